Context: an optimization exercise on an open-source flow, tuned for small area. The choices shown serve that exercise and are no tape-out recipe.
At most, simulation tests tie the RTL to the original design; equivalence was not proved.
The runs stand in the order in which they began. Some may have run side by side, so a run need not build on the results above it, and the first need not be the original design.
Not every run is shown, and edits may drop behaviour that the tests do not exercise.
Function not checked in run 1: the RTL went through the layout flow alone.
No driver is modelled on the clock port, so clock power and skew are understated where the tree is cut down; a real chip needs a root buffer or a tree.

==> design.v <==
module  ball ( input         Clk,                 
                             Reset,               
                             frame_clk,           
					input [15:0]  keycode,
               input [9:0]   DrawX, DrawY,        
					output logic [9:0]ballX, ballY,
					output left_out, attack_out
              );
    parameter [9:0] Ball_X_Center=320;   
    parameter [9:0] Ball_Y_Center=240;   
    parameter [9:0] Ball_X_Min=0;        
    parameter [9:0] Ball_X_Max=639;      
    parameter [9:0] Ball_Y_Min=0;        
    parameter [9:0] Ball_Y_Max=479;      
    parameter [9:0] Ball_X_Step=1;       
    parameter [9:0] Ball_Y_Step=1;       
    parameter [9:0] Ball_X_Size=15;         
	 parameter [9:0] Ball_Y_Size=28;
    logic [9:0] Ball_X_Pos, Ball_X_Motion, Ball_Y_Pos, Ball_Y_Motion;
    logic [9:0] Ball_X_Pos_in, Ball_X_Motion_in, Ball_Y_Pos_in, Ball_Y_Motion_in;
	 logic left, left_in, attack, attack_in;
    int Size_X, Size_Y;
    assign Size_X = Ball_X_Size;
	 assign Size_Y = Ball_Y_Size;
	 assign ballX = Ball_X_Pos;
	 assign ballY = Ball_Y_Pos;
	 assign left_out = left;
	 assign attack_out = attack;
    logic frame_clk_delayed;
    logic frame_clk_rising_edge;
    always_ff @ (posedge Clk) begin
        frame_clk_delayed <= frame_clk;
    end
    assign frame_clk_rising_edge = (frame_clk == 1'b1) && (frame_clk_delayed == 1'b0);
    always_ff @ (posedge Clk)
    begin
        if (Reset)
        begin
            Ball_X_Pos <= Ball_X_Center;
            Ball_Y_Pos <= Ball_Y_Center;
            Ball_X_Motion <= 10'd0;
            Ball_Y_Motion <= 10'd0;
            left <= 1'b0;
            attack <= 1'b0;
        end
        else if (frame_clk_rising_edge)         
        begin
            Ball_X_Pos <= Ball_X_Pos_in;
            Ball_Y_Pos <= Ball_Y_Pos_in;
            Ball_X_Motion <= Ball_X_Motion_in;
            Ball_Y_Motion <= Ball_Y_Motion_in;
				left <= left_in;
				attack <= attack_in;
        end
    end
    always_comb
    begin
        Ball_X_Motion_in = 10'd0;
        Ball_Y_Motion_in = 10'd0;
		  left_in = left;
		  attack_in = 10'd0;
		 unique case(keycode[7:0])
				8'h1A:  
					begin
						Ball_X_Motion_in=0;
						Ball_Y_Motion_in=(~(Ball_Y_Step)+1'b1);
					end
				8'h07:  
					begin
						Ball_Y_Motion_in=0;
						Ball_X_Motion_in=Ball_X_Step;
						left_in = 0;
					end
				8'h16:  
					begin
						Ball_X_Motion_in=0;
						Ball_Y_Motion_in=Ball_Y_Step;
					end
				8'h04:  
					begin
						Ball_X_Motion_in=(~(Ball_X_Step)+1'b1);
						Ball_Y_Motion_in=0;
						left_in = 1;
					end
				8'h08:  
					begin
						Ball_X_Motion_in = 0;
						Ball_Y_Motion_in = 0;
						attack_in = 1;
					end
				default: ;
			endcase
        if( Ball_Y_Pos + Ball_Y_Size >= Ball_Y_Max )   
				begin
				Ball_X_Motion_in = 0;
            Ball_Y_Motion_in = (~(Ball_Y_Step) + 1'b1);   
				end
        else if ( Ball_Y_Pos <= Ball_Y_Min + Ball_Y_Size )   
				begin
				Ball_X_Motion_in = 0;
            Ball_Y_Motion_in = Ball_Y_Step;
				end
		  else if (Ball_X_Pos+Ball_X_Size>=Ball_X_Max)
				begin
				Ball_X_Motion_in = (~(Ball_X_Step) + 1'b1);
				Ball_Y_Motion_in = 0;
				end
			else if (Ball_X_Pos <= Ball_X_Min + Ball_X_Size )
				begin
				Ball_X_Motion_in = Ball_X_Step;
				Ball_Y_Motion_in = 0;
				end
	    else if(Ball_X_Pos+14 == 184 && ((Ball_Y_Pos-21<=230 && Ball_Y_Pos-21>=66) || (Ball_Y_Pos+21<=230 && Ball_Y_Pos+21>=66)
			|| (Ball_Y_Pos<=230 && Ball_Y_Pos>=66)))
				begin
				Ball_X_Motion_in = (~(Ball_X_Step) + 1'b1);
				Ball_Y_Motion_in = 0;
				end
	    else if(Ball_X_Pos-14 == 191 && ((Ball_Y_Pos-21<=230 && Ball_Y_Pos-21>=66) || (Ball_Y_Pos+21<=230 && Ball_Y_Pos+21>=66)
			|| (Ball_Y_Pos<=230 && Ball_Y_Pos>=66)))
				begin
				Ball_X_Motion_in = Ball_X_Step;
				Ball_Y_Motion_in = 0;
				end
	    else if (Ball_Y_Pos-21 == 230 && Ball_X_Pos-14<=191 && Ball_X_Pos+14>=184)
				begin
				Ball_X_Motion_in =0;
				Ball_Y_Motion_in =Ball_Y_Step;
				end
	    else if(Ball_Y_Pos+21 ==66 && Ball_X_Pos-14<=191 && Ball_X_Pos+14>=184)
				begin
				Ball_X_Motion_in = 0;
				Ball_Y_Motion_in = (~(Ball_Y_Step) + 1'b1);
				end
	    else if(Ball_X_Pos+14 == 184 && ((Ball_Y_Pos-21<=72 && Ball_Y_Pos-21>=66) || (Ball_Y_Pos+21<=72 && Ball_Y_Pos+21>=66)
			|| (Ball_Y_Pos<=72 && Ball_Y_Pos>=66)))
				begin
				Ball_X_Motion_in = (~(Ball_X_Step) + 1'b1);
				Ball_Y_Motion_in = 0;
				end
	    else if(Ball_X_Pos-14 == 540 && ((Ball_Y_Pos-21<=72 && Ball_Y_Pos-21>=66) || (Ball_Y_Pos+21<=72 && Ball_Y_Pos+21>=66)
			|| (Ball_Y_Pos<=72 && Ball_Y_Pos>=66)))
				begin
				Ball_X_Motion_in = Ball_X_Step;
				Ball_Y_Motion_in = 0;
				end
	    else if (Ball_Y_Pos-21 == 72 && Ball_X_Pos-14<=540 && Ball_X_Pos+14>=184)
				begin
				Ball_X_Motion_in =0;
				Ball_Y_Motion_in =Ball_Y_Step;
				end
	    else if(Ball_Y_Pos+21 ==66 && Ball_X_Pos-14<=540 && Ball_X_Pos+14>=184)
				begin
				Ball_X_Motion_in = 0;
				Ball_Y_Motion_in = (~(Ball_Y_Step) + 1'b1);
				end
	    else if(Ball_X_Pos+14 == 412 && ((Ball_Y_Pos-21<=230 && Ball_Y_Pos-21>=66) || (Ball_Y_Pos+21<=230 && Ball_Y_Pos+21>=66)
			|| (Ball_Y_Pos<=230 && Ball_Y_Pos>=66)))
				begin
				Ball_X_Motion_in = (~(Ball_X_Step) + 1'b1);
				Ball_Y_Motion_in = 0;
				end
	    else if(Ball_X_Pos-14 == 415 && ((Ball_Y_Pos-21<=230 && Ball_Y_Pos-21>=66) || (Ball_Y_Pos+21<=230 && Ball_Y_Pos+21>=66)
			|| (Ball_Y_Pos<=230 && Ball_Y_Pos>=66)))
				begin
				Ball_X_Motion_in = Ball_X_Step;
				Ball_Y_Motion_in = 0;
				end
	    else if (Ball_Y_Pos-21 == 230 && Ball_X_Pos-14<=415 && Ball_X_Pos+14>=412)
				begin
				Ball_X_Motion_in =0;
				Ball_Y_Motion_in =Ball_Y_Step;
				end
	    else if(Ball_Y_Pos+21 ==66 && Ball_X_Pos-14<=415 && Ball_X_Pos+14>=412)
				begin
				Ball_X_Motion_in = 0;
				Ball_Y_Motion_in = (~(Ball_Y_Step) + 1'b1);
				end
	    else if(Ball_X_Pos+14 == 532 && ((Ball_Y_Pos-21<=286 && Ball_Y_Pos-21>=64) || (Ball_Y_Pos+21<=286 && Ball_Y_Pos+21>=64)
			|| (Ball_Y_Pos<=286 && Ball_Y_Pos>=66)))
				begin
				Ball_X_Motion_in = (~(Ball_X_Step) + 1'b1);
				Ball_Y_Motion_in = 0;
				end
	    else if(Ball_X_Pos-14 == 540 && ((Ball_Y_Pos-21<=286 && Ball_Y_Pos-21>=64) || (Ball_Y_Pos+21<=286 && Ball_Y_Pos+21>=64)
			|| (Ball_Y_Pos<=286 && Ball_Y_Pos>=66)))
				begin
				Ball_X_Motion_in = Ball_X_Step;
				Ball_Y_Motion_in = 0;
				end
	    else if (Ball_Y_Pos-21 == 286 && Ball_X_Pos-14<=540 && Ball_X_Pos+14>=532)
				begin
				Ball_X_Motion_in =0;
				Ball_Y_Motion_in =Ball_Y_Step;
				end
	    else if(Ball_Y_Pos+21 ==66 && Ball_X_Pos-14<=540 && Ball_X_Pos+14>=532)
				begin
				Ball_X_Motion_in = 0;
				Ball_Y_Motion_in = (~(Ball_Y_Step) + 1'b1);
				end
        else if(Ball_X_Pos+14 == 55 && ((Ball_Y_Pos-21<=108 && Ball_Y_Pos-21>=102) || (Ball_Y_Pos+21<=108 && Ball_Y_Pos+21>=102)
  			|| (Ball_Y_Pos<=108 && Ball_Y_Pos>=102)))
  				begin
  				Ball_X_Motion_in = (~(Ball_X_Step) + 1'b1);
  				Ball_Y_Motion_in = 0;
  				end
  	    else if(Ball_X_Pos-14 == 186 && ((Ball_Y_Pos-21<=250 && Ball_Y_Pos-21>=66) || (Ball_Y_Pos+21<=108 && Ball_Y_Pos+21>=102)
  			|| (Ball_Y_Pos<=108 && Ball_Y_Pos>=102)))
  				begin
  				Ball_X_Motion_in = Ball_X_Step;
  				Ball_Y_Motion_in = 0;
  				end
  	    else if (Ball_Y_Pos-21 == 108 && Ball_X_Pos-14<=186 && Ball_X_Pos+14>=55)
  				begin
  				Ball_X_Motion_in =0;
  				Ball_Y_Motion_in =Ball_Y_Step;
  				end
  	    else if(Ball_Y_Pos+21 ==102 && Ball_X_Pos-14<=186 && Ball_X_Pos+14>=55)
  				begin
  				Ball_X_Motion_in = 0;
  				Ball_Y_Motion_in = (~(Ball_Y_Step) + 1'b1);
  				end
          else if(Ball_X_Pos+14 == 55 && ((Ball_Y_Pos-21<=250 && Ball_Y_Pos-21>=102) || (Ball_Y_Pos+21<=250 && Ball_Y_Pos+21>=102)
    			|| (Ball_Y_Pos<=250 && Ball_Y_Pos>=102)))
    				begin
    				Ball_X_Motion_in = (~(Ball_X_Step) + 1'b1);
    				Ball_Y_Motion_in = 0;
    				end
    	    else if(Ball_X_Pos-14 == 60 && ((Ball_Y_Pos-21<=250 && Ball_Y_Pos-21>=102) || (Ball_Y_Pos+21<=250 && Ball_Y_Pos+21>=66)
    			|| (Ball_Y_Pos<=250 && Ball_Y_Pos>=66)))
    				begin
    				Ball_X_Motion_in = Ball_X_Step;
    				Ball_Y_Motion_in = 0;
    				end
    	    else if (Ball_Y_Pos-21 == 250 && Ball_X_Pos-14<=60 && Ball_X_Pos+14>=55)
    				begin
    				Ball_X_Motion_in =0;
    				Ball_Y_Motion_in =Ball_Y_Step;
    				end
    	    else if(Ball_Y_Pos+21 ==102 && Ball_X_Pos-14<=60 && Ball_X_Pos+14>=55)
    				begin
    				Ball_X_Motion_in = 0;
    				Ball_Y_Motion_in = (~(Ball_Y_Step) + 1'b1);
    				end
            else if(Ball_X_Pos+14 == 55 && ((Ball_Y_Pos-21<=175 && Ball_Y_Pos-21>=179) || (Ball_Y_Pos+21<=175 && Ball_Y_Pos+21>=175)
      			|| (Ball_Y_Pos<=179 && Ball_Y_Pos>=175)))
      				begin
      				Ball_X_Motion_in = (~(Ball_X_Step) + 1'b1);
      				Ball_Y_Motion_in = 0;
      				end
      	    else if(Ball_X_Pos-14 == 100 && ((Ball_Y_Pos-21<=175 && Ball_Y_Pos-21>=179) || (Ball_Y_Pos+21<=175 && Ball_Y_Pos+21>=179)
      			|| (Ball_Y_Pos<=179 && Ball_Y_Pos>=175)))
      				begin
      				Ball_X_Motion_in = Ball_X_Step;
      				Ball_Y_Motion_in = 0;
      				end
      	    else if (Ball_Y_Pos-21 == 179 && Ball_X_Pos-14<=100 && Ball_X_Pos+14>=55)
      				begin
      				Ball_X_Motion_in =0;
      				Ball_Y_Motion_in =Ball_Y_Step;
      				end
      	    else if(Ball_Y_Pos+21 ==175 && Ball_X_Pos-14<=100 && Ball_X_Pos+14>=55)
      				begin
      				Ball_X_Motion_in = 0;
      				Ball_Y_Motion_in = (~(Ball_Y_Step) + 1'b1);
      				end
              else if(Ball_X_Pos+14 == 140 && ((Ball_Y_Pos-21<=180 && Ball_Y_Pos-21>=102) || (Ball_Y_Pos+21<=180 && Ball_Y_Pos+21>=102)
              || (Ball_Y_Pos<=180 && Ball_Y_Pos>=102)))
                begin
                Ball_X_Motion_in = (~(Ball_X_Step) + 1'b1);
                Ball_Y_Motion_in = 0;
                end
              else if(Ball_X_Pos-14 == 141 && ((Ball_Y_Pos-21<=180 && Ball_Y_Pos-21>=102) || (Ball_Y_Pos+21<=180 && Ball_Y_Pos+21>=102)
              || (Ball_Y_Pos<=180 && Ball_Y_Pos>=102)))
                begin
                Ball_X_Motion_in = Ball_X_Step;
                Ball_Y_Motion_in = 0;
                end
              else if (Ball_Y_Pos-21 == 180 && Ball_X_Pos-14<=141 && Ball_X_Pos+14>=140)
                begin
                Ball_X_Motion_in =0;
                Ball_Y_Motion_in =Ball_Y_Step;
                end
              else if(Ball_Y_Pos+21 ==102 && Ball_X_Pos-14<=141 && Ball_X_Pos+14>=140)
                begin
                Ball_X_Motion_in = 0;
                Ball_Y_Motion_in = (~(Ball_Y_Step) + 1'b1);
                end
                else if(Ball_X_Pos+14 == 133 && ((Ball_Y_Pos-21<=179 && Ball_Y_Pos-21>=174) || (Ball_Y_Pos+21<=179 && Ball_Y_Pos+21>=174)
          			|| (Ball_Y_Pos<=179 && Ball_Y_Pos>=174)))
          				begin
          				Ball_X_Motion_in = (~(Ball_X_Step) + 1'b1);
          				Ball_Y_Motion_in = 0;
          				end
          	    else if(Ball_X_Pos-14 == 146 && ((Ball_Y_Pos-21<=179 && Ball_Y_Pos-21>=174) || (Ball_Y_Pos+21<=179 && Ball_Y_Pos+21>=174)
          			|| (Ball_Y_Pos<=179 && Ball_Y_Pos>=174)))
          				begin
          				Ball_X_Motion_in = Ball_X_Step;
          				Ball_Y_Motion_in = 0;
          				end
          	    else if (Ball_Y_Pos-21 == 179 && Ball_X_Pos-14<=146 && Ball_X_Pos+14>=133)
          				begin
          				Ball_X_Motion_in =0;
          				Ball_Y_Motion_in =Ball_Y_Step;
          				end
          	    else if(Ball_Y_Pos+21 ==174 && Ball_X_Pos-14<=146 && Ball_X_Pos+14>=133)
          				begin
          				Ball_X_Motion_in = 0;
          				Ball_Y_Motion_in = (~(Ball_Y_Step) + 1'b1);
          				end
                  else if(Ball_X_Pos+14 == 178 && ((Ball_Y_Pos-21<=179 && Ball_Y_Pos-21>=174) || (Ball_Y_Pos+21<=179 && Ball_Y_Pos+21>=174)
            			|| (Ball_Y_Pos<=179 && Ball_Y_Pos>=174)))
            				begin
            				Ball_X_Motion_in = (~(Ball_X_Step) + 1'b1);
            				Ball_Y_Motion_in = 0;
            				end
            	    else if(Ball_X_Pos-14 == 192 && ((Ball_Y_Pos-21<=179 && Ball_Y_Pos-21>=174) || (Ball_Y_Pos+21<=179 && Ball_Y_Pos+21>=174)
            			|| (Ball_Y_Pos<=179 && Ball_Y_Pos>=174)))
            				begin
            				Ball_X_Motion_in = Ball_X_Step;
            				Ball_Y_Motion_in = 0;
            				end
            	    else if (Ball_Y_Pos-21 == 179 && Ball_X_Pos-14<=192 && Ball_X_Pos+14>=178)
            				begin
            				Ball_X_Motion_in =0;
            				Ball_Y_Motion_in =Ball_Y_Step;
            				end
            	    else if(Ball_Y_Pos+21 ==174 && Ball_X_Pos-14<=192 && Ball_X_Pos+14>=178)
            				begin
            				Ball_X_Motion_in = 0;
            				Ball_Y_Motion_in = (~(Ball_Y_Step) + 1'b1);
            				end
                    else if(Ball_X_Pos+14 == 414 && ((Ball_Y_Pos-21<=194 && Ball_Y_Pos-21>=188) || (Ball_Y_Pos+21<=194 && Ball_Y_Pos+21>=188)
              			|| (Ball_Y_Pos<=194 && Ball_Y_Pos>=188)))
              				begin
              				Ball_X_Motion_in = (~(Ball_X_Step) + 1'b1);
              				Ball_Y_Motion_in = 0;
              				end
              	    else if(Ball_X_Pos-14 == 432 && ((Ball_Y_Pos-21<=194 && Ball_Y_Pos-21>=188) || (Ball_Y_Pos+21<=194 && Ball_Y_Pos+21>=188)
              			|| (Ball_Y_Pos<=194 && Ball_Y_Pos>=188)))
              				begin
              				Ball_X_Motion_in = Ball_X_Step;
              				Ball_Y_Motion_in = 0;
              				end
              	    else if (Ball_Y_Pos-21 == 194 && Ball_X_Pos-14<=432 && Ball_X_Pos+14>=414)
              				begin
              				Ball_X_Motion_in =0;
              				Ball_Y_Motion_in =Ball_Y_Step;
              				end
              	    else if(Ball_Y_Pos+21 ==188 && Ball_X_Pos-14<=432 && Ball_X_Pos+14>=414)
              				begin
              				Ball_X_Motion_in = 0;
              				Ball_Y_Motion_in = (~(Ball_Y_Step) + 1'b1);
              				end
                      else if(Ball_X_Pos+14 == 475 && ((Ball_Y_Pos-21<=194 && Ball_Y_Pos-21>=188) || (Ball_Y_Pos+21<=194 && Ball_Y_Pos+21>=188)
                      || (Ball_Y_Pos<=194 && Ball_Y_Pos>=188)))
                        begin
                        Ball_X_Motion_in = (~(Ball_X_Step) + 1'b1);
                        Ball_Y_Motion_in = 0;
                        end
                      else if(Ball_X_Pos-14 == 540 && ((Ball_Y_Pos-21<=194 && Ball_Y_Pos-21>=188) || (Ball_Y_Pos+21<=194 && Ball_Y_Pos+21>=188)
                      || (Ball_Y_Pos<=194 && Ball_Y_Pos>=188)))
                        begin
                        Ball_X_Motion_in = Ball_X_Step;
                        Ball_Y_Motion_in = 0;
                        end
                      else if (Ball_Y_Pos-21 == 194 && Ball_X_Pos-14<=540 && Ball_X_Pos+14>=475)
                        begin
                        Ball_X_Motion_in =0;
                        Ball_Y_Motion_in =Ball_Y_Step;
                        end
                      else if(Ball_Y_Pos+21 ==188 && Ball_X_Pos-14<=540 && Ball_X_Pos+14>=475)
                        begin
                        Ball_X_Motion_in = 0;
                        Ball_Y_Motion_in = (~(Ball_Y_Step) + 1'b1);
                        end
                        else if(Ball_X_Pos+14 == 475 && ((Ball_Y_Pos-21<=287 && Ball_Y_Pos-21>=280) || (Ball_Y_Pos+21<=287 && Ball_Y_Pos+21>=280)
                        || (Ball_Y_Pos<=287 && Ball_Y_Pos>=280)))
                          begin
                          Ball_X_Motion_in = (~(Ball_X_Step) + 1'b1);
                          Ball_Y_Motion_in = 0;
                          end
                        else if(Ball_X_Pos-14 == 540 && ((Ball_Y_Pos-21<=287 && Ball_Y_Pos-21>=280) || (Ball_Y_Pos+21<=287 && Ball_Y_Pos+21>=280)
                        || (Ball_Y_Pos<=287 && Ball_Y_Pos>=280)))
                          begin
                          Ball_X_Motion_in = Ball_X_Step;
                          Ball_Y_Motion_in = 0;
                          end
                        else if (Ball_Y_Pos-21 == 287 && Ball_X_Pos-14<=540 && Ball_X_Pos+14>=475)
                          begin
                          Ball_X_Motion_in =0;
                          Ball_Y_Motion_in =Ball_Y_Step;
                          end
                        else if(Ball_Y_Pos+21 ==280 && Ball_X_Pos-14<=540 && Ball_X_Pos+14>=475)
                          begin
                          Ball_X_Motion_in = 0;
                          Ball_Y_Motion_in = (~(Ball_Y_Step) + 1'b1);
                          end
                          else if(Ball_X_Pos+14 == 321 && ((Ball_Y_Pos-21<=287 && Ball_Y_Pos-21>=280) || (Ball_Y_Pos+21<=287 && Ball_Y_Pos+21>=280)
                          || (Ball_Y_Pos<=287 && Ball_Y_Pos>=280)))
                            begin
                            Ball_X_Motion_in = (~(Ball_X_Step) + 1'b1);
                            Ball_Y_Motion_in = 0;
                            end
                          else if(Ball_X_Pos-14 == 428 && ((Ball_Y_Pos-21<=287 && Ball_Y_Pos-21>=280) || (Ball_Y_Pos+21<=287 && Ball_Y_Pos+21>=280)
                          || (Ball_Y_Pos<=287 && Ball_Y_Pos>=280)))
                            begin
                            Ball_X_Motion_in = Ball_X_Step;
                            Ball_Y_Motion_in = 0;
                            end
                          else if (Ball_Y_Pos-21 == 287 && Ball_X_Pos-14<=428 && Ball_X_Pos+14>=321)
                            begin
                            Ball_X_Motion_in =0;
                            Ball_Y_Motion_in =Ball_Y_Step;
                            end
                          else if(Ball_Y_Pos+21 ==280 && Ball_X_Pos-14<=428 && Ball_X_Pos+14>=321)
                            begin
                            Ball_X_Motion_in = 0;
                            Ball_Y_Motion_in = (~(Ball_Y_Step) + 1'b1);
                            end
                            else if(Ball_X_Pos+14 == 185 && ((Ball_Y_Pos-21<=287 && Ball_Y_Pos-21>=280) || (Ball_Y_Pos+21<=287 && Ball_Y_Pos+21>=280)
                            || (Ball_Y_Pos<=287 && Ball_Y_Pos>=280)))
                              begin
                              Ball_X_Motion_in = (~(Ball_X_Step) + 1'b1);
                              Ball_Y_Motion_in = 0;
                              end
                            else if(Ball_X_Pos-14 == 257 && ((Ball_Y_Pos-21<=287 && Ball_Y_Pos-21>=280) || (Ball_Y_Pos+21<=287 && Ball_Y_Pos+21>=280)
                            || (Ball_Y_Pos<=287 && Ball_Y_Pos>=280)))
                              begin
                              Ball_X_Motion_in = Ball_X_Step;
                              Ball_Y_Motion_in = 0;
                              end
                            else if (Ball_Y_Pos-21 == 287 && Ball_X_Pos-14<=257 && Ball_X_Pos+14>=185)
                              begin
                              Ball_X_Motion_in =0;
                              Ball_Y_Motion_in =Ball_Y_Step;
                              end
                            else if(Ball_Y_Pos+21 ==280 && Ball_X_Pos-14<=257 && Ball_X_Pos+14>=185)
                              begin
                              Ball_X_Motion_in = 0;
                              Ball_Y_Motion_in = (~(Ball_Y_Step) + 1'b1);
                              end
                              else if(Ball_X_Pos+14 == 10 && ((Ball_Y_Pos-21<=287 && Ball_Y_Pos-21>=280) || (Ball_Y_Pos+21<=287 && Ball_Y_Pos+21>=280)
                              || (Ball_Y_Pos<=287 && Ball_Y_Pos>=280)))
                                begin
                                Ball_X_Motion_in = (~(Ball_X_Step) + 1'b1);
                                Ball_Y_Motion_in = 0;
                                end
                              else if(Ball_X_Pos-14 == 60 && ((Ball_Y_Pos-21<=287 && Ball_Y_Pos-21>=280) || (Ball_Y_Pos+21<=287 && Ball_Y_Pos+21>=280)
                              || (Ball_Y_Pos<=287 && Ball_Y_Pos>=280)))
                                begin
                                Ball_X_Motion_in = Ball_X_Step;
                                Ball_Y_Motion_in = 0;
                                end
                              else if (Ball_Y_Pos-21 == 287 && Ball_X_Pos-14<=60 && Ball_X_Pos+14>=10)
                                begin
                                Ball_X_Motion_in =0;
                                Ball_Y_Motion_in =Ball_Y_Step;
                                end
                              else if(Ball_Y_Pos+21 ==280 && Ball_X_Pos-14<=60 && Ball_X_Pos+14>=10)
                                begin
                                Ball_X_Motion_in = 0;
                                Ball_Y_Motion_in = (~(Ball_Y_Step) + 1'b1);
                                end
                                else if(Ball_X_Pos+14 == 15 && ((Ball_Y_Pos-21<=191 && Ball_Y_Pos-21>=183) || (Ball_Y_Pos+21<=191 && Ball_Y_Pos+21>=183)
                                || (Ball_Y_Pos<=191 && Ball_Y_Pos>=183)))
                                  begin
                                  Ball_X_Motion_in = (~(Ball_X_Step) + 1'b1);
                                  Ball_Y_Motion_in = 0;
                                  end
                                else if(Ball_X_Pos-14 == 60 && ((Ball_Y_Pos-21<=191 && Ball_Y_Pos-21>=280) || (Ball_Y_Pos+21<=191 && Ball_Y_Pos+21>=280)
                                || (Ball_Y_Pos<=191 && Ball_Y_Pos>=183)))
                                  begin
                                  Ball_X_Motion_in = Ball_X_Step;
                                  Ball_Y_Motion_in = 0;
                                  end
                                else if (Ball_Y_Pos-21 == 191 && Ball_X_Pos-14<=60 && Ball_X_Pos+14>=15)
                                  begin
                                  Ball_X_Motion_in =0;
                                  Ball_Y_Motion_in =Ball_Y_Step;
                                  end
                                else if(Ball_Y_Pos+21 ==183 && Ball_X_Pos-14<=60 && Ball_X_Pos+14>=15)
                                  begin
                                  Ball_X_Motion_in = 0;
                                  Ball_Y_Motion_in = (~(Ball_Y_Step) + 1'b1);
                                  end
                                else if(Ball_X_Pos+14 == 185 && ((Ball_Y_Pos-21<=350 && Ball_Y_Pos-21>=280) || (Ball_Y_Pos+21<=350 && Ball_Y_Pos+21>=280)
                                || (Ball_Y_Pos<=350 && Ball_Y_Pos>=280)))
                                begin
                                Ball_X_Motion_in = (~(Ball_X_Step) + 1'b1);
                                Ball_Y_Motion_in = 0;
                                end
                                else if(Ball_X_Pos-14 == 191 && ((Ball_Y_Pos-21<=350 && Ball_Y_Pos-21>=280) || (Ball_Y_Pos+21<=350 && Ball_Y_Pos+21>=280)
                                || (Ball_Y_Pos<=350 && Ball_Y_Pos>=280)))
                                begin
                                Ball_X_Motion_in = Ball_X_Step;
                                Ball_Y_Motion_in = 0;
                                end
                                else if (Ball_Y_Pos-21 == 191 && Ball_X_Pos-14<=350 && Ball_X_Pos+14>=280)
                                begin
                                Ball_X_Motion_in =0;
                                Ball_Y_Motion_in =Ball_Y_Step;
                                end
                                else if(Ball_Y_Pos+21 ==183 && Ball_X_Pos-14<=350 && Ball_X_Pos+14>=280)
                                begin
                                Ball_X_Motion_in = 0;
                                Ball_Y_Motion_in = (~(Ball_Y_Step) + 1'b1);
                                end
else if(Ball_X_Pos+14 == 75 && ((Ball_Y_Pos-21<=350 && Ball_Y_Pos-21>=345) || (Ball_Y_Pos+21<=350 && Ball_Y_Pos+21>=345)
|| (Ball_Y_Pos<=350 && Ball_Y_Pos>=345)))
begin
Ball_X_Motion_in = (~(Ball_X_Step) + 1'b1);
Ball_Y_Motion_in = 0;
end
else if(Ball_X_Pos-14 == 170 && ((Ball_Y_Pos-21<=350 && Ball_Y_Pos-21>=345) || (Ball_Y_Pos+21<=350 && Ball_Y_Pos+21>=345)
|| (Ball_Y_Pos<=350 && Ball_Y_Pos>=345)))
begin
Ball_X_Motion_in = Ball_X_Step;
Ball_Y_Motion_in = 0;
end
else if (Ball_Y_Pos-21 == 350 && Ball_X_Pos-14<=170 && Ball_X_Pos+14>=75)
begin
Ball_X_Motion_in =0;
Ball_Y_Motion_in =Ball_Y_Step;
end
else if(Ball_Y_Pos+21 ==345 && Ball_X_Pos-14<=170 && Ball_X_Pos+14>=75)
begin
Ball_X_Motion_in = 0;
Ball_Y_Motion_in = (~(Ball_Y_Step) + 1'b1);
end
else if(Ball_X_Pos+14 == 185 && ((Ball_Y_Pos-21<=336 && Ball_Y_Pos-21>=329) || (Ball_Y_Pos+21<=336 && Ball_Y_Pos+21>=329)
|| (Ball_Y_Pos<=336 && Ball_Y_Pos>=329)))
begin
Ball_X_Motion_in = (~(Ball_X_Step) + 1'b1);
Ball_Y_Motion_in = 0;
end
else if(Ball_X_Pos-14 == 255 && ((Ball_Y_Pos-21<=336 && Ball_Y_Pos-21>=329) || (Ball_Y_Pos+21<=336 && Ball_Y_Pos+21>=329)
|| (Ball_Y_Pos<=350 && Ball_Y_Pos>=345)))
begin
Ball_X_Motion_in = Ball_X_Step;
Ball_Y_Motion_in = 0;
end
else if (Ball_Y_Pos-21 == 336 && Ball_X_Pos-14<=255 && Ball_X_Pos+14>=185)
begin
Ball_X_Motion_in =0;
Ball_Y_Motion_in =Ball_Y_Step;
end
else if(Ball_Y_Pos+21 ==329 && Ball_X_Pos-14<=255 && Ball_X_Pos+14>=185)
begin
Ball_X_Motion_in = 0;
Ball_Y_Motion_in = (~(Ball_Y_Step) + 1'b1);
end
else if(Ball_X_Pos+14 == 385 && ((Ball_Y_Pos-21<=334 && Ball_Y_Pos-21>=280) || (Ball_Y_Pos+21<=334 && Ball_Y_Pos+21>=280)
|| (Ball_Y_Pos<=350 && Ball_Y_Pos>=345)))
begin
Ball_X_Motion_in = (~(Ball_X_Step) + 1'b1);
Ball_Y_Motion_in = 0;
end
else if(Ball_X_Pos-14 == 391 && ((Ball_Y_Pos-21<=334 && Ball_Y_Pos-21>=280) || (Ball_Y_Pos+21<=334 && Ball_Y_Pos+21>=280)
|| (Ball_Y_Pos<=334 && Ball_Y_Pos>=280)))
begin
Ball_X_Motion_in = Ball_X_Step;
Ball_Y_Motion_in = 0;
end
else if (Ball_Y_Pos-21 == 334 && Ball_X_Pos-14<=391 && Ball_X_Pos+14>=385)
begin
Ball_X_Motion_in =0;
Ball_Y_Motion_in =Ball_Y_Step;
end
else if(Ball_Y_Pos+21 ==280 && Ball_X_Pos-14<=391 && Ball_X_Pos+14>=385)
begin
Ball_X_Motion_in = 0;
Ball_Y_Motion_in = (~(Ball_Y_Step) + 1'b1);
end
else if(Ball_X_Pos+14 == 405 && ((Ball_Y_Pos-21<=350 && Ball_Y_Pos-21>=345) || (Ball_Y_Pos+21<=350 && Ball_Y_Pos+21>=345)
|| (Ball_Y_Pos<=350 && Ball_Y_Pos>=345)))
begin
Ball_X_Motion_in = (~(Ball_X_Step) + 1'b1);
Ball_Y_Motion_in = 0;
end
else if(Ball_X_Pos-14 == 502 && ((Ball_Y_Pos-21<=350 && Ball_Y_Pos-21>=345) || (Ball_Y_Pos+21<=350 && Ball_Y_Pos+21>=345)
|| (Ball_Y_Pos<=350 && Ball_Y_Pos>=345)))
begin
Ball_X_Motion_in = Ball_X_Step;
Ball_Y_Motion_in = 0;
end
else if (Ball_Y_Pos-21 == 350 && Ball_X_Pos-14<=502 && Ball_X_Pos+14>=405)
begin
Ball_X_Motion_in =0;
Ball_Y_Motion_in =Ball_Y_Step;
end
else if(Ball_Y_Pos+21 ==345 && Ball_X_Pos-14<=502 && Ball_X_Pos+14>=405)
begin
Ball_X_Motion_in = 0;
Ball_Y_Motion_in = (~(Ball_Y_Step) + 1'b1);
end
else if(Ball_X_Pos+14 == 325 && ((Ball_Y_Pos-21<=337 && Ball_Y_Pos-21>=332) || (Ball_Y_Pos+21<=337 && Ball_Y_Pos+21>=332)
|| (Ball_Y_Pos<=337 && Ball_Y_Pos>=332)))
begin
Ball_X_Motion_in = (~(Ball_X_Step) + 1'b1);
Ball_Y_Motion_in = 0;
end
else if(Ball_X_Pos-14 == 390 && ((Ball_Y_Pos-21<=337 && Ball_Y_Pos-21>=332) || (Ball_Y_Pos+21<=337 && Ball_Y_Pos+21>=332)
|| (Ball_Y_Pos<=337 && Ball_Y_Pos>=332)))
begin
Ball_X_Motion_in = Ball_X_Step;
Ball_Y_Motion_in = 0;
end
else if (Ball_Y_Pos-21 == 337 && Ball_X_Pos-14<=390 && Ball_X_Pos+14>=325)
begin
Ball_X_Motion_in =0;
Ball_Y_Motion_in =Ball_Y_Step;
end
else if(Ball_Y_Pos+21 ==332 && Ball_X_Pos-14<=390 && Ball_X_Pos+14>=325)
begin
Ball_X_Motion_in = 0;
Ball_Y_Motion_in = (~(Ball_Y_Step) + 1'b1);
end
else if(Ball_X_Pos+14 == 517 && ((Ball_Y_Pos-21<=350 && Ball_Y_Pos-21>=280) || (Ball_Y_Pos+21<=350 && Ball_Y_Pos+21>=280)
|| (Ball_Y_Pos<=350 && Ball_Y_Pos>=280)))
begin
Ball_X_Motion_in = (~(Ball_X_Step) + 1'b1);
Ball_Y_Motion_in = 0;
end
else if(Ball_X_Pos-14 == 523 && ((Ball_Y_Pos-21<=350 && Ball_Y_Pos-21>=280) || (Ball_Y_Pos+21<=191 && Ball_Y_Pos+21>=280)
|| (Ball_Y_Pos<=350 && Ball_Y_Pos>=280)))
begin
Ball_X_Motion_in = Ball_X_Step;
Ball_Y_Motion_in = 0;
end
else if (Ball_Y_Pos-21 == 350 && Ball_X_Pos-14<=523 && Ball_X_Pos+14>=517)
begin
Ball_X_Motion_in =0;
Ball_Y_Motion_in =Ball_Y_Step;
end
else if(Ball_Y_Pos+21 ==280 && Ball_X_Pos-14<=523 && Ball_X_Pos+14>=517)
begin
Ball_X_Motion_in = 0;
Ball_Y_Motion_in = (~(Ball_Y_Step) + 1'b1);
end
else if(Ball_X_Pos+14 == 186 && ((Ball_Y_Pos-21<=336 && Ball_Y_Pos-21>=330) || (Ball_Y_Pos+21<=336 && Ball_Y_Pos+21>=330)
|| (Ball_Y_Pos<=336 && Ball_Y_Pos>=330)))
begin
Ball_X_Motion_in = (~(Ball_X_Step) + 1'b1);
Ball_Y_Motion_in = 0;
end
else if(Ball_X_Pos-14 == 255 && ((Ball_Y_Pos-21<=336 && Ball_Y_Pos-21>=330) || (Ball_Y_Pos+21<=336 && Ball_Y_Pos+21>=330)
|| (Ball_Y_Pos<=336 && Ball_Y_Pos>=330)))
begin
Ball_X_Motion_in = Ball_X_Step;
Ball_Y_Motion_in = 0;
end
else if (Ball_Y_Pos-21 == 336 && Ball_X_Pos-14<=255 && Ball_X_Pos+14>=186)
begin
Ball_X_Motion_in =0;
Ball_Y_Motion_in =Ball_Y_Step;
end
else if(Ball_Y_Pos+21 ==330 && Ball_X_Pos-14<=255 && Ball_X_Pos+14>=186)
begin
Ball_X_Motion_in = 0;
Ball_Y_Motion_in = (~(Ball_Y_Step) + 1'b1);
end
        Ball_X_Pos_in = Ball_X_Pos + Ball_X_Motion;
        Ball_Y_Pos_in = Ball_Y_Pos + Ball_Y_Motion;
    end
endmodule
==> run.sh <==
#!/bin/bash
# synth_recipe.tcl (not shown) runs the flow's synth.tcl, then flattens the netlist and writes it again
# the make line also repeats each setting of config.mk as NAME=value (left out here)
make -C /OpenROAD-flow-scripts/flow DESIGN_CONFIG=/design/flow/config.mk WORK_HOME=/design/flow/orfs CLKGATE_MAP_FILE= SYNTH_SCRIPT=/design/flow/synth_recipe.tcl finish
==> config.mk <==
export PLATFORM = sky130hd
export DESIGN_NAME = ball
export DESIGN_NICKNAME = ball
export VERILOG_FILES = /design/flow/design.v
export SDC_FILE = /design/flow/constraint.sdc
export NUM_CORES = 4
export LEC_CHECK = 0
export CAP_MARGIN = 20
export CORE_MARGIN = 2
export CORE_UTILIZATION = 40
export SLEW_MARGIN = 20
==> constraint.sdc <==
create_clock -name core_clock -period 10.0 [get_ports {Clk}]
set_input_delay 2.0000 -clock core_clock [delete_from_list [all_inputs] [get_ports {Clk}]]
set_output_delay 2.0000 -clock core_clock [all_outputs]
set_load 0.01 [all_outputs]
==> results of run 1 <==
[Yosys cell counts, types with 8 or more instances]
| master | count |
|---|---|
| o21ai_0 | 76 |
| nor3_1 | 65 |
| or3_1 | 20 |
| and3_1 | 13 |
| a2111oi_0 | 11 |
| or2_2 | 20 |
| buf_2 | 48 |
| a21o_1 | 24 |
| o221ai_1 | 11 |
| a22oi_1 | 9 |
| o22ai_1 | 9 |
| a21boi_0 | 10 |
| o211ai_1 | 39 |
| nand3_1 | 53 |
| o2111ai_1 | 18 |
| clkbuf_1 | 46 |
| a211o_1 | 18 |
| inv_1 | 39 |
| o32ai_1 | 9 |
| nand2_1 | 144 |
| nor2_1 | 122 |
| buf_1 | 12 |
| nand4_1 | 25 |
| o211a_1 | 9 |
| o21a_1 | 12 |
| o21bai_1 | 9 |
| dfxtp_1 | 27 |
| xnor2_1 | 35 |
| a31oi_1 | 23 |
| and2_1 | 28 |
| ha_1 | 31 |
| nor2b_1 | 30 |
| a211oi_1 | 33 |
| nor4_1 | 42 |
| nand2b_1 | 30 |
| a21oi_1 | 132 |
| xor2_1 | 8 |
| o31ai_1 | 9 |
| nor3b_1 | 8 |
[per-stage QoR]
step	hold slack [ns]	cells	cell area, um^2	utilization, %	worst slack (ns)
global route	0.4983	1785	10300	42.71	3.882
finish	0.4703	1786	10300	42.72	4.041
CTS	0.4756	1785	10300	42.71	4.366
floorplan	0.4762	1504	9744	-	5.659
detailed placement	0.4583	1781	10220	42.39	4.395
global placement	0.4467	1781	10220	42.39	4.394
[registers in the layout, summed over array words and instances (netlist names)]
signal / flops
Ball_Y_Motion: 2
Ball_X_Motion: 2
attack: 1
left: 1
Ball_Y_Pos: 10
Ball_X_Pos: 10
frame_clk_delayed: 1
[routing by layer]
layer  vias to the layer above  track usage (%)  wire [um]
met5                         -                0          0
met2                      1069            53.33      19890
met4                         0            11.18       1859
met3                       167            9.766       6855
met1                      6214            52.44      20470
li1                       5776                -          -
[area by class of cell]
class | count | share of cell area [%]
Antenna cell | 1 | 0.02430
Clock buffer | 4 | 0.7654
Inverter | 42 | 1.531
Multi-Input combinational cell | 1326 | 83.14
Sequential cell | 27 | 5.309
Tap cell | 324 | 3.936
Timing Repair Buffer | 62 | 5.297
[worst max-delay path by stage]
stage	slack [ns]	startpoint	to	cells past startpoint
after floorplan	5.66	Ball_Y_Pos[1]	Ball_X_Motion[8]	16
after global placement	4.39	Ball_Y_Pos[0]	Ball_X_Motion[0]	14
after detailed placement	4.39	Ball_Y_Pos[0]	Ball_X_Motion[0]	14
after CTS	4.37	Ball_Y_Pos[0]	Ball_X_Motion[0]	14
after global routing	3.88	Ball_Y_Pos[0]	Ball_X_Motion[0]	14
final	4.04	Ball_Y_Pos[0]	Ball_X_Motion[0]	14
[worst max-delay path, stage by stage (launching register included)]
cell       delay [ns]
dfxtp_1          0.30
buf_4            0.26
inv_1            0.34
ha_1             0.75
and3b_1          0.29
nor2_1           0.58
o2111ai_1        0.51
nor3_1           0.80
o2111ai_1        0.34
o311ai_2         0.29
a22oi_1          0.23
o2111a_1         0.31
a211oi_1         0.35
o21ai_0          0.12
a31oi_1          0.33
[kinds of logic after synthesis]
family / after synthesis / share of synthesized area [%]
simple gates: 662 / 36.09
compound gates: 579 / 42.50
buf+inv: 151 / 6.587
xor+xnor: 44 / 4.032
fa+ha+maj: 33 / 4.391
flops: 27 / 5.547
mux: 8 / 0.8475
==> notes.md, run 1 <==
Core Box Area 24110 um^2; WP data arrival 6.10 ns; # clock sinks 27; clock latency at the later pin of the worst-skew pair 0.26 ns; CP Capture Type register; Yosys top cell area share 6.780%; area taken by multi-input logic gates 8562 um^2; Synth Flop Type dfxtp_1; HP Start attack; Die Span X 160.1 um; Seq. cell area 546.8 um^2; Vias/cell 7.405; Post-synth EDFFs 0; sequential area share after synthesis 5.547%; drt first-iter violations 2319; most frequent cells in the layout nand2_1, a21oi_1, nor2_1; most common library cell in the layout ignoring fill and taps nand2_1; data required time of the worst path 10.15 ns; area leader, netlist a21oi_1; post-synthesis area per instance 6.479 um^2; CP Launch Type register; FP Rows 57; Port Buffers 32; starting density of the core 40.42%; HP Class register to register; final setup vio count 0; Final Max Tran Viols 0; gr usage total 36.67%; DRT Wirelength 49.07 mm; Synth async-reset ratio 0%; outcome no timing/DRC/antenna violations; largest net degree at the start of global routing 63; hold buffers post-CTS 0; via count 13230; Synth area leaders a21oi_1, dfxtp_1, nand2_1; setup_tns 0 ns; worst slew pin tran 1.147 ns; antenna violations before repair 0; fmax 167.8 MHz; Syn Inst Count 1504; final worst path period need 5.959 ns; fraction of layout cells with a size suffix above 1 6.571%; Min-Delay Endpoint attack; Post-DP HPWL 38.11 mm; Synthesized Nets 1576; DRT Pass-1 Iters 7; CTS tree yes; Area growth syn-to-layout 5.688%; RR Startpoint Ball_Y_Pos[0]; Unique masters post-synth 102; skew final 0.002793 ns; final net count 1534; post-cts resize count 0; reg2reg setup slack 4.04 ns; clock-pin slew on the worst setup and hold paths 0.07 ns; Filler cells 2692; unrepaired setup endpoints after global routing false; worst-case reg-to-reg path depth 14; H-tree Lvls 1; final hold viol count 0; critical-path maximum fanout 36; CTS Buf Count 3; WL per Instance 27.48 um; Hold Path Depth 2; first-pass GRT wire length 73.91 mm; Placer Congestion 1.086; Residual DRC 0; crit path kind register to register; RR Endpoint Ball_X_Motion[0]; vias in the first global route 11950; MaxCap Viol Count 0; DIE AREA 25630 um^2; clock root cell clkbuf_16; io pins 61; flops & latches, synth 27; Post-CTS Setup Bufs 0; GR Overflow Total 0; die height 160.1 um; remaining antenna violation count 0; Max transition margin 21.55%; Syn. warnings 1; CTS Buffer Depth 2; Synth Cell Area 9744 um^2; Final Cycle Share 59.59%
Power of run 1 is not shown: the default activity estimate is doubtful for this run.
==> run 2: changes to the inputs <==
==> design.v (replaced) <==
module ball ( input Clk, Reset, frame_clk,
              input [15:0] keycode,
              input [9:0] DrawX, DrawY,
              output logic [9:0] ballX, ballY,
              output left_out, attack_out );
  logic fcd;
  logic [9:0] X, Y;
  logic mr, ml, md, mu, left, attack;
  wire tick = frame_clk & ~fcd;
  wire hitV, hitH, dirX, dirY;
  ball_ov u_ov( .X(X), .Y(Y), .hitV(hitV), .hitH(hitH), .dirX(dirX), .dirY(dirY));
  wire [7:0] k = keycode[7:0];
  wire k_up = k == 8'h1A, k_rt = k == 8'h07, k_dn = k == 8'h16, k_lt = k == 8'h04, k_at = k == 8'h08;
  wire n_mr = hitV ? dirX : (~hitH & k_rt);
  wire n_ml = hitV ? ~dirX : (~hitH & k_lt);
  wire n_md = ~hitV & (hitH ? dirY : k_dn);
  wire n_mu = ~hitV & (hitH ? ~dirY : k_up);
  logic [9:0] xa, xz, ya, yz, tx, ty;
  always_comb begin
    xa[0] = 1'b1; xz[0] = 1'b1; ya[0] = 1'b1; yz[0] = 1'b1;
    for (int i = 1; i < 10; i++) begin
      xa[i] = xa[i-1] & X[i-1]; xz[i] = xz[i-1] & ~X[i-1];
      ya[i] = ya[i-1] & Y[i-1]; yz[i] = yz[i-1] & ~Y[i-1];
    end
    for (int i = 0; i < 10; i++) begin
      tx[i] = tick & ((mr & xa[i]) | (ml & xz[i]));
      ty[i] = tick & ((md & ya[i]) | (mu & yz[i]));
    end
  end
  always_ff @(posedge Clk) fcd <= frame_clk;
  always_ff @(posedge Clk) begin
    if (Reset) begin
      X <= 10'd320; Y <= 10'd240;
    end else begin
      X <= X ^ tx;
      Y <= Y ^ ty;
    end
  end
  always_ff @(posedge Clk) begin
    if (Reset) begin
      mr <= 0; ml <= 0; md <= 0; mu <= 0; left <= 0; attack <= 0;
    end else if (tick) begin
      mr <= n_mr; ml <= n_ml; md <= n_md; mu <= n_mu;
      left <= k_lt | (left & ~k_rt);
      attack <= k_at;
    end
  end
  assign ballX = X; assign ballY = Y;
  assign left_out = left; assign attack_out = attack;
endmodule
module ball_ov(input [9:0] X, input [9:0] Y, output hitV, output hitH, output dirX, output dirY);
  wire new_n25, new_n26, new_n27, new_n28, new_n29, new_n30, new_n31,
    new_n32, new_n33, new_n34, new_n35, new_n36, new_n37, new_n38, new_n39,
    new_n40, new_n41, new_n42, new_n43, new_n44, new_n45, new_n46, new_n47,
    new_n48, new_n49, new_n50, new_n51, new_n52, new_n53, new_n54, new_n55,
    new_n56, new_n57, new_n58, new_n59, new_n60, new_n61, new_n62, new_n63,
    new_n64, new_n65, new_n66, new_n67, new_n68, new_n69, new_n70, new_n71,
    new_n72, new_n73, new_n74, new_n75, new_n76, new_n77, new_n78, new_n79,
    new_n80, new_n81, new_n82, new_n83, new_n84, new_n85, new_n86, new_n87,
    new_n88, new_n89, new_n90, new_n91, new_n92, new_n93, new_n94, new_n95,
    new_n96, new_n97, new_n98, new_n99, new_n100, new_n101, new_n102,
    new_n103, new_n104, new_n105, new_n106, new_n107, new_n108, new_n109,
    new_n110, new_n111, new_n112, new_n113, new_n114, new_n115, new_n116,
    new_n117, new_n118, new_n119, new_n120, new_n121, new_n122, new_n123,
    new_n124, new_n125, new_n126, new_n127, new_n128, new_n129, new_n130,
    new_n131, new_n132, new_n133, new_n134, new_n135, new_n136, new_n137,
    new_n138, new_n139, new_n140, new_n141, new_n142, new_n143, new_n144,
    new_n145, new_n146, new_n147, new_n148, new_n149, new_n150, new_n151,
    new_n152, new_n153, new_n154, new_n155, new_n156, new_n157, new_n158,
    new_n159, new_n160, new_n161, new_n162, new_n163, new_n164, new_n165,
    new_n166, new_n167, new_n168, new_n169, new_n170, new_n171, new_n172,
    new_n173, new_n174, new_n175, new_n176, new_n177, new_n178, new_n179,
    new_n180, new_n181, new_n182, new_n183, new_n184, new_n185, new_n186,
    new_n187, new_n188, new_n189, new_n190, new_n191, new_n192, new_n193,
    new_n194, new_n195, new_n196, new_n197, new_n198, new_n199, new_n200,
    new_n201, new_n202, new_n203, new_n204, new_n205, new_n206, new_n207,
    new_n208, new_n209, new_n210, new_n211, new_n212, new_n213, new_n214,
    new_n215, new_n216, new_n217, new_n218, new_n219, new_n220, new_n221,
    new_n222, new_n223, new_n224, new_n225, new_n226, new_n227, new_n228,
    new_n229, new_n230, new_n231, new_n232, new_n233, new_n234, new_n235,
    new_n236, new_n237, new_n238, new_n239, new_n240, new_n241, new_n242,
    new_n243, new_n244, new_n245, new_n246, new_n247, new_n248, new_n249,
    new_n250, new_n251, new_n252, new_n253, new_n254, new_n255, new_n256,
    new_n257, new_n258, new_n259, new_n260, new_n261, new_n262, new_n263,
    new_n264, new_n265, new_n266, new_n267, new_n268, new_n269, new_n270,
    new_n271, new_n272, new_n273, new_n274, new_n275, new_n276, new_n277,
    new_n278, new_n279, new_n280, new_n281, new_n282, new_n283, new_n284,
    new_n285, new_n286, new_n287, new_n288, new_n289, new_n290, new_n291,
    new_n292, new_n293, new_n294, new_n295, new_n296, new_n297, new_n298,
    new_n299, new_n300, new_n301, new_n302, new_n303, new_n304, new_n305,
    new_n306, new_n307, new_n308, new_n309, new_n310, new_n311, new_n312,
    new_n313, new_n314, new_n315, new_n316, new_n317, new_n318, new_n319,
    new_n320, new_n321, new_n322, new_n323, new_n324, new_n325, new_n326,
    new_n327, new_n328, new_n329, new_n330, new_n331, new_n332, new_n333,
    new_n334, new_n335, new_n336, new_n337, new_n338, new_n339, new_n340,
    new_n341, new_n342, new_n343, new_n344, new_n345, new_n346, new_n347,
    new_n348, new_n349, new_n350, new_n351, new_n352, new_n353, new_n354,
    new_n355, new_n356, new_n357, new_n358, new_n359, new_n360, new_n361,
    new_n362, new_n363, new_n364, new_n365, new_n366, new_n367, new_n368,
    new_n369, new_n370, new_n371, new_n372, new_n373, new_n374, new_n375,
    new_n376, new_n377, new_n378, new_n379, new_n380, new_n381, new_n382,
    new_n383, new_n384, new_n385, new_n386, new_n387, new_n388, new_n389,
    new_n390, new_n391, new_n392, new_n393, new_n394, new_n395, new_n396,
    new_n397, new_n399, new_n400, new_n401, new_n402, new_n403, new_n404,
    new_n405, new_n406, new_n407, new_n408, new_n409, new_n410, new_n411,
    new_n412, new_n413, new_n414, new_n415, new_n416, new_n417, new_n418,
    new_n419, new_n420, new_n421, new_n422, new_n423, new_n424, new_n425,
    new_n426, new_n427, new_n428, new_n429, new_n430, new_n431, new_n432,
    new_n433, new_n434, new_n435, new_n436, new_n437, new_n438, new_n439,
    new_n440, new_n441, new_n442, new_n443, new_n444, new_n445, new_n446,
    new_n447, new_n448, new_n449, new_n450, new_n451, new_n452, new_n453,
    new_n454, new_n455, new_n456, new_n457, new_n458, new_n459, new_n460,
    new_n461, new_n462, new_n463, new_n464, new_n465, new_n466, new_n467,
    new_n468, new_n469, new_n470, new_n471, new_n472, new_n473, new_n474,
    new_n475, new_n476, new_n477, new_n478, new_n479, new_n480, new_n481,
    new_n482, new_n483, new_n484, new_n485, new_n486, new_n487, new_n488,
    new_n489, new_n490, new_n491, new_n492, new_n493, new_n494, new_n495,
    new_n496, new_n497, new_n498, new_n499, new_n500, new_n501, new_n502,
    new_n503, new_n504, new_n505, new_n506, new_n507, new_n508, new_n509,
    new_n510, new_n511, new_n512, new_n513, new_n514, new_n515, new_n516,
    new_n517, new_n518, new_n519, new_n521, new_n522, new_n523, new_n524,
    new_n525, new_n526, new_n527, new_n528, new_n529, new_n530, new_n531,
    new_n532, new_n533, new_n534, new_n535, new_n536, new_n537, new_n538,
    new_n539, new_n540, new_n541, new_n542, new_n543, new_n544, new_n545,
    new_n546, new_n547, new_n548, new_n549, new_n550, new_n551, new_n552,
    new_n553, new_n554, new_n555, new_n556, new_n557, new_n558, new_n559,
    new_n560, new_n561, new_n562, new_n563, new_n564, new_n565, new_n567,
    new_n568, new_n569, new_n570, new_n571, new_n572, new_n573;
  assign new_n25 = ~X[6] & ~X[7];
  assign new_n26 = ~X[9] & new_n25;
  assign new_n27 = ~Y[7] & Y[8];
  assign new_n28 = ~Y[9] & new_n27;
  assign new_n29 = ~Y[1] & ~Y[2];
  assign new_n30 = ~Y[4] & ~Y[5];
  assign new_n31 = Y[3] & new_n30;
  assign new_n32 = new_n29 & new_n31;
  assign new_n33 = ~Y[3] & ~Y[5];
  assign new_n34 = ~Y[4] & new_n33;
  assign new_n35 = Y[6] & ~new_n34;
  assign new_n36 = ~new_n32 & new_n35;
  assign new_n37 = Y[6] & ~new_n30;
  assign new_n38 = new_n29 & new_n33;
  assign new_n39 = ~Y[0] & new_n38;
  assign new_n40 = new_n37 & ~new_n39;
  assign new_n41 = new_n36 & ~new_n40;
  assign new_n42 = Y[2] & Y[3];
  assign new_n43 = Y[4] & Y[5];
  assign new_n44 = Y[8] & new_n43;
  assign new_n45 = Y[1] & Y[2];
  assign new_n46 = Y[0] & Y[2];
  assign new_n47 = ~new_n45 & ~new_n46;
  assign new_n48 = ~Y[3] & new_n47;
  assign new_n49 = new_n44 & ~new_n48;
  assign new_n50 = ~new_n42 & new_n49;
  assign new_n51 = ~new_n36 & new_n50;
  assign new_n52 = ~new_n41 & ~new_n51;
  assign new_n53 = new_n28 & ~new_n52;
  assign new_n54 = Y[6] & new_n28;
  assign new_n55 = ~Y[4] & Y[5];
  assign new_n56 = ~Y[3] & new_n55;
  assign new_n57 = ~new_n45 & new_n56;
  assign new_n58 = Y[3] & ~Y[5];
  assign new_n59 = Y[4] & new_n58;
  assign new_n60 = ~Y[0] & new_n29;
  assign new_n61 = new_n59 & ~new_n60;
  assign new_n62 = ~new_n57 & ~new_n61;
  assign new_n63 = new_n54 & ~new_n62;
  assign new_n64 = ~new_n53 & ~new_n63;
  assign new_n65 = new_n26 & ~new_n64;
  assign new_n66 = ~Y[2] & ~Y[3];
  assign new_n67 = new_n44 & ~new_n66;
  assign new_n68 = Y[6] & new_n67;
  assign new_n69 = new_n28 & ~new_n68;
  assign new_n70 = Y[1] & ~Y[2];
  assign new_n71 = Y[0] & new_n70;
  assign new_n72 = ~Y[2] & ~new_n71;
  assign new_n73 = ~Y[4] & ~new_n72;
  assign new_n74 = new_n58 & ~new_n73;
  assign new_n75 = new_n34 & ~new_n72;
  assign new_n76 = new_n43 & new_n48;
  assign new_n77 = Y[3] & ~new_n47;
  assign new_n78 = new_n55 & new_n77;
  assign new_n79 = ~new_n76 & ~new_n78;
  assign new_n80 = ~new_n75 & new_n79;
  assign new_n81 = ~new_n74 & new_n80;
  assign new_n82 = ~new_n30 & new_n81;
  assign new_n83 = Y[1] & new_n42;
  assign new_n84 = new_n55 & new_n83;
  assign new_n85 = ~new_n43 & ~new_n84;
  assign new_n86 = ~new_n66 & ~new_n84;
  assign new_n87 = ~new_n85 & ~new_n86;
  assign new_n88 = Y[0] & new_n45;
  assign new_n89 = ~new_n60 & ~new_n88;
  assign new_n90 = new_n59 & new_n89;
  assign new_n91 = ~new_n87 & ~new_n90;
  assign new_n92 = Y[2] & new_n34;
  assign new_n93 = ~new_n32 & ~new_n92;
  assign new_n94 = new_n91 & new_n93;
  assign new_n95 = ~Y[6] & ~Y[7];
  assign new_n96 = ~Y[3] & new_n95;
  assign new_n97 = new_n94 & new_n96;
  assign new_n98 = ~new_n82 & new_n97;
  assign new_n99 = new_n69 & ~new_n98;
  assign new_n100 = ~Y[8] & ~Y[9];
  assign new_n101 = Y[6] & Y[7];
  assign new_n102 = new_n43 & new_n101;
  assign new_n103 = new_n42 & new_n102;
  assign new_n104 = new_n100 & ~new_n103;
  assign new_n105 = ~Y[6] & ~new_n43;
  assign new_n106 = ~new_n78 & new_n105;
  assign new_n107 = ~Y[7] & new_n106;
  assign new_n108 = new_n104 & ~new_n107;
  assign new_n109 = ~X[8] & ~new_n108;
  assign new_n110 = ~new_n99 & new_n109;
  assign new_n111 = X[6] & X[7];
  assign new_n112 = Y[7] & new_n100;
  assign new_n113 = new_n31 & new_n60;
  assign new_n114 = Y[6] & ~new_n113;
  assign new_n115 = ~new_n75 & new_n114;
  assign new_n116 = new_n33 & ~new_n41;
  assign new_n117 = new_n115 & new_n116;
  assign new_n118 = ~Y[3] & ~new_n88;
  assign new_n119 = ~Y[6] & ~new_n118;
  assign new_n120 = Y[4] & ~new_n42;
  assign new_n121 = Y[5] & ~new_n120;
  assign new_n122 = new_n119 & new_n121;
  assign new_n123 = ~new_n87 & new_n122;
  assign new_n124 = ~new_n117 & ~new_n123;
  assign new_n125 = new_n112 & ~new_n124;
  assign new_n126 = ~Y[6] & new_n28;
  assign new_n127 = ~new_n81 & new_n126;
  assign new_n128 = X[8] & ~new_n127;
  assign new_n129 = ~new_n125 & new_n128;
  assign new_n130 = new_n111 & ~new_n129;
  assign new_n131 = ~new_n110 & new_n130;
  assign new_n132 = ~new_n65 & ~new_n131;
  assign new_n133 = X[0] & ~X[4];
  assign new_n134 = X[2] & X[3];
  assign new_n135 = ~X[1] & new_n134;
  assign new_n136 = new_n133 & new_n135;
  assign new_n137 = ~X[5] & new_n136;
  assign new_n138 = ~new_n132 & new_n137;
  assign new_n139 = X[4] & new_n125;
  assign new_n140 = Y[5] & Y[6];
  assign new_n141 = ~Y[7] & ~Y[8];
  assign new_n142 = ~new_n140 & new_n141;
  assign new_n143 = Y[4] & Y[6];
  assign new_n144 = new_n83 & new_n143;
  assign new_n145 = new_n142 & ~new_n144;
  assign new_n146 = new_n85 & new_n145;
  assign new_n147 = Y[4] & new_n77;
  assign new_n148 = Y[6] & ~new_n147;
  assign new_n149 = new_n146 & ~new_n148;
  assign new_n150 = ~X[4] & ~X[5];
  assign new_n151 = new_n104 & new_n150;
  assign new_n152 = ~new_n149 & new_n151;
  assign new_n153 = ~new_n139 & ~new_n152;
  assign new_n154 = ~X[6] & X[7];
  assign new_n155 = X[8] & new_n154;
  assign new_n156 = X[1] & new_n134;
  assign new_n157 = new_n155 & new_n156;
  assign new_n158 = ~new_n153 & new_n157;
  assign new_n159 = Y[3] & new_n73;
  assign new_n160 = new_n82 & new_n159;
  assign new_n161 = ~new_n67 & ~new_n145;
  assign new_n162 = ~new_n160 & ~new_n161;
  assign new_n163 = X[1] & X[2];
  assign new_n164 = ~X[3] & new_n150;
  assign new_n165 = ~X[6] & new_n164;
  assign new_n166 = new_n163 & new_n165;
  assign new_n167 = ~new_n100 & ~new_n126;
  assign new_n168 = X[9] & ~new_n167;
  assign new_n169 = new_n166 & new_n168;
  assign new_n170 = ~new_n162 & new_n169;
  assign new_n171 = X[1] & ~X[2];
  assign new_n172 = X[3] & new_n171;
  assign new_n173 = ~X[4] & ~new_n134;
  assign new_n174 = ~new_n172 & new_n173;
  assign new_n175 = X[5] & ~X[8];
  assign new_n176 = new_n154 & new_n175;
  assign new_n177 = ~new_n174 & new_n176;
  assign new_n178 = ~new_n173 & new_n176;
  assign new_n179 = ~new_n111 & ~new_n178;
  assign new_n180 = new_n177 & new_n179;
  assign new_n181 = new_n108 & new_n180;
  assign new_n182 = new_n54 & new_n87;
  assign new_n183 = X[3] & X[4];
  assign new_n184 = ~X[1] & ~X[2];
  assign new_n185 = new_n183 & new_n184;
  assign new_n186 = new_n176 & new_n185;
  assign new_n187 = new_n182 & new_n186;
  assign new_n188 = ~new_n181 & ~new_n187;
  assign new_n189 = ~new_n170 & new_n188;
  assign new_n190 = ~new_n158 & new_n189;
  assign new_n191 = ~X[0] & ~new_n190;
  assign new_n192 = new_n34 & new_n72;
  assign new_n193 = new_n180 & ~new_n192;
  assign new_n194 = ~Y[6] & ~new_n49;
  assign new_n195 = ~new_n193 & new_n194;
  assign new_n196 = ~X[5] & ~X[6];
  assign new_n197 = X[9] & new_n196;
  assign new_n198 = new_n185 & new_n197;
  assign new_n199 = ~new_n180 & ~new_n198;
  assign new_n200 = new_n69 & ~new_n199;
  assign new_n201 = ~new_n195 & new_n200;
  assign new_n202 = new_n155 & new_n166;
  assign new_n203 = new_n182 & new_n202;
  assign new_n204 = ~new_n201 & ~new_n203;
  assign new_n205 = X[0] & ~new_n204;
  assign new_n206 = new_n58 & new_n88;
  assign new_n207 = new_n47 & new_n56;
  assign new_n208 = ~new_n206 & ~new_n207;
  assign new_n209 = new_n54 & ~new_n208;
  assign new_n210 = ~new_n53 & ~new_n209;
  assign new_n211 = ~X[4] & ~new_n156;
  assign new_n212 = ~new_n136 & new_n211;
  assign new_n213 = new_n134 & new_n176;
  assign new_n214 = new_n212 & new_n213;
  assign new_n215 = ~new_n210 & new_n214;
  assign new_n216 = ~Y[6] & new_n91;
  assign new_n217 = X[4] & X[5];
  assign new_n218 = X[0] & new_n217;
  assign new_n219 = ~X[3] & new_n163;
  assign new_n220 = new_n218 & new_n219;
  assign new_n221 = ~X[8] & ~X[9];
  assign new_n222 = ~X[7] & new_n221;
  assign new_n223 = new_n220 & new_n222;
  assign new_n224 = ~X[0] & new_n150;
  assign new_n225 = ~X[8] & new_n111;
  assign new_n226 = new_n224 & new_n225;
  assign new_n227 = ~X[0] & ~X[3];
  assign new_n228 = ~X[1] & new_n227;
  assign new_n229 = new_n176 & new_n228;
  assign new_n230 = ~new_n226 & ~new_n229;
  assign new_n231 = ~new_n223 & new_n230;
  assign new_n232 = new_n112 & ~new_n115;
  assign new_n233 = ~new_n231 & new_n232;
  assign new_n234 = ~new_n216 & new_n233;
  assign new_n235 = new_n37 & ~new_n38;
  assign new_n236 = ~new_n70 & ~new_n235;
  assign new_n237 = new_n36 & new_n236;
  assign new_n238 = new_n43 & ~new_n77;
  assign new_n239 = new_n119 & new_n238;
  assign new_n240 = Y[8] & new_n140;
  assign new_n241 = new_n56 & new_n240;
  assign new_n242 = new_n89 & new_n241;
  assign new_n243 = ~new_n239 & ~new_n242;
  assign new_n244 = ~new_n237 & new_n243;
  assign new_n245 = X[8] & new_n25;
  assign new_n246 = new_n220 & new_n245;
  assign new_n247 = ~X[5] & new_n155;
  assign new_n248 = ~X[1] & ~X[3];
  assign new_n249 = ~X[2] & ~X[3];
  assign new_n250 = X[4] & ~new_n249;
  assign new_n251 = new_n248 & new_n250;
  assign new_n252 = new_n247 & new_n251;
  assign new_n253 = ~Y[3] & new_n71;
  assign new_n254 = ~X[0] & ~new_n253;
  assign new_n255 = new_n252 & new_n254;
  assign new_n256 = ~new_n246 & ~new_n255;
  assign new_n257 = new_n28 & ~new_n256;
  assign new_n258 = ~new_n244 & new_n257;
  assign new_n259 = ~new_n104 & new_n226;
  assign new_n260 = ~new_n40 & new_n141;
  assign new_n261 = Y[8] & ~new_n30;
  assign new_n262 = new_n25 & new_n133;
  assign new_n263 = new_n221 & new_n262;
  assign new_n264 = ~new_n261 & new_n263;
  assign new_n265 = ~new_n260 & new_n264;
  assign new_n266 = ~new_n259 & ~new_n265;
  assign new_n267 = X[3] & new_n184;
  assign new_n268 = ~new_n167 & new_n267;
  assign new_n269 = ~new_n266 & new_n268;
  assign new_n270 = ~new_n258 & ~new_n269;
  assign new_n271 = ~new_n234 & new_n270;
  assign new_n272 = ~new_n215 & new_n271;
  assign new_n273 = ~new_n205 & new_n272;
  assign new_n274 = X[5] & new_n183;
  assign new_n275 = ~X[6] & ~new_n274;
  assign new_n276 = ~X[7] & X[8];
  assign new_n277 = ~new_n275 & new_n276;
  assign new_n278 = ~X[3] & new_n171;
  assign new_n279 = new_n217 & new_n278;
  assign new_n280 = new_n277 & new_n279;
  assign new_n281 = ~new_n252 & ~new_n280;
  assign new_n282 = ~Y[4] & new_n66;
  assign new_n283 = new_n140 & ~new_n282;
  assign new_n284 = X[0] & ~new_n283;
  assign new_n285 = ~new_n281 & new_n284;
  assign new_n286 = new_n47 & new_n92;
  assign new_n287 = new_n43 & ~new_n72;
  assign new_n288 = ~new_n286 & ~new_n287;
  assign new_n289 = Y[6] & ~new_n288;
  assign new_n290 = ~X[5] & new_n211;
  assign new_n291 = X[8] & ~new_n290;
  assign new_n292 = new_n111 & new_n291;
  assign new_n293 = new_n220 & new_n292;
  assign new_n294 = ~new_n289 & new_n293;
  assign new_n295 = ~new_n285 & ~new_n294;
  assign new_n296 = new_n99 & ~new_n295;
  assign new_n297 = new_n26 & new_n150;
  assign new_n298 = new_n156 & new_n297;
  assign new_n299 = X[0] & new_n298;
  assign new_n300 = new_n155 & new_n274;
  assign new_n301 = ~new_n218 & ~new_n300;
  assign new_n302 = ~X[3] & new_n245;
  assign new_n303 = new_n218 & ~new_n302;
  assign new_n304 = new_n171 & ~new_n303;
  assign new_n305 = ~new_n301 & new_n304;
  assign new_n306 = ~new_n299 & ~new_n305;
  assign new_n307 = new_n127 & ~new_n306;
  assign new_n308 = X[4] & ~X[9];
  assign new_n309 = ~Y[6] & new_n308;
  assign new_n310 = new_n227 & new_n309;
  assign new_n311 = ~X[7] & ~X[8];
  assign new_n312 = new_n171 & new_n311;
  assign new_n313 = ~Y[0] & ~new_n43;
  assign new_n314 = new_n112 & ~new_n313;
  assign new_n315 = new_n312 & new_n314;
  assign new_n316 = new_n310 & new_n315;
  assign new_n317 = new_n87 & new_n316;
  assign new_n318 = new_n136 & new_n155;
  assign new_n319 = new_n104 & new_n318;
  assign new_n320 = ~new_n146 & new_n319;
  assign new_n321 = ~new_n317 & ~new_n320;
  assign new_n322 = X[5] & ~new_n321;
  assign new_n323 = ~Y[4] & ~Y[8];
  assign new_n324 = new_n95 & new_n323;
  assign new_n325 = ~new_n159 & new_n324;
  assign new_n326 = ~Y[5] & ~Y[8];
  assign new_n327 = new_n95 & new_n326;
  assign new_n328 = ~X[0] & X[9];
  assign new_n329 = ~X[6] & new_n328;
  assign new_n330 = new_n173 & new_n329;
  assign new_n331 = ~new_n327 & new_n330;
  assign new_n332 = ~new_n49 & new_n331;
  assign new_n333 = X[5] & ~new_n174;
  assign new_n334 = ~new_n167 & new_n333;
  assign new_n335 = new_n332 & new_n334;
  assign new_n336 = ~new_n325 & new_n335;
  assign new_n337 = ~new_n322 & ~new_n336;
  assign new_n338 = ~new_n307 & new_n337;
  assign new_n339 = new_n165 & new_n328;
  assign new_n340 = X[1] & new_n218;
  assign new_n341 = new_n217 & ~new_n249;
  assign new_n342 = ~new_n340 & ~new_n341;
  assign new_n343 = X[6] & ~new_n342;
  assign new_n344 = new_n222 & ~new_n343;
  assign new_n345 = X[0] & new_n274;
  assign new_n346 = new_n344 & new_n345;
  assign new_n347 = ~new_n339 & ~new_n346;
  assign new_n348 = ~X[1] & X[2];
  assign new_n349 = new_n54 & new_n348;
  assign new_n350 = ~new_n94 & new_n349;
  assign new_n351 = ~new_n347 & new_n350;
  assign new_n352 = Y[8] & new_n101;
  assign new_n353 = ~new_n192 & new_n352;
  assign new_n354 = ~new_n147 & new_n327;
  assign new_n355 = ~Y[9] & ~new_n354;
  assign new_n356 = ~new_n353 & new_n355;
  assign new_n357 = ~X[0] & ~new_n356;
  assign new_n358 = X[6] & X[9];
  assign new_n359 = new_n217 & new_n358;
  assign new_n360 = ~new_n357 & new_n359;
  assign new_n361 = ~new_n351 & ~new_n360;
  assign new_n362 = new_n338 & new_n361;
  assign new_n363 = ~new_n296 & new_n362;
  assign new_n364 = X[0] & ~new_n356;
  assign new_n365 = new_n297 & ~new_n364;
  assign new_n366 = ~Y[4] & Y[6];
  assign new_n367 = Y[4] & Y[7];
  assign new_n368 = ~new_n366 & ~new_n367;
  assign new_n369 = new_n38 & new_n368;
  assign new_n370 = new_n112 & ~new_n369;
  assign new_n371 = ~new_n36 & new_n370;
  assign new_n372 = ~Y[9] & new_n141;
  assign new_n373 = new_n235 & new_n372;
  assign new_n374 = ~new_n371 & ~new_n373;
  assign new_n375 = X[6] & ~X[7];
  assign new_n376 = new_n274 & new_n375;
  assign new_n377 = new_n163 & new_n376;
  assign new_n378 = ~X[0] & new_n377;
  assign new_n379 = X[0] & X[4];
  assign new_n380 = new_n154 & new_n379;
  assign new_n381 = new_n172 & new_n380;
  assign new_n382 = ~new_n378 & ~new_n381;
  assign new_n383 = ~new_n374 & ~new_n382;
  assign new_n384 = ~new_n365 & ~new_n383;
  assign new_n385 = ~X[8] & ~new_n384;
  assign new_n386 = ~new_n82 & new_n126;
  assign new_n387 = ~Y[9] & new_n260;
  assign new_n388 = ~new_n106 & new_n387;
  assign new_n389 = ~new_n370 & ~new_n388;
  assign new_n390 = ~new_n386 & new_n389;
  assign new_n391 = new_n172 & new_n224;
  assign new_n392 = new_n222 & new_n391;
  assign new_n393 = ~new_n390 & new_n392;
  assign new_n394 = ~new_n385 & ~new_n393;
  assign new_n395 = new_n363 & new_n394;
  assign new_n396 = new_n273 & new_n395;
  assign new_n397 = ~new_n191 & new_n396;
  assign hitV = new_n138 | ~new_n397;
  assign new_n399 = Y[8] & ~new_n72;
  assign new_n400 = new_n98 & new_n399;
  assign new_n401 = ~new_n221 & ~new_n297;
  assign new_n402 = ~X[8] & new_n179;
  assign new_n403 = ~new_n401 & ~new_n402;
  assign new_n404 = new_n44 & new_n96;
  assign new_n405 = ~new_n154 & new_n404;
  assign new_n406 = Y[0] & new_n241;
  assign new_n407 = ~new_n405 & ~new_n406;
  assign new_n408 = ~Y[1] & Y[2];
  assign new_n409 = ~new_n298 & new_n408;
  assign new_n410 = ~new_n407 & new_n409;
  assign new_n411 = new_n403 & new_n410;
  assign new_n412 = ~new_n400 & ~new_n411;
  assign new_n413 = new_n25 & ~new_n333;
  assign new_n414 = ~X[8] & new_n413;
  assign new_n415 = X[9] & ~new_n414;
  assign new_n416 = ~X[9] & ~new_n292;
  assign new_n417 = ~new_n415 & ~new_n416;
  assign new_n418 = ~X[5] & new_n174;
  assign new_n419 = X[6] & ~new_n418;
  assign new_n420 = new_n222 & ~new_n419;
  assign new_n421 = ~new_n184 & new_n300;
  assign new_n422 = new_n25 & ~new_n341;
  assign new_n423 = X[8] & ~X[9];
  assign new_n424 = ~new_n111 & new_n423;
  assign new_n425 = ~new_n422 & new_n424;
  assign new_n426 = ~new_n421 & new_n425;
  assign new_n427 = ~new_n420 & ~new_n426;
  assign new_n428 = ~new_n403 & new_n427;
  assign new_n429 = ~new_n417 & new_n428;
  assign new_n430 = ~new_n412 & ~new_n429;
  assign new_n431 = new_n163 & new_n274;
  assign new_n432 = X[7] & new_n423;
  assign new_n433 = X[5] & new_n432;
  assign new_n434 = ~new_n431 & new_n433;
  assign new_n435 = ~new_n417 & ~new_n434;
  assign new_n436 = ~Y[6] & ~Y[8];
  assign new_n437 = Y[7] & new_n436;
  assign new_n438 = new_n56 & new_n437;
  assign new_n439 = Y[4] & new_n33;
  assign new_n440 = new_n101 & new_n439;
  assign new_n441 = ~new_n438 & ~new_n440;
  assign new_n442 = new_n88 & ~new_n441;
  assign new_n443 = ~new_n435 & new_n442;
  assign new_n444 = new_n174 & new_n196;
  assign new_n445 = ~X[7] & new_n423;
  assign new_n446 = ~new_n444 & new_n445;
  assign new_n447 = ~new_n420 & ~new_n446;
  assign new_n448 = new_n70 & new_n438;
  assign new_n449 = new_n408 & new_n440;
  assign new_n450 = ~new_n448 & ~new_n449;
  assign new_n451 = X[5] & X[6];
  assign new_n452 = ~new_n212 & new_n451;
  assign new_n453 = ~new_n450 & ~new_n452;
  assign new_n454 = ~new_n447 & new_n453;
  assign new_n455 = ~Y[2] & new_n436;
  assign new_n456 = new_n59 & new_n455;
  assign new_n457 = Y[1] & new_n456;
  assign new_n458 = ~new_n413 & new_n457;
  assign new_n459 = new_n344 & new_n458;
  assign new_n460 = ~new_n454 & ~new_n459;
  assign new_n461 = ~Y[0] & ~new_n460;
  assign new_n462 = ~new_n443 & ~new_n461;
  assign new_n463 = ~X[6] & ~new_n431;
  assign new_n464 = new_n222 & ~new_n463;
  assign new_n465 = ~new_n165 & new_n432;
  assign new_n466 = new_n197 & new_n311;
  assign new_n467 = new_n183 & ~new_n184;
  assign new_n468 = new_n466 & ~new_n467;
  assign new_n469 = ~new_n465 & ~new_n468;
  assign new_n470 = ~new_n464 & new_n469;
  assign new_n471 = new_n154 & new_n221;
  assign new_n472 = ~new_n274 & new_n471;
  assign new_n473 = new_n470 & ~new_n472;
  assign new_n474 = Y[4] & ~new_n473;
  assign new_n475 = new_n341 & new_n375;
  assign new_n476 = ~X[5] & X[7];
  assign new_n477 = ~X[6] & new_n476;
  assign new_n478 = ~new_n475 & ~new_n477;
  assign new_n479 = ~X[6] & ~new_n248;
  assign new_n480 = new_n250 & new_n479;
  assign new_n481 = ~Y[4] & new_n423;
  assign new_n482 = ~new_n480 & new_n481;
  assign new_n483 = ~new_n478 & new_n482;
  assign new_n484 = ~new_n474 & ~new_n483;
  assign new_n485 = new_n240 & new_n253;
  assign new_n486 = ~new_n484 & new_n485;
  assign new_n487 = ~new_n111 & new_n221;
  assign new_n488 = ~new_n177 & new_n487;
  assign new_n489 = new_n324 & ~new_n488;
  assign new_n490 = new_n142 & new_n143;
  assign new_n491 = ~new_n222 & new_n490;
  assign new_n492 = ~new_n489 & ~new_n491;
  assign new_n493 = new_n42 & ~new_n492;
  assign new_n494 = ~new_n154 & ~new_n376;
  assign new_n495 = ~X[4] & new_n249;
  assign new_n496 = X[5] & new_n495;
  assign new_n497 = new_n221 & ~new_n496;
  assign new_n498 = ~new_n494 & new_n497;
  assign new_n499 = new_n456 & new_n498;
  assign new_n500 = ~new_n493 & ~new_n499;
  assign new_n501 = Y[0] & ~Y[1];
  assign new_n502 = ~new_n415 & new_n501;
  assign new_n503 = ~new_n500 & new_n502;
  assign new_n504 = ~new_n486 & ~new_n503;
  assign new_n505 = new_n462 & new_n504;
  assign new_n506 = X[5] & ~new_n211;
  assign new_n507 = new_n154 & ~new_n506;
  assign new_n508 = new_n291 & new_n507;
  assign new_n509 = new_n225 & new_n290;
  assign new_n510 = ~new_n177 & ~new_n509;
  assign new_n511 = ~new_n508 & new_n510;
  assign new_n512 = Y[3] & new_n71;
  assign new_n513 = new_n102 & new_n512;
  assign new_n514 = ~new_n511 & new_n513;
  assign new_n515 = Y[4] & ~new_n46;
  assign new_n516 = ~new_n72 & new_n515;
  assign new_n517 = ~new_n46 & ~new_n323;
  assign new_n518 = ~Y[5] & ~new_n517;
  assign new_n519 = ~new_n140 & ~new_n518;
  assign dirY = new_n516 | ~new_n519;
  assign new_n521 = new_n289 & ~dirY;
  assign new_n522 = ~new_n154 & new_n470;
  assign new_n523 = new_n521 & ~new_n522;
  assign new_n524 = new_n247 & ~new_n250;
  assign new_n525 = ~new_n277 & ~new_n524;
  assign new_n526 = new_n45 & new_n242;
  assign new_n527 = ~X[7] & new_n88;
  assign new_n528 = new_n404 & new_n527;
  assign new_n529 = ~new_n526 & ~new_n528;
  assign new_n530 = ~new_n525 & ~new_n529;
  assign new_n531 = ~new_n523 & ~new_n530;
  assign new_n532 = ~new_n514 & new_n531;
  assign new_n533 = ~X[9] & ~new_n532;
  assign new_n534 = Y[0] & ~Y[8];
  assign new_n535 = new_n487 & new_n534;
  assign new_n536 = new_n369 & new_n535;
  assign new_n537 = new_n31 & new_n95;
  assign new_n538 = new_n88 & new_n537;
  assign new_n539 = new_n420 & new_n538;
  assign new_n540 = ~new_n536 & ~new_n539;
  assign new_n541 = ~new_n413 & ~new_n540;
  assign new_n542 = new_n466 & new_n495;
  assign new_n543 = new_n521 & new_n542;
  assign new_n544 = ~new_n344 & ~new_n498;
  assign new_n545 = X[4] & new_n134;
  assign new_n546 = new_n476 & ~new_n545;
  assign new_n547 = Y[0] & ~new_n546;
  assign new_n548 = ~new_n377 & new_n547;
  assign new_n549 = new_n32 & new_n101;
  assign new_n550 = ~new_n548 & new_n549;
  assign new_n551 = ~new_n544 & new_n550;
  assign new_n552 = X[9] & new_n253;
  assign new_n553 = ~new_n163 & new_n164;
  assign new_n554 = new_n404 & ~new_n553;
  assign new_n555 = new_n552 & new_n554;
  assign new_n556 = new_n414 & new_n555;
  assign new_n557 = new_n47 & new_n327;
  assign new_n558 = ~new_n72 & new_n352;
  assign new_n559 = ~new_n557 & ~new_n558;
  assign new_n560 = ~new_n556 & new_n559;
  assign new_n561 = ~new_n551 & new_n560;
  assign new_n562 = ~new_n543 & new_n561;
  assign new_n563 = ~new_n541 & new_n562;
  assign new_n564 = ~new_n533 & new_n563;
  assign new_n565 = new_n505 & new_n564;
  assign hitH = new_n430 | ~new_n565;
  assign new_n567 = X[8] & new_n476;
  assign new_n568 = X[3] & ~new_n175;
  assign new_n569 = ~new_n567 & new_n568;
  assign new_n570 = ~X[2] & X[7];
  assign new_n571 = ~new_n196 & ~new_n570;
  assign new_n572 = ~X[1] & ~new_n571;
  assign new_n573 = ~new_n312 & ~new_n572;
  assign dirX = new_n569 | ~new_n573;
endmodule
--- a/config.mk
+++ b/config.mk
@@ -6,4 +6,5 @@
 export NUM_CORES = 4
 export LEC_CHECK = 0
+export ABC_AREA = 1
 export CAP_MARGIN = 20
 export CORE_MARGIN = 2
==> notes.md, run 2 <==
most frequent cell after synthesis nand2_1; MaxCap Viol Count 0 (unchanged); CTS Buf Count 3 (unchanged); Post-synth top cells nand2_1, nor2_1, nand3_1; area leader, netlist nand2_1; CP Capture Type output port; final setup vio count 0 (unchanged); unrepaired setup endpoints after global routing false; outcome no timing/DRC/antenna violations; final net count 771 (-50%); top flop regs X x10, Y x10; most frequent cells in the layout nand2_1, nor2_1, nand3_1; crit path kind register to output port; Area growth syn-to-layout 10.82%; via count 5058 (-62%); WP data arrival 1.95 ns (-4.15 ns); combinational family with the most area after synthesis simple AND/OR/NAND/NOR gates; Syn. warnings 1 (unchanged); final worst path period need 3.950 ns (-2.009 ns); CP Launch Type register; mux cell area share after synthesis 0% (-0.85 points); XOR/XNOR Fraction of Synth Area 0% (-4.0 points); remaining antenna violation count 0 (unchanged); Syn Inst Count 719 (-52%); Synth Flop Type dfxtp_1; DRT Pass-1 Iters 5 (-2); Crit path max-delay family flip-flops; io pins 61 (unchanged); Final Max Tran Viols 0 (unchanged); die height 98.83 um (-38%); DRT Wirelength 15.53 mm (-68%); Final Cycle Share 39.50% (-20 points); first-pass GRT wire length 24.30 mm (-67%); WL per Instance 18.50 um (-33%); Residual DRC 0 (unchanged); fmax 253.1 MHz (+51%); DIE AREA 9767 um^2 (-62%); post-synthesis area per instance 5.003 um^2 (-23%); Compound-Gate Fraction of Synth Area 18.30% (-24 points); skew final 0.005738 ns (+0.002945 ns); gr usage total 31.30% (-5.4 points); most common library cell in the layout ignoring fill and taps nand2_1; crit path buf inv count 1 (-1); clock-pin slew on the worst setup and hold paths 0.09 ns (+0.02 ns); H-tree Lvls 1 (unchanged); crit-path max cell delay 0.98 ns (+0.18 ns); Synth area leaders nand2_1, dfxtp_1, nor2_1; starting density of the core 41.25% (+0.82 points); vias in the first global route 4653 (-61%); Post-synth EDFFs 0 (unchanged); critical-path cell list clkdlybuf4s50_1; CTS tree yes; clock root cell clkbuf_8; GR Overflow Total 0 (unchanged); FP Rows 34 (-40%); Synth async-reset ratio 0% (unchanged); flops & latches, synth 27 (unchanged); CTS Buffer Depth 2 (unchanged); antenna cells 0 (-1); largest net degree at the start of global routing 25 (-60%); Unique masters post-synth 32 (-69%); Slowest-stage cell, CP dfxtp_1; Yosys top cell area share 21.91% (+15 points); # clock sinks 27 (unchanged); Synth Cell Area 3597 um^2 (-63%); post-cts resize count 0 (unchanged); adder-cell share of the synthesized area 0% (-4.4 points); critical-path maximum fanout 24 (-33%); drt first-iter violations 673 (-71%); Port Buffers 32 (unchanged); setup_tns 0 ns (unchanged); worst slew pin tran 0.9902 ns (-0.1569 ns); Placer Congestion 1.017 (-6.4%); sequential area share after synthesis 15.03% (+9.5 points); Max transition margin 33.90% (+12 points); Die Span X 98.83 um (-38%); clock latency at the later pin of the worst-skew pair 0.27 ns (about the same); HP Class register to register; fraction of layout cells with a size suffix above 1 3.146% (-3.4 points); final hold viol count 0 (unchanged); data required time of the worst path 8.00 ns (-2.15 ns); antenna violations before repair 0 (unchanged); Synthesized Nets 758 (-52%); simple-gate area share of the yosys netlist 54.71% (+19 points); Post-CTS Setup Bufs 0 (unchanged); hold buffers post-CTS 0 (unchanged); Vias/cell 6.029 (-19%); Core Box Area 8721 um^2 (-64%); Post-DP HPWL 12.29 mm (-68%)
run 2: per-layer routing:
metal | GRT usage (%) | vias up | share of wire (%) | routed length [um]
li1 | - | 2393 | - | -
met1 | 43.05 | 2245 | 42 | 6465
met2 | 46.57 | 355 | 42 | 6529
met3 | 5.248 | 65 | 11 | 1686
met4 | 16.86 | 0 | 5.4 | 843
met5 | 0 | - | 0 | 0
run 2: layout make-up:
type                    count  area [um^2]
repair buffers             34        335.3
multi-input cells         585         2626
fillers                   960         4735
well taps                 108        135.1
flip-flops and latches     27        540.5
inverters                  81        304.0
clock buffers               4        45.04
run 2: kinds of logic after synthesis:
logic type | count (synthesis)
flops | 27
simple gates | 461
compound gates | 124
buf+inv | 107
run 2: metrics by stage:
step	cells	setup WS (ns)	hold slack (ns)	area (um^2)	utilization (%)
final	839	6.050	0.4748	3986	45.71
after global routing	839	6.029	0.4994	3986	45.71
after CTS	839	6.116	0.4744	3986	45.71
after detailed placement	835	6.142	0.4613	3941	45.19
after global placement	835	6.148	0.4573	3941	45.19
after floorplan	719	6.909	0.4453	3597	-
run 2: path summary, 6_finish.rpt:
check / start / to / slack [ns] / cells after the start
max: Y[4] / ballY[4] / 6.05 / 1
min: ml / ml / 0.47 / 2
max reg2reg: Y[4] / mr / 6.83 / 14
min reg2reg: ml / ml / 0.47 / 2
Power of run 2 is not shown: the default activity estimate is doubtful for this run.
==> run 3: changes to the inputs <==
==> design.v (replaced) <==
module ball ( input Clk, Reset, frame_clk,
              input [15:0] keycode,
              input [9:0] DrawX, DrawY,
              output logic [9:0] ballX, ballY,
              output left_out, attack_out );
  logic fcd;
  logic [9:0] X, Y;
  logic mr, ml, md, mu, left, attack;
  wire [9:0] Xn, Yn;
  wire mrn, mln, mdn, mun, leftn, attackn;
  ball_next u_next(.X(X), .Y(Y), .mr(mr), .ml(ml), .md(md), .mu(mu), .left(left), .attack(attack),
                   .fcd(fcd), .frame_clk(frame_clk), .Reset(Reset), .k(keycode[7:0]),
                   .Xn(Xn), .Yn(Yn), .mrn(mrn), .mln(mln), .mdn(mdn), .mun(mun),
                   .leftn(leftn), .attackn(attackn));
  always_ff @(posedge Clk) begin
    fcd <= frame_clk;
    X <= Xn; Y <= Yn;
    mr <= mrn; ml <= mln; md <= mdn; mu <= mun;
    left <= leftn; attack <= attackn;
  end
  assign ballX = X; assign ballY = Y;
  assign left_out = left; assign attack_out = attack;
endmodule
module ball_next(input [9:0] X, input [9:0] Y, input mr, input ml, input md, input mu, input left, input attack, input fcd, input frame_clk, input Reset, input [7:0] k, output [9:0] Xn, output [9:0] Yn, output mrn, output mln, output mdn, output mun, output leftn, output attackn);
  wire new_n64, new_n65, new_n66, new_n67, new_n68, new_n69, new_n71,
    new_n72, new_n73, new_n74, new_n75, new_n76, new_n77, new_n79, new_n80,
    new_n81, new_n82, new_n83, new_n84, new_n85, new_n86, new_n87, new_n89,
    new_n90, new_n91, new_n92, new_n93, new_n94, new_n95, new_n97, new_n98,
    new_n99, new_n100, new_n101, new_n102, new_n103, new_n104, new_n105,
    new_n107, new_n108, new_n109, new_n110, new_n111, new_n112, new_n113,
    new_n114, new_n115, new_n116, new_n118, new_n119, new_n120, new_n121,
    new_n122, new_n123, new_n124, new_n125, new_n127, new_n128, new_n129,
    new_n130, new_n131, new_n132, new_n133, new_n134, new_n135, new_n136,
    new_n137, new_n138, new_n139, new_n141, new_n142, new_n143, new_n144,
    new_n145, new_n146, new_n147, new_n149, new_n150, new_n151, new_n152,
    new_n153, new_n154, new_n155, new_n157, new_n158, new_n159, new_n160,
    new_n161, new_n163, new_n164, new_n165, new_n166, new_n167, new_n168,
    new_n169, new_n171, new_n172, new_n173, new_n174, new_n175, new_n176,
    new_n177, new_n179, new_n180, new_n181, new_n182, new_n183, new_n184,
    new_n185, new_n186, new_n188, new_n189, new_n190, new_n191, new_n192,
    new_n193, new_n194, new_n195, new_n196, new_n197, new_n199, new_n200,
    new_n201, new_n202, new_n203, new_n204, new_n205, new_n206, new_n208,
    new_n209, new_n210, new_n211, new_n212, new_n213, new_n214, new_n215,
    new_n216, new_n217, new_n218, new_n219, new_n220, new_n221, new_n223,
    new_n224, new_n225, new_n226, new_n227, new_n228, new_n229, new_n230,
    new_n231, new_n232, new_n233, new_n234, new_n235, new_n236, new_n237,
    new_n238, new_n239, new_n240, new_n241, new_n242, new_n243, new_n244,
    new_n245, new_n246, new_n247, new_n248, new_n249, new_n250, new_n251,
    new_n252, new_n253, new_n254, new_n255, new_n256, new_n258, new_n259,
    new_n260, new_n261, new_n262, new_n263, new_n264, new_n265, new_n266,
    new_n268, new_n269, new_n270, new_n271, new_n272, new_n273, new_n274,
    new_n275, new_n276, new_n278, new_n279, new_n280, new_n281, new_n282,
    new_n283, new_n284, new_n285, new_n286, new_n287, new_n288, new_n289,
    new_n290, new_n291, new_n292, new_n293, new_n294, new_n295, new_n296,
    new_n297, new_n298, new_n299, new_n300, new_n301, new_n302, new_n303,
    new_n304, new_n305, new_n306, new_n307, new_n308, new_n309, new_n310,
    new_n311, new_n312, new_n313, new_n314, new_n315, new_n316, new_n317,
    new_n318, new_n319, new_n320, new_n321, new_n322, new_n323, new_n324,
    new_n325, new_n326, new_n327, new_n328, new_n329, new_n330, new_n331,
    new_n332, new_n333, new_n334, new_n335, new_n336, new_n337, new_n338,
    new_n339, new_n340, new_n341, new_n342, new_n343, new_n344, new_n345,
    new_n346, new_n347, new_n348, new_n349, new_n350, new_n351, new_n352,
    new_n353, new_n354, new_n355, new_n356, new_n357, new_n358, new_n359,
    new_n360, new_n361, new_n362, new_n363, new_n364, new_n365, new_n366,
    new_n367, new_n368, new_n369, new_n370, new_n371, new_n372, new_n373,
    new_n374, new_n375, new_n376, new_n377, new_n378, new_n379, new_n380,
    new_n381, new_n382, new_n383, new_n384, new_n385, new_n386, new_n387,
    new_n388, new_n389, new_n390, new_n391, new_n392, new_n393, new_n394,
    new_n395, new_n396, new_n397, new_n398, new_n399, new_n400, new_n401,
    new_n402, new_n403, new_n404, new_n405, new_n406, new_n407, new_n408,
    new_n409, new_n410, new_n411, new_n412, new_n413, new_n414, new_n415,
    new_n416, new_n417, new_n418, new_n419, new_n420, new_n421, new_n422,
    new_n423, new_n424, new_n425, new_n426, new_n427, new_n428, new_n429,
    new_n430, new_n431, new_n432, new_n433, new_n434, new_n435, new_n436,
    new_n437, new_n438, new_n439, new_n440, new_n441, new_n442, new_n443,
    new_n444, new_n445, new_n446, new_n447, new_n448, new_n449, new_n450,
    new_n451, new_n452, new_n453, new_n454, new_n455, new_n456, new_n457,
    new_n458, new_n459, new_n460, new_n461, new_n462, new_n463, new_n464,
    new_n465, new_n466, new_n467, new_n468, new_n469, new_n470, new_n471,
    new_n472, new_n473, new_n474, new_n475, new_n476, new_n477, new_n478,
    new_n479, new_n480, new_n481, new_n482, new_n483, new_n484, new_n485,
    new_n486, new_n487, new_n488, new_n489, new_n490, new_n491, new_n492,
    new_n493, new_n494, new_n495, new_n496, new_n497, new_n498, new_n499,
    new_n500, new_n501, new_n502, new_n503, new_n504, new_n505, new_n506,
    new_n507, new_n508, new_n509, new_n510, new_n511, new_n512, new_n513,
    new_n514, new_n515, new_n516, new_n517, new_n518, new_n519, new_n520,
    new_n521, new_n522, new_n523, new_n524, new_n525, new_n526, new_n527,
    new_n528, new_n529, new_n530, new_n531, new_n532, new_n533, new_n534,
    new_n535, new_n536, new_n537, new_n538, new_n539, new_n540, new_n541,
    new_n542, new_n543, new_n544, new_n545, new_n546, new_n547, new_n548,
    new_n549, new_n550, new_n551, new_n552, new_n553, new_n554, new_n555,
    new_n556, new_n557, new_n558, new_n559, new_n560, new_n561, new_n562,
    new_n563, new_n564, new_n565, new_n566, new_n567, new_n568, new_n569,
    new_n570, new_n571, new_n572, new_n573, new_n574, new_n575, new_n576,
    new_n577, new_n578, new_n579, new_n580, new_n581, new_n582, new_n583,
    new_n584, new_n585, new_n586, new_n587, new_n588, new_n589, new_n590,
    new_n591, new_n592, new_n593, new_n594, new_n595, new_n596, new_n597,
    new_n598, new_n599, new_n600, new_n601, new_n602, new_n603, new_n604,
    new_n605, new_n606, new_n607, new_n608, new_n609, new_n610, new_n611,
    new_n612, new_n613, new_n614, new_n615, new_n616, new_n617, new_n618,
    new_n619, new_n620, new_n621, new_n622, new_n623, new_n624, new_n625,
    new_n626, new_n627, new_n628, new_n629, new_n630, new_n631, new_n632,
    new_n633, new_n634, new_n635, new_n636, new_n637, new_n638, new_n639,
    new_n640, new_n641, new_n642, new_n643, new_n644, new_n645, new_n646,
    new_n647, new_n648, new_n649, new_n650, new_n651, new_n652, new_n653,
    new_n654, new_n655, new_n656, new_n657, new_n658, new_n659, new_n660,
    new_n661, new_n662, new_n663, new_n664, new_n665, new_n666, new_n667,
    new_n668, new_n669, new_n670, new_n671, new_n672, new_n673, new_n674,
    new_n675, new_n676, new_n677, new_n678, new_n679, new_n680, new_n681,
    new_n682, new_n683, new_n684, new_n685, new_n686, new_n687, new_n688,
    new_n689, new_n690, new_n691, new_n692, new_n693, new_n694, new_n695,
    new_n696, new_n697, new_n698, new_n699, new_n700, new_n701, new_n702,
    new_n703, new_n704, new_n705, new_n706, new_n707, new_n708, new_n709,
    new_n710, new_n711, new_n712, new_n713, new_n714, new_n715, new_n716,
    new_n717, new_n718, new_n719, new_n720, new_n721, new_n722, new_n723,
    new_n724, new_n725, new_n726, new_n727, new_n728, new_n729, new_n730,
    new_n731, new_n732, new_n733, new_n734, new_n735, new_n736, new_n737,
    new_n738, new_n739, new_n740, new_n741, new_n743, new_n744, new_n745,
    new_n746, new_n747, new_n748, new_n749, new_n750, new_n751, new_n753,
    new_n754, new_n755, new_n756, new_n757, new_n758, new_n759, new_n760,
    new_n761, new_n763, new_n764, new_n765, new_n766, new_n767, new_n768,
    new_n769, new_n771, new_n772, new_n774, new_n775;
  assign new_n64 = ~fcd & frame_clk;
  assign new_n65 = ~mr & ~ml;
  assign new_n66 = new_n64 & ~new_n65;
  assign new_n67 = ~X[0] & ~new_n66;
  assign new_n68 = X[0] & new_n66;
  assign new_n69 = ~Reset & ~new_n68;
  assign Xn[0] = ~new_n67 & new_n69;
  assign new_n71 = X[0] & ~mr;
  assign new_n72 = ~X[0] & ~ml;
  assign new_n73 = new_n64 & ~new_n72;
  assign new_n74 = ~new_n71 & new_n73;
  assign new_n75 = ~X[1] & ~new_n74;
  assign new_n76 = X[1] & new_n74;
  assign new_n77 = ~Reset & ~new_n76;
  assign Xn[1] = ~new_n75 & new_n77;
  assign new_n79 = X[0] & X[1];
  assign new_n80 = mr & new_n79;
  assign new_n81 = ~X[0] & ~X[1];
  assign new_n82 = ml & new_n81;
  assign new_n83 = ~new_n80 & ~new_n82;
  assign new_n84 = new_n64 & ~new_n83;
  assign new_n85 = X[2] & new_n84;
  assign new_n86 = ~X[2] & ~new_n84;
  assign new_n87 = ~Reset & ~new_n86;
  assign Xn[2] = ~new_n85 & new_n87;
  assign new_n89 = X[1] & X[2];
  assign new_n90 = ~X[1] & ~X[2];
  assign new_n91 = ~new_n89 & ~new_n90;
  assign new_n92 = new_n84 & ~new_n91;
  assign new_n93 = ~X[3] & ~new_n92;
  assign new_n94 = X[3] & new_n92;
  assign new_n95 = ~Reset & ~new_n94;
  assign Xn[3] = ~new_n93 & new_n95;
  assign new_n97 = ~X[1] & X[2];
  assign new_n98 = X[2] & X[3];
  assign new_n99 = ~X[1] & ~X[3];
  assign new_n100 = ~new_n98 & ~new_n99;
  assign new_n101 = ~new_n97 & ~new_n100;
  assign new_n102 = new_n84 & new_n101;
  assign new_n103 = ~X[4] & ~new_n102;
  assign new_n104 = X[4] & new_n102;
  assign new_n105 = ~Reset & ~new_n104;
  assign Xn[4] = ~new_n103 & new_n105;
  assign new_n107 = ~X[2] & ~X[3];
  assign new_n108 = ~X[4] & new_n107;
  assign new_n109 = ~X[1] & new_n108;
  assign new_n110 = X[3] & new_n89;
  assign new_n111 = X[4] & new_n110;
  assign new_n112 = ~new_n109 & ~new_n111;
  assign new_n113 = new_n84 & ~new_n112;
  assign new_n114 = X[5] & new_n113;
  assign new_n115 = ~X[5] & ~new_n113;
  assign new_n116 = ~Reset & ~new_n115;
  assign Xn[5] = ~new_n114 & new_n116;
  assign new_n118 = ~X[4] & ~X[5];
  assign new_n119 = X[4] & ~new_n107;
  assign new_n120 = X[5] & new_n119;
  assign new_n121 = ~new_n118 & ~new_n120;
  assign new_n122 = new_n113 & ~new_n121;
  assign new_n123 = X[6] & ~new_n122;
  assign new_n124 = ~X[6] & new_n122;
  assign new_n125 = ~Reset & ~new_n124;
  assign Xn[6] = new_n123 | ~new_n125;
  assign new_n127 = ~X[4] & ~new_n98;
  assign new_n128 = X[5] & ~new_n127;
  assign new_n129 = ~X[4] & new_n81;
  assign new_n130 = X[6] & ~new_n129;
  assign new_n131 = new_n128 & new_n130;
  assign new_n132 = X[3] & ~new_n90;
  assign new_n133 = new_n118 & ~new_n132;
  assign new_n134 = ~X[6] & new_n133;
  assign new_n135 = ~new_n131 & ~new_n134;
  assign new_n136 = new_n113 & ~new_n135;
  assign new_n137 = X[7] & new_n136;
  assign new_n138 = ~X[7] & ~new_n136;
  assign new_n139 = ~Reset & ~new_n138;
  assign Xn[7] = ~new_n137 & new_n139;
  assign new_n141 = ~X[6] & X[7];
  assign new_n142 = X[6] & ~X[7];
  assign new_n143 = ~new_n141 & ~new_n142;
  assign new_n144 = new_n136 & new_n143;
  assign new_n145 = ~X[8] & new_n144;
  assign new_n146 = X[8] & ~new_n144;
  assign new_n147 = ~Reset & ~new_n146;
  assign Xn[8] = new_n145 | ~new_n147;
  assign new_n149 = X[7] & X[8];
  assign new_n150 = ~X[7] & ~X[8];
  assign new_n151 = ~new_n149 & ~new_n150;
  assign new_n152 = new_n144 & ~new_n151;
  assign new_n153 = ~X[9] & ~new_n152;
  assign new_n154 = X[9] & new_n152;
  assign new_n155 = ~Reset & ~new_n154;
  assign Xn[9] = ~new_n153 & new_n155;
  assign new_n157 = ~md & ~mu;
  assign new_n158 = new_n64 & ~new_n157;
  assign new_n159 = ~Y[0] & ~new_n158;
  assign new_n160 = Y[0] & new_n158;
  assign new_n161 = ~Reset & ~new_n160;
  assign Yn[0] = ~new_n159 & new_n161;
  assign new_n163 = Y[0] & ~md;
  assign new_n164 = ~Y[0] & ~mu;
  assign new_n165 = new_n64 & ~new_n164;
  assign new_n166 = ~new_n163 & new_n165;
  assign new_n167 = Y[1] & new_n166;
  assign new_n168 = ~Y[1] & ~new_n166;
  assign new_n169 = ~Reset & ~new_n168;
  assign Yn[1] = ~new_n167 & new_n169;
  assign new_n171 = Y[0] & Y[1];
  assign new_n172 = ~Y[0] & ~Y[1];
  assign new_n173 = ~new_n171 & ~new_n172;
  assign new_n174 = new_n166 & ~new_n173;
  assign new_n175 = Y[2] & new_n174;
  assign new_n176 = ~Y[2] & ~new_n174;
  assign new_n177 = ~Reset & ~new_n176;
  assign Yn[2] = ~new_n175 & new_n177;
  assign new_n179 = ~Y[2] & ~new_n171;
  assign new_n180 = Y[2] & ~new_n172;
  assign new_n181 = ~new_n179 & ~new_n180;
  assign new_n182 = ~new_n173 & ~new_n181;
  assign new_n183 = new_n166 & new_n182;
  assign new_n184 = Y[3] & new_n183;
  assign new_n185 = ~Y[3] & ~new_n183;
  assign new_n186 = ~Reset & ~new_n185;
  assign Yn[3] = ~new_n184 & new_n186;
  assign new_n188 = Y[0] & Y[2];
  assign new_n189 = Y[1] & new_n188;
  assign new_n190 = ~Y[3] & ~new_n189;
  assign new_n191 = Y[2] & Y[3];
  assign new_n192 = ~new_n172 & new_n191;
  assign new_n193 = ~new_n190 & ~new_n192;
  assign new_n194 = new_n183 & ~new_n193;
  assign new_n195 = Y[4] & ~new_n194;
  assign new_n196 = ~Y[4] & new_n194;
  assign new_n197 = ~Reset & ~new_n196;
  assign Yn[4] = new_n195 | ~new_n197;
  assign new_n199 = Y[4] & new_n191;
  assign new_n200 = ~Y[2] & ~Y[3];
  assign new_n201 = ~Y[4] & new_n200;
  assign new_n202 = ~new_n199 & ~new_n201;
  assign new_n203 = new_n183 & ~new_n202;
  assign new_n204 = ~Y[5] & new_n203;
  assign new_n205 = Y[5] & ~new_n203;
  assign new_n206 = ~Reset & ~new_n205;
  assign Yn[5] = new_n204 | ~new_n206;
  assign new_n208 = Y[4] & ~Y[5];
  assign new_n209 = Y[3] & new_n208;
  assign new_n210 = ~new_n182 & new_n209;
  assign new_n211 = ~Y[4] & Y[5];
  assign new_n212 = ~Y[3] & new_n211;
  assign new_n213 = ~Y[1] & new_n212;
  assign new_n214 = Y[3] & ~new_n172;
  assign new_n215 = new_n208 & new_n214;
  assign new_n216 = ~new_n213 & ~new_n215;
  assign new_n217 = ~new_n210 & new_n216;
  assign new_n218 = new_n203 & new_n217;
  assign new_n219 = ~Y[6] & new_n218;
  assign new_n220 = Y[6] & ~new_n218;
  assign new_n221 = ~Reset & ~new_n220;
  assign Yn[6] = new_n219 | ~new_n221;
  assign new_n223 = ~Y[1] & ~Y[2];
  assign new_n224 = ~Y[5] & new_n223;
  assign new_n225 = ~Y[3] & new_n224;
  assign new_n226 = ~Y[0] & new_n225;
  assign new_n227 = ~Y[4] & ~Y[5];
  assign new_n228 = Y[6] & ~new_n227;
  assign new_n229 = ~new_n226 & new_n228;
  assign new_n230 = Y[3] & ~new_n223;
  assign new_n231 = new_n227 & ~new_n230;
  assign new_n232 = ~new_n199 & ~new_n231;
  assign new_n233 = ~new_n229 & new_n232;
  assign new_n234 = ~Y[1] & new_n233;
  assign new_n235 = ~Y[3] & ~new_n180;
  assign new_n236 = Y[4] & Y[5];
  assign new_n237 = new_n235 & new_n236;
  assign new_n238 = new_n192 & new_n211;
  assign new_n239 = ~new_n237 & ~new_n238;
  assign new_n240 = ~new_n179 & new_n231;
  assign new_n241 = Y[3] & ~Y[5];
  assign new_n242 = ~Y[4] & ~new_n179;
  assign new_n243 = new_n241 & ~new_n242;
  assign new_n244 = ~new_n240 & ~new_n243;
  assign new_n245 = new_n239 & new_n244;
  assign new_n246 = ~new_n234 & ~new_n245;
  assign new_n247 = ~new_n211 & new_n233;
  assign new_n248 = Y[5] & Y[6];
  assign new_n249 = ~Y[6] & new_n190;
  assign new_n250 = ~new_n248 & ~new_n249;
  assign new_n251 = ~new_n247 & new_n250;
  assign new_n252 = ~new_n246 & new_n251;
  assign new_n253 = new_n218 & ~new_n252;
  assign new_n254 = Y[7] & ~new_n253;
  assign new_n255 = ~Y[7] & new_n253;
  assign new_n256 = ~Reset & ~new_n255;
  assign Yn[7] = new_n254 | ~new_n256;
  assign new_n258 = Y[6] & Y[7];
  assign new_n259 = Y[5] & new_n258;
  assign new_n260 = ~Y[6] & ~Y[7];
  assign new_n261 = ~Y[5] & new_n260;
  assign new_n262 = ~new_n259 & ~new_n261;
  assign new_n263 = new_n218 & ~new_n262;
  assign new_n264 = ~Y[8] & ~new_n263;
  assign new_n265 = Y[8] & new_n263;
  assign new_n266 = ~Reset & ~new_n265;
  assign Yn[8] = ~new_n264 & new_n266;
  assign new_n268 = ~Y[8] & new_n261;
  assign new_n269 = ~new_n180 & new_n268;
  assign new_n270 = Y[8] & new_n258;
  assign new_n271 = ~new_n179 & new_n270;
  assign new_n272 = ~new_n269 & ~new_n271;
  assign new_n273 = new_n218 & ~new_n272;
  assign new_n274 = ~Y[9] & ~new_n273;
  assign new_n275 = Y[9] & new_n273;
  assign new_n276 = ~Reset & ~new_n275;
  assign Yn[9] = ~new_n274 & new_n276;
  assign new_n278 = ~X[3] & X[8];
  assign new_n279 = new_n143 & new_n278;
  assign new_n280 = X[0] & ~X[6];
  assign new_n281 = new_n279 & new_n280;
  assign new_n282 = X[3] & ~X[6];
  assign new_n283 = ~X[0] & new_n149;
  assign new_n284 = new_n282 & new_n283;
  assign new_n285 = ~new_n281 & ~new_n284;
  assign new_n286 = new_n111 & ~new_n285;
  assign new_n287 = ~X[5] & ~X[6];
  assign new_n288 = ~X[2] & X[7];
  assign new_n289 = ~new_n287 & ~new_n288;
  assign new_n290 = ~X[1] & ~new_n289;
  assign new_n291 = ~X[5] & new_n149;
  assign new_n292 = X[5] & ~X[8];
  assign new_n293 = X[3] & ~new_n292;
  assign new_n294 = ~new_n291 & new_n293;
  assign new_n295 = ~new_n290 & ~new_n294;
  assign new_n296 = X[0] & ~X[1];
  assign new_n297 = X[3] & new_n118;
  assign new_n298 = new_n296 & new_n297;
  assign new_n299 = new_n295 & new_n298;
  assign new_n300 = ~new_n286 & ~new_n299;
  assign new_n301 = new_n252 & ~new_n300;
  assign new_n302 = X[1] & ~X[2];
  assign new_n303 = ~X[0] & new_n302;
  assign new_n304 = ~X[9] & new_n150;
  assign new_n305 = new_n297 & new_n304;
  assign new_n306 = new_n303 & new_n305;
  assign new_n307 = ~Y[4] & ~Y[6];
  assign new_n308 = Y[4] & ~Y[7];
  assign new_n309 = ~new_n307 & ~new_n308;
  assign new_n310 = new_n225 & ~new_n309;
  assign new_n311 = new_n306 & ~new_n310;
  assign new_n312 = ~new_n301 & ~new_n311;
  assign new_n313 = Y[7] & ~new_n312;
  assign new_n314 = ~X[3] & new_n304;
  assign new_n315 = new_n79 & new_n120;
  assign new_n316 = new_n314 & new_n315;
  assign new_n317 = ~X[6] & new_n99;
  assign new_n318 = ~new_n118 & ~new_n317;
  assign new_n319 = X[7] & ~X[8];
  assign new_n320 = ~X[0] & new_n319;
  assign new_n321 = ~new_n287 & new_n320;
  assign new_n322 = ~new_n318 & new_n321;
  assign new_n323 = ~new_n316 & ~new_n322;
  assign new_n324 = ~Y[4] & new_n258;
  assign new_n325 = ~new_n214 & new_n324;
  assign new_n326 = ~new_n245 & new_n325;
  assign new_n327 = Y[3] & new_n211;
  assign new_n328 = Y[1] & Y[2];
  assign new_n329 = new_n327 & new_n328;
  assign new_n330 = ~new_n236 & ~new_n329;
  assign new_n331 = ~new_n200 & new_n236;
  assign new_n332 = ~new_n330 & ~new_n331;
  assign new_n333 = ~new_n210 & ~new_n332;
  assign new_n334 = ~Y[6] & Y[7];
  assign new_n335 = ~new_n333 & new_n334;
  assign new_n336 = ~new_n326 & ~new_n335;
  assign new_n337 = ~new_n323 & ~new_n336;
  assign new_n338 = ~Y[7] & ~new_n228;
  assign new_n339 = ~new_n310 & ~new_n338;
  assign new_n340 = new_n280 & new_n288;
  assign new_n341 = X[5] & new_n142;
  assign new_n342 = ~X[0] & X[2];
  assign new_n343 = new_n341 & new_n342;
  assign new_n344 = ~new_n340 & ~new_n343;
  assign new_n345 = ~new_n231 & new_n258;
  assign new_n346 = X[3] & X[4];
  assign new_n347 = X[1] & ~X[8];
  assign new_n348 = new_n346 & new_n347;
  assign new_n349 = ~new_n345 & new_n348;
  assign new_n350 = ~new_n344 & new_n349;
  assign new_n351 = new_n339 & new_n350;
  assign new_n352 = ~new_n337 & ~new_n351;
  assign new_n353 = ~new_n313 & new_n352;
  assign new_n354 = ~Y[8] & ~new_n353;
  assign new_n355 = new_n199 & new_n259;
  assign new_n356 = ~Y[8] & ~new_n355;
  assign new_n357 = X[6] & new_n319;
  assign new_n358 = new_n297 & new_n357;
  assign new_n359 = Y[8] & ~new_n260;
  assign new_n360 = new_n81 & ~new_n359;
  assign new_n361 = new_n358 & new_n360;
  assign new_n362 = ~new_n356 & new_n361;
  assign new_n363 = Y[8] & new_n260;
  assign new_n364 = ~Y[9] & new_n363;
  assign new_n365 = new_n227 & new_n364;
  assign new_n366 = ~Y[7] & ~new_n229;
  assign new_n367 = ~Y[8] & ~new_n366;
  assign new_n368 = ~new_n365 & ~new_n367;
  assign new_n369 = new_n282 & new_n296;
  assign new_n370 = new_n304 & new_n369;
  assign new_n371 = ~X[4] & new_n370;
  assign new_n372 = ~new_n368 & new_n371;
  assign new_n373 = ~new_n362 & ~new_n372;
  assign new_n374 = ~X[2] & ~new_n373;
  assign new_n375 = new_n231 & new_n245;
  assign new_n376 = new_n270 & ~new_n375;
  assign new_n377 = ~new_n172 & new_n199;
  assign new_n378 = new_n268 & ~new_n377;
  assign new_n379 = X[4] & X[5];
  assign new_n380 = X[6] & new_n379;
  assign new_n381 = X[9] & new_n380;
  assign new_n382 = ~X[6] & new_n118;
  assign new_n383 = new_n304 & new_n382;
  assign new_n384 = ~new_n381 & ~new_n383;
  assign new_n385 = ~new_n378 & ~new_n384;
  assign new_n386 = ~new_n376 & new_n385;
  assign new_n387 = ~new_n374 & ~new_n386;
  assign new_n388 = ~new_n354 & new_n387;
  assign new_n389 = ~Y[9] & ~new_n388;
  assign new_n390 = new_n260 & new_n330;
  assign new_n391 = ~Y[9] & new_n356;
  assign new_n392 = new_n149 & new_n391;
  assign new_n393 = ~new_n390 & new_n392;
  assign new_n394 = Y[1] & new_n199;
  assign new_n395 = ~Y[5] & ~Y[7];
  assign new_n396 = ~new_n394 & new_n395;
  assign new_n397 = new_n377 & new_n396;
  assign new_n398 = new_n110 & new_n382;
  assign new_n399 = ~new_n397 & new_n398;
  assign new_n400 = new_n393 & new_n399;
  assign new_n401 = ~X[6] & ~new_n128;
  assign new_n402 = X[5] & new_n132;
  assign new_n403 = new_n401 & ~new_n402;
  assign new_n404 = ~new_n110 & new_n118;
  assign new_n405 = X[6] & ~new_n404;
  assign new_n406 = new_n319 & ~new_n405;
  assign new_n407 = ~new_n403 & new_n406;
  assign new_n408 = ~Y[7] & ~Y[9];
  assign new_n409 = Y[6] & Y[8];
  assign new_n410 = new_n408 & new_n409;
  assign new_n411 = new_n90 & new_n346;
  assign new_n412 = new_n410 & new_n411;
  assign new_n413 = new_n332 & new_n412;
  assign new_n414 = new_n407 & new_n413;
  assign new_n415 = ~X[0] & ~new_n383;
  assign new_n416 = ~new_n414 & new_n415;
  assign new_n417 = ~new_n400 & new_n416;
  assign new_n418 = new_n211 & new_n235;
  assign new_n419 = new_n189 & new_n241;
  assign new_n420 = ~new_n418 & ~new_n419;
  assign new_n421 = ~new_n233 & new_n420;
  assign new_n422 = new_n217 & new_n421;
  assign new_n423 = ~Y[3] & new_n236;
  assign new_n424 = new_n363 & new_n423;
  assign new_n425 = new_n172 & new_n424;
  assign new_n426 = new_n260 & ~new_n331;
  assign new_n427 = Y[8] & ~new_n426;
  assign new_n428 = ~new_n425 & new_n427;
  assign new_n429 = new_n408 & new_n428;
  assign new_n430 = ~X[7] & ~X[9];
  assign new_n431 = new_n98 & new_n430;
  assign new_n432 = new_n382 & new_n431;
  assign new_n433 = new_n429 & new_n432;
  assign new_n434 = ~new_n422 & new_n433;
  assign new_n435 = ~new_n238 & new_n390;
  assign new_n436 = new_n391 & ~new_n435;
  assign new_n437 = Y[2] & new_n425;
  assign new_n438 = new_n201 & new_n261;
  assign new_n439 = ~new_n437 & ~new_n438;
  assign new_n440 = ~new_n331 & new_n410;
  assign new_n441 = ~new_n364 & ~new_n440;
  assign new_n442 = new_n439 & ~new_n441;
  assign new_n443 = ~new_n436 & ~new_n442;
  assign new_n444 = new_n358 & ~new_n443;
  assign new_n445 = ~X[4] & X[5];
  assign new_n446 = new_n282 & new_n445;
  assign new_n447 = ~new_n396 & new_n446;
  assign new_n448 = new_n393 & new_n447;
  assign new_n449 = ~new_n444 & ~new_n448;
  assign new_n450 = ~new_n434 & new_n449;
  assign new_n451 = new_n97 & ~new_n450;
  assign new_n452 = Y[6] & ~new_n201;
  assign new_n453 = new_n429 & ~new_n452;
  assign new_n454 = ~new_n440 & ~new_n453;
  assign new_n455 = X[9] & new_n287;
  assign new_n456 = new_n411 & new_n455;
  assign new_n457 = ~new_n454 & new_n456;
  assign new_n458 = X[0] & ~new_n381;
  assign new_n459 = ~new_n457 & new_n458;
  assign new_n460 = ~new_n451 & new_n459;
  assign new_n461 = ~new_n417 & ~new_n460;
  assign new_n462 = new_n193 & new_n453;
  assign new_n463 = ~Y[4] & ~new_n191;
  assign new_n464 = new_n410 & ~new_n463;
  assign new_n465 = ~new_n339 & new_n464;
  assign new_n466 = ~new_n462 & ~new_n465;
  assign new_n467 = new_n212 & new_n410;
  assign new_n468 = ~new_n182 & new_n467;
  assign new_n469 = ~new_n171 & new_n468;
  assign new_n470 = ~X[0] & ~new_n469;
  assign new_n471 = new_n466 & new_n470;
  assign new_n472 = new_n248 & ~new_n453;
  assign new_n473 = new_n442 & ~new_n472;
  assign new_n474 = X[0] & ~new_n473;
  assign new_n475 = X[0] & new_n302;
  assign new_n476 = new_n341 & new_n475;
  assign new_n477 = X[7] & new_n287;
  assign new_n478 = new_n97 & new_n477;
  assign new_n479 = ~new_n476 & ~new_n478;
  assign new_n480 = X[4] & new_n278;
  assign new_n481 = ~new_n479 & new_n480;
  assign new_n482 = ~new_n474 & new_n481;
  assign new_n483 = ~new_n471 & new_n482;
  assign new_n484 = new_n366 & new_n436;
  assign new_n485 = ~new_n365 & ~new_n484;
  assign new_n486 = new_n306 & ~new_n485;
  assign new_n487 = ~new_n200 & new_n231;
  assign new_n488 = new_n333 & ~new_n487;
  assign new_n489 = new_n370 & new_n379;
  assign new_n490 = ~X[3] & new_n382;
  assign new_n491 = X[9] & new_n81;
  assign new_n492 = Y[5] & new_n79;
  assign new_n493 = new_n149 & new_n492;
  assign new_n494 = ~new_n491 & ~new_n493;
  assign new_n495 = new_n490 & ~new_n494;
  assign new_n496 = ~new_n489 & ~new_n495;
  assign new_n497 = X[2] & new_n410;
  assign new_n498 = ~new_n496 & new_n497;
  assign new_n499 = new_n302 & new_n379;
  assign new_n500 = ~Y[6] & ~Y[8];
  assign new_n501 = Y[5] & Y[7];
  assign new_n502 = new_n500 & new_n501;
  assign new_n503 = ~X[0] & ~Y[9];
  assign new_n504 = ~Y[0] & Y[2];
  assign new_n505 = new_n503 & ~new_n504;
  assign new_n506 = new_n502 & new_n505;
  assign new_n507 = new_n499 & new_n506;
  assign new_n508 = new_n314 & new_n507;
  assign new_n509 = ~new_n498 & ~new_n508;
  assign new_n510 = ~new_n488 & ~new_n509;
  assign new_n511 = new_n303 & new_n446;
  assign new_n512 = ~X[9] & ~new_n319;
  assign new_n513 = new_n511 & ~new_n512;
  assign new_n514 = new_n436 & new_n513;
  assign new_n515 = ~new_n285 & new_n499;
  assign new_n516 = new_n79 & new_n432;
  assign new_n517 = ~new_n306 & ~new_n516;
  assign new_n518 = ~new_n299 & new_n517;
  assign new_n519 = ~new_n515 & new_n518;
  assign new_n520 = ~new_n245 & new_n364;
  assign new_n521 = ~new_n519 & new_n520;
  assign new_n522 = ~Y[9] & new_n511;
  assign new_n523 = new_n490 & new_n503;
  assign new_n524 = ~new_n427 & new_n523;
  assign new_n525 = ~new_n522 & ~new_n524;
  assign new_n526 = ~new_n260 & ~new_n396;
  assign new_n527 = new_n181 & new_n327;
  assign new_n528 = ~Y[8] & ~new_n527;
  assign new_n529 = ~new_n526 & new_n528;
  assign new_n530 = ~new_n89 & new_n490;
  assign new_n531 = X[9] & ~new_n530;
  assign new_n532 = ~new_n428 & new_n531;
  assign new_n533 = ~new_n529 & new_n532;
  assign new_n534 = ~new_n525 & new_n533;
  assign new_n535 = ~new_n521 & ~new_n534;
  assign new_n536 = ~new_n514 & new_n535;
  assign new_n537 = ~new_n510 & new_n536;
  assign new_n538 = ~new_n486 & new_n537;
  assign new_n539 = ~X[0] & new_n97;
  assign new_n540 = new_n429 & new_n539;
  assign new_n541 = ~new_n421 & new_n540;
  assign new_n542 = new_n375 & ~new_n440;
  assign new_n543 = ~new_n441 & new_n475;
  assign new_n544 = ~new_n542 & new_n543;
  assign new_n545 = ~new_n541 & ~new_n544;
  assign new_n546 = new_n319 & new_n446;
  assign new_n547 = ~new_n545 & new_n546;
  assign new_n548 = ~Y[4] & ~Y[8];
  assign new_n549 = ~new_n188 & ~new_n548;
  assign new_n550 = ~Y[5] & ~new_n549;
  assign new_n551 = Y[4] & new_n504;
  assign new_n552 = ~new_n248 & ~new_n551;
  assign new_n553 = ~new_n550 & new_n552;
  assign new_n554 = Y[2] & Y[6];
  assign new_n555 = new_n235 & new_n554;
  assign new_n556 = new_n553 & new_n555;
  assign new_n557 = ~Y[2] & new_n171;
  assign new_n558 = Y[4] & new_n557;
  assign new_n559 = new_n248 & new_n558;
  assign new_n560 = X[6] & ~new_n559;
  assign new_n561 = ~new_n556 & new_n560;
  assign new_n562 = ~new_n468 & ~new_n561;
  assign new_n563 = new_n442 & ~new_n562;
  assign new_n564 = new_n466 & ~new_n563;
  assign new_n565 = new_n279 & new_n315;
  assign new_n566 = ~new_n564 & new_n565;
  assign new_n567 = ~new_n547 & ~new_n566;
  assign new_n568 = new_n538 & new_n567;
  assign new_n569 = ~new_n483 & new_n568;
  assign new_n570 = ~new_n461 & new_n569;
  assign new_n571 = ~new_n389 & new_n570;
  assign new_n572 = ~new_n111 & new_n143;
  assign new_n573 = new_n150 & new_n403;
  assign new_n574 = ~X[8] & ~X[9];
  assign new_n575 = ~new_n141 & ~new_n150;
  assign new_n576 = new_n574 & ~new_n575;
  assign new_n577 = ~new_n573 & new_n576;
  assign new_n578 = ~new_n572 & new_n577;
  assign new_n579 = X[5] & new_n346;
  assign new_n580 = X[7] & new_n579;
  assign new_n581 = new_n578 & ~new_n580;
  assign new_n582 = ~new_n90 & new_n346;
  assign new_n583 = new_n150 & new_n455;
  assign new_n584 = ~new_n582 & new_n583;
  assign new_n585 = ~X[9] & new_n149;
  assign new_n586 = ~new_n490 & new_n585;
  assign new_n587 = ~new_n584 & ~new_n586;
  assign new_n588 = ~new_n581 & new_n587;
  assign new_n589 = new_n558 & ~new_n588;
  assign new_n590 = ~new_n99 & new_n119;
  assign new_n591 = new_n477 & ~new_n590;
  assign new_n592 = new_n120 & new_n142;
  assign new_n593 = ~new_n591 & ~new_n592;
  assign new_n594 = new_n557 & ~new_n593;
  assign new_n595 = ~X[6] & new_n404;
  assign new_n596 = X[8] & ~new_n595;
  assign new_n597 = ~Y[1] & new_n188;
  assign new_n598 = ~new_n596 & new_n597;
  assign new_n599 = new_n593 & new_n598;
  assign new_n600 = ~new_n594 & ~new_n599;
  assign new_n601 = ~X[6] & ~new_n579;
  assign new_n602 = ~X[7] & ~new_n601;
  assign new_n603 = ~new_n119 & new_n141;
  assign new_n604 = ~new_n602 & ~new_n603;
  assign new_n605 = ~new_n189 & ~new_n604;
  assign new_n606 = X[5] & X[7];
  assign new_n607 = new_n328 & ~new_n606;
  assign new_n608 = new_n605 & new_n607;
  assign new_n609 = new_n600 & ~new_n608;
  assign new_n610 = X[7] & ~new_n401;
  assign new_n611 = new_n574 & ~new_n610;
  assign new_n612 = ~X[9] & ~Y[4];
  assign new_n613 = ~new_n611 & new_n612;
  assign new_n614 = ~new_n609 & new_n613;
  assign new_n615 = ~new_n589 & ~new_n614;
  assign new_n616 = Y[8] & new_n248;
  assign new_n617 = ~new_n615 & new_n616;
  assign new_n618 = X[5] & ~new_n111;
  assign new_n619 = ~new_n405 & ~new_n618;
  assign new_n620 = new_n149 & ~new_n619;
  assign new_n621 = ~X[9] & ~new_n620;
  assign new_n622 = new_n189 & ~new_n621;
  assign new_n623 = X[8] & ~new_n135;
  assign new_n624 = X[6] & ~new_n133;
  assign new_n625 = ~X[8] & new_n624;
  assign new_n626 = ~Y[0] & ~new_n328;
  assign new_n627 = new_n430 & new_n626;
  assign new_n628 = ~new_n625 & new_n627;
  assign new_n629 = ~new_n623 & new_n628;
  assign new_n630 = ~new_n622 & ~new_n629;
  assign new_n631 = X[9] & ~new_n573;
  assign new_n632 = new_n208 & new_n554;
  assign new_n633 = Y[1] & new_n211;
  assign new_n634 = new_n500 & new_n633;
  assign new_n635 = ~new_n632 & ~new_n634;
  assign new_n636 = Y[7] & ~new_n635;
  assign new_n637 = ~new_n631 & new_n636;
  assign new_n638 = ~new_n630 & new_n637;
  assign new_n639 = ~Y[3] & ~new_n638;
  assign new_n640 = ~new_n617 & new_n639;
  assign new_n641 = ~X[4] & ~new_n110;
  assign new_n642 = X[5] & ~new_n641;
  assign new_n643 = new_n141 & ~new_n642;
  assign new_n644 = new_n596 & new_n643;
  assign new_n645 = ~new_n407 & ~new_n644;
  assign new_n646 = ~X[9] & new_n259;
  assign new_n647 = new_n558 & new_n646;
  assign new_n648 = ~new_n645 & new_n647;
  assign new_n649 = X[2] & new_n346;
  assign new_n650 = ~X[5] & ~new_n649;
  assign new_n651 = X[6] & new_n89;
  assign new_n652 = Y[0] & Y[6];
  assign new_n653 = ~new_n108 & ~new_n652;
  assign new_n654 = ~new_n651 & ~new_n653;
  assign new_n655 = ~new_n650 & new_n654;
  assign new_n656 = ~new_n143 & new_n574;
  assign new_n657 = new_n224 & ~new_n228;
  assign new_n658 = new_n656 & new_n657;
  assign new_n659 = ~X[7] & ~new_n579;
  assign new_n660 = Y[0] & ~Y[8];
  assign new_n661 = Y[4] & new_n660;
  assign new_n662 = ~new_n258 & ~new_n661;
  assign new_n663 = ~new_n659 & ~new_n662;
  assign new_n664 = new_n658 & new_n663;
  assign new_n665 = ~new_n655 & new_n664;
  assign new_n666 = Y[3] & ~new_n665;
  assign new_n667 = ~new_n648 & new_n666;
  assign new_n668 = ~new_n640 & ~new_n667;
  assign new_n669 = new_n310 & new_n577;
  assign new_n670 = new_n611 & new_n645;
  assign new_n671 = new_n307 & ~new_n670;
  assign new_n672 = Y[6] & new_n208;
  assign new_n673 = ~new_n304 & new_n672;
  assign new_n674 = ~new_n671 & ~new_n673;
  assign new_n675 = ~Y[1] & ~Y[7];
  assign new_n676 = new_n191 & new_n675;
  assign new_n677 = ~new_n631 & new_n676;
  assign new_n678 = ~new_n674 & new_n677;
  assign new_n679 = ~new_n669 & ~new_n678;
  assign new_n680 = new_n660 & ~new_n679;
  assign new_n681 = new_n531 & new_n557;
  assign new_n682 = new_n600 & ~new_n602;
  assign new_n683 = new_n575 & ~new_n605;
  assign new_n684 = ~new_n682 & new_n683;
  assign new_n685 = ~new_n681 & ~new_n684;
  assign new_n686 = new_n424 & ~new_n631;
  assign new_n687 = ~new_n685 & new_n686;
  assign new_n688 = ~new_n179 & ~new_n439;
  assign new_n689 = ~Y[7] & new_n307;
  assign new_n690 = new_n419 & new_n689;
  assign new_n691 = ~new_n403 & new_n690;
  assign new_n692 = ~new_n688 & ~new_n691;
  assign new_n693 = ~new_n624 & ~new_n692;
  assign new_n694 = new_n215 & new_n500;
  assign new_n695 = ~new_n403 & new_n694;
  assign new_n696 = ~new_n326 & ~new_n695;
  assign new_n697 = ~new_n79 & new_n107;
  assign new_n698 = new_n380 & ~new_n697;
  assign new_n699 = ~Y[0] & ~Y[2];
  assign new_n700 = ~new_n698 & new_n699;
  assign new_n701 = ~new_n696 & new_n700;
  assign new_n702 = ~new_n693 & ~new_n701;
  assign new_n703 = new_n304 & ~new_n702;
  assign new_n704 = new_n108 & new_n583;
  assign new_n705 = ~new_n585 & ~new_n704;
  assign new_n706 = ~new_n578 & new_n705;
  assign new_n707 = new_n556 & ~new_n706;
  assign new_n708 = ~new_n611 & new_n688;
  assign new_n709 = ~X[7] & ~new_n121;
  assign new_n710 = X[5] & new_n582;
  assign new_n711 = new_n141 & ~new_n710;
  assign new_n712 = X[8] & ~new_n405;
  assign new_n713 = ~new_n711 & new_n712;
  assign new_n714 = ~new_n709 & new_n713;
  assign new_n715 = ~new_n631 & ~new_n714;
  assign new_n716 = new_n708 & new_n715;
  assign new_n717 = new_n272 & ~new_n716;
  assign new_n718 = ~new_n707 & new_n717;
  assign new_n719 = ~new_n703 & new_n718;
  assign new_n720 = ~new_n687 & new_n719;
  assign new_n721 = ~new_n680 & new_n720;
  assign new_n722 = ~new_n668 & new_n721;
  assign new_n723 = new_n571 & new_n722;
  assign new_n724 = ~k[5] & ~k[6];
  assign new_n725 = ~k[7] & new_n724;
  assign new_n726 = k[1] & new_n725;
  assign new_n727 = k[2] & ~k[3];
  assign new_n728 = new_n726 & new_n727;
  assign new_n729 = k[0] & ~k[4];
  assign new_n730 = new_n64 & new_n729;
  assign new_n731 = new_n728 & new_n730;
  assign new_n732 = ~Reset & new_n731;
  assign new_n733 = new_n723 & new_n732;
  assign new_n734 = ~Reset & new_n64;
  assign new_n735 = ~new_n571 & new_n734;
  assign new_n736 = new_n150 & new_n302;
  assign new_n737 = new_n295 & ~new_n736;
  assign new_n738 = new_n735 & ~new_n737;
  assign new_n739 = ~Reset & ~new_n64;
  assign new_n740 = mr & new_n739;
  assign new_n741 = ~new_n738 & ~new_n740;
  assign mrn = new_n733 | ~new_n741;
  assign new_n743 = new_n735 & new_n737;
  assign new_n744 = ml & new_n739;
  assign new_n745 = ~k[0] & ~k[1];
  assign new_n746 = ~k[4] & new_n745;
  assign new_n747 = new_n734 & new_n746;
  assign new_n748 = new_n725 & new_n747;
  assign new_n749 = new_n727 & new_n748;
  assign new_n750 = new_n723 & new_n749;
  assign new_n751 = ~new_n744 & ~new_n750;
  assign mln = new_n743 | ~new_n751;
  assign new_n753 = md & new_n739;
  assign new_n754 = new_n571 & new_n734;
  assign new_n755 = ~k[0] & k[4];
  assign new_n756 = new_n728 & new_n755;
  assign new_n757 = new_n722 & ~new_n756;
  assign new_n758 = new_n553 & ~new_n558;
  assign new_n759 = ~new_n722 & new_n758;
  assign new_n760 = ~new_n757 & ~new_n759;
  assign new_n761 = new_n754 & new_n760;
  assign mdn = new_n753 | new_n761;
  assign new_n763 = mu & new_n739;
  assign new_n764 = ~k[2] & k[3];
  assign new_n765 = new_n755 & new_n764;
  assign new_n766 = new_n726 & new_n765;
  assign new_n767 = new_n722 & new_n766;
  assign new_n768 = ~new_n759 & ~new_n767;
  assign new_n769 = new_n754 & ~new_n768;
  assign mun = new_n763 | new_n769;
  assign new_n771 = left & ~Reset;
  assign new_n772 = ~new_n749 & ~new_n771;
  assign leftn = ~new_n731 & ~new_n772;
  assign new_n774 = new_n748 & new_n764;
  assign new_n775 = attack & new_n739;
  assign attackn = new_n774 | new_n775;
endmodule
==> flow/run.sh (new file) <==
#!/bin/bash
# Own layout flow: the standard flow (standard.sh) with two changes:
#  - synthesis: the standard flow's synthesis script unchanged, except that ABC's cell mapping uses
#    flow/area.abc (area-oriented mapping) instead of ORFS's abc_area.script;
#  - placement: the port buffers are the smallest buffer cell (buf_1).
# Registers, their names and cells are the standard synthesis's.
set -euo pipefail
here=$(pwd)
{ head -n 1 synth_recipe.tcl; cat flow/abc_override.tcl; tail -n +2 synth_recipe.tcl; } > my_synth.tcl
sed "s#SYNTH_SCRIPT=[^ ]*synth_recipe.tcl#SYNTH_SCRIPT=$here/my_synth.tcl#" standard.sh > my_standard.sh
grep -q "SYNTH_SCRIPT=$here/my_synth.tcl" my_standard.sh
export MY_ABC_SCRIPT=$here/flow/area.abc
export BUFFER_PORTS_ARGS="-buffer_cell sky130_fd_sc_hd__buf_1"
bash my_standard.sh > flow.log 2>&1
==> flow/abc_override.tcl (new file) <==
# ABC runs with the script named by MY_ABC_SCRIPT in place of the one synth.tcl passes.
proc abc {args} {
  set i [lsearch -exact $args -script]
  if { $i >= 0 } { lset args [expr {$i + 1}] $::env(MY_ABC_SCRIPT) }
  puts "abc (own flow script): $args"
  yosys abc {*}$args
}
==> flow/area.abc (new file) <==
strash
dch -f
amap
topo
==> standard.sh (new file) <==
#!/bin/bash
# synth_recipe.tcl (not shown) runs the flow's synth.tcl, then flattens the netlist and writes it again
# the make line also repeats each setting of config.mk as NAME=value (left out here)
make -C /OpenROAD-flow-scripts/flow DESIGN_CONFIG=/design/flow/config.mk WORK_HOME=/design/flow/orfs CLKGATE_MAP_FILE= SYNTH_SCRIPT=/design/flow/synth_recipe.tcl "${@:-finish}"
removed: run.sh
==> notes.md, run 3 <==
CP Capture Type register; clock root cell clkbuf_8; Post-DP HPWL 10.21 mm (-17%); Placer Congestion 1.017 (about the same); Compound-Gate Fraction of Synth Area 34.93% (+17 points); critical-path maximum fanout 8 (-67%); MaxCap Viol Count 0 (unchanged); Synth Flop Type dfxtp_1; area taken by multi-input logic gates 2163 um^2 (-18%); WL per Instance 21.64 um (+17%); fin worst setup slack 5.349 ns (-0.7008 ns); adder-cell share of the synthesized area 4.669% (+4.7 points); CP Launch Type register; io pins 61 (unchanged); Area growth syn-to-layout 10.19%; largest net degree at the start of global routing 20 (-20%); Post-CTS Setup Bufs 0 (unchanged); most common library cell in the layout ignoring fill and taps nor2_1; Most Crowded Layer GR met2; Synth async-reset ratio 0% (unchanged); FP Rows 31 (-8.8%); crit-path max cell delay 0.67 ns (-0.31 ns); final worst path period need 4.651 ns (+0.7008 ns); Post-synth EDFFs 0 (unchanged); antenna violations before repair 1 (+1); most frequent cell after synthesis nor2_1; DRT Pass-1 Iters 6 (+1); via count 4102 (-19%); Syn Inst Count 475 (-34%); mux cell area share after synthesis 0% (unchanged); Yosys top cell area share 18.34% (-3.6 points); top flop regs X x10, Y x10; remaining antenna violation count 0 (unchanged); clock latency at the later pin of the worst-skew pair 0.29 ns (+0.02 ns); simple-gate area share of the yosys netlist 33.79% (-21 points); data required time of the worst path 10.22 ns (+2.22 ns); most frequent cells in the layout nor2_1, clkinv_1, nand2_1; first-pass GRT wire length 20.25 mm (-17%); Die Span X 89.85 um (-9.1%); Max transition margin 44.18% (+10 points); M1 GR Usage 42.97% (-0.074 points); Final Max Tran Viols 0 (unchanged); Unique masters post-synth 46 (+44%); die height 89.85 um (-9.1%); Filler cells 796 (-17%); Syn. warnings 1 (unchanged); unrepaired setup endpoints after global routing false; clock-pin slew on the worst setup and hold paths 0.12 ns (+0.03 ns); post-cts resize count 0 (unchanged); Vias/cell 6.703 (+11%); CTS Buf Count 3 (unchanged); flops & latches, synth 27 (unchanged); hold buffers post-CTS 0 (unchanged); post-synthesis area per instance 6.206 um^2 (+24%); GR Overflow Total 0 (unchanged); worst slew pin tran 0.8285 ns (-0.1616 ns); crit path kind register to register; Placed Instances 607 (-27%); CTS tree yes; XOR/XNOR Fraction of Synth Area 0% (unchanged); Post-synth top cells nor2_1, clkinv_1, nand2_1; Place WS 5.450 ns (-0.6917 ns); sequential area share after synthesis 18.34% (+3.3 points); final net count 563 (-27%); critical-path cell list clkinv_1 -> nor2_1 -> o21ai_0 -> nand2_1 -> a21oi_1 -> clkinv_1 -> nor2_1 -> nor3_1 -> o21ai_0 -> a21oi_1 -> o21ai_0 -> o41a_1 -> nor3_1 -> nor3_1 -> o21ai_0 -> nor3b_1 -> nor2_1 -> o22ai_1; Final Cycle Share 46.51% (+7.0 points); WP data arrival 4.88 ns (+2.93 ns); met3 Use GR 4.946% (-0.30 points); H-tree Lvls 1 (unchanged); starting density of the core 41.08% (-0.17 points); DRT Wirelength 13.25 mm (-15%); Core Box Area 7176 um^2 (-18%); combinational family with the most area after synthesis compound AO/OA/AOI/OAI gates; Slowest-stage cell, CP o21ai_0; Finished Layout Cells 612 (-27%); drt first-iter violations 694 (+3.1%); Port Buffers 32 (unchanged); M2 GR Usage 49.18% (+2.6 points); CTS Buffer Depth 2 (unchanged); skew final 0.004883 ns (-0.0008555 ns); # clock sinks 27 (unchanged); gr usage total 31.44% (+0.14 points); Residual DRC 0 (unchanged); final setup vio count 0 (unchanged); DIE AREA 8072 um^2 (-17%); area leader, netlist dfxtp_1; fmax 215.0 MHz (-15%); Seq. cell area 540.5 um^2 (unchanged); Synth Cell Area 2948 um^2 (-18%); final hold viol count 0 (unchanged); vias in the first global route 3706 (-20%); Most common cell on crit path o21ai_0; outcome no timing/DRC/antenna violations; Synthesized Nets 525 (-31%); fraction of layout cells with a size suffix above 1 0.9766% (-2.2 points); setup_tns 0 ns (unchanged); Synth area leaders dfxtp_1, nor2_1, clkinv_1; HP Class register to register
[run 3: kinds of logic after synthesis]
logic type                 Yosys count
AOI/OAI and AO/OA                  144
adders and majority gates           11
buffers and inverters               65
DFF                                 27
and+or+nand+nor                    228
[run 3: layer usage]
layer	up-vias	wire, um
met5	-	0
met1	1853	5527
met3	74	1453
met2	336	5625
li1	1839	-
met4	0	639
[run 3: cell type report]
cell class,instances,share of cell area (%)
clock inverters,1,0.1541
flip-flops and latches,27,16.64
clock buffers,3,1.271
diodes,1,0.07704
repair buffers,33,3.929
multi-input cells,383,66.60
inverters,65,7.512
well taps,99,3.814
[run 3: stage by stage]
stage                     hold slack, ns  instance area, um^2  utilization (%)
after floorplan                   0.4450                 2948                -
after global placement            0.4613                 3199            44.59
after detailed placement          0.4685                 3199            44.59
after CTS                         0.4870                 3246            45.23
after global routing              0.5097                 3246            45.23
final                             0.4853                 3248            45.27
[run 3: worst paths after layout]
| kind | startpoint | end | slack [ns] | cells past startpoint |
|---|---|---|---|---|
| worst min register to register | left | left | 0.49 | 2 |
| worst max register to register | X[2] | mu | 5.35 | 18 |
| worst min-delay path | left | left | 0.49 | 2 |
| worst max-delay path | X[2] | mu | 5.35 | 18 |
[run 3: worst max-delay path: cells and delay by family, from the launching register on]
| family | cells | cell delay [ns] |
|---|---|---|
| AND/OR/NAND/NOR | 8 | 1.81 |
| AO/OA/AOI/OAI | 8 | 1.73 |
| flip-flops | 1 | 0.59 |
| buffers and inverters | 2 | 0.45 |
Power of run 3 is not shown: the default activity estimate is doubtful for this run.
==> run 4: changes to the inputs <==
==> design.v (replaced) <==
module ball ( input Clk, Reset, frame_clk,
              input [15:0] keycode,
              input [9:0] DrawX, DrawY,
              output logic [9:0] ballX, ballY,
              output left_out, attack_out );
  logic fcd;
  logic [9:0] X, Y;
  logic mv, ax, ng, left, attack;
  wire [9:0] Xn, Yn;
  wire mvn, axn, ngn, leftn, attackn;
  ball_next u_next(.X(X), .Y(Y), .mv(mv), .ax(ax), .ng(ng), .left(left), .attack(attack),
                   .fcd(fcd), .frame_clk(frame_clk), .Reset(Reset), .k(keycode[7:0]),
                   .Xn(Xn), .Yn(Yn), .mvn(mvn), .axn(axn), .ngn(ngn),
                   .leftn(leftn), .attackn(attackn));
  always_ff @(posedge Clk) begin
    fcd <= frame_clk;
    X <= Xn; Y <= Yn;
    mv <= mvn; ax <= axn; ng <= ngn;
    left <= leftn; attack <= attackn;
  end
  assign ballX = X; assign ballY = Y;
  assign left_out = left; assign attack_out = attack;
endmodule
module ball_next(input [9:0] X, input [9:0] Y, input mv, input ax, input ng, input left, input attack, input fcd, input frame_clk, input Reset, input [7:0] k, output [9:0] Xn, output [9:0] Yn, output mvn, output axn, output ngn, output leftn, output attackn);
  wire new_n62, new_n63, new_n64, new_n65, new_n66, new_n67, new_n69,
    new_n70, new_n71, new_n72, new_n73, new_n74, new_n75, new_n76, new_n78,
    new_n79, new_n80, new_n81, new_n82, new_n83, new_n84, new_n85, new_n86,
    new_n88, new_n89, new_n90, new_n91, new_n92, new_n93, new_n94, new_n96,
    new_n97, new_n98, new_n99, new_n100, new_n101, new_n102, new_n104,
    new_n105, new_n106, new_n107, new_n108, new_n109, new_n110, new_n111,
    new_n112, new_n114, new_n115, new_n116, new_n117, new_n118, new_n119,
    new_n120, new_n121, new_n122, new_n123, new_n125, new_n126, new_n127,
    new_n128, new_n129, new_n130, new_n131, new_n132, new_n133, new_n134,
    new_n135, new_n136, new_n137, new_n139, new_n140, new_n141, new_n142,
    new_n143, new_n144, new_n145, new_n146, new_n147, new_n149, new_n150,
    new_n151, new_n152, new_n153, new_n154, new_n155, new_n157, new_n158,
    new_n159, new_n160, new_n162, new_n163, new_n164, new_n165, new_n166,
    new_n167, new_n168, new_n170, new_n171, new_n172, new_n173, new_n174,
    new_n175, new_n176, new_n178, new_n179, new_n180, new_n181, new_n182,
    new_n183, new_n184, new_n185, new_n187, new_n188, new_n189, new_n190,
    new_n191, new_n192, new_n193, new_n194, new_n196, new_n197, new_n198,
    new_n199, new_n200, new_n201, new_n202, new_n203, new_n204, new_n205,
    new_n207, new_n208, new_n209, new_n210, new_n211, new_n212, new_n213,
    new_n214, new_n215, new_n216, new_n217, new_n218, new_n220, new_n221,
    new_n222, new_n223, new_n224, new_n225, new_n226, new_n227, new_n229,
    new_n230, new_n231, new_n232, new_n233, new_n234, new_n235, new_n236,
    new_n237, new_n239, new_n240, new_n241, new_n242, new_n243, new_n244,
    new_n245, new_n246, new_n247, new_n248, new_n249, new_n250, new_n252,
    new_n253, new_n254, new_n255, new_n256, new_n257, new_n258, new_n259,
    new_n260, new_n261, new_n262, new_n263, new_n264, new_n265, new_n266,
    new_n267, new_n268, new_n269, new_n270, new_n271, new_n272, new_n273,
    new_n274, new_n275, new_n276, new_n277, new_n278, new_n279, new_n280,
    new_n281, new_n282, new_n283, new_n284, new_n285, new_n286, new_n287,
    new_n288, new_n289, new_n290, new_n291, new_n292, new_n293, new_n294,
    new_n295, new_n296, new_n297, new_n298, new_n299, new_n300, new_n301,
    new_n302, new_n303, new_n304, new_n305, new_n306, new_n307, new_n308,
    new_n309, new_n310, new_n311, new_n312, new_n313, new_n314, new_n315,
    new_n316, new_n317, new_n318, new_n319, new_n320, new_n321, new_n322,
    new_n323, new_n324, new_n325, new_n326, new_n327, new_n328, new_n329,
    new_n330, new_n331, new_n332, new_n333, new_n334, new_n335, new_n336,
    new_n337, new_n338, new_n339, new_n340, new_n341, new_n342, new_n343,
    new_n344, new_n345, new_n346, new_n347, new_n348, new_n349, new_n350,
    new_n351, new_n352, new_n353, new_n354, new_n355, new_n356, new_n357,
    new_n358, new_n359, new_n360, new_n361, new_n362, new_n363, new_n364,
    new_n365, new_n366, new_n367, new_n368, new_n369, new_n370, new_n371,
    new_n372, new_n373, new_n374, new_n375, new_n376, new_n377, new_n378,
    new_n379, new_n380, new_n381, new_n382, new_n383, new_n384, new_n385,
    new_n386, new_n387, new_n388, new_n389, new_n390, new_n391, new_n392,
    new_n393, new_n394, new_n395, new_n396, new_n397, new_n398, new_n399,
    new_n400, new_n401, new_n402, new_n403, new_n404, new_n405, new_n406,
    new_n407, new_n408, new_n409, new_n410, new_n411, new_n412, new_n413,
    new_n414, new_n415, new_n416, new_n417, new_n418, new_n419, new_n420,
    new_n421, new_n422, new_n423, new_n424, new_n425, new_n426, new_n427,
    new_n428, new_n429, new_n430, new_n431, new_n432, new_n433, new_n434,
    new_n435, new_n436, new_n437, new_n438, new_n439, new_n440, new_n441,
    new_n442, new_n443, new_n444, new_n445, new_n446, new_n447, new_n448,
    new_n449, new_n450, new_n451, new_n452, new_n453, new_n454, new_n455,
    new_n456, new_n457, new_n458, new_n459, new_n460, new_n461, new_n462,
    new_n463, new_n464, new_n465, new_n466, new_n467, new_n468, new_n469,
    new_n470, new_n471, new_n472, new_n473, new_n474, new_n475, new_n476,
    new_n477, new_n478, new_n479, new_n480, new_n481, new_n482, new_n483,
    new_n484, new_n485, new_n486, new_n487, new_n488, new_n489, new_n490,
    new_n491, new_n492, new_n493, new_n494, new_n495, new_n496, new_n497,
    new_n498, new_n499, new_n500, new_n501, new_n502, new_n503, new_n504,
    new_n505, new_n506, new_n507, new_n508, new_n509, new_n510, new_n511,
    new_n512, new_n513, new_n514, new_n515, new_n516, new_n517, new_n518,
    new_n519, new_n520, new_n521, new_n522, new_n523, new_n524, new_n525,
    new_n526, new_n527, new_n528, new_n529, new_n530, new_n531, new_n532,
    new_n533, new_n534, new_n535, new_n536, new_n537, new_n538, new_n539,
    new_n540, new_n541, new_n542, new_n543, new_n544, new_n545, new_n546,
    new_n547, new_n548, new_n549, new_n550, new_n551, new_n552, new_n553,
    new_n554, new_n555, new_n556, new_n557, new_n558, new_n559, new_n560,
    new_n561, new_n562, new_n563, new_n564, new_n565, new_n566, new_n567,
    new_n568, new_n569, new_n570, new_n571, new_n572, new_n573, new_n574,
    new_n575, new_n576, new_n577, new_n578, new_n579, new_n580, new_n581,
    new_n582, new_n583, new_n584, new_n585, new_n586, new_n587, new_n588,
    new_n589, new_n590, new_n591, new_n592, new_n593, new_n594, new_n595,
    new_n596, new_n597, new_n598, new_n599, new_n600, new_n601, new_n602,
    new_n603, new_n604, new_n605, new_n606, new_n607, new_n608, new_n609,
    new_n610, new_n611, new_n612, new_n613, new_n614, new_n615, new_n616,
    new_n617, new_n618, new_n619, new_n620, new_n621, new_n622, new_n623,
    new_n624, new_n625, new_n626, new_n627, new_n628, new_n629, new_n630,
    new_n631, new_n632, new_n633, new_n634, new_n635, new_n636, new_n637,
    new_n638, new_n639, new_n640, new_n641, new_n642, new_n643, new_n644,
    new_n645, new_n646, new_n647, new_n648, new_n649, new_n650, new_n651,
    new_n652, new_n653, new_n654, new_n655, new_n656, new_n657, new_n658,
    new_n659, new_n660, new_n661, new_n662, new_n663, new_n664, new_n665,
    new_n666, new_n667, new_n668, new_n669, new_n670, new_n671, new_n672,
    new_n673, new_n674, new_n675, new_n676, new_n677, new_n678, new_n679,
    new_n680, new_n681, new_n682, new_n683, new_n684, new_n685, new_n686,
    new_n687, new_n688, new_n689, new_n690, new_n691, new_n692, new_n693,
    new_n694, new_n695, new_n696, new_n697, new_n698, new_n699, new_n700,
    new_n701, new_n702, new_n703, new_n704, new_n705, new_n706, new_n707,
    new_n708, new_n709, new_n710, new_n711, new_n712, new_n713, new_n714,
    new_n715, new_n716, new_n717, new_n718, new_n719, new_n720, new_n721,
    new_n722, new_n723, new_n725, new_n726, new_n728, new_n729, new_n730,
    new_n731, new_n732, new_n733, new_n734, new_n735, new_n736, new_n737,
    new_n738, new_n739, new_n740, new_n741, new_n742, new_n743, new_n744,
    new_n745, new_n746, new_n747, new_n748, new_n749, new_n750, new_n751,
    new_n752, new_n754, new_n755, new_n756, new_n757, new_n759, new_n760,
    new_n761, new_n762, new_n763;
  assign new_n62 = ~fcd & frame_clk;
  assign new_n63 = mv & new_n62;
  assign new_n64 = ax & new_n63;
  assign new_n65 = X[0] & ~new_n64;
  assign new_n66 = ~X[0] & new_n64;
  assign new_n67 = ~new_n65 & ~new_n66;
  assign Xn[0] = ~Reset & ~new_n67;
  assign new_n69 = ng & new_n64;
  assign new_n70 = ~new_n65 & ~new_n69;
  assign new_n71 = X[0] & ~X[1];
  assign new_n72 = ~X[0] & X[1];
  assign new_n73 = ~new_n71 & ~new_n72;
  assign new_n74 = ~new_n70 & ~new_n73;
  assign new_n75 = new_n70 & new_n73;
  assign new_n76 = ~Reset & ~new_n75;
  assign Xn[1] = ~new_n74 & new_n76;
  assign new_n78 = ~X[0] & ~X[1];
  assign new_n79 = ng & new_n78;
  assign new_n80 = X[0] & X[1];
  assign new_n81 = ~ng & new_n80;
  assign new_n82 = ~new_n79 & ~new_n81;
  assign new_n83 = new_n64 & ~new_n82;
  assign new_n84 = ~X[2] & ~new_n83;
  assign new_n85 = X[2] & new_n83;
  assign new_n86 = ~Reset & ~new_n85;
  assign Xn[2] = ~new_n84 & new_n86;
  assign new_n88 = X[2] & ~new_n81;
  assign new_n89 = ~X[2] & ~new_n79;
  assign new_n90 = new_n64 & ~new_n89;
  assign new_n91 = ~new_n88 & new_n90;
  assign new_n92 = X[3] & new_n91;
  assign new_n93 = ~X[3] & ~new_n91;
  assign new_n94 = ~Reset & ~new_n93;
  assign Xn[3] = ~new_n92 & new_n94;
  assign new_n96 = X[2] & ~X[3];
  assign new_n97 = ~X[2] & X[3];
  assign new_n98 = ~new_n96 & ~new_n97;
  assign new_n99 = new_n91 & new_n98;
  assign new_n100 = ~X[4] & ~new_n99;
  assign new_n101 = X[4] & new_n99;
  assign new_n102 = ~Reset & ~new_n101;
  assign Xn[4] = ~new_n100 & new_n102;
  assign new_n104 = X[2] & X[3];
  assign new_n105 = X[4] & new_n104;
  assign new_n106 = ~X[2] & ~X[3];
  assign new_n107 = ~X[4] & new_n106;
  assign new_n108 = ~new_n105 & ~new_n107;
  assign new_n109 = new_n91 & ~new_n108;
  assign new_n110 = X[5] & new_n109;
  assign new_n111 = ~X[5] & ~new_n109;
  assign new_n112 = ~Reset & ~new_n111;
  assign Xn[5] = ~new_n110 & new_n112;
  assign new_n114 = ~X[4] & ~X[5];
  assign new_n115 = new_n80 & new_n104;
  assign new_n116 = new_n114 & ~new_n115;
  assign new_n117 = X[5] & new_n104;
  assign new_n118 = ~new_n78 & new_n117;
  assign new_n119 = ~new_n116 & ~new_n118;
  assign new_n120 = new_n109 & ~new_n119;
  assign new_n121 = ~X[6] & new_n120;
  assign new_n122 = X[6] & ~new_n120;
  assign new_n123 = ~Reset & ~new_n122;
  assign Xn[6] = new_n121 | ~new_n123;
  assign new_n125 = X[4] & X[5];
  assign new_n126 = new_n119 & ~new_n125;
  assign new_n127 = X[5] & X[6];
  assign new_n128 = ~X[1] & ~X[2];
  assign new_n129 = X[3] & ~new_n128;
  assign new_n130 = ~X[5] & ~X[6];
  assign new_n131 = ~new_n129 & new_n130;
  assign new_n132 = ~new_n127 & ~new_n131;
  assign new_n133 = ~new_n126 & ~new_n132;
  assign new_n134 = new_n109 & new_n133;
  assign new_n135 = ~X[7] & ~new_n134;
  assign new_n136 = X[7] & new_n134;
  assign new_n137 = ~Reset & ~new_n136;
  assign Xn[7] = ~new_n135 & new_n137;
  assign new_n139 = ~X[6] & ~X[7];
  assign new_n140 = ng & new_n139;
  assign new_n141 = X[6] & X[7];
  assign new_n142 = ~ng & new_n141;
  assign new_n143 = ~new_n140 & ~new_n142;
  assign new_n144 = new_n120 & ~new_n143;
  assign new_n145 = X[8] & ~new_n144;
  assign new_n146 = ~X[8] & new_n144;
  assign new_n147 = ~Reset & ~new_n146;
  assign Xn[8] = new_n145 | ~new_n147;
  assign new_n149 = X[8] & ~new_n142;
  assign new_n150 = ~X[8] & ~new_n140;
  assign new_n151 = ~new_n149 & ~new_n150;
  assign new_n152 = new_n120 & new_n151;
  assign new_n153 = ~X[9] & ~new_n152;
  assign new_n154 = X[9] & new_n152;
  assign new_n155 = ~Reset & ~new_n154;
  assign Xn[9] = ~new_n153 & new_n155;
  assign new_n157 = ~ax & new_n63;
  assign new_n158 = Y[0] & new_n157;
  assign new_n159 = ~Y[0] & ~new_n157;
  assign new_n160 = ~Reset & ~new_n159;
  assign Yn[0] = ~new_n158 & new_n160;
  assign new_n162 = Y[0] & ~ng;
  assign new_n163 = ~Y[0] & ng;
  assign new_n164 = ~new_n162 & ~new_n163;
  assign new_n165 = new_n157 & ~new_n164;
  assign new_n166 = Y[1] & new_n165;
  assign new_n167 = ~Y[1] & ~new_n165;
  assign new_n168 = ~Reset & ~new_n167;
  assign Yn[1] = ~new_n166 & new_n168;
  assign new_n170 = ~Y[0] & ~Y[1];
  assign new_n171 = Y[0] & Y[1];
  assign new_n172 = ~new_n170 & ~new_n171;
  assign new_n173 = new_n165 & ~new_n172;
  assign new_n174 = ~Y[2] & ~new_n173;
  assign new_n175 = Y[2] & new_n173;
  assign new_n176 = ~Reset & ~new_n175;
  assign Yn[2] = ~new_n174 & new_n176;
  assign new_n178 = ~Y[2] & new_n170;
  assign new_n179 = Y[0] & Y[2];
  assign new_n180 = Y[1] & new_n179;
  assign new_n181 = ~new_n178 & ~new_n180;
  assign new_n182 = new_n165 & ~new_n181;
  assign new_n183 = Y[3] & new_n182;
  assign new_n184 = ~Y[3] & ~new_n182;
  assign new_n185 = ~Reset & ~new_n184;
  assign Yn[3] = ~new_n183 & new_n185;
  assign new_n187 = ~Y[3] & ~new_n180;
  assign new_n188 = Y[2] & ~new_n170;
  assign new_n189 = Y[3] & new_n188;
  assign new_n190 = ~new_n187 & ~new_n189;
  assign new_n191 = new_n182 & ~new_n190;
  assign new_n192 = Y[4] & ~new_n191;
  assign new_n193 = ~Y[4] & new_n191;
  assign new_n194 = ~Reset & ~new_n193;
  assign Yn[4] = new_n192 | ~new_n194;
  assign new_n196 = Y[2] & Y[3];
  assign new_n197 = Y[1] & new_n196;
  assign new_n198 = ~Y[4] & new_n197;
  assign new_n199 = ~Y[2] & ~Y[3];
  assign new_n200 = Y[4] & new_n199;
  assign new_n201 = ~new_n198 & ~new_n200;
  assign new_n202 = new_n191 & new_n201;
  assign new_n203 = ~Y[5] & new_n202;
  assign new_n204 = Y[5] & ~new_n202;
  assign new_n205 = ~Reset & ~new_n204;
  assign Yn[5] = new_n203 | ~new_n205;
  assign new_n207 = ~Y[4] & Y[5];
  assign new_n208 = ~Y[3] & new_n207;
  assign new_n209 = Y[1] & Y[2];
  assign new_n210 = new_n208 & ~new_n209;
  assign new_n211 = Y[3] & Y[4];
  assign new_n212 = ~Y[5] & new_n211;
  assign new_n213 = ~new_n178 & new_n212;
  assign new_n214 = ~new_n210 & ~new_n213;
  assign new_n215 = new_n202 & new_n214;
  assign new_n216 = ~Y[6] & new_n215;
  assign new_n217 = Y[6] & ~new_n215;
  assign new_n218 = ~Reset & ~new_n217;
  assign Yn[6] = new_n216 | ~new_n218;
  assign new_n220 = ~Y[4] & ~Y[5];
  assign new_n221 = Y[6] & ~new_n220;
  assign new_n222 = ~Y[6] & new_n220;
  assign new_n223 = ~new_n221 & ~new_n222;
  assign new_n224 = new_n215 & ~new_n223;
  assign new_n225 = Y[7] & ~new_n224;
  assign new_n226 = ~Y[7] & new_n224;
  assign new_n227 = ~Reset & ~new_n226;
  assign Yn[7] = new_n225 | ~new_n227;
  assign new_n229 = Y[3] & Y[7];
  assign new_n230 = Y[6] & new_n229;
  assign new_n231 = ~Y[6] & ~Y[7];
  assign new_n232 = ~Y[3] & new_n231;
  assign new_n233 = ~new_n230 & ~new_n232;
  assign new_n234 = new_n215 & ~new_n233;
  assign new_n235 = ~Y[8] & ~new_n234;
  assign new_n236 = Y[8] & new_n234;
  assign new_n237 = ~Reset & ~new_n236;
  assign Yn[8] = ~new_n235 & new_n237;
  assign new_n239 = Y[6] & Y[8];
  assign new_n240 = Y[7] & new_n239;
  assign new_n241 = ~Y[2] & ~new_n171;
  assign new_n242 = new_n240 & ~new_n241;
  assign new_n243 = ~Y[5] & new_n231;
  assign new_n244 = ~Y[8] & new_n243;
  assign new_n245 = ~new_n188 & new_n244;
  assign new_n246 = ~new_n242 & ~new_n245;
  assign new_n247 = new_n215 & ~new_n246;
  assign new_n248 = ~Y[9] & ~new_n247;
  assign new_n249 = Y[9] & new_n247;
  assign new_n250 = ~Reset & ~new_n249;
  assign Yn[9] = ~new_n248 & new_n250;
  assign new_n252 = ~Y[7] & Y[8];
  assign new_n253 = ~Y[9] & new_n252;
  assign new_n254 = new_n222 & new_n253;
  assign new_n255 = ~Y[8] & ~Y[9];
  assign new_n256 = new_n196 & new_n220;
  assign new_n257 = ~Y[1] & ~Y[5];
  assign new_n258 = new_n200 & new_n257;
  assign new_n259 = ~new_n256 & ~new_n258;
  assign new_n260 = ~Y[0] & ~new_n259;
  assign new_n261 = new_n221 & ~new_n260;
  assign new_n262 = ~Y[7] & ~new_n261;
  assign new_n263 = new_n255 & ~new_n262;
  assign new_n264 = ~new_n254 & ~new_n263;
  assign new_n265 = ~X[8] & ~X[9];
  assign new_n266 = new_n139 & new_n265;
  assign new_n267 = ~X[4] & new_n266;
  assign new_n268 = ~new_n264 & new_n267;
  assign new_n269 = Y[4] & Y[5];
  assign new_n270 = Y[8] & new_n269;
  assign new_n271 = new_n232 & new_n270;
  assign new_n272 = Y[2] & new_n170;
  assign new_n273 = new_n271 & new_n272;
  assign new_n274 = ~new_n199 & new_n269;
  assign new_n275 = ~new_n273 & new_n274;
  assign new_n276 = ~Y[6] & new_n253;
  assign new_n277 = ~new_n275 & new_n276;
  assign new_n278 = Y[6] & new_n274;
  assign new_n279 = new_n253 & ~new_n278;
  assign new_n280 = ~new_n277 & new_n279;
  assign new_n281 = X[9] & new_n130;
  assign new_n282 = X[4] & new_n281;
  assign new_n283 = new_n280 & new_n282;
  assign new_n284 = ~new_n268 & ~new_n283;
  assign new_n285 = new_n71 & ~new_n284;
  assign new_n286 = ~Y[4] & ~new_n241;
  assign new_n287 = Y[3] & new_n286;
  assign new_n288 = ~Y[3] & ~new_n286;
  assign new_n289 = ~new_n287 & ~new_n288;
  assign new_n290 = ~Y[5] & ~new_n289;
  assign new_n291 = ~new_n189 & new_n207;
  assign new_n292 = ~new_n290 & ~new_n291;
  assign new_n293 = new_n277 & new_n292;
  assign new_n294 = new_n199 & new_n222;
  assign new_n295 = new_n279 & ~new_n294;
  assign new_n296 = ~new_n293 & ~new_n295;
  assign new_n297 = ~X[6] & X[7];
  assign new_n298 = X[5] & ~X[8];
  assign new_n299 = new_n297 & new_n298;
  assign new_n300 = ~X[4] & new_n299;
  assign new_n301 = new_n80 & new_n300;
  assign new_n302 = ~new_n296 & new_n301;
  assign new_n303 = new_n230 & new_n269;
  assign new_n304 = Y[2] & new_n303;
  assign new_n305 = new_n255 & new_n304;
  assign new_n306 = ~new_n276 & ~new_n305;
  assign new_n307 = new_n114 & new_n141;
  assign new_n308 = ~X[8] & new_n307;
  assign new_n309 = new_n78 & new_n308;
  assign new_n310 = ~new_n306 & new_n309;
  assign new_n311 = ~new_n302 & ~new_n310;
  assign new_n312 = ~new_n285 & new_n311;
  assign new_n313 = new_n97 & ~new_n312;
  assign new_n314 = ~Y[1] & ~Y[2];
  assign new_n315 = Y[3] & ~new_n314;
  assign new_n316 = new_n220 & ~new_n315;
  assign new_n317 = Y[6] & new_n316;
  assign new_n318 = ~new_n261 & ~new_n317;
  assign new_n319 = Y[7] & new_n290;
  assign new_n320 = ~new_n318 & new_n319;
  assign new_n321 = ~Y[4] & new_n320;
  assign new_n322 = new_n240 & ~new_n321;
  assign new_n323 = Y[4] & new_n189;
  assign new_n324 = new_n244 & ~new_n323;
  assign new_n325 = ~Y[9] & ~new_n324;
  assign new_n326 = ~new_n322 & new_n325;
  assign new_n327 = X[0] & ~new_n326;
  assign new_n328 = new_n114 & new_n266;
  assign new_n329 = ~new_n327 & new_n328;
  assign new_n330 = ~Y[4] & new_n190;
  assign new_n331 = new_n196 & ~new_n198;
  assign new_n332 = ~new_n330 & ~new_n331;
  assign new_n333 = ~Y[6] & Y[7];
  assign new_n334 = Y[5] & new_n333;
  assign new_n335 = ~new_n332 & new_n334;
  assign new_n336 = ~new_n320 & ~new_n335;
  assign new_n337 = X[8] & new_n297;
  assign new_n338 = new_n72 & new_n337;
  assign new_n339 = new_n105 & new_n338;
  assign new_n340 = ~new_n336 & new_n339;
  assign new_n341 = ~Y[0] & Y[3];
  assign new_n342 = new_n241 & ~new_n341;
  assign new_n343 = new_n317 & ~new_n342;
  assign new_n344 = Y[5] & ~new_n201;
  assign new_n345 = ~new_n180 & new_n213;
  assign new_n346 = ~new_n344 & ~new_n345;
  assign new_n347 = ~Y[6] & ~new_n346;
  assign new_n348 = ~new_n343 & ~new_n347;
  assign new_n349 = X[0] & new_n96;
  assign new_n350 = ~X[0] & Y[5];
  assign new_n351 = new_n106 & new_n350;
  assign new_n352 = ~new_n341 & new_n351;
  assign new_n353 = ~new_n349 & ~new_n352;
  assign new_n354 = ~X[7] & new_n265;
  assign new_n355 = X[1] & new_n125;
  assign new_n356 = new_n354 & new_n355;
  assign new_n357 = ~new_n353 & new_n356;
  assign new_n358 = new_n78 & new_n299;
  assign new_n359 = ~X[3] & new_n358;
  assign new_n360 = ~X[0] & new_n308;
  assign new_n361 = ~new_n359 & ~new_n360;
  assign new_n362 = ~new_n357 & new_n361;
  assign new_n363 = Y[7] & ~new_n362;
  assign new_n364 = ~new_n348 & new_n363;
  assign new_n365 = Y[6] & ~new_n316;
  assign new_n366 = Y[7] & ~new_n365;
  assign new_n367 = ~Y[7] & new_n221;
  assign new_n368 = new_n259 & new_n367;
  assign new_n369 = ~new_n366 & ~new_n368;
  assign new_n370 = X[3] & new_n125;
  assign new_n371 = X[6] & ~X[7];
  assign new_n372 = new_n370 & new_n371;
  assign new_n373 = new_n72 & new_n105;
  assign new_n374 = new_n372 & new_n373;
  assign new_n375 = X[4] & new_n80;
  assign new_n376 = new_n97 & new_n297;
  assign new_n377 = new_n375 & new_n376;
  assign new_n378 = ~new_n374 & ~new_n377;
  assign new_n379 = ~X[8] & ~new_n378;
  assign new_n380 = ~new_n369 & new_n379;
  assign new_n381 = new_n114 & new_n354;
  assign new_n382 = new_n72 & new_n97;
  assign new_n383 = new_n381 & new_n382;
  assign new_n384 = Y[7] & new_n383;
  assign new_n385 = ~new_n380 & ~new_n384;
  assign new_n386 = ~Y[1] & new_n199;
  assign new_n387 = new_n222 & new_n386;
  assign new_n388 = ~new_n385 & ~new_n387;
  assign new_n389 = ~new_n364 & ~new_n388;
  assign new_n390 = ~new_n340 & new_n389;
  assign new_n391 = new_n255 & ~new_n390;
  assign new_n392 = ~Y[6] & new_n196;
  assign new_n393 = new_n318 & ~new_n392;
  assign new_n394 = ~new_n199 & new_n316;
  assign new_n395 = ~new_n345 & ~new_n394;
  assign new_n396 = Y[2] & new_n172;
  assign new_n397 = new_n395 & ~new_n396;
  assign new_n398 = ~X[0] & ~new_n397;
  assign new_n399 = ~new_n214 & ~new_n398;
  assign new_n400 = ~new_n393 & ~new_n399;
  assign new_n401 = ~X[4] & new_n104;
  assign new_n402 = new_n358 & new_n401;
  assign new_n403 = ~X[9] & new_n114;
  assign new_n404 = new_n139 & new_n403;
  assign new_n405 = new_n71 & new_n104;
  assign new_n406 = new_n404 & new_n405;
  assign new_n407 = ~new_n402 & ~new_n406;
  assign new_n408 = ~new_n400 & ~new_n407;
  assign new_n409 = ~X[4] & new_n96;
  assign new_n410 = new_n281 & new_n409;
  assign new_n411 = new_n78 & new_n410;
  assign new_n412 = new_n125 & new_n266;
  assign new_n413 = new_n405 & new_n412;
  assign new_n414 = ~new_n411 & ~new_n413;
  assign new_n415 = ~new_n395 & ~new_n414;
  assign new_n416 = ~new_n408 & ~new_n415;
  assign new_n417 = new_n280 & ~new_n416;
  assign new_n418 = new_n262 & new_n383;
  assign new_n419 = new_n308 & new_n405;
  assign new_n420 = new_n300 & new_n382;
  assign new_n421 = ~new_n419 & ~new_n420;
  assign new_n422 = ~new_n418 & new_n421;
  assign new_n423 = ~Y[4] & new_n231;
  assign new_n424 = ~new_n189 & new_n423;
  assign new_n425 = ~new_n243 & new_n255;
  assign new_n426 = ~new_n304 & new_n425;
  assign new_n427 = ~new_n424 & new_n426;
  assign new_n428 = ~new_n422 & new_n427;
  assign new_n429 = new_n115 & new_n404;
  assign new_n430 = ~new_n383 & ~new_n429;
  assign new_n431 = ~X[2] & new_n370;
  assign new_n432 = new_n338 & new_n431;
  assign new_n433 = new_n80 & new_n125;
  assign new_n434 = new_n139 & new_n433;
  assign new_n435 = X[8] & new_n106;
  assign new_n436 = new_n434 & new_n435;
  assign new_n437 = ~new_n432 & ~new_n436;
  assign new_n438 = new_n430 & new_n437;
  assign new_n439 = new_n293 & ~new_n438;
  assign new_n440 = ~new_n188 & new_n287;
  assign new_n441 = ~new_n221 & ~new_n440;
  assign new_n442 = ~Y[5] & ~new_n197;
  assign new_n443 = ~new_n441 & ~new_n442;
  assign new_n444 = ~Y[7] & ~Y[8];
  assign new_n445 = ~new_n443 & new_n444;
  assign new_n446 = ~Y[9] & new_n231;
  assign new_n447 = ~new_n274 & new_n446;
  assign new_n448 = ~new_n255 & ~new_n447;
  assign new_n449 = new_n72 & new_n410;
  assign new_n450 = ~new_n448 & new_n449;
  assign new_n451 = ~new_n445 & new_n450;
  assign new_n452 = new_n106 & new_n371;
  assign new_n453 = new_n433 & new_n452;
  assign new_n454 = ~X[5] & new_n297;
  assign new_n455 = ~X[1] & X[4];
  assign new_n456 = new_n454 & new_n455;
  assign new_n457 = new_n349 & new_n456;
  assign new_n458 = ~new_n453 & ~new_n457;
  assign new_n459 = ~Y[4] & new_n199;
  assign new_n460 = Y[5] & new_n239;
  assign new_n461 = ~new_n459 & new_n460;
  assign new_n462 = X[8] & ~new_n461;
  assign new_n463 = ~new_n458 & new_n462;
  assign new_n464 = ~new_n419 & ~new_n463;
  assign new_n465 = ~new_n273 & new_n295;
  assign new_n466 = ~new_n464 & new_n465;
  assign new_n467 = new_n254 & new_n383;
  assign new_n468 = new_n358 & new_n431;
  assign new_n469 = ~X[3] & new_n114;
  assign new_n470 = new_n337 & new_n469;
  assign new_n471 = X[2] & new_n80;
  assign new_n472 = new_n470 & new_n471;
  assign new_n473 = ~new_n468 & ~new_n472;
  assign new_n474 = new_n414 & new_n473;
  assign new_n475 = Y[6] & new_n253;
  assign new_n476 = new_n344 & new_n475;
  assign new_n477 = ~new_n474 & new_n476;
  assign new_n478 = ~new_n467 & ~new_n477;
  assign new_n479 = ~new_n466 & new_n478;
  assign new_n480 = ~new_n451 & new_n479;
  assign new_n481 = ~new_n439 & new_n480;
  assign new_n482 = ~new_n428 & new_n481;
  assign new_n483 = ~new_n417 & new_n482;
  assign new_n484 = ~new_n391 & new_n483;
  assign new_n485 = ~new_n329 & new_n484;
  assign new_n486 = ~new_n313 & new_n485;
  assign new_n487 = ~new_n106 & new_n125;
  assign new_n488 = new_n371 & new_n487;
  assign new_n489 = new_n354 & ~new_n453;
  assign new_n490 = ~new_n488 & new_n489;
  assign new_n491 = ~new_n105 & new_n454;
  assign new_n492 = ~new_n372 & ~new_n491;
  assign new_n493 = ~new_n107 & new_n297;
  assign new_n494 = new_n492 & ~new_n493;
  assign new_n495 = new_n265 & ~new_n494;
  assign new_n496 = ~new_n490 & ~new_n495;
  assign new_n497 = X[1] & new_n105;
  assign new_n498 = X[5] & ~new_n497;
  assign new_n499 = ~new_n492 & ~new_n498;
  assign new_n500 = Y[0] & ~new_n499;
  assign new_n501 = new_n229 & ~new_n500;
  assign new_n502 = ~new_n496 & new_n501;
  assign new_n503 = ~X[6] & ~new_n498;
  assign new_n504 = new_n298 & new_n503;
  assign new_n505 = ~X[8] & new_n371;
  assign new_n506 = X[7] & X[8];
  assign new_n507 = ~new_n297 & ~new_n506;
  assign new_n508 = ~new_n505 & new_n507;
  assign new_n509 = ~new_n504 & new_n508;
  assign new_n510 = ~X[9] & ~new_n509;
  assign new_n511 = ~X[7] & ~X[8];
  assign new_n512 = new_n281 & new_n511;
  assign new_n513 = new_n107 & new_n512;
  assign new_n514 = ~new_n510 & ~new_n513;
  assign new_n515 = Y[8] & new_n272;
  assign new_n516 = ~new_n514 & new_n515;
  assign new_n517 = ~new_n502 & ~new_n516;
  assign new_n518 = new_n317 & ~new_n517;
  assign new_n519 = ~X[4] & ~X[6];
  assign new_n520 = ~new_n129 & new_n519;
  assign new_n521 = ~new_n130 & ~new_n520;
  assign new_n522 = X[9] & new_n511;
  assign new_n523 = ~new_n521 & new_n522;
  assign new_n524 = ~X[9] & new_n506;
  assign new_n525 = X[1] & new_n104;
  assign new_n526 = ~X[4] & ~new_n127;
  assign new_n527 = ~new_n525 & new_n526;
  assign new_n528 = new_n524 & ~new_n527;
  assign new_n529 = ~new_n503 & new_n528;
  assign new_n530 = ~new_n523 & ~new_n529;
  assign new_n531 = new_n180 & ~new_n530;
  assign new_n532 = ~new_n129 & new_n381;
  assign new_n533 = ~new_n266 & ~new_n532;
  assign new_n534 = X[8] & ~X[9];
  assign new_n535 = ~X[7] & new_n534;
  assign new_n536 = ~new_n133 & new_n535;
  assign new_n537 = new_n533 & ~new_n536;
  assign new_n538 = ~Y[2] & Y[5];
  assign new_n539 = ~new_n257 & ~new_n538;
  assign new_n540 = ~Y[0] & ~new_n314;
  assign new_n541 = ~new_n539 & new_n540;
  assign new_n542 = ~new_n537 & new_n541;
  assign new_n543 = ~new_n531 & ~new_n542;
  assign new_n544 = ~Y[8] & new_n333;
  assign new_n545 = new_n208 & new_n544;
  assign new_n546 = ~new_n320 & ~new_n545;
  assign new_n547 = ~new_n543 & ~new_n546;
  assign new_n548 = new_n208 & new_n239;
  assign new_n549 = ~Y[2] & new_n171;
  assign new_n550 = ~X[3] & new_n456;
  assign new_n551 = ~new_n488 & ~new_n550;
  assign new_n552 = new_n549 & ~new_n551;
  assign new_n553 = X[4] & ~new_n106;
  assign new_n554 = new_n454 & ~new_n553;
  assign new_n555 = ~X[6] & ~new_n370;
  assign new_n556 = ~X[7] & ~new_n555;
  assign new_n557 = ~new_n554 & ~new_n556;
  assign new_n558 = X[8] & Y[2];
  assign new_n559 = X[7] & Y[0];
  assign new_n560 = ~new_n558 & ~new_n559;
  assign new_n561 = Y[1] & ~new_n179;
  assign new_n562 = ~new_n560 & new_n561;
  assign new_n563 = ~new_n557 & new_n562;
  assign new_n564 = ~new_n552 & ~new_n563;
  assign new_n565 = new_n548 & ~new_n564;
  assign new_n566 = ~Y[3] & new_n549;
  assign new_n567 = ~Y[7] & new_n222;
  assign new_n568 = new_n566 & new_n567;
  assign new_n569 = ~new_n273 & ~new_n568;
  assign new_n570 = ~new_n565 & new_n569;
  assign new_n571 = X[6] & ~new_n527;
  assign new_n572 = ~new_n371 & ~new_n571;
  assign new_n573 = new_n534 & ~new_n572;
  assign new_n574 = X[7] & new_n265;
  assign new_n575 = ~new_n404 & ~new_n574;
  assign new_n576 = ~X[6] & ~new_n125;
  assign new_n577 = new_n265 & new_n576;
  assign new_n578 = ~new_n117 & new_n577;
  assign new_n579 = ~new_n575 & ~new_n578;
  assign new_n580 = new_n487 & new_n535;
  assign new_n581 = ~X[6] & new_n524;
  assign new_n582 = new_n125 & new_n129;
  assign new_n583 = new_n581 & ~new_n582;
  assign new_n584 = ~new_n580 & ~new_n583;
  assign new_n585 = ~new_n579 & new_n584;
  assign new_n586 = ~new_n523 & new_n533;
  assign new_n587 = new_n585 & new_n586;
  assign new_n588 = ~new_n573 & new_n587;
  assign new_n589 = ~new_n570 & ~new_n588;
  assign new_n590 = X[1] & X[2];
  assign new_n591 = new_n469 & ~new_n590;
  assign new_n592 = new_n549 & ~new_n591;
  assign new_n593 = new_n523 & new_n592;
  assign new_n594 = new_n180 & new_n535;
  assign new_n595 = ~new_n555 & new_n594;
  assign new_n596 = ~new_n593 & ~new_n595;
  assign new_n597 = new_n271 & ~new_n596;
  assign new_n598 = new_n271 & ~new_n297;
  assign new_n599 = Y[0] & new_n548;
  assign new_n600 = ~new_n598 & ~new_n599;
  assign new_n601 = ~new_n265 & new_n525;
  assign new_n602 = ~Y[1] & Y[2];
  assign new_n603 = ~new_n601 & new_n602;
  assign new_n604 = ~new_n600 & new_n603;
  assign new_n605 = new_n579 & new_n604;
  assign new_n606 = new_n246 & ~new_n605;
  assign new_n607 = ~new_n597 & new_n606;
  assign new_n608 = new_n257 & new_n367;
  assign new_n609 = ~new_n222 & ~new_n608;
  assign new_n610 = ~Y[8] & ~new_n141;
  assign new_n611 = new_n265 & new_n610;
  assign new_n612 = new_n386 & new_n611;
  assign new_n613 = ~new_n609 & new_n612;
  assign new_n614 = new_n197 & new_n567;
  assign new_n615 = ~new_n533 & new_n614;
  assign new_n616 = ~new_n613 & ~new_n615;
  assign new_n617 = ~new_n521 & ~new_n533;
  assign new_n618 = Y[0] & ~new_n617;
  assign new_n619 = ~new_n616 & new_n618;
  assign new_n620 = new_n126 & new_n581;
  assign new_n621 = new_n521 & new_n574;
  assign new_n622 = ~new_n571 & new_n621;
  assign new_n623 = ~new_n620 & ~new_n622;
  assign new_n624 = new_n303 & new_n549;
  assign new_n625 = ~new_n623 & new_n624;
  assign new_n626 = ~new_n619 & ~new_n625;
  assign new_n627 = new_n607 & new_n626;
  assign new_n628 = ~new_n589 & new_n627;
  assign new_n629 = ~new_n547 & new_n628;
  assign new_n630 = ~new_n197 & new_n423;
  assign new_n631 = new_n265 & ~new_n521;
  assign new_n632 = new_n630 & ~new_n631;
  assign new_n633 = ~new_n608 & ~new_n632;
  assign new_n634 = ~X[9] & ~new_n511;
  assign new_n635 = ~new_n523 & ~new_n634;
  assign new_n636 = new_n189 & ~new_n635;
  assign new_n637 = ~new_n633 & new_n636;
  assign new_n638 = ~Y[0] & new_n521;
  assign new_n639 = ~new_n495 & ~new_n638;
  assign new_n640 = Y[1] & ~new_n490;
  assign new_n641 = new_n213 & ~new_n640;
  assign new_n642 = ~new_n639 & new_n641;
  assign new_n643 = new_n393 & new_n642;
  assign new_n644 = ~new_n637 & ~new_n643;
  assign new_n645 = ~Y[8] & ~new_n644;
  assign new_n646 = X[4] & new_n129;
  assign new_n647 = new_n512 & ~new_n646;
  assign new_n648 = ~new_n470 & new_n510;
  assign new_n649 = ~new_n647 & ~new_n648;
  assign new_n650 = new_n370 & new_n574;
  assign new_n651 = new_n566 & ~new_n650;
  assign new_n652 = new_n461 & new_n651;
  assign new_n653 = ~new_n649 & new_n652;
  assign new_n654 = ~new_n645 & ~new_n653;
  assign new_n655 = new_n629 & new_n654;
  assign new_n656 = ~new_n518 & new_n655;
  assign new_n657 = new_n255 & ~new_n336;
  assign new_n658 = ~new_n293 & ~new_n657;
  assign new_n659 = new_n307 & new_n405;
  assign new_n660 = ~new_n658 & new_n659;
  assign new_n661 = new_n337 & new_n401;
  assign new_n662 = ~X[5] & ~new_n72;
  assign new_n663 = X[5] & ~new_n71;
  assign new_n664 = ~new_n662 & ~new_n663;
  assign new_n665 = new_n661 & new_n664;
  assign new_n666 = ~new_n630 & new_n665;
  assign new_n667 = new_n426 & new_n666;
  assign new_n668 = new_n181 & new_n208;
  assign new_n669 = new_n259 & ~new_n668;
  assign new_n670 = Y[6] & ~new_n669;
  assign new_n671 = ~Y[6] & new_n274;
  assign new_n672 = new_n190 & new_n671;
  assign new_n673 = ~new_n670 & ~new_n672;
  assign new_n674 = ~X[0] & new_n456;
  assign new_n675 = ~new_n434 & ~new_n674;
  assign new_n676 = new_n253 & ~new_n675;
  assign new_n677 = ~new_n673 & new_n676;
  assign new_n678 = new_n141 & new_n433;
  assign new_n679 = new_n295 & new_n678;
  assign new_n680 = ~new_n677 & ~new_n679;
  assign new_n681 = X[8] & new_n96;
  assign new_n682 = ~new_n680 & new_n681;
  assign new_n683 = ~new_n667 & ~new_n682;
  assign new_n684 = ~new_n660 & new_n683;
  assign new_n685 = new_n656 & ~new_n684;
  assign new_n686 = ~X[0] & ~new_n326;
  assign new_n687 = X[4] & X[6];
  assign new_n688 = ~new_n686 & new_n687;
  assign new_n689 = ~new_n287 & new_n423;
  assign new_n690 = new_n425 & ~new_n689;
  assign new_n691 = ~new_n277 & ~new_n690;
  assign new_n692 = new_n382 & new_n519;
  assign new_n693 = ~new_n691 & new_n692;
  assign new_n694 = ~new_n688 & ~new_n693;
  assign new_n695 = X[5] & X[9];
  assign new_n696 = ~new_n694 & new_n695;
  assign new_n697 = ~new_n685 & ~new_n696;
  assign new_n698 = new_n486 & new_n697;
  assign new_n699 = ~k[5] & ~k[6];
  assign new_n700 = ~k[7] & new_n699;
  assign new_n701 = k[2] & ~k[3];
  assign new_n702 = new_n700 & new_n701;
  assign new_n703 = ~k[0] & new_n702;
  assign new_n704 = ~k[1] & ~k[4];
  assign new_n705 = new_n703 & new_n704;
  assign new_n706 = k[0] & k[1];
  assign new_n707 = ~k[4] & new_n706;
  assign new_n708 = new_n702 & new_n707;
  assign new_n709 = ~new_n705 & ~new_n708;
  assign new_n710 = new_n656 & ~new_n709;
  assign new_n711 = new_n62 & ~new_n710;
  assign new_n712 = new_n698 & new_n711;
  assign new_n713 = k[1] & k[4];
  assign new_n714 = ~k[0] & ~k[2];
  assign new_n715 = k[3] & new_n714;
  assign new_n716 = new_n700 & new_n715;
  assign new_n717 = new_n713 & new_n716;
  assign new_n718 = new_n656 & ~new_n717;
  assign new_n719 = new_n703 & new_n713;
  assign new_n720 = new_n718 & ~new_n719;
  assign new_n721 = new_n712 & new_n720;
  assign new_n722 = ~mv & ~new_n62;
  assign new_n723 = ~Reset & ~new_n722;
  assign mvn = ~new_n721 & new_n723;
  assign new_n725 = ~ax & ~new_n62;
  assign new_n726 = ~Reset & ~new_n725;
  assign axn = ~new_n712 & new_n726;
  assign new_n728 = ~X[5] & new_n506;
  assign new_n729 = X[3] & ~new_n298;
  assign new_n730 = ~new_n728 & new_n729;
  assign new_n731 = ~X[2] & X[7];
  assign new_n732 = ~new_n130 & ~new_n731;
  assign new_n733 = ~X[1] & ~new_n732;
  assign new_n734 = X[1] & ~X[2];
  assign new_n735 = new_n511 & new_n734;
  assign new_n736 = ~new_n733 & ~new_n735;
  assign new_n737 = ~new_n730 & new_n736;
  assign new_n738 = ~new_n698 & new_n737;
  assign new_n739 = ~new_n705 & new_n718;
  assign new_n740 = Y[8] & ~new_n179;
  assign new_n741 = new_n220 & new_n740;
  assign new_n742 = ~Y[6] & new_n188;
  assign new_n743 = ~new_n241 & ~new_n742;
  assign new_n744 = ~new_n220 & ~new_n743;
  assign new_n745 = ~new_n741 & ~new_n744;
  assign new_n746 = ~new_n656 & new_n745;
  assign new_n747 = ~new_n739 & ~new_n746;
  assign new_n748 = new_n698 & new_n747;
  assign new_n749 = new_n62 & ~new_n748;
  assign new_n750 = ~new_n738 & new_n749;
  assign new_n751 = ~ng & ~new_n62;
  assign new_n752 = ~Reset & ~new_n751;
  assign ngn = ~new_n750 & new_n752;
  assign new_n754 = new_n62 & new_n705;
  assign new_n755 = ~left & ~new_n754;
  assign new_n756 = new_n62 & new_n708;
  assign new_n757 = ~Reset & ~new_n756;
  assign leftn = ~new_n755 & new_n757;
  assign new_n759 = attack & ~Reset;
  assign new_n760 = ~new_n62 & new_n759;
  assign new_n761 = ~Reset & new_n62;
  assign new_n762 = new_n704 & new_n761;
  assign new_n763 = new_n716 & new_n762;
  assign attackn = new_n760 | new_n763;
endmodule
==> notes.md, run 4 <==
outcome no timing/DRC/antenna violations; Post-CTS Setup Bufs 0 (unchanged); Placer Congestion 0.9931 (-2.3%); antenna cells 0 (-1); most common library cell in the layout ignoring fill and taps nor2_1; data required time of the worst path 10.20 ns (-0.02 ns); Final Cycle Share 49.32% (+2.8 points); CP Launch Type register; Port Buffers 32 (unchanged); worst slew pin tran 0.7506 ns (-0.07792 ns); remaining antenna violation count 0 (unchanged); Core Box Area 7137 um^2 (-0.54%); unrepaired setup endpoints after global routing false; top flop regs X x10, Y x10; clock latency at the later pin of the worst-skew pair 0.27 ns (-0.02 ns); flops & latches, synth 26 (-3.7%); area leader, netlist dfxtp_1; HP Class register to register; Die Span X 89.37 um (-0.53%); Most common cell on crit path clkinv_1; Slowest-stage cell, CP dfxtp_1; first-pass GRT wire length 19.71 mm (-2.7%); worst-case reg-to-reg path depth 17 (-1); CTS Buffer Depth 2 (unchanged); Area growth syn-to-layout 10.82%; Most Crowded Layer GR met2; crit path buf inv count 4 (+2); M1 GR Usage 48.17% (+5.2 points); FP Rows 31 (unchanged); fraction of layout cells with a size suffix above 1 0.7737% (-0.20 points); WL per Instance 20.79 um (-3.9%); vias in the first global route 3580 (-3.4%); io pins 61 (unchanged); CTS tree yes; Final Max Tran Viols 0 (unchanged); Post-DP HPWL 10.22 mm (about the same); CTS Buf Count 3 (unchanged); Unique masters post-synth 40 (-13%); clock-pin slew on the worst setup and hold paths 0.09 ns (-0.03 ns); Synth Cell Area 2915 um^2 (-1.1%); crit-path max cell delay 0.65 ns (-0.02 ns); Residual DRC 0 (unchanged); crit path kind register to register; Stages on worst setup path 17 (-1); Filler cells 806 (+1.3%); M2 GR Usage 48.75% (-0.43 points); CP Capture Type register; DIE AREA 7987 um^2 (-1.1%); Synthesized Nets 531 (+1.1%); Syn. warnings 1 (unchanged); critical-path cell list clkinv_1 -> nor2_1 -> clkinv_1 -> nand2_1 -> o21ai_0 -> a21oi_1 -> nor4_1 -> o21a_1 -> or4_1 -> nor3_1 -> clkinv_1 -> nor2_1 -> nor3_1 -> o31ai_1 -> clkinv_1 -> a2111o_1 -> a31oi_1; Synth area leaders dfxtp_1, nor2_1, clkinv_1; final setup vio count 0 (unchanged); via count 3972 (-3.2%); Hold Path Depth 2 (unchanged); Crit path max-delay family simple AND/OR/NAND/NOR gates; DRT Pass-1 Iters 7 (+1); final hold viol count 0 (unchanged); DRT Wirelength 12.81 mm (-3.3%); critical-path maximum fanout 11 (+3); most frequent cells in the layout nor2_1, clkinv_1, nor3_1, nand2_1, buf_1; H-tree Lvls 1 (unchanged); antenna violations before repair 0 (-1); gr usage total 32.63% (+1.2 points); final worst path period need 4.932 ns (+0.2810 ns); met3 Use GR 2.401% (-2.5 points); Max transition margin 49.96% (+5.8 points); Synth async-reset ratio 0% (unchanged); hold buffers post-CTS 0 (unchanged); Yosys top cell area share 17.85% (-0.48 points); MaxCap Viol Count 0 (unchanged); final net count 568 (+0.89%); WP data arrival 5.13 ns (+0.25 ns); fmax 202.8 MHz (-5.7%); setup_tns 0 ns (unchanged); GR Overflow Total 0 (unchanged); clock root cell clkbuf_8; post-synthesis area per instance 6.061 um^2 (-2.3%); largest net degree at the start of global routing 17 (-15%); starting density of the core 40.85% (-0.23 points); Synth Flop Type dfxtp_1; Syn Inst Count 481 (+1.3%); most frequent cell after synthesis nor2_1; drt first-iter violations 540 (-22%); die height 89.37 um (-0.53%); post-cts resize count 0 (unchanged); Post-synth EDFFs 0 (unchanged); sequential area share after synthesis 17.85% (-0.48 points); # clock sinks 26 (-3.7%); skew final 0.001750 ns (-0.003133 ns); Post-synth top cells nor2_1, clkinv_1, nand2_1, nor3_1, a21oi_1; Vias/cell 6.448 (-3.8%)
==> run 4: logic make-up (layout without fill, tap and decap cells) <==
family / after synthesis / in the layout / share of synthesized area [%]
buffers and inverters: 68 / 104 / 8.755
DFF: 26 / 26 / 17.85
adders and majority gates: 11 / 11 / 4.721
AOI/OAI and AO/OA: 150 / 150 / 34.55
and+or+nand+nor: 226 / 226 / 34.12
==> run 4: per-layer routing <==
metal	vias to the layer above	routed length, um
met3	43	1162
met5	-	0
met2	265	5567
li1	1846	-
met4	0	521
met1	1818	5553
==> run 4: layout make-up <==
class                   instances  area (um^2)  area share, %
multi-input cells             387         2140          66.23
flip-flops and latches         26        520.5          16.11
inverters                      68        255.2          7.901
well taps                      99        123.9          3.834
repair buffers                 32        120.1          3.718
clock buffers                   3        41.29          1.278
clock inverters                 1        30.03         0.9295
==> run 4: final timing paths <==
path | startpoint | to | slack [ns]
worst min register to register | ax | ax | 0.51
worst min-delay path | ax | ax | 0.51
worst max-delay path | X[4] | ng | 5.07
worst max register to register | X[4] | ng | 5.07
==> run 4: worst register-to-register path, stage by stage, from the launching register on <==
cell and delay [ns]:
dfxtp_1 0.65, clkinv_1 0.44, nor2_1 0.39, clkinv_1 0.34, nand2_1 0.16, o21ai_0 0.13, a21oi_1 0.23, nor4_1 0.08
o21a_1 0.20, or4_1 0.51, nor3_1 0.39, clkinv_1 0.27, nor2_1 0.16, nor3_1 0.08, o31ai_1 0.16, clkinv_1 0.19
a2111o_1 0.31, a31oi_1 0.17
==> run 4: metrics by stage <==
step / instance area [um^2] / hold WS, ns / utilization, % / std cells / setup slack, ns
4_1_cts: 3231 / 0.5153 / 45.27 / 616 / 5.279
3_5_place_dp: 3159 / 0.5023 / 44.27 / 612 / 5.314
3_3_place_gp: 3159 / 0.4940 / 44.27 / 612 / 5.255
6_report: 3231 / 0.5146 / 45.27 / 616 / 5.068
5_1_grt: 3231 / 0.5265 / 45.27 / 616 / 4.778
2_1_floorplan: 2915 / 0.4814 / - / 481 / 6.142
Power of run 4 is not shown: the default activity estimate is doubtful for this run.
==> run 5: changes to the inputs <==
==> design.v (replaced) <==
module ball ( input Clk, Reset, frame_clk,
              input [15:0] keycode,
              input [9:0] DrawX, DrawY,
              output logic [9:0] ballX, ballY,
              output left_out, attack_out );
  logic fcd;
  logic [9:0] X, Y;
  logic mv, ax, ng, left, attack;
  wire [9:0] Xn, Yn;
  wire mvn, axn, ngn, leftn, attackn;
  ball_next u_next(.X(X), .Y(Y), .mv(mv), .ax(ax), .ng(ng), .left(left), .attack(attack),
                   .fcd(fcd), .frame_clk(frame_clk), .Reset(Reset), .k(keycode[7:0]),
                   .Xn(Xn), .Yn(Yn), .mvn(mvn), .axn(axn), .ngn(ngn),
                   .leftn(leftn), .attackn(attackn));
  always_ff @(posedge Clk) begin
    fcd <= frame_clk;
    X <= Xn; Y <= Yn;
    mv <= mvn; ax <= axn; ng <= ngn;
    left <= leftn; attack <= attackn;
  end
  assign ballX = X; assign ballY = Y;
  assign left_out = left; assign attack_out = attack;
endmodule
module ball_next(input [9:0] X, input [9:0] Y, input mv, input ax, input ng, input left, input attack, input fcd, input frame_clk, input Reset, input [7:0] k, output [9:0] Xn, output [9:0] Yn, output mvn, output axn, output ngn, output leftn, output attackn);
  wire new_n62, new_n63, new_n64, new_n65, new_n66, new_n67, new_n69,
    new_n70, new_n71, new_n72, new_n73, new_n74, new_n75, new_n77, new_n78,
    new_n79, new_n80, new_n81, new_n82, new_n83, new_n85, new_n86, new_n87,
    new_n88, new_n89, new_n90, new_n91, new_n93, new_n94, new_n95, new_n96,
    new_n97, new_n98, new_n99, new_n101, new_n102, new_n103, new_n104,
    new_n105, new_n106, new_n107, new_n108, new_n109, new_n111, new_n112,
    new_n113, new_n114, new_n115, new_n116, new_n117, new_n118, new_n119,
    new_n120, new_n121, new_n122, new_n124, new_n125, new_n126, new_n127,
    new_n128, new_n129, new_n130, new_n131, new_n132, new_n133, new_n135,
    new_n136, new_n137, new_n138, new_n139, new_n140, new_n141, new_n142,
    new_n143, new_n144, new_n145, new_n146, new_n148, new_n149, new_n150,
    new_n151, new_n152, new_n153, new_n154, new_n155, new_n156, new_n158,
    new_n159, new_n160, new_n161, new_n163, new_n164, new_n165, new_n166,
    new_n167, new_n168, new_n169, new_n171, new_n172, new_n173, new_n174,
    new_n175, new_n176, new_n177, new_n179, new_n180, new_n181, new_n182,
    new_n183, new_n184, new_n185, new_n186, new_n188, new_n189, new_n190,
    new_n191, new_n192, new_n193, new_n194, new_n196, new_n197, new_n198,
    new_n199, new_n200, new_n201, new_n202, new_n204, new_n205, new_n206,
    new_n207, new_n208, new_n209, new_n210, new_n211, new_n212, new_n214,
    new_n215, new_n216, new_n217, new_n218, new_n219, new_n220, new_n221,
    new_n222, new_n223, new_n224, new_n225, new_n226, new_n227, new_n229,
    new_n230, new_n231, new_n232, new_n233, new_n234, new_n235, new_n236,
    new_n237, new_n238, new_n239, new_n240, new_n241, new_n242, new_n243,
    new_n244, new_n245, new_n246, new_n247, new_n248, new_n249, new_n250,
    new_n252, new_n253, new_n254, new_n255, new_n256, new_n257, new_n258,
    new_n259, new_n260, new_n261, new_n262, new_n263, new_n265, new_n266,
    new_n267, new_n268, new_n269, new_n270, new_n271, new_n272, new_n273,
    new_n274, new_n275, new_n276, new_n277, new_n278, new_n279, new_n280,
    new_n281, new_n282, new_n283, new_n284, new_n285, new_n286, new_n287,
    new_n288, new_n289, new_n290, new_n291, new_n292, new_n293, new_n294,
    new_n295, new_n296, new_n297, new_n298, new_n299, new_n300, new_n301,
    new_n302, new_n303, new_n304, new_n305, new_n306, new_n307, new_n308,
    new_n309, new_n310, new_n311, new_n312, new_n313, new_n314, new_n315,
    new_n316, new_n317, new_n318, new_n319, new_n320, new_n321, new_n322,
    new_n323, new_n324, new_n325, new_n326, new_n327, new_n328, new_n329,
    new_n330, new_n331, new_n332, new_n333, new_n334, new_n335, new_n336,
    new_n337, new_n338, new_n339, new_n340, new_n341, new_n342, new_n343,
    new_n344, new_n345, new_n346, new_n347, new_n348, new_n349, new_n350,
    new_n351, new_n352, new_n353, new_n354, new_n355, new_n356, new_n357,
    new_n358, new_n359, new_n360, new_n361, new_n362, new_n363, new_n364,
    new_n365, new_n366, new_n367, new_n368, new_n369, new_n370, new_n371,
    new_n372, new_n373, new_n374, new_n375, new_n376, new_n377, new_n378,
    new_n379, new_n380, new_n381, new_n382, new_n383, new_n384, new_n385,
    new_n386, new_n387, new_n388, new_n389, new_n390, new_n391, new_n392,
    new_n393, new_n394, new_n395, new_n396, new_n397, new_n398, new_n399,
    new_n400, new_n401, new_n402, new_n403, new_n404, new_n405, new_n406,
    new_n407, new_n408, new_n409, new_n410, new_n411, new_n412, new_n413,
    new_n414, new_n415, new_n416, new_n417, new_n418, new_n419, new_n420,
    new_n421, new_n422, new_n423, new_n424, new_n425, new_n426, new_n427,
    new_n428, new_n429, new_n430, new_n431, new_n432, new_n433, new_n434,
    new_n435, new_n436, new_n437, new_n438, new_n439, new_n440, new_n441,
    new_n442, new_n443, new_n444, new_n445, new_n446, new_n447, new_n448,
    new_n449, new_n450, new_n451, new_n452, new_n453, new_n454, new_n455,
    new_n456, new_n457, new_n458, new_n459, new_n460, new_n461, new_n462,
    new_n463, new_n464, new_n465, new_n466, new_n467, new_n468, new_n469,
    new_n470, new_n471, new_n472, new_n473, new_n474, new_n475, new_n476,
    new_n477, new_n478, new_n479, new_n480, new_n481, new_n482, new_n483,
    new_n484, new_n485, new_n486, new_n487, new_n488, new_n489, new_n490,
    new_n491, new_n492, new_n493, new_n494, new_n495, new_n496, new_n497,
    new_n498, new_n499, new_n500, new_n501, new_n502, new_n503, new_n504,
    new_n505, new_n506, new_n507, new_n508, new_n509, new_n510, new_n511,
    new_n512, new_n513, new_n514, new_n515, new_n516, new_n517, new_n518,
    new_n519, new_n520, new_n521, new_n522, new_n523, new_n524, new_n525,
    new_n526, new_n527, new_n528, new_n529, new_n530, new_n531, new_n532,
    new_n533, new_n534, new_n535, new_n536, new_n537, new_n538, new_n539,
    new_n540, new_n541, new_n542, new_n543, new_n544, new_n545, new_n546,
    new_n547, new_n548, new_n549, new_n550, new_n551, new_n552, new_n553,
    new_n554, new_n555, new_n556, new_n557, new_n558, new_n559, new_n560,
    new_n561, new_n562, new_n563, new_n564, new_n565, new_n566, new_n567,
    new_n568, new_n569, new_n570, new_n571, new_n572, new_n573, new_n574,
    new_n575, new_n576, new_n577, new_n578, new_n579, new_n580, new_n581,
    new_n582, new_n583, new_n584, new_n585, new_n586, new_n587, new_n588,
    new_n589, new_n590, new_n591, new_n592, new_n593, new_n594, new_n595,
    new_n596, new_n597, new_n598, new_n599, new_n600, new_n601, new_n602,
    new_n603, new_n604, new_n605, new_n606, new_n607, new_n608, new_n609,
    new_n610, new_n611, new_n612, new_n613, new_n614, new_n615, new_n616,
    new_n617, new_n618, new_n619, new_n620, new_n621, new_n622, new_n623,
    new_n624, new_n625, new_n626, new_n627, new_n628, new_n629, new_n630,
    new_n631, new_n632, new_n633, new_n634, new_n635, new_n636, new_n637,
    new_n638, new_n639, new_n640, new_n641, new_n642, new_n643, new_n644,
    new_n645, new_n646, new_n647, new_n648, new_n649, new_n650, new_n651,
    new_n652, new_n653, new_n654, new_n655, new_n656, new_n657, new_n658,
    new_n659, new_n660, new_n661, new_n662, new_n663, new_n664, new_n665,
    new_n666, new_n667, new_n668, new_n669, new_n670, new_n671, new_n672,
    new_n673, new_n674, new_n675, new_n676, new_n677, new_n678, new_n679,
    new_n680, new_n681, new_n682, new_n683, new_n684, new_n685, new_n686,
    new_n687, new_n688, new_n689, new_n690, new_n691, new_n692, new_n693,
    new_n694, new_n695, new_n696, new_n697, new_n698, new_n699, new_n700,
    new_n701, new_n702, new_n703, new_n704, new_n705, new_n706, new_n707,
    new_n708, new_n709, new_n710, new_n711, new_n712, new_n713, new_n714,
    new_n716, new_n717, new_n719, new_n720, new_n721, new_n722, new_n723,
    new_n724, new_n725, new_n726, new_n727, new_n728, new_n729, new_n730,
    new_n731, new_n732, new_n733, new_n734, new_n735, new_n736, new_n737,
    new_n738, new_n739, new_n740, new_n741, new_n742, new_n743, new_n744,
    new_n745, new_n746, new_n747, new_n749, new_n750, new_n751, new_n752,
    new_n754, new_n755, new_n756;
  assign new_n62 = ~fcd & frame_clk;
  assign new_n63 = mv & new_n62;
  assign new_n64 = ax & new_n63;
  assign new_n65 = X[0] & new_n64;
  assign new_n66 = ~X[0] & ~new_n64;
  assign new_n67 = ~Reset & ~new_n66;
  assign Xn[0] = ~new_n65 & new_n67;
  assign new_n69 = X[0] & ~ng;
  assign new_n70 = ~X[0] & ng;
  assign new_n71 = ~new_n69 & ~new_n70;
  assign new_n72 = new_n64 & ~new_n71;
  assign new_n73 = X[1] & new_n72;
  assign new_n74 = ~X[1] & ~new_n72;
  assign new_n75 = ~Reset & ~new_n74;
  assign Xn[1] = ~new_n73 & new_n75;
  assign new_n77 = ~X[0] & ~X[1];
  assign new_n78 = X[0] & X[1];
  assign new_n79 = ~new_n77 & ~new_n78;
  assign new_n80 = new_n72 & ~new_n79;
  assign new_n81 = X[2] & new_n80;
  assign new_n82 = ~X[2] & ~new_n80;
  assign new_n83 = ~Reset & ~new_n82;
  assign Xn[2] = ~new_n81 & new_n83;
  assign new_n85 = ~X[1] & ~X[2];
  assign new_n86 = X[1] & X[2];
  assign new_n87 = ~new_n85 & ~new_n86;
  assign new_n88 = new_n80 & ~new_n87;
  assign new_n89 = X[3] & new_n88;
  assign new_n90 = ~X[3] & ~new_n88;
  assign new_n91 = ~Reset & ~new_n90;
  assign Xn[3] = ~new_n89 & new_n91;
  assign new_n93 = X[0] & ~X[3];
  assign new_n94 = ~X[0] & X[3];
  assign new_n95 = ~new_n93 & ~new_n94;
  assign new_n96 = new_n88 & new_n95;
  assign new_n97 = X[4] & new_n96;
  assign new_n98 = ~X[4] & ~new_n96;
  assign new_n99 = ~Reset & ~new_n98;
  assign Xn[4] = ~new_n97 & new_n99;
  assign new_n101 = ~X[2] & ~X[3];
  assign new_n102 = ~X[4] & new_n101;
  assign new_n103 = X[2] & X[3];
  assign new_n104 = X[4] & new_n103;
  assign new_n105 = ~new_n102 & ~new_n104;
  assign new_n106 = new_n88 & ~new_n105;
  assign new_n107 = X[5] & new_n106;
  assign new_n108 = ~X[5] & ~new_n106;
  assign new_n109 = ~Reset & ~new_n108;
  assign Xn[5] = ~new_n107 & new_n109;
  assign new_n111 = ~new_n77 & new_n103;
  assign new_n112 = ~X[4] & ~new_n111;
  assign new_n113 = X[5] & ~new_n112;
  assign new_n114 = ~X[4] & ~X[5];
  assign new_n115 = X[1] & new_n103;
  assign new_n116 = X[0] & new_n115;
  assign new_n117 = new_n114 & ~new_n116;
  assign new_n118 = ~new_n113 & ~new_n117;
  assign new_n119 = new_n106 & ~new_n118;
  assign new_n120 = X[6] & ~new_n119;
  assign new_n121 = ~X[6] & new_n119;
  assign new_n122 = ~Reset & ~new_n121;
  assign Xn[6] = new_n120 | ~new_n122;
  assign new_n124 = X[4] & X[5];
  assign new_n125 = X[6] & new_n124;
  assign new_n126 = new_n78 & new_n125;
  assign new_n127 = ~X[6] & new_n114;
  assign new_n128 = ~X[3] & new_n127;
  assign new_n129 = ~new_n126 & ~new_n128;
  assign new_n130 = new_n96 & ~new_n129;
  assign new_n131 = X[7] & new_n130;
  assign new_n132 = ~X[7] & ~new_n130;
  assign new_n133 = ~Reset & ~new_n132;
  assign Xn[7] = ~new_n131 & new_n133;
  assign new_n135 = X[6] & X[7];
  assign new_n136 = ~X[4] & X[5];
  assign new_n137 = new_n101 & new_n136;
  assign new_n138 = X[7] & ~new_n137;
  assign new_n139 = X[3] & new_n124;
  assign new_n140 = X[6] & new_n139;
  assign new_n141 = ~new_n138 & ~new_n140;
  assign new_n142 = ~new_n135 & ~new_n141;
  assign new_n143 = new_n130 & ~new_n142;
  assign new_n144 = X[8] & ~new_n143;
  assign new_n145 = ~X[8] & new_n143;
  assign new_n146 = ~Reset & ~new_n145;
  assign Xn[8] = new_n144 | ~new_n146;
  assign new_n148 = X[7] & X[8];
  assign new_n149 = ~ng & ~new_n148;
  assign new_n150 = ~X[7] & ~X[8];
  assign new_n151 = ng & ~new_n150;
  assign new_n152 = ~new_n149 & ~new_n151;
  assign new_n153 = new_n130 & new_n152;
  assign new_n154 = ~X[9] & ~new_n153;
  assign new_n155 = X[9] & new_n153;
  assign new_n156 = ~Reset & ~new_n155;
  assign Xn[9] = ~new_n154 & new_n156;
  assign new_n158 = ~ax & new_n63;
  assign new_n159 = Y[0] & new_n158;
  assign new_n160 = ~Y[0] & ~new_n158;
  assign new_n161 = ~Reset & ~new_n160;
  assign Yn[0] = ~new_n159 & new_n161;
  assign new_n163 = Y[0] & ~ng;
  assign new_n164 = ~Y[0] & ng;
  assign new_n165 = ~new_n163 & ~new_n164;
  assign new_n166 = new_n158 & ~new_n165;
  assign new_n167 = Y[1] & new_n166;
  assign new_n168 = ~Y[1] & ~new_n166;
  assign new_n169 = ~Reset & ~new_n168;
  assign Yn[1] = ~new_n167 & new_n169;
  assign new_n171 = ~Y[0] & ~Y[1];
  assign new_n172 = Y[0] & Y[1];
  assign new_n173 = ~new_n171 & ~new_n172;
  assign new_n174 = new_n166 & ~new_n173;
  assign new_n175 = ~Y[2] & ~new_n174;
  assign new_n176 = Y[2] & new_n174;
  assign new_n177 = ~Reset & ~new_n176;
  assign Yn[2] = ~new_n175 & new_n177;
  assign new_n179 = Y[1] & Y[2];
  assign new_n180 = Y[0] & new_n179;
  assign new_n181 = ~Y[2] & new_n171;
  assign new_n182 = ~new_n180 & ~new_n181;
  assign new_n183 = new_n166 & ~new_n182;
  assign new_n184 = Y[3] & new_n183;
  assign new_n185 = ~Y[3] & ~new_n183;
  assign new_n186 = ~Reset & ~new_n185;
  assign Yn[3] = ~new_n184 & new_n186;
  assign new_n188 = ~Y[2] & ~Y[3];
  assign new_n189 = Y[2] & Y[3];
  assign new_n190 = ~new_n188 & ~new_n189;
  assign new_n191 = new_n183 & ~new_n190;
  assign new_n192 = ~Y[4] & new_n191;
  assign new_n193 = Y[4] & ~new_n191;
  assign new_n194 = ~Reset & ~new_n193;
  assign Yn[4] = new_n192 | ~new_n194;
  assign new_n196 = ~Y[4] & new_n188;
  assign new_n197 = Y[4] & new_n189;
  assign new_n198 = ~new_n196 & ~new_n197;
  assign new_n199 = new_n183 & ~new_n198;
  assign new_n200 = Y[5] & ~new_n199;
  assign new_n201 = ~Y[5] & new_n199;
  assign new_n202 = ~Reset & ~new_n201;
  assign Yn[5] = new_n200 | ~new_n202;
  assign new_n204 = ~Y[1] & ~Y[2];
  assign new_n205 = Y[3] & ~new_n204;
  assign new_n206 = ~Y[5] & new_n205;
  assign new_n207 = ~Y[3] & Y[5];
  assign new_n208 = ~new_n206 & ~new_n207;
  assign new_n209 = new_n199 & new_n208;
  assign new_n210 = ~Y[6] & new_n209;
  assign new_n211 = Y[6] & ~new_n209;
  assign new_n212 = ~Reset & ~new_n211;
  assign Yn[6] = new_n210 | ~new_n212;
  assign new_n214 = Y[4] & Y[5];
  assign new_n215 = ~new_n188 & new_n214;
  assign new_n216 = Y[6] & ~new_n215;
  assign new_n217 = ~Y[2] & ~new_n172;
  assign new_n218 = ~Y[4] & ~new_n217;
  assign new_n219 = ~Y[3] & ~new_n218;
  assign new_n220 = ~Y[4] & ~Y[5];
  assign new_n221 = new_n219 & new_n220;
  assign new_n222 = ~Y[6] & ~new_n221;
  assign new_n223 = ~new_n216 & ~new_n222;
  assign new_n224 = new_n191 & new_n223;
  assign new_n225 = Y[7] & ~new_n224;
  assign new_n226 = ~Y[7] & new_n224;
  assign new_n227 = ~Reset & ~new_n226;
  assign Yn[7] = new_n225 | ~new_n227;
  assign new_n229 = ~Y[6] & ~Y[7];
  assign new_n230 = Y[1] & new_n189;
  assign new_n231 = ~Y[4] & ~new_n230;
  assign new_n232 = Y[5] & ~new_n231;
  assign new_n233 = new_n229 & ~new_n232;
  assign new_n234 = Y[2] & Y[4];
  assign new_n235 = Y[6] & Y[7];
  assign new_n236 = Y[3] & Y[5];
  assign new_n237 = new_n235 & new_n236;
  assign new_n238 = new_n234 & new_n237;
  assign new_n239 = ~new_n233 & ~new_n238;
  assign new_n240 = Y[4] & Y[6];
  assign new_n241 = ~Y[1] & ~Y[5];
  assign new_n242 = new_n188 & new_n241;
  assign new_n243 = new_n240 & ~new_n242;
  assign new_n244 = ~new_n189 & new_n220;
  assign new_n245 = ~new_n243 & ~new_n244;
  assign new_n246 = new_n191 & ~new_n245;
  assign new_n247 = ~new_n239 & new_n246;
  assign new_n248 = ~Y[8] & ~new_n247;
  assign new_n249 = Y[8] & new_n247;
  assign new_n250 = ~Reset & ~new_n249;
  assign Yn[8] = ~new_n248 & new_n250;
  assign new_n252 = Y[8] & new_n235;
  assign new_n253 = ~new_n217 & new_n252;
  assign new_n254 = ~Y[7] & ~Y[8];
  assign new_n255 = ~Y[5] & new_n254;
  assign new_n256 = ~Y[6] & new_n255;
  assign new_n257 = Y[2] & ~new_n171;
  assign new_n258 = new_n256 & ~new_n257;
  assign new_n259 = ~new_n253 & ~new_n258;
  assign new_n260 = new_n209 & ~new_n259;
  assign new_n261 = ~Y[9] & ~new_n260;
  assign new_n262 = Y[9] & new_n260;
  assign new_n263 = ~Reset & ~new_n262;
  assign Yn[9] = ~new_n261 & new_n263;
  assign new_n265 = ~X[5] & ~X[6];
  assign new_n266 = X[3] & ~new_n85;
  assign new_n267 = ~X[4] & ~X[6];
  assign new_n268 = ~new_n266 & new_n267;
  assign new_n269 = ~new_n265 & ~new_n268;
  assign new_n270 = X[9] & new_n150;
  assign new_n271 = ~new_n269 & new_n270;
  assign new_n272 = ~X[9] & new_n148;
  assign new_n273 = new_n114 & ~new_n115;
  assign new_n274 = X[6] & ~new_n273;
  assign new_n275 = new_n115 & new_n136;
  assign new_n276 = ~new_n115 & new_n124;
  assign new_n277 = ~new_n275 & ~new_n276;
  assign new_n278 = ~new_n274 & new_n277;
  assign new_n279 = new_n272 & ~new_n278;
  assign new_n280 = ~new_n271 & ~new_n279;
  assign new_n281 = new_n180 & ~new_n280;
  assign new_n282 = ~new_n265 & ~new_n267;
  assign new_n283 = ~new_n274 & new_n282;
  assign new_n284 = new_n148 & ~new_n283;
  assign new_n285 = ~new_n103 & new_n267;
  assign new_n286 = X[7] & ~X[8];
  assign new_n287 = ~new_n265 & new_n286;
  assign new_n288 = ~new_n285 & new_n287;
  assign new_n289 = ~X[7] & X[8];
  assign new_n290 = new_n127 & new_n289;
  assign new_n291 = ~new_n288 & ~new_n290;
  assign new_n292 = ~X[6] & ~new_n139;
  assign new_n293 = new_n289 & ~new_n292;
  assign new_n294 = X[8] & new_n124;
  assign new_n295 = ~X[2] & ~X[7];
  assign new_n296 = ~new_n266 & ~new_n295;
  assign new_n297 = new_n294 & new_n296;
  assign new_n298 = ~new_n293 & ~new_n297;
  assign new_n299 = new_n291 & new_n298;
  assign new_n300 = ~new_n284 & new_n299;
  assign new_n301 = ~X[9] & ~new_n300;
  assign new_n302 = ~X[7] & ~X[9];
  assign new_n303 = ~X[8] & new_n302;
  assign new_n304 = new_n114 & ~new_n266;
  assign new_n305 = X[6] & ~new_n304;
  assign new_n306 = new_n303 & ~new_n305;
  assign new_n307 = ~new_n271 & ~new_n306;
  assign new_n308 = ~new_n301 & new_n307;
  assign new_n309 = ~new_n113 & ~new_n308;
  assign new_n310 = X[6] & ~new_n309;
  assign new_n311 = Y[2] & new_n171;
  assign new_n312 = ~Y[5] & new_n311;
  assign new_n313 = Y[1] & Y[5];
  assign new_n314 = new_n217 & new_n313;
  assign new_n315 = ~new_n312 & ~new_n314;
  assign new_n316 = ~new_n266 & new_n290;
  assign new_n317 = new_n302 & ~new_n316;
  assign new_n318 = ~new_n315 & new_n317;
  assign new_n319 = ~new_n310 & new_n318;
  assign new_n320 = ~new_n281 & ~new_n319;
  assign new_n321 = ~Y[4] & ~Y[6];
  assign new_n322 = ~Y[5] & new_n240;
  assign new_n323 = ~new_n321 & ~new_n322;
  assign new_n324 = ~Y[8] & ~new_n220;
  assign new_n325 = ~Y[3] & Y[7];
  assign new_n326 = new_n324 & new_n325;
  assign new_n327 = ~new_n323 & new_n326;
  assign new_n328 = ~new_n320 & new_n327;
  assign new_n329 = ~new_n269 & ~new_n308;
  assign new_n330 = Y[4] & ~Y[7];
  assign new_n331 = ~new_n321 & ~new_n330;
  assign new_n332 = ~Y[8] & new_n242;
  assign new_n333 = ~new_n331 & new_n332;
  assign new_n334 = new_n220 & new_n229;
  assign new_n335 = new_n230 & new_n334;
  assign new_n336 = new_n306 & new_n335;
  assign new_n337 = ~new_n333 & ~new_n336;
  assign new_n338 = ~X[8] & ~X[9];
  assign new_n339 = ~new_n135 & new_n338;
  assign new_n340 = X[3] & X[4];
  assign new_n341 = ~new_n85 & new_n340;
  assign new_n342 = new_n150 & new_n265;
  assign new_n343 = ~new_n341 & new_n342;
  assign new_n344 = ~new_n339 & ~new_n343;
  assign new_n345 = ~new_n337 & ~new_n344;
  assign new_n346 = ~new_n329 & new_n345;
  assign new_n347 = X[7] & ~X[9];
  assign new_n348 = ~Y[4] & ~new_n269;
  assign new_n349 = new_n347 & ~new_n348;
  assign new_n350 = X[8] & ~X[9];
  assign new_n351 = ~new_n271 & ~new_n350;
  assign new_n352 = ~new_n349 & new_n351;
  assign new_n353 = ~Y[1] & new_n189;
  assign new_n354 = new_n254 & new_n353;
  assign new_n355 = ~new_n323 & new_n354;
  assign new_n356 = ~new_n352 & new_n355;
  assign new_n357 = ~new_n346 & ~new_n356;
  assign new_n358 = Y[0] & ~new_n357;
  assign new_n359 = ~new_n101 & new_n125;
  assign new_n360 = ~new_n265 & ~new_n359;
  assign new_n361 = ~Y[2] & ~new_n360;
  assign new_n362 = X[4] & new_n86;
  assign new_n363 = new_n148 & new_n265;
  assign new_n364 = ~new_n362 & new_n363;
  assign new_n365 = X[4] & new_n364;
  assign new_n366 = X[2] & new_n365;
  assign new_n367 = ~Y[0] & ~new_n366;
  assign new_n368 = ~new_n361 & ~new_n367;
  assign new_n369 = ~new_n340 & new_n364;
  assign new_n370 = ~new_n293 & ~new_n369;
  assign new_n371 = Y[5] & Y[6];
  assign new_n372 = ~Y[3] & Y[8];
  assign new_n373 = new_n371 & new_n372;
  assign new_n374 = ~Y[4] & new_n373;
  assign new_n375 = Y[1] & ~new_n217;
  assign new_n376 = new_n374 & new_n375;
  assign new_n377 = ~new_n370 & new_n376;
  assign new_n378 = ~new_n368 & new_n377;
  assign new_n379 = ~Y[7] & Y[8];
  assign new_n380 = ~Y[6] & new_n379;
  assign new_n381 = ~Y[3] & new_n214;
  assign new_n382 = new_n380 & new_n381;
  assign new_n383 = new_n311 & new_n382;
  assign new_n384 = new_n172 & new_n188;
  assign new_n385 = new_n334 & new_n384;
  assign new_n386 = ~new_n383 & ~new_n385;
  assign new_n387 = new_n180 & new_n382;
  assign new_n388 = new_n293 & new_n387;
  assign new_n389 = new_n386 & ~new_n388;
  assign new_n390 = ~new_n378 & new_n389;
  assign new_n391 = ~new_n308 & ~new_n390;
  assign new_n392 = new_n259 & ~new_n391;
  assign new_n393 = X[6] & new_n115;
  assign new_n394 = ~X[5] & ~new_n104;
  assign new_n395 = Y[0] & ~new_n394;
  assign new_n396 = ~new_n393 & new_n395;
  assign new_n397 = ~Y[4] & new_n241;
  assign new_n398 = new_n235 & new_n397;
  assign new_n399 = ~new_n396 & new_n398;
  assign new_n400 = ~Y[6] & ~new_n215;
  assign new_n401 = Y[3] & new_n182;
  assign new_n402 = Y[4] & new_n401;
  assign new_n403 = ~new_n205 & new_n220;
  assign new_n404 = ~new_n188 & new_n403;
  assign new_n405 = ~new_n232 & ~new_n404;
  assign new_n406 = ~new_n402 & new_n405;
  assign new_n407 = new_n400 & ~new_n406;
  assign new_n408 = new_n324 & new_n407;
  assign new_n409 = ~new_n399 & ~new_n408;
  assign new_n410 = ~Y[1] & new_n142;
  assign new_n411 = Y[1] & ~new_n269;
  assign new_n412 = ~X[7] & ~Y[0];
  assign new_n413 = ~new_n126 & new_n412;
  assign new_n414 = ~new_n359 & new_n413;
  assign new_n415 = ~new_n411 & new_n414;
  assign new_n416 = ~new_n410 & ~new_n415;
  assign new_n417 = ~Y[2] & Y[3];
  assign new_n418 = new_n338 & new_n417;
  assign new_n419 = ~new_n416 & new_n418;
  assign new_n420 = ~new_n409 & new_n419;
  assign new_n421 = ~Y[2] & Y[4];
  assign new_n422 = new_n172 & new_n421;
  assign new_n423 = new_n115 & new_n124;
  assign new_n424 = ~X[6] & new_n302;
  assign new_n425 = ~new_n423 & new_n424;
  assign new_n426 = ~new_n344 & ~new_n425;
  assign new_n427 = ~new_n272 & ~new_n426;
  assign new_n428 = new_n128 & ~new_n426;
  assign new_n429 = new_n139 & new_n286;
  assign new_n430 = new_n373 & ~new_n429;
  assign new_n431 = ~new_n428 & new_n430;
  assign new_n432 = ~new_n427 & new_n431;
  assign new_n433 = X[8] & ~new_n118;
  assign new_n434 = ~X[8] & ~new_n269;
  assign new_n435 = new_n237 & new_n347;
  assign new_n436 = ~new_n274 & new_n435;
  assign new_n437 = ~new_n434 & new_n436;
  assign new_n438 = ~new_n433 & new_n437;
  assign new_n439 = ~new_n86 & new_n128;
  assign new_n440 = new_n382 & ~new_n439;
  assign new_n441 = new_n271 & new_n440;
  assign new_n442 = ~new_n438 & ~new_n441;
  assign new_n443 = ~new_n432 & new_n442;
  assign new_n444 = new_n422 & ~new_n443;
  assign new_n445 = Y[0] & new_n374;
  assign new_n446 = ~X[6] & ~X[8];
  assign new_n447 = new_n382 & ~new_n446;
  assign new_n448 = ~new_n445 & ~new_n447;
  assign new_n449 = new_n115 & new_n127;
  assign new_n450 = ~X[9] & ~new_n449;
  assign new_n451 = ~new_n291 & new_n450;
  assign new_n452 = ~new_n448 & new_n451;
  assign new_n453 = ~Y[5] & new_n219;
  assign new_n454 = Y[6] & ~new_n453;
  assign new_n455 = new_n244 & new_n454;
  assign new_n456 = X[9] & ~new_n102;
  assign new_n457 = ~Y[0] & Y[8];
  assign new_n458 = ~new_n456 & new_n457;
  assign new_n459 = ~new_n427 & new_n458;
  assign new_n460 = new_n455 & new_n459;
  assign new_n461 = ~new_n452 & ~new_n460;
  assign new_n462 = ~Y[1] & Y[2];
  assign new_n463 = ~new_n461 & new_n462;
  assign new_n464 = ~new_n444 & ~new_n463;
  assign new_n465 = ~new_n420 & new_n464;
  assign new_n466 = new_n392 & new_n465;
  assign new_n467 = ~new_n358 & new_n466;
  assign new_n468 = ~new_n328 & new_n467;
  assign new_n469 = new_n111 & new_n278;
  assign new_n470 = ~Y[9] & new_n379;
  assign new_n471 = ~new_n230 & new_n255;
  assign new_n472 = Y[8] & ~new_n400;
  assign new_n473 = ~new_n471 & ~new_n472;
  assign new_n474 = ~new_n383 & ~new_n473;
  assign new_n475 = new_n470 & ~new_n474;
  assign new_n476 = Y[0] & Y[2];
  assign new_n477 = new_n236 & new_n476;
  assign new_n478 = new_n233 & ~new_n477;
  assign new_n479 = Y[3] & new_n218;
  assign new_n480 = ~Y[5] & ~new_n219;
  assign new_n481 = ~new_n479 & new_n480;
  assign new_n482 = new_n478 & ~new_n481;
  assign new_n483 = new_n475 & ~new_n482;
  assign new_n484 = ~new_n220 & new_n407;
  assign new_n485 = ~Y[3] & ~new_n180;
  assign new_n486 = Y[5] & ~new_n485;
  assign new_n487 = ~Y[6] & ~new_n486;
  assign new_n488 = new_n171 & new_n188;
  assign new_n489 = new_n240 & ~new_n488;
  assign new_n490 = Y[4] & ~new_n189;
  assign new_n491 = ~new_n489 & new_n490;
  assign new_n492 = ~Y[8] & ~Y[9];
  assign new_n493 = Y[7] & new_n492;
  assign new_n494 = ~new_n491 & new_n493;
  assign new_n495 = ~new_n487 & new_n494;
  assign new_n496 = ~new_n454 & new_n495;
  assign new_n497 = ~new_n484 & new_n496;
  assign new_n498 = ~new_n483 & ~new_n497;
  assign new_n499 = new_n135 & ~new_n498;
  assign new_n500 = ~X[4] & new_n148;
  assign new_n501 = X[0] & ~X[5];
  assign new_n502 = new_n492 & ~new_n501;
  assign new_n503 = new_n500 & new_n502;
  assign new_n504 = new_n239 & new_n503;
  assign new_n505 = ~new_n499 & ~new_n504;
  assign new_n506 = new_n469 & ~new_n505;
  assign new_n507 = ~X[0] & new_n365;
  assign new_n508 = ~X[7] & new_n93;
  assign new_n509 = X[7] & new_n94;
  assign new_n510 = ~new_n508 & ~new_n509;
  assign new_n511 = X[1] & ~X[6];
  assign new_n512 = new_n294 & new_n511;
  assign new_n513 = ~new_n510 & new_n512;
  assign new_n514 = ~new_n507 & ~new_n513;
  assign new_n515 = ~new_n181 & ~new_n486;
  assign new_n516 = ~Y[4] & ~new_n515;
  assign new_n517 = ~new_n171 & new_n197;
  assign new_n518 = new_n245 & ~new_n517;
  assign new_n519 = ~new_n487 & new_n518;
  assign new_n520 = ~new_n516 & new_n519;
  assign new_n521 = ~new_n514 & new_n520;
  assign new_n522 = new_n126 & new_n148;
  assign new_n523 = ~new_n223 & new_n522;
  assign new_n524 = ~new_n521 & ~new_n523;
  assign new_n525 = X[2] & ~X[3];
  assign new_n526 = new_n470 & new_n525;
  assign new_n527 = ~new_n524 & new_n526;
  assign new_n528 = ~new_n506 & ~new_n527;
  assign new_n529 = new_n468 & ~new_n528;
  assign new_n530 = X[2] & new_n364;
  assign new_n531 = X[1] & ~X[2];
  assign new_n532 = X[5] & new_n531;
  assign new_n533 = new_n293 & new_n532;
  assign new_n534 = ~new_n530 & ~new_n533;
  assign new_n535 = ~new_n196 & new_n371;
  assign new_n536 = new_n93 & ~new_n535;
  assign new_n537 = ~new_n534 & new_n536;
  assign new_n538 = X[3] & new_n85;
  assign new_n539 = ~X[6] & X[9];
  assign new_n540 = new_n501 & new_n539;
  assign new_n541 = new_n538 & new_n540;
  assign new_n542 = ~new_n475 & new_n541;
  assign new_n543 = ~new_n537 & ~new_n542;
  assign new_n544 = X[4] & ~new_n543;
  assign new_n545 = X[6] & new_n469;
  assign new_n546 = new_n286 & new_n545;
  assign new_n547 = ~Y[2] & ~new_n401;
  assign new_n548 = ~X[7] & ~new_n547;
  assign new_n549 = ~new_n180 & new_n489;
  assign new_n550 = ~new_n548 & new_n549;
  assign new_n551 = X[7] & new_n476;
  assign new_n552 = ~Y[4] & ~new_n179;
  assign new_n553 = new_n207 & new_n552;
  assign new_n554 = ~new_n551 & new_n553;
  assign new_n555 = ~new_n207 & new_n421;
  assign new_n556 = new_n207 & new_n234;
  assign new_n557 = ~new_n555 & ~new_n556;
  assign new_n558 = ~new_n206 & new_n557;
  assign new_n559 = ~new_n554 & new_n558;
  assign new_n560 = X[0] & new_n302;
  assign new_n561 = ~X[0] & X[7];
  assign new_n562 = ~new_n560 & ~new_n561;
  assign new_n563 = ~X[1] & ~X[6];
  assign new_n564 = new_n103 & new_n563;
  assign new_n565 = ~new_n562 & new_n564;
  assign new_n566 = ~Y[6] & ~new_n214;
  assign new_n567 = ~X[4] & ~new_n566;
  assign new_n568 = ~new_n291 & new_n567;
  assign new_n569 = new_n565 & new_n568;
  assign new_n570 = ~new_n559 & new_n569;
  assign new_n571 = ~new_n550 & new_n570;
  assign new_n572 = ~new_n546 & ~new_n571;
  assign new_n573 = ~new_n544 & new_n572;
  assign new_n574 = new_n386 & ~new_n573;
  assign new_n575 = X[0] & new_n286;
  assign new_n576 = new_n531 & new_n575;
  assign new_n577 = ~X[0] & new_n86;
  assign new_n578 = new_n150 & new_n577;
  assign new_n579 = ~new_n576 & ~new_n578;
  assign new_n580 = new_n142 & ~new_n579;
  assign new_n581 = new_n136 & new_n580;
  assign new_n582 = X[9] & new_n525;
  assign new_n583 = new_n127 & new_n582;
  assign new_n584 = ~X[2] & ~X[6];
  assign new_n585 = Y[5] & new_n584;
  assign new_n586 = new_n429 & new_n585;
  assign new_n587 = ~new_n583 & ~new_n586;
  assign new_n588 = new_n77 & ~new_n587;
  assign new_n589 = new_n124 & new_n303;
  assign new_n590 = new_n565 & new_n589;
  assign new_n591 = new_n78 & new_n525;
  assign new_n592 = Y[5] & new_n591;
  assign new_n593 = new_n364 & new_n592;
  assign new_n594 = ~new_n590 & ~new_n593;
  assign new_n595 = ~new_n588 & new_n594;
  assign new_n596 = Y[6] & ~new_n406;
  assign new_n597 = ~new_n595 & new_n596;
  assign new_n598 = ~new_n581 & ~new_n597;
  assign new_n599 = ~new_n574 & new_n598;
  assign new_n600 = ~new_n223 & new_n470;
  assign new_n601 = ~new_n599 & new_n600;
  assign new_n602 = X[3] & new_n114;
  assign new_n603 = ~X[3] & Y[7];
  assign new_n604 = new_n124 & new_n603;
  assign new_n605 = ~new_n401 & new_n604;
  assign new_n606 = new_n484 & new_n605;
  assign new_n607 = ~new_n602 & ~new_n606;
  assign new_n608 = Y[8] & ~new_n334;
  assign new_n609 = ~Y[9] & ~new_n608;
  assign new_n610 = ~new_n483 & ~new_n609;
  assign new_n611 = new_n254 & ~new_n371;
  assign new_n612 = ~new_n489 & new_n611;
  assign new_n613 = ~new_n478 & new_n612;
  assign new_n614 = ~new_n254 & ~new_n333;
  assign new_n615 = ~new_n613 & ~new_n614;
  assign new_n616 = new_n295 & new_n338;
  assign new_n617 = ~new_n615 & new_n616;
  assign new_n618 = ~new_n610 & new_n617;
  assign new_n619 = ~new_n607 & new_n618;
  assign new_n620 = ~X[6] & new_n148;
  assign new_n621 = new_n104 & new_n620;
  assign new_n622 = new_n497 & new_n621;
  assign new_n623 = ~new_n217 & new_n236;
  assign new_n624 = new_n233 & ~new_n623;
  assign new_n625 = new_n492 & ~new_n624;
  assign new_n626 = ~new_n475 & ~new_n625;
  assign new_n627 = new_n473 & new_n583;
  assign new_n628 = ~new_n613 & new_n627;
  assign new_n629 = ~new_n626 & new_n628;
  assign new_n630 = ~new_n622 & ~new_n629;
  assign new_n631 = ~new_n619 & new_n630;
  assign new_n632 = ~X[0] & X[1];
  assign new_n633 = ~new_n631 & new_n632;
  assign new_n634 = ~new_n333 & new_n340;
  assign new_n635 = new_n235 & ~new_n403;
  assign new_n636 = ~new_n612 & ~new_n635;
  assign new_n637 = new_n634 & new_n636;
  assign new_n638 = new_n580 & new_n637;
  assign new_n639 = ~X[0] & new_n285;
  assign new_n640 = new_n269 & new_n639;
  assign new_n641 = ~new_n545 & ~new_n640;
  assign new_n642 = ~new_n238 & new_n286;
  assign new_n643 = ~new_n641 & new_n642;
  assign new_n644 = ~new_n638 & ~new_n643;
  assign new_n645 = ~new_n478 & ~new_n644;
  assign new_n646 = ~new_n401 & new_n455;
  assign new_n647 = ~new_n484 & ~new_n646;
  assign new_n648 = ~X[3] & new_n563;
  assign new_n649 = ~new_n114 & ~new_n648;
  assign new_n650 = ~X[0] & new_n287;
  assign new_n651 = ~new_n649 & new_n650;
  assign new_n652 = new_n589 & new_n591;
  assign new_n653 = ~new_n651 & ~new_n652;
  assign new_n654 = Y[7] & ~new_n653;
  assign new_n655 = ~new_n647 & new_n654;
  assign new_n656 = ~new_n645 & ~new_n655;
  assign new_n657 = new_n492 & ~new_n656;
  assign new_n658 = ~new_n221 & new_n252;
  assign new_n659 = new_n256 & ~new_n517;
  assign new_n660 = ~Y[9] & ~new_n659;
  assign new_n661 = ~new_n658 & new_n660;
  assign new_n662 = ~X[0] & ~new_n661;
  assign new_n663 = new_n125 & ~new_n662;
  assign new_n664 = ~new_n626 & new_n640;
  assign new_n665 = ~new_n663 & ~new_n664;
  assign new_n666 = X[9] & ~new_n665;
  assign new_n667 = X[0] & ~new_n661;
  assign new_n668 = new_n127 & new_n303;
  assign new_n669 = ~new_n667 & new_n668;
  assign new_n670 = new_n449 & new_n560;
  assign new_n671 = ~X[2] & new_n513;
  assign new_n672 = ~new_n670 & ~new_n671;
  assign new_n673 = new_n483 & ~new_n672;
  assign new_n674 = ~Y[8] & new_n238;
  assign new_n675 = ~new_n380 & ~new_n674;
  assign new_n676 = new_n651 & ~new_n675;
  assign new_n677 = ~X[8] & new_n267;
  assign new_n678 = new_n560 & new_n677;
  assign new_n679 = ~new_n608 & new_n678;
  assign new_n680 = ~new_n612 & new_n679;
  assign new_n681 = ~new_n676 & ~new_n680;
  assign new_n682 = ~Y[9] & new_n538;
  assign new_n683 = ~new_n681 & new_n682;
  assign new_n684 = ~new_n673 & ~new_n683;
  assign new_n685 = ~new_n669 & new_n684;
  assign new_n686 = ~new_n666 & new_n685;
  assign new_n687 = ~new_n657 & new_n686;
  assign new_n688 = ~new_n633 & new_n687;
  assign new_n689 = ~new_n601 & new_n688;
  assign new_n690 = ~new_n529 & new_n689;
  assign new_n691 = k[2] & ~k[3];
  assign new_n692 = ~k[5] & ~k[6];
  assign new_n693 = ~k[7] & new_n692;
  assign new_n694 = ~k[0] & ~k[1];
  assign new_n695 = ~k[4] & new_n694;
  assign new_n696 = new_n693 & new_n695;
  assign new_n697 = new_n691 & new_n696;
  assign new_n698 = k[1] & new_n693;
  assign new_n699 = k[0] & ~k[4];
  assign new_n700 = new_n691 & new_n699;
  assign new_n701 = new_n698 & new_n700;
  assign new_n702 = ~new_n697 & ~new_n701;
  assign new_n703 = new_n468 & ~new_n702;
  assign new_n704 = new_n62 & ~new_n703;
  assign new_n705 = new_n690 & new_n704;
  assign new_n706 = ~k[2] & k[3];
  assign new_n707 = ~new_n691 & ~new_n706;
  assign new_n708 = ~k[0] & k[4];
  assign new_n709 = ~new_n707 & new_n708;
  assign new_n710 = new_n698 & new_n709;
  assign new_n711 = new_n468 & ~new_n710;
  assign new_n712 = new_n705 & new_n711;
  assign new_n713 = ~mv & ~new_n62;
  assign new_n714 = ~Reset & ~new_n713;
  assign mvn = ~new_n712 & new_n714;
  assign new_n716 = ~ax & ~new_n62;
  assign new_n717 = ~Reset & ~new_n716;
  assign axn = ~new_n705 & new_n717;
  assign new_n719 = ~Reset & new_n62;
  assign new_n720 = k[3] & new_n710;
  assign new_n721 = ~new_n697 & ~new_n720;
  assign new_n722 = new_n468 & ~new_n721;
  assign new_n723 = ~Y[4] & ~Y[8];
  assign new_n724 = ~new_n476 & ~new_n723;
  assign new_n725 = ~Y[5] & ~new_n724;
  assign new_n726 = ~Y[0] & new_n234;
  assign new_n727 = ~new_n371 & ~new_n422;
  assign new_n728 = ~new_n726 & new_n727;
  assign new_n729 = ~new_n725 & new_n728;
  assign new_n730 = ~new_n468 & new_n729;
  assign new_n731 = ~new_n722 & ~new_n730;
  assign new_n732 = new_n690 & ~new_n731;
  assign new_n733 = ~X[5] & new_n148;
  assign new_n734 = X[5] & ~X[8];
  assign new_n735 = X[3] & ~new_n734;
  assign new_n736 = ~new_n733 & new_n735;
  assign new_n737 = ~X[2] & X[7];
  assign new_n738 = ~new_n265 & ~new_n737;
  assign new_n739 = ~X[1] & ~new_n738;
  assign new_n740 = new_n150 & new_n531;
  assign new_n741 = ~new_n739 & ~new_n740;
  assign new_n742 = ~new_n736 & new_n741;
  assign new_n743 = ~new_n690 & new_n742;
  assign new_n744 = ~new_n732 & ~new_n743;
  assign new_n745 = new_n719 & ~new_n744;
  assign new_n746 = ~Reset & ~new_n62;
  assign new_n747 = ng & new_n746;
  assign ngn = new_n745 | new_n747;
  assign new_n749 = new_n62 & new_n701;
  assign new_n750 = left & ~new_n749;
  assign new_n751 = new_n62 & new_n697;
  assign new_n752 = ~new_n750 & ~new_n751;
  assign leftn = ~Reset & ~new_n752;
  assign new_n754 = attack & new_n746;
  assign new_n755 = new_n706 & new_n719;
  assign new_n756 = new_n696 & new_n755;
  assign attackn = new_n754 | new_n756;
endmodule
--- a/config.mk
+++ b/config.mk
@@ -10,3 +10,5 @@
 export CORE_MARGIN = 2
 export CORE_UTILIZATION = 40
+export CTS_CLUSTER_DIAMETER = 200
+export CTS_CLUSTER_SIZE = 30
 export SLEW_MARGIN = 20
==> notes.md, run 5 <==
outcome no timing/DRC/antenna violations; data required time of the worst path 10.20 ns (about the same); largest net degree at the start of global routing 17 (unchanged); Residual DRC 0 (unchanged); most common library cell in the layout ignoring fill and taps nor2_1; remaining antenna violation count 0 (unchanged); Post-synth EDFFs 0 (unchanged); adder-cell share of the synthesized area 6.496% (+1.8 points); Synth Cell Area 2889 um^2 (-0.90%); Final Cycle Share 48.38% (-0.94 points); Yosys top cell area share 18.02% (+0.16 points); most frequent cells in the layout nor2_1, clkinv_1, o21ai_0; H-tree Lvls 1 (unchanged); HP Class register to register; Final Max Tran Viols 0 (unchanged); critical-path cell list clkinv_1 -> nor2_1 -> clkinv_1 -> nor2_1 -> clkinv_1 -> nor2_1 -> nor2_1 -> and3_1 -> o21ai_0 -> a211oi_1 -> o221ai_1 -> a21boi_0 -> o221ai_1 -> o21ai_0 -> clkinv_1 -> o21ai_0 -> a31oi_1 -> o32ai_1; Crit path max-delay family compound AO/OA/AOI/OAI gates; crit path to ng; Post-CTS Setup Bufs 0 (unchanged); Area growth syn-to-layout 10.74% (about the same); vias in the first global route 3609 (+0.81%); Placer Congestion 1.080 (+8.7%); CTS Buffer Depth 2 (unchanged); critical-path maximum fanout 11 (unchanged); Filler cells 785 (-2.6%); gr usage total 33.31% (+0.68 points); CP startpoint X[3]; combinational family with the most area after synthesis compound AO/OA/AOI/OAI gates; Placed Instances 586 (-4.2%); met3 Use GR 5.263% (+2.9 points); Synth Flop Type dfxtp_1; clock latency at the later pin of the worst-skew pair 0.28 ns (about the same); fmax 206.7 MHz (+1.9%); Post-DP HPWL 9.858 mm (-3.5%); RR Endpoint ng; DRT Pass-1 Iters 8 (+1); Port Buffers 32 (unchanged); crit path buf inv count 4 (unchanged); Core Box Area 6907 um^2 (-3.2%); M1 GR Usage 47.64% (-0.54 points); Synthesized Nets 510 (-4.0%); post-cts resize count 0 (unchanged); FP Rows 30 (-3.2%); worst slew pin tran 0.7840 ns (+0.03337 ns); MaxCap Viol Count 0 (unchanged); Compound-Gate Fraction of Synth Area 35.08% (+0.53 points); crit-path max cell delay 0.64 ns (about the same); Finished Layout Cells 590 (-4.2%); Synth async-reset ratio 0% (unchanged); CP Launch Type register; drt first-iter violations 671 (+24%); die height 88.99 um (-0.43%); fraction of layout cells with a size suffix above 1 1.215% (+0.44 points); Synth area leaders dfxtp_1, nor2_1, clkinv_1; CTS Buf Count 3 (unchanged); Max transition margin 47.25% (-2.7 points); reg2reg setup slack 5.16 ns (+0.09 ns); top flop regs X x10, Y x10; final worst path period need 4.838 ns (-0.09379 ns); starting density of the core 41.83% (+0.98 points); GR Overflow Total 0 (unchanged); hold buffers post-CTS 0 (unchanged); worst-case reg-to-reg path depth 18 (+1); io pins 61 (unchanged); XOR/XNOR Fraction of Synth Area 0% (unchanged); WL per Instance 22.05 um (+6.1%); flops & latches, synth 26 (unchanged); Vias/cell 6.658 (+3.3%); setup_tns 0 ns (unchanged); final setup vio count 0 (unchanged); unrepaired setup endpoints after global routing false; first-pass GRT wire length 20.15 mm (+2.2%); simple-gate area share of the yosys netlist 31.18% (-2.9 points); CTS tree yes; DIE AREA 7918 um^2 (-0.86%); clock-pin slew on the worst setup and hold paths 0.11 ns (+0.02 ns); crit path kind register to register; sequential area share after synthesis 18.02% (+0.16 points); final hold viol count 0 (unchanged); Stages on worst setup path 18 (+1); clock root cell clkbuf_8; post-synthesis area per instance 6.336 um^2 (+4.5%); RR Startpoint X[3]; CP Capture Type register; Most Crowded Layer GR met2; Unique masters post-synth 45 (+13%); M2 GR Usage 50.27% (+1.5 points); antenna cells 0 (unchanged); most frequent cell after synthesis nor2_1; area leader, netlist dfxtp_1; Syn Inst Count 456 (-5.2%); antenna violations before repair 0 (unchanged); Slowest-stage cell, CP dfxtp_1; # clock sinks 26 (unchanged); Die Span X 88.99 um (-0.43%); HP Start attack; mux cell area share after synthesis 0% (unchanged); DRT Wirelength 13.01 mm (+1.6%); Post-synth top cells nor2_1, clkinv_1, o21ai_0; via count 3928 (-1.1%); WP data arrival 5.03 ns (-0.10 ns); Syn. warnings 1 (unchanged); final net count 549 (-3.3%); skew final 0.003999 ns (+0.002249 ns)
==> run 5: routing by layer <==
metal	wire length [um]	vias up
li1	-	1772
met1	5412	1788
met2	5606	309
met3	1415	59
met4	574	0
met5	0	-
==> run 5: how the worst min path moves through the flow <==
stage / to / slack [ns] / depth (start not counted)
2_1_floorplan: attack / 0.48 / 2
3_3_place_gp: attack / 0.46 / 2
3_5_place_dp: attack / 0.46 / 2
4_1_cts: attack / 0.48 / 2
5_1_grt: attack / 0.51 / 2
6_report: attack / 0.47 / 2
==> run 5: cells by family after synthesis <==
family,after synthesis
simple gates,199
flops,26
fa+ha+maj,15
buf+inv,71
compound gates,145
==> run 5: layout make-up <==
| type | count | area (um^2) | area share [%] |
|---|---|---|---|
| Tap cell | 96 | 120.1 | 3.754 |
| Timing Repair Buffer | 34 | 135.1 | 4.224 |
| Inverter | 71 | 266.5 | 8.330 |
| Multi-Input combinational cell | 359 | 2102 | 65.70 |
| Clock buffer | 4 | 55.05 | 1.721 |
| Sequential cell | 26 | 520.5 | 16.27 |
==> run 5: worst min-delay path: cells and delay by family (launching register included) <==
| family | cells | cell delay (ns) |
|---|---|---|
| DFF | 1 | 0.33 |
| AOI/OAI and AO/OA | 1 | 0.07 |
| buffers and inverters | 1 | 0.04 |
==> run 5: metrics by stage <==
step	cell area (um^2)	utilization, %	hold WS, ns	setup slack, ns
floorplan	2889	-	0.4801	6.242
global placement	3144	45.53	0.4583	5.342
detailed placement	3144	45.53	0.4607	5.458
CTS	3199	46.32	0.4845	5.432
global route	3199	46.32	0.5095	4.900
finish	3199	46.32	0.4740	5.162
Power of run 5 is not shown: the default activity estimate is doubtful for this run.
==> run 6: changes to the inputs <==
--- a/flow/run.sh
+++ b/flow/run.sh
@@ -3,4 +3,6 @@
 #  - synthesis: the standard flow's synthesis script unchanged, except that ABC's cell mapping uses
 #    flow/area.abc (area-oriented mapping) instead of ORFS's abc_area.script;
+#    and yosys's full/half-adder extraction is off (ADDER_MAP_FILE empty), so ABC maps
+#    all of the logic;
 #  - placement: the port buffers are the smallest buffer cell (buf_1).
 # Registers, their names and cells are the standard synthesis's.
@@ -11,4 +13,5 @@
 grep -q "SYNTH_SCRIPT=$here/my_synth.tcl" my_standard.sh
 export MY_ABC_SCRIPT=$here/flow/area.abc
+export ADDER_MAP_FILE=
 export BUFFER_PORTS_ARGS="-buffer_cell sky130_fd_sc_hd__buf_1"
 bash my_standard.sh > flow.log 2>&1
--- a/config.mk
+++ b/config.mk
@@ -10,5 +10,3 @@
 export CORE_MARGIN = 2
 export CORE_UTILIZATION = 40
-export CTS_CLUSTER_DIAMETER = 200
-export CTS_CLUSTER_SIZE = 30
 export SLEW_MARGIN = 20
==> notes.md, run 6 <==
most frequent cell after synthesis nor2_1; Post-CTS Setup Bufs 0 (unchanged); critical-path cell list clkinv_1 -> nor2_1 -> clkinv_1 -> nor3_1 -> nand3_1 -> a21oi_1 -> or4_1 -> o32ai_1 -> a222oi_1 -> nor2_1 -> o311ai_0 -> o2111a_1 -> o21ai_0 -> nor3_1 -> a31oi_1; top flop regs X x10, Y x10; CTS Buf Count 3 (unchanged); most frequent cells in the layout nor2_1, clkinv_1, o21ai_0; CP Capture Type register; setup_tns 0 ns (unchanged); CTS Buffer Depth 2 (unchanged); CP Launch Type register; hold slack final 0.4882 ns (+0.01428 ns); Final Max Tran Viols 0 (unchanged); gr usage total 33.14% (-0.18 points); GR Overflow Total 0 (unchanged); Max transition margin 50.97% (+3.7 points); Seq. cell area 520.5 um^2 (unchanged); antenna violations before repair 0 (unchanged); flops & latches, synth 26 (unchanged); DRT Pass-1 Iters 5 (-3); DRT Wirelength 12.34 mm (-5.2%); Die Span X 86.83 um (-2.4%); post-cts resize count 0 (unchanged); crit-path max cell delay 0.65 ns (about the same); Post-synth top cells nor2_1, clkinv_1, o21ai_0; WP data arrival 4.65 ns (-0.38 ns); Port Buffers 32 (unchanged); final worst path period need 4.473 ns (-0.3652 ns); Area growth syn-to-layout 10.62%; final net count 524 (-4.6%); # clock sinks 26 (unchanged); final setup vio count 0 (unchanged); Synth area leaders dfxtp_1, nor2_1, clkinv_1; FP Rows 30 (unchanged); critical-path maximum fanout 13 (+2); drt first-iter violations 646 (-3.7%); final hold viol count 0 (unchanged); vias in the first global route 3523 (-2.4%); Post-DP Area 2964 um^2 (-5.7%); worst slew pin tran 0.7354 ns (-0.04860 ns); Yosys top cell area share 18.97% (+0.95 points); worst-case reg-to-reg path depth 15 (-3); Syn Inst Count 448 (-1.8%); clock latency at the later pin of the worst-skew pair 0.29 ns (about the same); starting density of the core 40.84% (-0.99 points); Synth Cell Area 2744 um^2 (-5.0%); unrepaired setup endpoints after global routing false; fraction of layout cells with a size suffix above 1 0.8264% (-0.39 points); CTS tree yes; sequential area share after synthesis 18.97% (+0.95 points); skew final 0.01280 ns (+0.008802 ns); Placer Congestion 1.056 (-2.2%); reg2reg setup slack 5.53 ns (+0.37 ns); first-pass GRT wire length 19.21 mm (-4.7%); fin area 3035 um^2 (-5.1%); area leader, netlist dfxtp_1; HP Class register to register; hold buffers post-CTS 0 (unchanged); Post-synth EDFFs 0 (unchanged); Hold Path Depth 2 (unchanged); RR Endpoint mv; data required time of the worst path 10.17 ns (-0.03 ns); Synth async-reset ratio 0% (unchanged); via count 3943 (+0.38%); die height 86.83 um (-2.4%); area taken by multi-input logic gates 1968 um^2 (-6.4%); Final Cycle Share 44.73% (-3.7 points); WL per Instance 21.87 um (-0.80%); MaxCap Viol Count 0 (unchanged); most common library cell in the layout ignoring fill and taps nor2_1; Synth Flop Type dfxtp_1; clock-pin slew on the worst setup and hold paths 0.11 ns (about the same); crit path kind register to register; fmax 223.6 MHz (+8.2%); H-tree Lvls 1 (unchanged); DIE AREA 7539 um^2 (-4.8%); io pins 61 (unchanged); Core Box Area 6719 um^2 (-2.7%); Vias/cell 6.991 (+5.0%); HP Start attack; RR Startpoint Y[4]; Synthesized Nets 487 (-4.5%); Filler cells 747 (-4.8%); Post-DP HPWL 9.602 mm (-2.6%); clock root cell clkbuf_8; largest net degree at the start of global routing 18 (+1); Slowest-stage cell, CP dfxtp_1; Residual DRC 0 (unchanged); Unique masters post-synth 39 (-13%); antenna cells 0 (unchanged); Min-Delay Endpoint attack; outcome no timing/DRC/antenna violations; Syn. warnings 1 (unchanged); post-synthesis area per instance 6.125 um^2 (-3.3%); remaining antenna violation count 0 (unchanged)
[run 6: final cells by class]
class / count / area share [%]
clock buffers: 3 / 1.360
clock inverters: 1 / 0.9893
inverters: 68 / 8.409
multi-input cells: 354 / 64.84
flip-flops and latches: 26 / 17.15
well taps: 80 / 3.298
repair buffers: 32 / 3.957
[run 6: how the worst max path moves through the flow]
| stage | from | end | slack [ns] | depth (start not counted) |
|---|---|---|---|---|
| detailed placement | frame_clk | X[9] | 5.44 | 14 |
| floorplan | frame_clk | X[9] | 6.07 | 13 |
| finish | Y[4] | mv | 5.53 | 15 |
| global route | Y[2] | ng | 5.28 | 17 |
| CTS | Y[2] | ng | 5.72 | 17 |
| global placement | frame_clk | X[9] | 5.47 | 14 |
[run 6: metal layers]
| metal | global-route usage, % | wire length (um) |
|---|---|---|
| met5 | 0 | 0 |
| met2 | 48.30 | 5103 |
| met1 | 45.79 | 4878 |
| met4 | 17.76 | 816 |
| met3 | 6.286 | 1535 |
[run 6: critical path, delay by kind of cell (launching register included)]
kind                   cells  cell delay, ns
AOI/OAI and AO/OA          7            1.57
buffers and inverters      2            0.62
and+or+nand+nor            6            1.51
DFF                        1            0.65
[run 6: per-stage QoR]
step	util [%]	setup WS, ns	cells
final	45.18	5.527	564
after global placement	44.12	5.470	560
after global routing	45.18	5.282	564
after floorplan	-	6.074	448
after detailed placement	44.12	5.435	560
after CTS	45.18	5.718	564
[run 6: kinds of logic (layout without fill, tap and decap cells)]
family          Yosys count  after routing  synth area share (%)
simple gates            204            204                 33.15
compound gates          150            150                 38.58
buf+inv                  68            104                 9.302
flops                    26             26                 18.97
Power of run 6 is not shown: the default activity estimate is doubtful for this run.
==> run 7: changes to the inputs <==
--- a/flow/run.sh
+++ b/flow/run.sh
@@ -1,9 +1,10 @@
 #!/bin/bash
-# Own layout flow: the standard flow (standard.sh) with two changes:
+# Own layout flow: the standard flow (standard.sh) with these changes:
 #  - synthesis: the standard flow's synthesis script unchanged, except that ABC's cell mapping uses
-#    flow/area.abc (area-oriented mapping) instead of ORFS's abc_area.script;
+#    flow/area.abc (area-oriented mapping) instead of ORFS's abc_area.script,
 #    and yosys's full/half-adder extraction is off (ADDER_MAP_FILE empty), so ABC maps
 #    all of the logic;
-#  - placement: the port buffers are the smallest buffer cell (buf_1).
+#  - placement: the port buffers are the smallest buffer cell (buf_1);
+#  - clock tree: after CTS, flow/clock_trim.tcl leaves one clock buffer driving all registers.
 # Registers, their names and cells are the standard synthesis's.
 set -euo pipefail
@@ -15,3 +16,7 @@
 export ADDER_MAP_FILE=
 export BUFFER_PORTS_ARGS="-buffer_cell sky130_fd_sc_hd__buf_1"
+bash my_standard.sh cts > flow_to_cts.log 2>&1
+cts_odb=$here/orfs/results/$FLOW_PLATFORM/ball/base/4_cts.odb
+cp "$cts_odb" "$here/4_cts_before_trim.odb"
+TRIM_ODB="$cts_odb" FLOW_CLK_PORT=Clk openroad -no_init -exit $here/flow/clock_trim.tcl > clock_trim.log 2>&1 || true
 bash my_standard.sh > flow.log 2>&1
==> flow/clock_trim.tcl (new file) <==
# After CTS: the clock tree of this small design becomes a single buffer. The root clock
# buffer (the only cell the clock port drives) drives every register's clock pin directly;
# the sink-cluster buffers and CTS's dummy loads are removed. All registers keep the same
# clock arrival (one buffer stage); the clock port still drives only the root buffer, which
# becomes a clkbuf_16.
set odb_file $::env(TRIM_ODB)
read_db $odb_file
set block [ord::get_db_block]
set clk_port_net [$block findNet $::env(FLOW_CLK_PORT)]
set roots {}
foreach it [$clk_port_net getITerms] { lappend roots [$it getInst] }
if { [llength $roots] != 1 } { puts "clock_trim: clock port drives [llength $roots] cells, leaving the tree as it is"; exit 0 }
set root [lindex $roots 0]
set root_out [[$root findITerm X] getNet]
set dead_insts {}
set dead_nets {}
foreach it [$root_out getITerms] {
  set inst [$it getInst]
  if { $inst == $root } { continue }
  set mname [[$inst getMaster] getName]
  if { [string match "*clkbuf*" $mname] || [string match "*clkinv*" $mname] } {
    set out_it [$inst findITerm X]
    if { $out_it == "NULL" || $out_it == "" } { set out_it [$inst findITerm Y] }
    if { $out_it != "NULL" && $out_it != "" } {
      set leaf_net [$out_it getNet]
      if { $leaf_net != "NULL" && $leaf_net != "" } {
        foreach lit [$leaf_net getITerms] {
          set li [$lit getInst]
          if { $li == $inst } { continue }
          set lm [[$li getMaster] getName]
          $lit disconnect
          if { [string match "*clkbuf*" $lm] || [string match "*clkinv*" $lm] } {
            lappend dead_insts $li
          } else {
            $lit connect $root_out
          }
        }
        lappend dead_nets $leaf_net
      }
    }
    lappend dead_insts $inst
  }
}
set n 0
foreach i [lsort -unique $dead_insts] { odb::dbInst_destroy $i; incr n }
foreach net [lsort -unique $dead_nets] { odb::dbNet_destroy $net }
# the single buffer drives all the registers: make it the strongest clock buffer and legalise
set db [ord::get_db]
set big [$db findMaster sky130_fd_sc_hd__clkbuf_16]
$root swapMaster $big
detailed_placement
check_placement
set sinks 0
foreach it [$root_out getITerms] { incr sinks }
puts "clock_trim: removed $n clock cells; root [$root getName] ([[$root getMaster] getName]) now has [expr {$sinks - 1}] sinks"
write_db $odb_file
==> notes.md, run 7 <==
most frequent cells in the layout nor2_1, clkinv_1, o21ai_0; fmax 221.4 MHz (-0.99%); final worst path period need 4.518 ns (+0.04451 ns); Synth Flop Type dfxtp_1; CP Capture Type register; XOR/XNOR Fraction of Synth Area 0% (unchanged); Synth Cell Area 2744 um^2 (unchanged); Vias/cell 6.975 (-0.23%); Final Cycle Share 45.18% (+0.45 points); Post-CTS Setup Bufs 0 (unchanged); WL per Instance 22.20 um (+1.5%); DIE AREA 7539 um^2 (unchanged); data required time of the worst path 10.07 ns (-0.10 ns); Filler cells 745 (-0.27%); sequential area share after synthesis 18.97% (unchanged); remaining antenna violation count 0 (unchanged); gr usage total 34.65% (+1.5 points); final setup vio count 0 (unchanged); Unique masters post-synth 39 (unchanged); Post-synth EDFFs 0 (unchanged); simple-gate area share of the yosys netlist 33.15% (unchanged); antenna cells 0 (unchanged); drt first-iter violations 753 (+17%); final hold viol count 0 (unchanged); post-synthesis area per instance 6.125 um^2 (unchanged); Residual DRC 0 (unchanged); adder-cell share of the synthesized area 0% (unchanged); Syn. warnings 1 (unchanged); Synth area leaders dfxtp_1, nor2_1, clkinv_1; clock-pin slew on the worst setup and hold paths 0.12 ns (about the same); die height 86.83 um (unchanged); hold slack final 0.4968 ns (+0.008569 ns); Area growth syn-to-layout 10.03%; Synth async-reset ratio 0% (unchanged); DRT Wirelength 12.47 mm (+1.1%); area leader, netlist dfxtp_1; GR Overflow Total 0 (unchanged); HP Class register to register; combinational family with the most area after synthesis compound AO/OA/AOI/OAI gates; Syn Inst Count 448 (unchanged); hold buffers post-CTS 0 (unchanged); Synthesized Nets 487 (unchanged); top flop regs X x10, Y x10; fraction of layout cells with a size suffix above 1 0.4149% (-0.41 points); FP Rows 30 (unchanged); Final Max Tran Viols 0 (unchanged); worst slew pin tran 0.7168 ns (-0.01861 ns); clock latency at the later pin of the worst-skew pair 0.18 ns (-0.11 ns); Seq. cell area 520.5 um^2 (unchanged); post-cts resize count 0 (unchanged); Core Box Area 6719 um^2 (unchanged); first-pass GRT wire length 19.20 mm (about the same); Post-DP HPWL 9.602 mm (unchanged); unrepaired setup endpoints after global routing false; CP Launch Type register; antenna violations before repair 0 (unchanged); most common library cell in the layout ignoring fill and taps nor2_1; # clock sinks 26 (unchanged); skew final 0.001507 ns (-0.01129 ns); area taken by multi-input logic gates 1968 um^2 (unchanged); vias in the first global route 3499 (-0.68%); crit path kind register to register; setup_tns 0 ns (unchanged); WP data arrival 4.58 ns (-0.07 ns); outcome no timing/DRC/antenna violations; via count 3920 (-0.58%); DRT Pass-1 Iters 6 (+1); Placer Congestion 1.056 (unchanged); flops & latches, synth 26 (unchanged); io pins 61 (unchanged); Compound-Gate Fraction of Synth Area 38.58% (unchanged); Yosys top cell area share 18.97% (unchanged); starting density of the core 40.84% (unchanged); MaxCap Viol Count 0 (unchanged); Max transition margin 52.22% (+1.2 points); final net count 522 (-0.38%); critical-path maximum fanout 13 (unchanged); largest net degree at the start of global routing 28 (+10); mux cell area share after synthesis 0% (unchanged); Post-synth top cells nor2_1, clkinv_1, o21ai_0; Port Buffers 32 (unchanged); Die Span X 86.83 um (unchanged); most frequent cell after synthesis nor2_1
-- run 7: cell counts after synthesis --
Identical to the previous run, type by type.
-- run 7: final cells by class --
type	instances	area share [%]
well taps	80	3.315
clock buffers	1	0.8288
inverters	68	8.454
clock inverters	1	0.9946
multi-input cells	354	65.19
repair buffers	32	3.978
flip-flops and latches	26	17.24
-- run 7: stage by stage --
stage	setup WS [ns]	instances	instance area (um^2)	utilization (%)
3_5_place_dp	5.435	560	2964	44.12
3_3_place_gp	5.470	560	2964	44.12
2_1_floorplan	6.074	448	2744	-
5_1_grt	5.280	562	3019	44.93
6_report	5.482	562	3019	44.93
4_1_cts	5.718	564	3035	45.18
-- run 7: cell families after synthesis --
logic type,Yosys count
AND/OR/NAND/NOR,204
flip-flops,26
AO/OA/AOI/OAI,150
buffers and inverters,68
-- run 7: layer usage --
| layer | up-vias | wire, um | global-route usage [%] |
|---|---|---|---|
| li1 | 1763 | - | - |
| met1 | 1759 | 4991 | 49.02 |
| met2 | 335 | 5237 | 51.35 |
| met3 | 63 | 1500 | 5.238 |
| met4 | 0 | 745 | 16.05 |
| met5 | - | 0 | 0 |
-- run 7: worst paths after layout --
kind	from	end	slack [ns]	cells past startpoint
setup / recovery	Y[4]	mv	5.48	15
hold / removal	attack	attack	0.50	2
setup reg to reg	Y[4]	mv	5.48	15
hold reg to reg	attack	attack	0.50	2
-- run 7: critical path, stage by stage, from the launching register on --
cell and delay, ns:
dfxtp_1 0.66, clkinv_1 0.50, nor2_1 0.29, clkinv_1 0.12
nor3_1 0.46, nand3_1 0.21, a21oi_1 0.29, or4_1 0.17
o32ai_1 0.07, a222oi_1 0.30, nor2_1 0.09, o311ai_0 0.30
o2111a_1 0.30, o21ai_0 0.17, nor3_1 0.32, a31oi_1 0.13
Power of run 7 is not shown: the default activity estimate is doubtful for this run.
==> run 8: changes to the inputs <==
==> design.v (replaced) <==
module ball ( input Clk, Reset, frame_clk,
              input [15:0] keycode,
              input [9:0] DrawX, DrawY,
              output logic [9:0] ballX, ballY,
              output left_out, attack_out );
  logic fcd;
  logic [9:0] X;
  logic [8:0] Y;   
  logic mv, ax, ng, left, attack;
  wire [9:0] Xn;
  wire [8:0] Yn;
  wire mvn, axn, ngn, leftn, attackn;
  ball_next u_next(.X(X), .Y(Y), .mv(mv), .ax(ax), .ng(ng), .left(left), .attack(attack),
                   .fcd(fcd), .frame_clk(frame_clk), .Reset(Reset), .k(keycode[7:0]),
                   .Xn(Xn), .Yn(Yn), .mvn(mvn), .axn(axn), .ngn(ngn),
                   .leftn(leftn), .attackn(attackn));
  always_ff @(posedge Clk) begin
    fcd <= frame_clk;
    X <= Xn; Y <= Yn;
    mv <= mvn; ax <= axn; ng <= ngn;
    left <= leftn; attack <= attackn;
  end
  assign ballX = X; assign ballY = {1'b0, Y};
  assign left_out = left; assign attack_out = attack;
endmodule
module ball_next(input [9:0] X, input [8:0] Y, input mv, input ax, input ng, input left, input attack, input fcd, input frame_clk, input Reset, input [7:0] k, output [9:0] Xn, output [8:0] Yn, output mvn, output axn, output ngn, output leftn, output attackn);
  wire new_n60, new_n61, new_n62, new_n63, new_n64, new_n65, new_n67,
    new_n68, new_n69, new_n70, new_n71, new_n72, new_n73, new_n75, new_n76,
    new_n77, new_n78, new_n79, new_n80, new_n81, new_n83, new_n84, new_n85,
    new_n86, new_n87, new_n88, new_n89, new_n91, new_n92, new_n93, new_n94,
    new_n95, new_n96, new_n97, new_n98, new_n100, new_n101, new_n102,
    new_n103, new_n104, new_n105, new_n106, new_n107, new_n109, new_n110,
    new_n111, new_n112, new_n113, new_n114, new_n115, new_n116, new_n117,
    new_n118, new_n119, new_n120, new_n122, new_n123, new_n124, new_n125,
    new_n126, new_n127, new_n128, new_n129, new_n130, new_n132, new_n133,
    new_n134, new_n135, new_n136, new_n137, new_n138, new_n140, new_n141,
    new_n142, new_n143, new_n144, new_n145, new_n146, new_n147, new_n148,
    new_n149, new_n150, new_n151, new_n153, new_n154, new_n155, new_n156,
    new_n158, new_n159, new_n160, new_n161, new_n162, new_n163, new_n164,
    new_n165, new_n167, new_n168, new_n169, new_n170, new_n171, new_n172,
    new_n173, new_n175, new_n176, new_n177, new_n178, new_n179, new_n180,
    new_n181, new_n183, new_n184, new_n185, new_n186, new_n187, new_n188,
    new_n189, new_n191, new_n192, new_n193, new_n194, new_n195, new_n196,
    new_n197, new_n198, new_n199, new_n200, new_n202, new_n203, new_n204,
    new_n205, new_n206, new_n207, new_n208, new_n209, new_n210, new_n211,
    new_n212, new_n214, new_n215, new_n216, new_n217, new_n218, new_n219,
    new_n220, new_n221, new_n222, new_n223, new_n224, new_n225, new_n226,
    new_n227, new_n228, new_n229, new_n230, new_n231, new_n233, new_n234,
    new_n235, new_n236, new_n237, new_n238, new_n239, new_n240, new_n241,
    new_n243, new_n244, new_n245, new_n246, new_n247, new_n248, new_n249,
    new_n250, new_n251, new_n252, new_n253, new_n254, new_n255, new_n256,
    new_n257, new_n258, new_n259, new_n260, new_n261, new_n262, new_n263,
    new_n264, new_n265, new_n266, new_n267, new_n268, new_n269, new_n270,
    new_n271, new_n272, new_n273, new_n274, new_n275, new_n276, new_n277,
    new_n278, new_n279, new_n280, new_n281, new_n282, new_n283, new_n284,
    new_n285, new_n286, new_n287, new_n288, new_n289, new_n290, new_n291,
    new_n292, new_n293, new_n294, new_n295, new_n296, new_n297, new_n298,
    new_n299, new_n300, new_n301, new_n302, new_n303, new_n304, new_n305,
    new_n306, new_n307, new_n308, new_n309, new_n310, new_n311, new_n312,
    new_n313, new_n314, new_n315, new_n316, new_n317, new_n318, new_n319,
    new_n320, new_n321, new_n322, new_n323, new_n324, new_n325, new_n326,
    new_n327, new_n328, new_n329, new_n330, new_n331, new_n332, new_n333,
    new_n334, new_n335, new_n336, new_n337, new_n338, new_n339, new_n340,
    new_n341, new_n342, new_n343, new_n344, new_n345, new_n346, new_n347,
    new_n348, new_n349, new_n350, new_n351, new_n352, new_n353, new_n354,
    new_n355, new_n356, new_n357, new_n358, new_n359, new_n360, new_n361,
    new_n362, new_n363, new_n364, new_n365, new_n366, new_n367, new_n368,
    new_n369, new_n370, new_n371, new_n372, new_n373, new_n374, new_n375,
    new_n376, new_n377, new_n378, new_n379, new_n380, new_n381, new_n382,
    new_n383, new_n384, new_n385, new_n386, new_n387, new_n388, new_n389,
    new_n390, new_n391, new_n392, new_n393, new_n394, new_n395, new_n396,
    new_n397, new_n398, new_n399, new_n400, new_n401, new_n402, new_n403,
    new_n404, new_n405, new_n406, new_n407, new_n408, new_n409, new_n410,
    new_n411, new_n412, new_n413, new_n414, new_n415, new_n416, new_n417,
    new_n418, new_n419, new_n420, new_n421, new_n422, new_n423, new_n424,
    new_n425, new_n426, new_n427, new_n428, new_n429, new_n430, new_n431,
    new_n432, new_n433, new_n434, new_n435, new_n436, new_n437, new_n438,
    new_n439, new_n440, new_n441, new_n442, new_n443, new_n444, new_n445,
    new_n446, new_n447, new_n448, new_n449, new_n450, new_n451, new_n452,
    new_n453, new_n454, new_n455, new_n456, new_n457, new_n458, new_n459,
    new_n460, new_n461, new_n462, new_n463, new_n464, new_n465, new_n466,
    new_n467, new_n468, new_n469, new_n470, new_n471, new_n472, new_n473,
    new_n474, new_n475, new_n476, new_n477, new_n478, new_n479, new_n480,
    new_n481, new_n482, new_n483, new_n484, new_n485, new_n486, new_n487,
    new_n488, new_n489, new_n490, new_n491, new_n492, new_n493, new_n494,
    new_n495, new_n496, new_n497, new_n498, new_n499, new_n500, new_n501,
    new_n502, new_n503, new_n504, new_n505, new_n506, new_n507, new_n508,
    new_n509, new_n510, new_n511, new_n512, new_n513, new_n514, new_n515,
    new_n516, new_n517, new_n518, new_n519, new_n520, new_n521, new_n522,
    new_n523, new_n524, new_n525, new_n526, new_n527, new_n528, new_n529,
    new_n530, new_n531, new_n532, new_n533, new_n534, new_n535, new_n536,
    new_n537, new_n538, new_n539, new_n540, new_n541, new_n542, new_n543,
    new_n544, new_n545, new_n546, new_n547, new_n548, new_n549, new_n550,
    new_n551, new_n552, new_n553, new_n554, new_n555, new_n556, new_n557,
    new_n558, new_n559, new_n560, new_n561, new_n562, new_n563, new_n564,
    new_n565, new_n566, new_n567, new_n568, new_n569, new_n570, new_n571,
    new_n572, new_n573, new_n574, new_n575, new_n576, new_n577, new_n578,
    new_n579, new_n580, new_n581, new_n582, new_n583, new_n584, new_n585,
    new_n586, new_n587, new_n588, new_n589, new_n590, new_n591, new_n592,
    new_n593, new_n594, new_n595, new_n596, new_n597, new_n598, new_n599,
    new_n600, new_n601, new_n602, new_n603, new_n604, new_n605, new_n606,
    new_n607, new_n608, new_n609, new_n610, new_n611, new_n612, new_n613,
    new_n614, new_n615, new_n616, new_n617, new_n618, new_n619, new_n620,
    new_n621, new_n622, new_n623, new_n624, new_n625, new_n626, new_n627,
    new_n628, new_n629, new_n630, new_n631, new_n632, new_n633, new_n634,
    new_n635, new_n636, new_n637, new_n638, new_n639, new_n640, new_n641,
    new_n642, new_n643, new_n644, new_n645, new_n646, new_n647, new_n648,
    new_n649, new_n650, new_n651, new_n652, new_n653, new_n654, new_n655,
    new_n656, new_n657, new_n658, new_n659, new_n660, new_n661, new_n662,
    new_n663, new_n664, new_n665, new_n666, new_n667, new_n668, new_n669,
    new_n670, new_n671, new_n672, new_n673, new_n674, new_n675, new_n676,
    new_n677, new_n678, new_n679, new_n680, new_n681, new_n682, new_n683,
    new_n684, new_n685, new_n686, new_n687, new_n688, new_n689, new_n690,
    new_n691, new_n692, new_n693, new_n694, new_n695, new_n696, new_n697,
    new_n698, new_n699, new_n700, new_n701, new_n702, new_n703, new_n704,
    new_n705, new_n706, new_n707, new_n708, new_n709, new_n711, new_n712,
    new_n714, new_n715, new_n716, new_n717, new_n718, new_n719, new_n720,
    new_n721, new_n722, new_n723, new_n724, new_n725, new_n726, new_n727,
    new_n728, new_n729, new_n730, new_n731, new_n733, new_n734, new_n735,
    new_n736, new_n737, new_n739, new_n740, new_n741;
  assign new_n60 = ~fcd & frame_clk;
  assign new_n61 = mv & new_n60;
  assign new_n62 = ax & new_n61;
  assign new_n63 = X[0] & new_n62;
  assign new_n64 = ~X[0] & ~new_n62;
  assign new_n65 = ~Reset & ~new_n64;
  assign Xn[0] = ~new_n63 & new_n65;
  assign new_n67 = X[0] & ~ng;
  assign new_n68 = ~X[0] & ng;
  assign new_n69 = ~new_n67 & ~new_n68;
  assign new_n70 = new_n62 & ~new_n69;
  assign new_n71 = X[1] & new_n70;
  assign new_n72 = ~X[1] & ~new_n70;
  assign new_n73 = ~Reset & ~new_n72;
  assign Xn[1] = ~new_n71 & new_n73;
  assign new_n75 = ~X[1] & ~new_n68;
  assign new_n76 = X[1] & ~new_n67;
  assign new_n77 = ~new_n75 & ~new_n76;
  assign new_n78 = new_n62 & new_n77;
  assign new_n79 = X[2] & new_n78;
  assign new_n80 = ~X[2] & ~new_n78;
  assign new_n81 = ~Reset & ~new_n80;
  assign Xn[2] = ~new_n79 & new_n81;
  assign new_n83 = X[0] & X[2];
  assign new_n84 = ~X[0] & ~X[2];
  assign new_n85 = ~new_n83 & ~new_n84;
  assign new_n86 = new_n78 & ~new_n85;
  assign new_n87 = X[3] & new_n86;
  assign new_n88 = ~X[3] & ~new_n86;
  assign new_n89 = ~Reset & ~new_n88;
  assign Xn[3] = ~new_n87 & new_n89;
  assign new_n91 = X[0] & X[1];
  assign new_n92 = ~X[3] & new_n91;
  assign new_n93 = X[3] & new_n84;
  assign new_n94 = ~new_n92 & ~new_n93;
  assign new_n95 = new_n86 & new_n94;
  assign new_n96 = X[4] & new_n95;
  assign new_n97 = ~X[4] & ~new_n95;
  assign new_n98 = ~Reset & ~new_n97;
  assign Xn[4] = ~new_n96 & new_n98;
  assign new_n100 = X[2] & X[3];
  assign new_n101 = ~X[4] & ~new_n100;
  assign new_n102 = X[0] & X[4];
  assign new_n103 = ~new_n101 & ~new_n102;
  assign new_n104 = new_n95 & ~new_n103;
  assign new_n105 = X[5] & new_n104;
  assign new_n106 = ~X[5] & ~new_n104;
  assign new_n107 = ~Reset & ~new_n106;
  assign Xn[5] = ~new_n105 & new_n107;
  assign new_n109 = ~X[4] & ~X[5];
  assign new_n110 = new_n91 & new_n100;
  assign new_n111 = new_n109 & ~new_n110;
  assign new_n112 = ~X[0] & ~X[1];
  assign new_n113 = new_n100 & ~new_n112;
  assign new_n114 = ~X[4] & ~new_n113;
  assign new_n115 = X[5] & ~new_n114;
  assign new_n116 = ~new_n111 & ~new_n115;
  assign new_n117 = new_n104 & ~new_n116;
  assign new_n118 = X[6] & ~new_n117;
  assign new_n119 = ~X[6] & new_n117;
  assign new_n120 = ~Reset & ~new_n119;
  assign Xn[6] = new_n118 | ~new_n120;
  assign new_n122 = ~X[5] & ~X[6];
  assign new_n123 = ~X[4] & new_n122;
  assign new_n124 = X[4] & X[5];
  assign new_n125 = X[6] & new_n124;
  assign new_n126 = ~new_n123 & ~new_n125;
  assign new_n127 = new_n104 & ~new_n126;
  assign new_n128 = X[7] & new_n127;
  assign new_n129 = ~X[7] & ~new_n127;
  assign new_n130 = ~Reset & ~new_n129;
  assign Xn[7] = ~new_n128 & new_n130;
  assign new_n132 = X[6] & ~X[7];
  assign new_n133 = ~X[6] & X[7];
  assign new_n134 = ~new_n132 & ~new_n133;
  assign new_n135 = new_n127 & new_n134;
  assign new_n136 = ~X[8] & new_n135;
  assign new_n137 = X[8] & ~new_n135;
  assign new_n138 = ~Reset & ~new_n137;
  assign Xn[8] = new_n136 | ~new_n138;
  assign new_n140 = X[1] & new_n100;
  assign new_n141 = X[7] & new_n109;
  assign new_n142 = ~new_n140 & new_n141;
  assign new_n143 = ~new_n133 & ~new_n142;
  assign new_n144 = X[7] & X[8];
  assign new_n145 = ~X[7] & ~X[8];
  assign new_n146 = ~new_n144 & ~new_n145;
  assign new_n147 = new_n143 & ~new_n146;
  assign new_n148 = new_n135 & new_n147;
  assign new_n149 = ~X[9] & ~new_n148;
  assign new_n150 = X[9] & new_n148;
  assign new_n151 = ~Reset & ~new_n150;
  assign Xn[9] = ~new_n149 & new_n151;
  assign new_n153 = ~ax & new_n61;
  assign new_n154 = Y[0] & ~new_n153;
  assign new_n155 = ~Y[0] & new_n153;
  assign new_n156 = ~new_n154 & ~new_n155;
  assign Yn[0] = ~Reset & ~new_n156;
  assign new_n158 = ng & new_n153;
  assign new_n159 = ~new_n154 & ~new_n158;
  assign new_n160 = Y[0] & Y[1];
  assign new_n161 = ~Y[0] & ~Y[1];
  assign new_n162 = ~new_n160 & ~new_n161;
  assign new_n163 = new_n159 & ~new_n162;
  assign new_n164 = ~new_n159 & new_n162;
  assign new_n165 = ~Reset & ~new_n164;
  assign Yn[1] = ~new_n163 & new_n165;
  assign new_n167 = ~ng & ~new_n160;
  assign new_n168 = ng & ~new_n161;
  assign new_n169 = ~new_n167 & ~new_n168;
  assign new_n170 = new_n153 & new_n169;
  assign new_n171 = Y[2] & new_n170;
  assign new_n172 = ~Y[2] & ~new_n170;
  assign new_n173 = ~Reset & ~new_n172;
  assign Yn[2] = ~new_n171 & new_n173;
  assign new_n175 = Y[1] & ~Y[2];
  assign new_n176 = ~Y[1] & Y[2];
  assign new_n177 = ~new_n175 & ~new_n176;
  assign new_n178 = new_n170 & new_n177;
  assign new_n179 = ~Y[3] & ~new_n178;
  assign new_n180 = Y[3] & new_n178;
  assign new_n181 = ~Reset & ~new_n180;
  assign Yn[3] = ~new_n179 & new_n181;
  assign new_n183 = ~Y[2] & ~Y[3];
  assign new_n184 = Y[2] & Y[3];
  assign new_n185 = ~new_n183 & ~new_n184;
  assign new_n186 = new_n178 & ~new_n185;
  assign new_n187 = ~Y[4] & new_n186;
  assign new_n188 = Y[4] & ~new_n186;
  assign new_n189 = ~Reset & ~new_n188;
  assign Yn[4] = new_n187 | ~new_n189;
  assign new_n191 = Y[3] & Y[4];
  assign new_n192 = Y[2] & new_n191;
  assign new_n193 = ~Y[1] & ~Y[2];
  assign new_n194 = Y[3] & ~new_n193;
  assign new_n195 = ~Y[4] & ~new_n194;
  assign new_n196 = ~new_n192 & ~new_n195;
  assign new_n197 = new_n186 & ~new_n196;
  assign new_n198 = ~Y[5] & new_n197;
  assign new_n199 = Y[5] & ~new_n197;
  assign new_n200 = ~Reset & ~new_n199;
  assign Yn[5] = new_n198 | ~new_n200;
  assign new_n202 = Y[2] & ~new_n161;
  assign new_n203 = ~Y[4] & Y[5];
  assign new_n204 = ~Y[3] & new_n203;
  assign new_n205 = ~new_n202 & new_n204;
  assign new_n206 = ~Y[5] & new_n160;
  assign new_n207 = new_n184 & new_n206;
  assign new_n208 = ~new_n205 & ~new_n207;
  assign new_n209 = new_n197 & new_n208;
  assign new_n210 = ~Y[6] & new_n209;
  assign new_n211 = Y[6] & ~new_n209;
  assign new_n212 = ~Reset & ~new_n211;
  assign Yn[6] = new_n210 | ~new_n212;
  assign new_n214 = ~Y[2] & ~new_n160;
  assign new_n215 = ~Y[4] & ~new_n214;
  assign new_n216 = ~Y[5] & Y[6];
  assign new_n217 = ~Y[3] & new_n216;
  assign new_n218 = ~new_n215 & new_n217;
  assign new_n219 = Y[2] & ~Y[3];
  assign new_n220 = new_n160 & new_n219;
  assign new_n221 = Y[3] & ~new_n202;
  assign new_n222 = ~new_n220 & ~new_n221;
  assign new_n223 = ~new_n191 & ~new_n222;
  assign new_n224 = ~new_n184 & ~new_n223;
  assign new_n225 = Y[5] & ~Y[6];
  assign new_n226 = ~new_n224 & new_n225;
  assign new_n227 = ~new_n218 & ~new_n226;
  assign new_n228 = new_n209 & new_n227;
  assign new_n229 = Y[7] & ~new_n228;
  assign new_n230 = ~Y[7] & new_n228;
  assign new_n231 = ~Reset & ~new_n230;
  assign Yn[7] = new_n229 | ~new_n231;
  assign new_n233 = Y[5] & Y[6];
  assign new_n234 = Y[7] & new_n233;
  assign new_n235 = ~Y[6] & ~Y[7];
  assign new_n236 = ~Y[5] & new_n235;
  assign new_n237 = ~new_n234 & ~new_n236;
  assign new_n238 = new_n209 & ~new_n237;
  assign new_n239 = ~Y[8] & ~new_n238;
  assign new_n240 = Y[8] & new_n238;
  assign new_n241 = ~Reset & ~new_n240;
  assign Yn[8] = ~new_n239 & new_n241;
  assign new_n243 = X[1] & X[3];
  assign new_n244 = ~new_n100 & ~new_n243;
  assign new_n245 = ~X[4] & new_n244;
  assign new_n246 = X[5] & ~new_n245;
  assign new_n247 = ~X[6] & ~new_n246;
  assign new_n248 = new_n145 & new_n247;
  assign new_n249 = X[9] & ~new_n248;
  assign new_n250 = ~X[9] & new_n145;
  assign new_n251 = ~Y[4] & ~Y[5];
  assign new_n252 = Y[6] & ~new_n251;
  assign new_n253 = ~Y[3] & new_n193;
  assign new_n254 = Y[4] & ~new_n253;
  assign new_n255 = ~Y[5] & ~new_n254;
  assign new_n256 = ~Y[0] & new_n255;
  assign new_n257 = new_n252 & ~new_n256;
  assign new_n258 = ~Y[7] & ~Y[8];
  assign new_n259 = ~new_n257 & new_n258;
  assign new_n260 = ~new_n203 & new_n259;
  assign new_n261 = ~Y[4] & new_n202;
  assign new_n262 = Y[5] & ~new_n261;
  assign new_n263 = Y[3] & new_n235;
  assign new_n264 = ~new_n262 & new_n263;
  assign new_n265 = Y[4] & Y[5];
  assign new_n266 = ~Y[3] & new_n235;
  assign new_n267 = new_n265 & new_n266;
  assign new_n268 = ~new_n202 & new_n267;
  assign new_n269 = ~new_n264 & ~new_n268;
  assign new_n270 = ~new_n260 & new_n269;
  assign new_n271 = new_n215 & new_n236;
  assign new_n272 = Y[8] & ~new_n271;
  assign new_n273 = ~new_n270 & new_n272;
  assign new_n274 = new_n270 & new_n271;
  assign new_n275 = ~new_n273 & ~new_n274;
  assign new_n276 = Y[5] & ~new_n219;
  assign new_n277 = ~Y[5] & ~new_n183;
  assign new_n278 = ~new_n276 & ~new_n277;
  assign new_n279 = ~new_n275 & new_n278;
  assign new_n280 = new_n196 & ~new_n257;
  assign new_n281 = new_n208 & ~new_n280;
  assign new_n282 = new_n177 & ~new_n281;
  assign new_n283 = Y[7] & ~Y[8];
  assign new_n284 = ~new_n227 & new_n283;
  assign new_n285 = ~new_n282 & new_n284;
  assign new_n286 = new_n220 & new_n285;
  assign new_n287 = ~new_n279 & ~new_n286;
  assign new_n288 = new_n147 & ~new_n287;
  assign new_n289 = X[7] & ~X[8];
  assign new_n290 = new_n247 & new_n289;
  assign new_n291 = ~Y[4] & ~new_n290;
  assign new_n292 = ~new_n216 & ~new_n291;
  assign new_n293 = Y[0] & Y[3];
  assign new_n294 = new_n176 & new_n293;
  assign new_n295 = ~Y[4] & Y[6];
  assign new_n296 = new_n258 & ~new_n295;
  assign new_n297 = new_n294 & new_n296;
  assign new_n298 = ~new_n292 & new_n297;
  assign new_n299 = X[3] & new_n124;
  assign new_n300 = ~X[6] & ~new_n299;
  assign new_n301 = ~X[7] & ~new_n300;
  assign new_n302 = Y[2] & ~new_n301;
  assign new_n303 = X[1] & X[2];
  assign new_n304 = ~X[3] & new_n123;
  assign new_n305 = ~new_n303 & new_n304;
  assign new_n306 = ~X[9] & ~Y[2];
  assign new_n307 = Y[8] & new_n160;
  assign new_n308 = ~new_n306 & new_n307;
  assign new_n309 = new_n267 & new_n308;
  assign new_n310 = ~new_n305 & new_n309;
  assign new_n311 = ~new_n302 & new_n310;
  assign new_n312 = ~new_n298 & ~new_n311;
  assign new_n313 = ~new_n288 & new_n312;
  assign new_n314 = ~new_n250 & ~new_n313;
  assign new_n315 = ~X[6] & ~new_n140;
  assign new_n316 = X[8] & ~new_n304;
  assign new_n317 = ~X[8] & new_n300;
  assign new_n318 = ~new_n316 & ~new_n317;
  assign new_n319 = ~new_n315 & new_n318;
  assign new_n320 = ~X[7] & ~new_n319;
  assign new_n321 = X[7] & new_n318;
  assign new_n322 = ~new_n320 & ~new_n321;
  assign new_n323 = X[4] & ~new_n244;
  assign new_n324 = ~X[5] & X[9];
  assign new_n325 = ~new_n323 & new_n324;
  assign new_n326 = ~new_n322 & ~new_n325;
  assign new_n327 = new_n183 & new_n265;
  assign new_n328 = Y[6] & new_n307;
  assign new_n329 = new_n327 & new_n328;
  assign new_n330 = ~new_n326 & new_n329;
  assign new_n331 = ~new_n314 & ~new_n330;
  assign new_n332 = ~new_n249 & ~new_n331;
  assign new_n333 = new_n109 & new_n244;
  assign new_n334 = X[6] & ~new_n333;
  assign new_n335 = ~X[7] & ~new_n334;
  assign new_n336 = ~X[2] & ~X[3];
  assign new_n337 = X[4] & ~new_n336;
  assign new_n338 = X[5] & new_n337;
  assign new_n339 = X[8] & ~new_n338;
  assign new_n340 = new_n335 & ~new_n339;
  assign new_n341 = X[5] & ~X[6];
  assign new_n342 = new_n323 & new_n341;
  assign new_n343 = X[8] & ~new_n134;
  assign new_n344 = ~new_n342 & new_n343;
  assign new_n345 = X[5] & ~X[8];
  assign new_n346 = new_n133 & new_n345;
  assign new_n347 = ~new_n101 & new_n346;
  assign new_n348 = X[6] & new_n289;
  assign new_n349 = ~X[7] & new_n123;
  assign new_n350 = ~new_n348 & ~new_n349;
  assign new_n351 = ~new_n347 & new_n350;
  assign new_n352 = ~new_n344 & new_n351;
  assign new_n353 = ~new_n340 & new_n352;
  assign new_n354 = new_n279 & ~new_n353;
  assign new_n355 = X[4] & new_n140;
  assign new_n356 = ~X[4] & ~new_n140;
  assign new_n357 = X[5] & new_n144;
  assign new_n358 = ~new_n356 & new_n357;
  assign new_n359 = ~new_n355 & new_n358;
  assign new_n360 = new_n286 & new_n359;
  assign new_n361 = ~X[8] & ~new_n247;
  assign new_n362 = X[8] & new_n116;
  assign new_n363 = ~new_n361 & ~new_n362;
  assign new_n364 = new_n175 & new_n191;
  assign new_n365 = new_n234 & new_n364;
  assign new_n366 = ~new_n143 & new_n365;
  assign new_n367 = ~new_n363 & new_n366;
  assign new_n368 = ~new_n289 & ~new_n361;
  assign new_n369 = new_n192 & new_n234;
  assign new_n370 = ~Y[8] & ~new_n369;
  assign new_n371 = ~new_n236 & new_n370;
  assign new_n372 = Y[1] & new_n184;
  assign new_n373 = new_n335 & new_n372;
  assign new_n374 = ~new_n371 & ~new_n373;
  assign new_n375 = ~Y[5] & ~Y[6];
  assign new_n376 = ~Y[4] & new_n183;
  assign new_n377 = new_n375 & new_n376;
  assign new_n378 = ~Y[1] & new_n377;
  assign new_n379 = ~Y[7] & new_n255;
  assign new_n380 = ~new_n378 & ~new_n379;
  assign new_n381 = ~new_n295 & ~new_n348;
  assign new_n382 = ~new_n380 & new_n381;
  assign new_n383 = ~new_n374 & new_n382;
  assign new_n384 = ~new_n368 & new_n383;
  assign new_n385 = ~new_n367 & ~new_n384;
  assign new_n386 = Y[0] & ~new_n385;
  assign new_n387 = Y[8] & ~new_n214;
  assign new_n388 = ~X[6] & ~X[8];
  assign new_n389 = new_n267 & ~new_n388;
  assign new_n390 = Y[6] & new_n204;
  assign new_n391 = Y[0] & new_n390;
  assign new_n392 = ~new_n389 & ~new_n391;
  assign new_n393 = X[8] & new_n140;
  assign new_n394 = ~Y[1] & ~new_n393;
  assign new_n395 = ~new_n351 & new_n394;
  assign new_n396 = ~new_n392 & new_n395;
  assign new_n397 = ~X[5] & new_n133;
  assign new_n398 = ~X[1] & X[2];
  assign new_n399 = ~X[3] & new_n398;
  assign new_n400 = new_n397 & new_n399;
  assign new_n401 = ~Y[2] & ~new_n400;
  assign new_n402 = ~new_n302 & ~new_n401;
  assign new_n403 = new_n132 & new_n338;
  assign new_n404 = ~new_n337 & new_n397;
  assign new_n405 = ~new_n403 & ~new_n404;
  assign new_n406 = ~new_n402 & new_n405;
  assign new_n407 = ~new_n162 & new_n177;
  assign new_n408 = new_n390 & ~new_n407;
  assign new_n409 = X[8] & Y[1];
  assign new_n410 = new_n408 & new_n409;
  assign new_n411 = ~new_n406 & new_n410;
  assign new_n412 = ~new_n396 & ~new_n411;
  assign new_n413 = new_n387 & ~new_n412;
  assign new_n414 = X[4] & new_n100;
  assign new_n415 = ~X[5] & ~new_n414;
  assign new_n416 = new_n125 & new_n140;
  assign new_n417 = Y[0] & ~new_n416;
  assign new_n418 = ~new_n415 & new_n417;
  assign new_n419 = new_n195 & new_n277;
  assign new_n420 = Y[6] & Y[7];
  assign new_n421 = ~Y[3] & new_n251;
  assign new_n422 = new_n420 & ~new_n421;
  assign new_n423 = new_n419 & new_n422;
  assign new_n424 = ~new_n418 & new_n423;
  assign new_n425 = new_n175 & ~new_n247;
  assign new_n426 = ~Y[0] & ~new_n425;
  assign new_n427 = ~Y[8] & new_n375;
  assign new_n428 = new_n191 & new_n427;
  assign new_n429 = ~new_n426 & new_n428;
  assign new_n430 = ~new_n424 & ~new_n429;
  assign new_n431 = ~new_n91 & new_n336;
  assign new_n432 = new_n125 & ~new_n431;
  assign new_n433 = ~X[7] & ~Y[0];
  assign new_n434 = ~X[4] & X[5];
  assign new_n435 = new_n336 & new_n434;
  assign new_n436 = new_n133 & new_n193;
  assign new_n437 = ~new_n435 & new_n436;
  assign new_n438 = ~new_n433 & ~new_n437;
  assign new_n439 = ~new_n432 & ~new_n438;
  assign new_n440 = X[5] & new_n132;
  assign new_n441 = X[3] & X[4];
  assign new_n442 = new_n193 & new_n441;
  assign new_n443 = new_n440 & new_n442;
  assign new_n444 = ~new_n439 & ~new_n443;
  assign new_n445 = ~X[8] & ~new_n444;
  assign new_n446 = ~new_n430 & new_n445;
  assign new_n447 = X[8] & ~new_n115;
  assign new_n448 = new_n334 & ~new_n447;
  assign new_n449 = Y[1] & ~new_n208;
  assign new_n450 = ~Y[3] & Y[6];
  assign new_n451 = new_n176 & new_n450;
  assign new_n452 = ~new_n449 & ~new_n451;
  assign new_n453 = new_n122 & new_n245;
  assign new_n454 = ~new_n233 & ~new_n251;
  assign new_n455 = new_n283 & new_n433;
  assign new_n456 = new_n454 & new_n455;
  assign new_n457 = ~new_n453 & new_n456;
  assign new_n458 = ~new_n452 & new_n457;
  assign new_n459 = ~new_n448 & new_n458;
  assign new_n460 = ~new_n446 & ~new_n459;
  assign new_n461 = ~new_n413 & new_n460;
  assign new_n462 = ~new_n386 & new_n461;
  assign new_n463 = ~new_n360 & new_n462;
  assign new_n464 = ~new_n354 & new_n463;
  assign new_n465 = ~X[9] & ~new_n464;
  assign new_n466 = ~Y[7] & new_n427;
  assign new_n467 = ~new_n202 & new_n466;
  assign new_n468 = new_n387 & new_n420;
  assign new_n469 = ~new_n467 & ~new_n468;
  assign new_n470 = ~new_n465 & new_n469;
  assign new_n471 = ~new_n332 & new_n470;
  assign new_n472 = ~X[2] & new_n145;
  assign new_n473 = new_n304 & new_n472;
  assign new_n474 = ~X[9] & ~new_n320;
  assign new_n475 = ~new_n473 & ~new_n474;
  assign new_n476 = Y[0] & Y[2];
  assign new_n477 = ~Y[6] & new_n476;
  assign new_n478 = ~new_n214 & ~new_n477;
  assign new_n479 = ~new_n251 & ~new_n478;
  assign new_n480 = Y[8] & new_n251;
  assign new_n481 = ~new_n476 & new_n480;
  assign new_n482 = ~new_n479 & ~new_n481;
  assign new_n483 = ~new_n348 & new_n451;
  assign new_n484 = ~new_n482 & new_n483;
  assign new_n485 = ~new_n475 & new_n484;
  assign new_n486 = new_n471 & ~new_n485;
  assign new_n487 = ~k[1] & ~k[4];
  assign new_n488 = ~k[5] & ~k[6];
  assign new_n489 = ~k[7] & new_n488;
  assign new_n490 = k[2] & ~k[3];
  assign new_n491 = new_n489 & new_n490;
  assign new_n492 = ~k[0] & new_n491;
  assign new_n493 = new_n487 & new_n492;
  assign new_n494 = k[0] & k[1];
  assign new_n495 = ~k[4] & new_n494;
  assign new_n496 = new_n491 & new_n495;
  assign new_n497 = ~new_n493 & ~new_n496;
  assign new_n498 = new_n486 & ~new_n497;
  assign new_n499 = new_n113 & new_n142;
  assign new_n500 = ~new_n247 & new_n499;
  assign new_n501 = new_n275 & ~new_n285;
  assign new_n502 = new_n500 & ~new_n501;
  assign new_n503 = ~new_n184 & new_n251;
  assign new_n504 = Y[6] & ~new_n503;
  assign new_n505 = new_n255 & new_n504;
  assign new_n506 = ~new_n222 & new_n265;
  assign new_n507 = ~X[6] & ~new_n408;
  assign new_n508 = ~new_n506 & new_n507;
  assign new_n509 = ~new_n505 & new_n508;
  assign new_n510 = ~new_n183 & new_n265;
  assign new_n511 = Y[6] & new_n510;
  assign new_n512 = ~Y[7] & Y[8];
  assign new_n513 = ~new_n377 & new_n512;
  assign new_n514 = ~new_n511 & new_n513;
  assign new_n515 = new_n103 & new_n400;
  assign new_n516 = new_n92 & new_n134;
  assign new_n517 = new_n338 & new_n516;
  assign new_n518 = ~new_n515 & ~new_n517;
  assign new_n519 = new_n514 & ~new_n518;
  assign new_n520 = ~new_n509 & new_n519;
  assign new_n521 = ~Y[4] & new_n235;
  assign new_n522 = ~new_n372 & new_n521;
  assign new_n523 = ~X[4] & new_n133;
  assign new_n524 = X[0] & ~X[5];
  assign new_n525 = X[1] & X[5];
  assign new_n526 = ~new_n524 & ~new_n525;
  assign new_n527 = new_n523 & new_n526;
  assign new_n528 = new_n113 & new_n527;
  assign new_n529 = ~new_n522 & new_n528;
  assign new_n530 = new_n371 & new_n529;
  assign new_n531 = ~new_n520 & ~new_n530;
  assign new_n532 = X[8] & ~new_n531;
  assign new_n533 = ~new_n502 & ~new_n532;
  assign new_n534 = new_n486 & ~new_n533;
  assign new_n535 = ~X[6] & new_n441;
  assign new_n536 = new_n144 & new_n535;
  assign new_n537 = new_n285 & new_n536;
  assign new_n538 = Y[3] & new_n215;
  assign new_n539 = ~new_n372 & ~new_n538;
  assign new_n540 = new_n270 & ~new_n539;
  assign new_n541 = ~new_n233 & new_n258;
  assign new_n542 = ~new_n540 & new_n541;
  assign new_n543 = new_n235 & ~new_n510;
  assign new_n544 = Y[8] & ~new_n543;
  assign new_n545 = ~X[3] & X[9];
  assign new_n546 = new_n123 & new_n545;
  assign new_n547 = ~new_n544 & new_n546;
  assign new_n548 = ~new_n542 & new_n547;
  assign new_n549 = ~new_n537 & ~new_n548;
  assign new_n550 = new_n303 & ~new_n549;
  assign new_n551 = ~new_n294 & new_n522;
  assign new_n552 = new_n371 & ~new_n551;
  assign new_n553 = ~X[0] & ~new_n552;
  assign new_n554 = new_n101 & new_n243;
  assign new_n555 = new_n346 & new_n554;
  assign new_n556 = ~new_n268 & new_n544;
  assign new_n557 = new_n325 & new_n535;
  assign new_n558 = new_n556 & new_n557;
  assign new_n559 = ~new_n555 & ~new_n558;
  assign new_n560 = ~new_n553 & ~new_n559;
  assign new_n561 = ~Y[8] & new_n522;
  assign new_n562 = ~new_n538 & new_n561;
  assign new_n563 = X[9] & new_n341;
  assign new_n564 = ~new_n556 & new_n563;
  assign new_n565 = ~new_n562 & new_n564;
  assign new_n566 = new_n235 & new_n251;
  assign new_n567 = new_n283 & ~new_n378;
  assign new_n568 = ~new_n566 & ~new_n567;
  assign new_n569 = new_n270 & new_n568;
  assign new_n570 = ~X[5] & new_n250;
  assign new_n571 = ~new_n569 & new_n570;
  assign new_n572 = ~new_n565 & ~new_n571;
  assign new_n573 = ~new_n466 & new_n554;
  assign new_n574 = ~new_n572 & new_n573;
  assign new_n575 = ~new_n560 & ~new_n574;
  assign new_n576 = ~new_n550 & new_n575;
  assign new_n577 = ~X[0] & ~new_n576;
  assign new_n578 = new_n275 & new_n514;
  assign new_n579 = ~new_n552 & ~new_n578;
  assign new_n580 = new_n500 & ~new_n579;
  assign new_n581 = ~X[9] & new_n349;
  assign new_n582 = Y[8] & new_n422;
  assign new_n583 = ~new_n191 & new_n466;
  assign new_n584 = ~new_n582 & ~new_n583;
  assign new_n585 = new_n469 & new_n584;
  assign new_n586 = X[0] & ~new_n585;
  assign new_n587 = new_n581 & ~new_n586;
  assign new_n588 = ~new_n419 & new_n422;
  assign new_n589 = ~X[0] & new_n440;
  assign new_n590 = ~X[2] & new_n133;
  assign new_n591 = ~new_n589 & ~new_n590;
  assign new_n592 = new_n441 & ~new_n591;
  assign new_n593 = X[1] & ~Y[8];
  assign new_n594 = ~new_n84 & new_n593;
  assign new_n595 = ~new_n235 & new_n594;
  assign new_n596 = new_n592 & new_n595;
  assign new_n597 = ~new_n588 & new_n596;
  assign new_n598 = new_n380 & new_n597;
  assign new_n599 = ~new_n587 & ~new_n598;
  assign new_n600 = ~new_n580 & new_n599;
  assign new_n601 = ~X[8] & ~new_n600;
  assign new_n602 = X[1] & new_n440;
  assign new_n603 = ~new_n400 & ~new_n602;
  assign new_n604 = new_n233 & ~new_n376;
  assign new_n605 = new_n102 & ~new_n604;
  assign new_n606 = new_n339 & new_n605;
  assign new_n607 = ~new_n603 & new_n606;
  assign new_n608 = ~new_n279 & new_n607;
  assign new_n609 = ~new_n560 & ~new_n608;
  assign new_n610 = new_n514 & ~new_n609;
  assign new_n611 = X[4] & new_n341;
  assign new_n612 = ~new_n94 & new_n611;
  assign new_n613 = new_n353 & new_n612;
  assign new_n614 = X[0] & new_n581;
  assign new_n615 = new_n140 & new_n614;
  assign new_n616 = ~new_n560 & ~new_n615;
  assign new_n617 = ~new_n613 & new_n616;
  assign new_n618 = ~new_n275 & ~new_n617;
  assign new_n619 = new_n112 & new_n346;
  assign new_n620 = ~Y[0] & ~Y[4];
  assign new_n621 = Y[5] & new_n84;
  assign new_n622 = ~new_n620 & new_n621;
  assign new_n623 = ~new_n83 & ~new_n622;
  assign new_n624 = X[1] & new_n124;
  assign new_n625 = new_n250 & new_n624;
  assign new_n626 = ~new_n623 & new_n625;
  assign new_n627 = ~new_n619 & ~new_n626;
  assign new_n628 = ~X[3] & ~new_n627;
  assign new_n629 = ~X[0] & new_n109;
  assign new_n630 = new_n348 & new_n629;
  assign new_n631 = ~new_n628 & ~new_n630;
  assign new_n632 = Y[6] & ~new_n293;
  assign new_n633 = new_n251 & ~new_n632;
  assign new_n634 = ~new_n252 & new_n283;
  assign new_n635 = ~new_n633 & new_n634;
  assign new_n636 = ~new_n631 & new_n635;
  assign new_n637 = new_n592 & new_n619;
  assign new_n638 = X[0] & new_n144;
  assign new_n639 = new_n303 & new_n638;
  assign new_n640 = new_n304 & new_n639;
  assign new_n641 = ~new_n637 & ~new_n640;
  assign new_n642 = new_n233 & ~new_n641;
  assign new_n643 = X[0] & new_n299;
  assign new_n644 = ~new_n629 & ~new_n643;
  assign new_n645 = ~new_n250 & ~new_n545;
  assign new_n646 = ~X[6] & Y[6];
  assign new_n647 = new_n398 & new_n646;
  assign new_n648 = ~new_n645 & new_n647;
  assign new_n649 = ~new_n644 & new_n648;
  assign new_n650 = ~new_n642 & ~new_n649;
  assign new_n651 = ~new_n376 & new_n512;
  assign new_n652 = ~new_n650 & new_n651;
  assign new_n653 = ~new_n636 & ~new_n652;
  assign new_n654 = new_n203 & new_n372;
  assign new_n655 = new_n160 & new_n421;
  assign new_n656 = ~new_n327 & ~new_n655;
  assign new_n657 = ~new_n654 & new_n656;
  assign new_n658 = ~Y[5] & new_n191;
  assign new_n659 = ~new_n407 & new_n658;
  assign new_n660 = ~new_n419 & ~new_n659;
  assign new_n661 = new_n657 & new_n660;
  assign new_n662 = ~new_n653 & ~new_n661;
  assign new_n663 = ~Y[1] & new_n204;
  assign new_n664 = ~new_n659 & ~new_n663;
  assign new_n665 = X[0] & ~new_n664;
  assign new_n666 = new_n281 & ~new_n665;
  assign new_n667 = ~X[0] & ~X[4];
  assign new_n668 = new_n346 & new_n667;
  assign new_n669 = ~new_n614 & ~new_n668;
  assign new_n670 = X[3] & ~Y[7];
  assign new_n671 = new_n398 & new_n670;
  assign new_n672 = new_n556 & new_n671;
  assign new_n673 = ~new_n669 & new_n672;
  assign new_n674 = ~new_n666 & new_n673;
  assign new_n675 = ~new_n370 & new_n630;
  assign new_n676 = X[0] & ~X[6];
  assign new_n677 = new_n250 & new_n676;
  assign new_n678 = ~new_n675 & ~new_n677;
  assign new_n679 = X[0] & ~new_n251;
  assign new_n680 = new_n235 & ~new_n679;
  assign new_n681 = Y[8] & ~new_n680;
  assign new_n682 = X[3] & new_n245;
  assign new_n683 = ~new_n681 & new_n682;
  assign new_n684 = ~new_n678 & new_n683;
  assign new_n685 = ~new_n259 & new_n684;
  assign new_n686 = ~X[0] & ~new_n585;
  assign new_n687 = X[9] & new_n125;
  assign new_n688 = ~new_n686 & new_n687;
  assign new_n689 = new_n60 & ~new_n688;
  assign new_n690 = ~new_n685 & new_n689;
  assign new_n691 = ~new_n674 & new_n690;
  assign new_n692 = ~new_n662 & new_n691;
  assign new_n693 = ~new_n618 & new_n692;
  assign new_n694 = ~new_n610 & new_n693;
  assign new_n695 = ~new_n601 & new_n694;
  assign new_n696 = ~new_n577 & new_n695;
  assign new_n697 = ~new_n534 & new_n696;
  assign new_n698 = ~new_n498 & new_n697;
  assign new_n699 = k[1] & k[4];
  assign new_n700 = ~k[0] & ~k[2];
  assign new_n701 = k[3] & new_n700;
  assign new_n702 = new_n489 & new_n701;
  assign new_n703 = new_n699 & new_n702;
  assign new_n704 = new_n486 & ~new_n703;
  assign new_n705 = new_n492 & new_n699;
  assign new_n706 = new_n704 & ~new_n705;
  assign new_n707 = new_n698 & new_n706;
  assign new_n708 = ~mv & ~new_n60;
  assign new_n709 = ~Reset & ~new_n708;
  assign mvn = ~new_n707 & new_n709;
  assign new_n711 = ~ax & ~new_n60;
  assign new_n712 = ~Reset & ~new_n711;
  assign axn = ~new_n698 & new_n712;
  assign new_n714 = X[1] & ~new_n472;
  assign new_n715 = ~X[2] & X[7];
  assign new_n716 = ~X[1] & ~new_n122;
  assign new_n717 = ~new_n715 & new_n716;
  assign new_n718 = ~new_n714 & ~new_n717;
  assign new_n719 = ~X[5] & new_n144;
  assign new_n720 = X[3] & ~new_n345;
  assign new_n721 = ~new_n719 & new_n720;
  assign new_n722 = ~new_n718 & ~new_n721;
  assign new_n723 = new_n60 & ~new_n722;
  assign new_n724 = ~new_n697 & ~new_n723;
  assign new_n725 = ~new_n493 & new_n704;
  assign new_n726 = ~new_n471 & new_n482;
  assign new_n727 = new_n697 & ~new_n726;
  assign new_n728 = ~new_n725 & new_n727;
  assign new_n729 = ~new_n724 & ~new_n728;
  assign new_n730 = ~ng & ~new_n60;
  assign new_n731 = ~Reset & ~new_n730;
  assign ngn = ~new_n729 & new_n731;
  assign new_n733 = new_n60 & new_n487;
  assign new_n734 = new_n492 & new_n733;
  assign new_n735 = ~left & ~new_n734;
  assign new_n736 = new_n60 & new_n496;
  assign new_n737 = ~Reset & ~new_n736;
  assign leftn = ~new_n735 & new_n737;
  assign new_n739 = new_n702 & new_n733;
  assign new_n740 = attack & ~new_n60;
  assign new_n741 = ~new_n739 & ~new_n740;
  assign attackn = ~Reset & ~new_n741;
endmodule
==> notes.md, run 8 <==
crit path buf inv count 1 (-1); HP Class register to register; most common library cell in the layout ignoring fill and taps nor2_1; Post-CTS Setup Bufs 0 (unchanged); final hold viol count 0 (unchanged); io pins 61 (unchanged); post-synthesis area per instance 5.906 um^2 (-3.6%); WP data arrival 4.72 ns (+0.14 ns); crit-path max cell delay 0.61 ns (-0.05 ns); Post-DP HPWL 9.236 mm (-3.8%); met3 WL post-DR 1.748 mm (+17%); Syn. warnings 1 (unchanged); Synth Flop Type dfxtp_1; vias in the first global route 3543 (+1.3%); clock-pin slew on the worst setup and hold paths 0.11 ns (about the same); outcome no timing/DRC/antenna violations; Synth async-reset ratio 0% (unchanged); Port Buffers 31 (-3.1%); flops & latches, synth 25 (-3.8%); antenna cells 0 (unchanged); skew final 0.007810 ns (+0.006303 ns); CP Launch Type register; Reg with most FFs X; Yosys top cell area share 18.54% (-0.43 points); gr usage total 34.37% (-0.29 points); antenna violations before repair 0 (unchanged); Final Cycle Share 46.34% (+1.2 points); HP Start ax; Placer Congestion 1.120 (+6.1%); Synthesized Nets 496 (+1.8%); largest net degree at the start of global routing 26 (-7.1%); hold slack final 0.5156 ns (+0.01884 ns); most frequent cell after synthesis nor2_1; Synth Cell Area 2699 um^2 (-1.6%); final worst path period need 4.634 ns (+0.1165 ns); Min-Delay Endpoint ax; Crit path max-delay family compound AO/OA/AOI/OAI gates; DIE AREA 7420 um^2 (-1.6%); RR Endpoint ng; fmax 215.8 MHz (-2.5%); critical-path cell list clkinv_1 -> a31oi_1 -> nor2_1 -> nor3_1 -> nor2_1 -> a211oi_1 -> nor3_1 -> a21oi_1 -> or3_1 -> a21o_1 -> a31oi_1 -> o22a_1 -> nor3_1 -> o31ai_1 -> o2111ai_1 -> nor2_1 -> a311oi_1; starting density of the core 42.02% (+1.2 points); setup_tns 0 ns (unchanged); Die Span X 86.14 um (-0.79%); data required time of the worst path 10.09 ns (+0.02 ns); Max transition margin 32.96% (-19 points); Unique masters post-synth 37 (-5.1%); reg2reg setup slack 5.37 ns (-0.12 ns); # clock sinks 25 (-3.8%); top flop regs X x10, Y x9; Core Box Area 6422 um^2 (-4.4%); worst-case reg-to-reg path depth 17 (+2); area leader, netlist dfxtp_1; die height 86.14 um (-0.79%); DRT Wirelength 12.20 mm (-2.2%); most frequent cells in the layout nor2_1, clkinv_1, nand2_1; CP Capture Type register; Post-synth top cells nor2_1, clkinv_1, nand2_1; post-cts resize count 0 (unchanged); remaining antenna violation count 0 (unchanged); via count 4038 (+3.0%); first-pass GRT wire length 18.88 mm (-1.7%); drt first-iter violations 986 (+31%); worst slew pin tran 1.006 ns (+0.2888 ns); WL per Instance 21.55 um (-2.9%); Slowest-stage cell, CP dfxtp_1; Area growth syn-to-layout 8.809%; Hold Path Depth 2 (unchanged); unrepaired setup endpoints after global routing false; met1 WL 4.596 mm (-7.9%); WL met2 4.990 mm (-4.7%); hold buffers post-CTS 0 (unchanged); clock latency at the later pin of the worst-skew pair 0.17 ns (about the same); Synth area leaders dfxtp_1, nor2_1, clkinv_1; sequential area share after synthesis 18.54% (-0.43 points); final net count 530 (+1.5%); RR Startpoint Y[3]; DRT Pass-1 Iters 7 (+1); Final Max Tran Viols 0 (unchanged); FP Rows 29 (-3.3%); Top Layer Used met4; Post-synth EDFFs 0 (unchanged); fraction of layout cells with a size suffix above 1 0.4090% (-0.0059 points); critical-path maximum fanout 13 (unchanged); final setup vio count 0 (unchanged); crit path kind register to register; max FFs per register 10; Residual DRC 0 (unchanged); GR Overflow Total 0 (unchanged); Vias/cell 7.134 (+2.3%); Syn Inst Count 457 (+2.0%); MaxCap Viol Count 0 (unchanged)
-- run 8: worst max-delay path by stage --
stage | start | end | cells past startpoint
finish | Y[3] | ng | 17
global route | Y[3] | ng | 17
CTS | Y[3] | ng | 17
detailed placement | frame_clk | Y[8] | 15
global placement | frame_clk | Y[8] | 15
floorplan | frame_clk | X[9] | 15
-- run 8: metal layers --
metal | up-vias | global-route usage (%)
met2 | 406 | 50.32
met3 | 99 | 8.277
met5 | - | 0
met1 | 1765 | 47.20
li1 | 1768 | -
met4 | 0 | 16.16
-- run 8: logic make-up (layout without fill, tap and decap cells) --
group	Yosys count	in the layout	share of synthesized area (%)
compound gates	156	156	38.94
buf+inv	63	95	8.901
flops	25	25	18.54
other cells	1	1	0.1389
simple gates	212	212	33.47
-- run 8: worst reg2reg max path: cells and delay by family, from the launching register on --
kind	cells	cell delay [ns]
AOI/OAI and AO/OA	9	2.38
DFF	1	0.61
buffers and inverters	1	0.44
and+or+nand+nor	7	1.13
-- run 8: area by class of cell --
class | count | area [um^2]
inverter | 62 | 232.7
clock buffer | 1 | 25.02
sequential | 25 | 500.5
multi-input combinational | 369 | 1958
fill | 702 | 3486
tap | 77 | 96.34
timing repair buffer | 32 | 123.9
-- run 8: per-stage QoR --
stage | cell area (um^2) | setup slack (ns) | instances | util [%]
6_report | 2937 | 5.366 | 566 | 45.72
5_1_grt | 2937 | 4.905 | 566 | 45.72
4_1_cts | 2960 | 5.541 | 569 | 46.09
3_5_place_dp | 2912 | 5.278 | 565 | 45.33
3_3_place_gp | 2912 | 5.352 | 565 | 45.33
2_1_floorplan | 2699 | 5.912 | 457 | -
Power of run 8 is not shown: the default activity estimate is doubtful for this run.
==> run 9: changes to the inputs <==
==> design.v (replaced) <==
module ball ( input Clk, Reset, frame_clk,
              input [15:0] keycode,
              input [9:0] DrawX, DrawY,
              output logic [9:0] ballX, ballY,
              output left_out, attack_out );
  logic fcd;
  logic [9:0] X;
  logic [8:0] Y;   
  logic mv, ax, ng, left, attack;
  wire [9:0] Xn;
  wire [8:0] Yn;
  wire mvn, axn, ngn, leftn, attackn;
  ball_next u_next(.X(X), .Y(Y), .mv(mv), .ax(ax), .ng(ng), .left(left), .attack(attack),
                   .fcd(fcd), .frame_clk(frame_clk), .Reset(Reset), .k(keycode[7:0]),
                   .Xn(Xn), .Yn(Yn), .mvn(mvn), .axn(axn), .ngn(ngn),
                   .leftn(leftn), .attackn(attackn));
  always_ff @(posedge Clk) begin
    fcd <= frame_clk;
    X <= Xn; Y <= Yn;
    mv <= mvn; ax <= axn; ng <= ngn;
    left <= leftn; attack <= attackn;
  end
  assign ballX = X; assign ballY = {1'b0, Y};
  assign left_out = left; assign attack_out = attack;
endmodule
module ball_next(input [9:0] X, input [8:0] Y, input mv, input ax, input ng, input left, input attack, input fcd, input frame_clk, input Reset, input [7:0] k, output [9:0] Xn, output [8:0] Yn, output mvn, output axn, output ngn, output leftn, output attackn);
  wire new_n60, new_n61, new_n62, new_n63, new_n64, new_n65, new_n67,
    new_n68, new_n69, new_n70, new_n71, new_n72, new_n73, new_n75, new_n76,
    new_n77, new_n78, new_n79, new_n80, new_n81, new_n83, new_n84, new_n85,
    new_n86, new_n87, new_n88, new_n89, new_n91, new_n92, new_n93, new_n94,
    new_n95, new_n96, new_n97, new_n99, new_n100, new_n101, new_n102,
    new_n103, new_n104, new_n105, new_n106, new_n108, new_n109, new_n110,
    new_n111, new_n112, new_n113, new_n114, new_n116, new_n117, new_n118,
    new_n119, new_n120, new_n121, new_n122, new_n123, new_n124, new_n125,
    new_n126, new_n127, new_n128, new_n129, new_n130, new_n131, new_n132,
    new_n134, new_n135, new_n136, new_n137, new_n138, new_n139, new_n140,
    new_n141, new_n142, new_n143, new_n144, new_n146, new_n147, new_n148,
    new_n149, new_n150, new_n151, new_n152, new_n154, new_n155, new_n156,
    new_n157, new_n159, new_n160, new_n161, new_n162, new_n163, new_n164,
    new_n165, new_n167, new_n168, new_n169, new_n170, new_n171, new_n172,
    new_n173, new_n175, new_n176, new_n177, new_n178, new_n179, new_n180,
    new_n181, new_n183, new_n184, new_n185, new_n186, new_n187, new_n188,
    new_n189, new_n190, new_n191, new_n193, new_n194, new_n195, new_n196,
    new_n197, new_n198, new_n199, new_n200, new_n201, new_n203, new_n204,
    new_n205, new_n206, new_n207, new_n208, new_n209, new_n210, new_n211,
    new_n212, new_n213, new_n214, new_n215, new_n216, new_n217, new_n218,
    new_n219, new_n221, new_n222, new_n223, new_n224, new_n225, new_n226,
    new_n227, new_n229, new_n230, new_n231, new_n232, new_n233, new_n234,
    new_n235, new_n237, new_n238, new_n239, new_n240, new_n241, new_n242,
    new_n243, new_n244, new_n245, new_n246, new_n247, new_n248, new_n249,
    new_n250, new_n251, new_n252, new_n253, new_n254, new_n255, new_n256,
    new_n257, new_n258, new_n259, new_n260, new_n261, new_n262, new_n263,
    new_n264, new_n265, new_n266, new_n267, new_n268, new_n269, new_n270,
    new_n271, new_n272, new_n273, new_n274, new_n275, new_n276, new_n277,
    new_n278, new_n279, new_n280, new_n281, new_n282, new_n283, new_n284,
    new_n285, new_n286, new_n287, new_n288, new_n289, new_n290, new_n291,
    new_n292, new_n293, new_n294, new_n295, new_n296, new_n297, new_n298,
    new_n299, new_n300, new_n301, new_n302, new_n303, new_n304, new_n305,
    new_n306, new_n307, new_n308, new_n309, new_n310, new_n311, new_n312,
    new_n313, new_n314, new_n315, new_n316, new_n317, new_n318, new_n319,
    new_n320, new_n321, new_n322, new_n323, new_n324, new_n325, new_n326,
    new_n327, new_n328, new_n329, new_n330, new_n331, new_n332, new_n333,
    new_n334, new_n335, new_n336, new_n337, new_n338, new_n339, new_n340,
    new_n341, new_n342, new_n343, new_n344, new_n345, new_n346, new_n347,
    new_n348, new_n349, new_n350, new_n351, new_n352, new_n353, new_n354,
    new_n355, new_n356, new_n357, new_n358, new_n359, new_n360, new_n361,
    new_n362, new_n363, new_n364, new_n365, new_n366, new_n367, new_n368,
    new_n369, new_n370, new_n371, new_n372, new_n373, new_n374, new_n375,
    new_n376, new_n377, new_n378, new_n379, new_n380, new_n381, new_n382,
    new_n383, new_n384, new_n385, new_n386, new_n387, new_n388, new_n389,
    new_n390, new_n391, new_n392, new_n393, new_n394, new_n395, new_n396,
    new_n397, new_n398, new_n399, new_n400, new_n401, new_n402, new_n403,
    new_n404, new_n405, new_n406, new_n407, new_n408, new_n409, new_n410,
    new_n411, new_n412, new_n413, new_n414, new_n415, new_n416, new_n417,
    new_n418, new_n419, new_n420, new_n421, new_n422, new_n423, new_n424,
    new_n425, new_n426, new_n427, new_n428, new_n429, new_n430, new_n431,
    new_n432, new_n433, new_n434, new_n435, new_n436, new_n437, new_n438,
    new_n439, new_n440, new_n441, new_n442, new_n443, new_n444, new_n445,
    new_n446, new_n447, new_n448, new_n449, new_n450, new_n451, new_n452,
    new_n453, new_n454, new_n455, new_n456, new_n457, new_n458, new_n459,
    new_n460, new_n461, new_n462, new_n463, new_n464, new_n465, new_n466,
    new_n467, new_n468, new_n469, new_n470, new_n471, new_n472, new_n473,
    new_n474, new_n475, new_n476, new_n477, new_n478, new_n479, new_n480,
    new_n481, new_n482, new_n483, new_n484, new_n485, new_n486, new_n487,
    new_n488, new_n489, new_n490, new_n491, new_n492, new_n493, new_n494,
    new_n495, new_n496, new_n497, new_n498, new_n499, new_n500, new_n501,
    new_n502, new_n503, new_n504, new_n505, new_n506, new_n507, new_n508,
    new_n509, new_n510, new_n511, new_n512, new_n513, new_n514, new_n515,
    new_n516, new_n517, new_n518, new_n519, new_n520, new_n521, new_n522,
    new_n523, new_n524, new_n525, new_n526, new_n527, new_n528, new_n529,
    new_n530, new_n531, new_n532, new_n533, new_n534, new_n535, new_n536,
    new_n537, new_n538, new_n539, new_n540, new_n541, new_n542, new_n543,
    new_n544, new_n545, new_n546, new_n547, new_n548, new_n549, new_n550,
    new_n551, new_n552, new_n553, new_n554, new_n555, new_n556, new_n557,
    new_n558, new_n559, new_n560, new_n561, new_n562, new_n563, new_n564,
    new_n565, new_n566, new_n567, new_n568, new_n569, new_n570, new_n571,
    new_n572, new_n573, new_n574, new_n575, new_n576, new_n577, new_n578,
    new_n579, new_n580, new_n581, new_n582, new_n583, new_n584, new_n585,
    new_n586, new_n587, new_n588, new_n589, new_n590, new_n591, new_n592,
    new_n593, new_n594, new_n595, new_n596, new_n597, new_n598, new_n599,
    new_n600, new_n601, new_n602, new_n603, new_n604, new_n605, new_n606,
    new_n607, new_n608, new_n609, new_n610, new_n611, new_n612, new_n613,
    new_n614, new_n615, new_n616, new_n617, new_n618, new_n619, new_n620,
    new_n621, new_n622, new_n623, new_n624, new_n625, new_n626, new_n627,
    new_n628, new_n629, new_n630, new_n631, new_n632, new_n633, new_n634,
    new_n635, new_n636, new_n637, new_n638, new_n639, new_n640, new_n641,
    new_n642, new_n643, new_n644, new_n645, new_n646, new_n647, new_n648,
    new_n649, new_n650, new_n651, new_n652, new_n653, new_n654, new_n655,
    new_n656, new_n657, new_n658, new_n659, new_n660, new_n661, new_n662,
    new_n663, new_n664, new_n665, new_n666, new_n667, new_n668, new_n669,
    new_n670, new_n671, new_n672, new_n673, new_n674, new_n675, new_n676,
    new_n677, new_n678, new_n679, new_n680, new_n681, new_n682, new_n683,
    new_n684, new_n685, new_n686, new_n687, new_n688, new_n689, new_n690,
    new_n691, new_n692, new_n693, new_n695, new_n696, new_n697, new_n698,
    new_n700, new_n701, new_n702, new_n703, new_n704, new_n705, new_n706,
    new_n707, new_n708, new_n709, new_n710, new_n711, new_n712, new_n713,
    new_n714, new_n715, new_n716, new_n717, new_n718, new_n719, new_n720,
    new_n722, new_n723, new_n724, new_n725, new_n726, new_n727, new_n729,
    new_n730, new_n731;
  assign new_n60 = ~fcd & frame_clk;
  assign new_n61 = mv & new_n60;
  assign new_n62 = ax & new_n61;
  assign new_n63 = X[0] & new_n62;
  assign new_n64 = ~X[0] & ~new_n62;
  assign new_n65 = ~Reset & ~new_n64;
  assign Xn[0] = ~new_n63 & new_n65;
  assign new_n67 = X[0] & ~ng;
  assign new_n68 = ~X[0] & ng;
  assign new_n69 = ~new_n67 & ~new_n68;
  assign new_n70 = new_n62 & ~new_n69;
  assign new_n71 = X[1] & new_n70;
  assign new_n72 = ~X[1] & ~new_n70;
  assign new_n73 = ~Reset & ~new_n72;
  assign Xn[1] = ~new_n71 & new_n73;
  assign new_n75 = ~X[0] & ~X[1];
  assign new_n76 = X[0] & X[1];
  assign new_n77 = ~new_n75 & ~new_n76;
  assign new_n78 = new_n70 & ~new_n77;
  assign new_n79 = X[2] & new_n78;
  assign new_n80 = ~X[2] & ~new_n78;
  assign new_n81 = ~Reset & ~new_n80;
  assign Xn[2] = ~new_n79 & new_n81;
  assign new_n83 = X[0] & ~X[2];
  assign new_n84 = ~X[0] & X[2];
  assign new_n85 = ~new_n83 & ~new_n84;
  assign new_n86 = new_n78 & new_n85;
  assign new_n87 = X[3] & new_n86;
  assign new_n88 = ~X[3] & ~new_n86;
  assign new_n89 = ~Reset & ~new_n88;
  assign Xn[3] = ~new_n87 & new_n89;
  assign new_n91 = ~X[2] & ~X[3];
  assign new_n92 = X[2] & X[3];
  assign new_n93 = ~new_n91 & ~new_n92;
  assign new_n94 = new_n86 & ~new_n93;
  assign new_n95 = X[4] & new_n94;
  assign new_n96 = ~X[4] & ~new_n94;
  assign new_n97 = ~Reset & ~new_n96;
  assign Xn[4] = ~new_n95 & new_n97;
  assign new_n99 = X[1] & new_n92;
  assign new_n100 = ~X[4] & ~new_n99;
  assign new_n101 = X[4] & new_n99;
  assign new_n102 = ~new_n100 & ~new_n101;
  assign new_n103 = new_n94 & ~new_n102;
  assign new_n104 = X[5] & new_n103;
  assign new_n105 = ~X[5] & ~new_n103;
  assign new_n106 = ~Reset & ~new_n105;
  assign Xn[5] = ~new_n104 & new_n106;
  assign new_n108 = X[5] & ~new_n100;
  assign new_n109 = ~X[5] & new_n100;
  assign new_n110 = ~new_n108 & ~new_n109;
  assign new_n111 = new_n103 & ~new_n110;
  assign new_n112 = X[6] & ~new_n111;
  assign new_n113 = ~X[6] & new_n111;
  assign new_n114 = ~Reset & ~new_n113;
  assign Xn[6] = new_n112 | ~new_n114;
  assign new_n116 = ~X[1] & ~X[2];
  assign new_n117 = X[3] & ~new_n116;
  assign new_n118 = ~X[4] & ~X[6];
  assign new_n119 = ~new_n117 & new_n118;
  assign new_n120 = X[5] & X[6];
  assign new_n121 = ~new_n119 & ~new_n120;
  assign new_n122 = ~new_n75 & new_n92;
  assign new_n123 = ~X[4] & X[5];
  assign new_n124 = ~new_n122 & new_n123;
  assign new_n125 = ~X[5] & new_n92;
  assign new_n126 = new_n76 & new_n125;
  assign new_n127 = ~new_n124 & ~new_n126;
  assign new_n128 = ~new_n121 & new_n127;
  assign new_n129 = new_n103 & new_n128;
  assign new_n130 = X[7] & new_n129;
  assign new_n131 = ~X[7] & ~new_n129;
  assign new_n132 = ~Reset & ~new_n131;
  assign Xn[7] = ~new_n130 & new_n132;
  assign new_n134 = new_n91 & new_n123;
  assign new_n135 = ~X[6] & X[7];
  assign new_n136 = ~new_n134 & new_n135;
  assign new_n137 = X[3] & X[4];
  assign new_n138 = ~X[7] & new_n120;
  assign new_n139 = new_n137 & new_n138;
  assign new_n140 = ~new_n136 & ~new_n139;
  assign new_n141 = new_n129 & new_n140;
  assign new_n142 = ~X[8] & new_n141;
  assign new_n143 = X[8] & ~new_n141;
  assign new_n144 = ~Reset & ~new_n143;
  assign Xn[8] = new_n142 | ~new_n144;
  assign new_n146 = ~X[7] & ~X[8];
  assign new_n147 = X[7] & X[8];
  assign new_n148 = ~new_n146 & ~new_n147;
  assign new_n149 = new_n141 & ~new_n148;
  assign new_n150 = ~X[9] & ~new_n149;
  assign new_n151 = X[9] & new_n149;
  assign new_n152 = ~Reset & ~new_n151;
  assign Xn[9] = ~new_n150 & new_n152;
  assign new_n154 = ~ax & new_n61;
  assign new_n155 = Y[0] & new_n154;
  assign new_n156 = ~Y[0] & ~new_n154;
  assign new_n157 = ~Reset & ~new_n156;
  assign Yn[0] = ~new_n155 & new_n157;
  assign new_n159 = Y[0] & ~ng;
  assign new_n160 = ~Y[0] & ng;
  assign new_n161 = ~new_n159 & ~new_n160;
  assign new_n162 = new_n154 & ~new_n161;
  assign new_n163 = Y[1] & new_n162;
  assign new_n164 = ~Y[1] & ~new_n162;
  assign new_n165 = ~Reset & ~new_n164;
  assign Yn[1] = ~new_n163 & new_n165;
  assign new_n167 = ~Y[0] & ~Y[1];
  assign new_n168 = Y[0] & Y[1];
  assign new_n169 = ~new_n167 & ~new_n168;
  assign new_n170 = new_n162 & ~new_n169;
  assign new_n171 = ~Y[2] & ~new_n170;
  assign new_n172 = Y[2] & new_n170;
  assign new_n173 = ~Reset & ~new_n172;
  assign Yn[2] = ~new_n171 & new_n173;
  assign new_n175 = ~Y[2] & new_n167;
  assign new_n176 = Y[2] & new_n168;
  assign new_n177 = ~new_n175 & ~new_n176;
  assign new_n178 = new_n162 & ~new_n177;
  assign new_n179 = Y[3] & new_n178;
  assign new_n180 = ~Y[3] & ~new_n178;
  assign new_n181 = ~Reset & ~new_n180;
  assign Yn[3] = ~new_n179 & new_n181;
  assign new_n183 = ~Y[2] & ~new_n168;
  assign new_n184 = Y[3] & ~new_n183;
  assign new_n185 = ~Y[2] & ~Y[3];
  assign new_n186 = ~new_n168 & new_n185;
  assign new_n187 = ~new_n184 & ~new_n186;
  assign new_n188 = new_n178 & ~new_n187;
  assign new_n189 = ~Y[4] & new_n188;
  assign new_n190 = Y[4] & ~new_n188;
  assign new_n191 = ~Reset & ~new_n190;
  assign Yn[4] = new_n189 | ~new_n191;
  assign new_n193 = Y[4] & ~new_n185;
  assign new_n194 = Y[2] & Y[3];
  assign new_n195 = Y[1] & new_n194;
  assign new_n196 = ~Y[4] & ~new_n195;
  assign new_n197 = ~new_n193 & ~new_n196;
  assign new_n198 = new_n188 & ~new_n197;
  assign new_n199 = ~Y[5] & new_n198;
  assign new_n200 = Y[5] & ~new_n198;
  assign new_n201 = ~Reset & ~new_n200;
  assign Yn[5] = new_n199 | ~new_n201;
  assign new_n203 = Y[0] & Y[3];
  assign new_n204 = new_n167 & new_n185;
  assign new_n205 = ~new_n203 & ~new_n204;
  assign new_n206 = Y[4] & ~new_n205;
  assign new_n207 = ~Y[1] & ~Y[2];
  assign new_n208 = Y[3] & ~new_n207;
  assign new_n209 = ~new_n206 & ~new_n208;
  assign new_n210 = ~Y[5] & ~new_n209;
  assign new_n211 = ~Y[4] & Y[5];
  assign new_n212 = ~Y[3] & new_n211;
  assign new_n213 = Y[1] & Y[2];
  assign new_n214 = new_n212 & ~new_n213;
  assign new_n215 = ~new_n210 & ~new_n214;
  assign new_n216 = new_n198 & new_n215;
  assign new_n217 = ~Y[6] & new_n216;
  assign new_n218 = Y[6] & ~new_n216;
  assign new_n219 = ~Reset & ~new_n218;
  assign Yn[6] = new_n217 | ~new_n219;
  assign new_n221 = Y[4] & Y[6];
  assign new_n222 = ~Y[4] & ~Y[6];
  assign new_n223 = ~new_n221 & ~new_n222;
  assign new_n224 = new_n216 & ~new_n223;
  assign new_n225 = ~Y[7] & new_n224;
  assign new_n226 = Y[7] & ~new_n224;
  assign new_n227 = ~Reset & ~new_n226;
  assign Yn[7] = new_n225 | ~new_n227;
  assign new_n229 = ~Y[6] & ~Y[7];
  assign new_n230 = Y[6] & Y[7];
  assign new_n231 = ~new_n229 & ~new_n230;
  assign new_n232 = new_n224 & ~new_n231;
  assign new_n233 = ~Y[8] & ~new_n232;
  assign new_n234 = Y[8] & new_n232;
  assign new_n235 = ~Reset & ~new_n234;
  assign Yn[8] = ~new_n233 & new_n235;
  assign new_n237 = Y[3] & Y[4];
  assign new_n238 = ~Y[6] & ~new_n194;
  assign new_n239 = new_n215 & ~new_n238;
  assign new_n240 = ~new_n167 & new_n239;
  assign new_n241 = Y[4] & Y[5];
  assign new_n242 = new_n229 & ~new_n241;
  assign new_n243 = ~new_n240 & new_n242;
  assign new_n244 = ~new_n237 & new_n243;
  assign new_n245 = Y[2] & ~new_n167;
  assign new_n246 = ~Y[3] & ~new_n245;
  assign new_n247 = new_n241 & ~new_n246;
  assign new_n248 = Y[8] & new_n229;
  assign new_n249 = ~new_n247 & new_n248;
  assign new_n250 = ~new_n244 & new_n249;
  assign new_n251 = ~Y[4] & ~Y[5];
  assign new_n252 = new_n248 & new_n251;
  assign new_n253 = ~new_n250 & ~new_n252;
  assign new_n254 = ~new_n187 & ~new_n250;
  assign new_n255 = ~new_n253 & ~new_n254;
  assign new_n256 = Y[5] & Y[6];
  assign new_n257 = new_n193 & new_n256;
  assign new_n258 = ~Y[7] & Y[8];
  assign new_n259 = ~new_n257 & new_n258;
  assign new_n260 = ~Y[6] & new_n251;
  assign new_n261 = new_n185 & new_n260;
  assign new_n262 = new_n259 & ~new_n261;
  assign new_n263 = X[0] & ~new_n262;
  assign new_n264 = ~new_n255 & new_n263;
  assign new_n265 = Y[3] & new_n230;
  assign new_n266 = Y[2] & new_n241;
  assign new_n267 = new_n265 & new_n266;
  assign new_n268 = ~Y[8] & ~new_n267;
  assign new_n269 = ~new_n243 & new_n268;
  assign new_n270 = ~X[0] & ~new_n269;
  assign new_n271 = ~X[2] & ~new_n270;
  assign new_n272 = ~new_n264 & new_n271;
  assign new_n273 = ~new_n249 & new_n259;
  assign new_n274 = ~new_n239 & new_n273;
  assign new_n275 = Y[5] & new_n197;
  assign new_n276 = ~Y[5] & new_n237;
  assign new_n277 = new_n177 & new_n276;
  assign new_n278 = ~new_n275 & ~new_n277;
  assign new_n279 = Y[0] & ~Y[4];
  assign new_n280 = Y[2] & ~Y[3];
  assign new_n281 = new_n279 & new_n280;
  assign new_n282 = new_n84 & ~new_n281;
  assign new_n283 = new_n278 & new_n282;
  assign new_n284 = new_n274 & new_n283;
  assign new_n285 = ~new_n272 & ~new_n284;
  assign new_n286 = new_n117 & new_n135;
  assign new_n287 = ~new_n127 & new_n286;
  assign new_n288 = ~new_n285 & new_n287;
  assign new_n289 = Y[7] & ~Y[8];
  assign new_n290 = ~Y[1] & ~Y[6];
  assign new_n291 = new_n289 & ~new_n290;
  assign new_n292 = ~new_n204 & new_n221;
  assign new_n293 = ~new_n256 & ~new_n292;
  assign new_n294 = ~new_n261 & new_n293;
  assign new_n295 = new_n269 & new_n294;
  assign new_n296 = ~new_n291 & ~new_n295;
  assign new_n297 = new_n253 & new_n296;
  assign new_n298 = ~X[0] & X[3];
  assign new_n299 = X[1] & ~X[2];
  assign new_n300 = new_n298 & new_n299;
  assign new_n301 = ~X[7] & ~X[9];
  assign new_n302 = ~X[4] & ~X[5];
  assign new_n303 = new_n301 & new_n302;
  assign new_n304 = new_n300 & new_n303;
  assign new_n305 = ~new_n297 & new_n304;
  assign new_n306 = X[6] & X[7];
  assign new_n307 = new_n109 & new_n306;
  assign new_n308 = new_n122 & new_n307;
  assign new_n309 = ~new_n250 & new_n262;
  assign new_n310 = ~new_n269 & ~new_n309;
  assign new_n311 = new_n308 & ~new_n310;
  assign new_n312 = ~X[6] & new_n303;
  assign new_n313 = ~Y[5] & ~Y[8];
  assign new_n314 = new_n229 & new_n313;
  assign new_n315 = ~new_n245 & new_n314;
  assign new_n316 = Y[8] & new_n230;
  assign new_n317 = ~new_n183 & new_n316;
  assign new_n318 = ~new_n315 & ~new_n317;
  assign new_n319 = ~Y[3] & ~Y[5];
  assign new_n320 = ~Y[4] & new_n319;
  assign new_n321 = new_n316 & ~new_n320;
  assign new_n322 = ~new_n237 & new_n314;
  assign new_n323 = ~new_n321 & ~new_n322;
  assign new_n324 = new_n318 & new_n323;
  assign new_n325 = X[0] & ~new_n324;
  assign new_n326 = new_n312 & ~new_n325;
  assign new_n327 = new_n184 & new_n211;
  assign new_n328 = new_n242 & ~new_n327;
  assign new_n329 = ~Y[8] & ~new_n328;
  assign new_n330 = ~new_n249 & ~new_n329;
  assign new_n331 = Y[6] & ~new_n251;
  assign new_n332 = new_n195 & new_n331;
  assign new_n333 = Y[8] & ~new_n193;
  assign new_n334 = Y[6] & ~new_n313;
  assign new_n335 = ~Y[7] & ~new_n334;
  assign new_n336 = ~new_n333 & new_n335;
  assign new_n337 = ~new_n332 & new_n336;
  assign new_n338 = ~new_n243 & new_n337;
  assign new_n339 = new_n330 & ~new_n338;
  assign new_n340 = X[0] & ~X[6];
  assign new_n341 = ~X[4] & new_n340;
  assign new_n342 = new_n301 & new_n341;
  assign new_n343 = ~Y[7] & ~new_n260;
  assign new_n344 = new_n293 & new_n343;
  assign new_n345 = new_n342 & ~new_n344;
  assign new_n346 = ~X[5] & ~X[6];
  assign new_n347 = X[7] & ~new_n346;
  assign new_n348 = ~X[0] & new_n302;
  assign new_n349 = new_n347 & new_n348;
  assign new_n350 = ~new_n268 & new_n349;
  assign new_n351 = ~new_n345 & ~new_n350;
  assign new_n352 = X[3] & new_n116;
  assign new_n353 = ~new_n351 & new_n352;
  assign new_n354 = ~new_n339 & new_n353;
  assign new_n355 = ~new_n326 & ~new_n354;
  assign new_n356 = ~new_n311 & new_n355;
  assign new_n357 = ~new_n305 & new_n356;
  assign new_n358 = ~new_n288 & new_n357;
  assign new_n359 = ~X[8] & ~new_n358;
  assign new_n360 = Y[6] & ~new_n186;
  assign new_n361 = new_n278 & ~new_n360;
  assign new_n362 = new_n221 & new_n319;
  assign new_n363 = ~Y[2] & ~Y[6];
  assign new_n364 = ~Y[0] & new_n363;
  assign new_n365 = new_n212 & new_n364;
  assign new_n366 = ~new_n362 & ~new_n365;
  assign new_n367 = ~new_n361 & new_n366;
  assign new_n368 = new_n289 & ~new_n367;
  assign new_n369 = ~Y[3] & ~new_n176;
  assign new_n370 = new_n211 & ~new_n369;
  assign new_n371 = ~new_n239 & ~new_n370;
  assign new_n372 = new_n368 & ~new_n371;
  assign new_n373 = ~new_n255 & ~new_n372;
  assign new_n374 = new_n308 & ~new_n373;
  assign new_n375 = X[4] & ~X[5];
  assign new_n376 = new_n127 & ~new_n375;
  assign new_n377 = new_n242 & ~new_n275;
  assign new_n378 = new_n135 & new_n268;
  assign new_n379 = new_n110 & new_n378;
  assign new_n380 = ~new_n377 & new_n379;
  assign new_n381 = X[2] & new_n76;
  assign new_n382 = ~X[3] & X[7];
  assign new_n383 = new_n120 & new_n382;
  assign new_n384 = new_n381 & new_n383;
  assign new_n385 = new_n262 & new_n384;
  assign new_n386 = ~new_n380 & ~new_n385;
  assign new_n387 = new_n376 & ~new_n386;
  assign new_n388 = ~Y[3] & ~new_n168;
  assign new_n389 = new_n241 & ~new_n388;
  assign new_n390 = new_n194 & new_n251;
  assign new_n391 = ~new_n389 & ~new_n390;
  assign new_n392 = ~new_n240 & ~new_n391;
  assign new_n393 = new_n207 & new_n319;
  assign new_n394 = ~new_n223 & new_n393;
  assign new_n395 = new_n177 & new_n212;
  assign new_n396 = ~new_n394 & ~new_n395;
  assign new_n397 = ~new_n392 & new_n396;
  assign new_n398 = new_n273 & ~new_n397;
  assign new_n399 = ~X[3] & ~X[6];
  assign new_n400 = ~X[1] & X[7];
  assign new_n401 = new_n375 & new_n400;
  assign new_n402 = new_n84 & new_n401;
  assign new_n403 = X[4] & X[5];
  assign new_n404 = ~X[7] & new_n403;
  assign new_n405 = new_n381 & new_n404;
  assign new_n406 = ~new_n402 & ~new_n405;
  assign new_n407 = new_n399 & ~new_n406;
  assign new_n408 = new_n398 & new_n407;
  assign new_n409 = ~new_n387 & ~new_n408;
  assign new_n410 = X[8] & ~new_n409;
  assign new_n411 = ~new_n374 & ~new_n410;
  assign new_n412 = Y[2] & ~new_n250;
  assign new_n413 = ~Y[2] & ~new_n252;
  assign new_n414 = new_n286 & new_n403;
  assign new_n415 = X[8] & ~X[9];
  assign new_n416 = ~new_n91 & new_n403;
  assign new_n417 = ~X[6] & ~X[7];
  assign new_n418 = ~new_n302 & new_n417;
  assign new_n419 = ~new_n416 & new_n418;
  assign new_n420 = new_n415 & ~new_n419;
  assign new_n421 = ~new_n414 & new_n420;
  assign new_n422 = ~new_n307 & new_n421;
  assign new_n423 = ~new_n119 & ~new_n346;
  assign new_n424 = new_n146 & ~new_n423;
  assign new_n425 = X[6] & ~X[8];
  assign new_n426 = new_n301 & ~new_n425;
  assign new_n427 = ~new_n117 & new_n303;
  assign new_n428 = ~new_n426 & ~new_n427;
  assign new_n429 = ~X[8] & ~new_n428;
  assign new_n430 = ~new_n92 & new_n118;
  assign new_n431 = ~X[8] & ~X[9];
  assign new_n432 = new_n347 & new_n431;
  assign new_n433 = ~new_n430 & new_n432;
  assign new_n434 = ~new_n429 & ~new_n433;
  assign new_n435 = ~new_n424 & new_n434;
  assign new_n436 = ~new_n422 & new_n435;
  assign new_n437 = ~new_n413 & ~new_n436;
  assign new_n438 = ~new_n412 & new_n437;
  assign new_n439 = Y[0] & Y[2];
  assign new_n440 = ~Y[4] & ~Y[8];
  assign new_n441 = ~new_n439 & ~new_n440;
  assign new_n442 = ~Y[5] & ~new_n441;
  assign new_n443 = Y[4] & ~new_n439;
  assign new_n444 = ~new_n183 & new_n443;
  assign new_n445 = ~new_n256 & ~new_n444;
  assign new_n446 = ~new_n442 & new_n445;
  assign new_n447 = ~Y[1] & new_n446;
  assign new_n448 = X[5] & ~X[8];
  assign new_n449 = new_n137 & new_n448;
  assign new_n450 = X[7] & new_n449;
  assign new_n451 = new_n302 & new_n399;
  assign new_n452 = new_n147 & new_n451;
  assign new_n453 = ~Y[2] & new_n241;
  assign new_n454 = ~new_n452 & new_n453;
  assign new_n455 = ~new_n450 & new_n454;
  assign new_n456 = ~new_n447 & ~new_n455;
  assign new_n457 = ~Y[2] & ~new_n117;
  assign new_n458 = X[4] & ~new_n457;
  assign new_n459 = Y[2] & ~new_n91;
  assign new_n460 = new_n146 & new_n346;
  assign new_n461 = ~new_n459 & new_n460;
  assign new_n462 = ~new_n458 & new_n461;
  assign new_n463 = ~X[9] & ~new_n306;
  assign new_n464 = ~new_n415 & ~new_n463;
  assign new_n465 = ~new_n462 & new_n464;
  assign new_n466 = X[1] & X[2];
  assign new_n467 = new_n449 & new_n466;
  assign new_n468 = new_n426 & ~new_n467;
  assign new_n469 = Y[6] & Y[8];
  assign new_n470 = ~new_n468 & new_n469;
  assign new_n471 = ~new_n465 & new_n470;
  assign new_n472 = ~new_n456 & new_n471;
  assign new_n473 = X[6] & new_n416;
  assign new_n474 = ~Y[2] & ~new_n473;
  assign new_n475 = ~X[7] & ~new_n474;
  assign new_n476 = ~X[3] & ~new_n466;
  assign new_n477 = ~new_n459 & new_n476;
  assign new_n478 = X[4] & ~new_n477;
  assign new_n479 = new_n346 & ~new_n439;
  assign new_n480 = ~new_n478 & new_n479;
  assign new_n481 = ~new_n475 & ~new_n480;
  assign new_n482 = ~new_n137 & new_n417;
  assign new_n483 = Y[1] & ~new_n482;
  assign new_n484 = new_n421 & new_n483;
  assign new_n485 = ~new_n481 & new_n484;
  assign new_n486 = new_n398 & new_n485;
  assign new_n487 = ~new_n472 & ~new_n486;
  assign new_n488 = ~new_n438 & new_n487;
  assign new_n489 = ~Y[3] & ~new_n183;
  assign new_n490 = ~new_n488 & new_n489;
  assign new_n491 = X[2] & new_n340;
  assign new_n492 = new_n401 & new_n491;
  assign new_n493 = ~X[2] & new_n403;
  assign new_n494 = new_n76 & new_n138;
  assign new_n495 = new_n493 & new_n494;
  assign new_n496 = ~new_n492 & ~new_n495;
  assign new_n497 = ~X[8] & ~Y[0];
  assign new_n498 = new_n301 & new_n497;
  assign new_n499 = ~new_n473 & new_n498;
  assign new_n500 = new_n496 & new_n499;
  assign new_n501 = ~Y[8] & new_n363;
  assign new_n502 = new_n276 & new_n501;
  assign new_n503 = new_n500 & new_n502;
  assign new_n504 = new_n194 & new_n279;
  assign new_n505 = new_n429 & new_n504;
  assign new_n506 = new_n243 & new_n505;
  assign new_n507 = ~new_n503 & ~new_n506;
  assign new_n508 = new_n423 & ~new_n507;
  assign new_n509 = X[9] & new_n424;
  assign new_n510 = X[6] & ~new_n109;
  assign new_n511 = ~new_n102 & ~new_n510;
  assign new_n512 = X[7] & new_n415;
  assign new_n513 = new_n423 & new_n512;
  assign new_n514 = ~new_n511 & new_n513;
  assign new_n515 = ~new_n509 & ~new_n514;
  assign new_n516 = ~new_n211 & new_n361;
  assign new_n517 = Y[2] & ~new_n516;
  assign new_n518 = ~new_n515 & new_n517;
  assign new_n519 = new_n368 & new_n518;
  assign new_n520 = new_n241 & new_n249;
  assign new_n521 = new_n302 & new_n476;
  assign new_n522 = new_n520 & ~new_n521;
  assign new_n523 = new_n509 & new_n522;
  assign new_n524 = Y[1] & ~new_n523;
  assign new_n525 = ~new_n519 & new_n524;
  assign new_n526 = Y[0] & ~new_n525;
  assign new_n527 = ~new_n508 & ~new_n526;
  assign new_n528 = ~new_n99 & new_n312;
  assign new_n529 = ~X[6] & Y[4];
  assign new_n530 = new_n433 & ~new_n529;
  assign new_n531 = ~new_n528 & ~new_n530;
  assign new_n532 = new_n280 & ~new_n531;
  assign new_n533 = new_n274 & new_n532;
  assign new_n534 = X[7] & ~X[9];
  assign new_n535 = ~Y[6] & ~new_n423;
  assign new_n536 = new_n534 & ~new_n535;
  assign new_n537 = ~new_n415 & ~new_n509;
  assign new_n538 = ~new_n536 & new_n537;
  assign new_n539 = new_n194 & ~new_n223;
  assign new_n540 = new_n336 & new_n539;
  assign new_n541 = ~new_n538 & new_n540;
  assign new_n542 = ~new_n208 & new_n251;
  assign new_n543 = new_n230 & ~new_n542;
  assign new_n544 = ~X[8] & ~Y[8];
  assign new_n545 = ~new_n543 & new_n544;
  assign new_n546 = new_n394 & new_n463;
  assign new_n547 = new_n545 & new_n546;
  assign new_n548 = ~new_n424 & new_n547;
  assign new_n549 = ~new_n140 & new_n431;
  assign new_n550 = new_n502 & new_n549;
  assign new_n551 = ~Y[1] & ~new_n550;
  assign new_n552 = ~new_n548 & new_n551;
  assign new_n553 = ~new_n541 & new_n552;
  assign new_n554 = ~new_n533 & new_n553;
  assign new_n555 = ~new_n527 & ~new_n554;
  assign new_n556 = ~new_n207 & new_n289;
  assign new_n557 = ~new_n366 & new_n556;
  assign new_n558 = ~new_n428 & new_n557;
  assign new_n559 = ~new_n128 & new_n558;
  assign new_n560 = ~new_n240 & new_n559;
  assign new_n561 = X[8] & new_n376;
  assign new_n562 = ~X[8] & ~new_n423;
  assign new_n563 = new_n168 & new_n534;
  assign new_n564 = new_n453 & new_n563;
  assign new_n565 = ~new_n562 & new_n564;
  assign new_n566 = ~new_n510 & new_n565;
  assign new_n567 = ~new_n561 & new_n566;
  assign new_n568 = X[4] & new_n92;
  assign new_n569 = ~X[5] & ~new_n568;
  assign new_n570 = ~X[7] & new_n466;
  assign new_n571 = Y[0] & ~new_n570;
  assign new_n572 = ~new_n569 & new_n571;
  assign new_n573 = new_n549 & ~new_n572;
  assign new_n574 = ~new_n500 & ~new_n573;
  assign new_n575 = new_n207 & new_n251;
  assign new_n576 = ~new_n574 & new_n575;
  assign new_n577 = ~new_n567 & ~new_n576;
  assign new_n578 = new_n265 & ~new_n577;
  assign new_n579 = new_n318 & ~new_n578;
  assign new_n580 = ~new_n560 & new_n579;
  assign new_n581 = ~new_n555 & new_n580;
  assign new_n582 = ~new_n490 & new_n581;
  assign new_n583 = ~new_n411 & new_n582;
  assign new_n584 = ~X[6] & new_n147;
  assign new_n585 = new_n298 & new_n584;
  assign new_n586 = ~X[3] & X[8];
  assign new_n587 = ~X[7] & new_n586;
  assign new_n588 = new_n340 & new_n587;
  assign new_n589 = ~new_n585 & ~new_n588;
  assign new_n590 = new_n493 & ~new_n589;
  assign new_n591 = new_n125 & new_n342;
  assign new_n592 = ~new_n590 & ~new_n591;
  assign new_n593 = new_n255 & ~new_n592;
  assign new_n594 = X[9] & new_n84;
  assign new_n595 = new_n451 & new_n594;
  assign new_n596 = ~new_n330 & new_n595;
  assign new_n597 = ~new_n338 & new_n596;
  assign new_n598 = ~new_n593 & ~new_n597;
  assign new_n599 = X[1] & ~new_n598;
  assign new_n600 = ~new_n239 & new_n591;
  assign new_n601 = ~new_n185 & new_n542;
  assign new_n602 = new_n278 & ~new_n601;
  assign new_n603 = X[0] & X[2];
  assign new_n604 = new_n301 & new_n603;
  assign new_n605 = ~X[2] & X[7];
  assign new_n606 = ~X[0] & Y[5];
  assign new_n607 = new_n605 & new_n606;
  assign new_n608 = ~new_n604 & ~new_n607;
  assign new_n609 = ~X[6] & new_n449;
  assign new_n610 = ~new_n608 & new_n609;
  assign new_n611 = ~new_n595 & ~new_n610;
  assign new_n612 = ~new_n602 & ~new_n611;
  assign new_n613 = X[9] & new_n83;
  assign new_n614 = new_n137 & new_n346;
  assign new_n615 = new_n613 & new_n614;
  assign new_n616 = ~new_n612 & ~new_n615;
  assign new_n617 = ~new_n600 & new_n616;
  assign new_n618 = ~X[1] & ~new_n617;
  assign new_n619 = new_n381 & new_n452;
  assign new_n620 = new_n275 & new_n619;
  assign new_n621 = ~new_n618 & ~new_n620;
  assign new_n622 = new_n273 & ~new_n621;
  assign new_n623 = new_n101 & ~new_n589;
  assign new_n624 = new_n372 & new_n623;
  assign new_n625 = ~X[0] & ~new_n324;
  assign new_n626 = X[4] & X[6];
  assign new_n627 = ~new_n625 & new_n626;
  assign new_n628 = new_n118 & new_n300;
  assign new_n629 = ~new_n330 & new_n628;
  assign new_n630 = ~new_n627 & ~new_n629;
  assign new_n631 = X[5] & X[9];
  assign new_n632 = ~new_n630 & new_n631;
  assign new_n633 = ~X[3] & new_n301;
  assign new_n634 = ~new_n406 & new_n633;
  assign new_n635 = new_n75 & new_n399;
  assign new_n636 = ~new_n348 & ~new_n635;
  assign new_n637 = new_n347 & ~new_n636;
  assign new_n638 = ~new_n634 & ~new_n637;
  assign new_n639 = Y[6] & new_n203;
  assign new_n640 = Y[7] & ~new_n639;
  assign new_n641 = ~new_n638 & new_n640;
  assign new_n642 = ~new_n361 & new_n641;
  assign new_n643 = new_n84 & new_n138;
  assign new_n644 = new_n83 & new_n135;
  assign new_n645 = ~new_n643 & ~new_n644;
  assign new_n646 = ~Y[7] & ~new_n331;
  assign new_n647 = X[1] & new_n137;
  assign new_n648 = ~new_n394 & new_n647;
  assign new_n649 = ~new_n646 & new_n648;
  assign new_n650 = ~new_n645 & new_n649;
  assign new_n651 = ~new_n642 & ~new_n650;
  assign new_n652 = new_n545 & ~new_n651;
  assign new_n653 = new_n185 & ~new_n221;
  assign new_n654 = ~new_n256 & ~new_n520;
  assign new_n655 = ~new_n653 & ~new_n654;
  assign new_n656 = ~X[0] & X[1];
  assign new_n657 = ~X[8] & new_n656;
  assign new_n658 = ~Y[0] & ~Y[4];
  assign new_n659 = new_n289 & ~new_n658;
  assign new_n660 = new_n657 & new_n659;
  assign new_n661 = new_n493 & new_n633;
  assign new_n662 = new_n660 & new_n661;
  assign new_n663 = new_n275 & new_n662;
  assign new_n664 = new_n262 & new_n586;
  assign new_n665 = ~new_n496 & new_n664;
  assign new_n666 = ~new_n663 & ~new_n665;
  assign new_n667 = ~new_n655 & ~new_n666;
  assign new_n668 = ~new_n652 & ~new_n667;
  assign new_n669 = ~new_n632 & new_n668;
  assign new_n670 = ~new_n624 & new_n669;
  assign new_n671 = ~new_n622 & new_n670;
  assign new_n672 = ~new_n599 & new_n671;
  assign new_n673 = ~new_n583 & new_n672;
  assign new_n674 = ~new_n359 & new_n673;
  assign new_n675 = new_n60 & new_n674;
  assign new_n676 = ~k[2] & k[3];
  assign new_n677 = k[4] & new_n676;
  assign new_n678 = k[1] & ~k[4];
  assign new_n679 = ~k[0] & new_n678;
  assign new_n680 = k[2] & ~k[3];
  assign new_n681 = ~new_n679 & new_n680;
  assign new_n682 = ~new_n677 & ~new_n681;
  assign new_n683 = k[0] & ~new_n678;
  assign new_n684 = ~k[1] & k[4];
  assign new_n685 = ~k[5] & ~k[6];
  assign new_n686 = ~k[7] & new_n685;
  assign new_n687 = ~new_n684 & new_n686;
  assign new_n688 = ~new_n683 & new_n687;
  assign new_n689 = ~new_n682 & new_n688;
  assign new_n690 = new_n582 & ~new_n689;
  assign new_n691 = new_n675 & new_n690;
  assign new_n692 = ~mv & ~new_n60;
  assign new_n693 = ~Reset & ~new_n692;
  assign mvn = ~new_n691 & new_n693;
  assign new_n695 = ~k[4] & new_n582;
  assign new_n696 = new_n675 & ~new_n695;
  assign new_n697 = ~ax & ~new_n60;
  assign new_n698 = ~Reset & ~new_n697;
  assign axn = ~new_n696 & new_n698;
  assign new_n700 = ~Reset & ~new_n60;
  assign new_n701 = ng & new_n700;
  assign new_n702 = ~Reset & new_n60;
  assign new_n703 = ~new_n446 & ~new_n582;
  assign new_n704 = ~k[1] & ~k[2];
  assign new_n705 = k[1] & k[2];
  assign new_n706 = ~new_n704 & ~new_n705;
  assign new_n707 = new_n582 & ~new_n706;
  assign new_n708 = ~new_n703 & ~new_n707;
  assign new_n709 = new_n674 & new_n708;
  assign new_n710 = ~new_n346 & ~new_n605;
  assign new_n711 = ~X[1] & ~new_n710;
  assign new_n712 = ~X[5] & new_n147;
  assign new_n713 = X[3] & ~new_n448;
  assign new_n714 = ~new_n712 & new_n713;
  assign new_n715 = new_n146 & new_n299;
  assign new_n716 = ~new_n714 & ~new_n715;
  assign new_n717 = ~new_n711 & new_n716;
  assign new_n718 = ~new_n674 & new_n717;
  assign new_n719 = ~new_n709 & ~new_n718;
  assign new_n720 = new_n702 & ~new_n719;
  assign ngn = new_n701 | new_n720;
  assign new_n722 = ~k[1] & new_n702;
  assign new_n723 = new_n689 & new_n722;
  assign new_n724 = ~k[4] & new_n60;
  assign new_n725 = new_n689 & new_n724;
  assign new_n726 = left & ~Reset;
  assign new_n727 = ~new_n725 & new_n726;
  assign leftn = new_n723 | new_n727;
  assign new_n729 = attack & new_n700;
  assign new_n730 = new_n676 & new_n722;
  assign new_n731 = new_n688 & new_n730;
  assign attackn = new_n729 | new_n731;
endmodule
==> notes.md, run 9 <==
outcome no timing/DRC/antenna violations; critical-path maximum fanout 14 (+1); io pins 61 (unchanged); WP data arrival 5.61 ns (+0.89 ns); critical-path cell list clkinv_1 -> nor2_1 -> clkinv_1 -> nor2_1 -> o22ai_1 -> nor2_1 -> a31oi_1 -> o21ai_0 -> a21oi_1 -> a221oi_1 -> o22ai_1 -> o21a_1 -> or4_1 -> a31oi_1 -> clkinv_1 -> a31oi_1 -> nor3_1 -> clkinv_1 -> nor2_1 -> o32ai_1; fmax 181.4 MHz (-16%); most common library cell in the layout ignoring fill and taps nor2_1; gr usage total 34.25% (-0.11 points); die height 85.11 um (-1.2%); Final Max Tran Viols 0 (unchanged); post-cts resize count 0 (unchanged); Post-synth top cells nor2_1, clkinv_1, nand2_1; first-pass GRT wire length 18.91 mm (+0.15%); starting density of the core 41.44% (-0.58 points); Filler cells 698 (-0.57%); CP Launch Type register; final hold viol count 0 (unchanged); # clock sinks 25 (unchanged); Port Buffers 31 (unchanged); Die Span X 85.11 um (-1.2%); Finished Layout Cells 544 (-3.9%); hold buffers post-CTS 0 (unchanged); Placer Congestion 1.078 (-3.8%); Yosys top cell area share 19.02% (+0.48 points); remaining antenna violation count 0 (unchanged); skew final 0.003538 ns (-0.004273 ns); WL met2 4.676 mm (-6.3%); Area growth syn-to-layout 9.082%; most frequent cell after synthesis nor2_1; Residual DRC 0 (unchanged); Post-CTS Setup Bufs 0 (unchanged); final worst path period need 5.514 ns (+0.8798 ns); Synthesized Nets 474 (-4.4%); GR Overflow Total 0 (unchanged); top flop regs X x10, Y x9; Slowest-stage cell, CP dfxtp_1; Post-DP Area 2836 um^2 (-2.6%); Synth Flop Type dfxtp_1; final setup vio count 0 (unchanged); vias in the first global route 3515 (-0.79%); MaxCap Viol Count 0 (unchanged); DRT Pass-1 Iters 8 (+1); antenna cells 0 (unchanged); Max transition margin 50.28% (+17 points); Synth async-reset ratio 0% (unchanged); HP Class register to register; DRT Wirelength 11.92 mm (-2.3%); crit-path max cell delay 0.71 ns (+0.10 ns); post-synthesis area per instance 6.049 um^2 (+2.4%); Top Layer Used met4; flops & latches, synth 25 (unchanged); Syn Inst Count 435 (-4.8%); drt first-iter violations 748 (-24%); fin worst setup slack 4.486 ns (-0.8798 ns); setup_tns 0 ns (unchanged); largest net degree at the start of global routing 27 (+3.8%); Unique masters post-synth 44 (+19%); met1 WL 4.538 mm (-1.3%); area leader, netlist dfxtp_1; sequential area share after synthesis 19.02% (+0.48 points); CP Capture Type register; Synth Cell Area 2631 um^2 (-2.5%); fin area 2870 um^2 (-2.3%); antenna violations before repair 0 (unchanged); DIE AREA 7243 um^2 (-2.4%); Seq. cell area 500.5 um^2 (unchanged); Vias/cell 7.215 (+1.1%); via count 3925 (-2.8%); area taken by multi-input logic gates 1906 um^2 (-2.7%); Final Cycle Share 55.14% (+8.8 points); crit path kind register to register; worst slew pin tran 0.7389 ns (-0.2667 ns); Synth area leaders dfxtp_1, nor2_1, clkinv_1; max FFs per register 10 (unchanged); Core Box Area 6350 um^2 (-1.1%); clock-pin slew on the worst setup and hold paths 0.12 ns (about the same); Syn. warnings 1 (unchanged); clock latency at the later pin of the worst-skew pair 0.18 ns (about the same); most frequent cells in the layout nor2_1, clkinv_1, nand2_1; Crit path max-delay family compound AO/OA/AOI/OAI gates; FP Rows 29 (unchanged); final net count 507 (-4.3%); Reg with most FFs X; Place WS 4.985 ns (-0.2934 ns); Post-synth EDFFs 0 (unchanged); unrepaired setup endpoints after global routing false; Placed Instances 542 (-4.1%); data required time of the worst path 10.09 ns (about the same); fraction of layout cells with a size suffix above 1 0.4283% (+0.019 points); Post-DP HPWL 8.911 mm (-3.5%); met3 WL post-DR 1.819 mm (+4.1%); crit path buf inv count 4 (+3); WL per Instance 21.91 um (+1.7%)
[run 9: cell types whose count changed after synthesis, sizes merged, moves of 5 or more]
cell and change:
nor3 -6, o21a -7, nand4 +5, nand2 -5
nor2 -6, o21ai -8, o22ai +5
[run 9: kinds of logic after synthesis]
group | Yosys count | share of synthesized area [%]
AND/OR/NAND/NOR | 208 | 34.62
flip-flops | 25 | 19.02
AO/OA/AOI/OAI | 142 | 37.66
other | 1 | 0.1425
buffers and inverters | 59 | 8.559
[run 9: metrics by stage]
step | hold WS, ns | utilization (%)
floorplan | 0.4782 | -
global placement | 0.4580 | 44.67
detailed placement | 0.4603 | 44.67
CTS | 0.4828 | 45.46
global route | 0.4994 | 45.20
finish | 0.4791 | 45.20
[run 9: final timing paths]
path,slack [ns],end,start,cells after the start
worst min register to register,0.48,attack,attack,2
worst max-delay path,4.49,ng,Y[2],20
worst max register to register,4.49,ng,Y[2],20
worst min-delay path,0.48,attack,attack,2
[run 9: layer usage]
metal	GRT usage [%]	up-vias
li1	-	1708
met1	46.41	1690
met2	49.50	413
met3	10.12	114
met4	16.59	0
met5	0	-
[run 9: final cells by class]
class                      instances  area share [%]
clock inverter                     1          0.3051
timing repair buffer              31           4.054
multi-input combinational        351           66.39
clock buffer                       1          0.8718
inverter                          58           7.585
tap                               77           3.357
sequential                        25           17.44
[run 9: worst reg2reg max path, stage by stage (launching register included)]
cell and delay [ns]:
dfxtp_1 0.71, clkinv_1 0.50, nor2_1 0.44, clkinv_1 0.18
nor2_1 0.24, o22ai_1 0.13, nor2_1 0.36, a31oi_1 0.16
o21ai_0 0.26, a21oi_1 0.17, a221oi_1 0.29, o22ai_1 0.10
o21a_1 0.12, or4_1 0.39, a31oi_1 0.32, clkinv_1 0.28
a31oi_1 0.21, nor3_1 0.14, clkinv_1 0.10, nor2_1 0.05
o32ai_1 0.28
Power of run 9 is not shown: the default activity estimate is doubtful for this run.

## re-timing with driven ports
Ports are ideal in the flow. The routed layouts listed here were re-timed in OpenROAD.
Step 1: set_driving_cell puts a clkbuf_16 on Clk and a buf_2 on each other input, an assumption about the parent block.
Step 2 times the ports against the registers' clock, not the clock port: input delays grow and output delays shrink by t, the midpoint of the rising clock arrivals with the driver on.
Three values: ideal ports, drivers, drivers and shift; two values: the first two.
run | shift t [ns] | setup WS [ns] | clock arrival spread, ns | slew at the worst register clock pin (ns) | worst data-port slew with drivers (ns)
run 1 | 0.295 | 4.041 / 4.041 / 4.041 | 0.003 / 0.003 | 0.07 / 0.07 | 0.03
run 2 | 0.299 | 6.050 / 6.021 / 6.127 | 0.006 / 0.006 | 0.09 / 0.09 | 0.03
run 3 | 0.321 | 5.349 / 5.349 / 5.349 | 0.005 / 0.005 | 0.12 / 0.12 | 0.03
run 4 | 0.291 | 5.068 / 5.068 / 5.068 | 0.001 / 0.001 | 0.09 / 0.09 | 0.03
run 5 | 0.315 | 5.162 / 5.162 / 5.162 | 0.004 / 0.005 | 0.11 / 0.11 | 0.03
run 6 | 0.311 | 5.527 / 5.527 / 5.365 | 0.013 / 0.012 | 0.11 / 0.11 | 0.03
run 7 | 0.211 | 5.482 / 5.482 / 5.364 | 0.001 / 0.002 | 0.12 / 0.12 | 0.03
run 8 | 0.204 | 5.366 / 5.366 / 5.199 | 0.010 / 0.010 | 0.11 / 0.11 | 0.03
run 9 | 0.215 | 4.486 / 4.486 / 4.486 | 0.005 / 0.005 | 0.12 / 0.12 | 0.03
After both steps every run listed still meets setup and hold. The setup slack of run 8, which loses most, moves by 0.000 ns with the drivers and by -0.167 ns with both steps.
